Context: an optimization exercise on an open-source flow, tuned for small area, a short achievable clock period and few clock cycles per item. The choices shown serve that exercise and are no tape-out recipe. RTL that was checked went through simulation tests only; none was proved equivalent to the original. Runs are listed by start time; runs that overlapped did not see each other's results, and the first one shown may already differ from the original design. Not every run is shown, and edits may drop behaviour that the tests do not exercise. Only the layout flow was run in runs 3 to 9, 15 to 17 and 28; the RTL was not checked for function there. Power figures rest on the tool's default switching activity, not on a simulated workload.

===== flow/run.sh =====
#!/bin/bash
# synth_recipe.tcl (not shown) runs the flow's synth.tcl, then flattens the netlist and writes it again
# the make line also repeats each setting of config.mk as NAME=value (left out here)
make -C /OpenROAD-flow-scripts/flow DESIGN_CONFIG=/design/flow/config.mk WORK_HOME=/design/flow/orfs CLKGATE_MAP_FILE= SYNTH_SCRIPT=/design/flow/synth_recipe.tcl finish

===== flow/config.mk =====
export PLATFORM = sky130hd
export DESIGN_NAME = pipelined_div_radix2
export DESIGN_NICKNAME = pipelined_div_radix2
export VERILOG_FILES = /design/flow/design.v
export SDC_FILE = /design/flow/constraint.sdc
export NUM_CORES = 4
export LEC_CHECK = 0
export CAP_MARGIN = 20
export CORE_MARGIN = 2
export CORE_UTILIZATION = 40
export SLEW_MARGIN = 20

===== flow/constraint.sdc =====
create_clock -name core_clock -period 10.0 [get_ports {iCLOCK}]
set_input_delay 2.0000 -clock core_clock [delete_from_list [all_inputs] [get_ports {iCLOCK}]]
set_output_delay 2.0000 -clock core_clock [all_outputs]
set_load 0.01 [all_outputs]

===== flow/design.v =====
`default_nettype none
module radix2_linediv(
		input wire [1:0] iSOURCE_DIVIDEND,
		input wire [31:0] iSOURCE_DIVISOR,
		input wire [31:0] iSOURCE_R,
		output wire [1:0] oOUT_DATA_Q,
		output wire [31:0] oOUT_DATA_R
	);
	wire q0, q1;
	wire [31:0] r0, r1;
	assign {q0, r0} = func_radix2_linediv({iSOURCE_R, iSOURCE_DIVIDEND[1]}, iSOURCE_DIVISOR);
	assign {q1, r1} = func_radix2_linediv({r0, iSOURCE_DIVIDEND[0]}, iSOURCE_DIVISOR);
	function [32:0] func_radix2_linediv;
		input [32:0] func_dividend;
		input [31:0] func_divisor;
		reg [33:0] func_sub;
		begin
			func_sub = {1'b0, func_dividend} + (~{2'b00, func_divisor} + 34'h1);
			if(func_sub[33])begin
				func_radix2_linediv = {1'b0, func_dividend[31:0]};
			end
			else begin
				func_radix2_linediv = {1'b1, func_sub[31:0]};
			end
		end
	endfunction
	assign oOUT_DATA_Q = {q0, q1};
	assign oOUT_DATA_R = r1;
endmodule
`default_nettype wire
`default_nettype none
module div_pipelined_latch #(
		parameter N = 4
	)(
		input wire iCLOCK,
		input wire inRESET,
		input wire iREMOVE,
		input wire iPREVIOUS_VALID,
		output wire oPREVIOUS_BUSY,
		input wire [1:0] iPREVIOUS_SIGN,
		input wire [31:0] iPREVIOUS_DIVISOR,
		input wire [31:0] iPREVIOUS_DIVIDEND,
		input wire [N-1:0] iPREVIOUS_Q,
		input wire [31:0] iPREVIOUS_R,
		output wire oNEXT_VALID,
		input wire iNEXT_BUSY,
		output wire [1:0] oNEXT_SIGN,
		output wire [31:0] oNEXT_DIVISOR,
		output wire [31:0] oNEXT_DIVIDEND,
		output wire [N-1:0] oNEXT_Q,
		output wire [31:0] oNEXT_R
	);
	reg b_valid;
	reg [1:0] b_sign;
	reg [31:0] b_divisor;
	reg [31:0] b_dividend;
	reg [N-1:0] b_q;	
	reg [31:0] b_r;
	always@(posedge iCLOCK or negedge inRESET)begin
		if(!inRESET)begin
			b_valid <= 1'b0;
			b_sign <= 2'b00;
			b_divisor <= {32{1'b0}};
			b_dividend <= {32{1'b0}};	
			b_q <= {N{1'b0}};		
			b_r <= {32{1'b0}};		
		end
		else if(iREMOVE)begin
			b_valid <= 1'b0;
			b_sign <= 2'b00;
			b_divisor <= {32{1'b0}};
			b_dividend <= {32{1'b0}};	
			b_q	<= {N{1'b0}};		
			b_r	<= {32{1'b0}};	
		end
		else begin
			if(!iNEXT_BUSY)begin
				b_valid <= iPREVIOUS_VALID;
				b_sign <= iPREVIOUS_SIGN;
				b_divisor <= iPREVIOUS_DIVISOR;
				b_dividend <= iPREVIOUS_DIVIDEND;	
				b_q	<= iPREVIOUS_Q;		
				b_r	<= iPREVIOUS_R;
			end
		end
	end
	assign oPREVIOUS_BUSY = iNEXT_BUSY;
	assign oNEXT_VALID = b_valid;
	assign oNEXT_SIGN = b_sign;
	assign oNEXT_DIVISOR = b_divisor;
	assign oNEXT_DIVIDEND = b_dividend;
	assign oNEXT_Q = b_q;
	assign oNEXT_R = b_r;
endmodule
`default_nettype wire
`default_nettype none
module pipelined_div_radix2(
		input wire iCLOCK,
		input wire inRESET,
		input wire iREMOVE,
		output wire oSOURCE_BUSY,
		input wire iSOURCE_VALID,
		input wire iSOURCE_SIGN,
		input wire [31:0] iSOURCE_DIVIDEND,
		input wire [31:0] iSOURCE_DIVISOR,
		input wire iOUT_BUSY,
		output wire oOUT_VALID,
		output wire [31:0] oOUT_DATA_Q,
		output wire [31:0] oOUT_DATA_R
	);
	wire [1:0] line0_q;
	wire [1:0] line1_q;
	wire [1:0] line2_q;
	wire [1:0] line3_q;
	wire [1:0] line4_q;
	wire [1:0] line5_q;
	wire [1:0] line6_q;
	wire [1:0] line7_q;
	wire [1:0] line8_q;
	wire [1:0] line9_q;
	wire [1:0] line10_q;
	wire [1:0] line11_q;
	wire [1:0] line12_q;
	wire [1:0] line13_q;
	wire [1:0] line14_q;
	wire [1:0] line15_q;
	wire [31:0] line0_r;
	wire [31:0] line1_r;
	wire [31:0] line2_r;
	wire [31:0] line3_r;
	wire [31:0] line4_r;
	wire [31:0] line5_r;
	wire [31:0] line6_r;
	wire [31:0] line7_r;
	wire [31:0] line8_r;
	wire [31:0] line9_r;
	wire [31:0] line10_r;
	wire [31:0] line11_r;
	wire [31:0] line12_r;
	wire [31:0] line13_r;
	wire [31:0] line14_r;
	wire [31:0] line15_r;
	wire latch0_valid;
	wire latch0_busy;
	wire [1:0] latch0_sign;
	wire [31:0] latch0_divisor;
	wire [31:0] latch0_dividend;
	wire [1:0] latch0_q;
	wire [31:0] latch0_r;
	wire latch1_valid;
	wire latch1_busy;
	wire [1:0] latch1_sign;
	wire [31:0] latch1_divisor;
	wire [31:0] latch1_dividend;
	wire [3:0] latch1_q;
	wire [31:0] latch1_r;
	wire latch2_valid;
	wire latch2_busy;
	wire [1:0] latch2_sign;
	wire [31:0] latch2_divisor;
	wire [31:0] latch2_dividend;
	wire [5:0] latch2_q;
	wire [31:0] latch2_r;
	wire latch3_valid;
	wire latch3_busy;
	wire [1:0] latch3_sign;
	wire [31:0] latch3_divisor;
	wire [31:0] latch3_dividend;
	wire [7:0] latch3_q;
	wire [31:0] latch3_r;
	wire latch4_valid;
	wire latch4_busy;
	wire [1:0] latch4_sign;
	wire [31:0] latch4_divisor;
	wire [31:0] latch4_dividend;
	wire [9:0] latch4_q;
	wire [31:0] latch4_r;
	wire latch5_valid;
	wire latch5_busy;
	wire [1:0] latch5_sign;
	wire [31:0] latch5_divisor;
	wire [31:0] latch5_dividend;
	wire [11:0] latch5_q;
	wire [31:0] latch5_r;
	wire latch6_valid;
	wire latch6_busy;
	wire [1:0] latch6_sign;
	wire [31:0] latch6_divisor;
	wire [31:0] latch6_dividend;
	wire [13:0] latch6_q;
	wire [31:0] latch6_r;
	wire latch7_valid;
	wire latch7_busy;
	wire [1:0] latch7_sign;
	wire [31:0] latch7_divisor;
	wire [31:0] latch7_dividend;
	wire [15:0] latch7_q;
	wire [31:0] latch7_r;
	wire latch8_valid;
	wire latch8_busy;
	wire [1:0] latch8_sign;
	wire [31:0] latch8_divisor;
	wire [31:0] latch8_dividend;
	wire [17:0] latch8_q;
	wire [31:0] latch8_r;	
	wire latch9_valid;
	wire latch9_busy;
	wire [1:0] latch9_sign;
	wire [31:0] latch9_divisor;
	wire [31:0] latch9_dividend;
	wire [19:0] latch9_q;
	wire [31:0] latch9_r;
	wire latch10_valid;
	wire latch10_busy;
	wire [1:0] latch10_sign;
	wire [31:0] latch10_divisor;
	wire [31:0] latch10_dividend;
	wire [21:0] latch10_q;
	wire [31:0] latch10_r;
	wire latch11_valid;
	wire latch11_busy;
	wire [1:0] latch11_sign;
	wire [31:0] latch11_divisor;
	wire [31:0] latch11_dividend;
	wire [23:0] latch11_q;
	wire [31:0] latch11_r;
	wire latch12_valid;
	wire latch12_busy;
	wire [1:0] latch12_sign;
	wire [31:0] latch12_divisor;
	wire [31:0] latch12_dividend;
	wire [25:0] latch12_q;
	wire [31:0] latch12_r;
	wire latch13_valid;
	wire latch13_busy;
	wire [1:0] latch13_sign;
	wire [31:0] latch13_divisor;
	wire [31:0] latch13_dividend;
	wire [27:0] latch13_q;
	wire [31:0] latch13_r;
	wire latch14_valid;
	wire latch14_busy;
	wire [1:0] latch14_sign;
	wire [31:0] latch14_divisor;
	wire [31:0] latch14_dividend;
	wire [29:0] latch14_q;
	wire [31:0] latch14_r;
	wire latch15_valid;
	wire [1:0] latch15_sign;
	wire [31:0] latch15_divisor;
	wire [31:0] latch15_dividend;
	wire [31:0] latch15_q;
	wire [31:0] latch15_r;
	reg signed_flag;
	reg signed_r_flag;
	reg [31:0] diviend;
	reg [31:0] divider;
	always@* begin
		if(iSOURCE_SIGN)begin
			signed_flag = iSOURCE_DIVIDEND[31] ^ iSOURCE_DIVISOR[31];
			signed_r_flag = iSOURCE_DIVIDEND[31];
			if(iSOURCE_DIVIDEND[31])begin
				diviend = ~iSOURCE_DIVIDEND + 32'h1;
			end
			else begin
				diviend = iSOURCE_DIVIDEND;
			end
			if(iSOURCE_DIVISOR[31])begin
				divider = ~iSOURCE_DIVISOR + 32'h1;
			end
			else begin
				divider = iSOURCE_DIVISOR;
			end
		end
		else begin
			signed_flag = 1'b0;
			signed_r_flag = 1'b0;
			diviend = iSOURCE_DIVIDEND;
			divider = iSOURCE_DIVISOR;
		end
	end
	radix2_linediv LINEDIV0(
		.iSOURCE_DIVIDEND(diviend[31:30]),
		.iSOURCE_DIVISOR(divider),
		.iSOURCE_R({32{1'b0}}),
		.oOUT_DATA_Q(line0_q),
		.oOUT_DATA_R(line0_r)
	);
	div_pipelined_latch #(2) LATCH0(
		.iCLOCK(iCLOCK),
		.inRESET(inRESET),
		.iREMOVE(iREMOVE),
		.iPREVIOUS_VALID(iSOURCE_VALID),
		.oPREVIOUS_BUSY(),
		.iPREVIOUS_SIGN({signed_r_flag, signed_flag}),
		.iPREVIOUS_DIVISOR(diviend),
		.iPREVIOUS_DIVIDEND(divider),
		.iPREVIOUS_Q(line0_q),
		.iPREVIOUS_R(line0_r),
		.oNEXT_VALID(latch0_valid),
		.iNEXT_BUSY(latch0_busy),
		.oNEXT_SIGN(latch0_sign),
		.oNEXT_DIVISOR(latch0_divisor),
		.oNEXT_DIVIDEND(latch0_dividend),
		.oNEXT_Q(latch0_q),
		.oNEXT_R(latch0_r)
	);
	radix2_linediv LINEDIV1(
		.iSOURCE_DIVIDEND(latch0_divisor[29:28]),
		.iSOURCE_DIVISOR(latch0_dividend),
		.iSOURCE_R(latch0_r),
		.oOUT_DATA_Q(line1_q),
		.oOUT_DATA_R(line1_r)
	);
	div_pipelined_latch #(4) LATCH1(
		.iCLOCK(iCLOCK),
		.inRESET(inRESET),
		.iREMOVE(iREMOVE),
		.iPREVIOUS_VALID(latch0_valid),
		.oPREVIOUS_BUSY(latch0_busy),
		.iPREVIOUS_SIGN(latch0_sign),
		.iPREVIOUS_DIVISOR(latch0_divisor),
		.iPREVIOUS_DIVIDEND(latch0_dividend),
		.iPREVIOUS_Q({latch0_q, line1_q}),
		.iPREVIOUS_R(line1_r),
		.oNEXT_VALID(latch1_valid),
		.iNEXT_BUSY(latch1_busy),
		.oNEXT_SIGN(latch1_sign),
		.oNEXT_DIVISOR(latch1_divisor),
		.oNEXT_DIVIDEND(latch1_dividend),
		.oNEXT_Q(latch1_q),
		.oNEXT_R(latch1_r)
	);
	radix2_linediv LINEDIV2(
		.iSOURCE_DIVIDEND(latch1_divisor[27:26]),
		.iSOURCE_DIVISOR(latch1_dividend),
		.iSOURCE_R(latch1_r),
		.oOUT_DATA_Q(line2_q),
		.oOUT_DATA_R(line2_r)
	);
	div_pipelined_latch #(6) LATCH2(
		.iCLOCK(iCLOCK),
		.inRESET(inRESET),
		.iREMOVE(iREMOVE),
		.iPREVIOUS_VALID(latch1_valid),
		.oPREVIOUS_BUSY(latch1_busy),
		.iPREVIOUS_SIGN(latch1_sign),
		.iPREVIOUS_DIVISOR(latch1_divisor),
		.iPREVIOUS_DIVIDEND(latch1_dividend),
		.iPREVIOUS_Q({latch1_q, line2_q}),
		.iPREVIOUS_R(line2_r),
		.oNEXT_VALID(latch2_valid),
		.iNEXT_BUSY(latch2_busy),
		.oNEXT_SIGN(latch2_sign),
		.oNEXT_DIVISOR(latch2_divisor),
		.oNEXT_DIVIDEND(latch2_dividend),
		.oNEXT_Q(latch2_q),
		.oNEXT_R(latch2_r)
	);
	radix2_linediv LINEDIV3(
		.iSOURCE_DIVIDEND(latch2_divisor[25:24]),
		.iSOURCE_DIVISOR(latch2_dividend),
		.iSOURCE_R(latch2_r),
		.oOUT_DATA_Q(line3_q),
		.oOUT_DATA_R(line3_r)
	);
	div_pipelined_latch #(8) LATCH3(
		.iCLOCK(iCLOCK),
		.inRESET(inRESET),
		.iREMOVE(iREMOVE),
		.iPREVIOUS_VALID(latch2_valid),
		.oPREVIOUS_BUSY(latch2_busy),
		.iPREVIOUS_SIGN(latch2_sign),
		.iPREVIOUS_DIVISOR(latch2_divisor),
		.iPREVIOUS_DIVIDEND(latch2_dividend),
		.iPREVIOUS_Q({latch2_q, line3_q}),
		.iPREVIOUS_R(line3_r),
		.oNEXT_VALID(latch3_valid),
		.iNEXT_BUSY(latch3_busy),
		.oNEXT_SIGN(latch3_sign),
		.oNEXT_DIVISOR(latch3_divisor),
		.oNEXT_DIVIDEND(latch3_dividend),
		.oNEXT_Q(latch3_q),
		.oNEXT_R(latch3_r)
	);
	radix2_linediv LINEDIV4(
		.iSOURCE_DIVIDEND(latch3_divisor[23:22]),
		.iSOURCE_DIVISOR(latch3_dividend),
		.iSOURCE_R(latch3_r),
		.oOUT_DATA_Q(line4_q),
		.oOUT_DATA_R(line4_r)
	);
	div_pipelined_latch #(10) LATCH4(
		.iCLOCK(iCLOCK),
		.inRESET(inRESET),
		.iREMOVE(iREMOVE),
		.iPREVIOUS_VALID(latch3_valid),
		.oPREVIOUS_BUSY(latch3_busy),
		.iPREVIOUS_SIGN(latch3_sign),
		.iPREVIOUS_DIVISOR(latch3_divisor),
		.iPREVIOUS_DIVIDEND(latch3_dividend),
		.iPREVIOUS_Q({latch3_q, line4_q}),
		.iPREVIOUS_R(line4_r),
		.oNEXT_VALID(latch4_valid),
		.iNEXT_BUSY(latch4_busy),
		.oNEXT_SIGN(latch4_sign),
		.oNEXT_DIVISOR(latch4_divisor),
		.oNEXT_DIVIDEND(latch4_dividend),
		.oNEXT_Q(latch4_q),
		.oNEXT_R(latch4_r)
	);
	radix2_linediv LINEDIV5(
		.iSOURCE_DIVIDEND(latch4_divisor[21:20]),
		.iSOURCE_DIVISOR(latch4_dividend),
		.iSOURCE_R(latch4_r),
		.oOUT_DATA_Q(line5_q),
		.oOUT_DATA_R(line5_r)
	);
	div_pipelined_latch #(12) LATCH5(
		.iCLOCK(iCLOCK),
		.inRESET(inRESET),
		.iREMOVE(iREMOVE),
		.iPREVIOUS_VALID(latch4_valid),
		.oPREVIOUS_BUSY(latch4_busy),
		.iPREVIOUS_SIGN(latch4_sign),
		.iPREVIOUS_DIVISOR(latch4_divisor),
		.iPREVIOUS_DIVIDEND(latch4_dividend),
		.iPREVIOUS_Q({latch4_q, line5_q}),
		.iPREVIOUS_R(line5_r),
		.oNEXT_VALID(latch5_valid),
		.iNEXT_BUSY(latch5_busy),
		.oNEXT_SIGN(latch5_sign),
		.oNEXT_DIVISOR(latch5_divisor),
		.oNEXT_DIVIDEND(latch5_dividend),
		.oNEXT_Q(latch5_q),
		.oNEXT_R(latch5_r)
	);
	radix2_linediv LINEDIV6(
		.iSOURCE_DIVIDEND(latch5_divisor[19:18]),
		.iSOURCE_DIVISOR(latch5_dividend),
		.iSOURCE_R(latch5_r),
		.oOUT_DATA_Q(line6_q),
		.oOUT_DATA_R(line6_r)
	);
	div_pipelined_latch #(14) LATCH6(
		.iCLOCK(iCLOCK),
		.inRESET(inRESET),
		.iREMOVE(iREMOVE),
		.iPREVIOUS_VALID(latch5_valid),
		.oPREVIOUS_BUSY(latch5_busy),
		.iPREVIOUS_SIGN(latch5_sign),
		.iPREVIOUS_DIVISOR(latch5_divisor),
		.iPREVIOUS_DIVIDEND(latch5_dividend),
		.iPREVIOUS_Q({latch5_q, line6_q}),
		.iPREVIOUS_R(line6_r),
		.oNEXT_VALID(latch6_valid),
		.iNEXT_BUSY(latch6_busy),
		.oNEXT_SIGN(latch6_sign),
		.oNEXT_DIVISOR(latch6_divisor),
		.oNEXT_DIVIDEND(latch6_dividend),
		.oNEXT_Q(latch6_q),
		.oNEXT_R(latch6_r)
	);
	radix2_linediv LINEDIV7(
		.iSOURCE_DIVIDEND(latch6_divisor[17:16]),
		.iSOURCE_DIVISOR(latch6_dividend),
		.iSOURCE_R(latch6_r),
		.oOUT_DATA_Q(line7_q),
		.oOUT_DATA_R(line7_r)
	);
	div_pipelined_latch #(16) LATCH7(
		.iCLOCK(iCLOCK),
		.inRESET(inRESET),
		.iREMOVE(iREMOVE),
		.iPREVIOUS_VALID(latch6_valid),
		.oPREVIOUS_BUSY(latch6_busy),
		.iPREVIOUS_SIGN(latch6_sign),
		.iPREVIOUS_DIVISOR(latch6_divisor),
		.iPREVIOUS_DIVIDEND(latch6_dividend),
		.iPREVIOUS_Q({latch6_q, line7_q}),
		.iPREVIOUS_R(line7_r),
		.oNEXT_VALID(latch7_valid),
		.iNEXT_BUSY(latch7_busy),
		.oNEXT_SIGN(latch7_sign),
		.oNEXT_DIVISOR(latch7_divisor),
		.oNEXT_DIVIDEND(latch7_dividend),
		.oNEXT_Q(latch7_q),
		.oNEXT_R(latch7_r)
	);
	radix2_linediv LINEDIV8(
		.iSOURCE_DIVIDEND(latch7_divisor[15:14]),
		.iSOURCE_DIVISOR(latch7_dividend),
		.iSOURCE_R(latch7_r),
		.oOUT_DATA_Q(line8_q),
		.oOUT_DATA_R(line8_r)
	);
	div_pipelined_latch #(18) LATCH8(
		.iCLOCK(iCLOCK),
		.inRESET(inRESET),
		.iREMOVE(iREMOVE),
		.iPREVIOUS_VALID(latch7_valid),
		.oPREVIOUS_BUSY(latch7_busy),
		.iPREVIOUS_SIGN(latch7_sign),
		.iPREVIOUS_DIVISOR(latch7_divisor),
		.iPREVIOUS_DIVIDEND(latch7_dividend),
		.iPREVIOUS_Q({latch7_q, line8_q}),
		.iPREVIOUS_R(line8_r),
		.oNEXT_VALID(latch8_valid),
		.iNEXT_BUSY(latch8_busy),
		.oNEXT_SIGN(latch8_sign),
		.oNEXT_DIVISOR(latch8_divisor),
		.oNEXT_DIVIDEND(latch8_dividend),
		.oNEXT_Q(latch8_q),
		.oNEXT_R(latch8_r)
	);
	radix2_linediv LINEDIV9(
		.iSOURCE_DIVIDEND(latch8_divisor[13:12]),
		.iSOURCE_DIVISOR(latch8_dividend),
		.iSOURCE_R(latch8_r),
		.oOUT_DATA_Q(line9_q),
		.oOUT_DATA_R(line9_r)
	);
	div_pipelined_latch #(20) LATCH9(
		.iCLOCK(iCLOCK),
		.inRESET(inRESET),
		.iREMOVE(iREMOVE),
		.iPREVIOUS_VALID(latch8_valid),
		.oPREVIOUS_BUSY(latch8_busy),
		.iPREVIOUS_SIGN(latch8_sign),
		.iPREVIOUS_DIVISOR(latch8_divisor),
		.iPREVIOUS_DIVIDEND(latch8_dividend),
		.iPREVIOUS_Q({latch8_q, line9_q}),
		.iPREVIOUS_R(line9_r),
		.oNEXT_VALID(latch9_valid),
		.iNEXT_BUSY(latch9_busy),
		.oNEXT_SIGN(latch9_sign),
		.oNEXT_DIVISOR(latch9_divisor),
		.oNEXT_DIVIDEND(latch9_dividend),
		.oNEXT_Q(latch9_q),
		.oNEXT_R(latch9_r)
	);
	radix2_linediv LINEDIV10(
		.iSOURCE_DIVIDEND(latch9_divisor[11:10]),
		.iSOURCE_DIVISOR(latch9_dividend),
		.iSOURCE_R(latch9_r),
		.oOUT_DATA_Q(line10_q),
		.oOUT_DATA_R(line10_r)
	);
	div_pipelined_latch #(22) LATCH10(
		.iCLOCK(iCLOCK),
		.inRESET(inRESET),
		.iREMOVE(iREMOVE),
		.iPREVIOUS_VALID(latch9_valid),
		.oPREVIOUS_BUSY(latch9_busy),
		.iPREVIOUS_SIGN(latch9_sign),
		.iPREVIOUS_DIVISOR(latch9_divisor),
		.iPREVIOUS_DIVIDEND(latch9_dividend),
		.iPREVIOUS_Q({latch9_q, line10_q}),
		.iPREVIOUS_R(line10_r),
		.oNEXT_VALID(latch10_valid),
		.iNEXT_BUSY(latch10_busy),
		.oNEXT_SIGN(latch10_sign),
		.oNEXT_DIVISOR(latch10_divisor),
		.oNEXT_DIVIDEND(latch10_dividend),
		.oNEXT_Q(latch10_q),
		.oNEXT_R(latch10_r)
	);
	radix2_linediv LINEDIV11(
		.iSOURCE_DIVIDEND(latch10_divisor[9:8]),
		.iSOURCE_DIVISOR(latch10_dividend),
		.iSOURCE_R(latch10_r),
		.oOUT_DATA_Q(line11_q),
		.oOUT_DATA_R(line11_r)
	);
	div_pipelined_latch #(24) LATCH11(
		.iCLOCK(iCLOCK),
		.inRESET(inRESET),
		.iREMOVE(iREMOVE),
		.iPREVIOUS_VALID(latch10_valid),
		.oPREVIOUS_BUSY(latch10_busy),
		.iPREVIOUS_SIGN(latch10_sign),
		.iPREVIOUS_DIVISOR(latch10_divisor),
		.iPREVIOUS_DIVIDEND(latch10_dividend),
		.iPREVIOUS_Q({latch10_q, line11_q}),
		.iPREVIOUS_R(line11_r),
		.oNEXT_VALID(latch11_valid),
		.iNEXT_BUSY(latch11_busy),
		.oNEXT_SIGN(latch11_sign),
		.oNEXT_DIVISOR(latch11_divisor),
		.oNEXT_DIVIDEND(latch11_dividend),
		.oNEXT_Q(latch11_q),
		.oNEXT_R(latch11_r)
	);
	radix2_linediv LINEDIV12(
		.iSOURCE_DIVIDEND(latch11_divisor[7:6]),
		.iSOURCE_DIVISOR(latch11_dividend),
		.iSOURCE_R(latch11_r),
		.oOUT_DATA_Q(line12_q),
		.oOUT_DATA_R(line12_r)
	);
	div_pipelined_latch #(26) LATCH12(
		.iCLOCK(iCLOCK),
		.inRESET(inRESET),
		.iREMOVE(iREMOVE),
		.iPREVIOUS_VALID(latch11_valid),
		.oPREVIOUS_BUSY(latch11_busy),
		.iPREVIOUS_SIGN(latch11_sign),
		.iPREVIOUS_DIVISOR(latch11_divisor),
		.iPREVIOUS_DIVIDEND(latch11_dividend),
		.iPREVIOUS_Q({latch11_q, line12_q}),
		.iPREVIOUS_R(line12_r),
		.oNEXT_VALID(latch12_valid),
		.iNEXT_BUSY(latch12_busy),
		.oNEXT_SIGN(latch12_sign),
		.oNEXT_DIVISOR(latch12_divisor),
		.oNEXT_DIVIDEND(latch12_dividend),
		.oNEXT_Q(latch12_q),
		.oNEXT_R(latch12_r)
	);
	radix2_linediv LINEDIV13(
		.iSOURCE_DIVIDEND(latch12_divisor[5:4]),
		.iSOURCE_DIVISOR(latch12_dividend),
		.iSOURCE_R(latch12_r),
		.oOUT_DATA_Q(line13_q),
		.oOUT_DATA_R(line13_r)
	);
	div_pipelined_latch #(28) LATCH13(
		.iCLOCK(iCLOCK),
		.inRESET(inRESET),
		.iREMOVE(iREMOVE),
		.iPREVIOUS_VALID(latch12_valid),
		.oPREVIOUS_BUSY(latch12_busy),
		.iPREVIOUS_SIGN(latch12_sign),
		.iPREVIOUS_DIVISOR(latch12_divisor),
		.iPREVIOUS_DIVIDEND(latch12_dividend),
		.iPREVIOUS_Q({latch12_q, line13_q}),
		.iPREVIOUS_R(line13_r),
		.oNEXT_VALID(latch13_valid),
		.iNEXT_BUSY(latch13_busy),
		.oNEXT_SIGN(latch13_sign),
		.oNEXT_DIVISOR(latch13_divisor),
		.oNEXT_DIVIDEND(latch13_dividend),
		.oNEXT_Q(latch13_q),
		.oNEXT_R(latch13_r)
	);
	radix2_linediv LINEDIV14(
		.iSOURCE_DIVIDEND(latch13_divisor[3:2]),
		.iSOURCE_DIVISOR(latch13_dividend),
		.iSOURCE_R(latch13_r),
		.oOUT_DATA_Q(line14_q),
		.oOUT_DATA_R(line14_r)
	);
	div_pipelined_latch #(30) LATCH14(
		.iCLOCK(iCLOCK),
		.inRESET(inRESET),
		.iREMOVE(iREMOVE),
		.iPREVIOUS_VALID(latch13_valid),
		.oPREVIOUS_BUSY(latch13_busy),
		.iPREVIOUS_SIGN(latch13_sign),
		.iPREVIOUS_DIVISOR(latch13_divisor),
		.iPREVIOUS_DIVIDEND(latch13_dividend),
		.iPREVIOUS_Q({latch13_q, line14_q}),
		.iPREVIOUS_R(line14_r),
		.oNEXT_VALID(latch14_valid),
		.iNEXT_BUSY(latch14_busy),
		.oNEXT_SIGN(latch14_sign),
		.oNEXT_DIVISOR(latch14_divisor),
		.oNEXT_DIVIDEND(latch14_dividend),
		.oNEXT_Q(latch14_q),
		.oNEXT_R(latch14_r)
	);
	radix2_linediv LINEDIV15(
		.iSOURCE_DIVIDEND(latch14_divisor[1:0]),
		.iSOURCE_DIVISOR(latch14_dividend),
		.iSOURCE_R(latch14_r),
		.oOUT_DATA_Q(line15_q),
		.oOUT_DATA_R(line15_r)
	);
	div_pipelined_latch #(32) LATCH15(
		.iCLOCK(iCLOCK),
		.inRESET(inRESET),
		.iREMOVE(iREMOVE),
		.iPREVIOUS_VALID(latch14_valid),
		.oPREVIOUS_BUSY(latch14_busy),
		.iPREVIOUS_SIGN(latch14_sign),
		.iPREVIOUS_DIVISOR(latch14_divisor),
		.iPREVIOUS_DIVIDEND(latch14_dividend),
		.iPREVIOUS_Q({latch14_q, line15_q}),
		.iPREVIOUS_R(line15_r),
		.oNEXT_VALID(latch15_valid),
		.iNEXT_BUSY(iOUT_BUSY),
		.oNEXT_SIGN(latch15_sign),
		.oNEXT_DIVISOR(latch15_divisor),
		.oNEXT_DIVIDEND(latch15_dividend),
		.oNEXT_Q(latch15_q),
		.oNEXT_R(latch15_r)
	);
	assign oOUT_VALID = latch15_valid;
	assign oSOURCE_BUSY = iOUT_BUSY;
	assign oOUT_DATA_Q = (latch15_sign[0])? (~latch15_q + 32'b1) : latch15_q;
	assign oOUT_DATA_R = (latch15_sign[1])? (~latch15_r + 32'b1) : latch15_r;
endmodule
`default_nettype wire

==> out/metrics.json, run 1 <==
{
  "outcome": {"value": "timing/DRC/antenna clean"},
  "fraction_of_layout_cells_with_a_size_suffix_above_1": {"value": 8.08, "unit": "%"},
  "htree_levels": {"value": 4},
  "timing.rr.start": {"value": "LATCH12.b_dividend[3]$_DFFE_PN0P_"},
  "synthesis.yosys.warnings": {"value": 18},
  "timing.hold.worst.start": {"value": "LATCH0.b_divisor[8]$_DFFE_PN0P_"},
  "dp_hpwl": {"value": 301000, "unit": "um"},
  "worstReg2RegEnd": {"value": "LATCH13.b_r[30]$_DFFE_PN0P_"},
  "wl_per_cell": {"value": 20.3, "unit": "um"},
  "wl": {"value": 397000, "unit": "um"},
  "antenna_left": {"value": 0},
  "synth.yosys.seq_area_share": {"value": 30.0, "unit": "%"},
  "layout.filler_cells": {"value": 31778},
  "post-synth-top-area-fraction": {"value": 30.0, "unit": "%"},
  "timing.critical_path.buf_inv": {"value": 1},
  "floorplan.io_pins": {"value": 136},
  "dr.pass1.iters": {"value": 6},
  "tightestPinTransition": {"value": 1.12, "unit": "ns"},
  "die-area": {"value": 328000, "unit": "um^2"},
  "critical-path-slowest-cell": {"value": "sky130_fd_sc_hd__or4_1"},
  "rows": {"value": 208},
  "grt_overflow_total": {"value": 0},
  "placement.cell_area": {"value": 138000, "unit": "um^2"},
  "post-route-period-util": {"value": 96.4, "unit": "%"},
  "post-route-cell-area": {"value": 144000, "unit": "um^2"},
  "initial_core_util": {"value": 40.3, "unit": "%"},
  "power_density": {"value": 162, "unit": "nW/um^2"},
  "clk_pin_slew": {"value": 0.06, "unit": "ns"},
  "globalRouteTotalUtil": {"value": 23.4, "unit": "%"},
  "synth_async_sr_flop_share": {"value": 100, "unit": "%"},
  "critical_path_depth": {"value": 30},
  "rsz0062_at_grt": {"value": "no"},
  "place.port_buffers": {"value": 135},
  "synth.ff_latch_count": {"value": 1552},
  "hold_class": {"value": "reg -> reg"},
  "timing.final.hold_violations": {"value": 0},
  "synth_area_leaders": {"value": "sky130_fd_sc_hd__dfrtp_1 (30%), sky130_fd_sc_hd__ha_1 (10%), sky130_fd_sc_hd__mux2i_1 (8.0%)"},
  "final_max_slew_viol_count": {"value": 0},
  "cts_sinks": {"value": 1552},
  "cts_made_buffers": {"value": 195},
  "flop2flop_setup_slack": {"value": 0.36, "unit": "ns"},
  "final_net_count": {"value": 16235},
  "critPathArrivalTime": {"value": 10.45, "unit": "ns"},
  "timing.final.setup_violations": {"value": 0},
  "antenna_found_initial": {"value": 13},
  "synthesis.area_per_instance": {"value": 8.66, "unit": "um^2"},
  "worst_path_most_repeated_cell": {"value": "sky130_fd_sc_hd__a21oi_1"},
  "max-cap-violations": {"value": 0},
  "timing.setup.critical_path_class": {"value": "reg -> reg"},
  "avgViaCountPerCell": {"value": 5.70},
  "clock_tree_from_tritoncts": {"value": "built"},
  "synth_edf_count": {"value": 0},
  "holdBufCountCts": {"value": 0},
  "hold_crit_endpoint": {"value": "LATCH0.b_divisor[8]$_DFFE_PN0P_"},
  "start_kind": {"value": "register"},
  "chipWidth": {"value": 573, "unit": "um"},
  "first_iter_violations": {"value": 8251},
  "first_global_vias": {"value": 106679},
  "capturing_element_type_of_the_critical_path": {"value": "register"},
  "post-synth-top-area-cell": {"value": "sky130_fd_sc_hd__dfrtp_1"},
  "grt_first_pass_wirelength": {"value": 623000, "unit": "um"},
  "ctsRootBufferMaster": {"value": "sky130_fd_sc_hd__clkbuf_16"},
  "grt_start_max_net_pins": {"value": 177},
  "final_period_minus_worst_setup_slack": {"value": 9.64, "unit": "ns"},
  "hold_ws": {"value": 0.482, "unit": "ns"},
  "ir_worst_vdd": {"value": 353, "unit": "uV"},
  "path_max_fanout": {"value": 37},
  "fmax": {"value": 104, "unit": "MHz"},
  "hold_depth": {"value": 2},
  "max_slew_margin": {"value": 25.5, "unit": "%"},
  "synth_top_flop_cell": {"value": "sky130_fd_sc_hd__dfrtp_1"},
  "die-height": {"value": 573, "unit": "um"},
  "max-clock-path-buffers": {"value": 4},
  "drcViolationCount": {"value": 0},
  "fp.coreArea": {"value": 322000, "unit": "um^2"},
  "clock_latency": {"value": 0.90, "unit": "ns"},
  "netlist-cell-type-count": {"value": 118},
  "reg2reg_depth": {"value": 30},
  "syn-instance-count": {"value": 14965},
  "detailroute.via_count": {"value": 111445},
  "synthToLayoutAreaGrowth": {"value": 11.5, "unit": "%"},
  "worst_ep_required_time": {"value": 10.81, "unit": "ns"},
  "gp_routability_congestion": {"value": 0.929},
  "cp_slowest_stage_delay": {"value": 0.60, "unit": "ns"},
  "post_synth_instance_area": {"value": 130000, "unit": "um^2"},
  "critical-path-top-delay-family": {"value": "compound AO/OA/AOI/OAI gates"},
  "static-leakage-power": {"value": 72.0, "unit": "nW"},
  "clock-skew-final": {"value": 0.0679, "unit": "ns"}
}
[per-stage QoR]
stage / total power [mW] / setup TNS [ns] / std cells / setup slack (ns) / utilization [%]
finish: 23.4 / 0 / 19552 / 0.359 / 44.9
global route: 24.9 / 0 / 19549 / 0.00747 / 44.9
CTS: 23.6 / 0 / 19542 / 0.275 / 44.9
detailed placement: 16.0 / -0.00971 / 19196 / -0.00971 / 42.8
global placement: 15.9 / 0 / 19196 / 0.0153 / 42.8
floorplan: 13.6 / 0 / 14978 / 1.18 / -
[metal layers]
layer | wire (um) | track usage (%)
met1 | 188000 | 32.8
met2 | 176000 | 37.1
met3 | 19100 | 2.75
met4 | 14400 | 8.10
met5 | 33 | 0
[cells in the final DEF, fill, tap and decap left out, types with 44 or more instances in the layout]
cell type | Yosys | routed
sky130_fd_sc_hd__nand2b_1 | 160 | 160
sky130_fd_sc_hd__a21o_1 | 450 | 450
sky130_fd_sc_hd__xor2_1 | 466 | 461
sky130_fd_sc_hd__o21bai_1 | 125 | 125
sky130_fd_sc_hd__buf_12 | 0 | 44
sky130_fd_sc_hd__o31ai_1 | 99 | 98
sky130_fd_sc_hd__o21ai_0 | 778 | 775
sky130_fd_sc_hd__buf_4 | 8 | 341
sky130_fd_sc_hd__clkbuf_16 | 0 | 200
sky130_fd_sc_hd__o211ai_1 | 88 | 88
sky130_fd_sc_hd__mux2_2 | 308 | 308
sky130_fd_sc_hd__clkdlybuf4s50_1 | 0 | 132
sky130_fd_sc_hd__xnor2_1 | 909 | 902
sky130_fd_sc_hd__o21a_1 | 144 | 144
sky130_fd_sc_hd__nand3b_1 | 46 | 46
sky130_fd_sc_hd__ha_1 | 1045 | 1045
sky130_fd_sc_hd__mux2i_1 | 1035 | 1035
sky130_fd_sc_hd__inv_1 | 358 | 358
sky130_fd_sc_hd__nor3_1 | 477 | 475
sky130_fd_sc_hd__and2_1 | 76 | 76
sky130_fd_sc_hd__and3_1 | 110 | 110
sky130_fd_sc_hd__a221o_1 | 82 | 82
sky130_fd_sc_hd__or2_2 | 69 | 69
sky130_fd_sc_hd__nor4_1 | 136 | 134
sky130_fd_sc_hd__or3_1 | 154 | 154
sky130_fd_sc_hd__nand4_1 | 80 | 80
sky130_fd_sc_hd__dfrtp_1 | 1552 | 1552
sky130_fd_sc_hd__a31oi_1 | 102 | 102
sky130_fd_sc_hd__nor2_1 | 1956 | 1952
sky130_fd_sc_hd__nor2b_1 | 110 | 110
sky130_fd_sc_hd__or4_1 | 84 | 84
sky130_fd_sc_hd__a211oi_1 | 237 | 234
sky130_fd_sc_hd__nand3_1 | 288 | 287
sky130_fd_sc_hd__a21oi_1 | 955 | 953
sky130_fd_sc_hd__nand2_1 | 1094 | 1093
[power breakdown]
| part | leakage [nW] | total [mW] | internal [mW] | switching [mW] |
|---|---|---|---|---|
| clock | 3.26 | 7.45 | 4.47 | 2.98 |
| combinational | 47.4 | 9.06 | 3.82 | 5.24 |
| sequential | 21.4 | 6.94 | 6.59 | 0.350 |
| total | 72.0 | 23.4 | 14.9 | 8.57 |
[worst max-delay path by stage]
stage	start	endpoint	slack (ns)
finish	LATCH12.b_dividend[3]$_DFFE_PN0P_	LATCH13.b_r[30]$_DFFE_PN0P_	0.36
global route	LATCH6.b_dividend[5]$_DFFE_PN0P_	LATCH7.b_r[24]$_DFFE_PN0P_	0.007
CTS	LATCH6.b_dividend[5]$_DFFE_PN0P_	LATCH7.b_r[21]$_DFFE_PN0P_	0.28
detailed placement	iSOURCE_DIVISOR[0]	LATCH0.b_r[23]$_DFFE_PN0P_	-0.01
global placement	iSOURCE_DIVISOR[0]	LATCH0.b_r[17]$_DFFE_PN0P_	0.02
floorplan	LATCH13.b_dividend[5]$_DFFE_PN0P_	LATCH14.b_r[11]$_DFFE_PN0P_	1.18
[tightest hold or removal path, cell delays in order, from the launching register on]
cell and delay (ns):
sky130_fd_sc_hd__dfrtp_1 0.34, sky130_fd_sc_hd__nand2_1 0.05, sky130_fd_sc_hd__o21ai_0 0.06
[cells by family after synthesis]
logic type	after synthesis	share of synthesized area, %
and+or+nand+nor	4976	17.9
xor gates and xnor gates	1380	9.36
adders and majority gates	1076	10.6
other	1	0.00290
buffers and inverters	969	2.88
DFF	1552	30.0
muxes	1346	10.7
AOI/OAI and AO/OA	3665	18.6
[Yosys cell counts, drive strengths merged, types with 135 or more instances]
cell	instances
nand2	1095
nor2	1958
mux2i	1035
nor4	146
nor3	482
a21o	450
inv	360
mux2	311
nand3	290
nand2b	162
o21a	144
a21oi	956
xor2	468
dfrtp	1552
o21ai	796
buf	135
xnor2	912
ha	1045
clkbuf	471
or3	154
a211oi	242
[timing repair]
item / CTS / global route
setup buffers: 0 / 1
resized for setup: 0 / 18
setup endpoints to repair: 0 / 142
endpoints found under the hold margin: 0 / 0
[area by class of cell]
type                            count  area, um^2  area share (%)
Antenna cell                        9        22.5          0.0156
Sequential cell                  1552       38800            26.9
Clock inverter                     81        1080           0.745
Inverter                          363        1370           0.950
Clock buffer                      265        5610            3.88
Tap cell                         4305        5390            3.73
Multi-Input combinational cell  12457       87300            60.5
Timing Repair Buffer              520        4830            3.34
Testbench counts, summed over its fixed seeds: cycles 2,176, items 2,048.
==> run 2: changes to the inputs <==
==> flow/design.v (replaced) <==
`default_nettype none
`default_nettype wire
`default_nettype none
`default_nettype wire
`default_nettype none
module pipelined_div_radix2(
		input wire iCLOCK,
		input wire inRESET,
		input wire iREMOVE,
		output wire oSOURCE_BUSY,
		input wire iSOURCE_VALID,
		input wire iSOURCE_SIGN,
		input wire [31:0] iSOURCE_DIVIDEND,
		input wire [31:0] iSOURCE_DIVISOR,
		input wire iOUT_BUSY,
		output wire oOUT_VALID,
		output wire [31:0] oOUT_DATA_Q,
		output wire [31:0] oOUT_DATA_R
	);
	localparam [1:0] PH_ALIGN = 2'd0;
	localparam [1:0] PH_ITER  = 2'd1;
	localparam [1:0] PH_NEGQ  = 2'd2;
	localparam [1:0] PH_NEGR  = 2'd3;
	reg b_run;
	reg b_valid;
	reg [1:0] b_ph;
	reg b_an;			 
	reg b_bn;			 
	reg [5:0] b_sa;		 
	reg [5:0] b_sb;		 
	reg [5:0] b_cnt;	 
	reg [31:0] b_r;		 
	reg [32:0] b_d;		 
	reg [31:0] b_q;		 
	wire accept = iSOURCE_VALID && !oSOURCE_BUSY && !iREMOVE;
	wire src_an = iSOURCE_SIGN && iSOURCE_DIVIDEND[31];
	wire src_bn = iSOURCE_SIGN && iSOURCE_DIVISOR[31];
	function [5:0] func_clz;
		input [31:0] v;
		integer i;
		begin
			func_clz = 6'd32;
			for(i = 0; i < 32; i = i + 1)begin
				if(v[i])begin
					func_clz = 6'd31 - i[5:0];
				end
			end
		end
	endfunction
	wire [6:0] align_j = {1'b0, b_sb} - {1'b0, b_sa};
	wire align_skip = align_j[6];
	wire b_zero = (b_sb == 6'd32) && !b_bn;
	wire [32:0] align_d = b_d << align_j[5:0];
	wire qn = b_an ^ b_bn;
	wire add_mode = (b_ph == PH_ITER) && b_bn;
	wire [32:0] add_x = (b_ph == PH_NEGQ)? 33'd0 : {1'b0, b_r};
	wire [32:0] add_y = (b_ph == PH_ITER)? b_d : ((b_ph == PH_NEGQ)? {1'b0, b_q} : {b_r, 1'b0});
	wire [33:0] add_s = {1'b0, add_x} + {1'b0, (add_mode? add_y : ~add_y)} + {33'd0, !add_mode};
	wire step_ok = add_s[33];
	wire last_iter = (b_cnt == 6'd0);
	assign oSOURCE_BUSY = b_run || (b_valid && iOUT_BUSY);
	always@(posedge iCLOCK or negedge inRESET)begin
		if(!inRESET)begin
			b_run <= 1'b0;
			b_valid <= 1'b0;
		end
		else if(iREMOVE)begin
			b_run <= 1'b0;
			b_valid <= 1'b0;
		end
		else if(accept)begin
			b_run <= 1'b1;
			b_valid <= 1'b0;
		end
		else if(b_run)begin
			case(b_ph)
				PH_ALIGN : begin
					if(align_skip)begin
						b_run <= 1'b0;
						b_valid <= 1'b1;
					end
				end
				PH_ITER : begin
					if(last_iter && !qn && !b_an)begin
						b_run <= 1'b0;
						b_valid <= 1'b1;
					end
				end
				PH_NEGQ : begin
					if(!b_an)begin
						b_run <= 1'b0;
						b_valid <= 1'b1;
					end
				end
				default : begin
					b_run <= 1'b0;
					b_valid <= 1'b1;
				end
			endcase
		end
		else if(!iOUT_BUSY)begin
			b_valid <= 1'b0;
		end
	end
	always@(posedge iCLOCK)begin
		if(accept)begin
			b_ph <= PH_ALIGN;
			b_an <= src_an;
			b_bn <= src_bn;
			b_sa <= func_clz(iSOURCE_DIVIDEND ^ {32{src_an}}) - {5'd0, src_an};
			b_sb <= func_clz(iSOURCE_DIVISOR ^ {32{src_bn}});
			b_r <= iSOURCE_DIVIDEND;
			b_d <= {src_bn, iSOURCE_DIVISOR};
		end
		else if(b_run)begin
			case(b_ph)
				PH_ALIGN : begin
					b_ph <= PH_ITER;
					b_cnt <= align_j[5:0];
					b_d <= align_d;
					b_q <= {32{b_zero}};
					if(b_an && !align_skip)begin
						b_r <= add_s[31:0];
					end
					else if(align_skip)begin
						b_q <= 32'd0;
					end
				end
				PH_ITER : begin
					b_cnt <= b_cnt - 6'd1;
					b_d <= {b_d[32], b_d[32:1]};
					b_q <= {b_q[30:0], step_ok};
					if(step_ok)begin
						b_r <= add_s[31:0];
					end
					if(last_iter)begin
						b_ph <= qn? PH_NEGQ : PH_NEGR;
					end
				end
				PH_NEGQ : begin
					b_q <= add_s[31:0];
					b_ph <= PH_NEGR;
				end
				default : begin
					b_r <= add_s[31:0];
				end
			endcase
		end
	end
	assign oOUT_VALID = b_valid;
	assign oOUT_DATA_Q = b_q;
	assign oOUT_DATA_R = b_r;
endmodule
`default_nettype wire
==> run 2 against run 1 <==
Worst hold slack gained 0.11 ns. Critical path type is now in -> reg. First-iteration DRC count shrank 86%. Count of clock-buffer cells in the layout shrank 245. Critical path depth shrank 16. Sequential cell count shrank 1431. Synthesized cell count shrank 91%. Register-to-register slack gained 4.4 ns. Maximum frequency grew 80%. Critical endpoint is now b_sa[4]$_DFFE_PP_. Wire length shrank 89%. Sequential share of layout area shrank 1.5 points. Cell area shrank 90%. Still clean on timing, DRC and antenna. Synthesized area shrank 91%.
==> out/metrics.json, run 2 <==
{
  "wl": {"value": 41800, "unit": "um", "change": "-89%"},
  "hold_depth": {"value": 2, "change": "unchanged"},
  "fmax": {"value": 186, "unit": "MHz", "change": "+80%"},
  "max-clock-path-buffers": {"value": 2, "change": "-2"},
  "ctsRootBufferMaster": {"value": "sky130_fd_sc_hd__clkbuf_16"},
  "worstReg2RegEnd": {"value": "b_r[11]$_DFFE_PP_"},
  "layout.filler_cells": {"value": 2907, "change": "-91%"},
  "post-synth-top-area-cell": {"value": "sky130_fd_sc_hd__edfxtp_1"},
  "critical-path-top-delay-family": {"value": "buffers and inverters"},
  "dr.pass1.iters": {"value": 8, "change": "+2"},
  "synthesis.area_per_instance": {"value": 8.56, "unit": "um^2", "change": "-1.1%"},
  "clock-skew-final": {"value": 0.0126, "unit": "ns", "change": "-0.0553 ns"},
  "timing.hold.worst.start": {"value": "b_ph[1]$_SDFFE_PP0P_"},
  "first_iter_violations": {"value": 1128, "change": "-86%"},
  "post_synth_instance_area": {"value": 12000, "unit": "um^2", "change": "-91%"},
  "capturing_element_type_of_the_critical_path": {"value": "register"},
  "hold_class": {"value": "reg -> reg"},
  "cts_sinks": {"value": 121, "change": "-92%"},
  "reg2reg_depth": {"value": 14, "change": "-53%"},
  "final_max_slew_viol_count": {"value": 0, "change": "unchanged"},
  "worst_path_most_repeated_cell": {"value": "sky130_fd_sc_hd__nand2_1"},
  "mostFrequentLayoutCell": {"value": "sky130_fd_sc_hd__nand2_1"},
  "critical-path-slowest-cell": {"value": "sky130_fd_sc_hd__clkdlybuf4s50_1"},
  "path_max_fanout": {"value": 24, "change": "-35%"},
  "synth.yosys.seq_area_share": {"value": 30.1, "unit": "%", "change": "+0.086 points"},
  "post-route-period-util": {"value": 53.6, "unit": "%", "change": "-43 points"},
  "cp_slowest_stage_delay": {"value": 0.94, "unit": "ns", "change": "+0.34 ns"},
  "fin_tns_setup": {"value": 0, "unit": "ns", "change": "unchanged"},
  "grt_start_max_net_pins": {"value": 80, "change": "-55%"},
  "antenna_left": {"value": 0, "change": "unchanged"},
  "timing.final.setup_violations": {"value": 0, "change": "unchanged"},
  "holdBufCountCts": {"value": 0, "change": "unchanged"},
  "rows": {"value": 63, "change": "-70%"},
  "synth_area_leaders": {"value": "sky130_fd_sc_hd__edfxtp_1 (29%), sky130_fd_sc_hd__nand2_1 (5.2%), sky130_fd_sc_hd__ha_1 (4.7%)"},
  "multiInputGateArea": {"value": 7880, "unit": "um^2", "change": "-91%"},
  "dp_hpwl": {"value": 30500, "unit": "um", "change": "-90%"},
  "post_cts_repair_setup_buffers": {"value": 0, "change": "unchanged"},
  "timing.critical_path.buf_inv": {"value": 2, "change": "+1"},
  "wl_per_cell": {"value": 22.3, "unit": "um", "change": "+9.8%"},
  "timing.final.hold_violations": {"value": 0, "change": "unchanged"},
  "crit_path_cell_trace": {"value": "clkdlybuf4s50_1 > nand2_1 > inv_1 > nand2_1 > a2bb2oi_1 > a211oi_1 > o221ai_1 > nand3_1 > o21ai_0 > nand2_1 > ha_1 > ha_1 > a31o_2 > a21oi_1"},
  "flop2flop_setup_slack": {"value": 4.78, "unit": "ns", "change": "+4.42 ns"},
  "max_slew_margin": {"value": 24.5, "unit": "%", "change": "-0.92 points"},
  "final_period_minus_worst_setup_slack": {"value": 5.36, "unit": "ns", "change": "-4.28 ns"},
  "seqCellArea": {"value": 3600, "unit": "um^2", "change": "-91%"},
  "rsz0062_at_grt": {"value": "no"},
  "gp_routability_congestion": {"value": 0.937, "change": "+0.93%"},
  "antenna_found_initial": {"value": 0, "change": "-13"},
  "htree_levels": {"value": 4, "change": "unchanged"},
  "place.port_buffers": {"value": 135, "change": "unchanged"},
  "reg_top3": {"value": "b_d (33), b_q (32), b_r (32)"},
  "layout_common_cells": {"value": "sky130_fd_sc_hd__nand2_1 (165), sky130_fd_sc_hd__clkdlybuf4s50_1 (135), sky130_fd_sc_hd__edfxtp_1 (117)"},
  "chipWidth": {"value": 177, "unit": "um", "change": "-69%"},
  "avgViaCountPerCell": {"value": 6.21, "change": "+8.9%"},
  "globalRouteTotalUtil": {"value": 26.5, "unit": "%", "change": "+3.1 points"},
  "start_kind": {"value": "input port"},
  "hold_crit_endpoint": {"value": "b_ph[1]$_SDFFE_PP0P_"},
  "synthesis.yosys.warnings": {"value": 1, "change": "-17"},
  "die-height": {"value": 177, "unit": "um", "change": "-69%"},
  "clock_latency": {"value": 0.43, "unit": "ns", "change": "-0.47 ns"},
  "synth_most_common_cell": {"value": "sky130_fd_sc_hd__nand2_1"},
  "grt_overflow_total": {"value": 0, "change": "unchanged"},
  "synth_async_sr_flop_share": {"value": 1.65, "unit": "%", "change": "-98 points"},
  "clk_pin_slew": {"value": 0.06, "unit": "ns", "change": "about the same"},
  "worst_ep_required_time": {"value": 10.17, "unit": "ns", "change": "-0.64 ns"},
  "fp.coreArea": {"value": 29600, "unit": "um^2", "change": "-91%"},
  "timing.setup.critical_path_class": {"value": "in -> reg"},
  "die-area": {"value": 31400, "unit": "um^2", "change": "-90%"},
  "synth_edf_count": {"value": 117, "change": "+117"},
  "critPathArrivalTime": {"value": 5.54, "unit": "ns", "change": "-4.91 ns"},
  "syn-instance-count": {"value": 1400, "change": "-91%"},
  "max-cap-violations": {"value": 0, "change": "unchanged"},
  "synth_top_flop_cell": {"value": "sky130_fd_sc_hd__edfxtp_1"},
  "largest_register_ffs": {"value": 33},
  "synthToLayoutAreaGrowth": {"value": 18.6, "unit": "%"},
  "largest-register": {"value": "b_d"},
  "initial_core_util": {"value": 40.5, "unit": "%", "change": "+0.27 points"},
  "antenna_cells": {"value": 0, "change": "-9"},
  "synth.ff_latch_count": {"value": 121, "change": "-92%"},
  "tightestPinTransition": {"value": 1.13, "unit": "ns", "change": "+0.0127 ns"},
  "outcome": {"value": "timing/DRC/antenna clean"},
  "synth.top_cells.by_count": {"value": "sky130_fd_sc_hd__nand2_1 (165), sky130_fd_sc_hd__edfxtp_1 (117), sky130_fd_sc_hd__nor2_1 (87), sky130_fd_sc_hd__a21oi_1 (78), sky130_fd_sc_hd__clkbuf_1 (74)"},
  "fraction_of_layout_cells_with_a_size_suffix_above_1": {"value": 7.34, "unit": "%", "change": "-0.74 points"},
  "drcViolationCount": {"value": 0, "change": "unchanged"},
  "cts_made_buffers": {"value": 17, "change": "-91%"},
  "detailroute.via_count": {"value": 11639, "change": "-90%"},
  "clock_tree_from_tritoncts": {"value": "built"},
  "timing.rr.start": {"value": "b_ph[1]$_SDFFE_PP0P_"},
  "netlist-cell-type-count": {"value": 78, "change": "-34%"},
  "placedCellCount": {"value": 1842, "change": "-90%"},
  "post-synth-top-area-fraction": {"value": 29.3, "unit": "%", "change": "-0.67 points"},
  "number_of_resized_instances_in_the_post_cts_repair_step": {"value": 0, "change": "unchanged"},
  "grt_first_pass_wirelength": {"value": 63900, "unit": "um", "change": "-90%"},
  "final_net_count": {"value": 1589, "change": "-90%"},
  "first_global_vias": {"value": 10681, "change": "-90%"},
  "floorplan.io_pins": {"value": 136, "change": "unchanged"},
  "finish.cell_count_without_fillers": {"value": 1875, "change": "-90%"}
}
run 2: tightest hold or removal path, stage by stage, from the launching register on:
cell and delay, ns:
sky130_fd_sc_hd__dfxtp_1 0.35, sky130_fd_sc_hd__mux2i_1 0.14, sky130_fd_sc_hd__nor2_1 0.05
run 2: how the worst max path moves through the flow:
stage / from / endpoint / slack, ns / cells past startpoint
after floorplan: iSOURCE_SIGN / b_sa[4]$_DFFE_PP_ / 5.37 / 15
after global placement: iSOURCE_SIGN / b_sa[4]$_DFFE_PP_ / 4.44 / 14
after detailed placement: iSOURCE_SIGN / b_sa[4]$_DFFE_PP_ / 4.29 / 14
after CTS: iSOURCE_SIGN / b_sa[4]$_DFFE_PP_ / 4.73 / 14
after global routing: iSOURCE_DIVIDEND[31] / b_sa[4]$_DFFE_PP_ / 4.36 / 14
final: iSOURCE_SIGN / b_sa[4]$_DFFE_PP_ / 4.64 / 14
run 2: per-layer routing:
layer  global-route usage, %  up-vias  wire length (um)  part of all wire [%]
li1                        -     5450                 -                     -
met1                    39.0     5635             19200                    46
met2                    40.3      491             18700                    45
met3                    3.05       63              2760                   6.6
met4                    8.75        0              1120                   2.7
met5                       0        -                 0                     0
run 2: cell type report:
class / instances / share of cell area, %
clock buffer: 20 / 3.07
clock inverter: 12 / 1.07
inverter: 45 / 1.19
multi-input combinational: 1136 / 55.5
sequential: 121 / 25.3
tap: 390 / 3.43
timing repair buffer: 151 / 10.4
run 2: cells by family after synthesis:
kind of cell,count (synthesis),share of synthesized area (%)
and+or+nand+nor,478,19.2
buffers and inverters,143,4.69
AOI/OAI and AO/OA,447,26.1
xor gates and xnor gates,71,5.19
DFF,121,30.1
adders and majority gates,47,5.03
muxes,93,9.66
run 2: per-stage QoR:
step,instance area [um^2],worst slack (ns),hold slack (ns),utilization [%]
2_1_floorplan,12000,5.37,0.510,-
3_3_place_gp,13600,4.44,0.553,46.0
3_5_place_dp,13600,4.29,0.567,46.0
4_1_cts,14200,4.73,0.579,48.0
5_1_grt,14200,4.36,0.604,48.1
6_report,14200,4.64,0.592,48.1
Testbench counts for the RTL of run 2, summed over its fixed seeds: cycles 30,832, items 2,048.
Power of run 2 is not shown: the default activity estimate is doubtful for this run.
==> run 3: changes to the inputs <==
==> flow/design.v (replaced) <==
`default_nettype none
`default_nettype wire
`default_nettype none
`default_nettype wire
`default_nettype none
module pipelined_div_radix2(
		input wire iCLOCK,
		input wire inRESET,
		input wire iREMOVE,
		output wire oSOURCE_BUSY,
		input wire iSOURCE_VALID,
		input wire iSOURCE_SIGN,
		input wire [31:0] iSOURCE_DIVIDEND,
		input wire [31:0] iSOURCE_DIVISOR,
		input wire iOUT_BUSY,
		output wire oOUT_VALID,
		output wire [31:0] oOUT_DATA_Q,
		output wire [31:0] oOUT_DATA_R
	);
	localparam [2:0] PH_FIRST = 3'd0;
	localparam [2:0] PH_ITER  = 3'd1;
	localparam [2:0] PH_NEG1  = 3'd2;
	localparam [2:0] PH_NEG2  = 3'd3;
	localparam [2:0] PH_PSUB  = 3'd4;
	reg b_run;
	reg b_valid;
	reg [2:0] b_ph;
	reg b_post;			 
	reg b_an;			 
	reg b_bn;			 
	reg [5:0] b_sa;		 
	reg [5:0] b_cnt;	 
	reg [31:0] b_r;		 
	reg [32:0] b_d;		 
	reg [31:0] b_q;		 
	wire accept = iSOURCE_VALID && !oSOURCE_BUSY && !iREMOVE;
	wire src_an = iSOURCE_SIGN && iSOURCE_DIVIDEND[31];
	wire src_bn = iSOURCE_SIGN && iSOURCE_DIVISOR[31];
	function [5:0] func_clz;
		input [31:0] v;
		integer i;
		begin
			func_clz = 6'd32;
			for(i = 0; i < 32; i = i + 1)begin
				if(v[i])begin
					func_clz = 6'd31 - i[5:0];
				end
			end
		end
	endfunction
	wire qn = b_an ^ b_bn;
	wire [6:0] first_j = {1'b0, b_cnt} - {1'b0, b_sa} + {6'd0, b_an};
	wire first_skip = first_j[6];
	wire first_bz = (b_cnt == 6'd32) && !b_bn;
	wire ph_first = (b_ph == PH_FIRST);
	wire ph_iter = (b_ph == PH_ITER);
	wire ph_neg1 = (b_ph == PH_NEG1);
	wire ph_neg2 = (b_ph == PH_NEG2);
	wire ph_psub = (b_ph == PH_PSUB);
	wire amt_zero = qn && (ph_first || (ph_neg2 && !b_post));
	wire [5:0] sh_amt = amt_zero? 6'd0 : (ph_first? first_j[5:0] : b_cnt);
	wire [32:0] sh_d = {b_bn, b_q} << sh_amt;
	wire add_mode = b_bn && (ph_iter || ph_psub);
	wire [33:0] add_s = {2'b00, b_r} + {1'b0, (add_mode? b_d : ~b_d)} + {33'd0, !add_mode};
	wire step_ok = add_s[33];
	wire last_iter = (b_cnt == 6'd0);
	reg fin;
	always@* begin
		fin = 1'b0;
		case(b_ph)
			PH_FIRST : fin = first_bz || first_skip;
			PH_ITER  : fin = last_iter && !b_an;
			PH_NEG2  : fin = b_post;
			PH_PSUB  : fin = !step_ok && !b_an;
			default  : fin = 1'b0;
		endcase
	end
	assign oSOURCE_BUSY = b_run || (b_valid && iOUT_BUSY);
	always@(posedge iCLOCK or negedge inRESET)begin
		if(!inRESET)begin
			b_run <= 1'b0;
			b_valid <= 1'b0;
		end
		else if(iREMOVE)begin
			b_run <= 1'b0;
			b_valid <= 1'b0;
		end
		else if(accept)begin
			b_run <= 1'b1;
			b_valid <= 1'b0;
		end
		else if(b_run)begin
			if(fin)begin
				b_run <= 1'b0;
				b_valid <= 1'b1;
			end
		end
		else if(!iOUT_BUSY)begin
			b_valid <= 1'b0;
		end
	end
	always@(posedge iCLOCK)begin
		if(accept)begin
			b_ph <= PH_FIRST;
			b_post <= 1'b0;
			b_an <= src_an;
			b_bn <= src_bn;
			b_sa <= func_clz(iSOURCE_DIVIDEND ^ {32{src_an}});
			b_cnt <= func_clz(iSOURCE_DIVISOR ^ {32{src_bn}});
			b_r <= iSOURCE_DIVIDEND;
			b_q <= iSOURCE_DIVISOR;
		end
		else if(b_run)begin
			case(b_ph)
				PH_FIRST : begin
					b_cnt <= first_j[5:0];
					if(first_bz)begin
						b_q <= {{31{!b_an}}, 1'b1};
					end
					else if(first_skip)begin
						b_q <= 32'd0;
					end
					else if(b_an)begin
						b_d <= {b_r[31], b_r};
						b_r <= 32'd0;
						b_ph <= PH_NEG2;
					end
					else if(qn)begin
						b_d <= sh_d;
						b_ph <= PH_PSUB;
					end
					else begin
						b_d <= sh_d;
						b_q <= 32'd0;
						b_ph <= PH_ITER;
					end
				end
				PH_NEG1 : begin
					b_d <= {b_r[31], b_r};
					b_r <= 32'd0;
					b_ph <= PH_NEG2;
				end
				PH_NEG2 : begin
					b_r <= add_s[31:0];
					b_d <= sh_d;
					if(b_post)begin
						b_ph <= PH_NEG2;
					end
					else if(qn)begin
						b_ph <= PH_PSUB;
					end
					else begin
						b_q <= 32'd0;
						b_ph <= PH_ITER;
					end
				end
				PH_PSUB : begin
					b_d <= sh_d;
					if(step_ok)begin
						b_r <= add_s[31:0];
						b_q <= 32'hFFFFFFFF;
						b_ph <= PH_ITER;
					end
					else begin
						b_q <= 32'd0;
						b_post <= 1'b1;
						b_ph <= PH_NEG1;
					end
				end
				default : begin
					b_cnt <= b_cnt - 6'd1;
					b_d <= {b_d[32], b_d[32:1]};
					b_q <= {b_q[30:0], step_ok ^ qn};
					if(step_ok)begin
						b_r <= add_s[31:0];
					end
					if(last_iter)begin
						b_post <= 1'b1;
						b_ph <= PH_NEG1;
					end
				end
			endcase
		end
	end
	assign oOUT_VALID = b_valid;
	assign oOUT_DATA_Q = b_q;
	assign oOUT_DATA_R = b_r;
endmodule
`default_nettype wire
--- a/flow/config.mk
+++ b/flow/config.mk
@@ -5,7 +5,9 @@
 export SDC_FILE = /design/flow/constraint.sdc
 export NUM_CORES = 4
 export LEC_CHECK = 0
+export ABC_CLOCK_PERIOD_IN_PS = 3500
 export CAP_MARGIN = 20
 export CORE_MARGIN = 2
 export CORE_UTILIZATION = 40
+export SETUP_SLACK_MARGIN = 5
 export SLEW_MARGIN = 20
==> run 3 against run 2 <==
Count of clock-buffer cells in the layout shrank 2. Cell count shrank 4.2%. Sequential cell count shrank 4. Core utilization grew 0.91 points. Still clean.
==> out/metrics.json, run 3 <==
{
  "clock-skew-final": {"value": 0.0129, "unit": "ns", "change": "+0.000243 ns"},
  "final_period_minus_worst_setup_slack": {"value": 4.93, "unit": "ns", "change": "-0.438 ns"},
  "avgViaCountPerCell": {"value": 5.95, "change": "-4.2%"},
  "largest-register": {"value": "b_d"},
  "synth_edf_count": {"value": 111, "change": "-5.1%"},
  "outcome": {"value": "timing/DRC/antenna clean"},
  "syn-instance-count": {"value": 1356, "change": "-3.1%"},
  "timing.setup.critical_path_class": {"value": "in -> out"},
  "max-cap-violations": {"value": 0, "change": "unchanged"},
  "grt_first_pass_wirelength": {"value": 55100, "unit": "um", "change": "-14%"},
  "post-synth-top-area-fraction": {"value": 30.3, "unit": "%", "change": "+0.95 points"},
  "post-synth-top-area-cell": {"value": "sky130_fd_sc_hd__edfxtp_1"},
  "initial_core_util": {"value": 40.7, "unit": "%", "change": "+0.21 points"},
  "synth_top_flop_cell": {"value": "sky130_fd_sc_hd__edfxtp_1"},
  "synth.top_cells.by_count": {"value": "sky130_fd_sc_hd__nand2_1 (193), sky130_fd_sc_hd__o21ai_0 (136), sky130_fd_sc_hd__a21oi_1 (112), sky130_fd_sc_hd__edfxtp_1 (111), sky130_fd_sc_hd__nor2_1 (90)"},
  "timing.hold.worst.start": {"value": "b_valid$_DFFE_PN0P_"},
  "timing.final.hold_violations": {"value": 0, "change": "unchanged"},
  "wl": {"value": 35300, "unit": "um", "change": "-15%"},
  "worst_ep_required_time": {"value": 8.00, "unit": "ns", "change": "-2.17 ns"},
  "dr.pass1.iters": {"value": 5, "change": "-3"},
  "layout.filler_cells": {"value": 2621, "change": "-9.8%"},
  "antenna_cells": {"value": 0, "change": "unchanged"},
  "path_max_fanout": {"value": 3, "change": "-88%"},
  "largest_register_ffs": {"value": 33, "change": "unchanged"},
  "antenna_left": {"value": 0, "change": "unchanged"},
  "wl_per_cell": {"value": 19.7, "unit": "um", "change": "-12%"},
  "first_global_vias": {"value": 9839, "change": "-7.9%"},
  "synthesis.yosys.warnings": {"value": 1, "change": "unchanged"},
  "reg_top3": {"value": "b_d (33), b_q (32), b_r (32)"},
  "grt_overflow_total": {"value": 0, "change": "unchanged"},
  "synthesis.area_per_instance": {"value": 8.12, "unit": "um^2", "change": "-5.1%"},
  "netlist-cell-type-count": {"value": 76, "change": "-2.6%"},
  "synth.yosys.seq_area_share": {"value": 31.4, "unit": "%", "change": "+1.4 points"},
  "layout_common_cells": {"value": "sky130_fd_sc_hd__nand2_1 (193), sky130_fd_sc_hd__o21ai_0 (133), sky130_fd_sc_hd__clkdlybuf4s50_1 (133)"},
  "post_synth_instance_area": {"value": 11000, "unit": "um^2", "change": "-8.1%"},
  "final_net_count": {"value": 1561, "change": "-1.8%"},
  "antenna_found_initial": {"value": 1, "change": "+1"},
  "fp.coreArea": {"value": 27000, "unit": "um^2", "change": "-8.6%"},
  "fraction_of_layout_cells_with_a_size_suffix_above_1": {"value": 6.59, "unit": "%", "change": "-0.75 points"},
  "start_kind": {"value": "input port"},
  "critPathArrivalTime": {"value": 2.92, "unit": "ns", "change": "-2.62 ns"},
  "synth_most_common_cell": {"value": "sky130_fd_sc_hd__nand2_1"},
  "max_slew_margin": {"value": 28.8, "unit": "%", "change": "+4.2 points"},
  "synth_area_leaders": {"value": "sky130_fd_sc_hd__edfxtp_1 (30%), sky130_fd_sc_hd__nand2_1 (6.6%), sky130_fd_sc_hd__o21ai_0 (6.2%)"},
  "rsz0062_at_grt": {"value": "yes"},
  "synth_async_sr_flop_share": {"value": 1.71, "unit": "%", "change": "+0.057 points"},
  "timing.final.setup_violations": {"value": 0, "change": "unchanged"},
  "place.port_buffers": {"value": 135, "change": "unchanged"},
  "floorplan.io_pins": {"value": 136, "change": "unchanged"},
  "dp_hpwl": {"value": 26500, "unit": "um", "change": "-13%"},
  "die-area": {"value": 28900, "unit": "um^2", "change": "-7.9%"},
  "globalRouteTotalUtil": {"value": 24.4, "unit": "%", "change": "-2.1 points"},
  "fin_tns_setup": {"value": 0, "unit": "ns", "change": "unchanged"},
  "grt_start_max_net_pins": {"value": 43, "change": "-46%"},
  "startpoint": {"value": "iOUT_BUSY"},
  "mostFrequentLayoutCell": {"value": "sky130_fd_sc_hd__nand2_1"},
  "detailroute.via_count": {"value": 10691, "change": "-8.1%"},
  "capturing_element_type_of_the_critical_path": {"value": "output pin"},
  "clk_pin_slew": {"value": 0.06, "unit": "ns", "change": "about the same"},
  "tightestPinTransition": {"value": 1.07, "unit": "ns", "change": "-0.0649 ns"},
  "cts_sinks": {"value": 117, "change": "-3.3%"},
  "first_iter_violations": {"value": 911, "change": "-19%"},
  "clock_latency": {"value": 0.43, "unit": "ns", "change": "about the same"},
  "synth.ff_latch_count": {"value": 117, "change": "-3.3%"},
  "final_max_slew_viol_count": {"value": 0, "change": "unchanged"},
  "die-height": {"value": 170, "unit": "um", "change": "-4.0%"},
  "timing.rr.start": {"value": "b_bn$_DFFE_PP_"},
  "rows": {"value": 60, "change": "-4.8%"},
  "synthToLayoutAreaGrowth": {"value": 20.2, "unit": "%"},
  "gp_routability_congestion": {"value": 0.912, "change": "-2.7%"},
  "cts_made_buffers": {"value": 17, "change": "unchanged"},
  "htree_levels": {"value": 4, "change": "unchanged"},
  "fmax": {"value": 203, "unit": "MHz", "change": "+8.9%"},
  "post-route-period-util": {"value": 49.3, "unit": "%", "change": "-4.4 points"},
  "clock_tree_from_tritoncts": {"value": "built"},
  "chipWidth": {"value": 170, "unit": "um", "change": "-4.0%"},
  "max-clock-path-buffers": {"value": 2, "change": "unchanged"},
  "ctsRootBufferMaster": {"value": "sky130_fd_sc_hd__clkbuf_16"},
  "drcViolationCount": {"value": 0, "change": "unchanged"},
  "hold_class": {"value": "reg -> reg"}
}
run 3: metal layers:
| layer | vias up | global-route usage, % | wire, um |
|---|---|---|---|
| met3 | 48 | 3.63 | 1990 |
| met2 | 355 | 39.6 | 16200 |
| met4 | 0 | 7.06 | 787 |
| li1 | 5184 | - | - |
| met5 | - | 0 | 0 |
| met1 | 5104 | 33.9 | 16300 |
run 3: repair_timing:
action,in CTS,in global routing
endpoints found under the setup margin,73,68
endpoints found under the hold margin,0,0
hold buffers,0,0
buffers inserted,0,0
resized for setup,9,11
gates cloned,0,0
run 3: kinds of logic (layout without fill, tap and decap cells):
kind of cell / count (synthesis) / in the layout / share of synthesized area (%)
AOI/OAI and AO/OA: 429 / 429 / 24.8
xor gates and xnor gates: 73 / 73 / 5.81
adders and majority gates: 48 / 48 / 5.59
buffers and inverters: 131 / 231 / 4.84
DFF: 117 / 117 / 31.4
muxes: 75 / 75 / 7.01
and+or+nand+nor: 483 / 483 / 20.5
run 3: path summary, 6_finish.rpt:
kind | end | depth (start not counted) | slack [ns]
worst max-delay path | oSOURCE_BUSY | 4 | 5.08
max in group asynchronous | b_run$_DFF_PN0_ | 1 | 8.16
worst min register to register | b_valid$_DFFE_PN0P_ | 2 | 0.58
worst min-delay path | b_valid$_DFFE_PN0P_ | 2 | 0.58
min in group asynchronous | b_valid$_DFFE_PN0P_ | 1 | 1.73
worst max register to register | b_r[30]$_DFFE_PP_ | 16 | 5.21
run 3: worst max-delay path, stage by stage:
cell	delay [ns]
sky130_fd_sc_hd__clkdlybuf4s50_1	0.42
sky130_fd_sc_hd__a21oi_2	0.18
sky130_fd_sc_hd__inv_1	0.05
sky130_fd_sc_hd__dlygate4sd2_1	0.28
run 3: layout make-up:
type | count | area (um^2) | share of cell area, %
well taps | 341 | 427 | 3.22
multi-input cells | 1108 | 7100 | 53.6
repair buffers | 153 | 1510 | 11.4
inverters | 46 | 175 | 1.32
flip-flops and latches | 117 | 3470 | 26.2
clock inverters | 14 | 136 | 1.03
clock buffers | 18 | 429 | 3.24
run 3: stage by stage:
step / utilization (%) / hold slack, ns / setup slack [ns] / instances / instance area (um^2)
after floorplan: - / 0.493 / 5.03 / 1356 / 11000
final: 49.0 / 0.580 / 5.08 / 1797 / 13200
after global placement: 46.6 / 0.562 / 4.26 / 1764 / 12600
after global routing: 49.0 / 0.610 / 4.94 / 1797 / 13200
after CTS: 48.8 / 0.584 / 4.86 / 1797 / 13200
after detailed placement: 46.7 / 0.560 / 4.21 / 1765 / 12600
Power of run 3 is not shown: the default activity estimate is doubtful for this run.
==> run 4: changes to the inputs <==
--- a/flow/config.mk
+++ b/flow/config.mk
@@ -5,7 +5,6 @@
 export SDC_FILE = /design/flow/constraint.sdc
 export NUM_CORES = 4
 export LEC_CHECK = 0
-export ABC_CLOCK_PERIOD_IN_PS = 3500
 export CAP_MARGIN = 20
 export CORE_MARGIN = 2
 export CORE_UTILIZATION = 40
==> run 4 against run 3 <==
Cell count is the same. Sequential share of layout area stayed put. Worst hold slack stayed put. Maximum frequency is the same. Cell area is the same. Core utilization is the same. Via count is the same. Clock skew did not move. Critical endpoint unchanged. Synthesized cell count is the same. Setup slack unchanged.
==> out/metrics.json, run 4 <==
{
  "globalRouteTotalUtil": {"value": 24.4, "unit": "%", "change": "unchanged"},
  "worst_ep_required_time": {"value": 8.00, "unit": "ns", "change": "about the same"},
  "post-synth-top-area-fraction": {"value": 30.3, "unit": "%", "change": "unchanged"},
  "final_max_slew_viol_count": {"value": 0, "change": "unchanged"},
  "synth.ff_latch_count": {"value": 117, "change": "unchanged"},
  "timing.setup.critical_path_class": {"value": "in -> out"},
  "chipWidth": {"value": 170, "unit": "um", "change": "unchanged"},
  "synth_simple_gate_area_share": {"value": 20.5, "unit": "%", "change": "unchanged"},
  "placement.cell_area": {"value": 12600, "unit": "um^2", "change": "unchanged"},
  "max-clock-path-buffers": {"value": 2, "change": "unchanged"},
  "antenna_left": {"value": 0, "change": "unchanged"},
  "yosys-mux-area-fraction": {"value": 7.01, "unit": "%", "change": "unchanged"},
  "synth_area_leaders": {"value": "sky130_fd_sc_hd__edfxtp_1 (30%), sky130_fd_sc_hd__nand2_1 (6.6%), sky130_fd_sc_hd__o21ai_0 (6.2%)"},
  "antenna_found_initial": {"value": 1, "change": "unchanged"},
  "number_of_resized_instances_in_the_post_cts_repair_step": {"value": 9, "change": "unchanged"},
  "syn-instance-count": {"value": 1356, "change": "unchanged"},
  "rows": {"value": 60, "change": "unchanged"},
  "netlist-cell-type-count": {"value": 76, "change": "unchanged"},
  "largest_register_ffs": {"value": 33, "change": "unchanged"},
  "synth_top_flop_cell": {"value": "sky130_fd_sc_hd__edfxtp_1"},
  "post_synth_instance_area": {"value": 11000, "unit": "um^2", "change": "unchanged"},
  "outcome": {"value": "timing/DRC/antenna clean"},
  "clk_pin_slew": {"value": 0.06, "unit": "ns", "change": "about the same"},
  "synth.yosys.seq_area_share": {"value": 31.4, "unit": "%", "change": "unchanged"},
  "post_cts_repair_setup_buffers": {"value": 0, "change": "unchanged"},
  "initial_core_util": {"value": 40.7, "unit": "%", "change": "unchanged"},
  "capturing_element_type_of_the_critical_path": {"value": "output pin"},
  "grt_start_max_net_pins": {"value": 43, "change": "unchanged"},
  "clock_tree_from_tritoncts": {"value": "built"},
  "max-cap-violations": {"value": 0, "change": "unchanged"},
  "tightestPinTransition": {"value": 1.07, "unit": "ns", "change": "unchanged"},
  "avgViaCountPerCell": {"value": 5.95, "change": "unchanged"},
  "fmax": {"value": 203, "unit": "MHz", "change": "unchanged"},
  "post-route-cell-area": {"value": 13200, "unit": "um^2", "change": "unchanged"},
  "first_iter_violations": {"value": 911, "change": "unchanged"},
  "holdBufCountCts": {"value": 0, "change": "unchanged"},
  "synthesis.yosys.warnings": {"value": 1, "change": "unchanged"},
  "dr.pass1.iters": {"value": 5, "change": "unchanged"},
  "synthesis.area_per_instance": {"value": 8.12, "unit": "um^2", "change": "unchanged"},
  "yosys.area_share.adder": {"value": 5.59, "unit": "%", "change": "unchanged"},
  "synth_async_sr_flop_share": {"value": 1.71, "unit": "%", "change": "unchanged"},
  "synth_top_family_by_area": {"value": "compound AO/OA/AOI/OAI gates"},
  "layout_common_cells": {"value": "sky130_fd_sc_hd__nand2_1 (193), sky130_fd_sc_hd__o21ai_0 (133), sky130_fd_sc_hd__clkdlybuf4s50_1 (133)"},
  "wl_per_cell": {"value": 19.7, "unit": "um", "change": "unchanged"},
  "fraction_of_layout_cells_with_a_size_suffix_above_1": {"value": 6.59, "unit": "%", "change": "unchanged"},
  "post-route-period-util": {"value": 49.3, "unit": "%", "change": "unchanged"},
  "clock-skew-final": {"value": 0.0129, "unit": "ns", "change": "unchanged"},
  "grt_overflow_total": {"value": 0, "change": "unchanged"},
  "synthToLayoutAreaGrowth": {"value": 20.2, "unit": "%", "change": "unchanged"},
  "post_synth_xor_area_fraction": {"value": 5.81, "unit": "%", "change": "unchanged"},
  "dp_hpwl": {"value": 26500, "unit": "um", "change": "unchanged"},
  "floorplan.io_pins": {"value": 136, "change": "unchanged"},
  "die-area": {"value": 28900, "unit": "um^2", "change": "unchanged"},
  "synth_most_common_cell": {"value": "sky130_fd_sc_hd__nand2_1"},
  "flop2flop_setup_slack": {"value": 5.21, "unit": "ns", "change": "about the same"},
  "max_slew_margin": {"value": 28.8, "unit": "%", "change": "unchanged"},
  "hold_depth": {"value": 2, "change": "unchanged"},
  "rsz0062_at_grt": {"value": "yes"},
  "path_max_fanout": {"value": 3, "change": "unchanged"},
  "synth.top_cells.by_count": {"value": "sky130_fd_sc_hd__nand2_1 (193), sky130_fd_sc_hd__o21ai_0 (136), sky130_fd_sc_hd__a21oi_1 (112), sky130_fd_sc_hd__edfxtp_1 (111), sky130_fd_sc_hd__nor2_1 (90)"},
  "cts_made_buffers": {"value": 17, "change": "unchanged"},
  "mostFrequentLayoutCell": {"value": "sky130_fd_sc_hd__nand2_1"},
  "ctsRootBufferMaster": {"value": "sky130_fd_sc_hd__clkbuf_16"},
  "final_period_minus_worst_setup_slack": {"value": 4.93, "unit": "ns", "change": "unchanged"},
  "die-height": {"value": 170, "unit": "um", "change": "unchanged"},
  "cts_sinks": {"value": 117, "change": "unchanged"},
  "htree_levels": {"value": 4, "change": "unchanged"},
  "drcViolationCount": {"value": 0, "change": "unchanged"},
  "timing.final.hold_violations": {"value": 0, "change": "unchanged"},
  "first_global_vias": {"value": 9839, "change": "unchanged"},
  "wl": {"value": 35300, "unit": "um", "change": "unchanged"},
  "postLayoutCoreUtil": {"value": 49.0, "unit": "%", "change": "unchanged"},
  "timing.final.setup_violations": {"value": 0, "change": "unchanged"},
  "reg2reg_depth": {"value": 16, "change": "unchanged"},
  "start_kind": {"value": "input port"},
  "gp_routability_congestion": {"value": 0.912, "change": "unchanged"},
  "critPathArrivalTime": {"value": 2.92, "unit": "ns", "change": "about the same"},
  "post-synth-top-area-cell": {"value": "sky130_fd_sc_hd__edfxtp_1"},
  "fin_tns_setup": {"value": 0, "unit": "ns", "change": "unchanged"},
  "place.port_buffers": {"value": 135, "change": "unchanged"},
  "clock_latency": {"value": 0.43, "unit": "ns", "change": "about the same"},
  "final_net_count": {"value": 1561, "change": "unchanged"},
  "hold_class": {"value": "reg -> reg"},
  "reg_top3": {"value": "b_d (33), b_q (32), b_r (32)"},
  "synth_edf_count": {"value": 111, "change": "unchanged"},
  "fp.coreArea": {"value": 27000, "unit": "um^2", "change": "unchanged"},
  "largest-register": {"value": "b_d"},
  "synth_compound_gate_area_share": {"value": 24.8, "unit": "%", "change": "unchanged"},
  "antenna_cells": {"value": 0, "change": "unchanged"},
  "detailroute.via_count": {"value": 10691, "change": "unchanged"},
  "grt_first_pass_wirelength": {"value": 55100, "unit": "um", "change": "unchanged"}
}
run 4: cell counts after synthesis:
Identical to the previous run, type by type.
run 4: cells by family (layout without fill, tap and decap cells):
logic type | after synthesis | count (layout)
buffers and inverters | 131 | 231
flip-flops | 117 | 117
AO/OA/AOI/OAI | 429 | 429
multiplexers | 75 | 75
AND/OR/NAND/NOR | 483 | 483
adder cells (fa/ha/maj) | 48 | 48
XOR/XNOR | 73 | 73
run 4: layout make-up:
class	count	area (um^2)
Clock buffer	18	429
Fill cell	2621	13800
Clock inverter	14	136
Multi-Input combinational cell	1108	7100
Tap cell	341	427
Timing Repair Buffer	153	1510
Inverter	46	175
Sequential cell	117	3470
run 4: routing by layer:
layer / part of all wire [%] / up-vias / global-route usage (%)
met1: 46 / 5104 / 33.9
met5: 0 / - / 0
li1: - / 5184 / -
met4: 2.2 / 0 / 7.06
met3: 5.6 / 48 / 3.63
met2: 46 / 355 / 39.6
run 4: final timing paths:
kind                                      from                  end
max                                  iOUT_BUSY         oSOURCE_BUSY
min reg2reg                b_valid$_DFFE_PN0P_  b_valid$_DFFE_PN0P_
min                        b_valid$_DFFE_PN0P_  b_valid$_DFFE_PN0P_
max in group asynchronous              inRESET      b_run$_DFF_PN0_
max reg2reg                     b_bn$_DFFE_PP_    b_r[30]$_DFFE_PP_
min in group asynchronous              inRESET  b_valid$_DFFE_PN0P_
run 4: worst max-delay path, cell delays in order:
cell	delay [ns]
sky130_fd_sc_hd__clkdlybuf4s50_1	0.42
sky130_fd_sc_hd__a21oi_2	0.18
sky130_fd_sc_hd__inv_1	0.05
sky130_fd_sc_hd__dlygate4sd2_1	0.28
run 4: stage by stage:
stage / worst slack [ns] / instances / hold slack (ns)
after floorplan: 5.03 / 1356 / 0.493
after global placement: 4.26 / 1764 / 0.562
after detailed placement: 4.21 / 1765 / 0.560
after CTS: 4.86 / 1797 / 0.584
after global routing: 4.94 / 1797 / 0.610
final: 5.08 / 1797 / 0.580
Power of run 4 is not shown: the default activity estimate is doubtful for this run.
==> run 5: changes to the inputs <==
--- a/flow/design.v
+++ b/flow/design.v
@@ -3,7 +3,9 @@
 `default_nettype none
 `default_nettype wire
 `default_nettype none
-module pipelined_div_radix2(
+module pipelined_div_radix2 #(
+		parameter COMB_BUSY = 1
+	)(
 		input wire iCLOCK,
 		input wire inRESET,
 		input wire iREMOVE,
@@ -28,10 +30,11 @@
 	reg b_post;			 
 	reg b_an;			 
 	reg b_bn;			 
+	reg b_cin;			 
 	reg [5:0] b_sa;		 
 	reg [5:0] b_cnt;	 
 	reg [31:0] b_r;		 
-	reg [32:0] b_d;		 
+	reg [31:0] b_y;		 
 	reg [31:0] b_q;		 
 	wire accept = iSOURCE_VALID && !oSOURCE_BUSY && !iREMOVE;
 	wire src_an = iSOURCE_SIGN && iSOURCE_DIVIDEND[31];
@@ -49,24 +52,20 @@
 		end
 	endfunction
 	wire qn = b_an ^ b_bn;
-	wire [6:0] first_j = {1'b0, b_cnt} - {1'b0, b_sa} + {6'd0, b_an};
-	wire first_skip = first_j[6];
+	wire [6:0] first_d = {1'b0, b_cnt} - {1'b0, b_sa};
+	wire first_skip = first_d[6];
+	wire [4:0] first_j = first_d[5]? 5'd31 : first_d[4:0];
 	wire first_bz = (b_cnt == 6'd32) && !b_bn;
 	wire ph_first = (b_ph == PH_FIRST);
 	wire ph_iter = (b_ph == PH_ITER);
-	wire ph_neg1 = (b_ph == PH_NEG1);
-	wire ph_neg2 = (b_ph == PH_NEG2);
-	wire ph_psub = (b_ph == PH_PSUB);
-	wire amt_zero = qn && (ph_first || (ph_neg2 && !b_post));
-	wire [5:0] sh_amt = amt_zero? 6'd0 : (ph_first? first_j[5:0] : b_cnt);
-	wire [32:0] sh_d = {b_bn, b_q} << sh_amt;
-	wire add_mode = b_bn && (ph_iter || ph_psub);
-	wire [33:0] add_s = {2'b00, b_r} + {1'b0, (add_mode? b_d : ~b_d)} + {33'd0, !add_mode};
-	wire step_ok = add_s[33];
+	wire amt_zero = qn && (ph_first || (b_ph == PH_NEG2));
+	wire [4:0] sh_amt = amt_zero? 5'd0 : (ph_first? first_j : b_cnt[4:0]);
+	wire [31:0] sh_y = (b_q << sh_amt) ^ {32{!b_bn}};
+	wire [32:0] add_s = {1'b0, b_r} + {1'b0, b_y} + {32'd0, b_cin};
+	wire step_ok = add_s[32];
 	wire last_iter = (b_cnt == 6'd0);
 	reg fin;
 	always@* begin
-		fin = 1'b0;
 		case(b_ph)
 			PH_FIRST : fin = first_bz || first_skip;
 			PH_ITER  : fin = last_iter && !b_an;
@@ -75,7 +74,14 @@
 			default  : fin = 1'b0;
 		endcase
 	end
-	assign oSOURCE_BUSY = b_run || (b_valid && iOUT_BUSY);
+	generate
+		if(COMB_BUSY)begin : GEN_COMB_BUSY
+			assign oSOURCE_BUSY = b_run || (b_valid && iOUT_BUSY);
+		end
+		else begin : GEN_REG_BUSY
+			assign oSOURCE_BUSY = b_run || b_valid;
+		end
+	endgenerate
 	always@(posedge iCLOCK or negedge inRESET)begin
 		if(!inRESET)begin
 			b_run <= 1'b0;
@@ -105,7 +111,7 @@
 			b_post <= 1'b0;
 			b_an <= src_an;
 			b_bn <= src_bn;
-			b_sa <= func_clz(iSOURCE_DIVIDEND ^ {32{src_an}});
+			b_sa <= src_an? 6'd0 : func_clz(iSOURCE_DIVIDEND);
 			b_cnt <= func_clz(iSOURCE_DIVISOR ^ {32{src_bn}});
 			b_r <= iSOURCE_DIVIDEND;
 			b_q <= iSOURCE_DIVISOR;
@@ -113,7 +119,9 @@
 		else if(b_run)begin
 			case(b_ph)
 				PH_FIRST : begin
-					b_cnt <= first_j[5:0];
+					b_cnt <= {1'b0, first_j};
+					b_y <= sh_y;
+					b_cin <= !b_bn;
 					if(first_bz)begin
 						b_q <= {{31{!b_an}}, 1'b1};
 					end
@@ -121,28 +129,29 @@
 						b_q <= 32'd0;
 					end
 					else if(b_an)begin
-						b_d <= {b_r[31], b_r};
+						b_y <= ~b_r;
+						b_cin <= 1'b1;
 						b_r <= 32'd0;
 						b_ph <= PH_NEG2;
 					end
 					else if(qn)begin
-						b_d <= sh_d;
 						b_ph <= PH_PSUB;
 					end
 					else begin
-						b_d <= sh_d;
 						b_q <= 32'd0;
 						b_ph <= PH_ITER;
 					end
 				end
 				PH_NEG1 : begin
-					b_d <= {b_r[31], b_r};
+					b_y <= ~b_r;
+					b_cin <= 1'b1;
 					b_r <= 32'd0;
 					b_ph <= PH_NEG2;
 				end
 				PH_NEG2 : begin
 					b_r <= add_s[31:0];
-					b_d <= sh_d;
+					b_y <= sh_y;
+					b_cin <= !b_bn;
 					if(b_post)begin
 						b_ph <= PH_NEG2;
 					end
@@ -155,7 +164,7 @@
 					end
 				end
 				PH_PSUB : begin
-					b_d <= sh_d;
+					b_y <= sh_y;
 					if(step_ok)begin
 						b_r <= add_s[31:0];
 						b_q <= 32'hFFFFFFFF;
@@ -169,7 +178,7 @@
 				end
 				default : begin
 					b_cnt <= b_cnt - 6'd1;
-					b_d <= {b_d[32], b_d[32:1]};
+					b_y <= {1'b1, b_y[31:1]};
 					b_q <= {b_q[30:0], step_ok ^ qn};
 					if(step_ok)begin
 						b_r <= add_s[31:0];
==> run 5 against run 4 <==
Still clean. Worst hold slack worse by 0.051 ns. Cell count down 0.17%. Critical path depth unchanged. Via count up 5.6%. Synthesized area up 0.36%. Synthesized cell count down 0.81%. Register-to-register slack better by 0.05 ns. Largest cell class unchanged.
==> out/metrics.json, run 5 <==
{
  "outcome": {"value": "timing/DRC/antenna clean"},
  "wl_per_cell": {"value": 22.7, "unit": "um", "change": "+15%"},
  "layout.filler_cells": {"value": 2643, "change": "+0.84%"},
  "max-clock-path-buffers": {"value": 2, "change": "unchanged"},
  "crit_path_cell_trace": {"value": "clkdlybuf4s50_1 > nand2_1 > nand2_1 > clkdlybuf4s15_1"},
  "fraction_of_layout_cells_with_a_size_suffix_above_1": {"value": 7.57, "unit": "%", "change": "+0.98 points"},
  "worst_path_most_repeated_cell": {"value": "sky130_fd_sc_hd__nand2_1"},
  "detailroute.via_count": {"value": 11294, "change": "+5.6%"},
  "cts_sinks": {"value": 117, "change": "unchanged"},
  "reg2reg_depth": {"value": 12, "change": "-4"},
  "mostFrequentLayoutCell": {"value": "sky130_fd_sc_hd__clkdlybuf4s50_1"},
  "timing.hold.worst.start": {"value": "b_valid$_DFFE_PN0P_"},
  "synth_most_common_cell": {"value": "sky130_fd_sc_hd__nand2_1"},
  "timing.final.hold_violations": {"value": 0, "change": "unchanged"},
  "synth_async_sr_flop_share": {"value": 1.71, "unit": "%", "change": "unchanged"},
  "max-cap-violations": {"value": 0, "change": "unchanged"},
  "grt_first_pass_wirelength": {"value": 61700, "unit": "um", "change": "+12%"},
  "start_kind": {"value": "input port"},
  "antenna_found_initial": {"value": 0, "change": "-1"},
  "avgViaCountPerCell": {"value": 6.30, "change": "+5.8%"},
  "fmax": {"value": 203, "unit": "MHz", "change": "-0.18%"},
  "capturing_element_type_of_the_critical_path": {"value": "output pin"},
  "tightestPinTransition": {"value": 1.09, "unit": "ns", "change": "+0.0280 ns"},
  "floorplan.io_pins": {"value": 136, "change": "unchanged"},
  "reg_top3": {"value": "b_q (32), b_r (32), b_y (32)"},
  "synth_top_flop_cell": {"value": "sky130_fd_sc_hd__edfxtp_1"},
  "timing.setup.critical_path_class": {"value": "in -> out"},
  "rows": {"value": 60, "change": "unchanged"},
  "grt_overflow_total": {"value": 0, "change": "unchanged"},
  "place.port_buffers": {"value": 135, "change": "unchanged"},
  "clock_tree_from_tritoncts": {"value": "built"},
  "synthesis.yosys.warnings": {"value": 1, "change": "unchanged"},
  "critical-path-top-delay-family": {"value": "buffers and inverters"},
  "post-route-period-util": {"value": 49.3, "unit": "%", "change": "+0.089 points"},
  "worstReg2RegEnd": {"value": "b_y[31]$_DFFE_PP_"},
  "finish.cell_count_without_fillers": {"value": 1794, "change": "-0.17%"},
  "post-synth-top-area-cell": {"value": "sky130_fd_sc_hd__edfxtp_1"},
  "wl": {"value": 40700, "unit": "um", "change": "+15%"},
  "layout_common_cells": {"value": "sky130_fd_sc_hd__clkdlybuf4s50_1 (134), sky130_fd_sc_hd__nand2_1 (133), sky130_fd_sc_hd__edfxtp_1 (111)"},
  "rsz0062_at_grt": {"value": "yes"},
  "drcViolationCount": {"value": 0, "change": "unchanged"},
  "post_synth_instance_area": {"value": 11100, "unit": "um^2", "change": "+0.36%"},
  "gp_routability_congestion": {"value": 0.954, "change": "+4.6%"},
  "placedCellCount": {"value": 1756, "change": "-0.51%"},
  "antenna_left": {"value": 0, "change": "unchanged"},
  "synth_area_leaders": {"value": "sky130_fd_sc_hd__edfxtp_1 (30%), sky130_fd_sc_hd__a21oi_1 (5.0%), sky130_fd_sc_hd__o21ai_0 (4.9%)"},
  "netlist-cell-type-count": {"value": 83, "change": "+9.2%"},
  "holdBufCountCts": {"value": 0, "change": "unchanged"},
  "die-height": {"value": 170, "unit": "um", "change": "+0.18%"},
  "die-area": {"value": 29000, "unit": "um^2", "change": "+0.35%"},
  "globalRouteTotalUtil": {"value": 27.8, "unit": "%", "change": "+3.4 points"},
  "final_max_slew_viol_count": {"value": 0, "change": "unchanged"},
  "worst_ep_required_time": {"value": 8.00, "unit": "ns", "change": "about the same"},
  "path_max_fanout": {"value": 3, "change": "unchanged"},
  "initial_core_util": {"value": 40.9, "unit": "%", "change": "+0.15 points"},
  "synth_edf_count": {"value": 111, "change": "unchanged"},
  "critical-path-slowest-cell": {"value": "sky130_fd_sc_hd__clkdlybuf4s50_1"},
  "first_global_vias": {"value": 10575, "change": "+7.5%"},
  "antenna_cells": {"value": 0, "change": "unchanged"},
  "hold_crit_endpoint": {"value": "b_valid$_DFFE_PN0P_"},
  "cp_slowest_stage_delay": {"value": 0.45, "unit": "ns", "change": "+0.03 ns"},
  "final_net_count": {"value": 1553, "change": "-0.51%"},
  "ctsRootBufferMaster": {"value": "sky130_fd_sc_hd__clkbuf_16"},
  "timing.critical_path.buf_inv": {"value": 2, "change": "-1"},
  "timing.final.setup_violations": {"value": 0, "change": "unchanged"},
  "max_slew_margin": {"value": 26.5, "unit": "%", "change": "-2.3 points"},
  "clock-skew-final": {"value": 0.0149, "unit": "ns", "change": "+0.00202 ns"},
  "hold_depth": {"value": 2, "change": "unchanged"},
  "post-synth-top-area-fraction": {"value": 30.2, "unit": "%", "change": "-0.11 points"},
  "synth.yosys.seq_area_share": {"value": 31.3, "unit": "%", "change": "-0.11 points"},
  "synthToLayoutAreaGrowth": {"value": 21.5, "unit": "%"},
  "synth.top_cells.by_count": {"value": "sky130_fd_sc_hd__nand2_1 (136), sky130_fd_sc_hd__edfxtp_1 (111), sky130_fd_sc_hd__a21oi_1 (110), sky130_fd_sc_hd__nor2_1 (108), sky130_fd_sc_hd__o21ai_0 (108)"},
  "cts_made_buffers": {"value": 17, "change": "unchanged"},
  "first_iter_violations": {"value": 1229, "change": "+35%"},
  "syn-instance-count": {"value": 1345, "change": "-0.81%"},
  "clk_pin_slew": {"value": 0.06, "unit": "ns", "change": "about the same"},
  "clock_latency": {"value": 0.43, "unit": "ns", "change": "about the same"},
  "dp_hpwl": {"value": 31100, "unit": "um", "change": "+17%"},
  "synthesis.area_per_instance": {"value": 8.22, "unit": "um^2", "change": "+1.2%"},
  "timing.rr.start": {"value": "b_bn$_DFFE_PP_"},
  "final_period_minus_worst_setup_slack": {"value": 4.93, "unit": "ns", "change": "+0.00887 ns"},
  "dr.pass1.iters": {"value": 5, "change": "unchanged"},
  "chipWidth": {"value": 170, "unit": "um", "change": "+0.18%"},
  "fp.coreArea": {"value": 27000, "unit": "um^2", "change": "unchanged"},
  "critPathArrivalTime": {"value": 2.93, "unit": "ns", "change": "about the same"},
  "htree_levels": {"value": 4, "change": "unchanged"},
  "flop2flop_setup_slack": {"value": 5.26, "unit": "ns", "change": "+0.05 ns"},
  "grt_start_max_net_pins": {"value": 77, "change": "+79%"},
  "synth.ff_latch_count": {"value": 117, "change": "unchanged"},
  "hold_class": {"value": "reg -> reg"},
  "fin_tns_setup": {"value": 0, "unit": "ns", "change": "unchanged"}
}
-- run 5: per-layer routing --
metal | vias to the layer above | wire length, um | track usage (%)
li1 | 5350 | - | -
met1 | 5420 | 17700 | 37.8
met2 | 446 | 19000 | 45.4
met3 | 78 | 2580 | 3.58
met4 | 0 | 1390 | 10.4
met5 | - | 0 | 0
-- run 5: final cells by class --
type	instances	area, um^2	area share, %
flip-flops and latches	117	3460	25.8
clock inverters	15	179	1.33
clock buffers	17	425	3.17
repair inverters	1	5.00	0.0373
inverters	36	139	1.03
well taps	341	427	3.18
multi-input cells	1107	7180	53.5
repair buffers	160	1610	12.0
-- run 5: worst min-delay path: stages (launching register included) --
cell and delay [ns]:
sky130_fd_sc_hd__dfrtp_1 0.36, sky130_fd_sc_hd__a21oi_1 0.07, sky130_fd_sc_hd__o31ai_1 0.06
-- run 5: cell families (layout without fill, tap and decap cells) --
kind of cell	after synthesis	count (layout)	synth area share, %
flip-flops	117	117	31.3
buffers and inverters	121	229	4.41
XOR/XNOR	51	51	4.04
AND/OR/NAND/NOR	486	486	21.1
adder cells (fa/ha/maj)	43	43	5.07
multiplexers	38	38	4.46
AO/OA/AOI/OAI	489	489	29.5
-- run 5: how the worst max path moves through the flow --
stage,depth (start not counted),slack (ns),start,to
6_report,4,5.07,iOUT_BUSY,oSOURCE_BUSY
5_1_grt,14,5.00,b_cnt[0]$_DFFE_PP_,b_y[30]$_DFFE_PP_
4_1_cts,4,5.03,iOUT_BUSY,oSOURCE_BUSY
3_5_place_dp,13,4.68,iSOURCE_DIVISOR[31],b_cnt[1]$_DFFE_PP_
3_3_place_gp,7,4.67,iREMOVE,b_r[11]$_DFFE_PP_
2_1_floorplan,13,5.43,b_r[0]$_DFFE_PP_,b_r[0]$_DFFE_PP_
-- run 5: timing repair --
item,in CTS,in global routing
pin swaps,0,2
setup endpoints to repair,40,51
setup buffers,0,4
resized for setup,6,8
cloned,0,1
-- run 5: per-stage QoR --
step	hold WS, ns	instance area, um^2	utilization (%)	setup WS [ns]
3_5_place_dp	0.513	12700	46.9	4.68
5_1_grt	0.543	13400	49.7	5.00
4_1_cts	0.526	13300	49.2	5.03
3_3_place_gp	0.520	12600	46.8	4.67
6_report	0.529	13400	49.7	5.07
2_1_floorplan	0.478	11100	-	5.43
Power of run 5 is not shown: the default activity estimate is doubtful for this run.
==> run 6: changes to the inputs <==
--- a/flow/design.v
+++ b/flow/design.v
@@ -4,7 +4,7 @@
 `default_nettype wire
 `default_nettype none
 module pipelined_div_radix2 #(
-		parameter COMB_BUSY = 1
+		parameter COMB_BUSY = 0
 	)(
 		input wire iCLOCK,
 		input wire inRESET,
==> run 6 against run 5 <==
Non-clock buffer count decreased by 8. Via count shrank 0.39%. Clock skew up 0.0028 ns. Synthesized cell count increased by 1.3%. Critical path type is now reg -> reg. Global-route usage down 1.8 points. Setup slack gained 0.28 ns. Worst hold slack gained 0.014 ns. Die area grew 1.8%. Sequential share of layout area about the same. Cell area decreased by 0.12%. Synthesized area is 1.9% higher.
==> out/metrics.json, run 6 <==
{
  "globalRouteTotalUtil": {"value": 26.0, "unit": "%", "change": "-1.8 points"},
  "clock_latency": {"value": 0.44, "unit": "ns", "change": "about the same"},
  "grt_overflow_total": {"value": 0, "change": "unchanged"},
  "worstReg2RegEnd": {"value": "b_y[18]$_DFFE_PP_"},
  "fp.coreArea": {"value": 27800, "unit": "um^2", "change": "+2.8%"},
  "critPathArrivalTime": {"value": 4.82, "unit": "ns", "change": "+1.89 ns"},
  "first_iter_violations": {"value": 1223, "change": "-0.49%"},
  "avgViaCountPerCell": {"value": 6.12, "change": "-2.8%"},
  "fraction_of_layout_cells_with_a_size_suffix_above_1": {"value": 5.82, "unit": "%", "change": "-1.7 points"},
  "dp_hpwl": {"value": 28300, "unit": "um", "change": "-8.9%"},
  "clock-skew-final": {"value": 0.0177, "unit": "ns", "change": "+0.00282 ns"},
  "antenna_found_initial": {"value": 0, "change": "unchanged"},
  "antenna_cells": {"value": 0, "change": "unchanged"},
  "postLayoutCoreUtil": {"value": 48.3, "unit": "%", "change": "-1.4 points"},
  "grt_first_pass_wirelength": {"value": 59900, "unit": "um", "change": "-3.0%"},
  "fmax": {"value": 215, "unit": "MHz", "change": "+6.1%"},
  "fin_tns_setup": {"value": 0, "unit": "ns", "change": "unchanged"},
  "synth_top_flop_cell": {"value": "sky130_fd_sc_hd__edfxtp_1"},
  "hold_class": {"value": "reg -> reg"},
  "synthesis.yosys.warnings": {"value": 1, "change": "unchanged"},
  "path_max_fanout": {"value": 26, "change": "+23"},
  "startpoint": {"value": "b_bn$_DFFE_PP_"},
  "detailroute.via_count": {"value": 11250, "change": "-0.39%"},
  "chipWidth": {"value": 172, "unit": "um", "change": "+0.91%"},
  "antenna_left": {"value": 0, "change": "unchanged"},
  "drcViolationCount": {"value": 0, "change": "unchanged"},
  "grt_start_max_net_pins": {"value": 69, "change": "-10%"},
  "post_synth_instance_area": {"value": 11300, "unit": "um^2", "change": "+1.9%"},
  "synth.yosys.seq_area_share": {"value": 30.8, "unit": "%", "change": "-0.58 points"},
  "max-cap-violations": {"value": 0, "change": "unchanged"},
  "max_slew_margin": {"value": 28.7, "unit": "%", "change": "+2.2 points"},
  "timing.final.setup_violations": {"value": 0, "change": "unchanged"},
  "worst_setup_path_endpoint": {"value": "b_y[18]$_DFFE_PP_"},
  "wl_per_cell": {"value": 20.8, "unit": "um", "change": "-8.5%"},
  "netlist-cell-type-count": {"value": 82, "change": "-1.2%"},
  "timing.setup.critical_path_class": {"value": "reg -> reg"},
  "worst_ep_required_time": {"value": 10.17, "unit": "ns", "change": "+2.17 ns"},
  "final_period_minus_worst_setup_slack": {"value": 4.65, "unit": "ns", "change": "-0.284 ns"},
  "clk_pin_slew": {"value": 0.06, "unit": "ns", "change": "about the same"},
  "flop2flop_setup_slack": {"value": 5.35, "unit": "ns", "change": "+0.09 ns"},
  "final_max_slew_viol_count": {"value": 0, "change": "unchanged"},
  "gp_routability_congestion": {"value": 0.896, "change": "-6.1%"},
  "layout_common_cells": {"value": "sky130_fd_sc_hd__clkdlybuf4s50_1 (135), sky130_fd_sc_hd__nand2_1 (131), sky130_fd_sc_hd__o21ai_0 (119)"},
  "cts_sinks": {"value": 117, "change": "unchanged"},
  "rsz0062_at_grt": {"value": "no"},
  "layout.filler_cells": {"value": 2738, "change": "+3.6%"},
  "outcome": {"value": "timing/DRC/antenna clean"},
  "synthesis.area_per_instance": {"value": 8.26, "unit": "um^2", "change": "+0.53%"},
  "die-area": {"value": 29500, "unit": "um^2", "change": "+1.8%"},
  "synth_edf_count": {"value": 111, "change": "unchanged"},
  "post-route-period-util": {"value": 46.5, "unit": "%", "change": "-2.8 points"},
  "ctsRootBufferMaster": {"value": "sky130_fd_sc_hd__clkbuf_16"},
  "timing.final.hold_violations": {"value": 0, "change": "unchanged"},
  "reg_top3": {"value": "b_q (32), b_r (32), b_y (32)"},
  "die-height": {"value": 172, "unit": "um", "change": "+0.91%"},
  "synth_async_sr_flop_share": {"value": 1.71, "unit": "%", "change": "unchanged"},
  "reg2reg_depth": {"value": 10, "change": "-2"},
  "post-synth-top-area-fraction": {"value": 29.6, "unit": "%", "change": "-0.56 points"},
  "place.port_buffers": {"value": 135, "change": "unchanged"},
  "start_kind": {"value": "register"},
  "floorplan.io_pins": {"value": 136, "change": "unchanged"},
  "first_global_vias": {"value": 10512, "change": "-0.60%"},
  "post-synth-top-area-cell": {"value": "sky130_fd_sc_hd__edfxtp_1"},
  "max-clock-path-buffers": {"value": 2, "change": "unchanged"},
  "htree_levels": {"value": 4, "change": "unchanged"},
  "cts_made_buffers": {"value": 17, "change": "unchanged"},
  "worst_setup_slack_post_dpl": {"value": 4.98, "unit": "ns", "change": "+0.295 ns"},
  "layout_setup_ws": {"value": 5.35, "unit": "ns", "change": "+0.284 ns"},
  "initial_core_util": {"value": 40.5, "unit": "%", "change": "-0.36 points"},
  "synthToLayoutAreaGrowth": {"value": 19.1, "unit": "%"},
  "synth_area_leaders": {"value": "sky130_fd_sc_hd__edfxtp_1 (30%), sky130_fd_sc_hd__mux2i_1 (6.3%), sky130_fd_sc_hd__o21ai_0 (5.3%)"},
  "final_net_count": {"value": 1560, "change": "+0.45%"},
  "timing.rr.start": {"value": "b_bn$_DFFE_PP_"},
  "capturing_element_type_of_the_critical_path": {"value": "register"},
  "syn-instance-count": {"value": 1363, "change": "+1.3%"},
  "wl": {"value": 38200, "unit": "um", "change": "-6.3%"},
  "mostFrequentLayoutCell": {"value": "sky130_fd_sc_hd__clkdlybuf4s50_1"},
  "tightestPinTransition": {"value": 1.07, "unit": "ns", "change": "-0.0274 ns"},
  "synth.top_cells.by_count": {"value": "sky130_fd_sc_hd__nand2_1 (132), sky130_fd_sc_hd__o21ai_0 (120), sky130_fd_sc_hd__a21oi_1 (116), sky130_fd_sc_hd__edfxtp_1 (111), sky130_fd_sc_hd__nor2_1 (111)"},
  "clock_tree_from_tritoncts": {"value": "built"},
  "synth.ff_latch_count": {"value": 117, "change": "unchanged"},
  "dr.pass1.iters": {"value": 7, "change": "+2"},
  "synth_most_common_cell": {"value": "sky130_fd_sc_hd__nand2_1"},
  "rows": {"value": 61, "change": "+1.7%"}
}
-- run 6: cell count changes after synthesis, moves of 8 or more --
cell,change
sky130_fd_sc_hd__a211o_1,-9
sky130_fd_sc_hd__a211oi_1,-10
sky130_fd_sc_hd__a21o_1,-10
sky130_fd_sc_hd__a22o_1,+20
sky130_fd_sc_hd__a31oi_1,-8
sky130_fd_sc_hd__and3_1,-8
sky130_fd_sc_hd__inv_1,+9
sky130_fd_sc_hd__mux2i_1,+49
sky130_fd_sc_hd__nand3_1,-34
sky130_fd_sc_hd__nor2b_1,+26
sky130_fd_sc_hd__nor3b_1,-26
sky130_fd_sc_hd__o211ai_1,-25
sky130_fd_sc_hd__o21ai_0,+12
sky130_fd_sc_hd__or3_1,+21
-- run 6: repair_timing --
| action | 4_1_cts | 5_1_grt |
|---|---|---|
| gates resized for setup | 0 | 2 |
| hold buffers | 0 | 0 |
| endpoints found under the setup margin | 0 | 14 |
| buffers inserted | 0 | 0 |
-- run 6: metal layers --
| metal | vias up | track usage (%) | share of wire, % |
|---|---|---|---|
| li1 | 5317 | - | - |
| met3 | 51 | 3.59 | 6.8 |
| met1 | 5442 | 37.7 | 46 |
| met2 | 440 | 40.4 | 45 |
| met4 | 0 | 7.45 | 2.0 |
| met5 | - | 0 | 0 |
-- run 6: cell families after synthesis --
group | count (synthesis) | share of synthesized area, %
simple gates | 470 | 20.4
compound gates | 467 | 27.2
buf+inv | 130 | 4.98
flops | 117 | 30.8
mux | 85 | 7.81
xor+xnor | 51 | 3.97
fa+ha+maj | 43 | 4.98
-- run 6: how the worst min path moves through the flow --
stage | to | cells after the start | slack (ns) | from
global route | b_valid$_DFFE_PN0P_ | 2 | 0.57 | b_valid$_DFFE_PN0P_
global placement | b_post$_SDFFE_PP0P_ | 1 | 0.52 | b_post$_SDFFE_PP0P_
floorplan | b_post$_SDFFE_PP0P_ | 1 | 0.49 | b_post$_SDFFE_PP0P_
CTS | b_post$_SDFFE_PP0P_ | 1 | 0.55 | b_post$_SDFFE_PP0P_
finish | b_post$_SDFFE_PP0P_ | 1 | 0.54 | b_post$_SDFFE_PP0P_
detailed placement | b_post$_SDFFE_PP0P_ | 1 | 0.53 | b_post$_SDFFE_PP0P_
-- run 6: final cells by class --
type | count | area (um^2) | share of cell area (%)
multi-input combinational | 1116 | 7250 | 54.1
clock inverter | 13 | 149 | 1.11
sequential | 117 | 3460 | 25.8
tap | 378 | 473 | 3.53
inverter | 43 | 161 | 1.20
clock buffer | 19 | 433 | 3.23
timing repair buffer | 152 | 1480 | 11.0
-- run 6: critical path, cell delays in order (launching register included) --
cell and delay, ns:
sky130_fd_sc_hd__edfxtp_1 0.77, sky130_fd_sc_hd__ha_1 0.48, sky130_fd_sc_hd__a211o_1 0.24, sky130_fd_sc_hd__a21boi_1 0.60
sky130_fd_sc_hd__and2_2 0.66, sky130_fd_sc_hd__mux2i_1 0.46, sky130_fd_sc_hd__nand2_1 0.09, sky130_fd_sc_hd__and3_1 0.20
sky130_fd_sc_hd__o32ai_1 0.56, sky130_fd_sc_hd__mux2i_1 0.27, sky130_fd_sc_hd__a211oi_1 0.07
-- run 6: stage by stage --
stage | area, um^2 | instances | hold slack, ns
6_report | 13400 | 1838 | 0.543
5_1_grt | 13400 | 1838 | 0.568
3_5_place_dp | 12800 | 1806 | 0.534
4_1_cts | 13400 | 1838 | 0.547
3_3_place_gp | 12800 | 1806 | 0.515
2_1_floorplan | 11300 | 1363 | 0.487
Power of run 6 is not shown: the default activity estimate is doubtful for this run.
==> run 7: changes to the inputs <==
==> flow/flow/run.sh (new file) <==
#!/bin/bash
cp standard.sh standard_sh.txt
export SETUP_SLACK_MARGIN=6
bash standard.sh > standard.log 2>&1
==> flow/standard.sh (new file) <==
#!/bin/bash
# synth_recipe.tcl (not shown) runs the flow's synth.tcl, then flattens the netlist and writes it again
# the make line also repeats each setting of config.mk as NAME=value (left out here)
make -C /OpenROAD-flow-scripts/flow DESIGN_CONFIG=/design/flow/config.mk WORK_HOME=/design/flow/orfs CLKGATE_MAP_FILE= SYNTH_SCRIPT=/design/flow/synth_recipe.tcl "${@:-finish}"
--- a/flow/config.mk
+++ b/flow/config.mk
@@ -8,5 +8,4 @@
 export CAP_MARGIN = 20
 export CORE_MARGIN = 2
 export CORE_UTILIZATION = 40
-export SETUP_SLACK_MARGIN = 5
 export SLEW_MARGIN = 20
removed: flow/run.sh
==> run 7 against run 6 <==
Count of clock-buffer cells in the layout unchanged. First-iteration DRC count up 8.3%. Clock skew is 0.0037 ns lower. Wire length rose by 5.4%. Setup slack better by 0.73 ns. Global-route usage grew 0.48 points. Non-clock buffer count increased by 24. Core utilization rose by 2.5 points. Worst hold slack better by 0.013 ns. Maximum frequency up 19%. Sequential cell count is the same. Critical endpoint is now b_y[27]$_DFFE_PP_. Largest cell class unchanged.
==> out/metrics.json, run 7 <==
{
  "critPathArrivalTime": {"value": 4.17, "unit": "ns", "change": "-0.65 ns"},
  "critical-path-top-delay-family": {"value": "compound AO/OA/AOI/OAI gates"},
  "fmax": {"value": 255, "unit": "MHz", "change": "+19%"},
  "capturing_element_type_of_the_critical_path": {"value": "register"},
  "wl": {"value": 40200, "unit": "um", "change": "+5.4%"},
  "syn-instance-count": {"value": 1363, "change": "unchanged"},
  "drcViolationCount": {"value": 0, "change": "unchanged"},
  "synth.yosys.seq_area_share": {"value": 30.8, "unit": "%", "change": "unchanged"},
  "dp_hpwl": {"value": 28300, "unit": "um", "change": "unchanged"},
  "final_net_count": {"value": 1587, "change": "+1.7%"},
  "synth_most_common_cell": {"value": "sky130_fd_sc_hd__nand2_1"},
  "floorplan.io_pins": {"value": 136, "change": "unchanged"},
  "finish.cell_count_without_fillers": {"value": 1865, "change": "+1.5%"},
  "holdBufCountCts": {"value": 0, "change": "unchanged"},
  "post_synth_xor_area_fraction": {"value": 3.97, "unit": "%", "change": "unchanged"},
  "timing.final.setup_violations": {"value": 0, "change": "unchanged"},
  "chipWidth": {"value": 172, "unit": "um", "change": "unchanged"},
  "max_slew_margin": {"value": 28.2, "unit": "%", "change": "-0.55 points"},
  "die-height": {"value": 172, "unit": "um", "change": "unchanged"},
  "grt_first_pass_wirelength": {"value": 60800, "unit": "um", "change": "+1.6%"},
  "post-synth-top-area-fraction": {"value": 29.6, "unit": "%", "change": "unchanged"},
  "antenna_left": {"value": 0, "change": "unchanged"},
  "clock-skew-final": {"value": 0.0141, "unit": "ns", "change": "-0.00366 ns"},
  "worst_path_most_repeated_cell": {"value": "sky130_fd_sc_hd__nor2_1"},
  "fin_tns_setup": {"value": 0, "unit": "ns", "change": "unchanged"},
  "synthesis.area_per_instance": {"value": 8.26, "unit": "um^2", "change": "unchanged"},
  "synthesis.yosys.warnings": {"value": 1, "change": "unchanged"},
  "synth_top_flop_cell": {"value": "sky130_fd_sc_hd__edfxtp_1"},
  "htree_levels": {"value": 4, "change": "unchanged"},
  "reg_top3": {"value": "b_q (32), b_r (32), b_y (32)"},
  "cp_slowest_stage_delay": {"value": 0.52, "unit": "ns", "change": "-0.25 ns"},
  "synth_edf_count": {"value": 111, "change": "unchanged"},
  "rows": {"value": 61, "change": "unchanged"},
  "synth.ff_latch_count": {"value": 117, "change": "unchanged"},
  "die-area": {"value": 29500, "unit": "um^2", "change": "unchanged"},
  "clk_pin_slew": {"value": 0.07, "unit": "ns", "change": "about the same"},
  "clock_tree_from_tritoncts": {"value": "built"},
  "fp.coreArea": {"value": 27800, "unit": "um^2", "change": "unchanged"},
  "synth_simple_gate_area_share": {"value": 20.4, "unit": "%", "change": "unchanged"},
  "antenna_found_initial": {"value": 0, "change": "unchanged"},
  "cts_sinks": {"value": 117, "change": "unchanged"},
  "gp_routability_congestion": {"value": 0.896, "change": "unchanged"},
  "first_global_vias": {"value": 10668, "change": "+1.5%"},
  "crit_path_cell_trace": {"value": "inv_1 > ha_1 > nor2b_1 > o2111a_2 > o311a_1 > o21ai_4 > buf_12 > and2_2 > mux2_2 > nor2_1 > nor2_1 > mux4_2 > mux2i_2 > a211oi_1"},
  "worst_ep_required_time": {"value": 10.25, "unit": "ns", "change": "+0.08 ns"},
  "mostFrequentLayoutCell": {"value": "sky130_fd_sc_hd__nand2_1"},
  "grt_overflow_total": {"value": 0, "change": "unchanged"},
  "initial_core_util": {"value": 40.5, "unit": "%", "change": "unchanged"},
  "timing.final.hold_violations": {"value": 0, "change": "unchanged"},
  "globalRouteTotalUtil": {"value": 26.5, "unit": "%", "change": "+0.48 points"},
  "synth_async_sr_flop_share": {"value": 1.71, "unit": "%", "change": "unchanged"},
  "synth_compound_gate_area_share": {"value": 27.2, "unit": "%", "change": "unchanged"},
  "dr.pass1.iters": {"value": 5, "change": "-2"},
  "post-synth-top-area-cell": {"value": "sky130_fd_sc_hd__edfxtp_1"},
  "post-route-period-util": {"value": 39.2, "unit": "%", "change": "-7.3 points"},
  "antenna_cells": {"value": 0, "change": "unchanged"},
  "rsz0062_at_grt": {"value": "yes"},
  "detailroute.via_count": {"value": 11498, "change": "+2.2%"},
  "layout_common_cells": {"value": "sky130_fd_sc_hd__nand2_1 (125), sky130_fd_sc_hd__o21ai_0 (117), sky130_fd_sc_hd__clkdlybuf4s50_1 (112)"},
  "clock_latency": {"value": 0.44, "unit": "ns", "change": "about the same"},
  "synth.top_cells.by_count": {"value": "sky130_fd_sc_hd__nand2_1 (132), sky130_fd_sc_hd__o21ai_0 (120), sky130_fd_sc_hd__a21oi_1 (116), sky130_fd_sc_hd__edfxtp_1 (111), sky130_fd_sc_hd__nor2_1 (111)"},
  "timing.setup.critical_path_class": {"value": "reg -> reg"},
  "wl_per_cell": {"value": 21.6, "unit": "um", "change": "+3.9%"},
  "placedCellCount": {"value": 1806, "change": "unchanged"},
  "avgViaCountPerCell": {"value": 6.17, "change": "+0.72%"},
  "grt_start_max_net_pins": {"value": 69, "change": "unchanged"},
  "path_max_fanout": {"value": 6, "change": "-77%"},
  "outcome": {"value": "timing/DRC/antenna clean"},
  "synth_area_leaders": {"value": "sky130_fd_sc_hd__edfxtp_1 (30%), sky130_fd_sc_hd__mux2i_1 (6.3%), sky130_fd_sc_hd__o21ai_0 (5.3%)"},
  "first_iter_violations": {"value": 1325, "change": "+8.3%"},
  "worst_setup_slack_post_dpl": {"value": 4.98, "unit": "ns", "change": "unchanged"},
  "hold_class": {"value": "reg -> reg"},
  "layout_setup_ws": {"value": 6.08, "unit": "ns", "change": "+0.727 ns"},
  "hold_ws": {"value": 0.556, "unit": "ns", "change": "+0.0125 ns"},
  "critical-path-slowest-cell": {"value": "sky130_fd_sc_hd__mux4_2"},
  "netlist-cell-type-count": {"value": 82, "change": "unchanged"},
  "max-clock-path-buffers": {"value": 2, "change": "unchanged"},
  "yosys.area_share.adder": {"value": 4.98, "unit": "%", "change": "unchanged"},
  "ctsRootBufferMaster": {"value": "sky130_fd_sc_hd__clkbuf_16"},
  "yosys-mux-area-fraction": {"value": 7.81, "unit": "%", "change": "unchanged"},
  "final_max_slew_viol_count": {"value": 0, "change": "unchanged"},
  "synthToLayoutAreaGrowth": {"value": 25.3, "unit": "%"},
  "fraction_of_layout_cells_with_a_size_suffix_above_1": {"value": 12.0, "unit": "%", "change": "+6.1 points"},
  "tightestPinTransition": {"value": 1.07, "unit": "ns", "change": "+0.00824 ns"},
  "timing.critical_path.buf_inv": {"value": 2, "change": "+2"},
  "post_synth_instance_area": {"value": 11300, "unit": "um^2", "change": "unchanged"},
  "final_period_minus_worst_setup_slack": {"value": 3.92, "unit": "ns", "change": "-0.727 ns"},
  "max-cap-violations": {"value": 0, "change": "unchanged"},
  "synth_top_family_by_area": {"value": "compound AO/OA/AOI/OAI gates"},
  "place.port_buffers": {"value": 135, "change": "unchanged"},
  "start_kind": {"value": "register"},
  "layout.filler_cells": {"value": 2683, "change": "-2.0%"},
  "cts_made_buffers": {"value": 17, "change": "unchanged"}
}
==> run 7: layout make-up <==
class	instances	area, um^2	share of cell area [%]
clock inverter	13	149	1.06
timing repair buffer	176	1790	12.7
clock buffer	19	433	3.07
inverter	43	161	1.14
tap	378	473	3.35
multi-input combinational	1119	7640	54.1
sequential	117	3460	24.6
==> run 7: final timing paths <==
check                                            from                  end  slack, ns  depth (start not counted)
worst min-delay path              b_post$_SDFFE_PP0P_  b_post$_SDFFE_PP0P_       0.56                          1
worst max register to register  b_sa[1]$_SDFFCE_PP0P_    b_y[27]$_DFFE_PP_       6.08                         14
min in group asynchronous                     inRESET  b_valid$_DFFE_PN0P_       1.73                          1
worst max-delay path            b_sa[1]$_SDFFCE_PP0P_    b_y[27]$_DFFE_PP_       6.08                         14
worst min register to register    b_post$_SDFFE_PP0P_  b_post$_SDFFE_PP0P_       0.56                          1
max in group asynchronous                     inRESET      b_run$_DFF_PN0_       8.15                          1
==> run 7: cell families (layout without fill, tap and decap cells) <==
logic type / Yosys count / in the layout
and+or+nand+nor: 470 / 473
AOI/OAI and AO/OA: 467 / 467
buffers and inverters: 130 / 251
DFF: 117 / 117
muxes: 85 / 85
xor gates and xnor gates: 51 / 51
adders and majority gates: 43 / 43
==> run 7: worst reg2reg max path, cell delays in order, from the launching register on <==
cell and delay (ns):
sky130_fd_sc_hd__edfxtp_1 0.43, sky130_fd_sc_hd__inv_1 0.07, sky130_fd_sc_hd__ha_1 0.28, sky130_fd_sc_hd__nor2b_1 0.14, sky130_fd_sc_hd__o2111a_2 0.32, sky130_fd_sc_hd__o311a_1 0.39
sky130_fd_sc_hd__o21ai_4 0.21, sky130_fd_sc_hd__buf_12 0.15, sky130_fd_sc_hd__and2_2 0.27, sky130_fd_sc_hd__mux2_2 0.38, sky130_fd_sc_hd__nor2_1 0.10, sky130_fd_sc_hd__nor2_1 0.06
sky130_fd_sc_hd__mux4_2 0.52, sky130_fd_sc_hd__mux2i_2 0.19, sky130_fd_sc_hd__a211oi_1 0.22
==> run 7: repair_timing <==
action / CTS / global route
pin swaps: 6 / 19
endpoints found under the setup margin: 131 / 94
gates cloned: 3 / 3
gates resized for setup: 62 / 91
buffers inserted: 8 / 13
==> run 7: through the flow <==
step           instance area (um^2)  utilization (%)
2_1_floorplan                 11300                -
3_3_place_gp                  12800             46.1
3_5_place_dp                  12800             46.1
4_1_cts                       13700             49.2
5_1_grt                       14100             50.8
6_report                      14100             50.8
==> run 7: routing by layer <==
metal / wire (um) / up-vias / GRT usage (%)
met5: 0 / - / 0
met4: 815 / 0 / 8.04
met3: 3000 / 55 / 3.98
met2: 18300 / 495 / 40.6
met1: 18100 / 5573 / 38.4
li1: - / 5375 / -
Power of run 7 is not shown: default switching activity piles up to over one toggle a cycle in this logic, so the estimate is an artifact.
==> run 8: changes to the inputs <==
==> flow/flow/run.sh (replaced) <==
#!/bin/bash
cp standard.sh standard_sh.txt
export SETUP_SLACK_MARGIN=7.2
bash standard.sh > standard.log 2>&1
==> run 8 against run 7 <==
Global-route usage up 6.1 points. Highest routed layer unchanged. Count of clock-buffer cells in the layout down 2. Synthesized cell count unchanged. Synthesized area unchanged. Core utilization grew 16 points. Register-to-register slack barely moved. Maximum frequency hardly changed. Wire length up 30%.
==> out/metrics.json, run 8 <==
{
  "outcome": {"value": "timing/DRC/antenna clean"},
  "timing.final.setup_violations": {"value": 0, "change": "unchanged"},
  "final_net_count": {"value": 1856, "change": "+17%"},
  "reg2reg_depth": {"value": 16, "change": "+2"},
  "yosys-mux-area-fraction": {"value": 7.81, "unit": "%", "change": "unchanged"},
  "max_slew_margin": {"value": 28.2, "unit": "%", "change": "+0.039 points"},
  "tightestPinTransition": {"value": 1.07, "unit": "ns", "change": "-0.000587 ns"},
  "synth.yosys.seq_area_share": {"value": 30.8, "unit": "%", "change": "unchanged"},
  "clk_pin_slew": {"value": 0.06, "unit": "ns", "change": "about the same"},
  "synth_async_sr_flop_share": {"value": 1.71, "unit": "%", "change": "unchanged"},
  "worst_ep_required_time": {"value": 10.19, "unit": "ns", "change": "-0.06 ns"},
  "post-synth-top-area-fraction": {"value": 29.6, "unit": "%", "change": "unchanged"},
  "holdBufCountCts": {"value": 0, "change": "unchanged"},
  "syn-instance-count": {"value": 1363, "change": "unchanged"},
  "die-area": {"value": 29500, "unit": "um^2", "change": "unchanged"},
  "layout.filler_cells": {"value": 2112, "change": "-21%"},
  "mostFrequentLayoutCell": {"value": "sky130_fd_sc_hd__buf_4"},
  "synth_edf_count": {"value": 111, "change": "unchanged"},
  "cts_made_buffers": {"value": 17, "change": "unchanged"},
  "wl": {"value": 52200, "unit": "um", "change": "+30%"},
  "fmax": {"value": 255, "unit": "MHz", "change": "about the same"},
  "synthesis.area_per_instance": {"value": 8.26, "unit": "um^2", "change": "unchanged"},
  "gp_routability_congestion": {"value": 0.917, "change": "+2.4%"},
  "final_max_slew_viol_count": {"value": 0, "change": "unchanged"},
  "worstReg2RegEnd": {"value": "b_y[31]$_DFFE_PP_"},
  "multiInputGateArea": {"value": 9780, "unit": "um^2", "change": "+28%"},
  "fraction_of_layout_cells_with_a_size_suffix_above_1": {"value": 46.5, "unit": "%", "change": "+35 points"},
  "drcViolationCount": {"value": 0, "change": "unchanged"},
  "start_kind": {"value": "register"},
  "antenna_cells": {"value": 0, "change": "unchanged"},
  "synth_top_flop_cell": {"value": "sky130_fd_sc_hd__edfxtp_1"},
  "timing.hold.worst.start": {"value": "b_post$_SDFFE_PP0P_"},
  "layout_setup_ws": {"value": 6.07, "unit": "ns", "change": "-0.00317 ns"},
  "fp.coreArea": {"value": 27800, "unit": "um^2", "change": "unchanged"},
  "reg_top3": {"value": "b_q (32), b_r (32), b_y (32)"},
  "timing.rr.start": {"value": "b_an$_DFFE_PP_"},
  "critPathArrivalTime": {"value": 4.12, "unit": "ns", "change": "-0.05 ns"},
  "rsz0062_at_grt": {"value": "yes"},
  "clock_tree_from_tritoncts": {"value": "built"},
  "clock_latency": {"value": 0.45, "unit": "ns", "change": "about the same"},
  "path_max_fanout": {"value": 8, "change": "+2"},
  "post-synth-top-area-cell": {"value": "sky130_fd_sc_hd__edfxtp_1"},
  "max-cap-violations": {"value": 0, "change": "unchanged"},
  "fin_tns_setup": {"value": 0, "unit": "ns", "change": "unchanged"},
  "cts_sinks": {"value": 117, "change": "unchanged"},
  "post-route-period-util": {"value": 39.3, "unit": "%", "change": "about the same"},
  "antenna_found_initial": {"value": 0, "change": "unchanged"},
  "final_period_minus_worst_setup_slack": {"value": 3.93, "unit": "ns", "change": "+0.00317 ns"},
  "yosys.area_share.adder": {"value": 4.98, "unit": "%", "change": "unchanged"},
  "antenna_left": {"value": 0, "change": "unchanged"},
  "synthesis.yosys.warnings": {"value": 1, "change": "unchanged"},
  "flop2flop_setup_slack": {"value": 6.07, "unit": "ns", "change": "about the same"},
  "initial_core_util": {"value": 40.5, "unit": "%", "change": "unchanged"},
  "htree_levels": {"value": 4, "change": "unchanged"},
  "floorplan.io_pins": {"value": 136, "change": "unchanged"},
  "synth_most_common_cell": {"value": "sky130_fd_sc_hd__nand2_1"},
  "startpoint": {"value": "b_an$_DFFE_PP_"},
  "layout_common_cells": {"value": "sky130_fd_sc_hd__buf_4 (194), sky130_fd_sc_hd__edfxtp_1 (111), sky130_fd_sc_hd__nand2_1 (102)"},
  "synth_simple_gate_area_share": {"value": 20.4, "unit": "%", "change": "unchanged"},
  "first_global_vias": {"value": 12201, "change": "+14%"},
  "rows": {"value": 61, "change": "unchanged"},
  "ctsRootBufferMaster": {"value": "sky130_fd_sc_hd__clkbuf_16"},
  "netlist-cell-type-count": {"value": 82, "change": "unchanged"},
  "avgViaCountPerCell": {"value": 6.38, "change": "+3.5%"},
  "place.port_buffers": {"value": 135, "change": "unchanged"},
  "postLayoutCoreUtil": {"value": 67.2, "unit": "%", "change": "+16 points"},
  "synth_compound_gate_area_share": {"value": 27.2, "unit": "%", "change": "unchanged"},
  "synthToLayoutAreaGrowth": {"value": 65.7, "unit": "%"},
  "synth.ff_latch_count": {"value": 117, "change": "unchanged"},
  "grt_overflow_total": {"value": 0, "change": "unchanged"},
  "hold_crit_endpoint": {"value": "b_post$_SDFFE_PP0P_"},
  "hold_class": {"value": "reg -> reg"},
  "die-height": {"value": 172, "unit": "um", "change": "unchanged"},
  "detailroute.via_count": {"value": 13615, "change": "+18%"},
  "synth.top_cells.by_count": {"value": "sky130_fd_sc_hd__nand2_1 (132), sky130_fd_sc_hd__o21ai_0 (120), sky130_fd_sc_hd__a21oi_1 (116), sky130_fd_sc_hd__edfxtp_1 (111), sky130_fd_sc_hd__nor2_1 (111)"},
  "capturing_element_type_of_the_critical_path": {"value": "register"},
  "first_iter_violations": {"value": 1692, "change": "+28%"},
  "synth_area_leaders": {"value": "sky130_fd_sc_hd__edfxtp_1 (30%), sky130_fd_sc_hd__mux2i_1 (6.3%), sky130_fd_sc_hd__o21ai_0 (5.3%)"},
  "worst_setup_slack_post_dpl": {"value": 4.28, "unit": "ns", "change": "-0.703 ns"},
  "wl_per_cell": {"value": 24.5, "unit": "um", "change": "+13%"},
  "timing.setup.critical_path_class": {"value": "reg -> reg"},
  "seqCellArea": {"value": 3460, "unit": "um^2", "change": "unchanged"},
  "globalRouteTotalUtil": {"value": 32.6, "unit": "%", "change": "+6.1 points"},
  "dp_hpwl": {"value": 29000, "unit": "um", "change": "+2.5%"},
  "grt_first_pass_wirelength": {"value": 73400, "unit": "um", "change": "+21%"},
  "post_synth_xor_area_fraction": {"value": 3.97, "unit": "%", "change": "unchanged"},
  "grt_start_max_net_pins": {"value": 33, "change": "-52%"},
  "dr.pass1.iters": {"value": 6, "change": "+1"},
  "timing.final.hold_violations": {"value": 0, "change": "unchanged"},
  "clock-skew-final": {"value": 0.0166, "unit": "ns", "change": "+0.00253 ns"},
  "post_synth_instance_area": {"value": 11300, "unit": "um^2", "change": "unchanged"},
  "chipWidth": {"value": 172, "unit": "um", "change": "unchanged"},
  "hold_depth": {"value": 1, "change": "unchanged"},
  "max-clock-path-buffers": {"value": 2, "change": "unchanged"},
  "synth_top_family_by_area": {"value": "compound AO/OA/AOI/OAI gates"}
}
run 8: cell count changes in the layout (fill, tap and decap cells not counted), sizes merged, moves of 2 or more:
cell	before	now
clkdlybuf4s50	112	10
inv	47	51
nand2	132	138
buf	41	377
nor2	111	113
dlymetal6s2s	10	1
dlygate4sd2	6	22
bufbuf	1	5
clkdlybuf4s15	1	10
run 8: logic make-up after synthesis:
group	count (synthesis)
adder cells (fa/ha/maj)	43
flip-flops	117
AO/OA/AOI/OAI	467
XOR/XNOR	51
buffers and inverters	130
AND/OR/NAND/NOR	470
multiplexers	85
run 8: how the worst max path moves through the flow:
stage,end,slack [ns],cells past startpoint
after CTS,b_y[21]$_DFFE_PP_,6.19,13
final,b_y[31]$_DFFE_PP_,6.07,16
after detailed placement,b_r[20]$_DFFE_PP_,4.28,10
after floorplan,b_cnt[0]$_DFFE_PP_,6.19,12
after global placement,b_r[20]$_DFFE_PP_,4.29,10
after global routing,b_cnt[0]$_DFFE_PP_,6.00,13
run 8: final cells by class:
cell class / count / share of cell area (%)
Multi-Input combinational cell: 1130 / 52.4
Timing Repair Buffer: 432 / 22.2
Sequential cell: 117 / 18.6
Tap cell: 378 / 2.53
Clock buffer: 17 / 2.28
Inverter: 43 / 1.09
Clock inverter: 15 / 0.898
Timing Repair inverter: 2 / 0.0939
run 8: layer usage:
metal  global-route usage [%]  vias to the layer above  share of wire (%)
met5                        0                        -                  0
met4                     8.04                        0                2.3
met3                     4.97                      117                 10
met2                     51.1                      867                 46
met1                     47.1                     6669                 42
li1                         -                     5962                  -
run 8: repair_timing:
action	in CTS	in global routing
setup endpoints to repair	260	249
setup buffers	190	75
gates cloned	27	6
gates resized for setup	686	237
pin swaps	133	162
run 8: metrics by stage:
step                instances  hold WS (ns)  cell area (um^2)
floorplan                1363         0.487             12100
global placement         1804         0.519             13400
detailed placement       1804         0.534             13500
CTS                      2053         0.548             17000
global route             2134         0.588             18700
finish                   2134         0.569             18700
run 8: worst max-delay path, stage by stage (launching register included):
cell	delay (ns)
sky130_fd_sc_hd__edfxtp_1	0.54
sky130_fd_sc_hd__inv_1	0.17
sky130_fd_sc_hd__ha_4	0.30
sky130_fd_sc_hd__a211o_2	0.20
sky130_fd_sc_hd__a21boi_4	0.30
sky130_fd_sc_hd__and3_4	0.32
sky130_fd_sc_hd__buf_12	0.15
sky130_fd_sc_hd__buf_16	0.14
sky130_fd_sc_hd__mux2i_4	0.25
sky130_fd_sc_hd__mux2i_2	0.12
sky130_fd_sc_hd__buf_4	0.16
sky130_fd_sc_hd__mux2i_2	0.16
sky130_fd_sc_hd__buf_4	0.17
sky130_fd_sc_hd__a21oi_1	0.08
sky130_fd_sc_hd__a32oi_2	0.21
sky130_fd_sc_hd__mux2i_1	0.31
sky130_fd_sc_hd__a21oi_1	0.06
Power of run 8 is left out for the same reason.
==> run 9: changes to the inputs <==
==> flow/flow/run.sh (replaced) <==
#!/bin/bash
cp standard.sh standard_sh.txt
export SETUP_SLACK_MARGIN=6.6
bash standard.sh > standard.log 2>&1
==> run 9 against run 8 <==
Still clean. Synthesized area unchanged. Clock skew decreased by 0.00081 ns. Die area unchanged. First-iteration DRC count increased by 4.1%. Cell count decreased by 4.5%. Synthesized cell count unchanged. Maximum frequency increased by 0.47%. Largest cell class unchanged.
==> out/metrics.json, run 9 <==
{
  "outcome": {"value": "timing/DRC/antenna clean"},
  "postLayoutCoreUtil": {"value": 62.5, "unit": "%", "change": "-4.7 points"},
  "post_synth_instance_area": {"value": 11300, "unit": "um^2", "change": "unchanged"},
  "flop2flop_setup_slack": {"value": 6.09, "unit": "ns", "change": "+0.02 ns"},
  "start_kind": {"value": "register"},
  "synthToLayoutAreaGrowth": {"value": 54.1, "unit": "%"},
  "synth.yosys.seq_area_share": {"value": 30.8, "unit": "%", "change": "unchanged"},
  "antenna_found_initial": {"value": 1, "change": "+1"},
  "synthesis.yosys.warnings": {"value": 1, "change": "unchanged"},
  "fraction_of_layout_cells_with_a_size_suffix_above_1": {"value": 33.5, "unit": "%", "change": "-13 points"},
  "synth_edf_count": {"value": 111, "change": "unchanged"},
  "tightestPinTransition": {"value": 0.963, "unit": "ns", "change": "-0.111 ns"},
  "wl_per_cell": {"value": 24.0, "unit": "um", "change": "-1.9%"},
  "reg2reg_depth": {"value": 15, "change": "-1"},
  "mostFrequentLayoutCell": {"value": "sky130_fd_sc_hd__buf_4"},
  "chipWidth": {"value": 172, "unit": "um", "change": "unchanged"},
  "final_net_count": {"value": 1761, "change": "-5.1%"},
  "grt_first_pass_wirelength": {"value": 70700, "unit": "um", "change": "-3.7%"},
  "max-cap-violations": {"value": 0, "change": "unchanged"},
  "grt_overflow_total": {"value": 0, "change": "unchanged"},
  "syn-instance-count": {"value": 1363, "change": "unchanged"},
  "post-synth-top-area-cell": {"value": "sky130_fd_sc_hd__edfxtp_1"},
  "antenna_cells": {"value": 0, "change": "unchanged"},
  "reg_top3": {"value": "b_q (32), b_r (32), b_y (32)"},
  "avgViaCountPerCell": {"value": 6.41, "change": "+0.46%"},
  "worstReg2RegEnd": {"value": "b_y[18]$_DFFE_PP_"},
  "worst_setup_path_endpoint": {"value": "b_y[18]$_DFFE_PP_"},
  "startpoint": {"value": "b_cnt[1]$_DFFE_PP_"},
  "cts_sinks": {"value": 117, "change": "unchanged"},
  "max_slew_margin": {"value": 35.1, "unit": "%", "change": "+6.9 points"},
  "layout_common_cells": {"value": "sky130_fd_sc_hd__buf_4 (152), sky130_fd_sc_hd__nand2_1 (117), sky130_fd_sc_hd__edfxtp_1 (111)"},
  "worst_ep_required_time": {"value": 10.17, "unit": "ns", "change": "-0.02 ns"},
  "grt_start_max_net_pins": {"value": 36, "change": "+9.1%"},
  "fp.coreArea": {"value": 27800, "unit": "um^2", "change": "unchanged"},
  "final_period_minus_worst_setup_slack": {"value": 3.91, "unit": "ns", "change": "-0.0183 ns"},
  "synth_top_flop_cell": {"value": "sky130_fd_sc_hd__edfxtp_1"},
  "die-area": {"value": 29500, "unit": "um^2", "change": "unchanged"},
  "floorplan.io_pins": {"value": 136, "change": "unchanged"},
  "synthesis.area_per_instance": {"value": 8.26, "unit": "um^2", "change": "unchanged"},
  "synth_async_sr_flop_share": {"value": 1.71, "unit": "%", "change": "unchanged"},
  "synth.ff_latch_count": {"value": 117, "change": "unchanged"},
  "place.port_buffers": {"value": 135, "change": "unchanged"},
  "clk_pin_slew": {"value": 0.06, "unit": "ns", "change": "about the same"},
  "max-clock-path-buffers": {"value": 2, "change": "unchanged"},
  "fmax": {"value": 256, "unit": "MHz", "change": "+0.47%"},
  "synth_area_leaders": {"value": "sky130_fd_sc_hd__edfxtp_1 (30%), sky130_fd_sc_hd__mux2i_1 (6.3%), sky130_fd_sc_hd__o21ai_0 (5.3%)"},
  "timing.rr.start": {"value": "b_cnt[1]$_DFFE_PP_"},
  "dp_hpwl": {"value": 28500, "unit": "um", "change": "-2.0%"},
  "netlist-cell-type-count": {"value": 82, "change": "unchanged"},
  "synth_most_common_cell": {"value": "sky130_fd_sc_hd__nand2_1"},
  "timing.final.setup_violations": {"value": 0, "change": "unchanged"},
  "synth.top_cells.by_count": {"value": "sky130_fd_sc_hd__nand2_1 (132), sky130_fd_sc_hd__o21ai_0 (120), sky130_fd_sc_hd__a21oi_1 (116), sky130_fd_sc_hd__edfxtp_1 (111), sky130_fd_sc_hd__nor2_1 (111)"},
  "wl": {"value": 48900, "unit": "um", "change": "-6.3%"},
  "ctsRootBufferMaster": {"value": "sky130_fd_sc_hd__clkbuf_16"},
  "final_max_slew_viol_count": {"value": 0, "change": "unchanged"},
  "timing.setup.critical_path_class": {"value": "reg -> reg"},
  "detailroute.via_count": {"value": 13069, "change": "-4.0%"},
  "capturing_element_type_of_the_critical_path": {"value": "register"},
  "timing.final.hold_violations": {"value": 0, "change": "unchanged"},
  "timing.hold.worst.start": {"value": "b_post$_SDFFE_PP0P_"},
  "initial_core_util": {"value": 40.5, "unit": "%", "change": "unchanged"},
  "gp_routability_congestion": {"value": 0.869, "change": "-5.3%"},
  "hold_class": {"value": "reg -> reg"},
  "post-route-period-util": {"value": 39.1, "unit": "%", "change": "-0.18 points"},
  "cts_made_buffers": {"value": 17, "change": "unchanged"},
  "rows": {"value": 61, "change": "unchanged"},
  "fin_tns_setup": {"value": 0, "unit": "ns", "change": "unchanged"},
  "first_global_vias": {"value": 12032, "change": "-1.4%"},
  "globalRouteTotalUtil": {"value": 31.4, "unit": "%", "change": "-1.2 points"},
  "first_iter_violations": {"value": 1762, "change": "+4.1%"},
  "clock_latency": {"value": 0.43, "unit": "ns", "change": "-0.02 ns"},
  "htree_levels": {"value": 4, "change": "unchanged"},
  "die-height": {"value": 172, "unit": "um", "change": "unchanged"},
  "path_max_fanout": {"value": 8, "change": "unchanged"},
  "dr.pass1.iters": {"value": 7, "change": "+1"},
  "antenna_left": {"value": 0, "change": "unchanged"},
  "critPathArrivalTime": {"value": 4.08, "unit": "ns", "change": "-0.04 ns"},
  "clock_tree_from_tritoncts": {"value": "built"},
  "clock-skew-final": {"value": 0.0158, "unit": "ns", "change": "-0.000807 ns"},
  "post-synth-top-area-fraction": {"value": 29.6, "unit": "%", "change": "unchanged"},
  "drcViolationCount": {"value": 0, "change": "unchanged"},
  "rsz0062_at_grt": {"value": "yes"}
}
-- run 9: worst max-delay path, cell delays in order (launching register included) --
cell and delay [ns]:
sky130_fd_sc_hd__edfxtp_1 0.45, sky130_fd_sc_hd__ha_1 0.33, sky130_fd_sc_hd__nor2b_4 0.13, sky130_fd_sc_hd__o2111a_2 0.33, sky130_fd_sc_hd__or3_4 0.35, sky130_fd_sc_hd__and3_4 0.20
sky130_fd_sc_hd__buf_12 0.14, sky130_fd_sc_hd__buf_16 0.15, sky130_fd_sc_hd__buf_4 0.15, sky130_fd_sc_hd__mux2i_4 0.20, sky130_fd_sc_hd__mux2i_4 0.25, sky130_fd_sc_hd__nand2_1 0.10
sky130_fd_sc_hd__and3_4 0.19, sky130_fd_sc_hd__o32ai_4 0.33, sky130_fd_sc_hd__mux2i_1 0.28, sky130_fd_sc_hd__a211oi_1 0.07
-- run 9: logic make-up after synthesis --
logic type | count (synthesis) | share of synthesized area [%]
DFF | 117 | 30.8
and+or+nand+nor | 470 | 20.4
muxes | 85 | 7.81
AOI/OAI and AO/OA | 467 | 27.2
xor gates and xnor gates | 51 | 3.97
adders and majority gates | 43 | 4.98
buffers and inverters | 130 | 4.98
-- run 9: final cells by class --
cell class | instances | area, um^2
timing repair buffer | 341 | 3460
fill | 2271 | 10400
sequential | 117 | 3470
tap | 378 | 473
timing repair inverter | 1 | 8.76
inverter | 43 | 190
multi-input combinational | 1127 | 9150
clock inverter | 14 | 179
clock buffer | 18 | 429
-- run 9: through the flow --
| stage | hold WS (ns) | instances | instance area (um^2) | worst slack, ns |
|---|---|---|---|---|
| 5_1_grt | 0.555 | 2039 | 17400 | 5.97 |
| 6_report | 0.551 | 2039 | 17400 | 6.09 |
| 2_1_floorplan | 0.487 | 1363 | 11300 | 6.19 |
| 4_1_cts | 0.533 | 1986 | 16100 | 6.18 |
| 3_3_place_gp | 0.506 | 1802 | 12800 | 4.72 |
| 3_5_place_dp | 0.519 | 1802 | 12800 | 4.70 |
-- run 9: routing by layer --
| layer | vias up | track usage (%) | part of all wire (%) |
|---|---|---|---|
| met2 | 803 | 49.4 | 46 |
| met5 | - | 0 | 0.025 |
| li1 | 5744 | - | - |
| met1 | 6380 | 43.1 | 41 |
| met4 | 2 | 8.40 | 3.1 |
| met3 | 140 | 7.73 | 10 |
-- run 9: timing repair --
item / CTS / global route
hold buffers: 0 / 0
gates cloned: 25 / 2
pin swaps: 85 / 85
setup endpoints to repair: 252 / 177
buffers inserted: 127 / 51
resized for setup: 409 / 179
-- run 9: worst min path at each step --
stage	endpoint	slack, ns	depth (start not counted)
2_1_floorplan	b_post$_SDFFE_PP0P_	0.49	1
3_3_place_gp	b_post$_SDFFE_PP0P_	0.51	1
3_5_place_dp	b_post$_SDFFE_PP0P_	0.52	1
4_1_cts	b_post$_SDFFE_PP0P_	0.53	1
5_1_grt	b_post$_SDFFE_PP0P_	0.55	1
6_report	b_post$_SDFFE_PP0P_	0.55	1
Power of run 9 is left out for the same reason.
==> run 10: changes to the inputs <==
--- a/flow/design.v
+++ b/flow/design.v
@@ -52,9 +52,9 @@
 		end
 	endfunction
 	wire qn = b_an ^ b_bn;
-	wire [6:0] first_d = {1'b0, b_cnt} - {1'b0, b_sa};
-	wire first_skip = first_d[6];
-	wire [4:0] first_j = first_d[5]? 5'd31 : first_d[4:0];
+	wire [5:0] first_d = b_cnt - b_sa;
+	wire first_skip = first_d[5];
+	wire [4:0] first_j = first_d[4:0];
 	wire first_bz = (b_cnt == 6'd32) && !b_bn;
 	wire ph_first = (b_ph == PH_FIRST);
 	wire ph_iter = (b_ph == PH_ITER);
@@ -106,13 +106,21 @@
 		end
 	end
 	always@(posedge iCLOCK)begin
+		b_sa <= func_clz(iSOURCE_DIVIDEND);
+		case(b_ph)
+			PH_FIRST : b_y <= b_an? ~b_r : sh_y;
+			PH_NEG1  : b_y <= ~b_r;
+			PH_ITER  : b_y <= {1'b1, b_y[31:1]};
+			default  : b_y <= sh_y;
+		endcase
+	end
+	always@(posedge iCLOCK)begin
 		if(accept)begin
 			b_ph <= PH_FIRST;
 			b_post <= 1'b0;
 			b_an <= src_an;
 			b_bn <= src_bn;
-			b_sa <= src_an? 6'd0 : func_clz(iSOURCE_DIVIDEND);
-			b_cnt <= func_clz(iSOURCE_DIVISOR ^ {32{src_bn}});
+			b_cnt <= func_clz((iSOURCE_DIVISOR ^ {32{src_bn}}) | {31'd0, src_bn});
 			b_r <= iSOURCE_DIVIDEND;
 			b_q <= iSOURCE_DIVISOR;
 		end
@@ -120,7 +128,6 @@
 			case(b_ph)
 				PH_FIRST : begin
 					b_cnt <= {1'b0, first_j};
-					b_y <= sh_y;
 					b_cin <= !b_bn;
 					if(first_bz)begin
 						b_q <= {{31{!b_an}}, 1'b1};
@@ -129,7 +136,6 @@
 						b_q <= 32'd0;
 					end
 					else if(b_an)begin
-						b_y <= ~b_r;
 						b_cin <= 1'b1;
 						b_r <= 32'd0;
 						b_ph <= PH_NEG2;
@@ -143,14 +149,12 @@
 					end
 				end
 				PH_NEG1 : begin
-					b_y <= ~b_r;
 					b_cin <= 1'b1;
 					b_r <= 32'd0;
 					b_ph <= PH_NEG2;
 				end
 				PH_NEG2 : begin
 					b_r <= add_s[31:0];
-					b_y <= sh_y;
 					b_cin <= !b_bn;
 					if(b_post)begin
 						b_ph <= PH_NEG2;
@@ -164,7 +168,6 @@
 					end
 				end
 				PH_PSUB : begin
-					b_y <= sh_y;
 					if(step_ok)begin
 						b_r <= add_s[31:0];
 						b_q <= 32'hFFFFFFFF;
@@ -178,7 +181,6 @@
 				end
 				default : begin
 					b_cnt <= b_cnt - 6'd1;
-					b_y <= {1'b1, b_y[31:1]};
 					b_q <= {b_q[30:0], step_ok ^ qn};
 					if(step_ok)begin
 						b_r <= add_s[31:0];
==> flow/flow/run.sh (replaced) <==
#!/bin/bash
cp standard.sh standard_sh.txt
export SETUP_SLACK_MARGIN=6
bash standard.sh > standard.log 2>&1
==> run 10 against run 9 <==
Count of clock-buffer cells in the layout up 1. Setup slack worse by 0.014 ns. Still clean on timing, DRC and antenna. Largest cell class unchanged. Core utilization down 11 points. Critical path type is now in -> reg. Wire length down 25%.
==> out/metrics.json, run 10 <==
{
  "synth.top_cells.by_count": {"value": "sky130_fd_sc_hd__nor2_1 (136), sky130_fd_sc_hd__a21oi_1 (134), sky130_fd_sc_hd__nand2_1 (93), sky130_fd_sc_hd__nor3_1 (89), sky130_fd_sc_hd__mux2i_1 (86)"},
  "clock_latency": {"value": 0.43, "unit": "ns", "change": "about the same"},
  "reg_top3": {"value": "b_q (32), b_r (32), b_y (32)"},
  "synth_compound_gate_area_share": {"value": 22.7, "unit": "%", "change": "-4.5 points"},
  "worst_setup_slack_post_dpl": {"value": 4.77, "unit": "ns", "change": "+0.0670 ns"},
  "crit_path_cell_trace": {"value": "clkdlybuf4s50_1 > or3b_4 > buf_12 > inv_16 > buf_16 > nand3_1 > or3_1 > o32ai_1"},
  "synth_async_sr_flop_share": {"value": 1.71, "unit": "%", "change": "unchanged"},
  "drcViolationCount": {"value": 0, "change": "unchanged"},
  "ctsRootBufferMaster": {"value": "sky130_fd_sc_hd__clkbuf_16"},
  "rsz0062_at_grt": {"value": "no"},
  "grt_first_pass_wirelength": {"value": 55600, "unit": "um", "change": "-21%"},
  "multiInputGateArea": {"value": 6880, "unit": "um^2", "change": "-25%"},
  "grt_overflow_total": {"value": 0, "change": "unchanged"},
  "hold_ws": {"value": 0.547, "unit": "ns", "change": "-0.00381 ns"},
  "initial_core_util": {"value": 40.5, "unit": "%", "change": "about the same"},
  "avgViaCountPerCell": {"value": 6.12, "change": "-4.6%"},
  "layout_setup_ws": {"value": 6.08, "unit": "ns", "change": "-0.0144 ns"},
  "cp_slowest_stage_delay": {"value": 0.44, "unit": "ns", "change": "about the same"},
  "synth_edf_count": {"value": 73, "change": "-34%"},
  "tightestPinTransition": {"value": 1.07, "unit": "ns", "change": "+0.108 ns"},
  "post_synth_instance_area": {"value": 10100, "unit": "um^2", "change": "-10%"},
  "timing.final.hold_violations": {"value": 0, "change": "unchanged"},
  "antenna_found_initial": {"value": 0, "change": "-1"},
  "worst_ep_required_time": {"value": 10.25, "unit": "ns", "change": "+0.08 ns"},
  "chipWidth": {"value": 163, "unit": "um", "change": "-5.0%"},
  "globalRouteTotalUtil": {"value": 26.9, "unit": "%", "change": "-4.5 points"},
  "synth_area_leaders": {"value": "sky130_fd_sc_hd__edfxtp_1 (22%), sky130_fd_sc_hd__mux2i_1 (8.5%), sky130_fd_sc_hd__dfxtp_1 (8.3%)"},
  "fp.coreArea": {"value": 25000, "unit": "um^2", "change": "-9.9%"},
  "wl": {"value": 36800, "unit": "um", "change": "-25%"},
  "antenna_cells": {"value": 0, "change": "unchanged"},
  "layout.filler_cells": {"value": 2403, "change": "+5.8%"},
  "max_slew_margin": {"value": 28.0, "unit": "%", "change": "-7.2 points"},
  "synthesis.yosys.warnings": {"value": 1, "change": "unchanged"},
  "post_synth_xor_area_fraction": {"value": 5.27, "unit": "%", "change": "+1.3 points"},
  "critical-path-slowest-cell": {"value": "sky130_fd_sc_hd__clkdlybuf4s50_1"},
  "die-height": {"value": 163, "unit": "um", "change": "-5.0%"},
  "cts_made_buffers": {"value": 17, "change": "unchanged"},
  "cts_sinks": {"value": 117, "change": "unchanged"},
  "capturing_element_type_of_the_critical_path": {"value": "register"},
  "fmax": {"value": 255, "unit": "MHz", "change": "-0.37%"},
  "fin_tns_setup": {"value": 0, "unit": "ns", "change": "unchanged"},
  "yosys-mux-area-fraction": {"value": 10.5, "unit": "%", "change": "+2.7 points"},
  "final_max_slew_viol_count": {"value": 0, "change": "unchanged"},
  "first_iter_violations": {"value": 1111, "change": "-37%"},
  "first_global_vias": {"value": 9569, "change": "-20%"},
  "clk_pin_slew": {"value": 0.07, "unit": "ns", "change": "about the same"},
  "dp_hpwl": {"value": 26300, "unit": "um", "change": "-7.5%"},
  "final_period_minus_worst_setup_slack": {"value": 3.92, "unit": "ns", "change": "+0.0144 ns"},
  "floorplan.io_pins": {"value": 136, "change": "unchanged"},
  "gp_routability_congestion": {"value": 0.916, "change": "+5.5%"},
  "fraction_of_layout_cells_with_a_size_suffix_above_1": {"value": 10.0, "unit": "%", "change": "-23 points"},
  "clock-skew-final": {"value": 0.0143, "unit": "ns", "change": "-0.00145 ns"},
  "synth.ff_latch_count": {"value": 117, "change": "unchanged"},
  "holdBufCountCts": {"value": 0, "change": "unchanged"},
  "rows": {"value": 58, "change": "-4.9%"},
  "synth.yosys.seq_area_share": {"value": 30.4, "unit": "%", "change": "-0.35 points"},
  "start_kind": {"value": "input port"},
  "max-cap-violations": {"value": 0, "change": "unchanged"},
  "netlist-cell-type-count": {"value": 80, "change": "-2.4%"},
  "detailroute.via_count": {"value": 10459, "change": "-20%"},
  "hold_class": {"value": "reg -> reg"},
  "critPathArrivalTime": {"value": 4.17, "unit": "ns", "change": "+0.09 ns"},
  "syn-instance-count": {"value": 1249, "change": "-8.4%"},
  "die-area": {"value": 26600, "unit": "um^2", "change": "-9.7%"},
  "placement.cell_area": {"value": 11800, "unit": "um^2", "change": "-7.9%"},
  "synthToLayoutAreaGrowth": {"value": 27.1, "unit": "%"},
  "layout_common_cells": {"value": "sky130_fd_sc_hd__nor2_1 (134), sky130_fd_sc_hd__a21oi_1 (128), sky130_fd_sc_hd__clkdlybuf4s50_1 (116)"},
  "mostFrequentLayoutCell": {"value": "sky130_fd_sc_hd__nor2_1"},
  "synthesis.area_per_instance": {"value": 8.12, "unit": "um^2", "change": "-1.7%"},
  "timing.final.setup_violations": {"value": 0, "change": "unchanged"},
  "post-synth-top-area-fraction": {"value": 21.6, "unit": "%", "change": "-8.0 points"},
  "post-synth-top-area-cell": {"value": "sky130_fd_sc_hd__edfxtp_1"},
  "antenna_left": {"value": 0, "change": "unchanged"},
  "path_max_fanout": {"value": 27, "change": "+19"},
  "timing.setup.critical_path_class": {"value": "in -> reg"},
  "clock_tree_from_tritoncts": {"value": "built"},
  "synth_top_flop_cell": {"value": "sky130_fd_sc_hd__edfxtp_1"},
  "synth_most_common_cell": {"value": "sky130_fd_sc_hd__nor2_1"},
  "htree_levels": {"value": 4, "change": "unchanged"},
  "post-route-cell-area": {"value": 12900, "unit": "um^2", "change": "-26%"},
  "wl_per_cell": {"value": 21.5, "unit": "um", "change": "-10%"},
  "final_net_count": {"value": 1479, "change": "-16%"},
  "grt_start_max_net_pins": {"value": 54, "change": "+50%"},
  "max-clock-path-buffers": {"value": 2, "change": "unchanged"},
  "yosys.area_share.adder": {"value": 5.41, "unit": "%", "change": "+0.43 points"},
  "post-route-period-util": {"value": 39.2, "unit": "%", "change": "+0.14 points"},
  "dr.pass1.iters": {"value": 5, "change": "-2"},
  "place.port_buffers": {"value": 135, "change": "unchanged"},
  "seqCellArea": {"value": 3080, "unit": "um^2", "change": "-11%"},
  "outcome": {"value": "timing/DRC/antenna clean"},
  "synth_simple_gate_area_share": {"value": 21.1, "unit": "%", "change": "+0.77 points"},
  "synth_top_family_by_area": {"value": "compound AO/OA/AOI/OAI gates"}
}
run 10: cell types whose count changed in the layout (fill, tap and decap cells not counted), moves of 36 or more:
| cell | delta |
|---|---|
| sky130_fd_sc_hd__o21ai_0 | -42 |
| sky130_fd_sc_hd__buf_4 | -124 |
| sky130_fd_sc_hd__nor2_1 | +38 |
| sky130_fd_sc_hd__a21oi_2 | -37 |
| sky130_fd_sc_hd__nor3_1 | +66 |
| sky130_fd_sc_hd__edfxtp_1 | -38 |
| sky130_fd_sc_hd__mux2i_1 | +61 |
| sky130_fd_sc_hd__dfxtp_1 | +40 |
| sky130_fd_sc_hd__clkdlybuf4s50_1 | +44 |
| sky130_fd_sc_hd__o22ai_1 | +36 |
| sky130_fd_sc_hd__a21oi_1 | +60 |
run 10: path summary, 6_finish.rpt:
kind                                        to            start  slack, ns  cells after the start
hold / removal                 b_y[25]$_DFF_P_  b_y[26]$_DFF_P_       0.55                      2
max in group asynchronous      b_run$_DFF_PN0_          inRESET       8.15                      1
min in group asynchronous  b_valid$_DFFE_PN0P_          inRESET       1.73                      1
setup reg to reg               b_y[31]$_DFF_P_   b_an$_DFFE_PP_       6.09                     13
setup / recovery            b_cnt[5]$_DFFE_PP_          iREMOVE       6.08                      8
hold reg to reg                b_y[25]$_DFF_P_  b_y[26]$_DFF_P_       0.55                      2
run 10: kinds of logic (layout without fill, tap and decap cells):
logic type,after synthesis,count (layout)
compound gates,368,370
xor+xnor,61,61
fa+ha+maj,42,42
buf+inv,111,238
flops,117,117
mux,102,102
simple gates,448,450
run 10: worst max-delay path: cells and delay by family:
kind / cells / cell delay (ns)
AND/OR/NAND/NOR: 3 / 0.95
AO/OA/AOI/OAI: 1 / 0.24
buffers and inverters: 4 / 0.96
run 10: what timing repair did:
| item | CTS | global route |
|---|---|---|
| cloned | 4 | 3 |
| setup endpoints to repair | 123 | 93 |
| resized for setup | 31 | 36 |
| buffers inserted | 7 | 7 |
| pin swaps | 6 | 11 |
run 10: metal layers:
| metal | vias up | track usage, % | part of all wire (%) |
|---|---|---|---|
| met3 | 51 | 3.35 | 7.4 |
| met5 | - | 0 | 0 |
| met1 | 5023 | 37.4 | 43 |
| li1 | 4896 | - | - |
| met4 | 0 | 7.44 | 1.9 |
| met2 | 489 | 44.1 | 47 |
run 10: cell type report:
type / instances / share of cell area [%]
multi-input combinational: 1025 / 53.4
clock buffer: 19 / 3.52
timing repair buffer: 172 / 13.7
sequential: 117 / 23.9
inverter: 34 / 1.12
clock inverter: 13 / 1.14
tap: 330 / 3.20
run 10: per-stage QoR:
| stage | cells | util (%) |
|---|---|---|
| global route | 1710 | 51.5 |
| finish | 1710 | 51.5 |
| CTS | 1700 | 50.6 |
| detailed placement | 1657 | 47.2 |
| floorplan | 1249 | - |
| global placement | 1657 | 47.2 |
Testbench counts for the RTL of run 10, summed over its fixed seeds: cycles 33,048, items 2,048.
Power of run 10 is not shown: the default activity estimate is doubtful for this run.
==> run 11: changes to the inputs <==
==> flow/flow/run.sh (replaced) <==
#!/bin/bash
cp standard.sh standard_sh.txt
export SETUP_SLACK_MARGIN=6.8
bash standard.sh > standard.log 2>&1
==> run 11 against run 10 <==
Still clean on timing, DRC and antenna. Synthesized cell count unchanged. Sequential cell count did not move. Global-route usage is 2.9 points higher. Wire length is 16% higher.
==> out/metrics.json, run 11 <==
{
  "outcome": {"value": "timing/DRC/antenna clean"},
  "cts_made_buffers": {"value": 17, "change": "unchanged"},
  "tightestPinTransition": {"value": 1.06, "unit": "ns", "change": "-0.0116 ns"},
  "worst_ep_required_time": {"value": 10.16, "unit": "ns", "change": "-0.09 ns"},
  "reg_top3": {"value": "b_q (32), b_r (32), b_y (32)"},
  "max_slew_margin": {"value": 29.1, "unit": "%", "change": "+1.1 points"},
  "floorplan.io_pins": {"value": 136, "change": "unchanged"},
  "synthesis.yosys.warnings": {"value": 1, "change": "unchanged"},
  "avgViaCountPerCell": {"value": 6.18, "change": "+1.0%"},
  "post-synth-top-area-fraction": {"value": 21.6, "unit": "%", "change": "unchanged"},
  "synthToLayoutAreaGrowth": {"value": 53.9, "unit": "%"},
  "antenna_cells": {"value": 0, "change": "unchanged"},
  "start_kind": {"value": "register"},
  "clock_tree_from_tritoncts": {"value": "built"},
  "final_net_count": {"value": 1633, "change": "+10%"},
  "fin_tns_setup": {"value": 0, "unit": "ns", "change": "unchanged"},
  "final_max_slew_viol_count": {"value": 0, "change": "unchanged"},
  "layout_common_cells": {"value": "sky130_fd_sc_hd__buf_4 (140), sky130_fd_sc_hd__nor2_1 (124), sky130_fd_sc_hd__nand2_1 (88)"},
  "layout.filler_cells": {"value": 2096, "change": "-13%"},
  "synth_area_leaders": {"value": "sky130_fd_sc_hd__edfxtp_1 (22%), sky130_fd_sc_hd__mux2i_1 (8.5%), sky130_fd_sc_hd__dfxtp_1 (8.3%)"},
  "synth.ff_latch_count": {"value": 117, "change": "unchanged"},
  "netlist-cell-type-count": {"value": 80, "change": "unchanged"},
  "antenna_found_initial": {"value": 0, "change": "unchanged"},
  "fraction_of_layout_cells_with_a_size_suffix_above_1": {"value": 33.3, "unit": "%", "change": "+23 points"},
  "synth.yosys.seq_area_share": {"value": 30.4, "unit": "%", "change": "unchanged"},
  "gp_routability_congestion": {"value": 0.903, "change": "-1.5%"},
  "timing.final.setup_violations": {"value": 0, "change": "unchanged"},
  "post_synth_instance_area": {"value": 10100, "unit": "um^2", "change": "unchanged"},
  "wl": {"value": 42700, "unit": "um", "change": "+16%"},
  "globalRouteTotalUtil": {"value": 29.9, "unit": "%", "change": "+2.9 points"},
  "synth_top_flop_cell": {"value": "sky130_fd_sc_hd__edfxtp_1"},
  "final_period_minus_worst_setup_slack": {"value": 3.84, "unit": "ns", "change": "-0.0835 ns"},
  "dr.pass1.iters": {"value": 6, "change": "+1"},
  "timing.final.hold_violations": {"value": 0, "change": "unchanged"},
  "drcViolationCount": {"value": 0, "change": "unchanged"},
  "hold_class": {"value": "reg -> reg"},
  "wl_per_cell": {"value": 22.9, "unit": "um", "change": "+6.3%"},
  "clk_pin_slew": {"value": 0.06, "unit": "ns", "change": "about the same"},
  "rows": {"value": 58, "change": "unchanged"},
  "worstReg2RegEnd": {"value": "b_q[14]$_DFFE_PP_"},
  "first_iter_violations": {"value": 1358, "change": "+22%"},
  "grt_first_pass_wirelength": {"value": 60800, "unit": "um", "change": "+9.4%"},
  "flop2flop_setup_slack": {"value": 6.16, "unit": "ns", "change": "+0.07 ns"},
  "place.port_buffers": {"value": 135, "change": "unchanged"},
  "first_global_vias": {"value": 10609, "change": "+11%"},
  "post-route-period-util": {"value": 38.4, "unit": "%", "change": "-0.83 points"},
  "ctsRootBufferMaster": {"value": "sky130_fd_sc_hd__clkbuf_16"},
  "syn-instance-count": {"value": 1249, "change": "unchanged"},
  "synth_async_sr_flop_share": {"value": 1.71, "unit": "%", "change": "unchanged"},
  "detailroute.via_count": {"value": 11518, "change": "+10%"},
  "timing.hold.worst.start": {"value": "b_y[23]$_DFF_P_"},
  "timing.rr.start": {"value": "b_r[17]$_DFFE_PP_"},
  "die-area": {"value": 26600, "unit": "um^2", "change": "unchanged"},
  "synth_edf_count": {"value": 73, "change": "unchanged"},
  "rsz0062_at_grt": {"value": "yes"},
  "synthesis.area_per_instance": {"value": 8.12, "unit": "um^2", "change": "unchanged"},
  "initial_core_util": {"value": 40.5, "unit": "%", "change": "unchanged"},
  "grt_start_max_net_pins": {"value": 42, "change": "-22%"},
  "clock-skew-final": {"value": 0.0135, "unit": "ns", "change": "-0.000878 ns"},
  "chipWidth": {"value": 163, "unit": "um", "change": "unchanged"},
  "htree_levels": {"value": 4, "change": "unchanged"},
  "capturing_element_type_of_the_critical_path": {"value": "register"},
  "fmax": {"value": 261, "unit": "MHz", "change": "+2.2%"},
  "path_max_fanout": {"value": 8, "change": "-70%"},
  "mostFrequentLayoutCell": {"value": "sky130_fd_sc_hd__buf_4"},
  "die-height": {"value": 163, "unit": "um", "change": "unchanged"},
  "synth_most_common_cell": {"value": "sky130_fd_sc_hd__nor2_1"},
  "reg2reg_depth": {"value": 13, "change": "unchanged"},
  "dp_hpwl": {"value": 26000, "unit": "um", "change": "-1.2%"},
  "max-clock-path-buffers": {"value": 2, "change": "unchanged"},
  "max-cap-violations": {"value": 0, "change": "unchanged"},
  "clock_latency": {"value": 0.43, "unit": "ns", "change": "about the same"},
  "grt_overflow_total": {"value": 0, "change": "unchanged"},
  "critPathArrivalTime": {"value": 4.00, "unit": "ns", "change": "-0.17 ns"},
  "timing.setup.critical_path_class": {"value": "reg -> reg"},
  "hold_depth": {"value": 2, "change": "unchanged"},
  "hold_crit_endpoint": {"value": "b_y[22]$_DFF_P_"},
  "post-synth-top-area-cell": {"value": "sky130_fd_sc_hd__edfxtp_1"},
  "cts_sinks": {"value": 117, "change": "unchanged"},
  "synth.top_cells.by_count": {"value": "sky130_fd_sc_hd__nor2_1 (136), sky130_fd_sc_hd__a21oi_1 (134), sky130_fd_sc_hd__nand2_1 (93), sky130_fd_sc_hd__nor3_1 (89), sky130_fd_sc_hd__mux2i_1 (86)"},
  "fp.coreArea": {"value": 25000, "unit": "um^2", "change": "unchanged"},
  "antenna_left": {"value": 0, "change": "unchanged"}
}
[run 11: cell count changes in the layout (fill, tap and decap cells not counted), moves of 24 or more]
cell / previous run / this run
sky130_fd_sc_hd__mux2i_2: 2 / 26
sky130_fd_sc_hd__buf_6: 2 / 31
sky130_fd_sc_hd__a21oi_2: 5 / 41
sky130_fd_sc_hd__mux2i_1: 86 / 47
sky130_fd_sc_hd__clkdlybuf4s50_1: 116 / 13
sky130_fd_sc_hd__dlygate4sd2_1: 4 / 63
sky130_fd_sc_hd__buf_4: 28 / 140
sky130_fd_sc_hd__a21oi_1: 128 / 82
[run 11: what timing repair did]
| item | in CTS | in global routing |
|---|---|---|
| hold buffers | 0 | 0 |
| cloned | 16 | 5 |
| pin swaps | 74 | 90 |
| buffers inserted | 116 | 41 |
| gates resized for setup | 400 | 206 |
| setup endpoints to repair | 253 | 183 |
[run 11: final cells by class]
cell class / instances / area [um^2] / share of cell area (%)
flip-flops and latches: 117 / 3090 / 19.8
multi-input cells: 1026 / 8150 / 52.2
clock buffers: 18 / 439 / 2.82
repair inverters: 2 / 17.5 / 0.112
clock inverters: 14 / 184 / 1.18
well taps: 330 / 413 / 2.65
repair buffers: 323 / 3170 / 20.3
inverters: 34 / 146 / 0.938
[run 11: worst max path at each step]
stage | from | endpoint | slack, ns | cells past startpoint
global placement | iSOURCE_DIVISOR[31] | b_cnt[0]$_DFFE_PP_ | 4.81 | 12
CTS | b_cin$_DFFE_PP_ | b_q[17]$_DFFE_PP_ | 6.32 | 16
global route | b_cin$_DFFE_PP_ | b_q[24]$_DFFE_PP_ | 6.09 | 16
detailed placement | iSOURCE_DIVISOR[31] | b_cnt[0]$_DFFE_PP_ | 4.75 | 12
floorplan | iSOURCE_DIVISOR[31] | b_cnt[0]$_DFFE_PP_ | 6.00 | 13
finish | b_r[17]$_DFFE_PP_ | b_q[14]$_DFFE_PP_ | 6.16 | 13
[run 11: cell families (layout without fill, tap and decap cells)]
group                      count (synthesis)  in the layout  share of synthesized area (%)
adders and majority gates                 42             42                           5.41
DFF                                      117            117                           30.4
muxes                                    102            102                           10.5
and+or+nand+nor                          448            450                           21.1
xor gates and xnor gates                  61             61                           5.27
buffers and inverters                    111            391                           4.58
AOI/OAI and AO/OA                        368            371                           22.7
[run 11: metrics by stage]
| stage | instance area (um^2) | worst slack [ns] | hold slack [ns] | utilization, % | instances |
|---|---|---|---|---|---|
| finish | 15600 | 6.16 | 0.549 | 62.3 | 1864 |
| global route | 15600 | 6.09 | 0.575 | 62.3 | 1864 |
| CTS | 14400 | 6.32 | 0.550 | 57.6 | 1818 |
| detailed placement | 11900 | 4.75 | 0.537 | 47.4 | 1654 |
| global placement | 11800 | 4.81 | 0.524 | 47.3 | 1653 |
| floorplan | 10400 | 6.00 | 0.503 | - | 1249 |
[run 11: layer usage]
metal | GRT usage [%] | vias to the layer above | routed length (um)
met4 | 12.3 | 0 | 1600
met2 | 46.9 | 593 | 19900
li1 | - | 5227 | -
met3 | 6.58 | 100 | 3730
met5 | 0 | - | 0
met1 | 39.8 | 5598 | 17500
[run 11: critical path, stage by stage, from the launching register on]
cell and delay [ns]:
sky130_fd_sc_hd__edfxtp_1 0.45, sky130_fd_sc_hd__ha_1 0.42, sky130_fd_sc_hd__a21oi_1 0.26, sky130_fd_sc_hd__o21ai_1 0.12, sky130_fd_sc_hd__a221o_1 0.31, sky130_fd_sc_hd__a21o_1 0.20
sky130_fd_sc_hd__a21o_1 0.17, sky130_fd_sc_hd__a21oi_1 0.39, sky130_fd_sc_hd__nand2_4 0.15, sky130_fd_sc_hd__a2111oi_4 0.45, sky130_fd_sc_hd__o31ai_4 0.21, sky130_fd_sc_hd__clkbuf_16 0.23
sky130_fd_sc_hd__a21oi_2 0.11, sky130_fd_sc_hd__nor3_1 0.07
Power of run 11 is not shown: the default activity estimate is doubtful for this run.
==> run 12: changes to the inputs <==
==> flow/flow/run.sh (replaced) <==
#!/bin/bash
cp standard.sh standard_sh.txt
export SETUP_SLACK_MARGIN=7.2
bash standard.sh > standard.log 2>&1
==> run 12 against run 11 <==
Die area unchanged. Synthesized area unchanged. Maximum frequency down 1.3%. Wire length up 25%. Sequential cell count unchanged. Register-to-register slack worse by 0.05 ns. Critical endpoint is now b_q[15]$_DFFE_PP_. Largest cell class unchanged.
==> out/metrics.json, run 12 <==
{
  "synthesis.area_per_instance": {"value": 8.12, "unit": "um^2", "change": "unchanged"},
  "max_slew_margin": {"value": 34.3, "unit": "%", "change": "+5.2 points"},
  "final_max_slew_viol_count": {"value": 0, "change": "unchanged"},
  "chipWidth": {"value": 163, "unit": "um", "change": "unchanged"},
  "synth_edf_count": {"value": 73, "change": "unchanged"},
  "timing.setup.critical_path_class": {"value": "reg -> reg"},
  "clock_latency": {"value": 0.45, "unit": "ns", "change": "+0.02 ns"},
  "outcome": {"value": "timing/DRC/antenna clean"},
  "syn-instance-count": {"value": 1249, "change": "unchanged"},
  "worst_ep_required_time": {"value": 10.18, "unit": "ns", "change": "+0.02 ns"},
  "antenna_left": {"value": 0, "change": "unchanged"},
  "timing.critical_path.buf_inv": {"value": 3, "change": "+2"},
  "fin_tns_setup": {"value": 0, "unit": "ns", "change": "unchanged"},
  "first_global_vias": {"value": 11691, "change": "+10%"},
  "drcViolationCount": {"value": 0, "change": "unchanged"},
  "critPathArrivalTime": {"value": 4.07, "unit": "ns", "change": "+0.07 ns"},
  "ctsRootBufferMaster": {"value": "sky130_fd_sc_hd__clkbuf_16"},
  "globalRouteTotalUtil": {"value": 34.4, "unit": "%", "change": "+4.5 points"},
  "synth.ff_latch_count": {"value": 117, "change": "unchanged"},
  "cp_slowest_stage_delay": {"value": 0.48, "unit": "ns", "change": "+0.03 ns"},
  "holdBufCountCts": {"value": 0, "change": "unchanged"},
  "timing.final.hold_violations": {"value": 0, "change": "unchanged"},
  "grt_start_max_net_pins": {"value": 37, "change": "-12%"},
  "synthesis.yosys.warnings": {"value": 1, "change": "unchanged"},
  "start_kind": {"value": "register"},
  "dp_hpwl": {"value": 26200, "unit": "um", "change": "+0.62%"},
  "worst_path_most_repeated_cell": {"value": "sky130_fd_sc_hd__fa_2"},
  "die-height": {"value": 163, "unit": "um", "change": "unchanged"},
  "post-synth-top-area-fraction": {"value": 21.6, "unit": "%", "change": "unchanged"},
  "synth_area_leaders": {"value": "sky130_fd_sc_hd__edfxtp_1 (22%), sky130_fd_sc_hd__mux2i_1 (8.5%), sky130_fd_sc_hd__dfxtp_1 (8.3%)"},
  "htree_levels": {"value": 4, "change": "unchanged"},
  "critical-path-slowest-cell": {"value": "sky130_fd_sc_hd__a2111oi_4"},
  "place.port_buffers": {"value": 135, "change": "unchanged"},
  "fp.coreArea": {"value": 25000, "unit": "um^2", "change": "unchanged"},
  "detailroute.via_count": {"value": 13150, "change": "+14%"},
  "synth_top_flop_cell": {"value": "sky130_fd_sc_hd__edfxtp_1"},
  "die-area": {"value": 26600, "unit": "um^2", "change": "unchanged"},
  "fraction_of_layout_cells_with_a_size_suffix_above_1": {"value": 49.0, "unit": "%", "change": "+16 points"},
  "grt_overflow_total": {"value": 0, "change": "unchanged"},
  "path_max_fanout": {"value": 8, "change": "unchanged"},
  "mostFrequentLayoutCell": {"value": "sky130_fd_sc_hd__buf_4"},
  "tightestPinTransition": {"value": 0.982, "unit": "ns", "change": "-0.0779 ns"},
  "reg_top3": {"value": "b_q (32), b_r (32), b_y (32)"},
  "capturing_element_type_of_the_critical_path": {"value": "register"},
  "cts_sinks": {"value": 117, "change": "unchanged"},
  "clk_pin_slew": {"value": 0.07, "unit": "ns", "change": "about the same"},
  "dr.pass1.iters": {"value": 6, "change": "unchanged"},
  "rsz0062_at_grt": {"value": "yes"},
  "synth.top_cells.by_count": {"value": "sky130_fd_sc_hd__nor2_1 (136), sky130_fd_sc_hd__a21oi_1 (134), sky130_fd_sc_hd__nand2_1 (93), sky130_fd_sc_hd__nor3_1 (89), sky130_fd_sc_hd__mux2i_1 (86)"},
  "clock-skew-final": {"value": 0.0113, "unit": "ns", "change": "-0.00219 ns"},
  "final_period_minus_worst_setup_slack": {"value": 3.89, "unit": "ns", "change": "+0.0490 ns"},
  "grt_first_pass_wirelength": {"value": 69600, "unit": "um", "change": "+14%"},
  "floorplan.io_pins": {"value": 136, "change": "unchanged"},
  "critical-path-top-delay-family": {"value": "compound AO/OA/AOI/OAI gates"},
  "wl_per_cell": {"value": 26.9, "unit": "um", "change": "+17%"},
  "timing.final.setup_violations": {"value": 0, "change": "unchanged"},
  "post_synth_instance_area": {"value": 10100, "unit": "um^2", "change": "unchanged"},
  "synth_async_sr_flop_share": {"value": 1.71, "unit": "%", "change": "unchanged"},
  "max-clock-path-buffers": {"value": 2, "change": "unchanged"},
  "crit_path_cell_trace": {"value": "fa_2 > inv_2 > fa_2 > nor2b_2 > o21a_1 > o21ai_2 > a21oi_4 > o41ai_4 > a21o_1 > nand2_4 > a2111oi_4 > o31ai_4 > buf_12 > buf_16 > a21oi_2 > nor3_1"},
  "netlist-cell-type-count": {"value": 80, "change": "unchanged"},
  "synth_most_common_cell": {"value": "sky130_fd_sc_hd__nor2_1"},
  "fmax": {"value": 257, "unit": "MHz", "change": "-1.3%"},
  "initial_core_util": {"value": 40.5, "unit": "%", "change": "unchanged"},
  "post-route-period-util": {"value": 38.9, "unit": "%", "change": "+0.49 points"},
  "hold_class": {"value": "reg -> reg"},
  "cts_made_buffers": {"value": 17, "change": "unchanged"},
  "first_iter_violations": {"value": 1917, "change": "+41%"},
  "post-synth-top-area-cell": {"value": "sky130_fd_sc_hd__edfxtp_1"},
  "layout_common_cells": {"value": "sky130_fd_sc_hd__buf_4 (190), sky130_fd_sc_hd__nor2_1 (114), sky130_fd_sc_hd__buf_6 (89)"},
  "antenna_found_initial": {"value": 1, "change": "+1"},
  "rows": {"value": 58, "change": "unchanged"},
  "avgViaCountPerCell": {"value": 6.64, "change": "+7.5%"},
  "gp_routability_congestion": {"value": 0.874, "change": "-3.1%"},
  "final_net_count": {"value": 1747, "change": "+7.0%"},
  "wl": {"value": 53200, "unit": "um", "change": "+25%"},
  "synth.yosys.seq_area_share": {"value": 30.4, "unit": "%", "change": "unchanged"},
  "layout.filler_cells": {"value": 1702, "change": "-19%"},
  "synthToLayoutAreaGrowth": {"value": 73.5, "unit": "%"},
  "max-cap-violations": {"value": 0, "change": "unchanged"},
  "clock_tree_from_tritoncts": {"value": "built"}
}
==> run 12: final timing paths <==
check / start / endpoint / slack (ns) / cells past startpoint
worst min-delay path: b_y[23]$_DFF_P_ / b_y[22]$_DFF_P_ / 0.56 / 2
worst min register to register: b_y[23]$_DFF_P_ / b_y[22]$_DFF_P_ / 0.56 / 2
worst max-delay path: b_r[0]$_DFFE_PP_ / b_q[15]$_DFFE_PP_ / 6.11 / 16
worst max register to register: b_r[0]$_DFFE_PP_ / b_q[15]$_DFFE_PP_ / 6.11 / 16
max in group asynchronous: inRESET / b_run$_DFF_PN0_ / 8.17 / 1
min in group asynchronous: inRESET / b_valid$_DFFE_PN0P_ / 1.70 / 1
==> run 12: repair_timing <==
item | in CTS | in global routing
pin swaps | 149 | 126
cloned | 28 | 2
resized for setup | 769 | 267
setup endpoints to repair | 253 | 252
buffers inserted | 189 | 75
==> run 12: metal layers <==
| metal | part of all wire, % | global-route usage (%) | vias up |
|---|---|---|---|
| met4 | 6.9 | 13.7 | 2 |
| met3 | 12 | 8.38 | 288 |
| met5 | 0.028 | 0 | - |
| met2 | 45 | 53.7 | 1058 |
| li1 | - | - | 5464 |
| met1 | 36 | 45.6 | 6338 |
==> run 12: per-stage QoR <==
stage / hold slack (ns) / worst slack [ns] / cells / util, % / instance area (um^2)
global route: 0.586 / 6.10 / 1978 / 70.2 / 17600
finish: 0.562 / 6.11 / 1979 / 70.2 / 17600
detailed placement: 0.532 / 4.73 / 1651 / 47.8 / 12000
CTS: 0.548 / 6.31 / 1900 / 63.6 / 15900
global placement: 0.525 / 4.79 / 1650 / 47.7 / 11900
floorplan: 0.503 / 6.00 / 1249 / - / 10600
==> run 12: cell families (layout without fill, tap and decap cells) <==
group	Yosys count	in the layout	share of synthesized area, %
adder cells (fa/ha/maj)	42	42	5.41
other	0	1	0
AND/OR/NAND/NOR	448	449	21.1
AO/OA/AOI/OAI	368	371	22.7
flip-flops	117	117	30.4
XOR/XNOR	61	61	5.27
multiplexers	102	102	10.5
buffers and inverters	111	506	4.58
==> run 12: cell type report <==
cell class                      count  area, um^2  share of cell area, %
Antenna cell                        1        2.50                 0.0142
Sequential cell                   117        3090                   17.6
Timing Repair Buffer              430        4240                   24.1
Clock inverter                     13         146                  0.832
Multi-Input combinational cell   1025        8950                   50.9
Timing Repair inverter             10         151                  0.861
Tap cell                          330         413                   2.35
Clock buffer                       19         454                   2.58
Inverter                           34         149                  0.847
==> run 12: worst reg2reg max path, stage by stage, from the launching register on <==
cell	delay, ns
sky130_fd_sc_hd__edfxtp_1	0.43
sky130_fd_sc_hd__fa_2	0.39
sky130_fd_sc_hd__inv_2	0.07
sky130_fd_sc_hd__fa_2	0.21
sky130_fd_sc_hd__nor2b_2	0.05
sky130_fd_sc_hd__o21a_1	0.20
sky130_fd_sc_hd__o21ai_2	0.24
sky130_fd_sc_hd__a21oi_4	0.13
sky130_fd_sc_hd__o41ai_4	0.30
sky130_fd_sc_hd__a21o_1	0.24
sky130_fd_sc_hd__nand2_4	0.09
sky130_fd_sc_hd__a2111oi_4	0.48
sky130_fd_sc_hd__o31ai_4	0.23
sky130_fd_sc_hd__buf_12	0.19
sky130_fd_sc_hd__buf_16	0.14
sky130_fd_sc_hd__a21oi_2	0.12
sky130_fd_sc_hd__nor3_1	0.09
Power of run 12 is not shown: the default activity estimate is doubtful for this run.
==> run 13: changes to the inputs <==
==> flow/flow/run.sh (replaced) <==
#!/bin/bash
cp standard.sh standard_sh.txt
export SETUP_SLACK_MARGIN=6.4
bash standard.sh > standard.log 2>&1
==> run 13 against run 12 <==
Highest routed layer is now met4. Non-clock buffer count decreased by 234. Setup slack better by 0.25 ns. Largest cell class unchanged. Maximum frequency is 6.8% higher. Still clean on timing, DRC and antenna. Worst hold slack worse by 0.012 ns. Synthesized cell count did not move. Wire length shrank 29%. Die area is the same.
==> out/metrics.json, run 13 <==
{
  "timing.rr.start": {"value": "b_r[17]$_DFFE_PP_"},
  "detailroute.via_count": {"value": 10578, "change": "-20%"},
  "dp_hpwl": {"value": 25800, "unit": "um", "change": "-1.4%"},
  "critPathArrivalTime": {"value": 3.83, "unit": "ns", "change": "-0.24 ns"},
  "grt_first_pass_wirelength": {"value": 57300, "unit": "um", "change": "-18%"},
  "timing.hold.worst.start": {"value": "b_y[21]$_DFF_P_"},
  "mostFrequentLayoutCell": {"value": "sky130_fd_sc_hd__nor2_1"},
  "htree_levels": {"value": 4, "change": "unchanged"},
  "synth_async_sr_flop_share": {"value": 1.71, "unit": "%", "change": "unchanged"},
  "max_slew_margin": {"value": 23.2, "unit": "%", "change": "-11 points"},
  "dr.pass1.iters": {"value": 5, "change": "-1"},
  "holdBufCountCts": {"value": 0, "change": "unchanged"},
  "globalRouteTotalUtil": {"value": 28.0, "unit": "%", "change": "-6.3 points"},
  "post-synth-top-area-cell": {"value": "sky130_fd_sc_hd__edfxtp_1"},
  "first_iter_violations": {"value": 1040, "change": "-46%"},
  "max-clock-path-buffers": {"value": 2, "change": "unchanged"},
  "avgViaCountPerCell": {"value": 6.08, "change": "-8.5%"},
  "rows": {"value": 58, "change": "unchanged"},
  "gp_routability_congestion": {"value": 0.920, "change": "+5.3%"},
  "synth_most_common_cell": {"value": "sky130_fd_sc_hd__nor2_1"},
  "synth.yosys.seq_area_share": {"value": 30.4, "unit": "%", "change": "unchanged"},
  "hold_class": {"value": "reg -> reg"},
  "synth_area_leaders": {"value": "sky130_fd_sc_hd__edfxtp_1 (22%), sky130_fd_sc_hd__mux2i_1 (8.5%), sky130_fd_sc_hd__dfxtp_1 (8.3%)"},
  "tightestPinTransition": {"value": 1.15, "unit": "ns", "change": "+0.170 ns"},
  "place.port_buffers": {"value": 135, "change": "unchanged"},
  "path_max_fanout": {"value": 5, "change": "-3"},
  "fp.coreArea": {"value": 25000, "unit": "um^2", "change": "unchanged"},
  "synthToLayoutAreaGrowth": {"value": 31.7, "unit": "%"},
  "ctsRootBufferMaster": {"value": "sky130_fd_sc_hd__clkbuf_16"},
  "grt_overflow_total": {"value": 0, "change": "unchanged"},
  "drcViolationCount": {"value": 0, "change": "unchanged"},
  "capturing_element_type_of_the_critical_path": {"value": "register"},
  "antenna_left": {"value": 0, "change": "unchanged"},
  "die-height": {"value": 163, "unit": "um", "change": "unchanged"},
  "timing.setup.critical_path_class": {"value": "in -> reg"},
  "synth.top_cells.by_count": {"value": "sky130_fd_sc_hd__nor2_1 (136), sky130_fd_sc_hd__a21oi_1 (134), sky130_fd_sc_hd__nand2_1 (93), sky130_fd_sc_hd__nor3_1 (89), sky130_fd_sc_hd__mux2i_1 (86)"},
  "cts_sinks": {"value": 117, "change": "unchanged"},
  "antenna_cells": {"value": 0, "change": "-1"},
  "placedCellCount": {"value": 1650, "change": "-0.061%"},
  "timing.final.setup_violations": {"value": 0, "change": "unchanged"},
  "reg_top3": {"value": "b_q (32), b_r (32), b_y (32)"},
  "post_synth_instance_area": {"value": 10100, "unit": "um^2", "change": "unchanged"},
  "synthesis.yosys.warnings": {"value": 1, "change": "unchanged"},
  "clock_tree_from_tritoncts": {"value": "built"},
  "post-synth-top-area-fraction": {"value": 21.6, "unit": "%", "change": "unchanged"},
  "antenna_found_initial": {"value": 1, "change": "unchanged"},
  "clock-skew-final": {"value": 0.0191, "unit": "ns", "change": "+0.00786 ns"},
  "first_global_vias": {"value": 9881, "change": "-15%"},
  "fraction_of_layout_cells_with_a_size_suffix_above_1": {"value": 17.1, "unit": "%", "change": "-32 points"},
  "wl": {"value": 37900, "unit": "um", "change": "-29%"},
  "synthesis.area_per_instance": {"value": 8.12, "unit": "um^2", "change": "unchanged"},
  "wl_per_cell": {"value": 21.8, "unit": "um", "change": "-19%"},
  "fin_tns_setup": {"value": 0, "unit": "ns", "change": "unchanged"},
  "layout.filler_cells": {"value": 2375, "change": "+40%"},
  "final_max_slew_viol_count": {"value": 0, "change": "unchanged"},
  "max-cap-violations": {"value": 0, "change": "unchanged"},
  "cts_made_buffers": {"value": 17, "change": "unchanged"},
  "synth.ff_latch_count": {"value": 117, "change": "unchanged"},
  "final_net_count": {"value": 1508, "change": "-14%"},
  "start_kind": {"value": "input port"},
  "worst_ep_required_time": {"value": 10.18, "unit": "ns", "change": "about the same"},
  "initial_core_util": {"value": 40.5, "unit": "%", "change": "unchanged"},
  "syn-instance-count": {"value": 1249, "change": "unchanged"},
  "outcome": {"value": "timing/DRC/antenna clean"},
  "hold_ws": {"value": 0.551, "unit": "ns", "change": "-0.0115 ns"},
  "synth_edf_count": {"value": 73, "change": "unchanged"},
  "rsz0062_at_grt": {"value": "yes"},
  "post-route-period-util": {"value": 36.4, "unit": "%", "change": "-2.5 points"},
  "netlist-cell-type-count": {"value": 80, "change": "unchanged"},
  "floorplan.io_pins": {"value": 136, "change": "unchanged"},
  "finish.cell_count_without_fillers": {"value": 1739, "change": "-12%"},
  "final_period_minus_worst_setup_slack": {"value": 3.64, "unit": "ns", "change": "-0.246 ns"},
  "chipWidth": {"value": 163, "unit": "um", "change": "unchanged"},
  "timing.final.hold_violations": {"value": 0, "change": "unchanged"},
  "die-area": {"value": 26600, "unit": "um^2", "change": "unchanged"},
  "synth_top_flop_cell": {"value": "sky130_fd_sc_hd__edfxtp_1"},
  "layout_common_cells": {"value": "sky130_fd_sc_hd__nor2_1 (133), sky130_fd_sc_hd__a21oi_1 (113), sky130_fd_sc_hd__clkdlybuf4s50_1 (96)"},
  "startpoint": {"value": "iSOURCE_DIVISOR[31]"},
  "clk_pin_slew": {"value": 0.06, "unit": "ns", "change": "about the same"},
  "clock_latency": {"value": 0.44, "unit": "ns", "change": "about the same"},
  "fmax": {"value": 275, "unit": "MHz", "change": "+6.8%"},
  "grt_start_max_net_pins": {"value": 42, "change": "+14%"}
}
-- run 13: cell counts after synthesis --
Identical to the previous run, type by type.
-- run 13: stage by stage --
stage               util, %  instance area (um^2)  worst slack, ns
finish                 53.3                 13300             6.36
global route           53.3                 13300             6.20
detailed placement     47.1                 11800             4.68
floorplan                 -                 10200             6.00
global placement       47.1                 11800             4.71
CTS                    51.8                 13000             6.35
-- run 13: layer usage --
layer	track usage (%)	part of all wire, %	up-vias
li1	-	-	4968
met1	37.8	43	5105
met2	45.6	47	432
met3	3.71	6.8	73
met4	10.7	3.5	0
met5	0	0	-
-- run 13: final cells by class --
type	count	area (um^2)	share of cell area, %
timing repair inverter	1	8.76	0.0656
tap	330	413	3.09
clock inverter	14	161	1.21
timing repair buffer	196	1860	13.9
clock buffer	18	429	3.22
sequential	117	3090	23.1
multi-input combinational	1029	7240	54.3
inverter	34	146	1.10
-- run 13: cells by family after synthesis --
kind of cell	Yosys count	share of synthesized area [%]
and+or+nand+nor	448	21.1
AOI/OAI and AO/OA	368	22.7
DFF	117	30.4
buffers and inverters	111	4.58
muxes	102	10.5
xor gates and xnor gates	61	5.27
adders and majority gates	42	5.41
-- run 13: path summary, 6_finish.rpt --
check | slack (ns) | cells after the start | end
worst max-delay path | 6.36 | 12 | b_cnt[0]$_DFFE_PP_
worst min-delay path | 0.55 | 2 | b_y[20]$_DFF_P_
worst max register to register | 6.40 | 13 | b_q[15]$_DFFE_PP_
worst min register to register | 0.55 | 2 | b_y[20]$_DFF_P_
max in group asynchronous | 8.14 | 1 | b_run$_DFF_PN0_
min in group asynchronous | 1.73 | 1 | b_run$_DFF_PN0_
-- run 13: worst max-delay path, stage by stage --
cell	delay, ns
sky130_fd_sc_hd__buf_12	0.10
sky130_fd_sc_hd__and2_4	0.17
sky130_fd_sc_hd__a211o_1	0.26
sky130_fd_sc_hd__a2111oi_4	0.30
sky130_fd_sc_hd__a221o_1	0.20
sky130_fd_sc_hd__a21oi_2	0.06
sky130_fd_sc_hd__nor2_1	0.09
sky130_fd_sc_hd__o21bai_1	0.08
sky130_fd_sc_hd__a221oi_2	0.29
sky130_fd_sc_hd__nor2_1	0.07
sky130_fd_sc_hd__a21oi_1	0.12
sky130_fd_sc_hd__nor2_1	0.06
-- run 13: timing repair --
action                     4_1_cts  5_1_grt
hold endpoints to repair         0        0
setup endpoints to repair      177       98
gates cloned                     8        2
pin swaps                       30       35
gates resized for setup        156       72
buffers inserted                27       20
Power of run 13 is not shown: the default activity estimate is doubtful for this run.
==> run 14: changes to the inputs <==
--- a/flow/config.mk
+++ b/flow/config.mk
@@ -5,6 +5,7 @@
 export SDC_FILE = /design/flow/constraint.sdc
 export NUM_CORES = 4
 export LEC_CHECK = 0
+export ABC_AREA = 1
 export CAP_MARGIN = 20
 export CORE_MARGIN = 2
 export CORE_UTILIZATION = 40
==> run 14 against run 13 <==
Cell count up 25%. Count of clock-buffer cells in the layout rose by 1. Setup slack got worse by 0.067 ns.
==> out/metrics.json, run 14 <==
{
  "first_iter_violations": {"value": 1258, "change": "+21%"},
  "dr.pass1.iters": {"value": 5, "change": "unchanged"},
  "post-route-period-util": {"value": 37.1, "unit": "%", "change": "+0.67 points"},
  "clk_pin_slew": {"value": 0.06, "unit": "ns", "change": "about the same"},
  "start_kind": {"value": "input port"},
  "wl_per_cell": {"value": 19.9, "unit": "um", "change": "-8.6%"},
  "max-clock-path-buffers": {"value": 2, "change": "unchanged"},
  "post_synth_instance_area": {"value": 10800, "unit": "um^2", "change": "+6.2%"},
  "initial_core_util": {"value": 40.3, "unit": "%", "change": "-0.20 points"},
  "synth.yosys.seq_area_share": {"value": 28.6, "unit": "%", "change": "-1.8 points"},
  "die-area": {"value": 28300, "unit": "um^2", "change": "+6.1%"},
  "syn-instance-count": {"value": 1636, "change": "+31%"},
  "post-synth-top-area-cell": {"value": "sky130_fd_sc_hd__edfxtp_1"},
  "hold_class": {"value": "reg -> reg"},
  "synth_top_flop_cell": {"value": "sky130_fd_sc_hd__edfxtp_1"},
  "worst_ep_required_time": {"value": 10.17, "unit": "ns", "change": "about the same"},
  "synth_area_leaders": {"value": "sky130_fd_sc_hd__edfxtp_1 (20%), sky130_fd_sc_hd__nand2_1 (16%), sky130_fd_sc_hd__dfxtp_1 (7.8%)"},
  "dp_hpwl": {"value": 27900, "unit": "um", "change": "+8.1%"},
  "capturing_element_type_of_the_critical_path": {"value": "register"},
  "final_period_minus_worst_setup_slack": {"value": 3.71, "unit": "ns", "change": "+0.0666 ns"},
  "drcViolationCount": {"value": 0, "change": "unchanged"},
  "clock_latency": {"value": 0.44, "unit": "ns", "change": "about the same"},
  "placement.cell_area": {"value": 12300, "unit": "um^2", "change": "+4.2%"},
  "post-route-cell-area": {"value": 14500, "unit": "um^2", "change": "+8.8%"},
  "layout_common_cells": {"value": "sky130_fd_sc_hd__nand2_1 (453), sky130_fd_sc_hd__inv_1 (149), sky130_fd_sc_hd__nor2_1 (149)"},
  "avgViaCountPerCell": {"value": 5.74, "change": "-5.6%"},
  "synthToLayoutAreaGrowth": {"value": 34.9, "unit": "%"},
  "clock_tree_from_tritoncts": {"value": "built"},
  "mostFrequentLayoutCell": {"value": "sky130_fd_sc_hd__nand2_1"},
  "fraction_of_layout_cells_with_a_size_suffix_above_1": {"value": 14.6, "unit": "%", "change": "-2.5 points"},
  "synthesis.yosys.warnings": {"value": 1, "change": "unchanged"},
  "timing.setup.critical_path_class": {"value": "in -> reg"},
  "cts_made_buffers": {"value": 17, "change": "unchanged"},
  "reg_top3": {"value": "b_q (32), b_r (32), b_y (32)"},
  "die-height": {"value": 168, "unit": "um", "change": "+3.0%"},
  "timing.final.setup_violations": {"value": 0, "change": "unchanged"},
  "clock-skew-final": {"value": 0.0127, "unit": "ns", "change": "-0.00640 ns"},
  "gp_routability_congestion": {"value": 0.911, "change": "-1.0%"},
  "grt_start_max_net_pins": {"value": 65, "change": "+55%"},
  "fmax": {"value": 270, "unit": "MHz", "change": "-1.8%"},
  "synth_async_sr_flop_share": {"value": 1.71, "unit": "%", "change": "unchanged"},
  "cts_sinks": {"value": 117, "change": "unchanged"},
  "hold_ws": {"value": 0.483, "unit": "ns", "change": "-0.0680 ns"},
  "holdBufCountCts": {"value": 0, "change": "unchanged"},
  "fin_tns_setup": {"value": 0, "unit": "ns", "change": "unchanged"},
  "tightestPinTransition": {"value": 1.11, "unit": "ns", "change": "-0.0413 ns"},
  "max_slew_margin": {"value": 25.9, "unit": "%", "change": "+2.7 points"},
  "antenna_cells": {"value": 0, "change": "unchanged"},
  "first_global_vias": {"value": 11306, "change": "+14%"},
  "place.port_buffers": {"value": 135, "change": "unchanged"},
  "fp.coreArea": {"value": 26700, "unit": "um^2", "change": "+6.7%"},
  "chipWidth": {"value": 168, "unit": "um", "change": "+3.0%"},
  "grt_first_pass_wirelength": {"value": 62300, "unit": "um", "change": "+8.8%"},
  "synth.ff_latch_count": {"value": 117, "change": "unchanged"},
  "critPathArrivalTime": {"value": 3.87, "unit": "ns", "change": "+0.04 ns"},
  "post-synth-top-area-fraction": {"value": 20.4, "unit": "%", "change": "-1.3 points"},
  "synthesis.area_per_instance": {"value": 6.58, "unit": "um^2", "change": "-19%"},
  "path_max_fanout": {"value": 8, "change": "+3"},
  "grt_overflow_total": {"value": 0, "change": "unchanged"},
  "ctsRootBufferMaster": {"value": "sky130_fd_sc_hd__clkbuf_16"},
  "synth_most_common_cell": {"value": "sky130_fd_sc_hd__nand2_1"},
  "floorplan.io_pins": {"value": 136, "change": "unchanged"},
  "outcome": {"value": "timing/DRC/antenna clean"},
  "final_net_count": {"value": 1924, "change": "+28%"},
  "rsz0062_at_grt": {"value": "yes"},
  "globalRouteTotalUtil": {"value": 28.3, "unit": "%", "change": "+0.27 points"},
  "timing.final.hold_violations": {"value": 0, "change": "unchanged"},
  "rows": {"value": 60, "change": "+3.4%"},
  "synth.top_cells.by_count": {"value": "sky130_fd_sc_hd__nand2_1 (468), sky130_fd_sc_hd__inv_1 (168), sky130_fd_sc_hd__nor2_1 (155), sky130_fd_sc_hd__o21ai_0 (118), sky130_fd_sc_hd__o21ai_1 (109)"},
  "wl": {"value": 43100, "unit": "um", "change": "+14%"},
  "antenna_found_initial": {"value": 0, "change": "-1"},
  "htree_levels": {"value": 4, "change": "unchanged"},
  "max-cap-violations": {"value": 0, "change": "unchanged"},
  "final_max_slew_viol_count": {"value": 0, "change": "unchanged"},
  "synth_edf_count": {"value": 73, "change": "unchanged"},
  "antenna_left": {"value": 0, "change": "unchanged"},
  "netlist-cell-type-count": {"value": 57, "change": "-29%"},
  "detailroute.via_count": {"value": 12436, "change": "+18%"}
}
[run 14: cell count changes in the layout (fill, tap and decap cells not counted), sizes merged, moves of 20 or more]
cell    previous run  this run
nand2             94       479
o21ai             70       228
inv               35       182
mux2i             88         3
nor3              90         6
a21oi            134        64
o311ai             0        30
o22ai             45        19
xor2              35        61
buf               73        94
nor2             137       158
o31ai             15        35
xnor2             26         6
[run 14: metal layers]
| metal | global-route usage (%) | vias to the layer above | wire [um] |
|---|---|---|---|
| li1 | - | 5918 | - |
| met1 | 37.7 | 5852 | 18100 |
| met3 | 6.11 | 89 | 3710 |
| met5 | 0 | - | 0 |
| met4 | 8.51 | 0 | 1310 |
| met2 | 46.1 | 577 | 19900 |
[run 14: what timing repair did]
item | in CTS | in global routing
cloned | 15 | 7
pin swaps | 42 | 73
endpoints found under the hold margin | 0 | 0
buffers inserted | 45 | 28
gates resized for setup | 159 | 126
endpoints found under the setup margin | 178 | 115
[run 14: cell type report]
class | count | area, um^2
multi-input combinational | 1262 | 7380
clock buffer | 19 | 454
timing repair buffer | 227 | 2330
timing repair inverter | 5 | 37.5
tap | 341 | 427
fill | 2613 | 12200
inverter | 182 | 716
clock inverter | 13 | 95.1
sequential | 117 | 3080
[run 14: worst paths after layout]
check | from | endpoint | slack [ns] | cells after the start
setup reg to reg | b_cin$_DFFE_PP_ | b_q[1]$_DFFE_PP_ | 6.47 | 22
max in group asynchronous | inRESET | b_run$_DFF_PN0_ | 8.16 | 1
min in group asynchronous | inRESET | b_valid$_DFFE_PN0P_ | 1.71 | 1
hold reg to reg | b_y[2]$_DFF_P_ | b_y[1]$_DFF_P_ | 0.48 | 2
setup / recovery | iSOURCE_SIGN | b_cnt[1]$_DFFE_PP_ | 6.29 | 18
hold / removal | b_y[2]$_DFF_P_ | b_y[1]$_DFF_P_ | 0.48 | 2
[run 14: stage by stage]
| step | util (%) | setup slack, ns | std cells |
|---|---|---|---|
| after global placement | 45.9 | 4.67 | 2038 |
| after global routing | 54.4 | 5.99 | 2166 |
| final | 54.4 | 6.29 | 2166 |
| after floorplan | - | 6.27 | 1636 |
| after detailed placement | 45.9 | 4.66 | 2038 |
| after CTS | 51.1 | 6.29 | 2130 |
[run 14: worst max-delay path, stage by stage]
cell                       delay (ns)
sky130_fd_sc_hd__buf_12          0.09
sky130_fd_sc_hd__nand2_8         0.08
sky130_fd_sc_hd__buf_6           0.12
sky130_fd_sc_hd__buf_6           0.11
sky130_fd_sc_hd__inv_4           0.06
sky130_fd_sc_hd__nor2_2          0.04
sky130_fd_sc_hd__o21ai_2         0.15
sky130_fd_sc_hd__o21ai_1         0.13
sky130_fd_sc_hd__a21oi_1         0.19
sky130_fd_sc_hd__nor2_1          0.07
sky130_fd_sc_hd__o21bai_1        0.19
sky130_fd_sc_hd__a21oi_1         0.10
sky130_fd_sc_hd__o21ai_1         0.13
sky130_fd_sc_hd__o21ai_1         0.09
sky130_fd_sc_hd__nand2_1         0.08
sky130_fd_sc_hd__nand2_1         0.05
sky130_fd_sc_hd__nand2_1         0.07
sky130_fd_sc_hd__o221ai_1        0.10
[run 14: cell families after synthesis]
group / Yosys count / share of synthesized area [%]
xor gates and xnor gates: 67 / 5.45
buffers and inverters: 267 / 10.0
AOI/OAI and AO/OA: 442 / 24.8
adders and majority gates: 42 / 5.09
DFF: 117 / 28.6
muxes: 3 / 0.279
and+or+nand+nor: 698 / 25.7
Power of run 14 is not shown: the default activity estimate is doubtful for this run.
==> run 15: changes to the inputs <==
==> flow/design.v (replaced) <==
`default_nettype none
`default_nettype wire
`default_nettype none
`default_nettype wire
`default_nettype none
module pipelined_div_radix2(
		input wire iCLOCK,
		input wire inRESET,
		input wire iREMOVE,
		output wire oSOURCE_BUSY,
		input wire iSOURCE_VALID,
		input wire iSOURCE_SIGN,
		input wire [31:0] iSOURCE_DIVIDEND,
		input wire [31:0] iSOURCE_DIVISOR,
		input wire iOUT_BUSY,
		output wire oOUT_VALID,
		output wire [31:0] oOUT_DATA_Q,
		output wire [31:0] oOUT_DATA_R
	);
	localparam [2:0] PH_ITER  = 3'd1;
	localparam [2:0] PH_NEG1  = 3'd2;
	localparam [2:0] PH_NEG2  = 3'd3;
	localparam [2:0] PH_PSUB  = 3'd4;
	reg b_run;			 
	reg b_valid;		 
	reg b_pend;			 
	reg [2:0] b_ph;
	reg b_post;			 
	reg b_an;			 
	reg b_bn;			 
	reg b_cin;			 
	reg [5:0] b_sa;		 
	reg [5:0] b_cnt;	 
	reg [31:0] b_r;		 
	reg [31:0] b_y;		 
	reg [31:0] b_dv;	 
	reg [31:0] b_q;		 
	function [5:0] func_clz;
		input [31:0] v;
		integer i;
		begin
			func_clz = 6'd32;
			for(i = 0; i < 32; i = i + 1)begin
				if(v[i])begin
					func_clz = 6'd31 - i[5:0];
				end
			end
		end
	endfunction
	wire qn = b_an ^ b_bn;
	wire [5:0] first_d = b_cnt - b_sa;
	wire first_skip = first_d[5];
	wire [4:0] first_j = first_d[4:0];
	wire first_bz = (b_cnt == 6'd32) && !b_bn;
	wire amt_zero = qn && (!b_run || ((b_ph == PH_NEG2) && !b_post));
	wire [4:0] sh_amt = amt_zero? 5'd0 : (!b_run? first_j : b_cnt[4:0]);
	wire [31:0] sh_y = (b_dv << sh_amt) ^ {32{!b_bn}};
	wire [32:0] add_s = {1'b0, b_r} + {1'b0, b_y} + {32'd0, b_cin};
	wire step_ok = add_s[32];
	wire last_iter = (b_cnt == 6'd0);
	reg fin;
	always@* begin
		case(b_ph)
			PH_ITER  : fin = last_iter && !b_an;
			PH_NEG2  : fin = b_post;
			PH_PSUB  : fin = !step_ok && !b_an;
			default  : fin = 1'b0;
		endcase
	end
	wire fin_early = ((b_ph == PH_ITER) && last_iter && !b_an) || ((b_ph == PH_NEG2) && b_post);
	assign oSOURCE_BUSY = b_pend || (b_run && !fin_early);
	wire accept = iSOURCE_VALID && !oSOURCE_BUSY && !iREMOVE;
	wire start = b_pend && !b_run && (!b_valid || !iOUT_BUSY) && !iREMOVE;
	wire start_done = first_bz || first_skip;
	wire src_an = iSOURCE_SIGN && iSOURCE_DIVIDEND[31];
	wire src_bn = iSOURCE_SIGN && iSOURCE_DIVISOR[31];
	always@(posedge iCLOCK or negedge inRESET)begin
		if(!inRESET)begin
			b_run <= 1'b0;
			b_valid <= 1'b0;
			b_pend <= 1'b0;
		end
		else if(iREMOVE)begin
			b_run <= 1'b0;
			b_valid <= 1'b0;
			b_pend <= 1'b0;
		end
		else begin
			if(accept)begin
				b_pend <= 1'b1;
			end
			if(start)begin
				b_pend <= 1'b0;
				b_run <= !start_done;
				b_valid <= start_done;
			end
			else if(b_run)begin
				if(fin)begin
					b_run <= 1'b0;
					b_valid <= 1'b1;
				end
			end
			else if(!iOUT_BUSY)begin
				b_valid <= 1'b0;
			end
		end
	end
	always@(posedge iCLOCK)begin
		if(start)begin
			b_post <= 1'b0;
			b_cnt <= {1'b0, first_j};
			b_cin <= !b_bn;
			b_r <= b_y;
			if(first_bz)begin
				b_q <= {{31{!b_an}}, 1'b1};
			end
			else if(first_skip)begin
				b_q <= 32'd0;
			end
			else if(b_an)begin
				b_ph <= PH_NEG1;
			end
			else if(qn)begin
				b_y <= sh_y;
				b_ph <= PH_PSUB;
			end
			else begin
				b_y <= sh_y;
				b_q <= 32'd0;
				b_ph <= PH_ITER;
			end
		end
		else if(b_run)begin
			case(b_ph)
				PH_NEG1 : begin
					b_y <= ~b_r;
					b_cin <= 1'b1;
					b_r <= 32'd0;
					b_ph <= PH_NEG2;
				end
				PH_NEG2 : begin
					b_r <= add_s[31:0];
					b_y <= sh_y;
					b_cin <= !b_bn;
					if(!b_post)begin
						if(qn)begin
							b_ph <= PH_PSUB;
						end
						else begin
							b_q <= 32'd0;
							b_ph <= PH_ITER;
						end
					end
				end
				PH_PSUB : begin
					b_y <= sh_y;
					if(step_ok)begin
						b_r <= add_s[31:0];
						b_q <= 32'hFFFFFFFF;
						b_ph <= PH_ITER;
					end
					else begin
						b_q <= 32'd0;
						b_post <= 1'b1;
						b_ph <= PH_NEG1;
					end
				end
				default : begin
					b_cnt <= b_cnt - 6'd1;
					b_y <= {1'b1, b_y[31:1]};
					b_q <= {b_q[30:0], step_ok ^ qn};
					if(step_ok)begin
						b_r <= add_s[31:0];
					end
					if(last_iter)begin
						b_post <= 1'b1;
						b_ph <= PH_NEG1;
					end
				end
			endcase
		end
		if(accept)begin
			b_an <= src_an;
			b_bn <= src_bn;
			b_sa <= func_clz(iSOURCE_DIVIDEND);
			b_cnt <= func_clz((iSOURCE_DIVISOR ^ {32{src_bn}}) | {31'd0, src_bn});
			b_y <= iSOURCE_DIVIDEND;
			b_dv <= iSOURCE_DIVISOR;
		end
	end
	assign oOUT_VALID = b_valid;
	assign oOUT_DATA_Q = b_q;
	assign oOUT_DATA_R = b_r;
endmodule
`default_nettype wire
--- a/flow/config.mk
+++ b/flow/config.mk
@@ -5,7 +5,6 @@
 export SDC_FILE = /design/flow/constraint.sdc
 export NUM_CORES = 4
 export LEC_CHECK = 0
-export ABC_AREA = 1
 export CAP_MARGIN = 20
 export CORE_MARGIN = 2
 export CORE_UTILIZATION = 40
==> run 15 against run 14 <==
Setup slack worse by 0.38 ns. Critical path type is now reg -> out. Sequential cell count up 33. Count of clock-buffer cells in the layout down 2. Wire length up 0.42%. Non-clock buffer count up 5. Die area up 12%. Critical path depth down 10. Highest routed layer is now met5. Cell area up 13%. Still clean.
==> out/metrics.json, run 15 <==
{
  "outcome": {"value": "timing/DRC/antenna clean"},
  "synth_most_common_cell": {"value": "sky130_fd_sc_hd__nand2_1"},
  "chipWidth": {"value": 178, "unit": "um", "change": "+5.7%"},
  "mostFrequentLayoutCell": {"value": "sky130_fd_sc_hd__nand2_1"},
  "power_switching": {"value": 1.14, "unit": "mW"},
  "wl": {"value": 43300, "unit": "um", "change": "+0.42%"},
  "first_global_vias": {"value": 11245, "change": "-0.54%"},
  "synthesis.yosys.warnings": {"value": 1, "change": "unchanged"},
  "critical-path-slowest-cell": {"value": "sky130_fd_sc_hd__or4b_4"},
  "detailroute.via_count": {"value": 12232, "change": "-1.6%"},
  "busiest_layer": {"value": "met2"},
  "fraction_of_layout_cells_with_a_size_suffix_above_1": {"value": 22.0, "unit": "%", "change": "+7.4 points"},
  "rows": {"value": 63, "change": "+5.0%"},
  "clock_latency": {"value": 0.45, "unit": "ns", "change": "about the same"},
  "grt_start_max_net_pins": {"value": 71, "change": "+9.2%"},
  "clk_pin_slew": {"value": 0.07, "unit": "ns", "change": "about the same"},
  "dr.pass1.iters": {"value": 7, "change": "+2"},
  "cp_slowest_stage_delay": {"value": 0.47, "unit": "ns", "change": "+0.28 ns"},
  "dp_hpwl": {"value": 27700, "unit": "um", "change": "-0.71%"},
  "post-synth-top-area-fraction": {"value": 36.3, "unit": "%", "change": "+16 points"},
  "final_net_count": {"value": 1662, "change": "-14%"},
  "drcViolationCount": {"value": 0, "change": "unchanged"},
  "antenna_found_initial": {"value": 1, "change": "+1"},
  "synth.top_cells.by_count": {"value": "sky130_fd_sc_hd__nand2_1 (160), sky130_fd_sc_hd__edfxtp_1 (146), sky130_fd_sc_hd__nor2_1 (115), sky130_fd_sc_hd__a21oi_1 (104), sky130_fd_sc_hd__o21ai_0 (101)"},
  "synth_area_leaders": {"value": "sky130_fd_sc_hd__edfxtp_1 (36%), sky130_fd_sc_hd__nand2_1 (5.0%), sky130_fd_sc_hd__mux2i_1 (4.6%)"},
  "post_synth_instance_area": {"value": 12100, "unit": "um^2", "change": "+12%"},
  "timing.critical_path.buf_inv": {"value": 3, "change": "-1"},
  "fp.coreArea": {"value": 29600, "unit": "um^2", "change": "+11%"},
  "first_iter_violations": {"value": 1456, "change": "+16%"},
  "post-route-period-util": {"value": 40.9, "unit": "%", "change": "+3.8 points"},
  "fmax": {"value": 244, "unit": "MHz", "change": "-9.4%"},
  "timing.final.hold_violations": {"value": 0, "change": "unchanged"},
  "synthesis.area_per_instance": {"value": 8.80, "unit": "um^2", "change": "+34%"},
  "gp_routability_congestion": {"value": 0.957, "change": "+5.0%"},
  "grt_first_pass_wirelength": {"value": 63700, "unit": "um", "change": "+2.3%"},
  "wl_per_cell": {"value": 22.1, "unit": "um", "change": "+11%"},
  "netlist-cell-type-count": {"value": 90, "change": "+58%"},
  "max-cap-violations": {"value": 0, "change": "unchanged"},
  "synthToLayoutAreaGrowth": {"value": 36.2, "unit": "%"},
  "timing.setup.critical_path_class": {"value": "reg -> out"},
  "crit_path_cell_trace": {"value": "inv_2 > ha_4 > or4b_4 > nor2_4 > a31oi_1 > nor2_1 > inv_1 > buf_2"},
  "synth_async_sr_flop_share": {"value": 2.00, "unit": "%", "change": "+0.29 points"},
  "ctsRootBufferMaster": {"value": "sky130_fd_sc_hd__clkbuf_16"},
  "synth_edf_count": {"value": 146, "change": "+100%"},
  "capturing_element_type_of_the_critical_path": {"value": "output pin"},
  "cell_internal_pwr": {"value": 1.75, "unit": "mW"},
  "critPathArrivalTime": {"value": 2.09, "unit": "ns", "change": "-1.78 ns"},
  "antenna_cells": {"value": 0, "change": "unchanged"},
  "antenna_left": {"value": 0, "change": "unchanged"},
  "gr-usage-met2": {"value": 42.9, "unit": "%", "change": "-3.2 points"},
  "synth.ff_latch_count": {"value": 150, "change": "+28%"},
  "ir_worst_vdd": {"value": 134, "unit": "uV"},
  "die-area": {"value": 31600, "unit": "um^2", "change": "+12%"},
  "grt_overflow_total": {"value": 0, "change": "unchanged"},
  "final_period_minus_worst_setup_slack": {"value": 4.09, "unit": "ns", "change": "+0.385 ns"},
  "synth.yosys.seq_area_share": {"value": 37.1, "unit": "%", "change": "+8.5 points"},
  "tightestPinTransition": {"value": 1.01, "unit": "ns", "change": "-0.0981 ns"},
  "synth_top_flop_cell": {"value": "sky130_fd_sc_hd__edfxtp_1"},
  "clock-skew-final": {"value": 0.0161, "unit": "ns", "change": "+0.00342 ns"},
  "post-synth-top-area-cell": {"value": "sky130_fd_sc_hd__edfxtp_1"},
  "power_frac_comb": {"value": 47.2, "unit": "%"},
  "path_max_fanout": {"value": 2, "change": "-6"},
  "power_density": {"value": 176, "unit": "nW/um^2"},
  "rsz0062_at_grt": {"value": "yes"},
  "worst_ep_required_time": {"value": 8.00, "unit": "ns", "change": "-2.17 ns"},
  "power.share.clock": {"value": 23.8, "unit": "%"},
  "switching_share_of_power": {"value": 39.5, "unit": "%"},
  "totalPowerFinal": {"value": 2.89, "unit": "mW"},
  "die-height": {"value": 178, "unit": "um", "change": "+5.7%"},
  "max_slew_margin": {"value": 31.5, "unit": "%", "change": "+5.6 points"},
  "max-clock-path-buffers": {"value": 2, "change": "unchanged"},
  "layout_common_cells": {"value": "sky130_fd_sc_hd__nand2_1 (153), sky130_fd_sc_hd__edfxtp_1 (146), sky130_fd_sc_hd__nor2_1 (100), sky130_fd_sc_hd__clkdlybuf4s50_1 (100), sky130_fd_sc_hd__a21oi_1 (85)"},
  "cts_sinks": {"value": 150, "change": "+28%"},
  "initial_core_util": {"value": 40.7, "unit": "%", "change": "+0.41 points"},
  "fin_tns_setup": {"value": 0, "unit": "ns", "change": "unchanged"},
  "critical-path-top-delay-family": {"value": "simple AND/OR/NAND/NOR gates"},
  "globalRouteTotalUtil": {"value": 26.1, "unit": "%", "change": "-2.2 points"},
  "place.port_buffers": {"value": 135, "change": "unchanged"},
  "start_kind": {"value": "register"},
  "hold_ws": {"value": 0.508, "unit": "ns", "change": "+0.0253 ns"},
  "cts_made_buffers": {"value": 17, "change": "unchanged"},
  "layout.filler_cells": {"value": 2669, "change": "+2.1%"},
  "globalRouteMet3Util": {"value": 3.68, "unit": "%", "change": "-2.4 points"},
  "htree_levels": {"value": 4, "change": "unchanged"},
  "static-leakage-power": {"value": 6.04, "unit": "nW"},
  "p_seq_share": {"value": 28.9, "unit": "%"},
  "clock_tree_from_tritoncts": {"value": "built"},
  "avgViaCountPerCell": {"value": 6.26, "change": "+9.1%"},
  "hold_class": {"value": "reg -> reg"},
  "timing.final.setup_violations": {"value": 0, "change": "unchanged"},
  "floorplan.io_pins": {"value": 136, "change": "unchanged"},
  "final_max_slew_viol_count": {"value": 0, "change": "unchanged"},
  "groute.layer.met1.usage": {"value": 34.8, "unit": "%", "change": "-2.9 points"},
  "syn-instance-count": {"value": 1371, "change": "-16%"}
}
[run 15: cell count changes in the layout (fill, tap and decap cells not counted), moves of 18 or more]
cell	previous run	this run
sky130_fd_sc_hd__xnor2_1	6	31
sky130_fd_sc_hd__dfxtp_1	42	1
sky130_fd_sc_hd__nor2_1	149	100
sky130_fd_sc_hd__a21oi_1	56	85
sky130_fd_sc_hd__a21o_1	3	21
sky130_fd_sc_hd__xor2_1	60	13
sky130_fd_sc_hd__edfxtp_1	73	146
sky130_fd_sc_hd__o31ai_1	35	10
sky130_fd_sc_hd__inv_2	21	2
sky130_fd_sc_hd__nand2_1	453	153
sky130_fd_sc_hd__a221o_1	0	32
sky130_fd_sc_hd__mux2i_1	3	27
sky130_fd_sc_hd__o21ai_1	130	10
sky130_fd_sc_hd__inv_1	149	51
[run 15: metal layers]
metal  vias to the layer above  routed length, um
met5                         -                 13
met4                         2               1340
met3                        93               2850
met2                       574              20800
met1                      5936              18300
li1                       5627                  -
[run 15: stage by stage]
stage                     util, %  cells  cell area [um^2]  setup slack [ns]
final                        55.4   1953             16400              5.91
after global routing         55.4   1953             16400              5.83
after CTS                    52.5   1928             15500              5.86
after detailed placement     46.4   1828             13700              4.85
after global placement       46.4   1828             13700              5.03
after floorplan                 -   1371             12200              6.30
[run 15: cell type report]
| class | instances | area [um^2] | share of cell area (%) |
|---|---|---|---|
| Inverter | 56 | 231 | 1.41 |
| Multi-Input combinational cell | 1093 | 8280 | 50.4 |
| Tap cell | 390 | 488 | 2.97 |
| Clock inverter | 15 | 185 | 1.13 |
| Sequential cell | 150 | 4480 | 27.3 |
| Clock buffer | 17 | 425 | 2.59 |
| Timing Repair Buffer | 232 | 2340 | 14.3 |
[run 15: worst paths after layout]
check | from | end | depth (start not counted) | slack, ns
min in group asynchronous | inRESET | b_run$_DFF_PN0_ | 1 | 1.72
max in group asynchronous | inRESET | b_valid$_DFFE_PN0P_ | 1 | 8.13
worst max-delay path | b_cnt[1]$_DFFE_PP_ | oSOURCE_BUSY | 8 | 5.91
worst min-delay path | b_post$_SDFFE_PP0P_ | b_post$_SDFFE_PP0P_ | 2 | 0.51
worst max register to register | b_cnt[0]$_DFFE_PP_ | b_y[27]$_DFFE_PP_ | 16 | 6.18
worst min register to register | b_post$_SDFFE_PP0P_ | b_post$_SDFFE_PP0P_ | 2 | 0.51
[run 15: worst register-to-register path, cell delays in order, from the launching register on]
cell and delay [ns]:
sky130_fd_sc_hd__edfxtp_1 0.40, sky130_fd_sc_hd__inv_2 0.10, sky130_fd_sc_hd__buf_4 0.11, sky130_fd_sc_hd__buf_6 0.09, sky130_fd_sc_hd__ha_4 0.12, sky130_fd_sc_hd__inv_1 0.04, sky130_fd_sc_hd__fa_1 0.46, sky130_fd_sc_hd__mux2_4 0.36
sky130_fd_sc_hd__o211a_4 0.19, sky130_fd_sc_hd__nor3_4 0.30, sky130_fd_sc_hd__a222oi_1 0.16, sky130_fd_sc_hd__buf_4 0.19, sky130_fd_sc_hd__mux2_4 0.27, sky130_fd_sc_hd__o211a_1 0.25, sky130_fd_sc_hd__a31oi_4 0.19, sky130_fd_sc_hd__mux2i_2 0.27
sky130_fd_sc_hd__nand2_1 0.08
[run 15: kinds of logic (layout without fill, tap and decap cells)]
family | Yosys count | after routing | synth area share (%)
and+or+nand+nor | 463 | 467 | 18.1
muxes | 66 | 66 | 5.64
adders and majority gates | 42 | 42 | 4.54
buffers and inverters | 139 | 320 | 4.85
AOI/OAI and AO/OA | 462 | 469 | 26.2
DFF | 150 | 150 | 37.1
xor gates and xnor gates | 49 | 49 | 3.56
[run 15: timing repair]
action / in CTS / in global routing
endpoints found under the hold margin: 0 / 0
hold buffers: 0 / 0
pin swaps: 53 / 81
setup buffers: 55 / 22
setup endpoints to repair: 226 / 102
resized for setup: 226 / 134
gates cloned: 13 / 3
[run 15: power groups by stage]
| stage | sequential [mW] | clock, mW | combinational (mW) |
|---|---|---|---|
| floorplan | 0.836 | 0 | 0.716 |
| global route | 0.842 | 0.715 | 1.45 |
| detailed placement | 0.848 | 0 | 0.995 |
| CTS | 0.833 | 0.688 | 1.17 |
| global placement | 0.847 | 0 | 0.990 |
| finish | 0.836 | 0.689 | 1.36 |
==> run 16: changes to the inputs <==
--- a/flow/design.v
+++ b/flow/design.v
@@ -21,9 +21,11 @@
 	localparam [2:0] PH_NEG1  = 3'd2;
 	localparam [2:0] PH_NEG2  = 3'd3;
 	localparam [2:0] PH_PSUB  = 3'd4;
+	localparam [2:0] PH_ZERO  = 3'd5;
 	reg b_run;			 
 	reg b_valid;		 
 	reg b_pend;			 
+	reg b_busy;			 
 	reg [2:0] b_ph;
 	reg b_post;			 
 	reg b_an;			 
@@ -63,29 +65,35 @@
 		case(b_ph)
 			PH_ITER  : fin = last_iter && !b_an;
 			PH_NEG2  : fin = b_post;
-			PH_PSUB  : fin = !step_ok && !b_an;
+			PH_ZERO  : fin = !b_an;
 			default  : fin = 1'b0;
 		endcase
 	end
-	wire fin_early = ((b_ph == PH_ITER) && last_iter && !b_an) || ((b_ph == PH_NEG2) && b_post);
-	assign oSOURCE_BUSY = b_pend || (b_run && !fin_early);
+	assign oSOURCE_BUSY = b_busy;
 	wire accept = iSOURCE_VALID && !oSOURCE_BUSY && !iREMOVE;
 	wire start = b_pend && !b_run && (!b_valid || !iOUT_BUSY) && !iREMOVE;
 	wire start_done = first_bz || first_skip;
 	wire src_an = iSOURCE_SIGN && iSOURCE_DIVIDEND[31];
 	wire src_bn = iSOURCE_SIGN && iSOURCE_DIVISOR[31];
+	wire pend_next = accept || (b_pend && !start);
+	wire run_next = start? !start_done : (b_run && !fin);
+	wire fin_next = start? ((first_j == 5'd0) && !b_an && !qn) : (b_run && (b_ph == PH_ITER) && (b_cnt == 6'd1) && !b_an);
+	wire busy_next = pend_next || (run_next && !fin_next);
 	always@(posedge iCLOCK or negedge inRESET)begin
 		if(!inRESET)begin
 			b_run <= 1'b0;
 			b_valid <= 1'b0;
 			b_pend <= 1'b0;
+			b_busy <= 1'b0;
 		end
 		else if(iREMOVE)begin
+			b_busy <= 1'b0;
 			b_run <= 1'b0;
 			b_valid <= 1'b0;
 			b_pend <= 1'b0;
 		end
 		else begin
+			b_busy <= busy_next;
 			if(accept)begin
 				b_pend <= 1'b1;
 			end
@@ -154,16 +162,19 @@
 				end
 				PH_PSUB : begin
 					b_y <= sh_y;
+					b_q <= 32'hFFFFFFFF;
 					if(step_ok)begin
 						b_r <= add_s[31:0];
-						b_q <= 32'hFFFFFFFF;
 						b_ph <= PH_ITER;
 					end
 					else begin
-						b_q <= 32'd0;
-						b_post <= 1'b1;
-						b_ph <= PH_NEG1;
-					end
+						b_ph <= PH_ZERO;
+					end
+				end
+				PH_ZERO : begin
+					b_q <= 32'd0;
+					b_post <= 1'b1;
+					b_ph <= PH_NEG1;
 				end
 				default : begin
 					b_cnt <= b_cnt - 6'd1;
==> flow/flow/run.sh (replaced) <==
#!/bin/bash
cp standard.sh standard_sh.txt
export SETUP_SLACK_MARGIN=6.0
bash standard.sh > standard.log 2>&1
==> run 16 against run 15 <==
Register-to-register slack got worse by 0.02 ns. Synthesized cell count is 11% higher. Sequential cell count up 1. Largest power group unchanged. First-iteration DRC count fell by 12%. Highest routed layer is now met4. Setup slack improved by 0.16 ns.
==> out/metrics.json, run 16 <==
{
  "drcViolationCount": {"value": 0, "change": "unchanged"},
  "initial_core_util": {"value": 40.7, "unit": "%", "change": "about the same"},
  "dp_hpwl": {"value": 30200, "unit": "um", "change": "+9.0%"},
  "chipWidth": {"value": 183, "unit": "um", "change": "+3.1%"},
  "post-route-period-util": {"value": 39.4, "unit": "%", "change": "-1.6 points"},
  "fp.coreArea": {"value": 31600, "unit": "um^2", "change": "+6.5%"},
  "start_kind": {"value": "input port"},
  "synthToLayoutAreaGrowth": {"value": 22.1, "unit": "%"},
  "placement.cell_area": {"value": 14500, "unit": "um^2", "change": "+5.6%"},
  "mostFrequentLayoutCell": {"value": "sky130_fd_sc_hd__nand2_1"},
  "grt_overflow_total": {"value": 0, "change": "unchanged"},
  "ir_worst_vdd": {"value": 141, "unit": "uV", "change": "+5.4%"},
  "final_max_slew_viol_count": {"value": 0, "change": "unchanged"},
  "synth_area_leaders": {"value": "sky130_fd_sc_hd__edfxtp_1 (34%), sky130_fd_sc_hd__a21oi_1 (5.1%), sky130_fd_sc_hd__nand2_1 (5.0%)"},
  "gp_routability_congestion": {"value": 0.994, "change": "+3.9%"},
  "fin_tns_setup": {"value": 0, "unit": "ns", "change": "unchanged"},
  "power_density": {"value": 169, "unit": "nW/um^2", "change": "-3.9%"},
  "netlist-cell-type-count": {"value": 80, "change": "-11%"},
  "cts_sinks": {"value": 151, "change": "+0.67%"},
  "hold_ws": {"value": 0.540, "unit": "ns", "change": "+0.0316 ns"},
  "synth.yosys.seq_area_share": {"value": 35.1, "unit": "%", "change": "-2.1 points"},
  "grt_start_max_net_pins": {"value": 79, "change": "+11%"},
  "hold_depth": {"value": 2, "change": "unchanged"},
  "static-leakage-power": {"value": 5.83, "unit": "nW", "change": "-3.4%"},
  "wl": {"value": 44600, "unit": "um", "change": "+3.0%"},
  "layout_common_cells": {"value": "sky130_fd_sc_hd__nand2_1 (170), sky130_fd_sc_hd__nor2_1 (156), sky130_fd_sc_hd__edfxtp_1 (146)"},
  "clk_pin_slew": {"value": 0.07, "unit": "ns", "change": "about the same"},
  "detailroute.via_count": {"value": 12954, "change": "+5.9%"},
  "synth_async_sr_flop_share": {"value": 2.65, "unit": "%", "change": "+0.65 points"},
  "post-synth-top-area-fraction": {"value": 34.1, "unit": "%", "change": "-2.2 points"},
  "layout.filler_cells": {"value": 3003, "change": "+13%"},
  "final_net_count": {"value": 1730, "change": "+4.1%"},
  "fraction_of_layout_cells_with_a_size_suffix_above_1": {"value": 8.28, "unit": "%", "change": "-14 points"},
  "synthesis.area_per_instance": {"value": 8.46, "unit": "um^2", "change": "-3.9%"},
  "globalRouteTotalUtil": {"value": 25.6, "unit": "%", "change": "-0.54 points"},
  "post-route-cell-area": {"value": 15700, "unit": "um^2", "change": "-4.5%"},
  "tightestPinTransition": {"value": 1.12, "unit": "ns", "change": "+0.112 ns"},
  "floorplan.io_pins": {"value": 136, "change": "unchanged"},
  "wl_per_cell": {"value": 21.9, "unit": "um", "change": "-0.96%"},
  "totalPowerFinal": {"value": 2.65, "unit": "mW", "change": "-8.3%"},
  "path_max_fanout": {"value": 39, "change": "+37"},
  "grt_first_pass_wirelength": {"value": 67900, "unit": "um", "change": "+6.5%"},
  "synth_edf_count": {"value": 146, "change": "unchanged"},
  "rows": {"value": 65, "change": "+3.2%"},
  "critPathArrivalTime": {"value": 4.11, "unit": "ns", "change": "+2.02 ns"},
  "syn-instance-count": {"value": 1518, "change": "+11%"},
  "first_iter_violations": {"value": 1279, "change": "-12%"},
  "antenna_found_initial": {"value": 0, "change": "-1"},
  "clock-skew-final": {"value": 0.0147, "unit": "ns", "change": "-0.00139 ns"},
  "ctsRootBufferMaster": {"value": "sky130_fd_sc_hd__clkbuf_16"},
  "capturing_element_type_of_the_critical_path": {"value": "register"},
  "max-cap-violations": {"value": 0, "change": "unchanged"},
  "max-clock-path-buffers": {"value": 2, "change": "unchanged"},
  "timing.setup.critical_path_class": {"value": "in -> reg"},
  "clock_tree_from_tritoncts": {"value": "built"},
  "worst_ep_required_time": {"value": 10.17, "unit": "ns", "change": "+2.17 ns"},
  "post-synth-top-area-cell": {"value": "sky130_fd_sc_hd__edfxtp_1"},
  "avgViaCountPerCell": {"value": 6.38, "change": "+1.8%"},
  "max_slew_margin": {"value": 24.5, "unit": "%", "change": "-7.0 points"},
  "synth_most_common_cell": {"value": "sky130_fd_sc_hd__nand2_1"},
  "synth.ff_latch_count": {"value": 151, "change": "+0.67%"},
  "final_period_minus_worst_setup_slack": {"value": 3.94, "unit": "ns", "change": "-0.156 ns"},
  "htree_levels": {"value": 4, "change": "unchanged"},
  "synth.top_cells.by_count": {"value": "sky130_fd_sc_hd__nand2_1 (171), sky130_fd_sc_hd__nor2_1 (163), sky130_fd_sc_hd__edfxtp_1 (146), sky130_fd_sc_hd__a21oi_1 (132), sky130_fd_sc_hd__o21ai_0 (90)"},
  "first_global_vias": {"value": 11884, "change": "+5.7%"},
  "rsz0062_at_grt": {"value": "no"},
  "timing.final.hold_violations": {"value": 0, "change": "unchanged"},
  "hold_class": {"value": "reg -> reg"},
  "fmax": {"value": 254, "unit": "MHz", "change": "+4.0%"},
  "synthesis.yosys.warnings": {"value": 1, "change": "unchanged"},
  "layout_setup_ws": {"value": 6.06, "unit": "ns", "change": "+0.156 ns"},
  "clock_latency": {"value": 0.44, "unit": "ns", "change": "about the same"},
  "worst_setup_slack_post_dpl": {"value": 4.44, "unit": "ns", "change": "-0.414 ns"},
  "place.port_buffers": {"value": 135, "change": "unchanged"},
  "reg2reg_depth": {"value": 14, "change": "-2"},
  "antenna_cells": {"value": 0, "change": "unchanged"},
  "cts_made_buffers": {"value": 17, "change": "unchanged"},
  "antenna_left": {"value": 0, "change": "unchanged"},
  "die-height": {"value": 183, "unit": "um", "change": "+3.1%"},
  "timing.final.setup_violations": {"value": 0, "change": "unchanged"},
  "die-area": {"value": 33600, "unit": "um^2", "change": "+6.3%"},
  "dr.pass1.iters": {"value": 6, "change": "-1"},
  "synth_top_flop_cell": {"value": "sky130_fd_sc_hd__edfxtp_1"},
  "outcome": {"value": "timing/DRC/antenna clean"},
  "post_synth_instance_area": {"value": 12800, "unit": "um^2", "change": "+6.5%"}
}
==> run 16: cell types whose count changed after synthesis, sizes merged, moves of 11 or more <==
cell,delta
a21oi,+27
nor2,+47
xnor2,-12
a22oi,+29
nor3,+11
clkbuf,+24
a22o,+46
mux2i,-11
o211ai,-11
inv,-17
nand2,+11
==> run 16: stage by stage <==
stage	instances	utilization, %
5_1_grt	2032	49.7
3_3_place_gp	1975	46.0
3_5_place_dp	1975	46.0
2_1_floorplan	1518	-
6_report	2032	49.7
4_1_cts	2017	48.7
==> run 16: routing by layer <==
layer	share of wire, %	vias up	GRT usage, %
met4	2.2	0	7.04
li1	-	6058	-
met5	0	-	0
met3	6.8	58	3.99
met1	45	6282	36.1
met2	46	556	40.6
==> run 16: logic make-up after synthesis <==
logic type / count (synthesis) / synth area share [%]
AOI/OAI and AO/OA: 567 / 30.8
xor gates and xnor gates: 38 / 2.59
adders and majority gates: 43 / 4.36
buffers and inverters: 142 / 4.37
DFF: 151 / 35.1
muxes: 58 / 4.65
and+or+nand+nor: 519 / 18.2
==> run 16: final timing paths <==
| check | from | endpoint | slack [ns] |
|---|---|---|---|
| max | iOUT_BUSY | b_y[7]$_DFFE_PP_ | 6.06 |
| min | b_post$_SDFFE_PP0P_ | b_post$_SDFFE_PP0P_ | 0.54 |
| max reg2reg | b_cin$_DFFE_PP_ | b_r[10]$_DFFE_PP_ | 6.16 |
| min reg2reg | b_post$_SDFFE_PP0P_ | b_post$_SDFFE_PP0P_ | 0.54 |
| max in group asynchronous | inRESET | b_valid$_DFFE_PN0P_ | 8.08 |
| min in group asynchronous | inRESET | b_pend$_DFFE_PN0P_ | 1.76 |
==> run 16: worst max-delay path, cell delays in order <==
cell and delay [ns]:
sky130_fd_sc_hd__clkdlybuf4s50_1 0.47, sky130_fd_sc_hd__a21oi_1 0.09, sky130_fd_sc_hd__and3b_2 0.26, sky130_fd_sc_hd__buf_16 0.19, sky130_fd_sc_hd__or3_4 0.49, sky130_fd_sc_hd__buf_12 0.17
sky130_fd_sc_hd__a221oi_1 0.32, sky130_fd_sc_hd__nor2_1 0.08
==> run 16: cell type report <==
class	count	area, um^2	share of cell area (%)
clock buffers	17	425	2.71
clock inverters	15	158	1.01
inverters	38	159	1.01
multi-input cells	1229	8050	51.3
flip-flops and latches	151	4500	28.7
well taps	402	503	3.21
repair buffers	179	1880	12.0
repair inverters	1	8.76	0.0559
==> run 16: report_power, final <==
| group | switching (mW) | internal [mW] |
|---|---|---|
| sequential | 0.0639 | 0.786 |
| clock | 0.309 | 0.354 |
| combinational | 0.664 | 0.470 |
| total | 1.04 | 1.61 |
==> run 16: what timing repair did <==
action | in CTS | in global routing
endpoints found under the setup margin | 222 | 121
pin swaps | 5 | 6
gates resized for setup | 44 | 22
gates cloned | 5 | 4
hold buffers | 0 | 0
setup buffers | 5 | 11
==> run 17: changes to the inputs <==
==> flow/flow/run.sh (replaced) <==
#!/bin/bash
cp standard.sh standard_sh.txt
export SETUP_SLACK_MARGIN=6.4
bash standard.sh > standard.log 2>&1
==> run 17 against run 16 <==
Still clean. Synthesized cell count is the same. Combinational power grew 17%. Maximum frequency grew 5.1%. Non-clock buffer count grew 38. Total power grew 7.0%. Via count grew 2.9%. Largest cell class unchanged. Highest routed layer unchanged.
==> out/metrics.json, run 17 <==
{
  "outcome": {"value": "timing/DRC/antenna clean"},
  "critPathArrivalTime": {"value": 3.89, "unit": "ns", "change": "-0.22 ns"},
  "wl_met3": {"value": 3470, "unit": "um", "change": "+14%"},
  "clock_latency": {"value": 0.45, "unit": "ns", "change": "about the same"},
  "path_max_fanout": {"value": 8, "change": "-79%"},
  "start_kind": {"value": "register"},
  "avgViaCountPerCell": {"value": 6.43, "change": "+0.87%"},
  "max_slew_margin": {"value": 46.8, "unit": "%", "change": "+22 points"},
  "synth.top_cells.by_count": {"value": "sky130_fd_sc_hd__nand2_1 (171), sky130_fd_sc_hd__nor2_1 (163), sky130_fd_sc_hd__edfxtp_1 (146), sky130_fd_sc_hd__a21oi_1 (132), sky130_fd_sc_hd__o21ai_0 (90)"},
  "grt_first_pass_wirelength": {"value": 71700, "unit": "um", "change": "+5.6%"},
  "antenna_left": {"value": 0, "change": "unchanged"},
  "synth_edf_count": {"value": 146, "change": "unchanged"},
  "synth.yosys.seq_area_share": {"value": 35.1, "unit": "%", "change": "unchanged"},
  "power_frac_comb": {"value": 46.5, "unit": "%", "change": "+3.6 points"},
  "fraction_of_layout_cells_with_a_size_suffix_above_1": {"value": 16.9, "unit": "%", "change": "+8.6 points"},
  "worst_ep_required_time": {"value": 10.14, "unit": "ns", "change": "-0.03 ns"},
  "clk_pin_slew": {"value": 0.07, "unit": "ns", "change": "about the same"},
  "initial_core_util": {"value": 40.7, "unit": "%", "change": "unchanged"},
  "synthToLayoutAreaGrowth": {"value": 30.6, "unit": "%"},
  "synth_async_sr_flop_share": {"value": 2.65, "unit": "%", "change": "unchanged"},
  "cts_sinks": {"value": 151, "change": "unchanged"},
  "gp_routability_congestion": {"value": 0.968, "change": "-2.6%"},
  "power_density": {"value": 169, "unit": "nW/um^2", "change": "about the same"},
  "grt_overflow_total": {"value": 0, "change": "unchanged"},
  "first_iter_violations": {"value": 1458, "change": "+14%"},
  "antenna_found_initial": {"value": 1, "change": "+1"},
  "synthesis.area_per_instance": {"value": 8.46, "unit": "um^2", "change": "unchanged"},
  "wl": {"value": 47100, "unit": "um", "change": "+5.8%"},
  "final_max_slew_viol_count": {"value": 0, "change": "unchanged"},
  "route.top_layer_used": {"value": "met4"},
  "die-area": {"value": 33600, "unit": "um^2", "change": "unchanged"},
  "timing.setup.critical_path_class": {"value": "reg -> reg"},
  "drcViolationCount": {"value": 0, "change": "unchanged"},
  "post_synth_instance_area": {"value": 12800, "unit": "um^2", "change": "unchanged"},
  "static-leakage-power": {"value": 6.28, "unit": "nW", "change": "+7.7%"},
  "post-route-period-util": {"value": 37.5, "unit": "%", "change": "-1.9 points"},
  "floorplan.io_pins": {"value": 136, "change": "unchanged"},
  "rsz0062_at_grt": {"value": "yes"},
  "seqCellArea": {"value": 4500, "unit": "um^2", "change": "unchanged"},
  "flop2flop_setup_slack": {"value": 6.25, "unit": "ns", "change": "+0.09 ns"},
  "timing.final.setup_violations": {"value": 0, "change": "unchanged"},
  "dr.pass1.iters": {"value": 6, "change": "unchanged"},
  "capturing_element_type_of_the_critical_path": {"value": "register"},
  "holdBufCountCts": {"value": 0, "change": "unchanged"},
  "die-height": {"value": 183, "unit": "um", "change": "unchanged"},
  "synth.ff_latch_count": {"value": 151, "change": "unchanged"},
  "cts_made_buffers": {"value": 17, "change": "unchanged"},
  "power.share.clock": {"value": 23.4, "unit": "%", "change": "-1.7 points"},
  "htree_levels": {"value": 4, "change": "unchanged"},
  "dp_hpwl": {"value": 30400, "unit": "um", "change": "+0.78%"},
  "first_global_vias": {"value": 12346, "change": "+3.9%"},
  "post-synth-top-area-cell": {"value": "sky130_fd_sc_hd__edfxtp_1"},
  "p_seq_share": {"value": 30.1, "unit": "%", "change": "-2.0 points"},
  "postLayoutCoreUtil": {"value": 53.1, "unit": "%", "change": "+3.4 points"},
  "netlist-cell-type-count": {"value": 80, "change": "unchanged"},
  "tightestPinTransition": {"value": 0.794, "unit": "ns", "change": "-0.330 ns"},
  "synth_top_flop_cell": {"value": "sky130_fd_sc_hd__edfxtp_1"},
  "max-cap-violations": {"value": 0, "change": "unchanged"},
  "timing.final.hold_violations": {"value": 0, "change": "unchanged"},
  "layout.filler_cells": {"value": 2912, "change": "-3.0%"},
  "fp.coreArea": {"value": 31600, "unit": "um^2", "change": "unchanged"},
  "final_net_count": {"value": 1771, "change": "+2.4%"},
  "synth_most_common_cell": {"value": "sky130_fd_sc_hd__nand2_1"},
  "globalRouteTotalUtil": {"value": 27.4, "unit": "%", "change": "+1.8 points"},
  "ir_worst_vdd": {"value": 140, "unit": "uV", "change": "-0.96%"},
  "fmax": {"value": 267, "unit": "MHz", "change": "+5.1%"},
  "fin_tns_setup": {"value": 0, "unit": "ns", "change": "unchanged"},
  "mostFrequentLayoutCell": {"value": "sky130_fd_sc_hd__nand2_1"},
  "rows": {"value": 65, "change": "unchanged"},
  "final_period_minus_worst_setup_slack": {"value": 3.75, "unit": "ns", "change": "-0.191 ns"},
  "routed-wl-met2": {"value": 21400, "unit": "um", "change": "+4.6%"},
  "clock_tree_from_tritoncts": {"value": "built"},
  "antenna_cells": {"value": 0, "change": "unchanged"},
  "route.layer.met1.wl": {"value": 20700, "unit": "um", "change": "+3.2%"},
  "cell_internal_pwr": {"value": 1.72, "unit": "mW", "change": "+6.5%"},
  "chipWidth": {"value": 183, "unit": "um", "change": "unchanged"},
  "wl_per_cell": {"value": 22.7, "unit": "um", "change": "+3.7%"},
  "grt_start_max_net_pins": {"value": 68, "change": "-14%"},
  "hold_ws": {"value": 0.540, "unit": "ns", "change": "+0.000874 ns"},
  "post-synth-top-area-fraction": {"value": 34.1, "unit": "%", "change": "unchanged"},
  "switching_share_of_power": {"value": 39.4, "unit": "%", "change": "+0.25 points"},
  "multiInputGateArea": {"value": 8730, "unit": "um^2", "change": "+8.5%"},
  "synthesis.yosys.warnings": {"value": 1, "change": "unchanged"},
  "synth_area_leaders": {"value": "sky130_fd_sc_hd__edfxtp_1 (34%), sky130_fd_sc_hd__a21oi_1 (5.1%), sky130_fd_sc_hd__nand2_1 (5.0%)"},
  "hold_class": {"value": "reg -> reg"},
  "max-clock-path-buffers": {"value": 2, "change": "unchanged"},
  "clock-skew-final": {"value": 0.0138, "unit": "ns", "change": "-0.000912 ns"},
  "detailroute.via_count": {"value": 13331, "change": "+2.9%"},
  "power_switching": {"value": 1.12, "unit": "mW", "change": "+7.7%"},
  "layout_common_cells": {"value": "sky130_fd_sc_hd__nand2_1 (162), sky130_fd_sc_hd__nor2_1 (153), sky130_fd_sc_hd__edfxtp_1 (146)"},
  "ctsRootBufferMaster": {"value": "sky130_fd_sc_hd__clkbuf_16"},
  "place.port_buffers": {"value": 135, "change": "unchanged"},
  "syn-instance-count": {"value": 1518, "change": "unchanged"}
}
## run 17: cell counts after synthesis
No cell type changed its count.
## run 17: final timing paths
path | start | to | depth (start not counted)
min in group asynchronous | inRESET | b_pend$_DFFE_PN0P_ | 1
max in group asynchronous | inRESET | b_valid$_DFFE_PN0P_ | 1
worst min-delay path | b_post$_SDFFE_PP0P_ | b_post$_SDFFE_PP0P_ | 2
worst max register to register | b_cin$_DFFE_PP_ | b_r[9]$_DFFE_PP_ | 14
worst min register to register | b_post$_SDFFE_PP0P_ | b_post$_SDFFE_PP0P_ | 2
worst max-delay path | b_cin$_DFFE_PP_ | b_r[9]$_DFFE_PP_ | 14
## run 17: repair_timing
action                                  in CTS  in global routing
setup buffers                               30                 20
gates resized for setup                    127                121
pin swaps                                   26                 43
cloned                                      15                  1
endpoints found under the setup margin     247                 78
## run 17: worst max-delay path, stage by stage (launching register included)
cell	delay [ns]
sky130_fd_sc_hd__edfxtp_1	0.51
sky130_fd_sc_hd__fa_2	0.41
sky130_fd_sc_hd__inv_2	0.07
sky130_fd_sc_hd__fa_2	0.20
sky130_fd_sc_hd__nor2b_2	0.06
sky130_fd_sc_hd__o31a_1	0.28
sky130_fd_sc_hd__o41a_1	0.38
sky130_fd_sc_hd__o32ai_4	0.27
sky130_fd_sc_hd__buf_12	0.16
sky130_fd_sc_hd__o31ai_4	0.09
sky130_fd_sc_hd__a211oi_2	0.28
sky130_fd_sc_hd__o21ai_2	0.12
sky130_fd_sc_hd__o211ai_1	0.22
sky130_fd_sc_hd__buf_6	0.25
sky130_fd_sc_hd__nand2_8	0.13
## run 17: layout make-up
cell class | count | area share (%)
clock buffers | 18 | 2.56
repair buffers | 217 | 13.6
multi-input cells | 1232 | 52.1
well taps | 402 | 3.00
repair inverters | 1 | 0.0522
clock inverters | 14 | 0.925
flip-flops and latches | 151 | 26.9
inverters | 38 | 0.963
## run 17: power groups by stage
| stage | Clock, mW | Combinational [mW] | Sequential, mW |
|---|---|---|---|
| floorplan | 0 | 0.736 | 0.845 |
| global placement | 0 | 1.03 | 0.863 |
| detailed placement | 0 | 1.04 | 0.863 |
| CTS | 0.667 | 1.16 | 0.849 |
| global route | 0.693 | 1.41 | 0.857 |
| finish | 0.664 | 1.32 | 0.851 |
## run 17: kinds of logic after synthesis
family / count (synthesis) / synth area share (%)
adders and majority gates: 43 / 4.36
xor gates and xnor gates: 38 / 2.59
muxes: 58 / 4.65
AOI/OAI and AO/OA: 567 / 30.8
and+or+nand+nor: 519 / 18.2
buffers and inverters: 142 / 4.37
DFF: 151 / 35.1
## run 17: layer usage
layer | GRT usage (%) | vias up
met5 | 0 | -
met1 | 37.9 | 6538
met4 | 9.18 | 0
met2 | 43.5 | 567
li1 | - | 6132
met3 | 4.51 | 94
## run 17: through the flow
step	power [mW]	setup slack, ns	cells	instance area (um^2)
3_3_place_gp	1.89	4.57	1975	14600
5_1_grt	2.96	6.15	2073	16800
4_1_cts	2.68	6.31	2052	16100
6_report	2.83	6.25	2073	16800
2_1_floorplan	1.58	6.24	1518	13000
3_5_place_dp	1.90	4.45	1975	14600
==> run 18: changes to the inputs <==
==> flow/design.v (replaced) <==
`default_nettype none
`default_nettype wire
`default_nettype none
`default_nettype wire
`default_nettype none
module pipelined_div_radix2 #(
		parameter COMB_BUSY = 0
	)(
		input wire iCLOCK,
		input wire inRESET,
		input wire iREMOVE,
		output wire oSOURCE_BUSY,
		input wire iSOURCE_VALID,
		input wire iSOURCE_SIGN,
		input wire [31:0] iSOURCE_DIVIDEND,
		input wire [31:0] iSOURCE_DIVISOR,
		input wire iOUT_BUSY,
		output wire oOUT_VALID,
		output wire [31:0] oOUT_DATA_Q,
		output wire [31:0] oOUT_DATA_R
	);
	localparam [2:0] PH_FIRST = 3'd0;
	localparam [2:0] PH_ITER  = 3'd1;
	localparam [2:0] PH_NEG1  = 3'd2;
	localparam [2:0] PH_NEG2  = 3'd3;
	localparam [2:0] PH_PSUB  = 3'd4;
	localparam [2:0] PH_ZERO  = 3'd5;
	reg b_run;
	reg b_valid;
	reg [2:0] b_ph;
	reg b_post;			 
	reg b_an;			 
	reg b_bn;			 
	reg b_cin;			 
	reg [5:0] b_sa;		 
	reg [5:0] b_cnt;	 
	reg [31:0] b_r;		 
	reg [31:0] b_y;		 
	reg [31:0] b_q;		 
	wire accept = iSOURCE_VALID && !oSOURCE_BUSY && !iREMOVE;
	wire src_an = iSOURCE_SIGN && iSOURCE_DIVIDEND[31];
	wire src_bn = iSOURCE_SIGN && iSOURCE_DIVISOR[31];
	function [5:0] func_clz;
		input [31:0] v;
		integer i;
		begin
			func_clz = 6'd32;
			for(i = 0; i < 32; i = i + 1)begin
				if(v[i])begin
					func_clz = 6'd31 - i[5:0];
				end
			end
		end
	endfunction
	wire qn = b_an ^ b_bn;
	wire [5:0] first_d = b_cnt - b_sa;
	wire first_skip = first_d[5];
	wire [4:0] first_j = first_d[4:0];
	wire first_bz = (b_cnt == 6'd32) && !b_bn;
	wire ph_first = (b_ph == PH_FIRST);
	wire ph_iter = (b_ph == PH_ITER);
	wire amt_zero = qn && (ph_first || (b_ph == PH_NEG2));
	wire [4:0] sh_amt = amt_zero? 5'd0 : (ph_first? first_j : b_cnt[4:0]);
	wire [31:0] sh_y = (b_q << sh_amt) ^ {32{!b_bn}};
	wire [32:0] add_s = {1'b0, b_r} + {1'b0, b_y} + {32'd0, b_cin};
	wire step_ok = add_s[32];
	wire last_iter = (b_cnt == 6'd0);
	reg fin;
	always@* begin
		case(b_ph)
			PH_FIRST : fin = first_bz || first_skip;
			PH_ITER  : fin = last_iter && !b_an;
			PH_NEG2  : fin = b_post;
			PH_ZERO  : fin = !b_an;
			default  : fin = 1'b0;
		endcase
	end
	generate
		if(COMB_BUSY)begin : GEN_COMB_BUSY
			assign oSOURCE_BUSY = b_run || (b_valid && iOUT_BUSY);
		end
		else begin : GEN_REG_BUSY
			assign oSOURCE_BUSY = b_run || b_valid;
		end
	endgenerate
	always@(posedge iCLOCK or negedge inRESET)begin
		if(!inRESET)begin
			b_run <= 1'b0;
			b_valid <= 1'b0;
		end
		else if(iREMOVE)begin
			b_run <= 1'b0;
			b_valid <= 1'b0;
		end
		else if(accept)begin
			b_run <= 1'b1;
			b_valid <= 1'b0;
		end
		else if(b_run)begin
			if(fin)begin
				b_run <= 1'b0;
				b_valid <= 1'b1;
			end
		end
		else if(!iOUT_BUSY)begin
			b_valid <= 1'b0;
		end
	end
	always@(posedge iCLOCK)begin
		b_sa <= func_clz(iSOURCE_DIVIDEND);
		case(b_ph)
			PH_FIRST : b_y <= b_an? ~b_r : sh_y;
			PH_NEG1  : b_y <= ~b_r;
			PH_ITER  : b_y <= {1'b1, b_y[31:1]};
			default  : b_y <= sh_y;
		endcase
	end
	always@(posedge iCLOCK)begin
		if(accept)begin
			b_ph <= PH_FIRST;
			b_post <= 1'b0;
			b_an <= src_an;
			b_bn <= src_bn;
			b_cnt <= func_clz((iSOURCE_DIVISOR ^ {32{src_bn}}) | {31'd0, src_bn});
			b_r <= iSOURCE_DIVIDEND;
			b_q <= iSOURCE_DIVISOR;
		end
		else if(b_run)begin
			case(b_ph)
				PH_FIRST : begin
					b_cnt <= {1'b0, first_j};
					b_cin <= !b_bn;
					if(first_bz)begin
						b_q <= {{31{!b_an}}, 1'b1};
					end
					else if(first_skip)begin
						b_q <= 32'd0;
					end
					else if(b_an)begin
						b_cin <= 1'b1;
						b_r <= 32'd0;
						b_ph <= PH_NEG2;
					end
					else if(qn)begin
						b_ph <= PH_PSUB;
					end
					else begin
						b_q <= 32'd0;
						b_ph <= PH_ITER;
					end
				end
				PH_NEG1 : begin
					b_cin <= 1'b1;
					b_r <= 32'd0;
					b_ph <= PH_NEG2;
				end
				PH_NEG2 : begin
					b_r <= add_s[31:0];
					b_cin <= !b_bn;
					if(b_post)begin
						b_ph <= PH_NEG2;
					end
					else if(qn)begin
						b_ph <= PH_PSUB;
					end
					else begin
						b_q <= 32'd0;
						b_ph <= PH_ITER;
					end
				end
				PH_PSUB : begin
					b_q <= 32'hFFFFFFFF;
					if(step_ok)begin
						b_r <= add_s[31:0];
						b_ph <= PH_ITER;
					end
					else begin
						b_ph <= PH_ZERO;
					end
				end
				PH_ZERO : begin
					b_q <= 32'd0;
					b_post <= 1'b1;
					b_ph <= PH_NEG1;
				end
				default : begin
					b_cnt <= b_cnt - 6'd1;
					b_q <= {b_q[30:0], step_ok ^ qn};
					if(step_ok)begin
						b_r <= add_s[31:0];
					end
					if(last_iter)begin
						b_post <= 1'b1;
						b_ph <= PH_NEG1;
					end
				end
			endcase
		end
	end
	assign oOUT_VALID = b_valid;
	assign oOUT_DATA_Q = b_q;
	assign oOUT_DATA_R = b_r;
endmodule
`default_nettype wire
==> flow/flow/run.sh (replaced) <==
#!/bin/bash
cp standard.sh standard_sh.txt
export SETUP_SLACK_MARGIN=6.6
bash standard.sh > standard.log 2>&1
==> run 18 against run 17 <==
Still clean on timing, DRC and antenna. Worst hold slack worse by 0.012 ns. Die area decreased by 17%. Critical path depth increased by 1. Global-route usage grew 0.98 points. Setup slack improved by 0.12 ns. First-iteration DRC count decreased by 27%. Clock skew fell by 0.0011 ns. Wire length fell by 9.1%. Count of clock-buffer cells in the layout up 7. Sequential share of layout area down 6.5 points. Via count down 10%. Sequential cell count decreased by 34. Critical path type unchanged. Highest routed layer unchanged.
==> out/metrics.json, run 18 <==
{
  "dr.pass1.iters": {"value": 5, "change": "-1"},
  "syn-instance-count": {"value": 1313, "change": "-14%"},
  "hold_class": {"value": "reg -> reg"},
  "dp_hpwl": {"value": 27500, "unit": "um", "change": "-9.5%"},
  "mostFrequentLayoutCell": {"value": "sky130_fd_sc_hd__a21oi_1"},
  "die-area": {"value": 27900, "unit": "um^2", "change": "-17%"},
  "ctsRootBufferMaster": {"value": "sky130_fd_sc_hd__clkbuf_16"},
  "flop2flop_setup_slack": {"value": 6.37, "unit": "ns", "change": "+0.12 ns"},
  "multiInputGateArea": {"value": 7800, "unit": "um^2", "change": "-11%"},
  "seqCellArea": {"value": 3090, "unit": "um^2", "change": "-31%"},
  "final_net_count": {"value": 1660, "change": "-6.3%"},
  "place.port_buffers": {"value": 135, "change": "unchanged"},
  "floorplan.io_pins": {"value": 136, "change": "unchanged"},
  "outcome": {"value": "timing/DRC/antenna clean"},
  "hold_depth": {"value": 2, "change": "unchanged"},
  "drcViolationCount": {"value": 0, "change": "unchanged"},
  "critPathArrivalTime": {"value": 3.77, "unit": "ns", "change": "-0.12 ns"},
  "synth_compound_gate_area_share": {"value": 32.9, "unit": "%", "change": "+2.1 points"},
  "synthesis.yosys.warnings": {"value": 1, "change": "unchanged"},
  "fmax": {"value": 276, "unit": "MHz", "change": "+3.2%"},
  "post-synth-top-area-cell": {"value": "sky130_fd_sc_hd__edfxtp_1"},
  "layout.filler_cells": {"value": 2293, "change": "-21%"},
  "timing.final.hold_violations": {"value": 0, "change": "unchanged"},
  "die-height": {"value": 167, "unit": "um", "change": "-8.8%"},
  "max_slew_margin": {"value": 32.2, "unit": "%", "change": "-15 points"},
  "post-synth-top-area-fraction": {"value": 20.6, "unit": "%", "change": "-14 points"},
  "synth_most_common_cell": {"value": "sky130_fd_sc_hd__a21oi_1"},
  "fraction_of_layout_cells_with_a_size_suffix_above_1": {"value": 24.3, "unit": "%", "change": "+7.4 points"},
  "antenna_left": {"value": 0, "change": "unchanged"},
  "cts_sinks": {"value": 117, "change": "-23%"},
  "antenna_cells": {"value": 0, "change": "unchanged"},
  "synthesis.area_per_instance": {"value": 8.10, "unit": "um^2", "change": "-4.2%"},
  "path_max_fanout": {"value": 8, "change": "unchanged"},
  "final_max_slew_viol_count": {"value": 0, "change": "unchanged"},
  "grt_overflow_total": {"value": 0, "change": "unchanged"},
  "fin_tns_setup": {"value": 0, "unit": "ns", "change": "unchanged"},
  "timing.setup.critical_path_class": {"value": "reg -> reg"},
  "capturing_element_type_of_the_critical_path": {"value": "register"},
  "synth_area_leaders": {"value": "sky130_fd_sc_hd__edfxtp_1 (21%), sky130_fd_sc_hd__dfxtp_1 (7.9%), sky130_fd_sc_hd__a21oi_1 (6.3%)"},
  "clk_pin_slew": {"value": 0.06, "unit": "ns", "change": "about the same"},
  "wl_per_cell": {"value": 22.6, "unit": "um", "change": "-0.57%"},
  "fp.coreArea": {"value": 26100, "unit": "um^2", "change": "-17%"},
  "hold_ws": {"value": 0.529, "unit": "ns", "change": "-0.0116 ns"},
  "synth_async_sr_flop_share": {"value": 1.71, "unit": "%", "change": "-0.94 points"},
  "reg_top3": {"value": "b_q (32), b_r (32), b_y (32)"},
  "start_kind": {"value": "register"},
  "yosys-mux-area-fraction": {"value": 7.12, "unit": "%", "change": "+2.5 points"},
  "first_global_vias": {"value": 10932, "change": "-11%"},
  "max-cap-violations": {"value": 0, "change": "unchanged"},
  "synth.yosys.seq_area_share": {"value": 29.0, "unit": "%", "change": "-6.1 points"},
  "post_synth_instance_area": {"value": 10600, "unit": "um^2", "change": "-17%"},
  "grt_start_max_net_pins": {"value": 35, "change": "-49%"},
  "antenna_found_initial": {"value": 0, "change": "-1"},
  "synth_top_flop_cell": {"value": "sky130_fd_sc_hd__edfxtp_1"},
  "gp_routability_congestion": {"value": 0.979, "change": "+1.2%"},
  "synth.top_cells.by_count": {"value": "sky130_fd_sc_hd__a21oi_1 (133), sky130_fd_sc_hd__nor2_1 (120), sky130_fd_sc_hd__o21ai_0 (115), sky130_fd_sc_hd__nand2_1 (114), sky130_fd_sc_hd__edfxtp_1 (73)"},
  "rows": {"value": 59, "change": "-9.2%"},
  "chipWidth": {"value": 167, "unit": "um", "change": "-8.8%"},
  "final_period_minus_worst_setup_slack": {"value": 3.63, "unit": "ns", "change": "-0.117 ns"},
  "avgViaCountPerCell": {"value": 6.33, "change": "-1.6%"},
  "yosys.area_share.adder": {"value": 5.15, "unit": "%", "change": "+0.79 points"},
  "grt_first_pass_wirelength": {"value": 62500, "unit": "um", "change": "-13%"},
  "synthToLayoutAreaGrowth": {"value": 42.3, "unit": "%"},
  "worstReg2RegEnd": {"value": "b_r[27]$_DFFE_PP_"},
  "clock-skew-final": {"value": 0.0127, "unit": "ns", "change": "-0.00114 ns"},
  "synth_edf_count": {"value": 73, "change": "-50%"},
  "startpoint": {"value": "b_cin$_DFFE_PP_"},
  "layout_common_cells": {"value": "sky130_fd_sc_hd__a21oi_1 (125), sky130_fd_sc_hd__buf_4 (124), sky130_fd_sc_hd__nor2_1 (111)"},
  "synth.ff_latch_count": {"value": 117, "change": "-23%"},
  "reg2reg_depth": {"value": 15, "change": "+1"},
  "cts_made_buffers": {"value": 17, "change": "unchanged"},
  "clock_latency": {"value": 0.43, "unit": "ns", "change": "-0.02 ns"},
  "rsz0062_at_grt": {"value": "yes"},
  "worst_setup_path_endpoint": {"value": "b_r[27]$_DFFE_PP_"},
  "post_synth_xor_area_fraction": {"value": 3.95, "unit": "%", "change": "+1.4 points"},
  "netlist-cell-type-count": {"value": 79, "change": "-1.3%"},
  "synth_top_family_by_area": {"value": "compound AO/OA/AOI/OAI gates"},
  "detailroute.via_count": {"value": 12003, "change": "-10%"},
  "worst_ep_required_time": {"value": 10.15, "unit": "ns", "change": "about the same"},
  "htree_levels": {"value": 4, "change": "unchanged"},
  "post-route-period-util": {"value": 36.3, "unit": "%", "change": "-1.2 points"},
  "max-clock-path-buffers": {"value": 2, "change": "unchanged"},
  "initial_core_util": {"value": 40.8, "unit": "%", "change": "+0.12 points"},
  "clock_tree_from_tritoncts": {"value": "built"},
  "tightestPinTransition": {"value": 1.01, "unit": "ns", "change": "+0.213 ns"},
  "wl": {"value": 42900, "unit": "um", "change": "-9.1%"},
  "timing.rr.start": {"value": "b_cin$_DFFE_PP_"},
  "globalRouteTotalUtil": {"value": 28.3, "unit": "%", "change": "+0.98 points"},
  "first_iter_violations": {"value": 1063, "change": "-27%"},
  "synth_simple_gate_area_share": {"value": 16.5, "unit": "%", "change": "-1.7 points"},
  "timing.final.setup_violations": {"value": 0, "change": "unchanged"}
}
## run 18: changes by cell type after synthesis, sizes merged, moves of 16 or more
cell and delta:
a22oi -33, o22ai +18, a221o -26, edfxtp -73, a22o -22, nand2 -57, dfxtp +41, o211ai +16
o21ai +25, clkbuf -21, nor2 -43
## run 18: worst min-delay path by stage
stage | startpoint | to | slack [ns]
floorplan | b_y[11]$_DFF_P_ | b_y[10]$_DFF_P_ | 0.49
global placement | b_y[11]$_DFF_P_ | b_y[10]$_DFF_P_ | 0.51
detailed placement | b_y[11]$_DFF_P_ | b_y[10]$_DFF_P_ | 0.52
CTS | b_y[11]$_DFF_P_ | b_y[10]$_DFF_P_ | 0.53
global route | b_y[14]$_DFF_P_ | b_y[13]$_DFF_P_ | 0.57
finish | b_y[11]$_DFF_P_ | b_y[10]$_DFF_P_ | 0.53
## run 18: per-layer routing
| layer | wire length (um) | vias to the layer above | part of all wire, % | global-route usage [%] |
|---|---|---|---|---|
| li1 | - | 5489 | - | - |
| met3 | 3350 | 106 | 7.8 | 4.61 |
| met4 | 1630 | 0 | 3.8 | 9.60 |
| met1 | 17900 | 5812 | 42 | 38.5 |
| met2 | 20000 | 596 | 47 | 45.9 |
| met5 | 0 | - | 0 | 0 |
## run 18: area by class of cell
| class | count | area share (%) |
|---|---|---|
| inverter | 54 | 1.50 |
| tap | 335 | 2.77 |
| clock inverter | 7 | 0.430 |
| sequential | 117 | 20.4 |
| clock buffer | 25 | 3.50 |
| multi-input combinational | 1063 | 51.5 |
| timing repair inverter | 1 | 0.0578 |
| timing repair buffer | 294 | 19.9 |
## run 18: logic make-up after synthesis
| logic type | Yosys count |
|---|---|
| AO/OA/AOI/OAI | 530 |
| AND/OR/NAND/NOR | 379 |
| buffers and inverters | 135 |
| flip-flops | 117 |
| multiplexers | 62 |
| XOR/XNOR | 48 |
| adder cells (fa/ha/maj) | 42 |
## run 18: repair_timing
item                       CTS  global route
hold buffers                 0             0
pin swaps                   34            64
resized for setup          172           165
setup buffers               75            52
gates cloned                 8             6
setup endpoints to repair  225           134
## run 18: stage by stage
stage	instance area, um^2	utilization, %	setup WS (ns)	std cells
after floorplan	10800	-	6.26	1313
after global placement	12300	47.2	5.47	1723
after detailed placement	12300	47.2	5.39	1723
after CTS	14000	53.8	6.40	1838
after global routing	15100	58.1	6.27	1896
final	15100	58.1	6.37	1896
## run 18: critical path: stages (launching register included)
cell                       delay [ns]
sky130_fd_sc_hd__edfxtp_1        0.54
sky130_fd_sc_hd__fa_2            0.30
sky130_fd_sc_hd__inv_2           0.04
sky130_fd_sc_hd__fa_2            0.33
sky130_fd_sc_hd__nor2b_1         0.13
sky130_fd_sc_hd__o21a_1          0.19
sky130_fd_sc_hd__o21ai_4         0.09
sky130_fd_sc_hd__a211oi_4        0.31
sky130_fd_sc_hd__o21ai_2         0.14
sky130_fd_sc_hd__o21a_2          0.25
sky130_fd_sc_hd__o311ai_4        0.28
sky130_fd_sc_hd__a22oi_2         0.12
sky130_fd_sc_hd__o31ai_4         0.22
sky130_fd_sc_hd__buf_6           0.17
sky130_fd_sc_hd__buf_12          0.11
sky130_fd_sc_hd__buf_16          0.12
Testbench counts for the RTL of run 18, summed over its fixed seeds: cycles 33,050, items 2,048.
Power of run 18 is not shown: the default activity estimate is doubtful for this run.
==> run 19: changes to the inputs <==
==> flow/flow/run.sh (replaced) <==
#!/bin/bash
cp standard.sh standard_sh.txt
export SETUP_SLACK_MARGIN=6.4
bash standard.sh > standard.log 2>&1
==> run 19 against run 18 <==
Critical endpoint is now b_r[3]$_DFFE_PP_. Critical path type unchanged. Wire length fell by 9.3%. Cell count fell by 4.9%. Synthesized area did not move. Highest routed layer unchanged. Critical path depth fell by 1.
==> out/metrics.json, run 19 <==
{
  "outcome": {"value": "timing/DRC/antenna clean"},
  "placedCellCount": {"value": 1725, "change": "+0.12%"},
  "synth.top_cells.by_count": {"value": "sky130_fd_sc_hd__a21oi_1 (133), sky130_fd_sc_hd__nor2_1 (120), sky130_fd_sc_hd__o21ai_0 (115), sky130_fd_sc_hd__nand2_1 (114), sky130_fd_sc_hd__edfxtp_1 (73)"},
  "worst_path_most_repeated_cell": {"value": "sky130_fd_sc_hd__fa_2"},
  "dr.pass1.iters": {"value": 6, "change": "+1"},
  "layout_common_cells": {"value": "sky130_fd_sc_hd__a21oi_1 (129), sky130_fd_sc_hd__nand2_1 (113), sky130_fd_sc_hd__nor2_1 (113)"},
  "clk_pin_slew": {"value": 0.06, "unit": "ns", "change": "about the same"},
  "final_max_slew_viol_count": {"value": 0, "change": "unchanged"},
  "timing.setup.critical_path_class": {"value": "reg -> reg"},
  "netlist-cell-type-count": {"value": 79, "change": "unchanged"},
  "synth.ff_latch_count": {"value": 117, "change": "unchanged"},
  "rsz0062_at_grt": {"value": "yes"},
  "synth_edf_count": {"value": 73, "change": "unchanged"},
  "worst_ep_required_time": {"value": 10.13, "unit": "ns", "change": "-0.02 ns"},
  "clock_tree_from_tritoncts": {"value": "built"},
  "synth_async_sr_flop_share": {"value": 1.71, "unit": "%", "change": "unchanged"},
  "reg2reg_depth": {"value": 14, "change": "-1"},
  "critPathArrivalTime": {"value": 3.71, "unit": "ns", "change": "-0.06 ns"},
  "gp_routability_congestion": {"value": 0.959, "change": "-2.1%"},
  "max_slew_margin": {"value": 32.4, "unit": "%", "change": "+0.19 points"},
  "first_iter_violations": {"value": 1103, "change": "+3.8%"},
  "fp.coreArea": {"value": 26100, "unit": "um^2", "change": "unchanged"},
  "synth_top_flop_cell": {"value": "sky130_fd_sc_hd__edfxtp_1"},
  "hold_ws": {"value": 0.535, "unit": "ns", "change": "+0.00573 ns"},
  "post-synth-top-area-cell": {"value": "sky130_fd_sc_hd__edfxtp_1"},
  "hold_crit_endpoint": {"value": "b_y[10]$_DFF_P_"},
  "dp_hpwl": {"value": 27500, "unit": "um", "change": "-0.10%"},
  "hold_depth": {"value": 2, "change": "unchanged"},
  "syn-instance-count": {"value": 1313, "change": "unchanged"},
  "avgViaCountPerCell": {"value": 6.21, "change": "-2.0%"},
  "hold_class": {"value": "reg -> reg"},
  "cts_made_buffers": {"value": 17, "change": "unchanged"},
  "detailroute.via_count": {"value": 11196, "change": "-6.7%"},
  "antenna_cells": {"value": 0, "change": "unchanged"},
  "cts_sinks": {"value": 117, "change": "unchanged"},
  "timing.final.setup_violations": {"value": 0, "change": "unchanged"},
  "synth_most_common_cell": {"value": "sky130_fd_sc_hd__a21oi_1"},
  "final_net_count": {"value": 1568, "change": "-5.5%"},
  "fin_tns_setup": {"value": 0, "unit": "ns", "change": "unchanged"},
  "wl_per_cell": {"value": 21.6, "unit": "um", "change": "-4.6%"},
  "clock_latency": {"value": 0.43, "unit": "ns", "change": "about the same"},
  "post-synth-top-area-fraction": {"value": 20.6, "unit": "%", "change": "unchanged"},
  "timing.hold.worst.start": {"value": "b_y[11]$_DFF_P_"},
  "path_max_fanout": {"value": 16, "change": "+8"},
  "first_global_vias": {"value": 10309, "change": "-5.7%"},
  "die-height": {"value": 167, "unit": "um", "change": "unchanged"},
  "fmax": {"value": 280, "unit": "MHz", "change": "+1.5%"},
  "antenna_found_initial": {"value": 0, "change": "unchanged"},
  "holdBufCountCts": {"value": 0, "change": "unchanged"},
  "cp_slowest_stage_delay": {"value": 0.52, "unit": "ns", "change": "-0.02 ns"},
  "crit_path_cell_trace": {"value": "fa_2 > inv_2 > fa_2 > nor2b_1 > o21a_1 > o21ai_4 > a211oi_4 > o21ai_2 > o21a_2 > o311ai_4 > a22oi_2 > o31ai_4 > buf_4 > buf_12"},
  "synthesis.yosys.warnings": {"value": 1, "change": "unchanged"},
  "capturing_element_type_of_the_critical_path": {"value": "register"},
  "grt_first_pass_wirelength": {"value": 58500, "unit": "um", "change": "-6.4%"},
  "reg_top3": {"value": "b_q (32), b_r (32), b_y (32)"},
  "max-clock-path-buffers": {"value": 2, "change": "unchanged"},
  "drcViolationCount": {"value": 0, "change": "unchanged"},
  "worstReg2RegEnd": {"value": "b_r[3]$_DFFE_PP_"},
  "max-cap-violations": {"value": 0, "change": "unchanged"},
  "post_synth_instance_area": {"value": 10600, "unit": "um^2", "change": "unchanged"},
  "post-route-period-util": {"value": 35.8, "unit": "%", "change": "-0.52 points"},
  "htree_levels": {"value": 4, "change": "unchanged"},
  "synth.yosys.seq_area_share": {"value": 29.0, "unit": "%", "change": "unchanged"},
  "chipWidth": {"value": 167, "unit": "um", "change": "unchanged"},
  "synth_area_leaders": {"value": "sky130_fd_sc_hd__edfxtp_1 (21%), sky130_fd_sc_hd__dfxtp_1 (7.9%), sky130_fd_sc_hd__a21oi_1 (6.3%)"},
  "wl": {"value": 38900, "unit": "um", "change": "-9.3%"},
  "finish.cell_count_without_fillers": {"value": 1804, "change": "-4.9%"},
  "tightestPinTransition": {"value": 1.00, "unit": "ns", "change": "-0.00288 ns"},
  "ctsRootBufferMaster": {"value": "sky130_fd_sc_hd__clkbuf_16"},
  "synthesis.area_per_instance": {"value": 8.10, "unit": "um^2", "change": "unchanged"},
  "die-area": {"value": 27900, "unit": "um^2", "change": "unchanged"},
  "timing.rr.start": {"value": "b_cin$_DFFE_PP_"},
  "floorplan.io_pins": {"value": 136, "change": "unchanged"},
  "grt_overflow_total": {"value": 0, "change": "unchanged"},
  "rows": {"value": 59, "change": "unchanged"},
  "flop2flop_setup_slack": {"value": 6.42, "unit": "ns", "change": "+0.05 ns"},
  "place.port_buffers": {"value": 135, "change": "unchanged"},
  "synthToLayoutAreaGrowth": {"value": 28.7, "unit": "%"},
  "final_period_minus_worst_setup_slack": {"value": 3.58, "unit": "ns", "change": "-0.0519 ns"},
  "initial_core_util": {"value": 40.8, "unit": "%", "change": "unchanged"},
  "seqCellArea": {"value": 3080, "unit": "um^2", "change": "about the same"},
  "clock-skew-final": {"value": 0.0115, "unit": "ns", "change": "-0.00120 ns"},
  "start_kind": {"value": "register"},
  "layout.filler_cells": {"value": 2454, "change": "+7.0%"},
  "globalRouteTotalUtil": {"value": 26.5, "unit": "%", "change": "-1.9 points"},
  "timing.final.hold_violations": {"value": 0, "change": "unchanged"},
  "multiInputGateArea": {"value": 7270, "unit": "um^2", "change": "-6.8%"},
  "antenna_left": {"value": 0, "change": "unchanged"},
  "fraction_of_layout_cells_with_a_size_suffix_above_1": {"value": 14.2, "unit": "%", "change": "-10 points"},
  "grt_start_max_net_pins": {"value": 33, "change": "-5.7%"},
  "critical-path-slowest-cell": {"value": "sky130_fd_sc_hd__edfxtp_1"},
  "mostFrequentLayoutCell": {"value": "sky130_fd_sc_hd__a21oi_1"}
}
==> run 19: cell counts after synthesis <==
No cell type changed its count.
==> run 19: worst max path at each step <==
stage                        start                  to  slack (ns)  cells past startpoint
2_1_floorplan     b_r[0]$_DFFE_PP_    b_r[0]$_DFFE_PP_        6.26                     12
3_3_place_gp   iSOURCE_DIVISOR[31]  b_cnt[1]$_DFFE_PP_        5.17                     10
6_report           b_cin$_DFFE_PP_    b_r[3]$_DFFE_PP_        6.42                     14
3_5_place_dp   iSOURCE_DIVISOR[31]  b_cnt[1]$_DFFE_PP_        5.13                     10
5_1_grt        iSOURCE_DIVISOR[23]  b_cnt[0]$_DFFE_PP_        6.33                     10
4_1_cts        iSOURCE_DIVISOR[13]  b_cnt[1]$_DFFE_PP_        6.27                      8
==> run 19: layer usage <==
metal | up-vias | wire length [um] | GRT usage (%)
met1 | 5363 | 16500 | 35.9
met3 | 56 | 2830 | 4.35
met4 | 0 | 978 | 8.43
li1 | 5282 | - | -
met5 | - | 0 | 0
met2 | 495 | 18600 | 43.2
==> run 19: per-stage QoR <==
step	area (um^2)	setup WS (ns)	util, %
after floorplan	10700	6.26	-
after global placement	12300	5.17	47.1
after detailed placement	12300	5.13	47.1
after CTS	13300	6.27	51.1
after global routing	13700	6.33	52.5
final	13700	6.42	52.5
==> run 19: critical path: cells and delay by family (launching register included) <==
family                     cells  cell delay [ns]
and+or+nand+nor                1             0.13
AOI/OAI and AO/OA              8             1.62
adders and majority gates      2             0.63
buffers and inverters          3             0.35
DFF                            1             0.52
==> run 19: area by class of cell <==
type	count	area share (%)
multi-input combinational	1061	53.1
sequential	117	22.5
timing repair buffer	204	15.5
clock buffer	21	3.52
tap	335	3.06
inverter	54	1.56
clock inverter	11	0.722
timing repair inverter	1	0.0548
==> run 19: cells by family (layout without fill, tap and decap cells) <==
group | after synthesis | in the layout | synth area share (%)
AO/OA/AOI/OAI | 530 | 530 | 32.9
XOR/XNOR | 48 | 48 | 3.95
adder cells (fa/ha/maj) | 42 | 42 | 5.15
buffers and inverters | 135 | 291 | 5.45
flip-flops | 117 | 117 | 29.0
multiplexers | 62 | 62 | 7.12
AND/OR/NAND/NOR | 379 | 379 | 16.5
==> run 19: repair_timing <==
action / 4_1_cts / 5_1_grt
pin swaps: 16 / 27
gates cloned: 5 / 4
setup endpoints to repair: 121 / 89
resized for setup: 61 / 59
buffers inserted: 19 / 19
Power of run 19 is not shown: the default activity estimate is doubtful for this run.
==> run 20: changes to the inputs <==
==> flow/flow/run.sh (replaced) <==
#!/bin/bash
cp standard.sh standard_sh.txt
export SETUP_SLACK_MARGIN=6.4
# Port buffers: the smallest buffer (resizing still upsizes where needed)
export BUFFER_PORTS_ARGS="-buffer_cell sky130_fd_sc_hd__buf_1"
bash standard.sh > standard.log 2>&1
==> run 20 against run 19 <==
Via count decreased by 1.2%. Synthesized area stayed put. Core utilization down 4.5 points. Worst hold slack better by 0.010 ns. Non-clock buffer count fell by 18. Sequential share of layout area grew 2.1 points. Die area is the same. Maximum frequency barely moved. First-iteration DRC count decreased by 6.0%. Setup slack about the same. Largest cell class unchanged.
==> out/metrics.json, run 20 <==
{
  "clock_tree_from_tritoncts": {"value": "built"},
  "fp.coreArea": {"value": 26100, "unit": "um^2", "change": "unchanged"},
  "flop2flop_setup_slack": {"value": 6.42, "unit": "ns", "change": "about the same"},
  "final_period_minus_worst_setup_slack": {"value": 3.58, "unit": "ns", "change": "+0.000490 ns"},
  "clock_latency": {"value": 0.43, "unit": "ns", "change": "about the same"},
  "hold_class": {"value": "reg -> reg"},
  "path_max_fanout": {"value": 8, "change": "-8"},
  "ctsRootBufferMaster": {"value": "sky130_fd_sc_hd__clkbuf_16"},
  "timing.rr.start": {"value": "b_cin$_DFFE_PP_"},
  "synth_edf_count": {"value": 73, "change": "unchanged"},
  "rows": {"value": 59, "change": "unchanged"},
  "wl_per_cell": {"value": 20.9, "unit": "um", "change": "-3.0%"},
  "place.port_buffers": {"value": 135, "change": "unchanged"},
  "cp_slowest_stage_delay": {"value": 0.51, "unit": "ns", "change": "about the same"},
  "post_synth_instance_area": {"value": 10600, "unit": "um^2", "change": "unchanged"},
  "timing.final.setup_violations": {"value": 0, "change": "unchanged"},
  "htree_levels": {"value": 4, "change": "unchanged"},
  "rsz0062_at_grt": {"value": "yes"},
  "reg_top3": {"value": "b_q (32), b_r (32), b_y (32)"},
  "synthToLayoutAreaGrowth": {"value": 17.7, "unit": "%"},
  "gp_routability_congestion": {"value": 0.954, "change": "-0.53%"},
  "crit_path_cell_trace": {"value": "fa_2 > inv_2 > fa_2 > nor2b_1 > o21a_1 > o21ai_4 > a211oi_4 > o21ai_2 > o21a_4 > o311ai_4 > a22oi_2 > o31ai_4 > buf_6 > clkbuf_16"},
  "hold_crit_endpoint": {"value": "b_y[10]$_DFF_P_"},
  "max-cap-violations": {"value": 0, "change": "unchanged"},
  "clk_pin_slew": {"value": 0.06, "unit": "ns", "change": "about the same"},
  "globalRouteTotalUtil": {"value": 26.0, "unit": "%", "change": "-0.47 points"},
  "reg2reg_depth": {"value": 14, "change": "unchanged"},
  "die-area": {"value": 27900, "unit": "um^2", "change": "unchanged"},
  "grt_start_max_net_pins": {"value": 69, "change": "+110%"},
  "post-synth-top-area-fraction": {"value": 20.6, "unit": "%", "change": "unchanged"},
  "synth_top_flop_cell": {"value": "sky130_fd_sc_hd__edfxtp_1"},
  "first_iter_violations": {"value": 1037, "change": "-6.0%"},
  "critical_path_depth": {"value": 14, "change": "unchanged"},
  "mostFrequentLayoutCell": {"value": "sky130_fd_sc_hd__buf_1"},
  "antenna_found_initial": {"value": 0, "change": "unchanged"},
  "hold_ws": {"value": 0.545, "unit": "ns", "change": "+0.0104 ns"},
  "syn-instance-count": {"value": 1313, "change": "unchanged"},
  "fmax": {"value": 280, "unit": "MHz", "change": "about the same"},
  "max_slew_margin": {"value": 40.7, "unit": "%", "change": "+8.3 points"},
  "fin_tns_setup": {"value": 0, "unit": "ns", "change": "unchanged"},
  "start_kind": {"value": "register"},
  "antenna_cells": {"value": 0, "change": "unchanged"},
  "timing.final.hold_violations": {"value": 0, "change": "unchanged"},
  "synth_async_sr_flop_share": {"value": 1.71, "unit": "%", "change": "unchanged"},
  "cts_sinks": {"value": 117, "change": "unchanged"},
  "timing.critical_path.buf_inv": {"value": 3, "change": "unchanged"},
  "max-clock-path-buffers": {"value": 2, "change": "unchanged"},
  "clock-skew-final": {"value": 0.0132, "unit": "ns", "change": "+0.00174 ns"},
  "post-route-period-util": {"value": 35.8, "unit": "%", "change": "about the same"},
  "capturing_element_type_of_the_critical_path": {"value": "register"},
  "worstReg2RegEnd": {"value": "b_r[21]$_DFFE_PP_"},
  "holdBufCountCts": {"value": 0, "change": "unchanged"},
  "final_max_slew_viol_count": {"value": 0, "change": "unchanged"},
  "tightestPinTransition": {"value": 0.887, "unit": "ns", "change": "-0.118 ns"},
  "worst_path_most_repeated_cell": {"value": "sky130_fd_sc_hd__fa_2"},
  "timing.setup.critical_path_class": {"value": "reg -> reg"},
  "synth.ff_latch_count": {"value": 117, "change": "unchanged"},
  "drcViolationCount": {"value": 0, "change": "unchanged"},
  "final_net_count": {"value": 1550, "change": "-1.1%"},
  "dr.pass1.iters": {"value": 6, "change": "unchanged"},
  "netlist-cell-type-count": {"value": 79, "change": "unchanged"},
  "detailroute.via_count": {"value": 11060, "change": "-1.2%"},
  "dp_hpwl": {"value": 27100, "unit": "um", "change": "-1.1%"},
  "grt_first_pass_wirelength": {"value": 58100, "unit": "um", "change": "-0.72%"},
  "worst_ep_required_time": {"value": 10.14, "unit": "ns", "change": "about the same"},
  "antenna_left": {"value": 0, "change": "unchanged"},
  "cts_made_buffers": {"value": 17, "change": "unchanged"},
  "chipWidth": {"value": 167, "unit": "um", "change": "unchanged"},
  "timing.hold.worst.start": {"value": "b_y[11]$_DFF_P_"},
  "critical-path-slowest-cell": {"value": "sky130_fd_sc_hd__edfxtp_1"},
  "synthesis.area_per_instance": {"value": 8.10, "unit": "um^2", "change": "unchanged"},
  "synth_area_leaders": {"value": "sky130_fd_sc_hd__edfxtp_1 (21%), sky130_fd_sc_hd__dfxtp_1 (7.9%), sky130_fd_sc_hd__a21oi_1 (6.3%)"},
  "hold_depth": {"value": 2, "change": "unchanged"},
  "fraction_of_layout_cells_with_a_size_suffix_above_1": {"value": 11.6, "unit": "%", "change": "-2.6 points"},
  "grt_overflow_total": {"value": 0, "change": "unchanged"},
  "critical-path-top-delay-family": {"value": "compound AO/OA/AOI/OAI gates"},
  "synth_most_common_cell": {"value": "sky130_fd_sc_hd__a21oi_1"},
  "outcome": {"value": "timing/DRC/antenna clean"},
  "synthesis.yosys.warnings": {"value": 1, "change": "unchanged"},
  "floorplan.io_pins": {"value": 136, "change": "unchanged"},
  "die-height": {"value": 167, "unit": "um", "change": "unchanged"},
  "first_global_vias": {"value": 10355, "change": "+0.45%"},
  "layout_common_cells": {"value": "sky130_fd_sc_hd__buf_1 (134), sky130_fd_sc_hd__a21oi_1 (131), sky130_fd_sc_hd__nor2_1 (117)"},
  "critPathArrivalTime": {"value": 3.72, "unit": "ns", "change": "about the same"},
  "post-synth-top-area-cell": {"value": "sky130_fd_sc_hd__edfxtp_1"},
  "wl": {"value": 37400, "unit": "um", "change": "-4.0%"},
  "initial_core_util": {"value": 40.8, "unit": "%", "change": "unchanged"},
  "synth.yosys.seq_area_share": {"value": 29.0, "unit": "%", "change": "unchanged"},
  "avgViaCountPerCell": {"value": 6.19, "change": "-0.22%"},
  "synth.top_cells.by_count": {"value": "sky130_fd_sc_hd__a21oi_1 (133), sky130_fd_sc_hd__nor2_1 (120), sky130_fd_sc_hd__o21ai_0 (115), sky130_fd_sc_hd__nand2_1 (114), sky130_fd_sc_hd__edfxtp_1 (73)"}
}
==> run 20: cell counts after synthesis <==
Identical to the previous run, type by type.
==> run 20: tightest hold or removal path: cells and delay by family (launching register included) <==
kind	cells	cell delay [ns]
DFF	1	0.34
AOI/OAI and AO/OA	2	0.17
==> run 20: area by class of cell <==
cell class              count  area, um^2
fillers                  2624       13500
multi-input cells        1061        7210
flip-flops and latches    117        3080
repair buffers            186        1030
clock buffers              25         527
well taps                 335         419
inverters                  54         206
clock inverters             7        42.5
repair inverters            1        7.51
==> run 20: cell families (layout without fill, tap and decap cells) <==
logic type,count (synthesis),after routing,synth area share [%]
flip-flops,117,117,29.0
XOR/XNOR,48,48,3.95
adder cells (fa/ha/maj),42,42,5.15
multiplexers,62,62,7.12
AO/OA/AOI/OAI,530,530,32.9
buffers and inverters,135,273,5.45
AND/OR/NAND/NOR,379,379,16.5
==> run 20: metrics by stage <==
step	util (%)	worst slack (ns)	area [um^2]	cells
floorplan	-	6.26	10700	1313
global placement	43.9	5.50	11400	1724
detailed placement	43.9	5.49	11400	1724
CTS	47.1	6.41	12300	1773
global route	48.1	6.33	12500	1786
finish	48.1	6.42	12500	1786
==> run 20: what timing repair did <==
action / 4_1_cts / 5_1_grt
gates cloned: 3 / 1
pin swaps: 8 / 9
setup endpoints to repair: 98 / 74
setup buffers: 14 / 12
gates resized for setup: 29 / 30
==> run 20: worst max-delay path by stage <==
stage | from | to
3_5_place_dp | iSOURCE_DIVISOR[31] | b_cnt[1]$_DFFE_PP_
4_1_cts | iREMOVE | b_cnt[4]$_DFFE_PP_
2_1_floorplan | b_r[0]$_DFFE_PP_ | b_r[0]$_DFFE_PP_
6_report | b_cin$_DFFE_PP_ | b_r[21]$_DFFE_PP_
3_3_place_gp | iSOURCE_DIVISOR[31] | b_cnt[1]$_DFFE_PP_
5_1_grt | b_cin$_DFFE_PP_ | b_r[23]$_DFFE_PP_
==> run 20: metal layers <==
layer | vias to the layer above | global-route usage (%) | routed length (um) | part of all wire [%]
li1 | 5247 | - | - | -
met1 | 5359 | 35.5 | 16800 | 45
met2 | 404 | 43.1 | 17900 | 48
met3 | 50 | 3.47 | 2020 | 5.4
met4 | 0 | 7.46 | 732 | 2.0
met5 | - | 0 | 0 | 0
Power of run 20 is not shown: the default activity estimate is doubtful for this run.
==> run 21: changes to the inputs <==
--- a/flow/config.mk
+++ b/flow/config.mk
@@ -7,5 +7,6 @@
 export LEC_CHECK = 0
 export CAP_MARGIN = 20
 export CORE_MARGIN = 2
-export CORE_UTILIZATION = 40
+export CORE_UTILIZATION = 60
+export CTS_BUF_LIST = sky130_fd_sc_hd__clkbuf_4 sky130_fd_sc_hd__clkbuf_8
 export SLEW_MARGIN = 20
==> run 21 against run 20 <==
Register-to-register slack gained 0.02 ns. Synthesized cell count is the same. Largest cell class unchanged. Count of clock-buffer cells in the layout shrank 8. Non-clock buffer count shrank 7. Worst hold slack lost 0.0077 ns. Sequential cell count is the same.
==> out/metrics.json, run 21 <==
{
  "outcome": {"value": "timing/DRC/antenna clean"},
  "timing.hold.worst.start": {"value": "b_y[11]$_DFF_P_"},
  "post-synth-top-area-cell": {"value": "sky130_fd_sc_hd__edfxtp_1"},
  "gp_routability_congestion": {"value": 1.04, "change": "+9.3%"},
  "synth_top_flop_cell": {"value": "sky130_fd_sc_hd__edfxtp_1"},
  "synth.ff_latch_count": {"value": 117, "change": "unchanged"},
  "reg2reg_depth": {"value": 14, "change": "unchanged"},
  "htree_levels": {"value": 4, "change": "unchanged"},
  "antenna_found_initial": {"value": 0, "change": "unchanged"},
  "synthesis.yosys.warnings": {"value": 1, "change": "unchanged"},
  "fraction_of_layout_cells_with_a_size_suffix_above_1": {"value": 11.9, "unit": "%", "change": "+0.25 points"},
  "first_global_vias": {"value": 9966, "change": "-3.8%"},
  "synth.yosys.seq_area_share": {"value": 29.0, "unit": "%", "change": "unchanged"},
  "timing.final.hold_violations": {"value": 0, "change": "unchanged"},
  "chipWidth": {"value": 137, "unit": "um", "change": "-18%"},
  "cp_slowest_stage_delay": {"value": 0.37, "unit": "ns", "change": "-0.14 ns"},
  "timing.critical_path.buf_inv": {"value": 3, "change": "unchanged"},
  "cts_made_buffers": {"value": 17, "change": "unchanged"},
  "capturing_element_type_of_the_critical_path": {"value": "register"},
  "wl": {"value": 34800, "unit": "um", "change": "-6.9%"},
  "synth_most_common_cell": {"value": "sky130_fd_sc_hd__a21oi_1"},
  "die-height": {"value": 137, "unit": "um", "change": "-18%"},
  "layout_setup_ws": {"value": 6.40, "unit": "ns", "change": "-0.0263 ns"},
  "start_kind": {"value": "input port"},
  "synth_area_leaders": {"value": "sky130_fd_sc_hd__edfxtp_1 (21%), sky130_fd_sc_hd__dfxtp_1 (7.9%), sky130_fd_sc_hd__a21oi_1 (6.3%)"},
  "clk_pin_slew": {"value": 0.07, "unit": "ns", "change": "about the same"},
  "final_net_count": {"value": 1545, "change": "-0.32%"},
  "synth.top_cells.by_count": {"value": "sky130_fd_sc_hd__a21oi_1 (133), sky130_fd_sc_hd__nor2_1 (120), sky130_fd_sc_hd__o21ai_0 (115), sky130_fd_sc_hd__nand2_1 (114), sky130_fd_sc_hd__edfxtp_1 (73)"},
  "timing.setup.critical_path_class": {"value": "in -> reg"},
  "critPathArrivalTime": {"value": 3.82, "unit": "ns", "change": "+0.10 ns"},
  "first_iter_violations": {"value": 1020, "change": "-1.6%"},
  "synthToLayoutAreaGrowth": {"value": 14.2, "unit": "%"},
  "hold_crit_endpoint": {"value": "b_y[10]$_DFF_P_"},
  "grt_start_max_net_pins": {"value": 55, "change": "-20%"},
  "netlist-cell-type-count": {"value": 79, "change": "unchanged"},
  "mostFrequentLayoutCell": {"value": "sky130_fd_sc_hd__buf_1"},
  "worst_ep_required_time": {"value": 10.22, "unit": "ns", "change": "+0.08 ns"},
  "timing.rr.start": {"value": "b_cin$_DFFE_PP_"},
  "antenna_cells": {"value": 0, "change": "unchanged"},
  "fmax": {"value": 277, "unit": "MHz", "change": "-0.73%"},
  "tightestPinTransition": {"value": 0.902, "unit": "ns", "change": "+0.0152 ns"},
  "wl_per_cell": {"value": 20.8, "unit": "um", "change": "-0.48%"},
  "path_max_fanout": {"value": 7, "change": "-1"},
  "crit_path_cell_trace": {"value": "buf_1 > nand2_4 > buf_4 > clkinvlp_4 > nand2_1 > a221oi_1 > o21ai_0 > a21oi_2 > o22a_1 > o22ai_1 > a31o_2"},
  "drcViolationCount": {"value": 0, "change": "unchanged"},
  "clock_latency": {"value": 0.47, "unit": "ns", "change": "+0.04 ns"},
  "die-area": {"value": 18800, "unit": "um^2", "change": "-33%"},
  "grt_overflow_total": {"value": 0, "change": "unchanged"},
  "globalRouteTotalUtil": {"value": 35.7, "unit": "%", "change": "+9.6 points"},
  "clock-skew-final": {"value": 0.0187, "unit": "ns", "change": "+0.00548 ns"},
  "clock_tree_from_tritoncts": {"value": "built"},
  "post_synth_instance_area": {"value": 10600, "unit": "um^2", "change": "unchanged"},
  "max-cap-violations": {"value": 0, "change": "unchanged"},
  "rsz0062_at_grt": {"value": "no"},
  "critical-path-slowest-cell": {"value": "sky130_fd_sc_hd__a221oi_1"},
  "fin_tns_setup": {"value": 0, "unit": "ns", "change": "unchanged"},
  "detailroute.via_count": {"value": 11230, "change": "+1.5%"},
  "holdBufCountCts": {"value": 0, "change": "unchanged"},
  "synth_edf_count": {"value": 73, "change": "unchanged"},
  "hold_depth": {"value": 2, "change": "unchanged"},
  "ctsRootBufferMaster": {"value": "sky130_fd_sc_hd__clkbuf_8"},
  "max_slew_margin": {"value": 39.3, "unit": "%", "change": "-1.3 points"},
  "initial_core_util": {"value": 61.5, "unit": "%", "change": "+21 points"},
  "grt_first_pass_wirelength": {"value": 52500, "unit": "um", "change": "-9.7%"},
  "floorplan.io_pins": {"value": 136, "change": "unchanged"},
  "antenna_left": {"value": 0, "change": "unchanged"},
  "critical-path-top-delay-family": {"value": "compound AO/OA/AOI/OAI gates"},
  "rows": {"value": 48, "change": "-19%"},
  "fp.coreArea": {"value": 17300, "unit": "um^2", "change": "-34%"},
  "synthesis.area_per_instance": {"value": 8.10, "unit": "um^2", "change": "unchanged"},
  "timing.final.setup_violations": {"value": 0, "change": "unchanged"},
  "synth_async_sr_flop_share": {"value": 1.71, "unit": "%", "change": "unchanged"},
  "worst_setup_slack_post_dpl": {"value": 5.10, "unit": "ns", "change": "-0.390 ns"},
  "avgViaCountPerCell": {"value": 6.72, "change": "+8.5%"},
  "post-synth-top-area-fraction": {"value": 20.6, "unit": "%", "change": "unchanged"},
  "flop2flop_setup_slack": {"value": 6.44, "unit": "ns", "change": "+0.02 ns"},
  "layout_common_cells": {"value": "sky130_fd_sc_hd__buf_1 (134), sky130_fd_sc_hd__a21oi_1 (128), sky130_fd_sc_hd__nor2_1 (117)"},
  "post-route-period-util": {"value": 36.0, "unit": "%", "change": "+0.26 points"},
  "final_max_slew_viol_count": {"value": 0, "change": "unchanged"},
  "reg_top3": {"value": "b_q (32), b_r (32), b_y (32)"},
  "max-clock-path-buffers": {"value": 2, "change": "unchanged"},
  "dr.pass1.iters": {"value": 6, "change": "unchanged"},
  "place.port_buffers": {"value": 135, "change": "unchanged"},
  "hold_class": {"value": "reg -> reg"},
  "cts_sinks": {"value": 117, "change": "unchanged"},
  "final_period_minus_worst_setup_slack": {"value": 3.60, "unit": "ns", "change": "+0.0263 ns"},
  "dp_hpwl": {"value": 24700, "unit": "um", "change": "-9.1%"},
  "worstReg2RegEnd": {"value": "b_r[16]$_DFFE_PP_"},
  "syn-instance-count": {"value": 1313, "change": "unchanged"}
}
run 21: worst max path at each step:
stage / start / endpoint / slack (ns) / cells past startpoint
6_report: iSOURCE_SIGN / b_cnt[1]$_DFFE_PP_ / 6.40 / 11
5_1_grt: iSOURCE_SIGN / b_cnt[1]$_DFFE_PP_ / 6.27 / 11
4_1_cts: b_cin$_DFFE_PP_ / b_r[31]$_DFFE_PP_ / 6.39 / 11
3_5_place_dp: iREMOVE / b_r[26]$_DFFE_PP_ / 5.10 / 7
3_3_place_gp: iREMOVE / b_r[24]$_DFFE_PP_ / 5.23 / 7
2_1_floorplan: b_r[0]$_DFFE_PP_ / b_r[0]$_DFFE_PP_ / 6.26 / 12
run 21: metal layers:
metal	global-route usage, %	routed length [um]
met5	0	0
met1	48.8	14600
met4	16.3	1550
met3	5.70	3080
met2	55.2	15500
run 21: worst register-to-register path: stages (launching register included):
cell	delay (ns)
sky130_fd_sc_hd__edfxtp_1	0.54
sky130_fd_sc_hd__fa_2	0.30
sky130_fd_sc_hd__inv_2	0.04
sky130_fd_sc_hd__fa_2	0.35
sky130_fd_sc_hd__nor2b_2	0.12
sky130_fd_sc_hd__o21a_1	0.15
sky130_fd_sc_hd__o21ai_2	0.09
sky130_fd_sc_hd__a211oi_2	0.30
sky130_fd_sc_hd__o21ai_2	0.13
sky130_fd_sc_hd__o21a_2	0.27
sky130_fd_sc_hd__o311ai_4	0.29
sky130_fd_sc_hd__a22oi_2	0.12
sky130_fd_sc_hd__o31ai_4	0.21
sky130_fd_sc_hd__buf_4	0.19
sky130_fd_sc_hd__buf_16	0.16
run 21: repair_timing:
| item | CTS | global route |
|---|---|---|
| gates cloned | 3 | 4 |
| pin swaps | 7 | 12 |
| resized for setup | 29 | 32 |
| buffers inserted | 10 | 13 |
| setup endpoints to repair | 97 | 114 |
| endpoints found under the hold margin | 0 | 0 |
run 21: kinds of logic (layout without fill, tap and decap cells):
| family | Yosys count | in the layout | share of synthesized area (%) |
|---|---|---|---|
| compound gates | 530 | 530 | 32.9 |
| simple gates | 379 | 381 | 16.5 |
| buf+inv | 135 | 266 | 5.45 |
| flops | 117 | 117 | 29.0 |
| mux | 62 | 62 | 7.12 |
| xor+xnor | 48 | 48 | 3.95 |
| fa+ha+maj | 42 | 42 | 5.15 |
run 21: cell type report:
type,instances,area (um^2)
fillers,1452,5150
repair inverters,1,7.51
well taps,225,282
flip-flops and latches,117,3080
repair buffers,179,971
clock buffers,17,234
inverters,54,209
multi-input cells,1063,7250
clock inverters,15,109
run 21: stage by stage:
stage	instances	utilization, %	instance area (um^2)	hold slack [ns]
global placement	1609	65.1	11300	0.510
floorplan	1313	-	10700	0.488
global route	1671	70.2	12100	0.570
detailed placement	1609	65.1	11300	0.520
CTS	1654	68.5	11800	0.540
finish	1671	70.2	12100	0.537
Power of run 21 is not shown: the default activity estimate is doubtful for this run.
==> run 22: changes to the inputs <==
--- a/flow/config.mk
+++ b/flow/config.mk
@@ -5,8 +5,8 @@
 export SDC_FILE = /design/flow/constraint.sdc
 export NUM_CORES = 4
 export LEC_CHECK = 0
-export CAP_MARGIN = 20
+export CAP_MARGIN = 0
 export CORE_MARGIN = 2
-export CORE_UTILIZATION = 60
+export CORE_UTILIZATION = 40
 export CTS_BUF_LIST = sky130_fd_sc_hd__clkbuf_4 sky130_fd_sc_hd__clkbuf_8
-export SLEW_MARGIN = 20
+export SLEW_MARGIN = 0
==> run 22 against run 21 <==
Core utilization shrank 23 points. Sequential share of layout area shrank 0.43 points. Synthesized area is the same. Cell count grew 7.1%. Die area grew 48%. First-iteration DRC count grew 0.59%.
==> out/metrics.json, run 22 <==
{
  "dp_hpwl": {"value": 27100, "unit": "um", "change": "+10%"},
  "layout.filler_cells": {"value": 2656, "change": "+83%"},
  "hold_depth": {"value": 2, "change": "unchanged"},
  "timing.rr.start": {"value": "b_cin$_DFFE_PP_"},
  "mostFrequentLayoutCell": {"value": "sky130_fd_sc_hd__buf_1"},
  "holdBufCountCts": {"value": 0, "change": "unchanged"},
  "fmax": {"value": 278, "unit": "MHz", "change": "+0.28%"},
  "synthesis.yosys.warnings": {"value": 1, "change": "unchanged"},
  "dr.pass1.iters": {"value": 5, "change": "-1"},
  "wl": {"value": 37400, "unit": "um", "change": "+7.4%"},
  "capturing_element_type_of_the_critical_path": {"value": "register"},
  "reg_top3": {"value": "b_q (32), b_r (32), b_y (32)"},
  "htree_levels": {"value": 4, "change": "unchanged"},
  "reg2reg_depth": {"value": 14, "change": "unchanged"},
  "netlist-cell-type-count": {"value": 79, "change": "unchanged"},
  "die-height": {"value": 167, "unit": "um", "change": "+22%"},
  "routed-wl-met2": {"value": 17900, "unit": "um", "change": "+15%"},
  "globalRouteTotalUtil": {"value": 26.0, "unit": "%", "change": "-9.6 points"},
  "outcome": {"value": "timing/DRC/antenna clean"},
  "final_max_slew_viol_count": {"value": 0, "change": "unchanged"},
  "grt_first_pass_wirelength": {"value": 58100, "unit": "um", "change": "+11%"},
  "clock_latency": {"value": 0.47, "unit": "ns", "change": "about the same"},
  "worst_ep_required_time": {"value": 10.18, "unit": "ns", "change": "-0.04 ns"},
  "initial_core_util": {"value": 40.8, "unit": "%", "change": "-21 points"},
  "post-synth-top-area-cell": {"value": "sky130_fd_sc_hd__edfxtp_1"},
  "hold_crit_endpoint": {"value": "b_y[10]$_DFF_P_"},
  "critical-path-slowest-cell": {"value": "sky130_fd_sc_hd__edfxtp_1"},
  "flop2flop_setup_slack": {"value": 6.41, "unit": "ns", "change": "-0.03 ns"},
  "fp.coreArea": {"value": 26100, "unit": "um^2", "change": "+51%"},
  "path_max_fanout": {"value": 16, "change": "+9"},
  "cp_slowest_stage_delay": {"value": 0.53, "unit": "ns", "change": "+0.16 ns"},
  "final_net_count": {"value": 1554, "change": "+0.58%"},
  "worst_path_most_repeated_cell": {"value": "sky130_fd_sc_hd__fa_2"},
  "synth_top_flop_cell": {"value": "sky130_fd_sc_hd__edfxtp_1"},
  "route.layer.met1.wl": {"value": 16800, "unit": "um", "change": "+15%"},
  "grt_start_max_net_pins": {"value": 69, "change": "+25%"},
  "clock_tree_from_tritoncts": {"value": "built"},
  "detailroute.via_count": {"value": 11096, "change": "-1.2%"},
  "cts_sinks": {"value": 117, "change": "unchanged"},
  "final_period_minus_worst_setup_slack": {"value": 3.59, "unit": "ns", "change": "-0.00999 ns"},
  "synth_async_sr_flop_share": {"value": 1.71, "unit": "%", "change": "unchanged"},
  "post-synth-top-area-fraction": {"value": 20.6, "unit": "%", "change": "unchanged"},
  "synth.ff_latch_count": {"value": 117, "change": "unchanged"},
  "timing.hold.worst.start": {"value": "b_y[11]$_DFF_P_"},
  "fraction_of_layout_cells_with_a_size_suffix_above_1": {"value": 12.0, "unit": "%", "change": "+0.13 points"},
  "max-clock-path-buffers": {"value": 2, "change": "unchanged"},
  "clock-skew-final": {"value": 0.0190, "unit": "ns", "change": "+0.000288 ns"},
  "syn-instance-count": {"value": 1313, "change": "unchanged"},
  "rows": {"value": 59, "change": "+23%"},
  "max-cap-violations": {"value": 0, "change": "unchanged"},
  "tightestPinTransition": {"value": 1.09, "unit": "ns", "change": "+0.187 ns"},
  "worstReg2RegEnd": {"value": "b_r[23]$_DFFE_PP_"},
  "gp_routability_congestion": {"value": 0.954, "change": "-8.5%"},
  "wl_met3": {"value": 1890, "unit": "um", "change": "-39%"},
  "synth_area_leaders": {"value": "sky130_fd_sc_hd__edfxtp_1 (21%), sky130_fd_sc_hd__dfxtp_1 (7.9%), sky130_fd_sc_hd__a21oi_1 (6.3%)"},
  "hold_class": {"value": "reg -> reg"},
  "post-route-period-util": {"value": 35.9, "unit": "%", "change": "-0.10 points"},
  "wl_per_cell": {"value": 20.9, "unit": "um", "change": "+0.22%"},
  "synthToLayoutAreaGrowth": {"value": 16.1, "unit": "%"},
  "timing.setup.critical_path_class": {"value": "reg -> reg"},
  "post_synth_instance_area": {"value": 10600, "unit": "um^2", "change": "unchanged"},
  "max_slew_margin": {"value": 27.3, "unit": "%", "change": "-12 points"},
  "place.port_buffers": {"value": 135, "change": "unchanged"},
  "route.top_layer_used": {"value": "met4"},
  "critPathArrivalTime": {"value": 3.77, "unit": "ns", "change": "-0.05 ns"},
  "grt_overflow_total": {"value": 0, "change": "unchanged"},
  "timing.final.setup_violations": {"value": 0, "change": "unchanged"},
  "crit_path_cell_trace": {"value": "fa_2 > inv_2 > fa_2 > nor2b_1 > o21a_1 > o21ai_4 > a211oi_4 > o21ai_2 > o21a_4 > o311ai_4 > a22oi_2 > o31ai_4 > buf_6 > buf_16"},
  "antenna_left": {"value": 0, "change": "unchanged"},
  "clk_pin_slew": {"value": 0.08, "unit": "ns", "change": "about the same"},
  "drcViolationCount": {"value": 0, "change": "unchanged"},
  "antenna_cells": {"value": 0, "change": "unchanged"},
  "first_global_vias": {"value": 10349, "change": "+3.8%"},
  "avgViaCountPerCell": {"value": 6.20, "change": "-7.8%"},
  "synth_edf_count": {"value": 73, "change": "unchanged"},
  "first_iter_violations": {"value": 1026, "change": "+0.59%"},
  "synth.top_cells.by_count": {"value": "sky130_fd_sc_hd__a21oi_1 (133), sky130_fd_sc_hd__nor2_1 (120), sky130_fd_sc_hd__o21ai_0 (115), sky130_fd_sc_hd__nand2_1 (114), sky130_fd_sc_hd__edfxtp_1 (73)"},
  "fin_tns_setup": {"value": 0, "unit": "ns", "change": "unchanged"},
  "rsz0062_at_grt": {"value": "yes"},
  "chipWidth": {"value": 167, "unit": "um", "change": "+22%"},
  "synthesis.area_per_instance": {"value": 8.10, "unit": "um^2", "change": "unchanged"},
  "ctsRootBufferMaster": {"value": "sky130_fd_sc_hd__clkbuf_8"},
  "cts_made_buffers": {"value": 17, "change": "unchanged"},
  "timing.final.hold_violations": {"value": 0, "change": "unchanged"},
  "start_kind": {"value": "register"},
  "layout_common_cells": {"value": "sky130_fd_sc_hd__buf_1 (134), sky130_fd_sc_hd__a21oi_1 (131), sky130_fd_sc_hd__nor2_1 (116)"},
  "die-area": {"value": 27900, "unit": "um^2", "change": "+48%"},
  "synth.yosys.seq_area_share": {"value": 29.0, "unit": "%", "change": "unchanged"},
  "synth_most_common_cell": {"value": "sky130_fd_sc_hd__a21oi_1"},
  "floorplan.io_pins": {"value": 136, "change": "unchanged"},
  "antenna_found_initial": {"value": 0, "change": "unchanged"}
}
run 22: cell counts after synthesis:
No cell type changed its count.
run 22: how the worst max path moves through the flow:
stage | start | end | depth (start not counted)
after floorplan | b_r[0]$_DFFE_PP_ | b_r[0]$_DFFE_PP_ | 12
after global placement | iSOURCE_DIVISOR[31] | b_cnt[1]$_DFFE_PP_ | 10
after detailed placement | iSOURCE_DIVISOR[31] | b_cnt[1]$_DFFE_PP_ | 10
after CTS | b_an$_DFFE_PP_ | b_y[23]$_DFF_P_ | 12
after global routing | b_cin$_DFFE_PP_ | b_r[23]$_DFFE_PP_ | 14
final | b_cin$_DFFE_PP_ | b_r[23]$_DFFE_PP_ | 14
run 22: routing by layer:
layer	vias to the layer above	global-route usage (%)
met3	52	3.18
met4	0	7.83
met2	407	43.2
li1	5257	-
met5	-	0
met1	5380	35.5
run 22: critical path: cells and delay by family, from the launching register on:
family,cells,cell delay (ns)
adder cells (fa/ha/maj),2,0.63
buffers and inverters,3,0.39
flip-flops,1,0.53
AND/OR/NAND/NOR,1,0.13
AO/OA/AOI/OAI,8,1.61
run 22: cell type report:
class | instances | area [um^2] | share of cell area, %
Tap cell | 335 | 419 | 3.39
Sequential cell | 117 | 3080 | 25.0
Timing Repair Buffer | 190 | 1040 | 8.46
Clock buffer | 24 | 318 | 2.57
Inverter | 54 | 206 | 1.67
Timing Repair inverter | 1 | 7.51 | 0.0608
Multi-Input combinational cell | 1061 | 7200 | 58.3
Clock inverter | 8 | 72.6 | 0.587
run 22: logic make-up (layout without fill, tap and decap cells):
kind of cell / Yosys count / in the layout / share of synthesized area (%)
buffers and inverters: 135 / 277 / 5.45
adders and majority gates: 42 / 42 / 5.15
muxes: 62 / 62 / 7.12
AOI/OAI and AO/OA: 530 / 530 / 32.9
DFF: 117 / 117 / 29.0
xor gates and xnor gates: 48 / 48 / 3.95
and+or+nand+nor: 379 / 379 / 16.5
run 22: what timing repair did:
action	CTS	global route
gates resized for setup	28	27
pin swaps	8	9
gates cloned	3	1
buffers inserted	13	17
setup endpoints to repair	97	62
run 22: per-stage QoR:
| step | worst slack, ns | cell area [um^2] | cells | util (%) | hold WS [ns] |
|---|---|---|---|---|---|
| 2_1_floorplan | 6.26 | 10700 | 1313 | - | 0.488 |
| 3_3_place_gp | 5.50 | 11400 | 1724 | 43.9 | 0.511 |
| 3_5_place_dp | 5.49 | 11400 | 1724 | 43.9 | 0.537 |
| 4_1_cts | 6.41 | 12100 | 1772 | 46.4 | 0.554 |
| 5_1_grt | 6.32 | 12400 | 1790 | 47.4 | 0.580 |
| 6_report | 6.41 | 12400 | 1790 | 47.4 | 0.546 |
Power of run 22 is not shown: the default activity estimate is doubtful for this run.
==> run 23: changes to the inputs <==
--- a/flow/config.mk
+++ b/flow/config.mk
@@ -5,8 +5,8 @@
 export SDC_FILE = /design/flow/constraint.sdc
 export NUM_CORES = 4
 export LEC_CHECK = 0
-export CAP_MARGIN = 0
+export CAP_MARGIN = 20
 export CORE_MARGIN = 2
 export CORE_UTILIZATION = 40
 export CTS_BUF_LIST = sky130_fd_sc_hd__clkbuf_4 sky130_fd_sc_hd__clkbuf_8
-export SLEW_MARGIN = 0
+export SLEW_MARGIN = 20
==> run 23 against run 22 <==
First-iteration DRC count increased by 6.0%. Via count decreased by 0.23%. Cell area about the same. Largest cell class unchanged.
==> out/metrics.json, run 23 <==
{
  "fp.coreArea": {"value": 26100, "unit": "um^2", "change": "unchanged"},
  "synthToLayoutAreaGrowth": {"value": 16.2, "unit": "%", "change": "about the same"},
  "layout.filler_cells": {"value": 2655, "change": "-0.038%"},
  "fin_tns_setup": {"value": 0, "unit": "ns", "change": "unchanged"},
  "antenna_left": {"value": 0, "change": "unchanged"},
  "synth_async_sr_flop_share": {"value": 1.71, "unit": "%", "change": "unchanged"},
  "antenna_cells": {"value": 0, "change": "unchanged"},
  "hold_class": {"value": "reg -> reg"},
  "post-route-period-util": {"value": 36.0, "unit": "%", "change": "+0.043 points"},
  "max_slew_margin": {"value": 39.6, "unit": "%", "change": "+12 points"},
  "flop2flop_setup_slack": {"value": 6.40, "unit": "ns", "change": "about the same"},
  "clock-skew-final": {"value": 0.0180, "unit": "ns", "change": "-0.00102 ns"},
  "max-clock-path-buffers": {"value": 2, "change": "unchanged"},
  "chipWidth": {"value": 167, "unit": "um", "change": "unchanged"},
  "final_period_minus_worst_setup_slack": {"value": 3.60, "unit": "ns", "change": "+0.00430 ns"},
  "cts_made_buffers": {"value": 17, "change": "unchanged"},
  "detailroute.via_count": {"value": 11071, "change": "-0.23%"},
  "grt_overflow_total": {"value": 0, "change": "unchanged"},
  "layout_common_cells": {"value": "sky130_fd_sc_hd__buf_1 (134), sky130_fd_sc_hd__a21oi_1 (131), sky130_fd_sc_hd__nor2_1 (116)"},
  "initial_core_util": {"value": 40.8, "unit": "%", "change": "unchanged"},
  "ctsRootBufferMaster": {"value": "sky130_fd_sc_hd__clkbuf_8"},
  "post-synth-top-area-fraction": {"value": 20.6, "unit": "%", "change": "unchanged"},
  "antenna_found_initial": {"value": 0, "change": "unchanged"},
  "syn-instance-count": {"value": 1313, "change": "unchanged"},
  "capturing_element_type_of_the_critical_path": {"value": "register"},
  "timing.final.setup_violations": {"value": 0, "change": "unchanged"},
  "rows": {"value": 59, "change": "unchanged"},
  "path_max_fanout": {"value": 16, "change": "unchanged"},
  "dr.pass1.iters": {"value": 5, "change": "unchanged"},
  "synth.yosys.seq_area_share": {"value": 29.0, "unit": "%", "change": "unchanged"},
  "start_kind": {"value": "register"},
  "startpoint": {"value": "b_cin$_DFFE_PP_"},
  "synth.top_cells.by_count": {"value": "sky130_fd_sc_hd__a21oi_1 (133), sky130_fd_sc_hd__nor2_1 (120), sky130_fd_sc_hd__o21ai_0 (115), sky130_fd_sc_hd__nand2_1 (114), sky130_fd_sc_hd__edfxtp_1 (73)"},
  "first_iter_violations": {"value": 1088, "change": "+6.0%"},
  "tightestPinTransition": {"value": 0.903, "unit": "ns", "change": "-0.186 ns"},
  "wl": {"value": 37400, "unit": "um", "change": "about the same"},
  "worst_ep_required_time": {"value": 10.18, "unit": "ns", "change": "about the same"},
  "rsz0062_at_grt": {"value": "yes"},
  "globalRouteTotalUtil": {"value": 26.0, "unit": "%", "change": "unchanged"},
  "synthesis.area_per_instance": {"value": 8.10, "unit": "um^2", "change": "unchanged"},
  "grt_first_pass_wirelength": {"value": 58100, "unit": "um", "change": "unchanged"},
  "timing.hold.worst.start": {"value": "b_y[11]$_DFF_P_"},
  "fmax": {"value": 278, "unit": "MHz", "change": "-0.12%"},
  "first_global_vias": {"value": 10349, "change": "unchanged"},
  "timing.final.hold_violations": {"value": 0, "change": "unchanged"},
  "timing.setup.critical_path_class": {"value": "reg -> reg"},
  "post_synth_instance_area": {"value": 10600, "unit": "um^2", "change": "unchanged"},
  "synth_area_leaders": {"value": "sky130_fd_sc_hd__edfxtp_1 (21%), sky130_fd_sc_hd__dfxtp_1 (7.9%), sky130_fd_sc_hd__a21oi_1 (6.3%)"},
  "die-height": {"value": 167, "unit": "um", "change": "unchanged"},
  "synthesis.yosys.warnings": {"value": 1, "change": "unchanged"},
  "max-cap-violations": {"value": 0, "change": "unchanged"},
  "clk_pin_slew": {"value": 0.08, "unit": "ns", "change": "about the same"},
  "synth_edf_count": {"value": 73, "change": "unchanged"},
  "die-area": {"value": 27900, "unit": "um^2", "change": "unchanged"},
  "post-synth-top-area-cell": {"value": "sky130_fd_sc_hd__edfxtp_1"},
  "clock_latency": {"value": 0.47, "unit": "ns", "change": "about the same"},
  "drcViolationCount": {"value": 0, "change": "unchanged"},
  "synth_top_flop_cell": {"value": "sky130_fd_sc_hd__edfxtp_1"},
  "fraction_of_layout_cells_with_a_size_suffix_above_1": {"value": 12.0, "unit": "%", "change": "unchanged"},
  "htree_levels": {"value": 4, "change": "unchanged"},
  "synth.ff_latch_count": {"value": 117, "change": "unchanged"},
  "netlist-cell-type-count": {"value": 79, "change": "unchanged"},
  "final_max_slew_viol_count": {"value": 0, "change": "unchanged"},
  "floorplan.io_pins": {"value": 136, "change": "unchanged"},
  "mostFrequentLayoutCell": {"value": "sky130_fd_sc_hd__buf_1"},
  "avgViaCountPerCell": {"value": 6.18, "change": "-0.23%"},
  "outcome": {"value": "timing/DRC/antenna clean"},
  "gp_routability_congestion": {"value": 0.954, "change": "unchanged"},
  "cts_sinks": {"value": 117, "change": "unchanged"},
  "synth_most_common_cell": {"value": "sky130_fd_sc_hd__a21oi_1"},
  "timing.rr.start": {"value": "b_cin$_DFFE_PP_"},
  "clock_tree_from_tritoncts": {"value": "built"},
  "dp_hpwl": {"value": 27100, "unit": "um", "change": "unchanged"},
  "final_net_count": {"value": 1554, "change": "unchanged"},
  "reg_top3": {"value": "b_q (32), b_r (32), b_y (32)"},
  "place.port_buffers": {"value": 135, "change": "unchanged"},
  "holdBufCountCts": {"value": 0, "change": "unchanged"},
  "critPathArrivalTime": {"value": 3.77, "unit": "ns", "change": "about the same"},
  "grt_start_max_net_pins": {"value": 69, "change": "unchanged"},
  "wl_per_cell": {"value": 20.9, "unit": "um", "change": "about the same"}
}
run 23: repair_timing:
action	CTS	global route
endpoints found under the setup margin	97	62
resized for setup	28	27
buffers inserted	13	17
gates cloned	3	1
pin swaps	8	9
run 23: logic make-up after synthesis:
family / share of synthesized area (%)
AO/OA/AOI/OAI: 32.9
XOR/XNOR: 3.95
adder cells (fa/ha/maj): 5.15
buffers and inverters: 5.45
flip-flops: 29.0
multiplexers: 7.12
AND/OR/NAND/NOR: 16.5
run 23: worst paths after layout:
path,cells past startpoint,to
worst max-delay path,14,b_r[23]$_DFFE_PP_
worst min-delay path,2,b_y[10]$_DFF_P_
worst max register to register,14,b_r[23]$_DFFE_PP_
worst min register to register,2,b_y[10]$_DFF_P_
max in group asynchronous,1,b_run$_DFF_PN0_
min in group asynchronous,1,b_valid$_DFFE_PN0P_
run 23: routing by layer:
metal,vias up,routed length (um),track usage (%)
met5,-,0,0
met4,0,755,7.83
met3,48,1850,3.18
met2,376,18000,43.2
met1,5392,16800,35.5
li1,5255,-,-
run 23: area by class of cell:
class / count / area (um^2) / area share [%]
Clock inverter: 8 / 72.6 / 0.587
Tap cell: 335 / 419 / 3.39
Sequential cell: 117 / 3080 / 24.9
Timing Repair inverter: 1 / 7.51 / 0.0607
Timing Repair Buffer: 190 / 1040 / 8.45
Inverter: 54 / 206 / 1.67
Multi-Input combinational cell: 1061 / 7210 / 58.3
Clock buffer: 24 / 318 / 2.57
run 23: through the flow:
stage | worst slack [ns] | utilization (%) | cell area (um^2) | std cells | hold WS (ns)
after floorplan | 6.26 | - | 10700 | 1313 | 0.488
after global placement | 5.50 | 43.9 | 11400 | 1724 | 0.511
after detailed placement | 5.49 | 43.9 | 11400 | 1724 | 0.537
after CTS | 6.41 | 46.4 | 12100 | 1772 | 0.554
after global routing | 6.32 | 47.4 | 12400 | 1790 | 0.580
final | 6.40 | 47.4 | 12400 | 1790 | 0.548
run 23: critical path: stages (launching register included):
cell and delay, ns:
sky130_fd_sc_hd__edfxtp_1 0.53, sky130_fd_sc_hd__fa_2 0.30, sky130_fd_sc_hd__inv_2 0.04, sky130_fd_sc_hd__fa_2 0.33, sky130_fd_sc_hd__nor2b_1 0.13, sky130_fd_sc_hd__o21a_1 0.19, sky130_fd_sc_hd__o21ai_4 0.09, sky130_fd_sc_hd__a211oi_4 0.34
sky130_fd_sc_hd__o21ai_2 0.15, sky130_fd_sc_hd__o21a_4 0.24, sky130_fd_sc_hd__o311ai_4 0.31, sky130_fd_sc_hd__a22oi_2 0.12, sky130_fd_sc_hd__o31ai_4 0.19, sky130_fd_sc_hd__buf_6 0.18, sky130_fd_sc_hd__buf_16 0.17
Power of run 23 is not shown: the default activity estimate is doubtful for this run.
==> run 24: changes to the inputs <==
--- a/flow/config.mk
+++ b/flow/config.mk
@@ -9,4 +9,6 @@
 export CORE_MARGIN = 2
 export CORE_UTILIZATION = 40
 export CTS_BUF_LIST = sky130_fd_sc_hd__clkbuf_4 sky130_fd_sc_hd__clkbuf_8
+export CTS_CLUSTER_DIAMETER = 100
+export CTS_CLUSTER_SIZE = 40
 export SLEW_MARGIN = 20
==> run 24 against run 23 <==
Register-to-register slack barely moved. Largest cell class unchanged. Critical path depth unchanged. Wire length did not move. Maximum frequency did not move. First-iteration DRC count is the same. Cell area stayed put. Critical path type unchanged.
==> out/metrics.json, run 24 <==
{
  "outcome": {"value": "timing/DRC/antenna clean"},
  "post_synth_instance_area": {"value": 10600, "unit": "um^2", "change": "unchanged"},
  "wl": {"value": 37400, "unit": "um", "change": "unchanged"},
  "synth.top_cells.by_count": {"value": "sky130_fd_sc_hd__a21oi_1 (133), sky130_fd_sc_hd__nor2_1 (120), sky130_fd_sc_hd__o21ai_0 (115), sky130_fd_sc_hd__nand2_1 (114), sky130_fd_sc_hd__edfxtp_1 (73)"},
  "post-route-cell-area": {"value": 12400, "unit": "um^2", "change": "unchanged"},
  "die-height": {"value": 167, "unit": "um", "change": "unchanged"},
  "layout_common_cells": {"value": "sky130_fd_sc_hd__buf_1 (134), sky130_fd_sc_hd__a21oi_1 (131), sky130_fd_sc_hd__nor2_1 (116)"},
  "post-synth-top-area-fraction": {"value": 20.6, "unit": "%", "change": "unchanged"},
  "netlist-cell-type-count": {"value": 79, "change": "unchanged"},
  "placement.cell_area": {"value": 11400, "unit": "um^2", "change": "unchanged"},
  "clock_tree_from_tritoncts": {"value": "built"},
  "antenna_left": {"value": 0, "change": "unchanged"},
  "rsz0062_at_grt": {"value": "yes"},
  "synth_async_sr_flop_share": {"value": 1.71, "unit": "%", "change": "unchanged"},
  "drcViolationCount": {"value": 0, "change": "unchanged"},
  "fin_tns_setup": {"value": 0, "unit": "ns", "change": "unchanged"},
  "critPathArrivalTime": {"value": 3.77, "unit": "ns", "change": "about the same"},
  "synth_area_leaders": {"value": "sky130_fd_sc_hd__edfxtp_1 (21%), sky130_fd_sc_hd__dfxtp_1 (7.9%), sky130_fd_sc_hd__a21oi_1 (6.3%)"},
  "timing.final.setup_violations": {"value": 0, "change": "unchanged"},
  "final_net_count": {"value": 1554, "change": "unchanged"},
  "max-clock-path-buffers": {"value": 2, "change": "unchanged"},
  "post-synth-top-area-cell": {"value": "sky130_fd_sc_hd__edfxtp_1"},
  "synthToLayoutAreaGrowth": {"value": 16.2, "unit": "%", "change": "unchanged"},
  "worst_path_most_repeated_cell": {"value": "sky130_fd_sc_hd__fa_2"},
  "start_kind": {"value": "register"},
  "critical_path_depth": {"value": 14, "change": "unchanged"},
  "grt_first_pass_wirelength": {"value": 58100, "unit": "um", "change": "unchanged"},
  "critical-path-top-delay-family": {"value": "compound AO/OA/AOI/OAI gates"},
  "timing.final.hold_violations": {"value": 0, "change": "unchanged"},
  "synth.ff_latch_count": {"value": 117, "change": "unchanged"},
  "synth_top_flop_cell": {"value": "sky130_fd_sc_hd__edfxtp_1"},
  "multiInputGateArea": {"value": 7210, "unit": "um^2", "change": "unchanged"},
  "final_max_slew_viol_count": {"value": 0, "change": "unchanged"},
  "gp_routability_congestion": {"value": 0.954, "change": "unchanged"},
  "cts_sinks": {"value": 117, "change": "unchanged"},
  "worst_ep_required_time": {"value": 10.18, "unit": "ns", "change": "about the same"},
  "grt_overflow_total": {"value": 0, "change": "unchanged"},
  "initial_core_util": {"value": 40.8, "unit": "%", "change": "unchanged"},
  "first_global_vias": {"value": 10349, "change": "unchanged"},
  "place.port_buffers": {"value": 135, "change": "unchanged"},
  "synth_most_common_cell": {"value": "sky130_fd_sc_hd__a21oi_1"},
  "wl_per_cell": {"value": 20.9, "unit": "um", "change": "unchanged"},
  "dr.pass1.iters": {"value": 5, "change": "unchanged"},
  "synthesis.area_per_instance": {"value": 8.10, "unit": "um^2", "change": "unchanged"},
  "cts_made_buffers": {"value": 17, "change": "unchanged"},
  "detailroute.via_count": {"value": 11071, "change": "unchanged"},
  "ctsRootBufferMaster": {"value": "sky130_fd_sc_hd__clkbuf_8"},
  "reg_top3": {"value": "b_q (32), b_r (32), b_y (32)"},
  "layout.filler_cells": {"value": 2655, "change": "unchanged"},
  "dp_hpwl": {"value": 27100, "unit": "um", "change": "unchanged"},
  "hold_depth": {"value": 2, "change": "unchanged"},
  "tightestPinTransition": {"value": 0.903, "unit": "ns", "change": "unchanged"},
  "synthesis.yosys.warnings": {"value": 1, "change": "unchanged"},
  "max-cap-violations": {"value": 0, "change": "unchanged"},
  "antenna_found_initial": {"value": 0, "change": "unchanged"},
  "path_max_fanout": {"value": 16, "change": "unchanged"},
  "clock-skew-final": {"value": 0.0180, "unit": "ns", "change": "unchanged"},
  "htree_levels": {"value": 4, "change": "unchanged"},
  "crit_path_cell_trace": {"value": "fa_2 > inv_2 > fa_2 > nor2b_1 > o21a_1 > o21ai_4 > a211oi_4 > o21ai_2 > o21a_4 > o311ai_4 > a22oi_2 > o31ai_4 > buf_6 > buf_16"},
  "cp_slowest_stage_delay": {"value": 0.53, "unit": "ns", "change": "about the same"},
  "clock_latency": {"value": 0.47, "unit": "ns", "change": "about the same"},
  "max_slew_margin": {"value": 39.6, "unit": "%", "change": "unchanged"},
  "clk_pin_slew": {"value": 0.08, "unit": "ns", "change": "about the same"},
  "hold_class": {"value": "reg -> reg"},
  "fp.coreArea": {"value": 26100, "unit": "um^2", "change": "unchanged"},
  "rows": {"value": 59, "change": "unchanged"},
  "floorplan.io_pins": {"value": 136, "change": "unchanged"},
  "antenna_cells": {"value": 0, "change": "unchanged"},
  "mostFrequentLayoutCell": {"value": "sky130_fd_sc_hd__buf_1"},
  "capturing_element_type_of_the_critical_path": {"value": "register"},
  "syn-instance-count": {"value": 1313, "change": "unchanged"},
  "seqCellArea": {"value": 3080, "unit": "um^2", "change": "unchanged"},
  "postLayoutCoreUtil": {"value": 47.4, "unit": "%", "change": "unchanged"},
  "fraction_of_layout_cells_with_a_size_suffix_above_1": {"value": 12.0, "unit": "%", "change": "unchanged"},
  "holdBufCountCts": {"value": 0, "change": "unchanged"},
  "fmax": {"value": 278, "unit": "MHz", "change": "unchanged"},
  "die-area": {"value": 27900, "unit": "um^2", "change": "unchanged"},
  "post-route-period-util": {"value": 36.0, "unit": "%", "change": "unchanged"},
  "chipWidth": {"value": 167, "unit": "um", "change": "unchanged"},
  "critical-path-slowest-cell": {"value": "sky130_fd_sc_hd__edfxtp_1"},
  "avgViaCountPerCell": {"value": 6.18, "change": "unchanged"},
  "synth.yosys.seq_area_share": {"value": 29.0, "unit": "%", "change": "unchanged"},
  "synth_edf_count": {"value": 73, "change": "unchanged"},
  "final_period_minus_worst_setup_slack": {"value": 3.60, "unit": "ns", "change": "unchanged"},
  "grt_start_max_net_pins": {"value": 69, "change": "unchanged"},
  "timing.critical_path.buf_inv": {"value": 3, "change": "unchanged"},
  "timing.setup.critical_path_class": {"value": "reg -> reg"},
  "reg2reg_depth": {"value": 14, "change": "unchanged"},
  "globalRouteTotalUtil": {"value": 26.0, "unit": "%", "change": "unchanged"},
  "first_iter_violations": {"value": 1088, "change": "unchanged"}
}
## run 24: cell counts after synthesis
No cell type changed its count.
## run 24: logic make-up (layout without fill, tap and decap cells)
| family | Yosys count | in the layout | synth area share (%) |
|---|---|---|---|
| AOI/OAI and AO/OA | 530 | 530 | 32.9 |
| and+or+nand+nor | 379 | 379 | 16.5 |
| buffers and inverters | 135 | 277 | 5.45 |
| DFF | 117 | 117 | 29.0 |
| muxes | 62 | 62 | 7.12 |
| xor gates and xnor gates | 48 | 48 | 3.95 |
| adders and majority gates | 42 | 42 | 5.15 |
## run 24: final cells by class
cell class | count | share of cell area, %
tap | 335 | 3.39
sequential | 117 | 24.9
timing repair buffer | 190 | 8.45
timing repair inverter | 1 | 0.0607
inverter | 54 | 1.67
multi-input combinational | 1061 | 58.3
clock buffer | 24 | 2.57
clock inverter | 8 | 0.587
## run 24: per-stage QoR
step / hold WS [ns] / cells / worst slack [ns]
floorplan: 0.488 / 1313 / 6.26
global placement: 0.511 / 1724 / 5.50
detailed placement: 0.537 / 1724 / 5.49
CTS: 0.554 / 1772 / 6.41
global route: 0.580 / 1790 / 6.32
finish: 0.548 / 1790 / 6.40
## run 24: worst paths after layout
path	slack (ns)	start	endpoint
setup / recovery	6.40	b_cin$_DFFE_PP_	b_r[23]$_DFFE_PP_
hold / removal	0.55	b_y[11]$_DFF_P_	b_y[10]$_DFF_P_
setup reg to reg	6.40	b_cin$_DFFE_PP_	b_r[23]$_DFFE_PP_
hold reg to reg	0.55	b_y[11]$_DFF_P_	b_y[10]$_DFF_P_
max in group asynchronous	8.56	inRESET	b_run$_DFF_PN0_
min in group asynchronous	1.31	inRESET	b_valid$_DFFE_PN0P_
## run 24: timing repair
item,CTS,global route
setup buffers,13,17
gates resized for setup,28,27
gates cloned,3,1
pin swaps,8,9
setup endpoints to repair,97,62
## run 24: worst reg2reg max path: cells and delay by family (launching register included)
family / cells / cell delay [ns]
AO/OA/AOI/OAI: 8 / 1.63
adder cells (fa/ha/maj): 2 / 0.64
flip-flops: 1 / 0.53
buffers and inverters: 3 / 0.39
AND/OR/NAND/NOR: 1 / 0.13
## run 24: routing by layer
metal	track usage [%]	routed length [um]	vias up
met3	3.18	1850	48
li1	-	-	5255
met2	43.2	18000	376
met4	7.83	755	0
met5	0	0	-
met1	35.5	16800	5392
Power of run 24 is not shown: the default activity estimate is doubtful for this run.
==> run 25: changes to the inputs <==
==> flow/flow/run.sh (replaced) <==
#!/bin/bash
cp standard.sh standard_sh.txt
export SETUP_SLACK_MARGIN=6.2
# Port buffers: the smallest buffer (resizing still upsizes where needed)
export BUFFER_PORTS_ARGS="-buffer_cell sky130_fd_sc_hd__buf_1"
bash standard.sh > standard.log 2>&1
--- a/flow/config.mk
+++ b/flow/config.mk
@@ -9,6 +9,4 @@
 export CORE_MARGIN = 2
 export CORE_UTILIZATION = 40
 export CTS_BUF_LIST = sky130_fd_sc_hd__clkbuf_4 sky130_fd_sc_hd__clkbuf_8
-export CTS_CLUSTER_DIAMETER = 100
-export CTS_CLUSTER_SIZE = 40
 export SLEW_MARGIN = 20
==> run 25 against run 24 <==
Register-to-register slack lost 0.12 ns. Wire length shrank 2.0%. Non-clock buffer count shrank 17.
==> out/metrics.json, run 25 <==
{
  "netlist-cell-type-count": {"value": 79, "change": "unchanged"},
  "hold_class": {"value": "reg -> reg"},
  "post_synth_instance_area": {"value": 10600, "unit": "um^2", "change": "unchanged"},
  "tightestPinTransition": {"value": 0.896, "unit": "ns", "change": "-0.00740 ns"},
  "antenna_left": {"value": 0, "change": "unchanged"},
  "post-synth-top-area-cell": {"value": "sky130_fd_sc_hd__edfxtp_1"},
  "synth_edf_count": {"value": 73, "change": "unchanged"},
  "synth.yosys.seq_area_share": {"value": 29.0, "unit": "%", "change": "unchanged"},
  "timing.rr.start": {"value": "b_cin$_DFFE_PP_"},
  "layout_common_cells": {"value": "sky130_fd_sc_hd__buf_1 (135), sky130_fd_sc_hd__a21oi_1 (132), sky130_fd_sc_hd__nor2_1 (118)"},
  "final_net_count": {"value": 1537, "change": "-1.1%"},
  "flop2flop_setup_slack": {"value": 6.28, "unit": "ns", "change": "-0.12 ns"},
  "synth_area_leaders": {"value": "sky130_fd_sc_hd__edfxtp_1 (21%), sky130_fd_sc_hd__dfxtp_1 (7.9%), sky130_fd_sc_hd__a21oi_1 (6.3%)"},
  "die-area": {"value": 27900, "unit": "um^2", "change": "unchanged"},
  "grt_overflow_total": {"value": 0, "change": "unchanged"},
  "capturing_element_type_of_the_critical_path": {"value": "register"},
  "post-synth-top-area-fraction": {"value": 20.6, "unit": "%", "change": "unchanged"},
  "synthesis.area_per_instance": {"value": 8.10, "unit": "um^2", "change": "unchanged"},
  "initial_core_util": {"value": 40.8, "unit": "%", "change": "unchanged"},
  "worst_ep_required_time": {"value": 10.28, "unit": "ns", "change": "+0.10 ns"},
  "clock_latency": {"value": 0.47, "unit": "ns", "change": "about the same"},
  "first_global_vias": {"value": 10212, "change": "-1.3%"},
  "synth.top_cells.by_count": {"value": "sky130_fd_sc_hd__a21oi_1 (133), sky130_fd_sc_hd__nor2_1 (120), sky130_fd_sc_hd__o21ai_0 (115), sky130_fd_sc_hd__nand2_1 (114), sky130_fd_sc_hd__edfxtp_1 (73)"},
  "drcViolationCount": {"value": 0, "change": "unchanged"},
  "dp_hpwl": {"value": 27000, "unit": "um", "change": "-0.59%"},
  "timing.hold.worst.start": {"value": "b_y[11]$_DFF_P_"},
  "wl_per_cell": {"value": 20.7, "unit": "um", "change": "-1.0%"},
  "fraction_of_layout_cells_with_a_size_suffix_above_1": {"value": 9.74, "unit": "%", "change": "-2.3 points"},
  "timing.setup.critical_path_class": {"value": "in -> reg"},
  "hold_ws": {"value": 0.543, "unit": "ns", "change": "-0.00514 ns"},
  "start_kind": {"value": "input port"},
  "clock-skew-final": {"value": 0.0143, "unit": "ns", "change": "-0.00372 ns"},
  "grt_first_pass_wirelength": {"value": 56500, "unit": "um", "change": "-2.8%"},
  "post-route-period-util": {"value": 38.1, "unit": "%", "change": "+2.1 points"},
  "final_max_slew_viol_count": {"value": 0, "change": "unchanged"},
  "gp_routability_congestion": {"value": 0.954, "change": "about the same"},
  "synthToLayoutAreaGrowth": {"value": 13.7, "unit": "%"},
  "floorplan.io_pins": {"value": 136, "change": "unchanged"},
  "reg2reg_depth": {"value": 14, "change": "unchanged"},
  "max_slew_margin": {"value": 40.1, "unit": "%", "change": "+0.49 points"},
  "grt_start_max_net_pins": {"value": 58, "change": "-16%"},
  "path_max_fanout": {"value": 5, "change": "-11"},
  "first_iter_violations": {"value": 1028, "change": "-5.5%"},
  "cts_made_buffers": {"value": 17, "change": "unchanged"},
  "worstReg2RegEnd": {"value": "b_r[26]$_DFFE_PP_"},
  "max-clock-path-buffers": {"value": 2, "change": "unchanged"},
  "detailroute.via_count": {"value": 11098, "change": "+0.24%"},
  "wl": {"value": 36600, "unit": "um", "change": "-2.0%"},
  "fp.coreArea": {"value": 26100, "unit": "um^2", "change": "unchanged"},
  "critPathArrivalTime": {"value": 4.09, "unit": "ns", "change": "+0.32 ns"},
  "clk_pin_slew": {"value": 0.09, "unit": "ns", "change": "about the same"},
  "antenna_found_initial": {"value": 1, "change": "+1"},
  "place.port_buffers": {"value": 135, "change": "unchanged"},
  "rsz0062_at_grt": {"value": "no"},
  "globalRouteTotalUtil": {"value": 25.2, "unit": "%", "change": "-0.80 points"},
  "final_period_minus_worst_setup_slack": {"value": 3.81, "unit": "ns", "change": "+0.209 ns"},
  "synth.ff_latch_count": {"value": 117, "change": "unchanged"},
  "synth_most_common_cell": {"value": "sky130_fd_sc_hd__a21oi_1"},
  "synth_async_sr_flop_share": {"value": 1.71, "unit": "%", "change": "unchanged"},
  "ctsRootBufferMaster": {"value": "sky130_fd_sc_hd__clkbuf_8"},
  "startpoint": {"value": "iSOURCE_DIVIDEND[31]"},
  "mostFrequentLayoutCell": {"value": "sky130_fd_sc_hd__buf_1"},
  "clock_tree_from_tritoncts": {"value": "built"},
  "synth_top_flop_cell": {"value": "sky130_fd_sc_hd__edfxtp_1"},
  "fmax": {"value": 263, "unit": "MHz", "change": "-5.5%"},
  "timing.final.setup_violations": {"value": 0, "change": "unchanged"},
  "layout_setup_ws": {"value": 6.19, "unit": "ns", "change": "-0.209 ns"},
  "reg_top3": {"value": "b_q (32), b_r (32), b_y (32)"},
  "chipWidth": {"value": 167, "unit": "um", "change": "unchanged"},
  "synthesis.yosys.warnings": {"value": 1, "change": "unchanged"},
  "htree_levels": {"value": 4, "change": "unchanged"},
  "syn-instance-count": {"value": 1313, "change": "unchanged"},
  "dr.pass1.iters": {"value": 5, "change": "unchanged"},
  "hold_crit_endpoint": {"value": "b_y[10]$_DFF_P_"},
  "hold_depth": {"value": 2, "change": "unchanged"},
  "worst_setup_slack_post_dpl": {"value": 5.45, "unit": "ns", "change": "-0.0396 ns"},
  "fin_tns_setup": {"value": 0, "unit": "ns", "change": "unchanged"},
  "cts_sinks": {"value": 117, "change": "unchanged"},
  "avgViaCountPerCell": {"value": 6.26, "change": "+1.2%"},
  "postLayoutCoreUtil": {"value": 46.4, "unit": "%", "change": "-1.0 points"},
  "antenna_cells": {"value": 0, "change": "unchanged"},
  "outcome": {"value": "timing/DRC/antenna clean"},
  "die-height": {"value": 167, "unit": "um", "change": "unchanged"},
  "timing.final.hold_violations": {"value": 0, "change": "unchanged"},
  "rows": {"value": 59, "change": "unchanged"},
  "max-cap-violations": {"value": 0, "change": "unchanged"}
}
## run 25: area by class of cell
cell class                      instances  area, um^2
Clock buffer                           19         262
Clock inverter                         13         144
Fill cell                            2651       14000
Inverter                               54         206
Multi-Input combinational cell       1061        7090
Sequential cell                       117        3080
Tap cell                              335         419
Timing Repair Buffer                  173         883
Timing Repair inverter                  1        7.51
## run 25: per-stage QoR
step / cells / cell area [um^2]
global placement: 1719 / 11400
finish: 1773 / 12100
floorplan: 1313 / 10700
detailed placement: 1720 / 11400
global route: 1773 / 12100
CTS: 1763 / 11900
## run 25: per-layer routing
layer,GRT usage (%),share of wire [%],up-vias
met5,0,0,-
met4,8.02,2.2,0
met3,3.02,5.4,50
met2,41.3,48,417
met1,34.7,44,5410
li1,-,-,5221
## run 25: worst max path at each step
stage	end	depth (start not counted)	slack (ns)
floorplan	b_r[0]$_DFFE_PP_	12	6.21
global placement	b_cnt[1]$_DFFE_PP_	10	5.50
detailed placement	b_cnt[1]$_DFFE_PP_	10	5.45
CTS	b_r[3]$_DFFE_PP_	13	6.19
global route	b_r[26]$_DFFE_PP_	14	6.20
finish	b_sa[5]$_SDFF_PP0_	4	6.19
## run 25: cell families (layout without fill, tap and decap cells)
group | count (synthesis) | count (layout) | share of synthesized area (%)
xor gates and xnor gates | 48 | 48 | 3.95
AOI/OAI and AO/OA | 530 | 530 | 32.9
DFF | 117 | 117 | 29.0
buffers and inverters | 135 | 260 | 5.45
and+or+nand+nor | 379 | 379 | 16.5
adders and majority gates | 42 | 42 | 5.15
muxes | 62 | 62 | 7.12
## run 25: timing repair
action	CTS	global route
gates cloned	1	1
endpoints found under the hold margin	0	0
pin swaps	5	4
hold buffers	0	0
resized for setup	10	17
endpoints found under the setup margin	66	66
buffers inserted	10	9
## run 25: worst max-delay path: stages
cell and delay [ns]:
sky130_fd_sc_hd__buf_1 0.22, sky130_fd_sc_hd__nor4_1 0.71, sky130_fd_sc_hd__nand3_1 0.35, sky130_fd_sc_hd__nor4_1 0.80
Power of run 25 is not shown: the default activity estimate is doubtful for this run.
==> run 26: changes to the inputs <==
==> flow/flow/run.sh (replaced) <==
#!/bin/bash
cp standard.sh standard_sh.txt
export SETUP_SLACK_MARGIN=6.4
# Port buffers: the smallest buffer (resizing still upsizes where needed)
export BUFFER_PORTS_ARGS="-buffer_cell sky130_fd_sc_hd__buf_1"
bash standard.sh > standard.log 2>&1
--- a/flow/config.mk
+++ b/flow/config.mk
@@ -10,3 +10,4 @@
 export CORE_UTILIZATION = 40
 export CTS_BUF_LIST = sky130_fd_sc_hd__clkbuf_4 sky130_fd_sc_hd__clkbuf_8
 export SLEW_MARGIN = 20
+export TNS_END_PERCENT = 50
==> run 26 against run 25 <==
Die area is the same. Non-clock buffer count up 22. Synthesized area stayed put. Sequential cell count did not move. Maximum frequency rose by 3.5%. Synthesized cell count is the same. Highest routed layer unchanged.
==> out/metrics.json, run 26 <==
{
  "outcome": {"value": "timing/DRC/antenna clean"},
  "timing.final.setup_violations": {"value": 0, "change": "unchanged"},
  "synthesis.yosys.warnings": {"value": 1, "change": "unchanged"},
  "fp.coreArea": {"value": 26100, "unit": "um^2", "change": "unchanged"},
  "reg_top3": {"value": "b_q (32), b_r (32), b_y (32)"},
  "synthToLayoutAreaGrowth": {"value": 17.6, "unit": "%"},
  "worst_ep_required_time": {"value": 10.18, "unit": "ns", "change": "-0.10 ns"},
  "timing.final.hold_violations": {"value": 0, "change": "unchanged"},
  "critPathArrivalTime": {"value": 3.86, "unit": "ns", "change": "-0.23 ns"},
  "layout_common_cells": {"value": "sky130_fd_sc_hd__buf_1 (135), sky130_fd_sc_hd__a21oi_1 (132), sky130_fd_sc_hd__nor2_1 (117)"},
  "synthesis.area_per_instance": {"value": 8.10, "unit": "um^2", "change": "unchanged"},
  "hold_ws": {"value": 0.526, "unit": "ns", "change": "-0.0168 ns"},
  "timing.rr.start": {"value": "b_cin$_DFFE_PP_"},
  "grt_overflow_total": {"value": 0, "change": "unchanged"},
  "wl": {"value": 37800, "unit": "um", "change": "+3.1%"},
  "synth_top_flop_cell": {"value": "sky130_fd_sc_hd__edfxtp_1"},
  "drcViolationCount": {"value": 0, "change": "unchanged"},
  "antenna_left": {"value": 0, "change": "unchanged"},
  "clock_tree_from_tritoncts": {"value": "built"},
  "post-synth-top-area-cell": {"value": "sky130_fd_sc_hd__edfxtp_1"},
  "synth.ff_latch_count": {"value": 117, "change": "unchanged"},
  "initial_core_util": {"value": 40.8, "unit": "%", "change": "unchanged"},
  "grt_start_max_net_pins": {"value": 69, "change": "+19%"},
  "htree_levels": {"value": 4, "change": "unchanged"},
  "post_synth_instance_area": {"value": 10600, "unit": "um^2", "change": "unchanged"},
  "tightestPinTransition": {"value": 0.896, "unit": "ns", "change": "-0.0000243 ns"},
  "grt_first_pass_wirelength": {"value": 57500, "unit": "um", "change": "+1.9%"},
  "critical-path-slowest-cell": {"value": "sky130_fd_sc_hd__edfxtp_1"},
  "avgViaCountPerCell": {"value": 6.18, "change": "-1.2%"},
  "hold_class": {"value": "reg -> reg"},
  "final_net_count": {"value": 1559, "change": "+1.4%"},
  "synth_edf_count": {"value": 73, "change": "unchanged"},
  "worstReg2RegEnd": {"value": "b_r[3]$_DFFE_PP_"},
  "clock-skew-final": {"value": 0.0150, "unit": "ns", "change": "+0.000754 ns"},
  "wl_per_cell": {"value": 21.0, "unit": "um", "change": "+1.8%"},
  "die-area": {"value": 27900, "unit": "um^2", "change": "unchanged"},
  "synth.top_cells.by_count": {"value": "sky130_fd_sc_hd__a21oi_1 (133), sky130_fd_sc_hd__nor2_1 (120), sky130_fd_sc_hd__o21ai_0 (115), sky130_fd_sc_hd__nand2_1 (114), sky130_fd_sc_hd__edfxtp_1 (73)"},
  "die-height": {"value": 167, "unit": "um", "change": "unchanged"},
  "synth_most_common_cell": {"value": "sky130_fd_sc_hd__a21oi_1"},
  "cts_made_buffers": {"value": 17, "change": "unchanged"},
  "synth_area_leaders": {"value": "sky130_fd_sc_hd__edfxtp_1 (21%), sky130_fd_sc_hd__dfxtp_1 (7.9%), sky130_fd_sc_hd__a21oi_1 (6.3%)"},
  "timing.critical_path.buf_inv": {"value": 3, "change": "+2"},
  "antenna_cells": {"value": 0, "change": "unchanged"},
  "rsz0062_at_grt": {"value": "yes"},
  "synth_async_sr_flop_share": {"value": 1.71, "unit": "%", "change": "unchanged"},
  "reg2reg_depth": {"value": 14, "change": "unchanged"},
  "fmax": {"value": 272, "unit": "MHz", "change": "+3.5%"},
  "timing.setup.critical_path_class": {"value": "reg -> reg"},
  "max_slew_margin": {"value": 40.1, "unit": "%", "change": "+0.078 points"},
  "fin_tns_setup": {"value": 0, "unit": "ns", "change": "unchanged"},
  "antenna_found_initial": {"value": 0, "change": "-1"},
  "flop2flop_setup_slack": {"value": 6.32, "unit": "ns", "change": "+0.04 ns"},
  "gp_routability_congestion": {"value": 0.978, "change": "+2.5%"},
  "mostFrequentLayoutCell": {"value": "sky130_fd_sc_hd__buf_1"},
  "cts_sinks": {"value": 117, "change": "unchanged"},
  "start_kind": {"value": "register"},
  "layout.filler_cells": {"value": 2662, "change": "+0.41%"},
  "first_global_vias": {"value": 10242, "change": "+0.29%"},
  "post-synth-top-area-fraction": {"value": 20.6, "unit": "%", "change": "unchanged"},
  "floorplan.io_pins": {"value": 136, "change": "unchanged"},
  "holdBufCountCts": {"value": 0, "change": "unchanged"},
  "critical_path_depth": {"value": 14, "change": "+10"},
  "max-clock-path-buffers": {"value": 2, "change": "unchanged"},
  "detailroute.via_count": {"value": 11101, "change": "+0.027%"},
  "clock_latency": {"value": 0.47, "unit": "ns", "change": "about the same"},
  "syn-instance-count": {"value": 1313, "change": "unchanged"},
  "cp_slowest_stage_delay": {"value": 0.53, "unit": "ns", "change": "-0.27 ns"},
  "startpoint": {"value": "b_cin$_DFFE_PP_"},
  "netlist-cell-type-count": {"value": 79, "change": "unchanged"},
  "dp_hpwl": {"value": 27200, "unit": "um", "change": "+0.67%"},
  "ctsRootBufferMaster": {"value": "sky130_fd_sc_hd__clkbuf_8"},
  "dr.pass1.iters": {"value": 6, "change": "+1"},
  "post-route-period-util": {"value": 36.8, "unit": "%", "change": "-1.3 points"},
  "path_max_fanout": {"value": 8, "change": "+3"},
  "place.port_buffers": {"value": 135, "change": "unchanged"},
  "fraction_of_layout_cells_with_a_size_suffix_above_1": {"value": 12.0, "unit": "%", "change": "+2.3 points"},
  "final_max_slew_viol_count": {"value": 0, "change": "unchanged"},
  "crit_path_cell_trace": {"value": "fa_2 > inv_2 > fa_2 > nor2b_2 > o21a_1 > o21ai_4 > a211oi_4 > o21ai_4 > o21a_4 > o311ai_4 > a22oi_2 > o31ai_4 > buf_6 > buf_12"},
  "max-cap-violations": {"value": 0, "change": "unchanged"},
  "clk_pin_slew": {"value": 0.08, "unit": "ns", "change": "about the same"},
  "globalRouteTotalUtil": {"value": 25.9, "unit": "%", "change": "+0.71 points"},
  "worst_setup_path_endpoint": {"value": "b_r[3]$_DFFE_PP_"},
  "rows": {"value": 59, "change": "unchanged"},
  "chipWidth": {"value": 167, "unit": "um", "change": "unchanged"},
  "critical-path-top-delay-family": {"value": "compound AO/OA/AOI/OAI gates"},
  "final_period_minus_worst_setup_slack": {"value": 3.68, "unit": "ns", "change": "-0.127 ns"},
  "first_iter_violations": {"value": 1075, "change": "+4.6%"},
  "synth.yosys.seq_area_share": {"value": 29.0, "unit": "%", "change": "unchanged"},
  "capturing_element_type_of_the_critical_path": {"value": "register"}
}
## run 26: cell count changes in the layout (fill, tap and decap cells not counted), moves of 3 or more
cell,before,now
sky130_fd_sc_hd__buf_4,31,46
sky130_fd_sc_hd__mux2i_1,36,31
sky130_fd_sc_hd__bufinv_16,2,6
sky130_fd_sc_hd__inv_4,4,0
sky130_fd_sc_hd__buf_6,1,4
sky130_fd_sc_hd__clkinv_2,0,3
sky130_fd_sc_hd__mux2i_4,0,3
## run 26: worst reg2reg max path: stages (launching register included)
cell	delay, ns
sky130_fd_sc_hd__edfxtp_1	0.53
sky130_fd_sc_hd__fa_2	0.31
sky130_fd_sc_hd__inv_2	0.04
sky130_fd_sc_hd__fa_2	0.34
sky130_fd_sc_hd__nor2b_2	0.12
sky130_fd_sc_hd__o21a_1	0.18
sky130_fd_sc_hd__o21ai_4	0.08
sky130_fd_sc_hd__a211oi_4	0.39
sky130_fd_sc_hd__o21ai_4	0.11
sky130_fd_sc_hd__o21a_4	0.23
sky130_fd_sc_hd__o311ai_4	0.32
sky130_fd_sc_hd__a22oi_2	0.12
sky130_fd_sc_hd__o31ai_4	0.28
sky130_fd_sc_hd__buf_6	0.18
sky130_fd_sc_hd__buf_12	0.15
## run 26: repair_timing
action,in CTS,in global routing
cloned,3,3
endpoints found under the hold margin,0,0
resized for setup,27,31
setup buffers,13,18
pin swaps,9,14
endpoints found under the setup margin,101,88
## run 26: worst min-delay path by stage
| stage | from | endpoint | slack (ns) | cells past startpoint |
|---|---|---|---|---|
| final | b_y[11]$_DFF_P_ | b_y[10]$_DFF_P_ | 0.53 | 2 |
| after global routing | b_y[23]$_DFF_P_ | b_y[22]$_DFF_P_ | 0.60 | 2 |
| after CTS | b_y[11]$_DFF_P_ | b_y[10]$_DFF_P_ | 0.53 | 2 |
| after detailed placement | b_y[11]$_DFF_P_ | b_y[10]$_DFF_P_ | 0.53 | 2 |
| after global placement | b_y[11]$_DFF_P_ | b_y[10]$_DFF_P_ | 0.51 | 2 |
| after floorplan | b_y[11]$_DFF_P_ | b_y[10]$_DFF_P_ | 0.49 | 2 |
## run 26: logic make-up (layout without fill, tap and decap cells)
kind of cell	after synthesis	count (layout)	synth area share (%)
AO/OA/AOI/OAI	530	530	32.9
flip-flops	117	117	29.0
adder cells (fa/ha/maj)	42	42	5.15
AND/OR/NAND/NOR	379	379	16.5
buffers and inverters	135	282	5.45
XOR/XNOR	48	48	3.95
multiplexers	62	62	7.12
## run 26: layout make-up
class	instances	area, um^2	share of cell area, %
repair inverters	1	7.51	0.0600
clock buffers	19	249	1.99
well taps	335	419	3.35
clock inverters	13	229	1.83
multi-input cells	1061	7190	57.5
flip-flops and latches	117	3080	24.6
inverters	54	206	1.65
repair buffers	195	1120	8.97
## run 26: layer usage
layer  global-route usage, %  vias to the layer above  wire, um
li1                        -                     5259         -
met1                    35.2                     5359     16600
met2                    43.0                      434     18100
met3                    3.99                       49      2380
met4                    7.12                        0       707
met5                       0                        -         0
## run 26: per-stage QoR
stage                     cell area (um^2)  setup slack (ns)  cells  util [%]
after floorplan                      10700              6.25   1313         -
after global placement               11400              5.50   1726      43.9
after detailed placement             11400              5.48   1726      43.9
after CTS                            12200              6.38   1774      46.8
after global routing                 12500              6.25   1795      48.0
final                                12500              6.32   1795      48.0
Power of run 26 is not shown: the default activity estimate is doubtful for this run.
==> run 27: changes to the inputs <==
--- a/flow/config.mk
+++ b/flow/config.mk
@@ -10,4 +10,4 @@
 export CORE_UTILIZATION = 40
 export CTS_BUF_LIST = sky130_fd_sc_hd__clkbuf_4 sky130_fd_sc_hd__clkbuf_8
 export SLEW_MARGIN = 20
-export TNS_END_PERCENT = 50
+export TNS_END_PERCENT = 10
==> run 27 against run 26 <==
Still clean on timing, DRC and antenna. Wire length decreased by 0.78%. Maximum frequency grew 1.1%. Core utilization fell by 0.56 points. Register-to-register slack gained 0.05 ns. Cell area fell by 1.2%. Count of clock-buffer cells in the layout unchanged. Highest routed layer unchanged. Critical endpoint is now b_sa[1]$_SDFF_PP0_. Critical path depth fell by 4.
==> out/metrics.json, run 27 <==
{
  "clk_pin_slew": {"value": 0.08, "unit": "ns", "change": "about the same"},
  "synth_async_sr_flop_share": {"value": 1.71, "unit": "%", "change": "unchanged"},
  "hold_ws": {"value": 0.522, "unit": "ns", "change": "-0.00408 ns"},
  "clock_latency": {"value": 0.47, "unit": "ns", "change": "about the same"},
  "fp.coreArea": {"value": 26100, "unit": "um^2", "change": "unchanged"},
  "wl_per_cell": {"value": 21.0, "unit": "um", "change": "-0.23%"},
  "hold_class": {"value": "reg -> reg"},
  "die-height": {"value": 167, "unit": "um", "change": "unchanged"},
  "synthesis.area_per_instance": {"value": 8.10, "unit": "um^2", "change": "unchanged"},
  "critPathArrivalTime": {"value": 3.98, "unit": "ns", "change": "+0.12 ns"},
  "initial_core_util": {"value": 40.8, "unit": "%", "change": "unchanged"},
  "timing.setup.critical_path_class": {"value": "in -> reg"},
  "gp_routability_congestion": {"value": 0.978, "change": "unchanged"},
  "synth.ff_latch_count": {"value": 117, "change": "unchanged"},
  "rsz0062_at_grt": {"value": "yes"},
  "netlist-cell-type-count": {"value": 79, "change": "unchanged"},
  "fin_tns_setup": {"value": 0, "unit": "ns", "change": "unchanged"},
  "htree_levels": {"value": 4, "change": "unchanged"},
  "worst_setup_slack_post_dpl": {"value": 5.48, "unit": "ns", "change": "unchanged"},
  "drcViolationCount": {"value": 0, "change": "unchanged"},
  "syn-instance-count": {"value": 1313, "change": "unchanged"},
  "place.port_buffers": {"value": 135, "change": "unchanged"},
  "synth_area_leaders": {"value": "sky130_fd_sc_hd__edfxtp_1 (21%), sky130_fd_sc_hd__dfxtp_1 (7.9%), sky130_fd_sc_hd__a21oi_1 (6.3%)"},
  "layout_common_cells": {"value": "sky130_fd_sc_hd__buf_1 (135), sky130_fd_sc_hd__a21oi_1 (132), sky130_fd_sc_hd__nor2_1 (118)"},
  "grt_first_pass_wirelength": {"value": 57100, "unit": "um", "change": "-0.67%"},
  "final_max_slew_viol_count": {"value": 0, "change": "unchanged"},
  "layout_setup_ws": {"value": 6.36, "unit": "ns", "change": "+0.0411 ns"},
  "start_kind": {"value": "input port"},
  "final_period_minus_worst_setup_slack": {"value": 3.64, "unit": "ns", "change": "-0.0411 ns"},
  "timing.final.hold_violations": {"value": 0, "change": "unchanged"},
  "post_synth_instance_area": {"value": 10600, "unit": "um^2", "change": "unchanged"},
  "max-clock-path-buffers": {"value": 2, "change": "unchanged"},
  "antenna_left": {"value": 0, "change": "unchanged"},
  "detailroute.via_count": {"value": 11023, "change": "-0.70%"},
  "synth.top_cells.by_count": {"value": "sky130_fd_sc_hd__a21oi_1 (133), sky130_fd_sc_hd__nor2_1 (120), sky130_fd_sc_hd__o21ai_0 (115), sky130_fd_sc_hd__nand2_1 (114), sky130_fd_sc_hd__edfxtp_1 (73)"},
  "synth_most_common_cell": {"value": "sky130_fd_sc_hd__a21oi_1"},
  "dr.pass1.iters": {"value": 5, "change": "-1"},
  "mostFrequentLayoutCell": {"value": "sky130_fd_sc_hd__buf_1"},
  "synth.yosys.seq_area_share": {"value": 29.0, "unit": "%", "change": "unchanged"},
  "chipWidth": {"value": 167, "unit": "um", "change": "unchanged"},
  "floorplan.io_pins": {"value": 136, "change": "unchanged"},
  "tightestPinTransition": {"value": 0.902, "unit": "ns", "change": "+0.00618 ns"},
  "worst_ep_required_time": {"value": 10.35, "unit": "ns", "change": "+0.17 ns"},
  "avgViaCountPerCell": {"value": 6.18, "change": "-0.15%"},
  "outcome": {"value": "timing/DRC/antenna clean"},
  "wl": {"value": 37500, "unit": "um", "change": "-0.78%"},
  "first_global_vias": {"value": 10201, "change": "-0.40%"},
  "capturing_element_type_of_the_critical_path": {"value": "register"},
  "post-synth-top-area-cell": {"value": "sky130_fd_sc_hd__edfxtp_1"},
  "timing.final.setup_violations": {"value": 0, "change": "unchanged"},
  "max_slew_margin": {"value": 39.7, "unit": "%", "change": "-0.49 points"},
  "dp_hpwl": {"value": 27200, "unit": "um", "change": "unchanged"},
  "grt_overflow_total": {"value": 0, "change": "unchanged"},
  "ctsRootBufferMaster": {"value": "sky130_fd_sc_hd__clkbuf_8"},
  "synthToLayoutAreaGrowth": {"value": 16.2, "unit": "%"},
  "antenna_found_initial": {"value": 0, "change": "unchanged"},
  "cts_made_buffers": {"value": 17, "change": "unchanged"},
  "path_max_fanout": {"value": 4, "change": "-4"},
  "antenna_cells": {"value": 0, "change": "unchanged"},
  "synth_edf_count": {"value": 73, "change": "unchanged"},
  "fmax": {"value": 275, "unit": "MHz", "change": "+1.1%"},
  "cts_sinks": {"value": 117, "change": "unchanged"},
  "synth_top_flop_cell": {"value": "sky130_fd_sc_hd__edfxtp_1"},
  "rows": {"value": 59, "change": "unchanged"},
  "synthesis.yosys.warnings": {"value": 1, "change": "unchanged"},
  "post-route-period-util": {"value": 36.4, "unit": "%", "change": "-0.41 points"},
  "max-cap-violations": {"value": 0, "change": "unchanged"},
  "holdBufCountCts": {"value": 0, "change": "unchanged"},
  "final_net_count": {"value": 1549, "change": "-0.64%"},
  "clock-skew-final": {"value": 0.0196, "unit": "ns", "change": "+0.00454 ns"},
  "reg_top3": {"value": "b_q (32), b_r (32), b_y (32)"},
  "clock_tree_from_tritoncts": {"value": "built"},
  "post-synth-top-area-fraction": {"value": 20.6, "unit": "%", "change": "unchanged"},
  "first_iter_violations": {"value": 1094, "change": "+1.8%"},
  "layout.filler_cells": {"value": 2681, "change": "+0.71%"},
  "die-area": {"value": 27900, "unit": "um^2", "change": "unchanged"},
  "grt_start_max_net_pins": {"value": 69, "change": "unchanged"},
  "globalRouteTotalUtil": {"value": 25.7, "unit": "%", "change": "-0.22 points"},
  "fraction_of_layout_cells_with_a_size_suffix_above_1": {"value": 11.0, "unit": "%", "change": "-0.95 points"}
}
[run 27: layout make-up]
cell class	instances	area, um^2	area share (%)
Sequential cell	117	3080	24.9
Timing Repair inverter	1	7.51	0.0607
Multi-Input combinational cell	1061	7160	57.9
Timing Repair Buffer	185	1010	8.18
Inverter	54	206	1.67
Tap cell	335	419	3.39
Clock inverter	13	229	1.85
Clock buffer	19	249	2.01
[run 27: timing repair]
| action | CTS | global route |
|---|---|---|
| pin swaps | 9 | 10 |
| endpoints found under the hold margin | 0 | 0 |
| cloned | 2 | 3 |
| gates resized for setup | 24 | 21 |
| setup endpoints to repair | 101 | 88 |
| buffers inserted | 10 | 12 |
[run 27: through the flow]
step                cells  utilization, %  instance area, um^2
finish               1785            47.4                12400
global route         1785            47.4                12400
CTS                  1770            46.5                12100
detailed placement   1726            43.9                11400
global placement     1726            43.9                11400
floorplan            1313               -                10700
[run 27: cell families (layout without fill, tap and decap cells)]
group	after synthesis	after routing	synth area share, %
compound gates	530	530	32.9
xor+xnor	48	48	3.95
fa+ha+maj	42	42	5.15
buf+inv	135	272	5.45
flops	117	117	29.0
mux	62	62	7.12
simple gates	379	379	16.5
[run 27: critical path: stages]
cell and delay (ns):
sky130_fd_sc_hd__buf_1 0.12, sky130_fd_sc_hd__nor2_1 0.16, sky130_fd_sc_hd__o31ai_1 0.08, sky130_fd_sc_hd__a211oi_1 0.34, sky130_fd_sc_hd__o31ai_1 0.17, sky130_fd_sc_hd__a211o_1 0.34, sky130_fd_sc_hd__a211oi_1 0.32, sky130_fd_sc_hd__o31ai_1 0.13
sky130_fd_sc_hd__a211oi_1 0.25, sky130_fd_sc_hd__nor3_1 0.07
[run 27: final timing paths]
path	start	endpoint	slack, ns	cells after the start
setup / recovery	iSOURCE_DIVIDEND[1]	b_sa[1]$_SDFF_PP0_	6.36	10
hold / removal	b_y[11]$_DFF_P_	b_y[10]$_DFF_P_	0.52	2
setup reg to reg	b_cin$_DFFE_PP_	b_r[1]$_DFFE_PP_	6.37	14
hold reg to reg	b_y[11]$_DFF_P_	b_y[10]$_DFF_P_	0.52	2
max in group asynchronous	inRESET	b_run$_DFF_PN0_	8.55	1
min in group asynchronous	inRESET	b_valid$_DFFE_PN0P_	1.31	1
[run 27: metal layers]
metal | vias up | part of all wire [%] | global-route usage, % | wire length (um)
met5 | - | 0 | 0 | 0
met4 | 0 | 1.8 | 7.16 | 684
met3 | 41 | 6.0 | 3.99 | 2260
met2 | 414 | 48 | 42.5 | 17900
met1 | 5322 | 44 | 34.9 | 16600
li1 | 5246 | - | - | -
Power of run 27 is not shown: the default activity estimate is doubtful for this run.
==> run 28: changes to the inputs <==
--- a/flow/design.v
+++ b/flow/design.v
@@ -107,6 +107,15 @@
 		end
 	end
 	always@(posedge iCLOCK)begin
+		if(accept)begin
+			b_cin <= !src_bn;
+		end
+		else if((b_ph == PH_NEG1) || ((b_ph == PH_FIRST) && b_an))begin
+			b_cin <= 1'b1;
+		end
+		else begin
+			b_cin <= !b_bn;
+		end
 		b_sa <= func_clz(iSOURCE_DIVIDEND);
 		case(b_ph)
 			PH_FIRST : b_y <= b_an? ~b_r : sh_y;
@@ -129,7 +138,6 @@
 			case(b_ph)
 				PH_FIRST : begin
 					b_cnt <= {1'b0, first_j};
-					b_cin <= !b_bn;
 					if(first_bz)begin
 						b_q <= {{31{!b_an}}, 1'b1};
 					end
@@ -137,7 +145,6 @@
 						b_q <= 32'd0;
 					end
 					else if(b_an)begin
-						b_cin <= 1'b1;
 						b_r <= 32'd0;
 						b_ph <= PH_NEG2;
 					end
@@ -150,13 +157,11 @@
 					end
 				end
 				PH_NEG1 : begin
-					b_cin <= 1'b1;
 					b_r <= 32'd0;
 					b_ph <= PH_NEG2;
 				end
 				PH_NEG2 : begin
 					b_r <= add_s[31:0];
-					b_cin <= !b_bn;
 					if(b_post)begin
 						b_ph <= PH_NEG2;
 					end
--- a/flow/config.mk
+++ b/flow/config.mk
@@ -10,4 +10,3 @@
 export CORE_UTILIZATION = 40
 export CTS_BUF_LIST = sky130_fd_sc_hd__clkbuf_4 sky130_fd_sc_hd__clkbuf_8
 export SLEW_MARGIN = 20
-export TNS_END_PERCENT = 10
==> run 28 against run 27 <==
Via count grew 4.3%. Count of clock-buffer cells in the layout grew 1. Sequential cell count is the same. Critical path depth stayed put. Maximum frequency grew 2.2%. Cell area up 3.8%. Cell count is 3.8% higher. Die area decreased by 0.49%. Critical path type unchanged. Largest cell class unchanged.
==> out/metrics.json, run 28 <==
{
  "max-cap-violations": {"value": 0, "change": "unchanged"},
  "flop2flop_setup_slack": {"value": 6.44, "unit": "ns", "change": "+0.07 ns"},
  "cts_sinks": {"value": 117, "change": "unchanged"},
  "critPathArrivalTime": {"value": 3.78, "unit": "ns", "change": "-0.20 ns"},
  "antenna_left": {"value": 0, "change": "unchanged"},
  "timing.final.setup_violations": {"value": 0, "change": "unchanged"},
  "synth_area_leaders": {"value": "sky130_fd_sc_hd__edfxtp_1 (20%), sky130_fd_sc_hd__dfxtp_1 (8.1%), sky130_fd_sc_hd__o21ai_0 (7.0%)"},
  "fmax": {"value": 281, "unit": "MHz", "change": "+2.2%"},
  "rsz0062_at_grt": {"value": "yes"},
  "reg2reg_depth": {"value": 12, "change": "-2"},
  "synth_most_common_cell": {"value": "sky130_fd_sc_hd__nand2_1"},
  "first_global_vias": {"value": 10480, "change": "+2.7%"},
  "first_iter_violations": {"value": 1160, "change": "+6.0%"},
  "floorplan.io_pins": {"value": 136, "change": "unchanged"},
  "detailroute.via_count": {"value": 11496, "change": "+4.3%"},
  "post-synth-top-area-fraction": {"value": 20.4, "unit": "%", "change": "-0.18 points"},
  "globalRouteTotalUtil": {"value": 26.9, "unit": "%", "change": "+1.2 points"},
  "post_synth_instance_area": {"value": 10600, "unit": "um^2", "change": "-0.51%"},
  "fp.coreArea": {"value": 26000, "unit": "um^2", "change": "-0.28%"},
  "start_kind": {"value": "input port"},
  "grt_overflow_total": {"value": 0, "change": "unchanged"},
  "synth.ff_latch_count": {"value": 117, "change": "unchanged"},
  "fin_tns_setup": {"value": 0, "unit": "ns", "change": "unchanged"},
  "rows": {"value": 59, "change": "unchanged"},
  "chipWidth": {"value": 167, "unit": "um", "change": "-0.25%"},
  "path_max_fanout": {"value": 7, "change": "+3"},
  "avgViaCountPerCell": {"value": 6.21, "change": "+0.52%"},
  "globalRouteMet3Util": {"value": 3.54, "unit": "%", "change": "-0.45 points"},
  "final_max_slew_viol_count": {"value": 0, "change": "unchanged"},
  "dr.pass1.iters": {"value": 7, "change": "+2"},
  "synthToLayoutAreaGrowth": {"value": 21.3, "unit": "%"},
  "fraction_of_layout_cells_with_a_size_suffix_above_1": {"value": 14.6, "unit": "%", "change": "+3.5 points"},
  "reg_top3": {"value": "b_q (32), b_r (32), b_y (32)"},
  "ctsRootBufferMaster": {"value": "sky130_fd_sc_hd__clkbuf_8"},
  "synth.yosys.seq_area_share": {"value": 29.0, "unit": "%", "change": "+0.053 points"},
  "synthesis.yosys.warnings": {"value": 1, "change": "unchanged"},
  "dp_hpwl": {"value": 27700, "unit": "um", "change": "+2.1%"},
  "clock_tree_from_tritoncts": {"value": "built"},
  "outcome": {"value": "timing/DRC/antenna clean"},
  "clock-skew-final": {"value": 0.0220, "unit": "ns", "change": "+0.00243 ns"},
  "grt_first_pass_wirelength": {"value": 59600, "unit": "um", "change": "+4.2%"},
  "timing.rr.start": {"value": "b_bn$_DFFE_PP_"},
  "timing.final.hold_violations": {"value": 0, "change": "unchanged"},
  "busiest_layer": {"value": "met2"},
  "place.port_buffers": {"value": 135, "change": "unchanged"},
  "die-height": {"value": 167, "unit": "um", "change": "-0.25%"},
  "die-area": {"value": 27800, "unit": "um^2", "change": "-0.49%"},
  "clk_pin_slew": {"value": 0.08, "unit": "ns", "change": "about the same"},
  "gp_routability_congestion": {"value": 0.997, "change": "+1.9%"},
  "final_period_minus_worst_setup_slack": {"value": 3.56, "unit": "ns", "change": "-0.0770 ns"},
  "cts_made_buffers": {"value": 17, "change": "unchanged"},
  "synth.top_cells.by_count": {"value": "sky130_fd_sc_hd__nand2_1 (165), sky130_fd_sc_hd__o21ai_0 (147), sky130_fd_sc_hd__a21oi_1 (136), sky130_fd_sc_hd__nor2_1 (122), sky130_fd_sc_hd__edfxtp_1 (72)"},
  "final_net_count": {"value": 1616, "change": "+4.3%"},
  "max_slew_margin": {"value": 31.2, "unit": "%", "change": "-8.4 points"},
  "timing.hold.worst.start": {"value": "b_y[15]$_DFF_P_"},
  "max-clock-path-buffers": {"value": 2, "change": "unchanged"},
  "antenna_found_initial": {"value": 0, "change": "unchanged"},
  "post-synth-top-area-cell": {"value": "sky130_fd_sc_hd__edfxtp_1"},
  "drcViolationCount": {"value": 0, "change": "unchanged"},
  "groute.layer.met1.usage": {"value": 38.1, "unit": "%", "change": "+3.2 points"},
  "synth_edf_count": {"value": 72, "change": "-1.4%"},
  "post-route-period-util": {"value": 35.6, "unit": "%", "change": "-0.77 points"},
  "htree_levels": {"value": 4, "change": "unchanged"},
  "wl": {"value": 40000, "unit": "um", "change": "+6.7%"},
  "grt_start_max_net_pins": {"value": 55, "change": "-20%"},
  "netlist-cell-type-count": {"value": 83, "change": "+5.1%"},
  "synth_async_sr_flop_share": {"value": 1.71, "unit": "%", "change": "unchanged"},
  "layout_common_cells": {"value": "sky130_fd_sc_hd__nand2_1 (163), sky130_fd_sc_hd__o21ai_0 (139), sky130_fd_sc_hd__a21oi_1 (132)"},
  "gr-usage-met2": {"value": 42.3, "unit": "%", "change": "-0.26 points"},
  "clock_latency": {"value": 0.47, "unit": "ns", "change": "about the same"},
  "hold_crit_endpoint": {"value": "b_y[14]$_DFF_P_"},
  "worstReg2RegEnd": {"value": "b_y[31]$_DFF_P_"},
  "hold_depth": {"value": 2, "change": "unchanged"},
  "worst_ep_required_time": {"value": 10.22, "unit": "ns", "change": "-0.13 ns"},
  "wl_per_cell": {"value": 21.6, "unit": "um", "change": "+2.9%"},
  "antenna_cells": {"value": 0, "change": "unchanged"},
  "syn-instance-count": {"value": 1360, "change": "+3.6%"},
  "capturing_element_type_of_the_critical_path": {"value": "register"},
  "initial_core_util": {"value": 40.7, "unit": "%", "change": "-0.091 points"},
  "tightestPinTransition": {"value": 1.02, "unit": "ns", "change": "+0.120 ns"},
  "synth_top_flop_cell": {"value": "sky130_fd_sc_hd__edfxtp_1"},
  "hold_class": {"value": "reg -> reg"},
  "mostFrequentLayoutCell": {"value": "sky130_fd_sc_hd__nand2_1"},
  "timing.setup.critical_path_class": {"value": "in -> reg"},
  "holdBufCountCts": {"value": 0, "change": "unchanged"},
  "synthesis.area_per_instance": {"value": 7.78, "unit": "um^2", "change": "-3.9%"}
}
[run 28: logic make-up after synthesis]
group / after synthesis / share of synthesized area, %
mux: 52 / 5.39
buf+inv: 126 / 4.94
xor+xnor: 57 / 4.72
compound gates: 540 / 32.5
fa+ha+maj: 43 / 5.27
simple gates: 425 / 18.1
flops: 117 / 29.0
[run 28: routing by layer]
metal | up-vias | routed length [um] | part of all wire [%]
met5 | - | 0 | 0
met4 | 0 | 1070 | 2.7
met3 | 71 | 2920 | 7.3
met2 | 531 | 18300 | 46
met1 | 5471 | 17700 | 44
li1 | 5423 | - | -
[run 28: worst max-delay path, stage by stage]
cell	delay, ns
sky130_fd_sc_hd__clkbuf_2	0.20
sky130_fd_sc_hd__a2111oi_1	0.10
sky130_fd_sc_hd__a31o_4	0.22
sky130_fd_sc_hd__a32o_2	0.27
sky130_fd_sc_hd__a211oi_2	0.20
sky130_fd_sc_hd__nor2_1	0.10
sky130_fd_sc_hd__o31ai_2	0.30
sky130_fd_sc_hd__a22oi_2	0.11
sky130_fd_sc_hd__o211ai_1	0.19
sky130_fd_sc_hd__a31oi_1	0.09
[run 28: worst max-delay path by stage]
stage | from | endpoint | cells past startpoint
6_report | iSOURCE_DIVISOR[9] | b_cnt[0]$_DFFE_PP_ | 10
5_1_grt | iSOURCE_SIGN | b_cnt[0]$_DFFE_PP_ | 13
4_1_cts | b_cnt[0]$_DFFE_PP_ | b_y[12]$_DFF_P_ | 13
3_5_place_dp | iREMOVE | b_q[0]$_DFFE_PP_ | 10
3_3_place_gp | iREMOVE | b_q[0]$_DFFE_PP_ | 10
2_1_floorplan | iSOURCE_DIVISOR[16] | b_cnt[0]$_DFFE_PP_ | 9
[run 28: cell type report]
type	instances	area, um^2
Fill cell	2599	13100
Multi-Input combinational cell	1118	7430
Clock buffer	20	269
Sequential cell	117	3080
Inverter	43	186
Timing Repair Buffer	206	1320
Clock inverter	12	128
Timing Repair inverter	1	8.76
Tap cell	335	419
[run 28: metrics by stage]
stage	hold WS, ns	worst slack (ns)	cells	area, um^2	utilization, %
6_report	0.569	6.44	1852	12800	49.4
5_1_grt	0.585	6.33	1852	12800	49.4
4_1_cts	0.516	6.38	1811	12100	46.6
3_5_place_dp	0.495	5.21	1765	11400	43.8
3_3_place_gp	0.490	5.28	1765	11400	43.8
2_1_floorplan	0.437	6.29	1360	10700	-
[run 28: timing repair]
action                                  4_1_cts  5_1_grt
gates resized for setup                      45       89
buffers inserted                             10       37
endpoints found under the setup margin      113       60
pin swaps                                    12       31
cloned                                        4        4
Power of run 28 is not shown: the default activity estimate is doubtful for this run.
==> run 29: changes to the inputs <==
--- a/flow/design.v
+++ b/flow/design.v
@@ -107,15 +107,6 @@
 		end
 	end
 	always@(posedge iCLOCK)begin
-		if(accept)begin
-			b_cin <= !src_bn;
-		end
-		else if((b_ph == PH_NEG1) || ((b_ph == PH_FIRST) && b_an))begin
-			b_cin <= 1'b1;
-		end
-		else begin
-			b_cin <= !b_bn;
-		end
 		b_sa <= func_clz(iSOURCE_DIVIDEND);
 		case(b_ph)
 			PH_FIRST : b_y <= b_an? ~b_r : sh_y;
@@ -138,6 +129,7 @@
 			case(b_ph)
 				PH_FIRST : begin
 					b_cnt <= {1'b0, first_j};
+					b_cin <= !b_bn;
 					if(first_bz)begin
 						b_q <= {{31{!b_an}}, 1'b1};
 					end
@@ -145,6 +137,7 @@
 						b_q <= 32'd0;
 					end
 					else if(b_an)begin
+						b_cin <= 1'b1;
 						b_r <= 32'd0;
 						b_ph <= PH_NEG2;
 					end
@@ -157,11 +150,13 @@
 					end
 				end
 				PH_NEG1 : begin
+					b_cin <= 1'b1;
 					b_r <= 32'd0;
 					b_ph <= PH_NEG2;
 				end
 				PH_NEG2 : begin
 					b_r <= add_s[31:0];
+					b_cin <= !b_bn;
 					if(b_post)begin
 						b_ph <= PH_NEG2;
 					end
==> flow/flow/run.sh (replaced) <==
#!/bin/bash
cp standard.sh standard_sh.txt
export SETUP_SLACK_MARGIN=6.6
# Port buffers: the smallest buffer (resizing still upsizes where needed)
export BUFFER_PORTS_ARGS="-buffer_cell sky130_fd_sc_hd__buf_1"
bash standard.sh > standard.log 2>&1
==> run 29 against run 28 <==
Synthesized cell count down 3.5%. Wire length increased by 0.55%. Highest routed layer unchanged. Sequential share of layout area decreased by 0.53 points. Still clean on timing, DRC and antenna.
==> out/metrics.json, run 29 <==
{
  "final_period_minus_worst_setup_slack": {"value": 3.57, "unit": "ns", "change": "+0.00609 ns"},
  "critPathArrivalTime": {"value": 3.74, "unit": "ns", "change": "-0.04 ns"},
  "wl_per_cell": {"value": 22.2, "unit": "um", "change": "+2.9%"},
  "clk_pin_slew": {"value": 0.09, "unit": "ns", "change": "about the same"},
  "synthesis.yosys.warnings": {"value": 1, "change": "unchanged"},
  "netlist-cell-type-count": {"value": 79, "change": "-4.8%"},
  "grt_first_pass_wirelength": {"value": 59500, "unit": "um", "change": "-0.17%"},
  "clock_tree_from_tritoncts": {"value": "built"},
  "reg_top3": {"value": "b_q (32), b_r (32), b_y (32)"},
  "timing.setup.critical_path_class": {"value": "reg -> reg"},
  "synth_top_flop_cell": {"value": "sky130_fd_sc_hd__edfxtp_1"},
  "cts_made_buffers": {"value": 17, "change": "unchanged"},
  "cts_sinks": {"value": 117, "change": "unchanged"},
  "place.port_buffers": {"value": 135, "change": "unchanged"},
  "synth_async_sr_flop_share": {"value": 1.71, "unit": "%", "change": "unchanged"},
  "timing.final.setup_violations": {"value": 0, "change": "unchanged"},
  "max-clock-path-buffers": {"value": 2, "change": "unchanged"},
  "mostFrequentLayoutCell": {"value": "sky130_fd_sc_hd__a21oi_1"},
  "timing.final.hold_violations": {"value": 0, "change": "unchanged"},
  "die-height": {"value": 167, "unit": "um", "change": "+0.25%"},
  "fmax": {"value": 280, "unit": "MHz", "change": "-0.17%"},
  "final_net_count": {"value": 1574, "change": "-2.6%"},
  "htree_levels": {"value": 4, "change": "unchanged"},
  "synthesis.area_per_instance": {"value": 8.10, "unit": "um^2", "change": "+4.1%"},
  "post_synth_instance_area": {"value": 10600, "unit": "um^2", "change": "+0.51%"},
  "clock_latency": {"value": 0.48, "unit": "ns", "change": "about the same"},
  "antenna_left": {"value": 0, "change": "unchanged"},
  "hold_class": {"value": "reg -> reg"},
  "post-route-period-util": {"value": 35.7, "unit": "%", "change": "+0.061 points"},
  "clock-skew-final": {"value": 0.0244, "unit": "ns", "change": "+0.00244 ns"},
  "globalRouteTotalUtil": {"value": 26.7, "unit": "%", "change": "-0.15 points"},
  "syn-instance-count": {"value": 1313, "change": "-3.5%"},
  "antenna_cells": {"value": 0, "change": "unchanged"},
  "tightestPinTransition": {"value": 0.912, "unit": "ns", "change": "-0.111 ns"},
  "synth.top_cells.by_count": {"value": "sky130_fd_sc_hd__a21oi_1 (133), sky130_fd_sc_hd__nor2_1 (120), sky130_fd_sc_hd__o21ai_0 (115), sky130_fd_sc_hd__nand2_1 (114), sky130_fd_sc_hd__edfxtp_1 (73)"},
  "drcViolationCount": {"value": 0, "change": "unchanged"},
  "synth.ff_latch_count": {"value": 117, "change": "unchanged"},
  "ctsRootBufferMaster": {"value": "sky130_fd_sc_hd__clkbuf_8"},
  "layout_common_cells": {"value": "sky130_fd_sc_hd__a21oi_1 (128), sky130_fd_sc_hd__buf_1 (126), sky130_fd_sc_hd__nor2_1 (114)"},
  "rows": {"value": 59, "change": "unchanged"},
  "first_iter_violations": {"value": 1238, "change": "+6.7%"},
  "hold_ws": {"value": 0.532, "unit": "ns", "change": "-0.0368 ns"},
  "post-synth-top-area-fraction": {"value": 20.6, "unit": "%", "change": "+0.18 points"},
  "dr.pass1.iters": {"value": 8, "change": "+1"},
  "antenna_found_initial": {"value": 0, "change": "unchanged"},
  "die-area": {"value": 27900, "unit": "um^2", "change": "+0.49%"},
  "avgViaCountPerCell": {"value": 6.34, "change": "+2.1%"},
  "max_slew_margin": {"value": 39.1, "unit": "%", "change": "+7.9 points"},
  "path_max_fanout": {"value": 8, "change": "+1"},
  "rsz0062_at_grt": {"value": "yes"},
  "wl": {"value": 40200, "unit": "um", "change": "+0.55%"},
  "placement.cell_area": {"value": 11400, "unit": "um^2", "change": "+0.63%"},
  "floorplan.io_pins": {"value": 136, "change": "unchanged"},
  "detailroute.via_count": {"value": 11469, "change": "-0.23%"},
  "final_max_slew_viol_count": {"value": 0, "change": "unchanged"},
  "fin_tns_setup": {"value": 0, "unit": "ns", "change": "unchanged"},
  "grt_overflow_total": {"value": 0, "change": "unchanged"},
  "synth_most_common_cell": {"value": "sky130_fd_sc_hd__a21oi_1"},
  "synthToLayoutAreaGrowth": {"value": 23.8, "unit": "%"},
  "grt_start_max_net_pins": {"value": 56, "change": "+1.8%"},
  "post-route-cell-area": {"value": 13200, "unit": "um^2", "change": "+2.6%"},
  "synth.yosys.seq_area_share": {"value": 29.0, "unit": "%", "change": "-0.053 points"},
  "synth_area_leaders": {"value": "sky130_fd_sc_hd__edfxtp_1 (21%), sky130_fd_sc_hd__dfxtp_1 (7.9%), sky130_fd_sc_hd__a21oi_1 (6.3%)"},
  "gp_routability_congestion": {"value": 0.969, "change": "-2.7%"},
  "post-synth-top-area-cell": {"value": "sky130_fd_sc_hd__edfxtp_1"},
  "synth_edf_count": {"value": 73, "change": "+1.4%"},
  "outcome": {"value": "timing/DRC/antenna clean"},
  "chipWidth": {"value": 167, "unit": "um", "change": "+0.25%"},
  "worst_setup_slack_post_dpl": {"value": 5.70, "unit": "ns", "change": "+0.496 ns"},
  "capturing_element_type_of_the_critical_path": {"value": "register"},
  "max-cap-violations": {"value": 0, "change": "unchanged"},
  "first_global_vias": {"value": 10507, "change": "+0.26%"},
  "worst_ep_required_time": {"value": 10.17, "unit": "ns", "change": "-0.05 ns"},
  "fp.coreArea": {"value": 26100, "unit": "um^2", "change": "+0.28%"},
  "dp_hpwl": {"value": 26900, "unit": "um", "change": "-3.2%"},
  "fraction_of_layout_cells_with_a_size_suffix_above_1": {"value": 17.6, "unit": "%", "change": "+3.0 points"},
  "layout_setup_ws": {"value": 6.43, "unit": "ns", "change": "-0.00609 ns"},
  "initial_core_util": {"value": 40.8, "unit": "%", "change": "+0.091 points"},
  "start_kind": {"value": "register"}
}
## run 29: critical path, cell delays in order (launching register included)
cell and delay [ns]:
sky130_fd_sc_hd__edfxtp_1 0.53, sky130_fd_sc_hd__fa_2 0.30, sky130_fd_sc_hd__inv_2 0.04, sky130_fd_sc_hd__fa_2 0.34, sky130_fd_sc_hd__nor2b_2 0.12, sky130_fd_sc_hd__o21a_1 0.18
sky130_fd_sc_hd__o21ai_4 0.09, sky130_fd_sc_hd__a211oi_4 0.31, sky130_fd_sc_hd__o21ai_2 0.13, sky130_fd_sc_hd__o21a_2 0.25, sky130_fd_sc_hd__o311ai_4 0.28, sky130_fd_sc_hd__a22oi_2 0.12
sky130_fd_sc_hd__o31ai_4 0.23, sky130_fd_sc_hd__buf_6 0.18, sky130_fd_sc_hd__buf_12 0.14
## run 29: timing repair
| item | 4_1_cts | 5_1_grt |
|---|---|---|
| resized for setup | 62 | 110 |
| cloned | 7 | 7 |
| hold buffers | 0 | 0 |
| setup buffers | 22 | 21 |
| setup endpoints to repair | 135 | 108 |
| pin swaps | 16 | 33 |
## run 29: worst paths after layout
check | from | to | slack, ns | depth (start not counted)
setup reg to reg | b_cin$_DFFE_PP_ | b_r[2]$_DFFE_PP_ | 6.43 | 14
min in group asynchronous | inRESET | b_valid$_DFFE_PN0P_ | 1.30 | 1
hold reg to reg | b_y[11]$_DFF_P_ | b_y[10]$_DFF_P_ | 0.53 | 2
setup / recovery | b_cin$_DFFE_PP_ | b_r[2]$_DFFE_PP_ | 6.43 | 14
max in group asynchronous | inRESET | b_run$_DFF_PN0_ | 8.56 | 1
hold / removal | b_y[11]$_DFF_P_ | b_y[10]$_DFF_P_ | 0.53 | 2
## run 29: cell type report
cell class              count  area, um^2
clock buffers              19         249
clock inverters            13         159
fillers                  2531       12900
inverters                  54         215
multi-input cells        1065        7650
flip-flops and latches    117        3090
well taps                 335         419
repair buffers            206        1380
repair inverters            1        11.3
## run 29: metal layers
layer	track usage [%]	share of wire [%]	up-vias
met3	4.11	7.2	76
li1	-	-	5313
met1	36.6	43	5513
met4	8.13	2.4	0
met5	0	0	-
met2	43.5	47	567
## run 29: per-stage QoR
step                      cells  util, %
after floorplan            1313        -
after global placement     1721     43.9
after detailed placement   1721     43.9
after CTS                  1782     47.8
after global routing       1810     50.5
final                      1810     50.5
## run 29: cell families after synthesis
logic type / Yosys count / synth area share [%]
AO/OA/AOI/OAI: 530 / 32.9
XOR/XNOR: 48 / 3.95
adder cells (fa/ha/maj): 42 / 5.15
buffers and inverters: 135 / 5.45
flip-flops: 117 / 29.0
multiplexers: 62 / 7.12
AND/OR/NAND/NOR: 379 / 16.5
Testbench counts for the RTL of run 29, summed over its fixed seeds: cycles 33,050, items 2,048.
Power of run 29 is not shown: the default activity estimate is doubtful for this run.
==> run 30: changes to the inputs <==
==> flow/flow/run.sh (replaced) <==
#!/bin/bash
cp standard.sh standard_sh.txt
export SETUP_SLACK_MARGIN=6.4
# Port buffers: the smallest buffer (resizing still upsizes where needed)
export BUFFER_PORTS_ARGS="-buffer_cell sky130_fd_sc_hd__buf_1"
bash standard.sh > standard.log 2>&1
--- a/flow/config.mk
+++ b/flow/config.mk
@@ -9,4 +9,6 @@
 export CORE_MARGIN = 2
 export CORE_UTILIZATION = 40
 export CTS_BUF_LIST = sky130_fd_sc_hd__clkbuf_4 sky130_fd_sc_hd__clkbuf_8
+export GPL_ROUTABILITY_DRIVEN = 0
+export GPL_TIMING_DRIVEN = 0
 export SLEW_MARGIN = 20
==> run 30 against run 29 <==
Setup slack worse by 0.072 ns. Wire length is 0.23% lower. Still clean on timing, DRC and antenna. Critical path depth stayed put. Register-to-register slack worse by 0.07 ns. Maximum frequency is 2.0% lower. Synthesized area stayed put. Clock skew is 0.0038 ns lower. Cell count is 1.7% higher. Worst hold slack better by 0.017 ns. Largest cell class unchanged. Count of clock-buffer cells in the layout is 5 higher. Sequential cell count stayed put. First-iteration DRC count is 12% higher.
==> out/metrics.json, run 30 <==
{
  "critPathArrivalTime": {"value": 3.83, "unit": "ns", "change": "+0.09 ns"},
  "detailroute.via_count": {"value": 11572, "change": "+0.90%"},
  "final_period_minus_worst_setup_slack": {"value": 3.64, "unit": "ns", "change": "+0.0716 ns"},
  "chipWidth": {"value": 167, "unit": "um", "change": "unchanged"},
  "layout_common_cells": {"value": "sky130_fd_sc_hd__a21oi_1 (131), sky130_fd_sc_hd__buf_1 (131), sky130_fd_sc_hd__nor2_1 (119)"},
  "timing.final.hold_violations": {"value": 0, "change": "unchanged"},
  "start_kind": {"value": "register"},
  "max_slew_margin": {"value": 42.2, "unit": "%", "change": "+3.1 points"},
  "die-height": {"value": 167, "unit": "um", "change": "unchanged"},
  "final_max_slew_viol_count": {"value": 0, "change": "unchanged"},
  "initial_core_util": {"value": 40.8, "unit": "%", "change": "unchanged"},
  "htree_levels": {"value": 4, "change": "unchanged"},
  "cts_made_buffers": {"value": 17, "change": "unchanged"},
  "clk_pin_slew": {"value": 0.08, "unit": "ns", "change": "about the same"},
  "synth.top_cells.by_count": {"value": "sky130_fd_sc_hd__a21oi_1 (133), sky130_fd_sc_hd__nor2_1 (120), sky130_fd_sc_hd__o21ai_0 (115), sky130_fd_sc_hd__nand2_1 (114), sky130_fd_sc_hd__edfxtp_1 (73)"},
  "hold_class": {"value": "reg -> reg"},
  "synthesis.area_per_instance": {"value": 8.10, "unit": "um^2", "change": "unchanged"},
  "grt_first_pass_wirelength": {"value": 60900, "unit": "um", "change": "+2.4%"},
  "holdBufCountCts": {"value": 0, "change": "unchanged"},
  "netlist-cell-type-count": {"value": 79, "change": "unchanged"},
  "dr.pass1.iters": {"value": 5, "change": "-3"},
  "critical-path-slowest-cell": {"value": "sky130_fd_sc_hd__edfxtp_1"},
  "post_synth_instance_area": {"value": 10600, "unit": "um^2", "change": "unchanged"},
  "synth_async_sr_flop_share": {"value": 1.71, "unit": "%", "change": "unchanged"},
  "grt_start_max_net_pins": {"value": 22, "change": "-61%"},
  "avgViaCountPerCell": {"value": 6.29, "change": "-0.75%"},
  "antenna_found_initial": {"value": 2, "change": "+2"},
  "layout_setup_ws": {"value": 6.36, "unit": "ns", "change": "-0.0716 ns"},
  "post-route-period-util": {"value": 36.4, "unit": "%", "change": "+0.72 points"},
  "place.port_buffers": {"value": 131, "change": "-3.0%"},
  "worst_setup_slack_post_dpl": {"value": 5.16, "unit": "ns", "change": "-0.540 ns"},
  "crit_path_cell_trace": {"value": "fa_2 > inv_2 > fa_2 > nor2b_1 > o21a_1 > o21ai_4 > a211oi_4 > o21ai_2 > o21a_4 > o311ai_4 > a22oi_2 > o31ai_4 > buf_6 > clkbuf_16"},
  "antenna_left": {"value": 0, "change": "unchanged"},
  "floorplan.io_pins": {"value": 136, "change": "unchanged"},
  "globalRouteTotalUtil": {"value": 27.8, "unit": "%", "change": "+1.1 points"},
  "synth_edf_count": {"value": 73, "change": "unchanged"},
  "fraction_of_layout_cells_with_a_size_suffix_above_1": {"value": 12.6, "unit": "%", "change": "-5.0 points"},
  "max-cap-violations": {"value": 0, "change": "unchanged"},
  "worst_ep_required_time": {"value": 10.19, "unit": "ns", "change": "+0.02 ns"},
  "wl_per_cell": {"value": 21.8, "unit": "um", "change": "-1.9%"},
  "outcome": {"value": "timing/DRC/antenna clean"},
  "die-area": {"value": 27900, "unit": "um^2", "change": "unchanged"},
  "cts_sinks": {"value": 117, "change": "unchanged"},
  "grt_overflow_total": {"value": 0, "change": "unchanged"},
  "synthToLayoutAreaGrowth": {"value": 19.2, "unit": "%"},
  "finish.cell_count_without_fillers": {"value": 1840, "change": "+1.7%"},
  "post-route-cell-area": {"value": 12700, "unit": "um^2", "change": "-3.7%"},
  "synth_top_flop_cell": {"value": "sky130_fd_sc_hd__edfxtp_1"},
  "worst_path_most_repeated_cell": {"value": "sky130_fd_sc_hd__fa_2"},
  "wl": {"value": 40100, "unit": "um", "change": "-0.23%"},
  "placement.cell_area": {"value": 11700, "unit": "um^2", "change": "+2.0%"},
  "clock_latency": {"value": 0.48, "unit": "ns", "change": "about the same"},
  "synth_most_common_cell": {"value": "sky130_fd_sc_hd__a21oi_1"},
  "fin_tns_setup": {"value": 0, "unit": "ns", "change": "unchanged"},
  "timing.setup.critical_path_class": {"value": "reg -> reg"},
  "first_iter_violations": {"value": 1390, "change": "+12%"},
  "clock_tree_from_tritoncts": {"value": "built"},
  "tightestPinTransition": {"value": 0.858, "unit": "ns", "change": "-0.0535 ns"},
  "syn-instance-count": {"value": 1313, "change": "unchanged"},
  "synthesis.yosys.warnings": {"value": 1, "change": "unchanged"},
  "rsz0062_at_grt": {"value": "yes"},
  "clock-skew-final": {"value": 0.0207, "unit": "ns", "change": "-0.00375 ns"},
  "final_net_count": {"value": 1604, "change": "+1.9%"},
  "fmax": {"value": 275, "unit": "MHz", "change": "-2.0%"},
  "timing.final.setup_violations": {"value": 0, "change": "unchanged"},
  "synth.ff_latch_count": {"value": 117, "change": "unchanged"},
  "placedCellCount": {"value": 1782, "change": "+3.5%"},
  "reg_top3": {"value": "b_q (32), b_r (32), b_y (32)"},
  "ctsRootBufferMaster": {"value": "sky130_fd_sc_hd__clkbuf_8"},
  "fp.coreArea": {"value": 26100, "unit": "um^2", "change": "unchanged"},
  "dp_hpwl": {"value": 30700, "unit": "um", "change": "+14%"},
  "synth_area_leaders": {"value": "sky130_fd_sc_hd__edfxtp_1 (21%), sky130_fd_sc_hd__dfxtp_1 (7.9%), sky130_fd_sc_hd__a21oi_1 (6.3%)"},
  "rows": {"value": 59, "change": "unchanged"},
  "synth.yosys.seq_area_share": {"value": 29.0, "unit": "%", "change": "unchanged"},
  "first_global_vias": {"value": 10699, "change": "+1.8%"},
  "capturing_element_type_of_the_critical_path": {"value": "register"},
  "drcViolationCount": {"value": 0, "change": "unchanged"},
  "antenna_cells": {"value": 0, "change": "unchanged"},
  "path_max_fanout": {"value": 7, "change": "-1"},
  "post-synth-top-area-cell": {"value": "sky130_fd_sc_hd__edfxtp_1"},
  "cp_slowest_stage_delay": {"value": 0.50, "unit": "ns", "change": "-0.03 ns"},
  "post-synth-top-area-fraction": {"value": 20.6, "unit": "%", "change": "unchanged"},
  "max-clock-path-buffers": {"value": 2, "change": "unchanged"}
}
-- run 30: metrics by stage --
step | hold WS [ns] | util (%)
floorplan | 0.488 | -
global placement | 0.512 | 44.6
detailed placement | 0.531 | 44.8
CTS | 0.551 | 47.3
global route | 0.589 | 48.7
finish | 0.550 | 48.7
-- run 30: layout make-up --
cell class                      instances  area (um^2)
Multi-Input combinational cell       1061         7300
Clock inverter                          8          170
Clock buffer                           24          305
Tap cell                              335          419
Timing Repair Buffer                  160          777
Buffer                                 81          424
Inverter                               54          203
Fill cell                            2594        13400
Sequential cell                       117         3080
-- run 30: final timing paths --
check	start	to	slack [ns]	depth (start not counted)
max in group asynchronous	inRESET	b_run$_DFF_PN0_	8.58	1
max reg2reg	b_cin$_DFFE_PP_	b_r[8]$_DFFE_PP_	6.36	14
min	b_y[11]$_DFF_P_	b_y[10]$_DFF_P_	0.55	2
min in group asynchronous	inRESET	b_valid$_DFFE_PN0P_	1.30	1
min reg2reg	b_y[11]$_DFF_P_	b_y[10]$_DFF_P_	0.55	2
max	b_cin$_DFFE_PP_	b_r[8]$_DFFE_PP_	6.36	14
-- run 30: worst max-delay path, delay by kind of cell (launching register included) --
| kind | cells | cell delay [ns] |
|---|---|---|
| compound gates | 8 | 1.68 |
| simple gates | 1 | 0.13 |
| fa+ha+maj | 2 | 0.64 |
| flops | 1 | 0.50 |
| buf+inv | 3 | 0.40 |
-- run 30: cell families (layout without fill, tap and decap cells) --
group / count (synthesis) / after routing / share of synthesized area (%)
multiplexers: 62 / 62 / 7.12
adder cells (fa/ha/maj): 42 / 42 / 5.15
XOR/XNOR: 48 / 48 / 3.95
AND/OR/NAND/NOR: 379 / 379 / 16.5
flip-flops: 117 / 117 / 29.0
AO/OA/AOI/OAI: 530 / 530 / 32.9
buffers and inverters: 135 / 327 / 5.45
-- run 30: timing repair --
| item | in CTS | in global routing |
|---|---|---|
| pin swaps | 7 | 14 |
| endpoints found under the setup margin | 127 | 73 |
| cloned | 0 | 1 |
| setup buffers | 8 | 17 |
| resized for setup | 30 | 54 |
-- run 30: routing by layer --
layer / global-route usage [%] / wire, um
met1: 36.9 / 16800
met2: 45.5 / 18900
met3: 4.44 / 3150
met4: 10.5 / 1270
met5: 0 / 0
Power of run 30 is not shown: the default activity estimate is doubtful for this run.
==> run 31: changes to the inputs <==
--- a/flow/config.mk
+++ b/flow/config.mk
@@ -9,6 +9,5 @@
 export CORE_MARGIN = 2
 export CORE_UTILIZATION = 40
 export CTS_BUF_LIST = sky130_fd_sc_hd__clkbuf_4 sky130_fd_sc_hd__clkbuf_8
-export GPL_ROUTABILITY_DRIVEN = 0
-export GPL_TIMING_DRIVEN = 0
+export PLACE_DENSITY = 0.75
 export SLEW_MARGIN = 20
==> run 31 against run 30 <==
Clock skew up 0.00070 ns. Die area unchanged. Setup slack better by 0.076 ns. Cell area down 1.2%. Worst hold slack worse by 0.026 ns. Cell count down 2.3%. Critical path depth down 2. Synthesized cell count unchanged. Critical path type unchanged.
==> out/metrics.json, run 31 <==
{
  "capturing_element_type_of_the_critical_path": {"value": "register"},
  "reg2reg_depth": {"value": 12, "change": "-2"},
  "fmax": {"value": 281, "unit": "MHz", "change": "+2.1%"},
  "post_synth_instance_area": {"value": 10600, "unit": "um^2", "change": "unchanged"},
  "synth.yosys.seq_area_share": {"value": 29.0, "unit": "%", "change": "unchanged"},
  "fraction_of_layout_cells_with_a_size_suffix_above_1": {"value": 12.6, "unit": "%", "change": "+0.027 points"},
  "dr.pass1.iters": {"value": 6, "change": "+1"},
  "syn-instance-count": {"value": 1313, "change": "unchanged"},
  "hold_crit_endpoint": {"value": "b_y[10]$_DFF_P_"},
  "final_net_count": {"value": 1561, "change": "-2.7%"},
  "avgViaCountPerCell": {"value": 6.36, "change": "+1.2%"},
  "outcome": {"value": "timing/DRC/antenna clean"},
  "critPathArrivalTime": {"value": 3.87, "unit": "ns", "change": "+0.04 ns"},
  "rsz0062_at_grt": {"value": "yes"},
  "fin_tns_setup": {"value": 0, "unit": "ns", "change": "unchanged"},
  "busiest_layer": {"value": "met2"},
  "detailroute.via_count": {"value": 11434, "change": "-1.2%"},
  "wl": {"value": 37500, "unit": "um", "change": "-6.6%"},
  "mostFrequentLayoutCell": {"value": "sky130_fd_sc_hd__buf_1"},
  "synth.top_cells.by_count": {"value": "sky130_fd_sc_hd__a21oi_1 (133), sky130_fd_sc_hd__nor2_1 (120), sky130_fd_sc_hd__o21ai_0 (115), sky130_fd_sc_hd__nand2_1 (114), sky130_fd_sc_hd__edfxtp_1 (73)"},
  "start_kind": {"value": "register"},
  "path_max_fanout": {"value": 8, "change": "+1"},
  "layout.filler_cells": {"value": 2542, "change": "-2.0%"},
  "clock_latency": {"value": 0.47, "unit": "ns", "change": "about the same"},
  "place.port_buffers": {"value": 135, "change": "+3.1%"},
  "globalRouteMet3Util": {"value": 3.23, "unit": "%", "change": "-1.2 points"},
  "synth_top_flop_cell": {"value": "sky130_fd_sc_hd__edfxtp_1"},
  "dp_hpwl": {"value": 26100, "unit": "um", "change": "-15%"},
  "max-cap-violations": {"value": 0, "change": "unchanged"},
  "reg_top3": {"value": "b_q (32), b_r (32), b_y (32)"},
  "synthesis.yosys.warnings": {"value": 1, "change": "unchanged"},
  "startpoint": {"value": "b_cnt[0]$_DFFE_PP_"},
  "synth_async_sr_flop_share": {"value": 1.71, "unit": "%", "change": "unchanged"},
  "layout_setup_ws": {"value": 6.44, "unit": "ns", "change": "+0.0759 ns"},
  "globalRouteTotalUtil": {"value": 25.4, "unit": "%", "change": "-2.4 points"},
  "first_global_vias": {"value": 10189, "change": "-4.8%"},
  "flop2flop_setup_slack": {"value": 6.44, "unit": "ns", "change": "+0.08 ns"},
  "clk_pin_slew": {"value": 0.09, "unit": "ns", "change": "about the same"},
  "max-clock-path-buffers": {"value": 2, "change": "unchanged"},
  "antenna_cells": {"value": 0, "change": "unchanged"},
  "grt_first_pass_wirelength": {"value": 56800, "unit": "um", "change": "-6.7%"},
  "worst_ep_required_time": {"value": 10.31, "unit": "ns", "change": "+0.12 ns"},
  "post-synth-top-area-fraction": {"value": 20.6, "unit": "%", "change": "unchanged"},
  "hold_depth": {"value": 2, "change": "unchanged"},
  "die-height": {"value": 167, "unit": "um", "change": "unchanged"},
  "groute.layer.met1.usage": {"value": 35.6, "unit": "%", "change": "-1.3 points"},
  "cts_made_buffers": {"value": 17, "change": "unchanged"},
  "hold_ws": {"value": 0.524, "unit": "ns", "change": "-0.0260 ns"},
  "postLayoutCoreUtil": {"value": 48.1, "unit": "%", "change": "-0.57 points"},
  "timing.final.setup_violations": {"value": 0, "change": "unchanged"},
  "grt_overflow_total": {"value": 0, "change": "unchanged"},
  "antenna_found_initial": {"value": 0, "change": "-2"},
  "synthToLayoutAreaGrowth": {"value": 17.8, "unit": "%"},
  "die-area": {"value": 27900, "unit": "um^2", "change": "unchanged"},
  "timing.rr.start": {"value": "b_cnt[0]$_DFFE_PP_"},
  "clock-skew-final": {"value": 0.0214, "unit": "ns", "change": "+0.000702 ns"},
  "chipWidth": {"value": 167, "unit": "um", "change": "unchanged"},
  "drcViolationCount": {"value": 0, "change": "unchanged"},
  "worst_setup_slack_post_dpl": {"value": 5.57, "unit": "ns", "change": "+0.401 ns"},
  "tightestPinTransition": {"value": 1.09, "unit": "ns", "change": "+0.231 ns"},
  "timing.hold.worst.start": {"value": "b_y[11]$_DFF_P_"},
  "first_iter_violations": {"value": 1535, "change": "+10%"},
  "timing.final.hold_violations": {"value": 0, "change": "unchanged"},
  "timing.setup.critical_path_class": {"value": "reg -> reg"},
  "clock_tree_from_tritoncts": {"value": "built"},
  "synth_area_leaders": {"value": "sky130_fd_sc_hd__edfxtp_1 (21%), sky130_fd_sc_hd__dfxtp_1 (7.9%), sky130_fd_sc_hd__a21oi_1 (6.3%)"},
  "floorplan.io_pins": {"value": 136, "change": "unchanged"},
  "gr-usage-met2": {"value": 39.7, "unit": "%", "change": "-5.8 points"},
  "fp.coreArea": {"value": 26100, "unit": "um^2", "change": "unchanged"},
  "antenna_left": {"value": 0, "change": "unchanged"},
  "layout_common_cells": {"value": "sky130_fd_sc_hd__buf_1 (133), sky130_fd_sc_hd__a21oi_1 (130), sky130_fd_sc_hd__nor2_1 (118)"},
  "post-synth-top-area-cell": {"value": "sky130_fd_sc_hd__edfxtp_1"},
  "grt_start_max_net_pins": {"value": 55, "change": "+150%"},
  "initial_core_util": {"value": 40.8, "unit": "%", "change": "unchanged"},
  "wl_per_cell": {"value": 20.8, "unit": "um", "change": "-4.4%"},
  "synth_edf_count": {"value": 73, "change": "unchanged"},
  "ctsRootBufferMaster": {"value": "sky130_fd_sc_hd__clkbuf_8"},
  "worstReg2RegEnd": {"value": "b_y[25]$_DFF_P_"},
  "cts_sinks": {"value": 117, "change": "unchanged"},
  "synthesis.area_per_instance": {"value": 8.10, "unit": "um^2", "change": "unchanged"},
  "max_slew_margin": {"value": 27.4, "unit": "%", "change": "-15 points"},
  "synth_most_common_cell": {"value": "sky130_fd_sc_hd__a21oi_1"},
  "synth.ff_latch_count": {"value": 117, "change": "unchanged"},
  "hold_class": {"value": "reg -> reg"},
  "rows": {"value": 59, "change": "unchanged"},
  "gp_routability_congestion": {"value": 0.982},
  "netlist-cell-type-count": {"value": 79, "change": "unchanged"},
  "final_max_slew_viol_count": {"value": 0, "change": "unchanged"},
  "final_period_minus_worst_setup_slack": {"value": 3.56, "unit": "ns", "change": "-0.0759 ns"},
  "post-route-period-util": {"value": 35.6, "unit": "%", "change": "-0.76 points"},
  "htree_levels": {"value": 4, "change": "unchanged"}
}
run 31: worst max path at each step:
stage	to	slack [ns]	cells past startpoint
finish	b_y[25]$_DFF_P_	6.44	12
global route	b_r[28]$_DFFE_PP_	6.33	13
CTS	b_r[30]$_DFFE_PP_	6.34	8
detailed placement	b_cnt[1]$_DFFE_PP_	5.57	10
global placement	b_r[3]$_DFFE_PP_	5.55	6
floorplan	b_r[0]$_DFFE_PP_	6.26	12
run 31: worst max-delay path, stage by stage, from the launching register on:
cell,delay (ns)
sky130_fd_sc_hd__edfxtp_1,0.43
sky130_fd_sc_hd__inv_2,0.14
sky130_fd_sc_hd__ha_4,0.14
sky130_fd_sc_hd__inv_1,0.05
sky130_fd_sc_hd__fa_2,0.62
sky130_fd_sc_hd__nand3_4,0.17
sky130_fd_sc_hd__o21ai_4,0.19
sky130_fd_sc_hd__clkbuf_16,0.21
sky130_fd_sc_hd__mux2_2,0.32
sky130_fd_sc_hd__o211ai_1,0.33
sky130_fd_sc_hd__a311oi_1,0.17
sky130_fd_sc_hd__a221oi_1,0.45
sky130_fd_sc_hd__o221ai_1,0.17
run 31: what timing repair did:
item | in CTS | in global routing
pin swaps | 8 | 12
gates resized for setup | 20 | 47
setup buffers | 14 | 24
cloned | 4 | 4
hold buffers | 0 | 0
setup endpoints to repair | 100 | 89
run 31: stage by stage:
stage          cell area [um^2]  instances
6_report                  12500       1797
3_5_place_dp              11400       1719
3_3_place_gp              11400       1719
2_1_floorplan             10700       1313
5_1_grt                   12500       1797
4_1_cts                   12000       1769
run 31: kinds of logic after synthesis:
kind of cell	synth area share, %
compound gates	32.9
simple gates	16.5
buf+inv	5.45
flops	29.0
mux	7.12
xor+xnor	3.95
fa+ha+maj	5.15
run 31: cell type report:
class,count,area [um^2],share of cell area (%)
Clock inverter,15,150,1.20
Multi-Input combinational cell,1064,7290,58.2
Clock buffer,17,234,1.87
Timing Repair inverter,1,7.51,0.0599
Timing Repair Buffer,194,1130,9.06
Tap cell,335,419,3.34
Inverter,54,209,1.67
Sequential cell,117,3080,24.6
run 31: layer usage:
metal | share of wire [%] | routed length [um]
met1 | 43 | 16000
met2 | 46 | 17100
met3 | 8.3 | 3110
met4 | 3.2 | 1210
met5 | 0 | 0
Power of run 31 is not shown: the default activity estimate is doubtful for this run.

-- what the ideal ports hide --
In the flow no input, the clock included, has a driving cell. The finished layouts below were timed again as built, in two steps. Step 1: set_driving_cell puts a clkbuf_16 on iCLOCK and a buf_2 on each other input, an assumption about the parent block. Step 2 adds t to the input delays and takes it off the output delays; t is the mean of the earliest and latest rising clock arrival at the registers after step 1. Input paths then give back, and output paths get back, about the clock's delay inside the block. Three values: no drivers, after step 1, after step 2; two values: the first two.
run | shift t [ns] | slack for setup (ns) | hold slack, ns | slew at the worst register clock pin (ns)
run 1 | 0.989 | 0.359 / 0.359 / -0.089 | 0.482 / 0.482 / 0.482 | 0.07 / 0.07
run 2 | 0.479 | 4.637 / 4.667 / 4.188 | 0.592 / 0.592 / 0.592 | 0.07 / 0.07
run 3 | 0.474 | 5.075 / 5.046 / 4.785 | 0.580 / 0.580 / 0.580 | 0.06 / 0.06
run 4 | 0.474 | 5.075 / 5.046 / 4.785 | 0.580 / 0.580 / 0.580 | 0.06 / 0.06
run 5 | 0.474 | 5.066 / 5.043 / 4.813 | 0.529 / 0.529 / 0.529 | 0.07 / 0.07
run 6 | 0.478 | 5.350 / 5.350 / 4.910 | 0.543 / 0.543 / 0.543 | 0.08 / 0.08
run 7 | 0.477 | 6.077 / 6.077 / 5.675 | 0.556 / 0.556 / 0.556 | 0.07 / 0.07
run 8 | 0.495 | 6.074 / 6.074 / 5.673 | 0.569 / 0.569 / 0.569 | 0.07 / 0.07
run 9 | 0.476 | 6.092 / 6.092 / 5.793 | 0.551 / 0.551 / 0.551 | 0.07 / 0.07
run 10 | 0.473 | 6.078 / 6.088 / 5.636 | 0.547 / 0.547 / 0.547 | 0.07 / 0.07
run 11 | 0.472 | 6.161 / 6.161 / 5.942 | 0.549 / 0.549 / 0.549 | 0.06 / 0.06
run 12 | 0.499 | 6.112 / 6.112 / 5.869 | 0.562 / 0.562 / 0.562 | 0.07 / 0.07
run 13 | 0.478 | 6.359 / 6.360 / 5.883 | 0.551 / 0.551 / 0.551 | 0.06 / 0.06
run 14 | 0.484 | 6.292 / 6.280 / 5.796 | 0.483 / 0.483 / 0.483 | 0.07 / 0.07
run 15 | 0.495 | 5.907 / 5.856 / 5.884 | 0.508 / 0.508 / 0.508 | 0.08 / 0.08
run 16 | 0.486 | 6.063 / 6.091 / 5.605 | 0.540 / 0.540 / 0.540 | 0.08 / 0.08
run 17 | 0.498 | 6.254 / 6.254 / 5.974 | 0.540 / 0.540 / 0.540 | 0.08 / 0.08
run 18 | 0.473 | 6.371 / 6.371 / 6.186 | 0.529 / 0.529 / 0.529 | 0.06 / 0.06
run 19 | 0.473 | 6.423 / 6.406 / 5.977 | 0.535 / 0.535 / 0.535 | 0.06 / 0.06
run 20 | 0.472 | 6.423 / 6.423 / 6.034 | 0.545 / 0.545 / 0.545 | 0.06 / 0.06
run 21 | 0.500 | 6.396 / 6.417 / 5.917 | 0.537 / 0.537 / 0.537 | 0.09 / 0.09
run 22 | 0.504 | 6.406 / 6.406 / 6.016 | 0.546 / 0.546 / 0.546 | 0.09 / 0.09
run 23 | 0.502 | 6.402 / 6.402 / 6.025 | 0.548 / 0.548 / 0.548 | 0.09 / 0.09
run 24 | 0.502 | 6.402 / 6.402 / 6.025 | 0.548 / 0.548 / 0.548 | 0.09 / 0.09
run 25 | 0.502 | 6.193 / 6.217 / 5.714 | 0.543 / 0.543 / 0.543 | 0.09 / 0.09
run 26 | 0.512 | 6.320 / 6.320 / 5.886 | 0.526 / 0.526 / 0.526 | 0.09 / 0.09
run 27 | 0.506 | 6.361 / 6.370 / 5.876 | 0.522 / 0.522 / 0.522 | 0.09 / 0.09
run 28 | 0.504 | 6.438 / 6.441 / 5.940 | 0.569 / 0.569 / 0.569 | 0.09 / 0.09
run 29 | 0.504 | 6.432 / 6.432 / 6.115 | 0.532 / 0.532 / 0.532 | 0.09 / 0.09
run 30 | 0.507 | 6.361 / 6.361 / 5.964 | 0.550 / 0.550 / 0.550 | 0.09 / 0.09
run 31 | 0.499 | 6.436 / 6.436 / 5.965 | 0.524 / 0.524 / 0.524 | 0.09 / 0.09
Met with ideal ports but missed after step 2: setup timing in run 1. For run 28, which loses most, drivers alone change the setup slack by +0.003 ns; drivers and shift together by -0.498 ns.
